Source: an optimization exercise on an open RTL-to-GDS flow (aim: small area). Production flows keep margins and buffers that such runs may drop.
Where RTL was checked, it was by simulation tests only, not by an equivalence proof against the original.
The runs stand in the order in which they began. Some may have run side by side, so a run need not build on the results above it, and the first need not be the original design.
The series may have gaps, and a smaller design here may also do less where the tests do not look.
Function not checked in runs 2, 3, 7, 8, 19 and 20: the RTL went through the layout flow alone.
Power figures rest on the tool's default switching activity, not on a simulated workload.

==> flow/design.v <==
`timescale 1ns / 1ps
module vectoring_quadrant_init#(parameter data_width=16)(
    input clk,
    input enable,
    input nreset,
    input signed [data_width-1:0] x_vec_in,
    input signed [data_width-1:0] y_vec_in,
    output reg done,
    output reg signed [data_width-1:0] x_vec_out,
    output reg signed [data_width-1:0] y_vec_out,
    output reg [1:0]quadrant
    );
    always @(posedge clk) begin
        if (~nreset) begin
            x_vec_out <= {data_width{1'b0}};
            y_vec_out <= {data_width{1'b0}};
            quadrant <= 2'b00;
            done <= 1'b0;
        end
        else begin
            if (enable) begin
                if (x_vec_in[data_width-1]==1'b1) begin
                    if (y_vec_in[data_width-1]==1'b1) begin
                        x_vec_out <= -x_vec_in;
                        y_vec_out <= -y_vec_in;
                        quadrant <= 2'b11;
                    end
                    else begin
                        x_vec_out <= -x_vec_in;
                        y_vec_out <= y_vec_in;
                        quadrant <= 2'b10;
                    end
                end
                else begin
                    if (y_vec_in[data_width-1]==1'b1) begin
                        x_vec_out <= x_vec_in;
                        y_vec_out <= -y_vec_in;
                        quadrant <= 2'b01;
                    end
                    else begin
                        x_vec_out <= x_vec_in;
                        y_vec_out <= y_vec_in;
                        quadrant <= 2'b00;
                    end
                end
                done <= 1'b1;
            end
            else begin
                x_vec_out <= {data_width{1'b0}};
                y_vec_out <= {data_width{1'b0}};
                quadrant <= 2'b00;
                done <= 1'b0;
            end
        end
    end
endmodule
`timescale 1ns / 1ps
module assign_inital #(parameter data_width=16,cordic_steps=16)(
    input clk,
    input nreset,
    input enable,
    input signed [data_width-1:0] x_vec_in,
    input signed [data_width-1:0] y_vec_in,
    input [1:0] quad_in,
    output signed [data_width-1:0] x_vec_out,
    output signed [data_width-1:0] y_vec_out,
    output reg [cordic_steps-1:0]micro_rotation_out,
    output reg [1:0] quad_out,
    output reg done
    );
    reg [data_width-1:0]x_temp_out,y_temp_out;
    assign x_vec_out = x_temp_out;
    assign y_vec_out = y_temp_out;
    always @(posedge clk) begin
        if (~nreset) begin
            x_temp_out <= {data_width{1'b0}};
            y_temp_out <= {data_width{1'b0}};
            micro_rotation_out <= {cordic_steps{1'b0}};
            done <= 1'b0;
        end
        else begin
            if (enable) begin
                x_temp_out <= x_vec_in + y_vec_in;
                y_temp_out <= y_vec_in - x_vec_in;
                micro_rotation_out <= {{(cordic_steps-1){1'b0}},1'b1};
                quad_out <= quad_in;
                done <= 1'b1;
            end
            else begin
                done <= 1'b0;
            end
        end
    end
endmodule
`timescale 1ns / 1ps
module stages #(parameter rotation_stage = 1,data_width=16,cordic_steps=16)(
    input clk,
    input nreset,
    input enable,
    input signed [data_width-1:0] x_vec_in,
    input signed [data_width-1:0] y_vec_in,
    input [cordic_steps-1:0] micro_rotation_in,
    input [1:0] quad_in,
    output signed [data_width-1:0] x_vec_out,
    output signed [data_width-1:0] y_vec_out,
    output reg [cordic_steps-1:0] micro_rotation_out,
    output reg [1:0] quad_out,
    output reg done
    );
    reg [data_width-1:0]x_temp_out,y_temp_out;
    assign x_vec_out = x_temp_out;
    assign y_vec_out = y_temp_out;
    always @(posedge clk) begin
        if (~nreset) begin
            x_temp_out <= {data_width{1'b0}};
            y_temp_out <= {data_width{1'b0}};
            micro_rotation_out <= 1'b0;
            done <= 1'b0;
        end
        else begin
            if (enable) begin
                done <= 1'b1;
                if (!y_vec_in[data_width-1]) begin
                    x_temp_out <= x_vec_in + (y_vec_in>>>rotation_stage);
                    y_temp_out <= y_vec_in - (x_vec_in>>>rotation_stage);
                    micro_rotation_out <= {{(cordic_steps-1-rotation_stage){1'b0}},1'b1,micro_rotation_in[rotation_stage-1:0]};
                end
                else begin
                    x_temp_out <= x_vec_in - (y_vec_in>>>rotation_stage);
                    y_temp_out <= y_vec_in + (x_vec_in>>>rotation_stage);
                    micro_rotation_out <= {{(cordic_steps-1-rotation_stage){1'b0}},1'b0,micro_rotation_in[rotation_stage-1:0]};
                end
                quad_out <= quad_in;
            end
            else begin
                done <= 1'b0;
            end
        end
    end
endmodule
`timescale 1ns / 1ps
module micro_to_angle #(parameter cordic_steps=16,angle_width=16)(
    input clk,
    input nreset,
    input enable,
    input [1:0]quadrant,
    input [cordic_steps-1:0]micro_rotation,
    output reg signed [angle_width-1:0]angle_out,
    output reg done
    );
    wire signed [angle_width-1:0] atan [cordic_steps-1:0];
    assign atan[0] = 20'h02000; 
    assign atan[1] = 20'h012E4;
    assign atan[2] = 20'h009FB;
    assign atan[3] = 20'h00511;
    assign atan[4] = 20'h0028B;
    assign atan[5] = 20'h00145;
    assign atan[6] = 20'h000A2;
    assign atan[7] = 20'h00051;
    assign atan[8] = 20'h00028;
    assign atan[9] = 20'h00014;
    assign atan[10] = 20'h0000A;
    assign atan[11] = 20'h00005;
    assign atan[12] = 20'h00002;
    assign atan[13] = 20'h00001;
    assign atan[14] = 20'h00000;
    assign atan[15] = 20'h00000;
    wire signed [angle_width-1:0]angle_temp;
    assign angle_temp = (micro_rotation[0]?atan[0]:$signed(-atan[0])) + (micro_rotation[1]?atan[1]:$signed(-atan[1])) + (micro_rotation[2]?atan[2]:$signed(-atan[2])) + 
    (micro_rotation[3]?atan[3]:$signed(-atan[3])) + (micro_rotation[4]?atan[4]:$signed(-atan[4])) + (micro_rotation[5]?atan[5]:$signed(-atan[5])) +
    (micro_rotation[6]?atan[6]:$signed(-atan[6])) + (micro_rotation[7]?atan[7]:$signed(-atan[7])) + (micro_rotation[8]?atan[8]:$signed(-atan[8])) +
    (micro_rotation[9]?atan[9]:$signed(-atan[9])) + (micro_rotation[10]?atan[10]:$signed(-atan[10])) + (micro_rotation[11]?atan[11]:$signed(-atan[11])) +
    (micro_rotation[12]?atan[12]:$signed(-atan[12])) + (micro_rotation[13]?atan[13]:$signed(-atan[13])) + (micro_rotation[14]?atan[14]:$signed(-atan[14])) +
    (micro_rotation[15]?atan[15]:$signed(-atan[15]));
    always @(posedge clk) begin
        if (~nreset) begin
            angle_out <= {angle_width{1'b0}};
            done <= 1'b0;
        end
        else begin
            if (enable) begin
                if (quadrant == 2'b11) begin
                    angle_out <= $signed(angle_temp) - $signed(20'h08000);
                end
                else if (quadrant == 2'b10) begin
                    angle_out <= $signed(20'h08000) + $signed(-angle_temp);
                end
                else if (quadrant == 2'b01) begin
                    angle_out <= $signed(-angle_temp);
                end
                else begin
                    angle_out <= angle_temp;
                end
                done <= 1'b1;
            end
            else begin
                done <= 1'b0;
            end
        end
    end
endmodule
`timescale 1ns / 1ps
module cordic_vectoring_top #(parameter data_width=16,cordic_steps=16,angle_width=20)(
    input clk,
    input nreset,
    input enable,
    input signed [data_width-1:0] x_vec_in,
    input signed [data_width-1:0] y_vec_in,
    output wire signed [data_width-1:0] x_vec_out,
    output [cordic_steps-1:0] micro_rotation,
    output reg signed [angle_width-1:0] angle,
    output reg done
    );
    wire signed [data_width-1:0] x [0:cordic_steps];
    wire signed [data_width-1:0] y [0:cordic_steps];
    wire [0:cordic_steps-1] status;
    wire quad_out;
    wire [1:0] quadrant [0:cordic_steps];
    wire done_angle_conversion;
    wire signed [angle_width-1:0] temp_angle;
    reg counter;
    reg signed [data_width-1+16:0] temp_x_vec_out;
    reg signed [data_width-1:0] x_last;
    reg [cordic_steps-1:0] micro_last, micro_out;
    wire signed [data_width-1:0] temp_x_vec_in;
    wire signed [data_width-1:0] temp_y_vec_in;
    wire [cordic_steps-1:0]temp_micro_rotation[cordic_steps-1:0];
    assign x[0] = temp_x_vec_in;
    assign y[0] = temp_y_vec_in;
    assign micro_rotation = micro_out;
    vectoring_quadrant_init#(16)
    quad(
        .clk(clk),
        .enable(enable),
        .nreset(nreset),
        .x_vec_in(x_vec_in),
        .y_vec_in(y_vec_in),
        .done(quad_out),
        .x_vec_out(temp_x_vec_in),
        .y_vec_out(temp_y_vec_in),
        .quadrant(quadrant[0])
        );
    assign_inital INITIAL(
        .clk(clk),
        .nreset(nreset),
        .enable(quad_out),
        .x_vec_in(x[0]),
        .y_vec_in(y[0]),
        .quad_in(quadrant[0]),
        .x_vec_out(x[1]),
        .y_vec_out(y[1]),
        .quad_out(quadrant[1]),
        .micro_rotation_out(temp_micro_rotation[0]),
        .done(status[0])
        );
    genvar i;
    generate
        for (i=1;i<cordic_steps;i=i+1) begin:gen_vectoring
            stages #(
                .data_width(data_width),
                .rotation_stage(i),
                .cordic_steps(cordic_steps)
            )
            STAGE(
                .clk(clk),
                .nreset(nreset),
                .enable(status[i-1]),
                .x_vec_in(x[i]),
                .y_vec_in(y[i]),
                .quad_in(quadrant[i]),
                .micro_rotation_in(temp_micro_rotation[i-1]),
                .x_vec_out(x[i+1]),
                .y_vec_out(y[i+1]),
                .quad_out(quadrant[i+1]),
                .micro_rotation_out(temp_micro_rotation[i]),
                .done(status[i])
                );
        end
    endgenerate
    micro_to_angle #(
        .cordic_steps(cordic_steps),
        .angle_width(angle_width)
    )
    angle_conversion(
        .clk(clk),
        .nreset(nreset),
        .enable(status[cordic_steps-1]),
        .micro_rotation(temp_micro_rotation[cordic_steps-1]),
        .quadrant(quadrant[cordic_steps]),
        .angle_out(temp_angle),
        .done(done_angle_conversion)
        );
    assign x_vec_out = temp_x_vec_out[data_width+7:8];
    always @(posedge clk) begin
        if (status[cordic_steps-1]) begin
            x_last <= x[cordic_steps];
            micro_last <= temp_micro_rotation[cordic_steps-1];
        end
    end
    always @(posedge clk) begin
        if (~nreset) begin
            done <= 1'b0;
        end
        else begin
            done <= done_angle_conversion;
            if (done_angle_conversion) begin
                    temp_x_vec_out <= x_last*(16'b0000000010011011);
                    micro_out <= micro_last;
                    angle <= temp_angle;
            end
        end
    end
endmodule
==> flow/run.sh <==
#!/bin/bash
# synth_recipe.tcl (not shown) runs the flow's synth.tcl, then flattens the netlist and writes it again
# the make line also repeats each setting of config.mk as NAME=value (left out here)
make -C /OpenROAD-flow-scripts/flow DESIGN_CONFIG=/design/flow/config.mk WORK_HOME=/design/flow/orfs CLKGATE_MAP_FILE= SYNTH_SCRIPT=/design/flow/synth_recipe.tcl finish
==> flow/config.mk <==
export PLATFORM = sky130hd
export DESIGN_NAME = cordic_vectoring_top
export DESIGN_NICKNAME = cordic_vectoring_top
export VERILOG_FILES = /design/flow/design.v
export SDC_FILE = /design/flow/constraint.sdc
export NUM_CORES = 4
export LEC_CHECK = 0
export CAP_MARGIN = 20
export CORE_MARGIN = 2
export CORE_UTILIZATION = 40
export PLACE_DENSITY = 0.6
export SLEW_MARGIN = 20
==> flow/constraint.sdc <==
create_clock -name core_clock -period 7.0 [get_ports {clk}]
set_input_delay 1.4000 -clock core_clock [delete_from_list [all_inputs] [get_ports {clk}]]
set_output_delay 1.4000 -clock core_clock [all_outputs]
set_load 0.01 [all_outputs]
==> reports/metrics.yaml, run 1 <==
worst_setup_path:
  startpoint: "gen_vectoring[15].STAGE.micro_rotation_out[11]$_SDFFE_PN0P_"
  reg2reg_from: "gen_vectoring[15].STAGE.micro_rotation_out[11]$_SDFFE_PN0P_"
  criticalPathCategory: "reg2reg"
  rrSetupSlack_ps: 460
  end_kind: "flip-flop"
  required_ps: 7600
  r2r_end: "angle_conversion.angle_out[17]$_SDFFE_PN0P_"
  startpoint_type: "flip-flop"
  reg2reg_depth: 22
  cp_max_fo: 6
  arrival_ps: 7140
  crit_path_end: "angle_conversion.angle_out[17]$_SDFFE_PN0P_"
sta:
  hold_ws_ps: 417
  fin_crit_ps: 6540
  fin_ws_ps: 463
  period_share_pct: 93.4
  grt_setup_unrepaired: "no"
  hold_viol: 0
  maxSlewHeadroom_pct: 31.6
  fmax_mhz: 153
  skew_ps: 21.2
  tightest_slew_ps: 1010
  slew_viol_final: 0
  setup_viol: 0
  final.setup.tns_ps: 0
final_layout:
  fin_area_sq_mm: 0.0639
  antennaDiodeCount: 0
  layout.cells.non_filler: 8487
  fin_util_pct: 44.5
  finalNetCount: 7330
  syn_to_final_growth_pct: 10.4
  final_cell_mix: "nor2_1 (1011), dfxtp_1 (675), ha_1 (602)"
  drive_gt1_share_pct: 4.27
  layout_commonest_cell: "nor2_1"
clock_network:
  cts.sinks: 805
  insertion_delay_ps: 690
  clk_pin_slew_ps: 60
  htreeDepth: 3
  cts_buffer_depth: 3
  postCtsSetupRepairBufs: 0
  cts_root_buffer: "clkbuf_16"
  cts_buffers: 90
  cts_tree: "done"
synth:
  synth_seq_cells: 805
  syn-mean-instance-area_sq_um: 8.89
  synthCells: 6504
  synth_edf_count: 116
  synth_cell_type_count: 84
  synthesis.area_sq_mm: 0.0578
  yosysSeqAreaShare_pct: 29.9
  ys_warn_count: 19
  synth_top_flop_cell: "dfxtp_1"
  async_flop_share_pct: 0
hold_path:
  hold_class: "reg2reg"
die:
  die_w_um: 384
  die_y_um: 384
  start_util_pct: 40.3
  die_area_sq_mm: 0.148
  ios: 88
  core_sq_mm: 0.143
  rows: 139
flow_run:
  cap_viol_max_count: 0
power:
  powerDensity_mw_per_mm2: 197
  vdd_ir_drop_max_mv: 0.159
  p_leak_nw: 26.3
  design_power_total_mw: 12.6
placement:
  dp_slack_ps: 300
  placed_area_sq_mm: 0.0607
  gp_congestion: 0.842
  place_hpwl_mm: 99.5
  numPlacedInstances: 8321
  port_buffers: 87
drt:
  wl_mm: 131
  wl_per_cell_um: 15.4
  antenna_left: 0
  vias_per_cell: 5.27
  drtIter0Drc: 2207
  num_vias: 44700
  drc_errors: 0
  drt-pass1-iter-count: 5
global_routing:
  grt_pass1_wl_mm: 218
  grt_max_degree: 149
  grt_overflow: 0
  grt.total_usage_pct: 17.5
  grt_pass1_vias: 42600
  antenna_found_initial: 0
status:
  outcome: "no timing/DRC/antenna violations"
-- flip-flops by register name (all words and copies together), names as in the netlist, 16 cells and up --
| register | cells |
|---|---|
| micro_last | 16 |
| gen_vectoring.STAGE.quad_out | 30 |
| gen_vectoring.STAGE.y_temp_out | 209 |
| INITIAL.y_temp_out | 16 |
| angle | 20 |
| micro_out | 16 |
| gen_vectoring.STAGE.micro_rotation_out | 135 |
| gen_vectoring.STAGE.x_temp_out | 240 |
| quad.x_vec_out | 16 |
| quad.y_vec_out | 16 |
| angle_conversion.angle_out | 20 |
| temp_x_vec_out | 16 |
| x_last | 16 |
-- worst max-delay path: stages (launching register included) --
cell and delay (ps):
dfxtp_1 450, inv_2 150, fa_2 640, inv_1 80, fa_1 680, inv_2 130, fa_1 520, fa_1 540
fa_1 490, ha_1 310, ha_1 340, nor2b_1 160, o2111ai_1 320, nand3_1 130, a31oi_1 200, o21bai_1 90
xor2_1 250, inv_1 130, ha_1 230, nor2b_1 110, o22ai_1 100, xor2_1 160, a211oi_1 220
-- cell usage after synthesis (all sizes together), types with 59 or more instances --
library cell	n	share of area, %
nor2	1011	6.6
dfxtp	689	24
ha	602	13
mux2i	441	7.6
inv	426	2.8
xnor2	409	6.2
a21oi	357	3.1
nand2	263	1.7
o21ai	213	1.8
nor3	198	1.7
xor2	185	2.8
fa	183	6.3
clkbuf	169	1.1
a211oi	117	1.5
edfxtp	116	6.0
a21o	113	1.5
nand3	113	0.98
nand2b	72	0.78
nor2b	63	0.68
a31oi	59	0.64
-- cell type report --
| type | instances | area [sq um] |
|---|---|---|
| inverters | 429 | 1620 |
| multi-input cells | 5051 | 38100 |
| well taps | 1903 | 2380 |
| repair buffers | 133 | 1240 |
| fillers | 14000 | 79600 |
| clock buffers | 116 | 2480 |
| flip-flops and latches | 805 | 17300 |
| clock inverters | 50 | 712 |
-- layer usage --
layer	wire, um	vias to the layer above	track usage (%)	part of all wire, %
met5	0	-	0	0
met4	2380	0	3.63	1.8
met3	3840	137	2.18	2.9
met2	59200	508	28.6	45
met1	65500	21200	24.7	50
li1	-	22900	-	-
-- cells by family (layout without fill, tap and decap cells) --
family	Yosys count	count (layout)	synth area share (%)
xor+xnor	594	594	9.00
compound gates	1225	1225	14.0
buf+inv	648	728	4.21
flops	805	805	29.9
fa+ha+maj	785	785	19.4
mux	455	455	7.91
simple gates	1992	1992	15.7
-- timing repair --
action	CTS	global route
hold buffers	0	0
endpoints found under the setup margin	0	3
gates resized for setup	0	4
-- report_power, final --
part	internal [mW]	switching, mW
registers	4.74	0.0971
clock network	3.10	2.05
logic	1.17	1.44
total	9.01	3.59
-- how the worst min path moves through the flow --
stage | start | to | cells past startpoint
after CTS | gen_vectoring[6].STAGE.quad_out[1]$_DFFE_PP_ | gen_vectoring[7].STAGE.quad_out[1]$_DFFE_PP_ | 0
final | gen_vectoring[6].STAGE.quad_out[1]$_DFFE_PP_ | gen_vectoring[7].STAGE.quad_out[1]$_DFFE_PP_ | 0
after floorplan | quad.quadrant[0]$_SDFF_PN0_ | INITIAL.quad_out[0]$_DFFE_PP_ | 0
after global placement | gen_vectoring[5].STAGE.quad_out[0]$_DFFE_PP_ | gen_vectoring[6].STAGE.quad_out[0]$_DFFE_PP_ | 0
after detailed placement | gen_vectoring[6].STAGE.quad_out[1]$_DFFE_PP_ | gen_vectoring[7].STAGE.quad_out[1]$_DFFE_PP_ | 0
after global routing | gen_vectoring[6].STAGE.quad_out[1]$_DFFE_PP_ | gen_vectoring[7].STAGE.quad_out[1]$_DFFE_PP_ | 0
==> run 2: changes to the inputs <==
==> flow/design.v (replaced) <==
`timescale 1ns / 1ps
module cordic_vectoring_top #(parameter data_width=16,cordic_steps=16,angle_width=20)(
    input clk,
    input nreset,
    input enable,
    input signed [data_width-1:0] x_vec_in,
    input signed [data_width-1:0] y_vec_in,
    output wire signed [data_width-1:0] x_vec_out,
    output [cordic_steps-1:0] micro_rotation,
    output signed [angle_width-1:0] angle,
    output done
    );
    wire sx0 = x_vec_in[15], sy0 = y_vec_in[15];
    wire [15:0] ux = x_vec_in ^ {16{sx0}};
    wire [15:0] uy = y_vec_in ^ {16{sy0}};
    wire [15:0] ax = ux + {15'd0, sx0};
    wire [15:0] x_1, y_1;
    cv_add_sk #(16) a0x (.a(ax), .b(uy), .ci(sy0), .s(x_1));
    wire [15:0] axm = ax - {15'd0, sy0};
    cv_add_sk #(16) a0y (.a(uy), .b(~axm), .ci(1'b1), .s(y_1));
    wire n_1 = y_1[15];
    wire [14:0] z_1 = y_1[14:0] ^ {15{n_1}};
    wire [1:0] q_1 = {sx0, sx0 ^ sy0};    
    wire v_1 = nreset & enable;
    wire [15:0] m_1 = 16'd1;
    wire [15:0] x_2;
    cv_add_sk #(16) ax_2 (.a(x_1), .b({2'd0, z_1[14:1]}), .ci(n_1), .s(x_2));
    wire signed [15:0] xs_2 = $signed(x_1) >>> 1;
    wire [15:0] w_2;
    cv_add_sk #(16) aw_2 (.a({1'b0, z_1}), .b(~xs_2), .ci(1'b1), .s(w_2));
    wire n_2 = n_1 ^ w_2[15];
    wire [14:0] z_2 = w_2[14:0] ^ {15{w_2[15]}};
    wire [15:0] m_2 = m_1 | {14'd0, ~n_1, 1'd0};
    wire [1:0] q_2 = q_1;
    wire v_2 = v_1;
    reg [15:0] xr_2; reg [14:0] zr_2; reg nr_2; reg [1:0] qr_2; reg vr_2;
    reg [1:1] mr_2;
    always @(posedge clk) begin
        xr_2 <= x_2; zr_2 <= z_2; nr_2 <= n_2; qr_2 <= q_2;
        mr_2 <= m_2[1:1];
        vr_2 <= nreset & v_2;
    end
    wire [15:0] x_3;
    cv_add_sk #(16) ax_3 (.a(xr_2), .b({3'd0, zr_2[14:2]}), .ci(nr_2), .s(x_3));
    wire signed [15:0] xs_3 = $signed(xr_2) >>> 2;
    wire [15:0] w_3;
    cv_add_sk #(16) aw_3 (.a({1'b0, zr_2}), .b(~xs_3), .ci(1'b1), .s(w_3));
    wire n_3 = nr_2 ^ w_3[15];
    wire [14:0] z_3 = w_3[14:0] ^ {15{w_3[15]}};
    wire [15:0] m_3 = {14'd0, mr_2, 1'b1} | {13'd0, ~nr_2, 2'd0};
    wire [1:0] q_3 = qr_2;
    wire v_3 = vr_2;
    wire [15:0] x_4;
    cv_add_sk #(16) ax_4 (.a(x_3), .b({4'd0, z_3[14:3]}), .ci(n_3), .s(x_4));
    wire signed [15:0] xs_4 = $signed(x_3) >>> 3;
    wire [15:0] w_4;
    cv_add_sk #(16) aw_4 (.a({1'b0, z_3}), .b(~xs_4), .ci(1'b1), .s(w_4));
    wire n_4 = n_3 ^ w_4[15];
    wire [14:0] z_4 = w_4[14:0] ^ {15{w_4[15]}};
    wire [15:0] m_4 = m_3 | {12'd0, ~n_3, 3'd0};
    wire [1:0] q_4 = q_3;
    wire v_4 = v_3;
    wire [15:0] x_5;
    cv_add_sk #(16) ax_5 (.a(x_4), .b({5'd0, z_4[14:4]}), .ci(n_4), .s(x_5));
    wire signed [15:0] xs_5 = $signed(x_4) >>> 4;
    wire [15:0] w_5;
    cv_add_sk #(16) aw_5 (.a({1'b0, z_4}), .b(~xs_5), .ci(1'b1), .s(w_5));
    wire n_5 = n_4 ^ w_5[15];
    wire [14:0] z_5 = w_5[14:0] ^ {15{w_5[15]}};
    wire [15:0] m_5 = m_4 | {11'd0, ~n_4, 4'd0};
    wire [1:0] q_5 = q_4;
    wire v_5 = v_4;
    reg [15:0] xr_5; reg [14:0] zr_5; reg nr_5; reg [1:0] qr_5; reg vr_5;
    reg [4:1] mr_5;
    always @(posedge clk) begin
        xr_5 <= x_5; zr_5 <= z_5; nr_5 <= n_5; qr_5 <= q_5;
        mr_5 <= m_5[4:1];
        vr_5 <= nreset & v_5;
    end
    wire [15:0] x_6;
    cv_add_sk #(16) ax_6 (.a(xr_5), .b({6'd0, zr_5[14:5]}), .ci(nr_5), .s(x_6));
    wire signed [15:0] xs_6 = $signed(xr_5) >>> 5;
    wire [15:0] w_6;
    cv_add_sk #(16) aw_6 (.a({1'b0, zr_5}), .b(~xs_6), .ci(1'b1), .s(w_6));
    wire n_6 = nr_5 ^ w_6[15];
    wire [14:0] z_6 = w_6[14:0] ^ {15{w_6[15]}};
    wire [15:0] m_6 = {11'd0, mr_5, 1'b1} | {10'd0, ~nr_5, 5'd0};
    wire [1:0] q_6 = qr_5;
    wire v_6 = vr_5;
    wire [15:0] x_7;
    cv_add_sk #(16) ax_7 (.a(x_6), .b({7'd0, z_6[14:6]}), .ci(n_6), .s(x_7));
    wire signed [15:0] xs_7 = $signed(x_6) >>> 6;
    wire [15:0] w_7;
    cv_add_sk #(16) aw_7 (.a({1'b0, z_6}), .b(~xs_7), .ci(1'b1), .s(w_7));
    wire n_7 = n_6 ^ w_7[15];
    wire [14:0] z_7 = w_7[14:0] ^ {15{w_7[15]}};
    wire [15:0] m_7 = m_6 | {9'd0, ~n_6, 6'd0};
    wire [1:0] q_7 = q_6;
    wire v_7 = v_6;
    wire [15:0] x_8;
    cv_add_sk #(16) ax_8 (.a(x_7), .b({8'd0, z_7[14:7]}), .ci(n_7), .s(x_8));
    wire signed [15:0] xs_8 = $signed(x_7) >>> 7;
    wire [15:0] w_8;
    cv_add_sk #(16) aw_8 (.a({1'b0, z_7}), .b(~xs_8), .ci(1'b1), .s(w_8));
    wire n_8 = n_7 ^ w_8[15];
    wire [14:0] z_8 = w_8[14:0] ^ {15{w_8[15]}};
    wire [15:0] m_8 = m_7 | {8'd0, ~n_7, 7'd0};
    wire [1:0] q_8 = q_7;
    wire v_8 = v_7;
    reg [15:0] xr_8; reg [14:0] zr_8; reg nr_8; reg [1:0] qr_8; reg vr_8;
    reg [7:1] mr_8;
    always @(posedge clk) begin
        xr_8 <= x_8; zr_8 <= z_8; nr_8 <= n_8; qr_8 <= q_8;
        mr_8 <= m_8[7:1];
        vr_8 <= nreset & v_8;
    end
    wire [15:0] x_9;
    cv_add_sk #(16) ax_9 (.a(xr_8), .b({9'd0, zr_8[14:8]}), .ci(nr_8), .s(x_9));
    wire signed [15:0] xs_9 = $signed(xr_8) >>> 8;
    wire [15:0] w_9;
    cv_add_sk #(16) aw_9 (.a({1'b0, zr_8}), .b(~xs_9), .ci(1'b1), .s(w_9));
    wire n_9 = nr_8 ^ w_9[15];
    wire [14:0] z_9 = w_9[14:0] ^ {15{w_9[15]}};
    wire [15:0] m_9 = {8'd0, mr_8, 1'b1} | {7'd0, ~nr_8, 8'd0};
    wire [1:0] q_9 = qr_8;
    wire v_9 = vr_8;
    wire [15:0] x_10;
    cv_add_sk #(16) ax_10 (.a(x_9), .b({10'd0, z_9[14:9]}), .ci(n_9), .s(x_10));
    wire signed [15:0] xs_10 = $signed(x_9) >>> 9;
    wire [15:0] w_10;
    cv_add_sk #(16) aw_10 (.a({1'b0, z_9}), .b(~xs_10), .ci(1'b1), .s(w_10));
    wire n_10 = n_9 ^ w_10[15];
    wire [14:0] z_10 = w_10[14:0] ^ {15{w_10[15]}};
    wire [15:0] m_10 = m_9 | {6'd0, ~n_9, 9'd0};
    wire [1:0] q_10 = q_9;
    wire v_10 = v_9;
    wire [15:0] x_11;
    cv_add_sk #(16) ax_11 (.a(x_10), .b({11'd0, z_10[14:10]}), .ci(n_10), .s(x_11));
    wire signed [15:0] xs_11 = $signed(x_10) >>> 10;
    wire [15:0] w_11;
    cv_add_sk #(16) aw_11 (.a({1'b0, z_10}), .b(~xs_11), .ci(1'b1), .s(w_11));
    wire n_11 = n_10 ^ w_11[15];
    wire [14:0] z_11 = w_11[14:0] ^ {15{w_11[15]}};
    wire [15:0] m_11 = m_10 | {5'd0, ~n_10, 10'd0};
    wire [1:0] q_11 = q_10;
    wire v_11 = v_10;
    reg [15:0] xr_11; reg [14:0] zr_11; reg nr_11; reg [1:0] qr_11; reg vr_11;
    reg [10:1] mr_11;
    always @(posedge clk) begin
        xr_11 <= x_11; zr_11 <= z_11; nr_11 <= n_11; qr_11 <= q_11;
        mr_11 <= m_11[10:1];
        vr_11 <= nreset & v_11;
    end
    wire [15:0] x_12;
    cv_add_sk #(16) ax_12 (.a(xr_11), .b({12'd0, zr_11[14:11]}), .ci(nr_11), .s(x_12));
    wire signed [15:0] xs_12 = $signed(xr_11) >>> 11;
    wire [15:0] w_12;
    cv_add_sk #(16) aw_12 (.a({1'b0, zr_11}), .b(~xs_12), .ci(1'b1), .s(w_12));
    wire n_12 = nr_11 ^ w_12[15];
    wire [14:0] z_12 = w_12[14:0] ^ {15{w_12[15]}};
    wire [15:0] m_12 = {5'd0, mr_11, 1'b1} | {4'd0, ~nr_11, 11'd0};
    wire [1:0] q_12 = qr_11;
    wire v_12 = vr_11;
    wire [15:0] x_13;
    cv_add_sk #(16) ax_13 (.a(x_12), .b({13'd0, z_12[14:12]}), .ci(n_12), .s(x_13));
    wire signed [15:0] xs_13 = $signed(x_12) >>> 12;
    wire [15:0] w_13;
    cv_add_sk #(16) aw_13 (.a({1'b0, z_12}), .b(~xs_13), .ci(1'b1), .s(w_13));
    wire n_13 = n_12 ^ w_13[15];
    wire [14:0] z_13 = w_13[14:0] ^ {15{w_13[15]}};
    wire [15:0] m_13 = m_12 | {3'd0, ~n_12, 12'd0};
    wire [1:0] q_13 = q_12;
    wire v_13 = v_12;
    wire [15:0] x_14;
    cv_add_sk #(16) ax_14 (.a(x_13), .b({14'd0, z_13[14:13]}), .ci(n_13), .s(x_14));
    wire signed [15:0] xs_14 = $signed(x_13) >>> 13;
    wire [15:0] w_14;
    cv_add_sk #(16) aw_14 (.a({1'b0, z_13}), .b(~xs_14), .ci(1'b1), .s(w_14));
    wire n_14 = n_13 ^ w_14[15];
    wire [14:0] z_14 = w_14[14:0] ^ {15{w_14[15]}};
    wire [15:0] m_14 = m_13 | {2'd0, ~n_13, 13'd0};
    wire [1:0] q_14 = q_13;
    wire v_14 = v_13;
    reg [15:0] xr_14; reg [14:0] zr_14; reg nr_14; reg [1:0] qr_14; reg vr_14;
    reg [13:1] mr_14;
    always @(posedge clk) begin
        xr_14 <= x_14; zr_14 <= z_14; nr_14 <= n_14; qr_14 <= q_14;
        mr_14 <= m_14[13:1];
        vr_14 <= nreset & v_14;
    end
    wire [15:0] x_15;
    cv_add_sk #(16) ax_15 (.a(xr_14), .b({15'd0, zr_14[14:14]}), .ci(nr_14), .s(x_15));
    wire signed [15:0] xs_15 = $signed(xr_14) >>> 14;
    wire [15:0] w_15;
    cv_add_sk #(16) aw_15 (.a({1'b0, zr_14}), .b(~xs_15), .ci(1'b1), .s(w_15));
    wire n_15 = nr_14 ^ w_15[15];
    wire [14:0] z_15 = w_15[14:0] ^ {15{w_15[15]}};
    wire [15:0] m_15 = {2'd0, mr_14, 1'b1} | {1'd0, ~nr_14, 14'd0};
    wire [1:0] q_15 = qr_14;
    wire v_15 = vr_14;
    wire [15:0] x_16;
    assign x_16 = x_15 + {15'd0, n_15};
    wire [15:0] m_16 = m_15 | {~n_15, 15'd0};
    wire [1:0] q_16 = q_15;
    wire v_16 = v_15;
    reg [15:0] xr_16, mr_16; reg [1:0] qr_16; reg vr_16;
    always @(posedge clk) begin xr_16 <= x_16; mr_16 <= m_16; qr_16 <= q_16; vr_16 <= nreset & v_16; end
    assign micro_rotation = mr_16;
    assign done = vr_16;
    wire mt_s0 = ~xr_16[0] ^ ~xr_16[2] ^ 1'b1;
    wire mt_c0 = (~xr_16[0] & ~xr_16[2]) | (~xr_16[0] & 1'b1) | (~xr_16[2] & 1'b1);
    wire mt_s1 = xr_16[0] ^ ~xr_16[3] ^ ~xr_16[5];
    wire mt_c1 = (xr_16[0] & ~xr_16[3]) | (xr_16[0] & ~xr_16[5]) | (~xr_16[3] & ~xr_16[5]);
    wire mt_s2 = xr_16[1] ^ ~xr_16[4] ^ ~xr_16[6];
    wire mt_c2 = (xr_16[1] & ~xr_16[4]) | (xr_16[1] & ~xr_16[6]) | (~xr_16[4] & ~xr_16[6]);
    wire mt_s3 = xr_16[0] ^ xr_16[2] ^ ~xr_16[5];
    wire mt_c3 = (xr_16[0] & xr_16[2]) | (xr_16[0] & ~xr_16[5]) | (xr_16[2] & ~xr_16[5]);
    wire mt_s4 = xr_16[1] ^ xr_16[3] ^ ~xr_16[6];
    wire mt_c4 = (xr_16[1] & xr_16[3]) | (xr_16[1] & ~xr_16[6]) | (xr_16[3] & ~xr_16[6]);
    wire mt_s5 = xr_16[2] ^ xr_16[4] ^ ~xr_16[7];
    wire mt_c5 = (xr_16[2] & xr_16[4]) | (xr_16[2] & ~xr_16[7]) | (xr_16[4] & ~xr_16[7]);
    wire mt_s6 = xr_16[3] ^ xr_16[5] ^ ~xr_16[8];
    wire mt_c6 = (xr_16[3] & xr_16[5]) | (xr_16[3] & ~xr_16[8]) | (xr_16[5] & ~xr_16[8]);
    wire mt_s7 = xr_16[4] ^ xr_16[6] ^ ~xr_16[9];
    wire mt_c7 = (xr_16[4] & xr_16[6]) | (xr_16[4] & ~xr_16[9]) | (xr_16[6] & ~xr_16[9]);
    wire mt_s8 = xr_16[5] ^ xr_16[7] ^ ~xr_16[10];
    wire mt_c8 = (xr_16[5] & xr_16[7]) | (xr_16[5] & ~xr_16[10]) | (xr_16[7] & ~xr_16[10]);
    wire mt_s9 = xr_16[6] ^ xr_16[8] ^ ~xr_16[11];
    wire mt_c9 = (xr_16[6] & xr_16[8]) | (xr_16[6] & ~xr_16[11]) | (xr_16[8] & ~xr_16[11]);
    wire mt_s10 = xr_16[7] ^ xr_16[9] ^ ~xr_16[12];
    wire mt_c10 = (xr_16[7] & xr_16[9]) | (xr_16[7] & ~xr_16[12]) | (xr_16[9] & ~xr_16[12]);
    wire mt_s11 = xr_16[8] ^ xr_16[10] ^ ~xr_16[13];
    wire mt_c11 = (xr_16[8] & xr_16[10]) | (xr_16[8] & ~xr_16[13]) | (xr_16[10] & ~xr_16[13]);
    wire mt_s12 = xr_16[9] ^ xr_16[11] ^ ~xr_16[14];
    wire mt_c12 = (xr_16[9] & xr_16[11]) | (xr_16[9] & ~xr_16[14]) | (xr_16[11] & ~xr_16[14]);
    wire mt_s13 = xr_16[10] ^ xr_16[12] ^ ~xr_16[15];
    wire mt_c13 = (xr_16[10] & xr_16[12]) | (xr_16[10] & ~xr_16[15]) | (xr_16[12] & ~xr_16[15]);
    wire mt_s14 = xr_16[12] ^ xr_16[14] ^ 1'b1;
    wire mt_c14 = (xr_16[12] & xr_16[14]) | (xr_16[12] & 1'b1) | (xr_16[14] & 1'b1);
    wire mt_s15 = xr_16[13] ^ xr_16[15] ^ 1'b1;
    wire mt_c15 = (xr_16[13] & xr_16[15]) | (xr_16[13] & 1'b1) | (xr_16[15] & 1'b1);
    wire mt_s16 = mt_c0 ^ ~xr_16[1] ^ ~xr_16[3];
    wire mt_c16 = (mt_c0 & ~xr_16[1]) | (mt_c0 & ~xr_16[3]) | (~xr_16[1] & ~xr_16[3]);
    wire mt_s17 = mt_c2 ^ mt_s3 ^ ~xr_16[7];
    wire mt_c17 = (mt_c2 & mt_s3) | (mt_c2 & ~xr_16[7]) | (mt_s3 & ~xr_16[7]);
    wire mt_s18 = mt_c3 ^ mt_s4 ^ ~xr_16[8];
    wire mt_c18 = (mt_c3 & mt_s4) | (mt_c3 & ~xr_16[8]) | (mt_s4 & ~xr_16[8]);
    wire mt_s19 = mt_c4 ^ mt_s5 ^ ~xr_16[9];
    wire mt_c19 = (mt_c4 & mt_s5) | (mt_c4 & ~xr_16[9]) | (mt_s5 & ~xr_16[9]);
    wire mt_s20 = mt_c5 ^ mt_s6 ^ ~xr_16[10];
    wire mt_c20 = (mt_c5 & mt_s6) | (mt_c5 & ~xr_16[10]) | (mt_s6 & ~xr_16[10]);
    wire mt_s21 = mt_c6 ^ mt_s7 ^ ~xr_16[11];
    wire mt_c21 = (mt_c6 & mt_s7) | (mt_c6 & ~xr_16[11]) | (mt_s7 & ~xr_16[11]);
    wire mt_s22 = mt_c7 ^ mt_s8 ^ ~xr_16[12];
    wire mt_c22 = (mt_c7 & mt_s8) | (mt_c7 & ~xr_16[12]) | (mt_s8 & ~xr_16[12]);
    wire mt_s23 = mt_c8 ^ mt_s9 ^ ~xr_16[13];
    wire mt_c23 = (mt_c8 & mt_s9) | (mt_c8 & ~xr_16[13]) | (mt_s9 & ~xr_16[13]);
    wire mt_s24 = mt_c9 ^ mt_s10 ^ ~xr_16[14];
    wire mt_c24 = (mt_c9 & mt_s10) | (mt_c9 & ~xr_16[14]) | (mt_s10 & ~xr_16[14]);
    wire mt_s25 = mt_c10 ^ mt_s11 ^ ~xr_16[15];
    wire mt_c25 = (mt_c10 & mt_s11) | (mt_c10 & ~xr_16[15]) | (mt_s11 & ~xr_16[15]);
    wire mt_s26 = mt_c11 ^ mt_s12 ^ 1'b1;
    wire mt_c26 = (mt_c11 & mt_s12) | (mt_c11 & 1'b1) | (mt_s12 & 1'b1);
    wire mt_s27 = mt_c12 ^ mt_s13 ^ 1'b1;
    wire mt_c27 = (mt_c12 & mt_s13) | (mt_c12 & 1'b1) | (mt_s13 & 1'b1);
    wire mt_s28 = mt_c13 ^ xr_16[11] ^ xr_16[13];
    wire mt_c28 = (mt_c13 & xr_16[11]) | (mt_c13 & xr_16[13]) | (xr_16[11] & xr_16[13]);
    wire mt_s29 = mt_c15 ^ xr_16[14] ^ 1'b1;
    wire mt_c29 = (mt_c15 & xr_16[14]) | (mt_c15 & 1'b1) | (xr_16[14] & 1'b1);
    wire mt_s30 = mt_c16 ^ ~xr_16[2] ^ ~xr_16[4];
    wire mt_c30 = (mt_c16 & ~xr_16[2]) | (mt_c16 & ~xr_16[4]) | (~xr_16[2] & ~xr_16[4]);
    wire mt_s31 = mt_c29 ^ xr_16[15] ^ 1'b1;
    wire mt_c31 = (mt_c29 & xr_16[15]) | (mt_c29 & 1'b1) | (xr_16[15] & 1'b1);
    wire [23:0] mp_a = {mt_c31, mt_s31, mt_s29, mt_c14, mt_c28, mt_c27, mt_c26, mt_c25, mt_c24, mt_c23, mt_c22, mt_c21, mt_c20, mt_c19, mt_c18, mt_c17, mt_s17, mt_c1, mt_c30, mt_s30, mt_s16, mt_s0, ~xr_16[1], ~xr_16[0]};
    wire [23:0] mp_b = {1'b1, 1'b0, 1'b0, mt_s15, mt_s14, mt_s28, mt_s27, mt_s26, mt_s25, mt_s24, mt_s23, mt_s22, mt_s21, mt_s20, mt_s19, mt_s18, 1'b0, mt_s2, mt_s1, 1'b0, 1'b0, 1'b0, 1'b0, 1'b1};
    wire [23:0] mp_r;
    cv_add_ks #(24) mp_add (.a(mp_a), .b(mp_b), .ci(1'b0), .s(mp_r));
    assign x_vec_out = mp_r[23:8];
    wire neg = qr_16[0];
    wire [13:1] mq = mr_16[13:1] ^ {13{neg}};
    reg [19:0] kq;
    always @* case (qr_16) 2'd0: kq = 20'hff8ff; 2'd1: kq = 20'hfb8ff; 2'd2: kq = 20'hf78ff; default: kq = 20'h038ff; endcase
    wire at_s32 = mq[2] ^ mq[3] ^ mq[4];
    wire at_c32 = (mq[2] & mq[3]) | (mq[2] & mq[4]) | (mq[3] & mq[4]);
    wire at_s33 = mq[5] ^ mq[7] ^ mq[11];
    wire at_c33 = (mq[5] & mq[7]) | (mq[5] & mq[11]) | (mq[7] & mq[11]);
    wire at_s34 = mq[2] ^ mq[4] ^ mq[6];
    wire at_c34 = (mq[2] & mq[4]) | (mq[2] & mq[6]) | (mq[4] & mq[6]);
    wire at_s35 = mq[10] ^ mq[12] ^ 1'b1;
    wire at_c35 = (mq[10] & mq[12]) | (mq[10] & 1'b1) | (mq[12] & 1'b1);
    wire at_s36 = mq[1] ^ mq[5] ^ mq[9];
    wire at_c36 = (mq[1] & mq[5]) | (mq[1] & mq[9]) | (mq[5] & mq[9]);
    wire at_s37 = mq[2] ^ mq[4] ^ mq[8];
    wire at_c37 = (mq[2] & mq[4]) | (mq[2] & mq[8]) | (mq[4] & mq[8]);
    wire at_s38 = mq[2] ^ mq[3] ^ mq[7];
    wire at_c38 = (mq[2] & mq[3]) | (mq[2] & mq[7]) | (mq[3] & mq[7]);
    wire at_s39 = mq[1] ^ mq[2] ^ mq[6];
    wire at_c39 = (mq[1] & mq[2]) | (mq[1] & mq[6]) | (mq[2] & mq[6]);
    wire at_s40 = mq[1] ^ mq[2] ^ mq[5];
    wire at_c40 = (mq[1] & mq[2]) | (mq[1] & mq[5]) | (mq[2] & mq[5]);
    wire at_s41 = mq[1] ^ mq[2] ^ mq[4];
    wire at_c41 = (mq[1] & mq[2]) | (mq[1] & mq[4]) | (mq[2] & mq[4]);
    wire at_s42 = mq[2] ^ mq[3] ^ mq[5];
    wire at_c42 = (mq[2] & mq[3]) | (mq[2] & mq[5]) | (mq[3] & mq[5]);
    wire at_s43 = at_s32 ^ at_s33 ^ mq[13];
    wire at_c43 = (at_s32 & at_s33) | (at_s32 & mq[13]) | (at_s33 & mq[13]);
    wire at_s44 = at_c32 ^ at_c33 ^ at_s34;
    wire at_c44 = (at_c32 & at_c33) | (at_c32 & at_s34) | (at_c33 & at_s34);
    wire at_s45 = at_c34 ^ at_c35 ^ at_s36;
    wire at_c45 = (at_c34 & at_c35) | (at_c34 & at_s36) | (at_c35 & at_s36);
    wire at_s46 = at_c36 ^ at_s37 ^ mq[10];
    wire at_c46 = (at_c36 & at_s37) | (at_c36 & mq[10]) | (at_s37 & mq[10]);
    wire at_s47 = at_c37 ^ at_s38 ^ mq[9];
    wire at_c47 = (at_c37 & at_s38) | (at_c37 & mq[9]) | (at_s38 & mq[9]);
    wire at_s48 = at_c38 ^ at_s39 ^ mq[8];
    wire at_c48 = (at_c38 & at_s39) | (at_c38 & mq[8]) | (at_s39 & mq[8]);
    wire at_s49 = at_c39 ^ at_s40 ^ mq[7];
    wire at_c49 = (at_c39 & at_s40) | (at_c39 & mq[7]) | (at_s40 & mq[7]);
    wire at_s50 = at_c40 ^ at_s41 ^ mq[6];
    wire at_c50 = (at_c40 & at_s41) | (at_c40 & mq[6]) | (at_s41 & mq[6]);
    wire at_s51 = at_c42 ^ mq[1] ^ mq[4];
    wire at_c51 = (at_c42 & mq[1]) | (at_c42 & mq[4]) | (mq[1] & mq[4]);
    wire at_s52 = at_c43 ^ at_s44 ^ at_s35;
    wire at_c52 = (at_c43 & at_s44) | (at_c43 & at_s35) | (at_s44 & at_s35);
    wire at_s53 = at_c44 ^ at_s45 ^ mq[11];
    wire at_c53 = (at_c44 & at_s45) | (at_c44 & mq[11]) | (at_s45 & mq[11]);
    wire at_s54 = at_c45 ^ at_s46 ^ 1'b1;
    wire at_c54 = (at_c45 & at_s46) | (at_c45 & 1'b1) | (at_s46 & 1'b1);
    wire at_s55 = at_c46 ^ at_s47 ^ 1'b1;
    wire at_c55 = (at_c46 & at_s47) | (at_c46 & 1'b1) | (at_s47 & 1'b1);
    wire at_s56 = at_c47 ^ at_s48 ^ 1'b1;
    wire at_c56 = (at_c47 & at_s48) | (at_c47 & 1'b1) | (at_s48 & 1'b1);
    wire at_s57 = at_c48 ^ at_s49 ^ 1'b1;
    wire at_c57 = (at_c48 & at_s49) | (at_c48 & 1'b1) | (at_s49 & 1'b1);
    wire at_s58 = at_c50 ^ at_c41 ^ at_s42;
    wire at_c58 = (at_c50 & at_c41) | (at_c50 & at_s42) | (at_c41 & at_s42);
    wire at_s59 = at_c51 ^ mq[3] ^ 1'b1;
    wire at_c59 = (at_c51 & mq[3]) | (at_c51 & 1'b1) | (mq[3] & 1'b1);
    wire at_s60 = at_c52 ^ at_s53 ^ 1'b1;
    wire at_c60 = (at_c52 & at_s53) | (at_c52 & 1'b1) | (at_s53 & 1'b1);
    wire at_s61 = at_c57 ^ at_c49 ^ at_s50;
    wire at_c61 = (at_c57 & at_c49) | (at_c57 & at_s50) | (at_c49 & at_s50);
    wire at_s62 = at_c59 ^ mq[2] ^ 1'b1;
    wire at_c62 = (at_c59 & mq[2]) | (at_c59 & 1'b1) | (mq[2] & 1'b1);
    wire at_s63 = at_c60 ^ at_c53 ^ at_s54;
    wire at_c63 = (at_c60 & at_c53) | (at_c60 & at_s54) | (at_c53 & at_s54);
    wire at_s64 = at_c62 ^ mq[1] ^ 1'b1;
    wire at_c64 = (at_c62 & mq[1]) | (at_c62 & 1'b1) | (mq[1] & 1'b1);
    wire at_s65 = at_c63 ^ at_c54 ^ at_s55;
    wire at_c65 = (at_c63 & at_c54) | (at_c63 & at_s55) | (at_c54 & at_s55);
    wire at_s66 = at_c65 ^ at_c55 ^ at_s56;
    wire at_c66 = (at_c65 & at_c55) | (at_c65 & at_s56) | (at_c55 & at_s56);
    wire at_s67 = at_c66 ^ at_c56 ^ at_s57;
    wire at_c67 = (at_c66 & at_c56) | (at_c66 & at_s57) | (at_c56 & at_s57);
    wire [19:0] ap_a = {kq[19], kq[18], kq[17], kq[16], kq[15], at_c64, at_s64, at_s62, at_s59, at_c58, at_c61, at_c67, at_s67, at_s66, at_s65, at_s63, at_s60, at_s52, at_s43, 1'b1};
    wire [19:0] ap_b = {1'b0, 1'b0, 1'b0, 1'b0, 1'b0, kq[14], 1'b0, 1'b0, 1'b0, at_s51, at_s58, at_s61, 1'b0, 1'b0, 1'b0, 1'b0, 1'b0, 1'b0, 1'b1, 1'b0};
    wire [19:0] ap_r;
    cv_add_ks #(20) ap_add (.a(ap_a), .b(ap_b), .ci(1'b0), .s(ap_r));
    assign angle = ap_r;
endmodule
module cv_add_ks #(parameter W=16) (input [W-1:0] a, input [W-1:0] b, input ci, output [W-1:0] s);
    reg [W-1:0] p, g, pp, gg;
    integer i, j;
    always @* begin
        p = a ^ b;
        g = a & b;
        gg = g; pp = p;
        gg[0] = g[0] | (p[0] & ci);
        for (i = 0; (1 << i) < W; i = i + 1)
            for (j = W - 1; j >= (1 << i); j = j - 1) begin
                gg[j] = gg[j] | pp[j] & gg[j - (1 << i)];
                pp[j] = pp[j] & pp[j - (1 << i)];
            end
    end
    assign s = p ^ {gg[W-2:0], ci};
endmodule
module cv_add_sk #(parameter W=16) (input [W-1:0] a, input [W-1:0] b, input ci, output [W-1:0] s);
    reg [W-1:0] p, g, pp, gg;
    integer i, j;
    always @* begin
        p = a ^ b;
        g = a & b;
        gg = g; pp = p;
        gg[0] = g[0] | (p[0] & ci);
        for (i = 0; (1 << i) < W; i = i + 1)
            for (j = 0; j < W; j = j + 1)
                if (j & (1 << i)) begin
                    gg[j] = gg[j] | pp[j] & gg[((j >> i) << i) - 1];
                    pp[j] = pp[j] & pp[((j >> i) << i) - 1];
                end
    end
    assign s = p ^ {gg[W-2:0], ci};
endmodule
--- a/flow/config.mk
+++ b/flow/config.mk
@@ -5,8 +5,9 @@
 export SDC_FILE = /design/flow/constraint.sdc
 export NUM_CORES = 4
 export LEC_CHECK = 0
+export ABC_AREA = 1
 export CAP_MARGIN = 20
 export CORE_MARGIN = 2
-export CORE_UTILIZATION = 40
-export PLACE_DENSITY = 0.6
+export CORE_UTILIZATION = 50
+export PLACE_DENSITY = 0.65
 export SLEW_MARGIN = 20
==> reports/metrics.yaml, run 2 <==
synth:
  synth_common_cells: "inv_1 (627), nand2_1 (613), ha_1 (353)"
  synth.top_cell.area_share_pct: 18.7
  synth_top_flop_cell: "dfxtp_1"
  synth_compound_area_share_pct: 6.84
  async_flop_share_pct: 0
  synth_mux_area_share_pct: 0
  syn-mean-instance-area_sq_um: 8.00
  synth_edf_count: 0
  synthCells: 3257
  yosysMostFrequentCell: "inv_1"
  yosys.area_share.simple_pct: 17.5
  synth_area_leaders: "dfxtp_1 (19%), ha_1 (17%), fa_1 (13%)"
  synth_top_area_cell: "dfxtp_1"
  yosysSeqAreaShare_pct: 18.7
  synthesis.area_sq_mm: 0.0261
  ys_warn_count: 4
  synth_xor_xnor_area_share_pct: 17.5
  synth_cell_type_count: 60
  synth_seq_cells: 244
  synth_fa_ha_area_share_pct: 29.5
  synth_top_family_by_area: "adder cells"
global_routing:
  grt_use_met1_pct: 26.8
  grt_pass1_wl_mm: 101
  grtUsageMet3_pct: 2.20
  grt.total_usage_pct: 22.6
  grt.met2_usage_pct: 42.8
  grt_pass1_vias: 22100
  grt_overflow: 0
  busiest_layer: "met2"
  antenna_found_initial: 0
  grt_max_degree: 17
final_layout:
  final_cell_mix: "inv_1 (616), nand2_1 (564), ha_1 (339)"
  drive_gt1_share_pct: 19.7
  layout_commonest_cell: "inv_1"
  antennaDiodeCount: 0
  syn_to_final_growth_pct: 24.7
  n_fill_cell: 4377
  finalNetCount: 4256
worst_setup_path:
  end_kind: "output pin"
  required_ps: 5600
  reg2reg_depth: 51
  cp_max_fo: 5
  arrival_ps: 5740
  criticalPathCategory: "reg2out"
  startpoint_type: "flip-flop"
sta:
  grt_setup_unrepaired: "yes"
  period_share_pct: 102
  maxSlewHeadroom_pct: 56.9
  tightest_slew_ps: 643
  slew_viol_final: 0
  hold_ws_ps: 303
  fin_ws_ps: -145
  fmax_mhz: 140
  skew_ps: 27.3
  setup_viol: 7
  fin_crit_ps: 7140
  hold_viol: 0
drt:
  drt-pass1-iter-count: 6
  num_vias: 21500
  drtIter0Drc: 833
  antenna_left: 0
  vias_per_cell: 4.87
  drc_errors: 0
  wl_per_cell_um: 13.8
  wl_mm: 60.8
status:
  violatedChecks: "setup timing"
  outcome: "complete, but fails checks"
clock_network:
  clk_pin_slew_ps: 60
  hold_buffers: 0
  cts.sinks: 244
  insertion_delay_ps: 570
  cts_buffer_depth: 3
  cts_root_buffer: "clkbuf_16"
  cts_tree: "done"
  htreeDepth: 1
  cts_buffers: 28
hold_path:
  min_path_cells: 0
  hold_class: "reg2reg"
die:
  die_w_um: 232
  die_area_sq_mm: 0.0540
  core_sq_mm: 0.0514
  rows: 83
  ios: 88
  start_util_pct: 50.7
  die_y_um: 232
placement:
  gp_congestion: 0.922
  port_buffers: 85
  place_hpwl_mm: 51.6
flow_run:
  cap_viol_max_count: 0
-- run 2: layer usage --
metal / part of all wire (%) / wire length (um) / up-vias
met2: 51 / 31100 / 254
met4: 3.2 / 1950 / 0
met5: 0 / 0 / -
li1: - / - / 11100
met1: 43 / 26400 / 10000
met3: 2.2 / 1370 / 111
-- run 2: cell families after synthesis --
group	count (synthesis)
buffers and inverters	656
other	1
and+or+nand+nor	1036
AOI/OAI and AO/OA	299
xor gates and xnor gates	504
DFF	244
adders and majority gates	517
-- run 2: final timing paths --
path,from,slack [ps],endpoint
min reg2reg,mr_8[4]$_DFF_P_,300,mr_11[4]$_DFF_P_
max reg2reg,xr_8[8]$_DFF_P_,410,zr_11[14]$_DFF_P_
max,qr_16[0]$_DFF_P_,-140,angle[14]
min,mr_8[4]$_DFF_P_,300,mr_11[4]$_DFF_P_
-- run 2: per-stage QoR --
step	util [%]	setup TNS (ps)	cell area [sq um]	std cells	setup slack [ps]
2_1_floorplan	-	0	26100	3258	39.1
3_3_place_gp	58.5	-9970	30100	4316	-402
5_1_grt	63.2	-4370	32500	4405	-397
6_report	63.2	-710	32500	4405	-145
3_5_place_dp	58.5	-16750	30100	4316	-584
4_1_cts	60.8	-640	31200	4374	-195
-- run 2: layout make-up --
| type | count | area [sq um] | area share, % |
|---|---|---|---|
| Clock inverter | 16 | 216 | 0.666 |
| Inverter | 629 | 2360 | 7.28 |
| Tap cell | 680 | 851 | 2.62 |
| Timing Repair Buffer | 442 | 3650 | 11.2 |
| Multi-Input combinational cell | 2359 | 19700 | 60.7 |
| Clock buffer | 35 | 777 | 2.39 |
| Sequential cell | 244 | 4900 | 15.1 |
-- run 2: timing repair --
action,4_1_cts,5_1_grt
setup endpoints to repair,75,127
gates cloned,0,2
resized for setup,83,238
pin swaps,20,88
setup buffers,7,32
-- run 2: worst max-delay path, cell delays in order, from the launching register on --
cell     delay (ps)
dfxtp_4         370
buf_8           150
xnor2_4         140
fa_2            580
inv_2            40
fa_1            480
fa_2            360
inv_2            80
ha_4            120
inv_2            30
fa_2            330
fa_2            350
fa_2            350
fa_2            370
ha_4            290
nand2_2          50
inv_2            50
nand4_1          80
nand2_1         100
nand2_1          70
a21oi_2         160
nand2_1          80
nor2_2          130
buf_4           130
xor2_1          140
buf_2           150
Power of run 2 is left out: the tool's default activity adds up to more than one toggle a clock period on the data nets, which glitch-free logic cannot reach.
==> run 3: changes to the inputs <==
--- a/flow/design.v
+++ b/flow/design.v
@@ -23,33 +23,31 @@
     wire [1:0] q_1 = {sx0, sx0 ^ sy0};    
     wire v_1 = nreset & enable;
     wire [15:0] m_1 = 16'd1;
+    reg [15:0] xr_1; reg [14:0] zr_1; reg nr_1; reg [1:0] qr_1; reg vr_1;
+    always @(posedge clk) begin
+        xr_1 <= x_1; zr_1 <= z_1; nr_1 <= n_1; qr_1 <= q_1;
+        vr_1 <= nreset & v_1;
+    end
     wire [15:0] x_2;
-    cv_add_sk #(16) ax_2 (.a(x_1), .b({2'd0, z_1[14:1]}), .ci(n_1), .s(x_2));
-    wire signed [15:0] xs_2 = $signed(x_1) >>> 1;
+    cv_add_sk #(16) ax_2 (.a(xr_1), .b({2'd0, zr_1[14:1]}), .ci(nr_1), .s(x_2));
+    wire signed [15:0] xs_2 = $signed(xr_1) >>> 1;
     wire [15:0] w_2;
-    cv_add_sk #(16) aw_2 (.a({1'b0, z_1}), .b(~xs_2), .ci(1'b1), .s(w_2));
-    wire n_2 = n_1 ^ w_2[15];
+    cv_add_sk #(16) aw_2 (.a({1'b0, zr_1}), .b(~xs_2), .ci(1'b1), .s(w_2));
+    wire n_2 = nr_1 ^ w_2[15];
     wire [14:0] z_2 = w_2[14:0] ^ {15{w_2[15]}};
-    wire [15:0] m_2 = m_1 | {14'd0, ~n_1, 1'd0};
-    wire [1:0] q_2 = q_1;
-    wire v_2 = v_1;
-    reg [15:0] xr_2; reg [14:0] zr_2; reg nr_2; reg [1:0] qr_2; reg vr_2;
-    reg [1:1] mr_2;
-    always @(posedge clk) begin
-        xr_2 <= x_2; zr_2 <= z_2; nr_2 <= n_2; qr_2 <= q_2;
-        mr_2 <= m_2[1:1];
-        vr_2 <= nreset & v_2;
-    end
+    wire [15:0] m_2 = 16'd1 | {14'd0, ~nr_1, 1'd0};
+    wire [1:0] q_2 = qr_1;
+    wire v_2 = vr_1;
     wire [15:0] x_3;
-    cv_add_sk #(16) ax_3 (.a(xr_2), .b({3'd0, zr_2[14:2]}), .ci(nr_2), .s(x_3));
-    wire signed [15:0] xs_3 = $signed(xr_2) >>> 2;
+    cv_add_sk #(16) ax_3 (.a(x_2), .b({3'd0, z_2[14:2]}), .ci(n_2), .s(x_3));
+    wire signed [15:0] xs_3 = $signed(x_2) >>> 2;
     wire [15:0] w_3;
-    cv_add_sk #(16) aw_3 (.a({1'b0, zr_2}), .b(~xs_3), .ci(1'b1), .s(w_3));
-    wire n_3 = nr_2 ^ w_3[15];
+    cv_add_sk #(16) aw_3 (.a({1'b0, z_2}), .b(~xs_3), .ci(1'b1), .s(w_3));
+    wire n_3 = n_2 ^ w_3[15];
     wire [14:0] z_3 = w_3[14:0] ^ {15{w_3[15]}};
-    wire [15:0] m_3 = {14'd0, mr_2, 1'b1} | {13'd0, ~nr_2, 2'd0};
-    wire [1:0] q_3 = qr_2;
-    wire v_3 = vr_2;
+    wire [15:0] m_3 = m_2 | {13'd0, ~n_2, 2'd0};
+    wire [1:0] q_3 = q_2;
+    wire v_3 = v_2;
     wire [15:0] x_4;
     cv_add_sk #(16) ax_4 (.a(x_3), .b({4'd0, z_3[14:3]}), .ci(n_3), .s(x_4));
     wire signed [15:0] xs_4 = $signed(x_3) >>> 3;
@@ -60,33 +58,33 @@
     wire [15:0] m_4 = m_3 | {12'd0, ~n_3, 3'd0};
     wire [1:0] q_4 = q_3;
     wire v_4 = v_3;
+    reg [15:0] xr_4; reg [14:0] zr_4; reg nr_4; reg [1:0] qr_4; reg vr_4;
+    reg [3:1] mr_4;
+    always @(posedge clk) begin
+        xr_4 <= x_4; zr_4 <= z_4; nr_4 <= n_4; qr_4 <= q_4;
+        mr_4 <= m_4[3:1];
+        vr_4 <= nreset & v_4;
+    end
     wire [15:0] x_5;
-    cv_add_sk #(16) ax_5 (.a(x_4), .b({5'd0, z_4[14:4]}), .ci(n_4), .s(x_5));
-    wire signed [15:0] xs_5 = $signed(x_4) >>> 4;
+    cv_add_sk #(16) ax_5 (.a(xr_4), .b({5'd0, zr_4[14:4]}), .ci(nr_4), .s(x_5));
+    wire signed [15:0] xs_5 = $signed(xr_4) >>> 4;
     wire [15:0] w_5;
-    cv_add_sk #(16) aw_5 (.a({1'b0, z_4}), .b(~xs_5), .ci(1'b1), .s(w_5));
-    wire n_5 = n_4 ^ w_5[15];
+    cv_add_sk #(16) aw_5 (.a({1'b0, zr_4}), .b(~xs_5), .ci(1'b1), .s(w_5));
+    wire n_5 = nr_4 ^ w_5[15];
     wire [14:0] z_5 = w_5[14:0] ^ {15{w_5[15]}};
-    wire [15:0] m_5 = m_4 | {11'd0, ~n_4, 4'd0};
-    wire [1:0] q_5 = q_4;
-    wire v_5 = v_4;
-    reg [15:0] xr_5; reg [14:0] zr_5; reg nr_5; reg [1:0] qr_5; reg vr_5;
-    reg [4:1] mr_5;
-    always @(posedge clk) begin
-        xr_5 <= x_5; zr_5 <= z_5; nr_5 <= n_5; qr_5 <= q_5;
-        mr_5 <= m_5[4:1];
-        vr_5 <= nreset & v_5;
-    end
+    wire [15:0] m_5 = {12'd0, mr_4, 1'b1} | {11'd0, ~nr_4, 4'd0};
+    wire [1:0] q_5 = qr_4;
+    wire v_5 = vr_4;
     wire [15:0] x_6;
-    cv_add_sk #(16) ax_6 (.a(xr_5), .b({6'd0, zr_5[14:5]}), .ci(nr_5), .s(x_6));
-    wire signed [15:0] xs_6 = $signed(xr_5) >>> 5;
+    cv_add_sk #(16) ax_6 (.a(x_5), .b({6'd0, z_5[14:5]}), .ci(n_5), .s(x_6));
+    wire signed [15:0] xs_6 = $signed(x_5) >>> 5;
     wire [15:0] w_6;
-    cv_add_sk #(16) aw_6 (.a({1'b0, zr_5}), .b(~xs_6), .ci(1'b1), .s(w_6));
-    wire n_6 = nr_5 ^ w_6[15];
+    cv_add_sk #(16) aw_6 (.a({1'b0, z_5}), .b(~xs_6), .ci(1'b1), .s(w_6));
+    wire n_6 = n_5 ^ w_6[15];
     wire [14:0] z_6 = w_6[14:0] ^ {15{w_6[15]}};
-    wire [15:0] m_6 = {11'd0, mr_5, 1'b1} | {10'd0, ~nr_5, 5'd0};
-    wire [1:0] q_6 = qr_5;
-    wire v_6 = vr_5;
+    wire [15:0] m_6 = m_5 | {10'd0, ~n_5, 5'd0};
+    wire [1:0] q_6 = q_5;
+    wire v_6 = v_5;
     wire [15:0] x_7;
     cv_add_sk #(16) ax_7 (.a(x_6), .b({7'd0, z_6[14:6]}), .ci(n_6), .s(x_7));
     wire signed [15:0] xs_7 = $signed(x_6) >>> 6;
@@ -97,33 +95,33 @@
     wire [15:0] m_7 = m_6 | {9'd0, ~n_6, 6'd0};
     wire [1:0] q_7 = q_6;
     wire v_7 = v_6;
+    reg [15:0] xr_7; reg [14:0] zr_7; reg nr_7; reg [1:0] qr_7; reg vr_7;
+    reg [6:1] mr_7;
+    always @(posedge clk) begin
+        xr_7 <= x_7; zr_7 <= z_7; nr_7 <= n_7; qr_7 <= q_7;
+        mr_7 <= m_7[6:1];
+        vr_7 <= nreset & v_7;
+    end
     wire [15:0] x_8;
-    cv_add_sk #(16) ax_8 (.a(x_7), .b({8'd0, z_7[14:7]}), .ci(n_7), .s(x_8));
-    wire signed [15:0] xs_8 = $signed(x_7) >>> 7;
+    cv_add_sk #(16) ax_8 (.a(xr_7), .b({8'd0, zr_7[14:7]}), .ci(nr_7), .s(x_8));
+    wire signed [15:0] xs_8 = $signed(xr_7) >>> 7;
     wire [15:0] w_8;
-    cv_add_sk #(16) aw_8 (.a({1'b0, z_7}), .b(~xs_8), .ci(1'b1), .s(w_8));
-    wire n_8 = n_7 ^ w_8[15];
+    cv_add_sk #(16) aw_8 (.a({1'b0, zr_7}), .b(~xs_8), .ci(1'b1), .s(w_8));
+    wire n_8 = nr_7 ^ w_8[15];
     wire [14:0] z_8 = w_8[14:0] ^ {15{w_8[15]}};
-    wire [15:0] m_8 = m_7 | {8'd0, ~n_7, 7'd0};
-    wire [1:0] q_8 = q_7;
-    wire v_8 = v_7;
-    reg [15:0] xr_8; reg [14:0] zr_8; reg nr_8; reg [1:0] qr_8; reg vr_8;
-    reg [7:1] mr_8;
-    always @(posedge clk) begin
-        xr_8 <= x_8; zr_8 <= z_8; nr_8 <= n_8; qr_8 <= q_8;
-        mr_8 <= m_8[7:1];
-        vr_8 <= nreset & v_8;
-    end
+    wire [15:0] m_8 = {9'd0, mr_7, 1'b1} | {8'd0, ~nr_7, 7'd0};
+    wire [1:0] q_8 = qr_7;
+    wire v_8 = vr_7;
     wire [15:0] x_9;
-    cv_add_sk #(16) ax_9 (.a(xr_8), .b({9'd0, zr_8[14:8]}), .ci(nr_8), .s(x_9));
-    wire signed [15:0] xs_9 = $signed(xr_8) >>> 8;
+    cv_add_sk #(16) ax_9 (.a(x_8), .b({9'd0, z_8[14:8]}), .ci(n_8), .s(x_9));
+    wire signed [15:0] xs_9 = $signed(x_8) >>> 8;
     wire [15:0] w_9;
-    cv_add_sk #(16) aw_9 (.a({1'b0, zr_8}), .b(~xs_9), .ci(1'b1), .s(w_9));
-    wire n_9 = nr_8 ^ w_9[15];
+    cv_add_sk #(16) aw_9 (.a({1'b0, z_8}), .b(~xs_9), .ci(1'b1), .s(w_9));
+    wire n_9 = n_8 ^ w_9[15];
     wire [14:0] z_9 = w_9[14:0] ^ {15{w_9[15]}};
-    wire [15:0] m_9 = {8'd0, mr_8, 1'b1} | {7'd0, ~nr_8, 8'd0};
-    wire [1:0] q_9 = qr_8;
-    wire v_9 = vr_8;
+    wire [15:0] m_9 = m_8 | {7'd0, ~n_8, 8'd0};
+    wire [1:0] q_9 = q_8;
+    wire v_9 = v_8;
     wire [15:0] x_10;
     cv_add_sk #(16) ax_10 (.a(x_9), .b({10'd0, z_9[14:9]}), .ci(n_9), .s(x_10));
     wire signed [15:0] xs_10 = $signed(x_9) >>> 9;
@@ -134,33 +132,33 @@
     wire [15:0] m_10 = m_9 | {6'd0, ~n_9, 9'd0};
     wire [1:0] q_10 = q_9;
     wire v_10 = v_9;
+    reg [15:0] xr_10; reg [14:0] zr_10; reg nr_10; reg [1:0] qr_10; reg vr_10;
+    reg [9:1] mr_10;
+    always @(posedge clk) begin
+        xr_10 <= x_10; zr_10 <= z_10; nr_10 <= n_10; qr_10 <= q_10;
+        mr_10 <= m_10[9:1];
+        vr_10 <= nreset & v_10;
+    end
     wire [15:0] x_11;
-    cv_add_sk #(16) ax_11 (.a(x_10), .b({11'd0, z_10[14:10]}), .ci(n_10), .s(x_11));
-    wire signed [15:0] xs_11 = $signed(x_10) >>> 10;
+    cv_add_sk #(16) ax_11 (.a(xr_10), .b({11'd0, zr_10[14:10]}), .ci(nr_10), .s(x_11));
+    wire signed [15:0] xs_11 = $signed(xr_10) >>> 10;
     wire [15:0] w_11;
-    cv_add_sk #(16) aw_11 (.a({1'b0, z_10}), .b(~xs_11), .ci(1'b1), .s(w_11));
-    wire n_11 = n_10 ^ w_11[15];
+    cv_add_sk #(16) aw_11 (.a({1'b0, zr_10}), .b(~xs_11), .ci(1'b1), .s(w_11));
+    wire n_11 = nr_10 ^ w_11[15];
     wire [14:0] z_11 = w_11[14:0] ^ {15{w_11[15]}};
-    wire [15:0] m_11 = m_10 | {5'd0, ~n_10, 10'd0};
-    wire [1:0] q_11 = q_10;
-    wire v_11 = v_10;
-    reg [15:0] xr_11; reg [14:0] zr_11; reg nr_11; reg [1:0] qr_11; reg vr_11;
-    reg [10:1] mr_11;
-    always @(posedge clk) begin
-        xr_11 <= x_11; zr_11 <= z_11; nr_11 <= n_11; qr_11 <= q_11;
-        mr_11 <= m_11[10:1];
-        vr_11 <= nreset & v_11;
-    end
+    wire [15:0] m_11 = {6'd0, mr_10, 1'b1} | {5'd0, ~nr_10, 10'd0};
+    wire [1:0] q_11 = qr_10;
+    wire v_11 = vr_10;
     wire [15:0] x_12;
-    cv_add_sk #(16) ax_12 (.a(xr_11), .b({12'd0, zr_11[14:11]}), .ci(nr_11), .s(x_12));
-    wire signed [15:0] xs_12 = $signed(xr_11) >>> 11;
+    cv_add_sk #(16) ax_12 (.a(x_11), .b({12'd0, z_11[14:11]}), .ci(n_11), .s(x_12));
+    wire signed [15:0] xs_12 = $signed(x_11) >>> 11;
     wire [15:0] w_12;
-    cv_add_sk #(16) aw_12 (.a({1'b0, zr_11}), .b(~xs_12), .ci(1'b1), .s(w_12));
-    wire n_12 = nr_11 ^ w_12[15];
+    cv_add_sk #(16) aw_12 (.a({1'b0, z_11}), .b(~xs_12), .ci(1'b1), .s(w_12));
+    wire n_12 = n_11 ^ w_12[15];
     wire [14:0] z_12 = w_12[14:0] ^ {15{w_12[15]}};
-    wire [15:0] m_12 = {5'd0, mr_11, 1'b1} | {4'd0, ~nr_11, 11'd0};
-    wire [1:0] q_12 = qr_11;
-    wire v_12 = vr_11;
+    wire [15:0] m_12 = m_11 | {4'd0, ~n_11, 11'd0};
+    wire [1:0] q_12 = q_11;
+    wire v_12 = v_11;
     wire [15:0] x_13;
     cv_add_sk #(16) ax_13 (.a(x_12), .b({13'd0, z_12[14:12]}), .ci(n_12), .s(x_13));
     wire signed [15:0] xs_13 = $signed(x_12) >>> 12;
@@ -171,33 +169,33 @@
     wire [15:0] m_13 = m_12 | {3'd0, ~n_12, 12'd0};
     wire [1:0] q_13 = q_12;
     wire v_13 = v_12;
+    reg [15:0] xr_13; reg [14:0] zr_13; reg nr_13; reg [1:0] qr_13; reg vr_13;
+    reg [12:1] mr_13;
+    always @(posedge clk) begin
+        xr_13 <= x_13; zr_13 <= z_13; nr_13 <= n_13; qr_13 <= q_13;
+        mr_13 <= m_13[12:1];
+        vr_13 <= nreset & v_13;
+    end
     wire [15:0] x_14;
-    cv_add_sk #(16) ax_14 (.a(x_13), .b({14'd0, z_13[14:13]}), .ci(n_13), .s(x_14));
-    wire signed [15:0] xs_14 = $signed(x_13) >>> 13;
+    cv_add_sk #(16) ax_14 (.a(xr_13), .b({14'd0, zr_13[14:13]}), .ci(nr_13), .s(x_14));
+    wire signed [15:0] xs_14 = $signed(xr_13) >>> 13;
     wire [15:0] w_14;
-    cv_add_sk #(16) aw_14 (.a({1'b0, z_13}), .b(~xs_14), .ci(1'b1), .s(w_14));
-    wire n_14 = n_13 ^ w_14[15];
+    cv_add_sk #(16) aw_14 (.a({1'b0, zr_13}), .b(~xs_14), .ci(1'b1), .s(w_14));
+    wire n_14 = nr_13 ^ w_14[15];
     wire [14:0] z_14 = w_14[14:0] ^ {15{w_14[15]}};
-    wire [15:0] m_14 = m_13 | {2'd0, ~n_13, 13'd0};
-    wire [1:0] q_14 = q_13;
-    wire v_14 = v_13;
-    reg [15:0] xr_14; reg [14:0] zr_14; reg nr_14; reg [1:0] qr_14; reg vr_14;
-    reg [13:1] mr_14;
-    always @(posedge clk) begin
-        xr_14 <= x_14; zr_14 <= z_14; nr_14 <= n_14; qr_14 <= q_14;
-        mr_14 <= m_14[13:1];
-        vr_14 <= nreset & v_14;
-    end
+    wire [15:0] m_14 = {3'd0, mr_13, 1'b1} | {2'd0, ~nr_13, 13'd0};
+    wire [1:0] q_14 = qr_13;
+    wire v_14 = vr_13;
     wire [15:0] x_15;
-    cv_add_sk #(16) ax_15 (.a(xr_14), .b({15'd0, zr_14[14:14]}), .ci(nr_14), .s(x_15));
-    wire signed [15:0] xs_15 = $signed(xr_14) >>> 14;
+    cv_add_sk #(16) ax_15 (.a(x_14), .b({15'd0, z_14[14:14]}), .ci(n_14), .s(x_15));
+    wire signed [15:0] xs_15 = $signed(x_14) >>> 14;
     wire [15:0] w_15;
-    cv_add_sk #(16) aw_15 (.a({1'b0, zr_14}), .b(~xs_15), .ci(1'b1), .s(w_15));
-    wire n_15 = nr_14 ^ w_15[15];
+    cv_add_sk #(16) aw_15 (.a({1'b0, z_14}), .b(~xs_15), .ci(1'b1), .s(w_15));
+    wire n_15 = n_14 ^ w_15[15];
     wire [14:0] z_15 = w_15[14:0] ^ {15{w_15[15]}};
-    wire [15:0] m_15 = {2'd0, mr_14, 1'b1} | {1'd0, ~nr_14, 14'd0};
-    wire [1:0] q_15 = qr_14;
-    wire v_15 = vr_14;
+    wire [15:0] m_15 = m_14 | {1'd0, ~n_14, 14'd0};
+    wire [1:0] q_15 = q_14;
+    wire v_15 = v_14;
     wire [15:0] x_16;
     assign x_16 = x_15 + {15'd0, n_15};
     wire [15:0] m_16 = m_15 | {~n_15, 15'd0};
==> reports/metrics.yaml, run 3 <==
synth:
  synth_seq_cells: 239
  synth_edf_count: 0
  synth_top_area_cell: "dfxtp_1"
  synthesis.area_sq_mm: 0.0259
  syn-mean-instance-area_sq_um: 7.84
  synth_cell_type_count: 51
  yosysSeqAreaShare_pct: 18.5
  synth_common_cells: "nand2_1 (675), inv_1 (589), ha_1 (352)"
  synth_area_leaders: "dfxtp_1 (18%), ha_1 (17%), fa_1 (13%)"
  ys_warn_count: 4
  synthCells: 3300
  async_flop_share_pct: 0
  synth.top_cell.area_share_pct: 18.5
  synth_top_flop_cell: "dfxtp_1"
  yosysMostFrequentCell: "nand2_1"
final_layout:
  n_fill_cell: 4519
  layout_commonest_cell: "nand2_1"
  multi_input_area_sq_mm: 0.0198
  syn_to_final_growth_pct: 18.9
  seq_area_sq_mm: 0.00480
  fin_util_pct: 60.1
  final_cell_mix: "nand2_1 (612), inv_1 (567), ha_1 (340)"
  antennaDiodeCount: 0
  finalNetCount: 4116
  drive_gt1_share_pct: 13.6
global_routing:
  grt_overflow: 0
  antenna_found_initial: 0
  grt_pass1_vias: 21500
  grt.total_usage_pct: 21.4
  grt_max_degree: 19
  grt_pass1_wl_mm: 96.9
die:
  core_sq_mm: 0.0512
  ios: 88
  rows: 83
  die_y_um: 231
  die_area_sq_mm: 0.0536
  die_w_um: 231
  start_util_pct: 50.5
drt:
  drtIter0Drc: 693
  vias_per_cell: 5.00
  wl_per_cell_um: 13.6
  drc_errors: 0
  antenna_left: 0
  num_vias: 21300
  wl_mm: 58.1
  drt-pass1-iter-count: 5
worst_setup_path:
  reg2reg_from: "xr_7[15]$_DFF_P_"
  reg2reg_depth: 45
  arrival_ps: 5680
  criticalPathCategory: "reg2out"
  end_kind: "output pin"
  startpoint_type: "flip-flop"
  r2r_end: "zr_10[8]$_DFF_P_"
  required_ps: 5600
  cp_max_fo: 4
  rrSetupSlack_ps: 310
clock_network:
  cts_buffers: 28
  cts_tree: "done"
  cts_buffer_depth: 3
  insertion_delay_ps: 560
  htreeDepth: 1
  cts_root_buffer: "clkbuf_16"
  clk_pin_slew_ps: 60
  cts.sinks: 239
sta:
  skew_ps: 31.7
  fin_ws_ps: -82.7
  hold_ws_ps: 312
  setup_viol: 4
  hold_viol: 0
  fin_crit_ps: 7080
  tightest_slew_ps: 600
  fmax_mhz: 141
  slew_viol_final: 0
  period_share_pct: 101
  maxSlewHeadroom_pct: 59.6
  grt_setup_unrepaired: "yes"
placement:
  gp_congestion: 0.894
  place_hpwl_mm: 48.6
  port_buffers: 85
  dp_slack_ps: -399
hold_path:
  min_from: "qr_10[1]$_DFF_P_"
  whs_endpoint: "qr_13[1]$_DFF_P_"
  hold_class: "reg2reg"
  min_path_cells: 0
status:
  violatedChecks: "setup timing"
  outcome: "complete, but fails checks"
flow_run:
  cap_viol_max_count: 0
[run 3: cell types whose count changed in the layout (fill, tap and decap cells not counted), sizes merged, moves of 6 or more]
cell    delta
a211oi     +6
buf      -182
inv       -43
nand2     +44
nand3     +54
nand3b    +24
nand4      +8
o21ai     -10
or2        -7
xnor2     -20
[run 3: kinds of logic (layout without fill, tap and decap cells)]
family	Yosys count	in the layout	share of synthesized area, %
AOI/OAI and AO/OA	273	273	6.16
and+or+nand+nor	1160	1163	19.6
other	1	2	0.0145
buffers and inverters	620	894	9.30
DFF	239	239	18.5
adders and majority gates	518	518	29.9
xor gates and xnor gates	489	489	16.6
[run 3: critical path, stage by stage (launching register included)]
cell and delay, ps:
dfxtp_4 370, buf_12 150, xnor2_4 140, fa_2 580, inv_2 40, fa_1 490, fa_2 350, inv_2 70
ha_4 120, inv_2 30, fa_2 330, fa_2 340, fa_2 350, fa_2 360, ha_4 280, nand2_2 50
inv_2 50, nand4_1 80, nand2_1 130, a21oi_2 80, nor4_2 210, a21oi_1 130, nor2_1 170, a21oi_1 70
buf_2 150
[run 3: area by class of cell]
| cell class | count | area share (%) |
|---|---|---|
| sequential | 239 | 15.6 |
| timing repair buffer | 260 | 7.30 |
| tap | 680 | 2.77 |
| multi-input combinational | 2445 | 64.2 |
| clock inverter | 5 | 0.264 |
| inverter | 589 | 7.23 |
| clock buffer | 40 | 2.59 |
[run 3: worst max path at each step]
| stage | startpoint | end | slack (ps) |
|---|---|---|---|
| floorplan | xr_7[7]$_DFF_P_ | nr_10$_DFF_P_ | 30 |
| global placement | qr_16[0]$_DFF_P_ | angle[17] | -270 |
| detailed placement | qr_16[0]$_DFF_P_ | angle[18] | -400 |
| CTS | qr_16[0]$_DFF_P_ | angle[18] | -120 |
| global route | qr_16[0]$_DFF_P_ | angle[16] | -250 |
| finish | qr_16[0]$_DFF_P_ | angle[16] | -80 |
[run 3: layer usage]
metal  share of wire [%]  wire [um]  track usage [%]  vias to the layer above
met5                   0          0                0                        -
met4                 2.5       1440             6.09                        0
met3                 2.2       1310             1.82                       86
met2                  53      31000             42.0                      240
met1                  42      24300             24.4                    10000
li1                    -          -                -                    10900
[run 3: timing repair]
| action | CTS | global route |
|---|---|---|
| hold buffers | 0 | 0 |
| gates resized for setup | 82 | 233 |
| buffers inserted | 11 | 46 |
| endpoints found under the setup margin | 52 | 112 |
| pin swaps | 25 | 63 |
| cloned | 0 | 5 |
[run 3: stage by stage]
step	setup TNS [ps]	area, sq um	instances
after floorplan	0	26000	3301
after global placement	-1830	28400	4153
after detailed placement	-6810	28400	4153
after CTS	-370	29500	4209
after global routing	-6370	30800	4258
final	-244	30800	4258
Power of run 3 is left out for the same reason.
==> run 4: changes to the inputs <==
==> flow/design.v (replaced) <==
`timescale 1ns / 1ps
module cordic_vectoring_top #(parameter data_width=16,cordic_steps=16,angle_width=20)(
    input clk,
    input nreset,
    input enable,
    input signed [data_width-1:0] x_vec_in,
    input signed [data_width-1:0] y_vec_in,
    output wire signed [data_width-1:0] x_vec_out,
    output [cordic_steps-1:0] micro_rotation,
    output signed [angle_width-1:0] angle,
    output done
    );
    wire sx0 = x_vec_in[15], sy0 = y_vec_in[15];
    wire [15:0] ux = x_vec_in ^ {16{sx0}};
    wire [15:0] uy = y_vec_in ^ {16{sy0}};
    wire [15:0] ax = ux + {15'd0, sx0};
    wire [15:0] x_1, y_1;
    cv_add_sk #(16) a0x (.a(ax), .b(uy), .ci(sy0), .s(x_1));
    wire [15:0] axm = ax - {15'd0, sy0};
    cv_add_sk #(16) a0y (.a(uy), .b(~axm), .ci(1'b1), .s(y_1));
    wire n_1 = y_1[15];
    wire [14:0] z_1 = y_1[14:0] ^ {15{n_1}};
    wire [1:0] q_1 = {sx0, sx0 ^ sy0};    
    wire v_1 = nreset & enable;
    wire [15:0] m_1 = 16'd1;
    reg [15:0] xr_1; reg [14:0] zr_1; reg nr_1; reg [1:0] qr_1; reg vr_1;
    always @(posedge clk) begin
        xr_1 <= x_1; zr_1 <= z_1; nr_1 <= n_1; qr_1 <= q_1;
        vr_1 <= nreset & v_1;
    end
    wire [15:0] x_2;
    wire signed [15:0] xs_2 = $signed(xr_1) >>> 1;
    wire [15:0] w_2;
    cv_add_sk #(16) ax_2 (.a(xr_1), .b({2'd0, zr_1[14:1]}), .ci(nr_1), .s(x_2));
    cv_add_sk #(16) aw_2 (.a({1'b0, zr_1}), .b(~xs_2), .ci(1'b1), .s(w_2));
    wire n_2 = nr_1 ^ w_2[15];
    wire [14:0] z_2 = w_2[14:0] ^ {15{w_2[15]}};
    wire [15:0] m_2 = 16'd1 | {14'd0, ~nr_1, 1'd0};
    wire [1:0] q_2 = qr_1;
    wire v_2 = vr_1;
    wire [15:0] x_3;
    wire signed [15:0] xs_3 = $signed(x_2) >>> 2;
    wire [15:0] w_3;
    cv_add_sk #(16) ax_3 (.a(x_2), .b({3'd0, z_2[14:2]}), .ci(n_2), .s(x_3));
    cv_add_sk #(16) aw_3 (.a({1'b0, z_2}), .b(~xs_3), .ci(1'b1), .s(w_3));
    wire n_3 = n_2 ^ w_3[15];
    wire [14:0] z_3 = w_3[14:0] ^ {15{w_3[15]}};
    wire [15:0] m_3 = m_2 | {13'd0, ~n_2, 2'd0};
    wire [1:0] q_3 = q_2;
    wire v_3 = v_2;
    wire [15:0] x_4;
    wire signed [15:0] xs_4 = $signed(x_3) >>> 3;
    wire [15:0] w_4;
    cv_add_sk #(16) ax_4 (.a(x_3), .b({4'd0, z_3[14:3]}), .ci(n_3), .s(x_4));
    cv_add_sk #(16) aw_4 (.a({1'b0, z_3}), .b(~xs_4), .ci(1'b1), .s(w_4));
    wire n_4 = n_3 ^ w_4[15];
    wire [14:0] z_4 = w_4[14:0] ^ {15{w_4[15]}};
    wire [15:0] m_4 = m_3 | {12'd0, ~n_3, 3'd0};
    wire [1:0] q_4 = q_3;
    wire v_4 = v_3;
    reg [15:0] xr_4; reg [14:0] zr_4; reg nr_4; reg [1:0] qr_4; reg vr_4;
    reg [3:1] mr_4;
    always @(posedge clk) begin
        xr_4 <= x_4; zr_4 <= z_4; nr_4 <= n_4; qr_4 <= q_4;
        mr_4 <= m_4[3:1];
        vr_4 <= nreset & v_4;
    end
    wire [15:0] x_5;
    wire signed [15:0] xs_5 = $signed(xr_4) >>> 4;
    wire [15:0] w_5;
    cv_add_sk #(16) ax_5 (.a(xr_4), .b({5'd0, zr_4[14:4]}), .ci(nr_4), .s(x_5));
    cv_add_sk #(16) aw_5 (.a({1'b0, zr_4}), .b(~xs_5), .ci(1'b1), .s(w_5));
    wire n_5 = nr_4 ^ w_5[15];
    wire [14:0] z_5 = w_5[14:0] ^ {15{w_5[15]}};
    wire [15:0] m_5 = {12'd0, mr_4, 1'b1} | {11'd0, ~nr_4, 4'd0};
    wire [1:0] q_5 = qr_4;
    wire v_5 = vr_4;
    wire [15:0] x_6;
    wire signed [15:0] xs_6 = $signed(x_5) >>> 5;
    wire [15:0] w_6;
    cv_add_sk #(16) ax_6 (.a(x_5), .b({6'd0, z_5[14:5]}), .ci(n_5), .s(x_6));
    cv_add_sk #(16) aw_6 (.a({1'b0, z_5}), .b(~xs_6), .ci(1'b1), .s(w_6));
    wire n_6 = n_5 ^ w_6[15];
    wire [14:0] z_6 = w_6[14:0] ^ {15{w_6[15]}};
    wire [15:0] m_6 = m_5 | {10'd0, ~n_5, 5'd0};
    wire [1:0] q_6 = q_5;
    wire v_6 = v_5;
    wire [15:0] x_7;
    wire signed [15:0] xs_7 = $signed(x_6) >>> 6;
    wire [15:0] w_7;
    cv_add_sk #(16) ax_7 (.a(x_6), .b({7'd0, z_6[14:6]}), .ci(n_6), .s(x_7));
    cv_add_sk #(16) aw_7 (.a({1'b0, z_6}), .b(~xs_7), .ci(1'b1), .s(w_7));
    wire n_7 = n_6 ^ w_7[15];
    wire [14:0] z_7 = w_7[14:0] ^ {15{w_7[15]}};
    wire [15:0] m_7 = m_6 | {9'd0, ~n_6, 6'd0};
    wire [1:0] q_7 = q_6;
    wire v_7 = v_6;
    reg [15:0] xr_7; reg [14:0] zr_7; reg nr_7; reg [1:0] qr_7; reg vr_7;
    reg [6:1] mr_7;
    always @(posedge clk) begin
        xr_7 <= x_7; zr_7 <= z_7; nr_7 <= n_7; qr_7 <= q_7;
        mr_7 <= m_7[6:1];
        vr_7 <= nreset & v_7;
    end
    wire [15:0] x_8;
    wire signed [15:0] xs_8 = $signed(xr_7) >>> 7;
    wire [15:0] w_8;
    cv_add_sk #(16) ax_8 (.a(xr_7), .b({8'd0, zr_7[14:7]}), .ci(nr_7), .s(x_8));
    cv_add_sk #(16) aw_8 (.a({1'b0, zr_7}), .b(~xs_8), .ci(1'b1), .s(w_8));
    wire n_8 = nr_7 ^ w_8[15];
    wire [14:0] z_8 = w_8[14:0] ^ {15{w_8[15]}};
    wire [15:0] m_8 = {9'd0, mr_7, 1'b1} | {8'd0, ~nr_7, 7'd0};
    wire [1:0] q_8 = qr_7;
    wire v_8 = vr_7;
    wire [15:0] x_9;
    wire signed [15:0] xs_9 = $signed(x_8) >>> 8;
    wire [15:0] w_9;
    cv_add_sk #(16) ax_9 (.a(x_8), .b({9'd0, z_8[14:8]}), .ci(n_8), .s(x_9));
    cv_add_sk #(16) aw_9 (.a({1'b0, z_8}), .b(~xs_9), .ci(1'b1), .s(w_9));
    wire n_9 = n_8 ^ w_9[15];
    wire [14:0] z_9 = w_9[14:0] ^ {15{w_9[15]}};
    wire [15:0] m_9 = m_8 | {7'd0, ~n_8, 8'd0};
    wire [1:0] q_9 = q_8;
    wire v_9 = v_8;
    wire [15:0] x_10;
    wire signed [15:0] xs_10 = $signed(x_9) >>> 9;
    wire [15:0] w_10;
    cv_add_sk #(16) ax_10 (.a(x_9), .b({10'd0, z_9[14:9]}), .ci(n_9), .s(x_10));
    cv_add_sk #(16) aw_10 (.a({1'b0, z_9}), .b(~xs_10), .ci(1'b1), .s(w_10));
    wire n_10 = n_9 ^ w_10[15];
    wire [14:0] z_10 = w_10[14:0] ^ {15{w_10[15]}};
    wire [15:0] m_10 = m_9 | {6'd0, ~n_9, 9'd0};
    wire [1:0] q_10 = q_9;
    wire v_10 = v_9;
    reg [15:0] xr_10; reg [14:0] zr_10; reg nr_10; reg [1:0] qr_10; reg vr_10;
    reg [9:1] mr_10;
    always @(posedge clk) begin
        xr_10 <= x_10; zr_10 <= z_10; nr_10 <= n_10; qr_10 <= q_10;
        mr_10 <= m_10[9:1];
        vr_10 <= nreset & v_10;
    end
    wire [15:0] x_11;
    wire signed [15:0] xs_11 = $signed(xr_10) >>> 10;
    wire [15:0] w_11;
    cv_add_sk #(16) ax_11 (.a(xr_10), .b({11'd0, zr_10[14:10]}), .ci(nr_10), .s(x_11));
    cv_add_sk #(16) aw_11 (.a({1'b0, zr_10}), .b(~xs_11), .ci(1'b1), .s(w_11));
    wire n_11 = nr_10 ^ w_11[15];
    wire [14:0] z_11 = w_11[14:0] ^ {15{w_11[15]}};
    wire [15:0] m_11 = {6'd0, mr_10, 1'b1} | {5'd0, ~nr_10, 10'd0};
    wire [1:0] q_11 = qr_10;
    wire v_11 = vr_10;
    wire [15:0] x_12;
    wire signed [15:0] xs_12 = $signed(x_11) >>> 11;
    wire [15:0] w_12;
    cv_add_sk #(16) ax_12 (.a(x_11), .b({12'd0, z_11[14:11]}), .ci(n_11), .s(x_12));
    cv_add_sk #(16) aw_12 (.a({1'b0, z_11}), .b(~xs_12), .ci(1'b1), .s(w_12));
    wire n_12 = n_11 ^ w_12[15];
    wire [14:0] z_12 = w_12[14:0] ^ {15{w_12[15]}};
    wire [15:0] m_12 = m_11 | {4'd0, ~n_11, 11'd0};
    wire [1:0] q_12 = q_11;
    wire v_12 = v_11;
    wire [15:0] x_13;
    wire signed [15:0] xs_13 = $signed(x_12) >>> 12;
    wire [15:0] w_13;
    cv_add_sk #(16) ax_13 (.a(x_12), .b({13'd0, z_12[14:12]}), .ci(n_12), .s(x_13));
    cv_add_sk #(16) aw_13 (.a({1'b0, z_12}), .b(~xs_13), .ci(1'b1), .s(w_13));
    wire n_13 = n_12 ^ w_13[15];
    wire [14:0] z_13 = w_13[14:0] ^ {15{w_13[15]}};
    wire [15:0] m_13 = m_12 | {3'd0, ~n_12, 12'd0};
    wire [1:0] q_13 = q_12;
    wire v_13 = v_12;
    reg [15:0] xr_13; reg [14:0] zr_13; reg nr_13; reg [1:0] qr_13; reg vr_13;
    reg [12:1] mr_13;
    always @(posedge clk) begin
        xr_13 <= x_13; zr_13 <= z_13; nr_13 <= n_13; qr_13 <= q_13;
        mr_13 <= m_13[12:1];
        vr_13 <= nreset & v_13;
    end
    wire [15:0] x_14;
    wire signed [15:0] xs_14 = $signed(xr_13) >>> 13;
    wire [15:0] w_14;
    cv_add_sk #(16) ax_14 (.a(xr_13), .b({14'd0, zr_13[14:13]}), .ci(nr_13), .s(x_14));
    cv_add_sk #(16) aw_14 (.a({1'b0, zr_13}), .b(~xs_14), .ci(1'b1), .s(w_14));
    wire n_14 = nr_13 ^ w_14[15];
    wire [14:0] z_14 = w_14[14:0] ^ {15{w_14[15]}};
    wire [15:0] m_14 = {3'd0, mr_13, 1'b1} | {2'd0, ~nr_13, 13'd0};
    wire [1:0] q_14 = qr_13;
    wire v_14 = vr_13;
    wire [15:0] x_15;
    wire signed [15:0] xs_15 = $signed(x_14) >>> 14;
    wire [15:0] w_15;
    cv_add_sk #(16) ax_15 (.a(x_14), .b({15'd0, z_14[14:14]}), .ci(n_14), .s(x_15));
    cv_add_sk #(16) aw_15 (.a({1'b0, z_14}), .b(~xs_15), .ci(1'b1), .s(w_15));
    wire n_15 = n_14 ^ w_15[15];
    wire [14:0] z_15 = w_15[14:0] ^ {15{w_15[15]}};
    wire [15:0] m_15 = m_14 | {1'd0, ~n_14, 14'd0};
    wire [1:0] q_15 = q_14;
    wire v_15 = v_14;
    wire [15:0] x_16;
    assign x_16 = x_15 + {15'd0, n_15};
    wire [15:0] m_16 = m_15 | {~n_15, 15'd0};
    wire [1:0] q_16 = q_15;
    wire v_16 = v_15;
    reg [15:0] xr_16, mr_16; reg [1:0] qr_16; reg vr_16;
    always @(posedge clk) begin xr_16 <= x_16; mr_16 <= {m_16[15:14], m_16[13:1] ^ {13{q_16[0]}}, 1'b1}; qr_16 <= q_16; vr_16 <= nreset & v_16; end
    assign micro_rotation = {mr_16[15:14], mr_16[13:1] ^ {13{qr_16[0]}}, 1'b1};
    assign done = vr_16;
    wire mt_s0 = xr_16[0] ^ xr_16[2];
    wire mt_c0 = xr_16[0] & xr_16[2];
    wire mt_s1 = xr_16[1] ^ xr_16[3] ^ ~xr_16[6];
    wire mt_c1 = (xr_16[1] & xr_16[3]) | (xr_16[1] & ~xr_16[6]) | (xr_16[3] & ~xr_16[6]);
    wire mt_s2 = xr_16[2] ^ xr_16[4] ^ ~xr_16[7];
    wire mt_c2 = (xr_16[2] & xr_16[4]) | (xr_16[2] & ~xr_16[7]) | (xr_16[4] & ~xr_16[7]);
    wire mt_s3 = xr_16[3] ^ xr_16[5] ^ ~xr_16[8];
    wire mt_c3 = (xr_16[3] & xr_16[5]) | (xr_16[3] & ~xr_16[8]) | (xr_16[5] & ~xr_16[8]);
    wire mt_s4 = xr_16[4] ^ xr_16[6] ^ ~xr_16[9];
    wire mt_c4 = (xr_16[4] & xr_16[6]) | (xr_16[4] & ~xr_16[9]) | (xr_16[6] & ~xr_16[9]);
    wire mt_s5 = xr_16[5] ^ xr_16[7] ^ ~xr_16[10];
    wire mt_c5 = (xr_16[5] & xr_16[7]) | (xr_16[5] & ~xr_16[10]) | (xr_16[7] & ~xr_16[10]);
    wire mt_s6 = xr_16[6] ^ xr_16[8] ^ ~xr_16[11];
    wire mt_c6 = (xr_16[6] & xr_16[8]) | (xr_16[6] & ~xr_16[11]) | (xr_16[8] & ~xr_16[11]);
    wire mt_s7 = xr_16[7] ^ xr_16[9] ^ ~xr_16[12];
    wire mt_c7 = (xr_16[7] & xr_16[9]) | (xr_16[7] & ~xr_16[12]) | (xr_16[9] & ~xr_16[12]);
    wire mt_s8 = xr_16[8] ^ xr_16[10] ^ ~xr_16[13];
    wire mt_c8 = (xr_16[8] & xr_16[10]) | (xr_16[8] & ~xr_16[13]) | (xr_16[10] & ~xr_16[13]);
    wire mt_s9 = xr_16[9] ^ xr_16[11] ^ ~xr_16[14];
    wire mt_c9 = (xr_16[9] & xr_16[11]) | (xr_16[9] & ~xr_16[14]) | (xr_16[11] & ~xr_16[14]);
    wire mt_s10 = xr_16[10] ^ xr_16[12] ^ ~xr_16[15];
    wire mt_c10 = (xr_16[10] & xr_16[12]) | (xr_16[10] & ~xr_16[15]) | (xr_16[12] & ~xr_16[15]);
    wire mt_s11 = ~xr_16[0] ^ ~xr_16[2];
    wire mt_c11 = ~xr_16[0] & ~xr_16[2];
    wire mt_s12 = ~xr_16[1] ^ ~xr_16[3];
    wire mt_c12 = ~xr_16[1] & ~xr_16[3];
    wire mt_s13 = ~xr_16[2] ^ ~xr_16[4];
    wire mt_c13 = ~xr_16[2] & ~xr_16[4];
    wire mt_s14 = xr_16[0] ^ ~xr_16[3] ^ ~xr_16[5];
    wire mt_c14 = (xr_16[0] & ~xr_16[3]) | (xr_16[0] & ~xr_16[5]) | (~xr_16[3] & ~xr_16[5]);
    wire mt_s15 = xr_16[1] ^ ~xr_16[4] ^ ~xr_16[6];
    wire mt_c15 = (xr_16[1] & ~xr_16[4]) | (xr_16[1] & ~xr_16[6]) | (~xr_16[4] & ~xr_16[6]);
    wire mt_s16 = mt_s0 ^ ~xr_16[5] ^ ~xr_16[7];
    wire mt_c16 = (mt_s0 & ~xr_16[5]) | (mt_s0 & ~xr_16[7]) | (~xr_16[5] & ~xr_16[7]);
    wire mt_s17 = mt_c0 ^ mt_s1 ^ ~xr_16[8];
    wire mt_c17 = (mt_c0 & mt_s1) | (mt_c0 & ~xr_16[8]) | (mt_s1 & ~xr_16[8]);
    wire mt_s18 = mt_c1 ^ mt_s2 ^ ~xr_16[9];
    wire mt_c18 = (mt_c1 & mt_s2) | (mt_c1 & ~xr_16[9]) | (mt_s2 & ~xr_16[9]);
    wire mt_s19 = mt_c2 ^ mt_s3 ^ ~xr_16[10];
    wire mt_c19 = (mt_c2 & mt_s3) | (mt_c2 & ~xr_16[10]) | (mt_s3 & ~xr_16[10]);
    wire mt_s20 = mt_c3 ^ mt_s4 ^ ~xr_16[11];
    wire mt_c20 = (mt_c3 & mt_s4) | (mt_c3 & ~xr_16[11]) | (mt_s4 & ~xr_16[11]);
    wire mt_s21 = mt_c4 ^ mt_s5 ^ ~xr_16[12];
    wire mt_c21 = (mt_c4 & mt_s5) | (mt_c4 & ~xr_16[12]) | (mt_s5 & ~xr_16[12]);
    wire mt_s22 = mt_c5 ^ mt_s6 ^ ~xr_16[13];
    wire mt_c22 = (mt_c5 & mt_s6) | (mt_c5 & ~xr_16[13]) | (mt_s6 & ~xr_16[13]);
    wire mt_s23 = mt_c6 ^ mt_s7 ^ ~xr_16[14];
    wire mt_c23 = (mt_c6 & mt_s7) | (mt_c6 & ~xr_16[14]) | (mt_s7 & ~xr_16[14]);
    wire mt_s24 = mt_c7 ^ mt_s8 ^ ~xr_16[15];
    wire mt_c24 = (mt_c7 & mt_s8) | (mt_c7 & ~xr_16[15]) | (mt_s8 & ~xr_16[15]);
    wire mt_s25 = mt_c8 ^ mt_s9 ^ 1'b1;
    wire mt_c25 = (mt_c8 & mt_s9) | (mt_c8 & 1'b1) | (mt_s9 & 1'b1);
    wire mt_s26 = mt_c9 ^ mt_s10 ^ 1'b1;
    wire mt_c26 = (mt_c9 & mt_s10) | (mt_c9 & 1'b1) | (mt_s10 & 1'b1);
    wire mt_s27 = mt_c10 ^ xr_16[11] ^ xr_16[13];
    wire mt_c27 = (mt_c10 & xr_16[11]) | (mt_c10 & xr_16[13]) | (xr_16[11] & xr_16[13]);
    wire mt_s28 = xr_16[12] ^ xr_16[14] ^ 1'b1;
    wire mt_c28 = (xr_16[12] & xr_16[14]) | (xr_16[12] & 1'b1) | (xr_16[14] & 1'b1);
    wire mt_s29 = xr_16[13] ^ xr_16[15] ^ 1'b1;
    wire mt_c29 = (xr_16[13] & xr_16[15]) | (xr_16[13] & 1'b1) | (xr_16[15] & 1'b1);
    wire mt_s30 = xr_16[14] ^ 1'b1;
    wire mt_c30 = xr_16[14] & 1'b1;
    wire mt_s31 = xr_16[15] ^ 1'b1;
    wire mt_c31 = xr_16[15] & 1'b1;
    wire [23:0] mp_a = {mt_c31, mt_c30, mt_c29, mt_c28, mt_c27, mt_c26, mt_c25, mt_c24, mt_c23, mt_c22, mt_c21, mt_c20, mt_c19, mt_c18, mt_c17, mt_c16, mt_c15, mt_c14, mt_c13, mt_c12, mt_c11, mt_s11, ~xr_16[1], ~xr_16[0]};
    wire [23:0] mp_b = {1'b1, mt_s31, mt_s30, mt_s29, mt_s28, mt_s27, mt_s26, mt_s25, mt_s24, mt_s23, mt_s22, mt_s21, mt_s20, mt_s19, mt_s18, mt_s17, mt_s16, mt_s15, mt_s14, mt_s13, mt_s12, 1'b1, 1'b0, 1'b1};
    wire [23:0] mp_r;
    cv_add_bk #(24) mp_add (.a(mp_a), .b(mp_b), .ci(1'b0), .s(mp_r));
    assign x_vec_out = mp_r[23:8];
    wire neg = qr_16[0];
    wire [13:1] mq = mr_16[13:1];
    reg [19:0] kq;
    always @* case (qr_16) 2'd0: kq = 20'hff8ff; 2'd1: kq = 20'hfb8ff; 2'd2: kq = 20'hf78ff; default: kq = 20'h038ff; endcase
    wire at_s32 = mq[2] ^ mq[3] ^ mq[4];
    wire at_c32 = (mq[2] & mq[3]) | (mq[2] & mq[4]) | (mq[3] & mq[4]);
    wire at_s33 = mq[2] ^ mq[4];
    wire at_c33 = mq[2] & mq[4];
    wire at_s34 = at_s32 ^ mq[5] ^ mq[7];
    wire at_c34 = (at_s32 & mq[5]) | (at_s32 & mq[7]) | (mq[5] & mq[7]);
    wire at_s35 = at_c32 ^ at_s33 ^ mq[6];
    wire at_c35 = (at_c32 & at_s33) | (at_c32 & mq[6]) | (at_s33 & mq[6]);
    wire at_s36 = mq[10] ^ mq[12];
    wire at_c36 = mq[10] & mq[12];
    wire at_s37 = at_c33 ^ mq[1] ^ mq[5];
    wire at_c37 = (at_c33 & mq[1]) | (at_c33 & mq[5]) | (mq[1] & mq[5]);
    wire at_s38 = mq[9] ^ mq[11] ^ 1'b1;
    wire at_c38 = (mq[9] & mq[11]) | (mq[9] & 1'b1) | (mq[11] & 1'b1);
    wire at_s39 = mq[2] ^ mq[4] ^ mq[8];
    wire at_c39 = (mq[2] & mq[4]) | (mq[2] & mq[8]) | (mq[4] & mq[8]);
    wire at_s40 = mq[10] ^ 1'b1;
    wire at_c40 = mq[10] & 1'b1;
    wire at_s41 = mq[2] ^ mq[3] ^ mq[7];
    wire at_c41 = (mq[2] & mq[3]) | (mq[2] & mq[7]) | (mq[3] & mq[7]);
    wire at_s42 = mq[9] ^ 1'b1;
    wire at_c42 = mq[9] & 1'b1;
    wire at_s43 = mq[1] ^ mq[2] ^ mq[6];
    wire at_c43 = (mq[1] & mq[2]) | (mq[1] & mq[6]) | (mq[2] & mq[6]);
    wire at_s44 = mq[8] ^ 1'b1;
    wire at_c44 = mq[8] & 1'b1;
    wire at_s45 = mq[1] ^ mq[2] ^ mq[5];
    wire at_c45 = (mq[1] & mq[2]) | (mq[1] & mq[5]) | (mq[2] & mq[5]);
    wire at_s46 = mq[7] ^ 1'b1;
    wire at_c46 = mq[7] & 1'b1;
    wire at_s47 = mq[1] ^ mq[2] ^ mq[4];
    wire at_c47 = (mq[1] & mq[2]) | (mq[1] & mq[4]) | (mq[2] & mq[4]);
    wire at_s48 = at_s34 ^ mq[11];
    wire at_c48 = at_s34 & mq[11];
    wire at_s49 = at_c34 ^ at_s35 ^ at_s36;
    wire at_c49 = (at_c34 & at_s35) | (at_c34 & at_s36) | (at_s35 & at_s36);
    wire at_s50 = at_c35 ^ at_c36 ^ at_s37;
    wire at_c50 = (at_c35 & at_c36) | (at_c35 & at_s37) | (at_c36 & at_s37);
    wire at_s51 = at_c37 ^ at_c38 ^ at_s39;
    wire at_c51 = (at_c37 & at_c38) | (at_c37 & at_s39) | (at_c38 & at_s39);
    wire at_s52 = at_c39 ^ at_c40 ^ at_s41;
    wire at_c52 = (at_c39 & at_c40) | (at_c39 & at_s41) | (at_c40 & at_s41);
    wire at_s53 = at_c41 ^ at_c42 ^ at_s43;
    wire at_c53 = (at_c41 & at_c42) | (at_c41 & at_s43) | (at_c42 & at_s43);
    wire at_s54 = at_c43 ^ at_c44 ^ at_s45;
    wire at_c54 = (at_c43 & at_c44) | (at_c43 & at_s45) | (at_c44 & at_s45);
    wire at_s55 = at_c45 ^ at_c46 ^ at_s47;
    wire at_c55 = (at_c45 & at_c46) | (at_c45 & at_s47) | (at_c46 & at_s47);
    wire at_s56 = at_c47 ^ mq[2] ^ mq[3];
    wire at_c56 = (at_c47 & mq[2]) | (at_c47 & mq[3]) | (mq[2] & mq[3]);
    wire at_s57 = at_s48 ^ mq[13];
    wire at_c57 = at_s48 & mq[13];
    wire at_s58 = at_c48 ^ at_s49 ^ 1'b1;
    wire at_c58 = (at_c48 & at_s49) | (at_c48 & 1'b1) | (at_s49 & 1'b1);
    wire at_s59 = at_c49 ^ at_s50 ^ at_s38;
    wire at_c59 = (at_c49 & at_s50) | (at_c49 & at_s38) | (at_s50 & at_s38);
    wire at_s60 = at_c50 ^ at_s51 ^ at_s40;
    wire at_c60 = (at_c50 & at_s51) | (at_c50 & at_s40) | (at_s51 & at_s40);
    wire at_s61 = at_c51 ^ at_s52 ^ at_s42;
    wire at_c61 = (at_c51 & at_s52) | (at_c51 & at_s42) | (at_s52 & at_s42);
    wire at_s62 = at_c52 ^ at_s53 ^ at_s44;
    wire at_c62 = (at_c52 & at_s53) | (at_c52 & at_s44) | (at_s53 & at_s44);
    wire at_s63 = at_c53 ^ at_s54 ^ at_s46;
    wire at_c63 = (at_c53 & at_s54) | (at_c53 & at_s46) | (at_s54 & at_s46);
    wire at_s64 = at_c54 ^ at_s55 ^ mq[6];
    wire at_c64 = (at_c54 & at_s55) | (at_c54 & mq[6]) | (at_s55 & mq[6]);
    wire at_s65 = at_c55 ^ at_s56 ^ mq[5];
    wire at_c65 = (at_c55 & at_s56) | (at_c55 & mq[5]) | (at_s56 & mq[5]);
    wire at_s66 = at_c56 ^ mq[1] ^ mq[4];
    wire at_c66 = (at_c56 & mq[1]) | (at_c56 & mq[4]) | (mq[1] & mq[4]);
    wire at_s67 = mq[3] ^ 1'b1;
    wire at_c67 = mq[3] & 1'b1;
    wire at_s68 = mq[2] ^ 1'b1;
    wire at_c68 = mq[2] & 1'b1;
    wire at_s69 = mq[1] ^ 1'b1;
    wire at_c69 = mq[1] & 1'b1;
    wire [19:0] ap_a = {kq[19], kq[18], kq[17], kq[16], kq[15], at_c69, at_c68, at_c67, at_c66, at_c65, at_c64, at_c63, at_c62, at_c61, at_c60, at_c59, at_c58, at_c57, at_s57, 1'b1};
    wire [19:0] ap_b = {1'b0, 1'b0, 1'b0, 1'b0, 1'b0, kq[14], at_s69, at_s68, at_s67, at_s66, at_s65, at_s64, at_s63, at_s62, at_s61, at_s60, at_s59, at_s58, 1'b1, 1'b0};
    wire [19:0] ap_r;
    cv_add_bk #(20) ap_add (.a(ap_a), .b(ap_b), .ci(1'b0), .s(ap_r));
    assign angle = ap_r;
endmodule
module cv_add_bk #(parameter W=16) (input [W-1:0] a, input [W-1:0] b, input ci, output [W-1:0] s);
    reg [W-1:0] p, g, pp, gg;
    integer i, j;
    always @* begin
        p = a ^ b;
        g = a & b;
        gg = g; pp = p;
        gg[0] = g[0] | (p[0] & ci);
        for (i = 1; (1 << i) <= W; i = i + 1)
            for (j = (1 << i) - 1; j < W; j = j + (1 << i)) begin
                gg[j] = gg[j] | pp[j] & gg[j - (1 << (i-1))];
                pp[j] = pp[j] & pp[j - (1 << (i-1))];
            end
        for (i = 5; i > 0; i = i - 1)
            for (j = (1 << i) + (1 << (i-1)) - 1; j < W; j = j + (1 << i)) begin
                gg[j] = gg[j] | pp[j] & gg[j - (1 << (i-1))];
                pp[j] = pp[j] & pp[j - (1 << (i-1))];
            end
    end
    assign s = p ^ {gg[W-2:0], ci};
endmodule
module cv_add_sk #(parameter W=16) (input [W-1:0] a, input [W-1:0] b, input ci, output [W-1:0] s);
    reg [W-1:0] p, g, pp, gg;
    integer i, j;
    always @* begin
        p = a ^ b;
        g = a & b;
        gg = g; pp = p;
        gg[0] = g[0] | (p[0] & ci);
        for (i = 0; (1 << i) < W; i = i + 1)
            for (j = 0; j < W; j = j + 1)
                if (j & (1 << i)) begin
                    gg[j] = gg[j] | pp[j] & gg[((j >> i) << i) - 1];
                    pp[j] = pp[j] & pp[((j >> i) << i) - 1];
                end
    end
    assign s = p ^ {gg[W-2:0], ci};
endmodule
==> reports/metrics.yaml, run 4 <==
status:
  outcome: "no timing/DRC/antenna violations"
final_layout:
  finalNetCount: 4065
  layout_commonest_cell: "nand2_1"
  drive_gt1_share_pct: 13.5
  syn_to_final_growth_pct: 17.6
  n_fill_cell: 4509
  fin_util_pct: 59.6
  antennaDiodeCount: 0
  final_cell_mix: "nand2_1 (602), inv_1 (568), ha_1 (351)"
worst_setup_path:
  arrival_ps: 7270
  required_ps: 7530
  path_common_cell: "buf_4"
  critPathSlowestCell: "fa_1"
  cp_max_fo: 8
  reg2reg_from: "zr_1[0]$_DFF_P_"
  cp_slowest_stage_delay_ps: 380
  startpoint: "zr_1[0]$_DFF_P_"
  end_kind: "flip-flop"
  cp.depth: 53
  criticalPathCategory: "reg2reg"
  reg2reg_depth: 53
  rrSetupSlack_ps: 270
  startpoint_type: "flip-flop"
  crit_buf_inv: 15
  crit_path_end: "xr_4[7]$_DFF_P_"
  crit_family: "simple AND/OR/NAND/NOR gates"
  r2r_end: "xr_4[7]$_DFF_P_"
global_routing:
  antenna_found_initial: 0
  grt.total_usage_pct: 21.3
  grt_overflow: 0
  grt_pass1_vias: 21100
  grt_pass1_wl_mm: 96.5
  grt_max_degree: 19
synth:
  synth_top_flop_cell: "dfxtp_1"
  synth_edf_count: 0
  synth_top_area_cell: "dfxtp_1"
  synth_seq_cells: 239
  synth_cell_type_count: 56
  syn-mean-instance-area_sq_um: 7.99
  synth_common_cells: "nand2_1 (667), inv_1 (585), ha_1 (363)"
  yosysMostFrequentCell: "nand2_1"
  yosysSeqAreaShare_pct: 18.3
  ys_warn_count: 4
  async_flop_share_pct: 0
  synthCells: 3271
  synthesis.area_sq_mm: 0.0261
  synth_area_leaders: "dfxtp_1 (18%), ha_1 (17%), fa_1 (13%)"
  synth.top_cell.area_share_pct: 18.3
clock_network:
  hold_buffers: 0
  cts_root_buffer: "clkbuf_16"
  cts_buffers: 28
  cts_buffer_depth: 3
  htreeDepth: 1
  cts.sinks: 239
  insertion_delay_ps: 610
  cts_tree: "done"
  clk_pin_slew_ps: 60
die:
  ios: 88
  die_w_um: 233
  core_sq_mm: 0.0515
  die_y_um: 233
  start_util_pct: 50.7
  die_area_sq_mm: 0.0541
  rows: 83
sta:
  tightest_slew_ps: 750
  setup_viol: 0
  period_share_pct: 96.2
  skew_ps: 53.8
  fin_ws_ps: 269
  hold_viol: 0
  fin_crit_ps: 6730
  maxSlewHeadroom_pct: 50.0
  fmax_mhz: 149
  hold_ws_ps: 320
  slew_viol_final: 0
  final.setup.tns_ps: 0
placement:
  place_hpwl_mm: 47.8
  dp_slack_ps: -278
  port_buffers: 85
  gp_congestion: 0.856
drt:
  wl_mm: 58.2
  drt-pass1-iter-count: 5
  antenna_left: 0
  drc_errors: 0
  drtIter0Drc: 843
  wl_per_cell_um: 13.9
  num_vias: 20900
  vias_per_cell: 4.97
hold_path:
  hold_class: "reg2reg"
flow_run:
  cap_viol_max_count: 0
## run 4: worst min-delay path by stage
stage	startpoint	end	slack, ps	cells past startpoint
2_1_floorplan	mr_7[1]$_DFF_P_	mr_10[1]$_DFF_P_	310	0
6_report	qr_7[1]$_DFF_P_	qr_10[1]$_DFF_P_	320	0
4_1_cts	qr_7[1]$_DFF_P_	qr_10[1]$_DFF_P_	320	0
3_5_place_dp	qr_13[1]$_DFF_P_	qr_16[1]$_DFF_P_	310	0
5_1_grt	mr_10[7]$_DFF_P_	mr_13[7]$_DFF_P_	330	0
3_3_place_gp	qr_13[1]$_DFF_P_	qr_16[1]$_DFF_P_	310	0
## run 4: area by class of cell
cell class	count	area [sq um]	share of cell area [%]
clock buffer	34	763	2.48
clock inverter	17	210	0.684
tap	680	851	2.77
inverter	585	2210	7.18
multi-input combinational	2420	20000	65.0
sequential	239	4800	15.6
timing repair buffer	217	1920	6.24
## run 4: worst register-to-register path: cells and delay by family (launching register included)
family,cells,cell delay [ps]
buffers and inverters,15,1340
flip-flops,1,300
AO/OA/AOI/OAI,4,760
AND/OR/NAND/NOR,25,2100
XOR/XNOR,3,410
adder cells (fa/ha/maj),6,1750
## run 4: metrics by stage
| stage | cell area [sq um] | cells |
|---|---|---|
| after floorplan | 26100 | 3272 |
| after global placement | 28100 | 4071 |
| after detailed placement | 28100 | 4071 |
| after CTS | 29300 | 4139 |
| after global routing | 30700 | 4192 |
| final | 30700 | 4192 |
## run 4: metal layers
metal | track usage (%) | routed length [um] | part of all wire, % | up-vias
met3 | 1.85 | 1450 | 2.5 | 84
met1 | 25.2 | 24700 | 42 | 9821
met5 | 0 | 0 | 0 | -
met4 | 4.60 | 1100 | 1.9 | 0
met2 | 41.4 | 31000 | 53 | 248
li1 | - | - | - | 10700
## run 4: timing repair
| action | in CTS | in global routing |
|---|---|---|
| gates resized for setup | 25 | 233 |
| setup endpoints to repair | 60 | 108 |
| pin swaps | 10 | 81 |
| gates cloned | 2 | 1 |
| buffers inserted | 15 | 52 |
## run 4: cell families (layout without fill, tap and decap cells)
| family | Yosys count | count (layout) | share of synthesized area [%] |
|---|---|---|---|
| XOR/XNOR | 483 | 483 | 16.5 |
| other | 1 | 2 | 0.0143 |
| flip-flops | 239 | 239 | 18.3 |
| buffers and inverters | 616 | 853 | 9.26 |
| AND/OR/NAND/NOR | 1119 | 1122 | 18.8 |
| AO/OA/AOI/OAI | 274 | 274 | 6.28 |
| adder cells (fa/ha/maj) | 539 | 539 | 30.9 |
Power of run 4 is left out for the same reason.
==> run 5: changes to the inputs <==
--- a/flow/design.v
+++ b/flow/design.v
@@ -31,7 +31,7 @@
     wire [15:0] x_2;
     wire signed [15:0] xs_2 = $signed(xr_1) >>> 1;
     wire [15:0] w_2;
-    cv_add_sk #(16) ax_2 (.a(xr_1), .b({2'd0, zr_1[14:1]}), .ci(nr_1), .s(x_2));
+    cv_add_bk #(16) ax_2 (.a(xr_1), .b({2'd0, zr_1[14:1]}), .ci(nr_1), .s(x_2));
     cv_add_sk #(16) aw_2 (.a({1'b0, zr_1}), .b(~xs_2), .ci(1'b1), .s(w_2));
     wire n_2 = nr_1 ^ w_2[15];
     wire [14:0] z_2 = w_2[14:0] ^ {15{w_2[15]}};
@@ -41,7 +41,7 @@
     wire [15:0] x_3;
     wire signed [15:0] xs_3 = $signed(x_2) >>> 2;
     wire [15:0] w_3;
-    cv_add_sk #(16) ax_3 (.a(x_2), .b({3'd0, z_2[14:2]}), .ci(n_2), .s(x_3));
+    cv_add_bk #(16) ax_3 (.a(x_2), .b({3'd0, z_2[14:2]}), .ci(n_2), .s(x_3));
     cv_add_sk #(16) aw_3 (.a({1'b0, z_2}), .b(~xs_3), .ci(1'b1), .s(w_3));
     wire n_3 = n_2 ^ w_3[15];
     wire [14:0] z_3 = w_3[14:0] ^ {15{w_3[15]}};
@@ -51,7 +51,7 @@
     wire [15:0] x_4;
     wire signed [15:0] xs_4 = $signed(x_3) >>> 3;
     wire [15:0] w_4;
-    cv_add_sk #(16) ax_4 (.a(x_3), .b({4'd0, z_3[14:3]}), .ci(n_3), .s(x_4));
+    cv_add_bk #(16) ax_4 (.a(x_3), .b({4'd0, z_3[14:3]}), .ci(n_3), .s(x_4));
     cv_add_sk #(16) aw_4 (.a({1'b0, z_3}), .b(~xs_4), .ci(1'b1), .s(w_4));
     wire n_4 = n_3 ^ w_4[15];
     wire [14:0] z_4 = w_4[14:0] ^ {15{w_4[15]}};
@@ -68,7 +68,7 @@
     wire [15:0] x_5;
     wire signed [15:0] xs_5 = $signed(xr_4) >>> 4;
     wire [15:0] w_5;
-    cv_add_sk #(16) ax_5 (.a(xr_4), .b({5'd0, zr_4[14:4]}), .ci(nr_4), .s(x_5));
+    cv_add_bk #(16) ax_5 (.a(xr_4), .b({5'd0, zr_4[14:4]}), .ci(nr_4), .s(x_5));
     cv_add_sk #(16) aw_5 (.a({1'b0, zr_4}), .b(~xs_5), .ci(1'b1), .s(w_5));
     wire n_5 = nr_4 ^ w_5[15];
     wire [14:0] z_5 = w_5[14:0] ^ {15{w_5[15]}};
@@ -78,7 +78,7 @@
     wire [15:0] x_6;
     wire signed [15:0] xs_6 = $signed(x_5) >>> 5;
     wire [15:0] w_6;
-    cv_add_sk #(16) ax_6 (.a(x_5), .b({6'd0, z_5[14:5]}), .ci(n_5), .s(x_6));
+    cv_add_bk #(16) ax_6 (.a(x_5), .b({6'd0, z_5[14:5]}), .ci(n_5), .s(x_6));
     cv_add_sk #(16) aw_6 (.a({1'b0, z_5}), .b(~xs_6), .ci(1'b1), .s(w_6));
     wire n_6 = n_5 ^ w_6[15];
     wire [14:0] z_6 = w_6[14:0] ^ {15{w_6[15]}};
@@ -88,7 +88,7 @@
     wire [15:0] x_7;
     wire signed [15:0] xs_7 = $signed(x_6) >>> 6;
     wire [15:0] w_7;
-    cv_add_sk #(16) ax_7 (.a(x_6), .b({7'd0, z_6[14:6]}), .ci(n_6), .s(x_7));
+    cv_add_bk #(16) ax_7 (.a(x_6), .b({7'd0, z_6[14:6]}), .ci(n_6), .s(x_7));
     cv_add_sk #(16) aw_7 (.a({1'b0, z_6}), .b(~xs_7), .ci(1'b1), .s(w_7));
     wire n_7 = n_6 ^ w_7[15];
     wire [14:0] z_7 = w_7[14:0] ^ {15{w_7[15]}};
@@ -105,7 +105,7 @@
     wire [15:0] x_8;
     wire signed [15:0] xs_8 = $signed(xr_7) >>> 7;
     wire [15:0] w_8;
-    cv_add_sk #(16) ax_8 (.a(xr_7), .b({8'd0, zr_7[14:7]}), .ci(nr_7), .s(x_8));
+    cv_add_bk #(16) ax_8 (.a(xr_7), .b({8'd0, zr_7[14:7]}), .ci(nr_7), .s(x_8));
     cv_add_sk #(16) aw_8 (.a({1'b0, zr_7}), .b(~xs_8), .ci(1'b1), .s(w_8));
     wire n_8 = nr_7 ^ w_8[15];
     wire [14:0] z_8 = w_8[14:0] ^ {15{w_8[15]}};
@@ -115,7 +115,7 @@
     wire [15:0] x_9;
     wire signed [15:0] xs_9 = $signed(x_8) >>> 8;
     wire [15:0] w_9;
-    cv_add_sk #(16) ax_9 (.a(x_8), .b({9'd0, z_8[14:8]}), .ci(n_8), .s(x_9));
+    cv_add_bk #(16) ax_9 (.a(x_8), .b({9'd0, z_8[14:8]}), .ci(n_8), .s(x_9));
     cv_add_sk #(16) aw_9 (.a({1'b0, z_8}), .b(~xs_9), .ci(1'b1), .s(w_9));
     wire n_9 = n_8 ^ w_9[15];
     wire [14:0] z_9 = w_9[14:0] ^ {15{w_9[15]}};
@@ -125,7 +125,7 @@
     wire [15:0] x_10;
     wire signed [15:0] xs_10 = $signed(x_9) >>> 9;
     wire [15:0] w_10;
-    cv_add_sk #(16) ax_10 (.a(x_9), .b({10'd0, z_9[14:9]}), .ci(n_9), .s(x_10));
+    cv_add_bk #(16) ax_10 (.a(x_9), .b({10'd0, z_9[14:9]}), .ci(n_9), .s(x_10));
     cv_add_sk #(16) aw_10 (.a({1'b0, z_9}), .b(~xs_10), .ci(1'b1), .s(w_10));
     wire n_10 = n_9 ^ w_10[15];
     wire [14:0] z_10 = w_10[14:0] ^ {15{w_10[15]}};
@@ -142,7 +142,7 @@
     wire [15:0] x_11;
     wire signed [15:0] xs_11 = $signed(xr_10) >>> 10;
     wire [15:0] w_11;
-    cv_add_sk #(16) ax_11 (.a(xr_10), .b({11'd0, zr_10[14:10]}), .ci(nr_10), .s(x_11));
+    cv_add_bk #(16) ax_11 (.a(xr_10), .b({11'd0, zr_10[14:10]}), .ci(nr_10), .s(x_11));
     cv_add_sk #(16) aw_11 (.a({1'b0, zr_10}), .b(~xs_11), .ci(1'b1), .s(w_11));
     wire n_11 = nr_10 ^ w_11[15];
     wire [14:0] z_11 = w_11[14:0] ^ {15{w_11[15]}};
@@ -152,7 +152,7 @@
     wire [15:0] x_12;
     wire signed [15:0] xs_12 = $signed(x_11) >>> 11;
     wire [15:0] w_12;
-    cv_add_sk #(16) ax_12 (.a(x_11), .b({12'd0, z_11[14:11]}), .ci(n_11), .s(x_12));
+    cv_add_bk #(16) ax_12 (.a(x_11), .b({12'd0, z_11[14:11]}), .ci(n_11), .s(x_12));
     cv_add_sk #(16) aw_12 (.a({1'b0, z_11}), .b(~xs_12), .ci(1'b1), .s(w_12));
     wire n_12 = n_11 ^ w_12[15];
     wire [14:0] z_12 = w_12[14:0] ^ {15{w_12[15]}};
@@ -162,7 +162,7 @@
     wire [15:0] x_13;
     wire signed [15:0] xs_13 = $signed(x_12) >>> 12;
     wire [15:0] w_13;
-    cv_add_sk #(16) ax_13 (.a(x_12), .b({13'd0, z_12[14:12]}), .ci(n_12), .s(x_13));
+    cv_add_bk #(16) ax_13 (.a(x_12), .b({13'd0, z_12[14:12]}), .ci(n_12), .s(x_13));
     cv_add_sk #(16) aw_13 (.a({1'b0, z_12}), .b(~xs_13), .ci(1'b1), .s(w_13));
     wire n_13 = n_12 ^ w_13[15];
     wire [14:0] z_13 = w_13[14:0] ^ {15{w_13[15]}};
@@ -179,7 +179,7 @@
     wire [15:0] x_14;
     wire signed [15:0] xs_14 = $signed(xr_13) >>> 13;
     wire [15:0] w_14;
-    cv_add_sk #(16) ax_14 (.a(xr_13), .b({14'd0, zr_13[14:13]}), .ci(nr_13), .s(x_14));
+    cv_add_bk #(16) ax_14 (.a(xr_13), .b({14'd0, zr_13[14:13]}), .ci(nr_13), .s(x_14));
     cv_add_sk #(16) aw_14 (.a({1'b0, zr_13}), .b(~xs_14), .ci(1'b1), .s(w_14));
     wire n_14 = nr_13 ^ w_14[15];
     wire [14:0] z_14 = w_14[14:0] ^ {15{w_14[15]}};
@@ -189,7 +189,7 @@
     wire [15:0] x_15;
     wire signed [15:0] xs_15 = $signed(x_14) >>> 14;
     wire [15:0] w_15;
-    cv_add_sk #(16) ax_15 (.a(x_14), .b({15'd0, z_14[14:14]}), .ci(n_14), .s(x_15));
+    cv_add_bk #(16) ax_15 (.a(x_14), .b({15'd0, z_14[14:14]}), .ci(n_14), .s(x_15));
     cv_add_sk #(16) aw_15 (.a({1'b0, z_14}), .b(~xs_15), .ci(1'b1), .s(w_15));
     wire n_15 = n_14 ^ w_15[15];
     wire [14:0] z_15 = w_15[14:0] ^ {15{w_15[15]}};
@@ -272,7 +272,7 @@
     wire [23:0] mp_a = {mt_c31, mt_c30, mt_c29, mt_c28, mt_c27, mt_c26, mt_c25, mt_c24, mt_c23, mt_c22, mt_c21, mt_c20, mt_c19, mt_c18, mt_c17, mt_c16, mt_c15, mt_c14, mt_c13, mt_c12, mt_c11, mt_s11, ~xr_16[1], ~xr_16[0]};
     wire [23:0] mp_b = {1'b1, mt_s31, mt_s30, mt_s29, mt_s28, mt_s27, mt_s26, mt_s25, mt_s24, mt_s23, mt_s22, mt_s21, mt_s20, mt_s19, mt_s18, mt_s17, mt_s16, mt_s15, mt_s14, mt_s13, mt_s12, 1'b1, 1'b0, 1'b1};
     wire [23:0] mp_r;
-    cv_add_bk #(24) mp_add (.a(mp_a), .b(mp_b), .ci(1'b0), .s(mp_r));
+    cv_add_ks #(24) mp_add (.a(mp_a), .b(mp_b), .ci(1'b0), .s(mp_r));
     assign x_vec_out = mp_r[23:8];
     wire neg = qr_16[0];
     wire [13:1] mq = mr_16[13:1];
@@ -357,7 +357,7 @@
     wire [19:0] ap_a = {kq[19], kq[18], kq[17], kq[16], kq[15], at_c69, at_c68, at_c67, at_c66, at_c65, at_c64, at_c63, at_c62, at_c61, at_c60, at_c59, at_c58, at_c57, at_s57, 1'b1};
     wire [19:0] ap_b = {1'b0, 1'b0, 1'b0, 1'b0, 1'b0, kq[14], at_s69, at_s68, at_s67, at_s66, at_s65, at_s64, at_s63, at_s62, at_s61, at_s60, at_s59, at_s58, 1'b1, 1'b0};
     wire [19:0] ap_r;
-    cv_add_bk #(20) ap_add (.a(ap_a), .b(ap_b), .ci(1'b0), .s(ap_r));
+    cv_add_ks #(20) ap_add (.a(ap_a), .b(ap_b), .ci(1'b0), .s(ap_r));
     assign angle = ap_r;
 endmodule
 module cv_add_bk #(parameter W=16) (input [W-1:0] a, input [W-1:0] b, input ci, output [W-1:0] s);
@@ -380,6 +380,22 @@
             end
     end
     assign s = p ^ {gg[W-2:0], ci};
+endmodule
+module cv_add_ks #(parameter W=16) (input [W-1:0] a, input [W-1:0] b, input ci, output [W-1:0] s);
+    reg [W-1:0] p, g, pp, gg;
+    integer i, j;
+    always @* begin
+        p = a ^ b;
+        g = a & b;
+        gg = g; pp = p;
+        gg[0] = g[0] | (p[0] & ci);
+        for (i = 0; (1 << i) < W; i = i + 1)
+            for (j = W - 1; j >= (1 << i); j = j - 1) begin
+                gg[j] = gg[j] | pp[j] & gg[j - (1 << i)];
+                pp[j] = pp[j] & pp[j - (1 << i)];
+            end
+    end
+    assign s = p ^ {gg[W-2:0], ci};
 endmodule
 module cv_add_sk #(parameter W=16) (input [W-1:0] a, input [W-1:0] b, input ci, output [W-1:0] s);
     reg [W-1:0] p, g, pp, gg;
==> reports/metrics.yaml, run 5 <==
final_layout:
  drive_gt1_share_pct: 12.5
  multi_input_area_sq_mm: 0.0195
  n_fill_cell: 4480
  seq_area_sq_mm: 0.00480
  syn_to_final_growth_pct: 17.3
  layout_commonest_cell: "inv_1"
  antennaDiodeCount: 0
  finalNetCount: 3959
  layout.cells.non_filler: 4042
  final_cell_mix: "inv_1 (574), nand2_1 (483), ha_1 (396)"
worst_setup_path:
  end_kind: "output pin"
  reg2reg_from: "nr_4$_DFF_P_"
  cp_max_fo: 6
  rrSetupSlack_ps: 360
  arrival_ps: 5290
  path_cells: "fa_1, fa_1, inv_1, fa_1, fa_1, inv_1, ha_1, nand3_1, nand3_1, a21oi_1, o21bai_1, nand3_1, o21ai_2, nand3_1, nand2_1, nand2_1, a21oi_2, xor2_1, clkdlybuf4s50_1"
  cp_slowest_stage_delay_ps: 550
  critPathSlowestCell: "clkdlybuf4s50_1"
  startpoint_type: "flip-flop"
  startpoint: "mr_16[4]$_DFF_P_"
  required_ps: 5600
  crit_buf_inv: 3
  criticalPathCategory: "reg2out"
  crit_family: "adder cells"
  r2r_end: "xr_7[15]$_DFF_P_"
  reg2reg_depth: 42
sta:
  fmax_mhz: 149
  fin_crit_ps: 6690
  slew_viol_final: 0
  maxSlewHeadroom_pct: 35.4
  setup_viol: 0
  skew_ps: 24.3
  tightest_slew_ps: 967
  grt_setup_unrepaired: "yes"
  period_share_pct: 95.6
  hold_viol: 0
clock_network:
  cts_buffers: 28
  clk_pin_slew_ps: 60
  htreeDepth: 1
  cts_root_buffer: "clkbuf_16"
  cts_tree: "done"
  cts.sinks: 239
  cts_buffer_depth: 3
  insertion_delay_ps: 570
global_routing:
  grt_pass1_vias: 20200
  grt_pass1_wl_mm: 92.6
  grt.total_usage_pct: 20.8
  grt_use_met1_pct: 25.2
  antenna_found_initial: 0
  grt_overflow: 0
  grtUsageMet3_pct: 1.97
  grt_max_degree: 19
  busiest_layer: "met2"
  grt.met2_usage_pct: 38.9
synth:
  yosysSeqAreaShare_pct: 18.5
  synthCells: 3104
  yosysMostFrequentCell: "inv_1"
  syn-mean-instance-area_sq_um: 8.33
  async_flop_share_pct: 0
  synth_top_flop_cell: "dfxtp_1"
  synth_edf_count: 0
  synth_seq_cells: 239
  synth_area_leaders: "ha_1 (20%), dfxtp_1 (19%), fa_1 (14%)"
  synth_cell_type_count: 58
  synth.top_cell.area_share_pct: 19.6
  synth_top_area_cell: "ha_1"
  synth_common_cells: "inv_1 (580), nand2_1 (524), ha_1 (406)"
  synthesis.area_sq_mm: 0.0259
  ys_warn_count: 5
placement:
  gp_congestion: 0.888
  place_hpwl_mm: 47.8
  port_buffers: 85
  numPlacedInstances: 3953
status:
  outcome: "no timing/DRC/antenna violations"
die:
  core_sq_mm: 0.0512
  die_y_um: 231
  ios: 88
  rows: 83
  die_w_um: 231
  die_area_sq_mm: 0.0536
  start_util_pct: 50.5
drt:
  vias_per_cell: 4.96
  drt-pass1-iter-count: 5
  antenna_left: 0
  wl_per_cell_um: 14.0
  drc_errors: 0
  drtIter0Drc: 683
  wl_mm: 56.6
  num_vias: 20000
hold_path:
  hold_class: "reg2reg"
  whs_endpoint: "mr_13[5]$_DFF_P_"
  min_from: "mr_10[5]$_DFF_P_"
  min_path_cells: 0
flow_run:
  cap_viol_max_count: 0
==> run 5: layout make-up <==
cell class,instances,area share (%)
multi-input cells,2260,64.4
repair buffers,228,6.58
well taps,680,2.81
flip-flops and latches,239,15.8
clock buffers,33,2.47
clock inverters,18,0.672
inverters,584,7.24
==> run 5: metal layers <==
metal  wire [um]  up-vias
met4        1390        0
met1       24600     9460
li1            -    10200
met3        1820       93
met2       28900      263
met5           0        -
==> run 5: how the worst max path moves through the flow <==
stage | cells past startpoint | to
5_1_grt | 44 | xr_4[15]$_DFF_P_
3_3_place_gp | 42 | xr_7[15]$_DFF_P_
3_5_place_dp | 47 | zr_10[4]$_DFF_P_
6_report | 19 | angle[15]
4_1_cts | 45 | xr_10[15]$_DFF_P_
2_1_floorplan | 49 | zr_13[8]$_DFF_P_
==> run 5: through the flow <==
stage / util (%) / TNS [ps] / hold WS, ps / worst slack [ps] / cell area [sq um]
global placement: 55.2 / -855 / 310 / -157 / 28200
finish: 59.2 / 0 / 310 / 309 / 30300
detailed placement: 55.2 / -8920 / 312 / -342 / 28200
global route: 59.2 / -1410 / 311 / -91.3 / 30300
floorplan: - / 0 / 310 / 14.8 / 25900
CTS: 57.3 / 0 / 303 / 2.07 / 29400
==> run 5: logic make-up (layout without fill, tap and decap cells) <==
| logic type | count (synthesis) | after routing | share of synthesized area [%] |
|---|---|---|---|
| AOI/OAI and AO/OA | 294 | 294 | 6.63 |
| muxes | 2 | 2 | 0.0774 |
| adders and majority gates | 583 | 583 | 33.3 |
| buffers and inverters | 607 | 863 | 9.10 |
| DFF | 239 | 239 | 18.5 |
| and+or+nand+nor | 842 | 843 | 13.9 |
| xor gates and xnor gates | 536 | 536 | 18.5 |
| other | 1 | 2 | 0.0145 |
==> run 5: worst reg2reg max path, delay by kind of cell, from the launching register on <==
family	cells	cell delay, ps
buffers and inverters	6	490
adder cells (fa/ha/maj)	7	2140
AO/OA/AOI/OAI	11	1770
flip-flops	1	360
AND/OR/NAND/NOR	17	1600
XOR/XNOR	1	130
==> run 5: timing repair <==
action | 4_1_cts | 5_1_grt
buffers inserted | 2 | 34
hold endpoints to repair | 0 | 0
gates cloned | 0 | 2
hold buffers | 0 | 0
resized for setup | 30 | 178
setup endpoints to repair | 72 | 112
pin swaps | 2 | 69
Power of run 5 is left out for the same reason.
==> run 6: changes to the inputs <==
--- a/flow/config.mk
+++ b/flow/config.mk
@@ -6,8 +6,8 @@
 export NUM_CORES = 4
 export LEC_CHECK = 0
 export ABC_AREA = 1
-export CAP_MARGIN = 20
+export CAP_MARGIN = 0
 export CORE_MARGIN = 2
-export CORE_UTILIZATION = 50
-export PLACE_DENSITY = 0.65
-export SLEW_MARGIN = 20
+export CORE_UTILIZATION = 60
+export PLACE_DENSITY = 0.75
+export SLEW_MARGIN = 0
==> reports/metrics.yaml, run 6 <==
die:
  ios: 88
  die_area_sq_mm: 0.0448
  rows: 76
  core_sq_mm: 0.0428
  die_y_um: 212
  die_w_um: 212
  start_util_pct: 60.4
final_layout:
  final_cell_mix: "inv_1 (570), nand2_1 (485), ha_1 (390)"
  n_fill_cell: 3207
  antennaDiodeCount: 0
  fin_util_pct: 70.4
  finalNetCount: 3943
  multi_input_area_sq_mm: 0.0195
  layout_commonest_cell: "inv_1"
  fin_area_sq_mm: 0.0301
  syn_to_final_growth_pct: 16.5
  seq_area_sq_mm: 0.00480
  drive_gt1_share_pct: 12.6
sta:
  tightest_slew_ps: 869
  setup_viol: 0
  fmax_mhz: 148
  fin_crit_ps: 6750
  maxSlewHeadroom_pct: 42.0
  hold_viol: 0
  period_share_pct: 96.4
  grt_setup_unrepaired: "yes"
  skew_ps: 38.8
  hold_ws_ps: 304
  fin_ws_ps: 253
  slew_viol_final: 0
clock_network:
  cts_root_buffer: "clkbuf_16"
  hold_buffers: 0
  clk_pin_slew_ps: 70
  cts.sinks: 239
  cts_buffers: 28
  cts_tree: "done"
  htreeDepth: 1
  insertion_delay_ps: 590
  cts_buffer_depth: 3
global_routing:
  grt_pass1_wl_mm: 94.3
  grt_overflow: 0
  grt_max_degree: 19
  grt.total_usage_pct: 25.5
  antenna_found_initial: 0
  grt_pass1_vias: 21200
drt:
  drtIter0Drc: 743
  highest_layer: "met4"
  wl_met3_mm: 1.65
  routed-wl-met2_mm: 31.1
  drc_errors: 0
  wl_mm: 57.8
  drt-pass1-iter-count: 5
  vias_per_cell: 5.20
  antenna_left: 0
  drt-met1-wl_mm: 23.1
  wl_per_cell_um: 14.9
  num_vias: 20200
synth:
  syn-mean-instance-area_sq_um: 8.33
  synth_compound_area_share_pct: 6.63
  yosys.area_share.simple_pct: 13.9
  synthesis.area_sq_mm: 0.0259
  synth_fa_ha_area_share_pct: 33.3
  yosysMostFrequentCell: "inv_1"
  synth_mux_area_share_pct: 0.0774
  synth_edf_count: 0
  ys_warn_count: 5
  synth_top_area_cell: "ha_1"
  async_flop_share_pct: 0
  synth_seq_cells: 239
  synth_top_flop_cell: "dfxtp_1"
  synth_top_family_by_area: "adder cells"
  synthCells: 3104
  synth.top_cell.area_share_pct: 19.6
  yosysSeqAreaShare_pct: 18.5
  synth_area_leaders: "ha_1 (20%), dfxtp_1 (19%), fa_1 (14%)"
  synth_cell_type_count: 58
  synth_xor_xnor_area_share_pct: 18.5
  synth_common_cells: "inv_1 (580), nand2_1 (524), ha_1 (406)"
status:
  outcome: "no timing/DRC/antenna violations"
placement:
  place_hpwl_mm: 46.8
  placed_area_sq_mm: 0.0278
  dp_slack_ps: -167
  port_buffers: 85
  gp_congestion: 0.905
worst_setup_path:
  startpoint: "zr_7[0]$_DFF_P_"
  path_common_cell: "inv_1"
  criticalPathCategory: "reg2reg"
  end_kind: "flip-flop"
  required_ps: 7440
  cp_slowest_stage_delay_ps: 530
  reg2reg_from: "zr_7[0]$_DFF_P_"
  cp_max_fo: 12
  startpoint_type: "flip-flop"
  arrival_ps: 7190
  critPathSlowestCell: "fa_1"
hold_path:
  min_from: "qr_7[0]$_DFF_P_"
  hold_class: "reg2reg"
flow_run:
  cap_viol_max_count: 0
==> run 6: path summary, 6_finish.rpt <==
check	endpoint	slack (ps)	cells after the start
max	zr_10[5]$_DFF_P_	250	42
min	qr_10[0]$_DFF_P_	300	0
max reg2reg	zr_10[5]$_DFF_P_	250	42
min reg2reg	qr_10[0]$_DFF_P_	300	0
==> run 6: routing by layer <==
metal	up-vias	global-route usage, %
met1	9610	28.3
met3	127	2.67
met4	0	8.45
met2	312	50.2
li1	10200	-
met5	-	0
==> run 6: stage by stage <==
step / instances / setup TNS, ps
2_1_floorplan: 3105 / 0
3_3_place_gp: 3788 / 0
3_5_place_dp: 3788 / -1920
4_1_cts: 3839 / -36.4
5_1_grt: 3892 / -6890
6_report: 3892 / 0
==> run 6: layout make-up <==
| type | count | area share (%) |
|---|---|---|
| well taps | 546 | 2.27 |
| clock buffers | 34 | 2.60 |
| repair buffers | 213 | 6.38 |
| clock inverters | 17 | 0.698 |
| multi-input cells | 2259 | 64.8 |
| inverters | 584 | 7.30 |
| flip-flops and latches | 239 | 15.9 |
==> run 6: logic make-up after synthesis <==
kind of cell / count (synthesis)
other: 1
AO/OA/AOI/OAI: 294
buffers and inverters: 607
flip-flops: 239
XOR/XNOR: 536
adder cells (fa/ha/maj): 583
AND/OR/NAND/NOR: 842
multiplexers: 2
==> run 6: timing repair <==
item | 4_1_cts | 5_1_grt
gates resized for setup | 19 | 203
cloned | 0 | 1
endpoints found under the setup margin | 62 | 111
pin swaps | 1 | 70
buffers inserted | 0 | 52
==> run 6: critical path, delay by kind of cell, from the launching register on <==
kind | cells | cell delay [ps]
buffers and inverters | 9 | 760
XOR/XNOR | 3 | 560
AND/OR/NAND/NOR | 15 | 1320
AO/OA/AOI/OAI | 7 | 1270
adder cells (fa/ha/maj) | 8 | 2390
flip-flops | 1 | 310
Power of run 6 is left out for the same reason.
==> run 7: changes to the inputs <==
--- a/flow/design.v
+++ b/flow/design.v
@@ -23,31 +23,33 @@
     wire [1:0] q_1 = {sx0, sx0 ^ sy0};    
     wire v_1 = nreset & enable;
     wire [15:0] m_1 = 16'd1;
-    reg [15:0] xr_1; reg [14:0] zr_1; reg nr_1; reg [1:0] qr_1; reg vr_1;
-    always @(posedge clk) begin
-        xr_1 <= x_1; zr_1 <= z_1; nr_1 <= n_1; qr_1 <= q_1;
-        vr_1 <= nreset & v_1;
-    end
     wire [15:0] x_2;
-    wire signed [15:0] xs_2 = $signed(xr_1) >>> 1;
+    wire signed [15:0] xs_2 = $signed(x_1) >>> 1;
     wire [15:0] w_2;
-    cv_add_bk #(16) ax_2 (.a(xr_1), .b({2'd0, zr_1[14:1]}), .ci(nr_1), .s(x_2));
-    cv_add_sk #(16) aw_2 (.a({1'b0, zr_1}), .b(~xs_2), .ci(1'b1), .s(w_2));
-    wire n_2 = nr_1 ^ w_2[15];
+    cv_add_bk #(16) ax_2 (.a(x_1), .b({2'd0, z_1[14:1]}), .ci(n_1), .s(x_2));
+    cv_add_sk #(16) aw_2 (.a({1'b0, z_1}), .b(~xs_2), .ci(1'b1), .s(w_2));
+    wire n_2 = n_1 ^ w_2[15];
     wire [14:0] z_2 = w_2[14:0] ^ {15{w_2[15]}};
-    wire [15:0] m_2 = 16'd1 | {14'd0, ~nr_1, 1'd0};
-    wire [1:0] q_2 = qr_1;
-    wire v_2 = vr_1;
+    wire [15:0] m_2 = m_1 | {14'd0, ~n_1, 1'd0};
+    wire [1:0] q_2 = q_1;
+    wire v_2 = v_1;
+    reg [15:0] xr_2; reg [14:0] zr_2; reg nr_2; reg [1:0] qr_2; reg vr_2;
+    reg [1:1] mr_2;
+    always @(posedge clk) begin
+        xr_2 <= x_2; zr_2 <= z_2; nr_2 <= n_2; qr_2 <= q_2;
+        mr_2 <= m_2[1:1];
+        vr_2 <= nreset & v_2;
+    end
     wire [15:0] x_3;
-    wire signed [15:0] xs_3 = $signed(x_2) >>> 2;
+    wire signed [15:0] xs_3 = $signed(xr_2) >>> 2;
     wire [15:0] w_3;
-    cv_add_bk #(16) ax_3 (.a(x_2), .b({3'd0, z_2[14:2]}), .ci(n_2), .s(x_3));
-    cv_add_sk #(16) aw_3 (.a({1'b0, z_2}), .b(~xs_3), .ci(1'b1), .s(w_3));
-    wire n_3 = n_2 ^ w_3[15];
+    cv_add_bk #(16) ax_3 (.a(xr_2), .b({3'd0, zr_2[14:2]}), .ci(nr_2), .s(x_3));
+    cv_add_sk #(16) aw_3 (.a({1'b0, zr_2}), .b(~xs_3), .ci(1'b1), .s(w_3));
+    wire n_3 = nr_2 ^ w_3[15];
     wire [14:0] z_3 = w_3[14:0] ^ {15{w_3[15]}};
-    wire [15:0] m_3 = m_2 | {13'd0, ~n_2, 2'd0};
-    wire [1:0] q_3 = q_2;
-    wire v_3 = v_2;
+    wire [15:0] m_3 = {14'd0, mr_2, 1'b1} | {13'd0, ~nr_2, 2'd0};
+    wire [1:0] q_3 = qr_2;
+    wire v_3 = vr_2;
     wire [15:0] x_4;
     wire signed [15:0] xs_4 = $signed(x_3) >>> 3;
     wire [15:0] w_4;
@@ -58,33 +60,33 @@
     wire [15:0] m_4 = m_3 | {12'd0, ~n_3, 3'd0};
     wire [1:0] q_4 = q_3;
     wire v_4 = v_3;
-    reg [15:0] xr_4; reg [14:0] zr_4; reg nr_4; reg [1:0] qr_4; reg vr_4;
-    reg [3:1] mr_4;
-    always @(posedge clk) begin
-        xr_4 <= x_4; zr_4 <= z_4; nr_4 <= n_4; qr_4 <= q_4;
-        mr_4 <= m_4[3:1];
-        vr_4 <= nreset & v_4;
-    end
     wire [15:0] x_5;
-    wire signed [15:0] xs_5 = $signed(xr_4) >>> 4;
+    wire signed [15:0] xs_5 = $signed(x_4) >>> 4;
     wire [15:0] w_5;
-    cv_add_bk #(16) ax_5 (.a(xr_4), .b({5'd0, zr_4[14:4]}), .ci(nr_4), .s(x_5));
-    cv_add_sk #(16) aw_5 (.a({1'b0, zr_4}), .b(~xs_5), .ci(1'b1), .s(w_5));
-    wire n_5 = nr_4 ^ w_5[15];
+    cv_add_bk #(16) ax_5 (.a(x_4), .b({5'd0, z_4[14:4]}), .ci(n_4), .s(x_5));
+    cv_add_sk #(16) aw_5 (.a({1'b0, z_4}), .b(~xs_5), .ci(1'b1), .s(w_5));
+    wire n_5 = n_4 ^ w_5[15];
     wire [14:0] z_5 = w_5[14:0] ^ {15{w_5[15]}};
-    wire [15:0] m_5 = {12'd0, mr_4, 1'b1} | {11'd0, ~nr_4, 4'd0};
-    wire [1:0] q_5 = qr_4;
-    wire v_5 = vr_4;
+    wire [15:0] m_5 = m_4 | {11'd0, ~n_4, 4'd0};
+    wire [1:0] q_5 = q_4;
+    wire v_5 = v_4;
+    reg [15:0] xr_5; reg [14:0] zr_5; reg nr_5; reg [1:0] qr_5; reg vr_5;
+    reg [4:1] mr_5;
+    always @(posedge clk) begin
+        xr_5 <= x_5; zr_5 <= z_5; nr_5 <= n_5; qr_5 <= q_5;
+        mr_5 <= m_5[4:1];
+        vr_5 <= nreset & v_5;
+    end
     wire [15:0] x_6;
-    wire signed [15:0] xs_6 = $signed(x_5) >>> 5;
+    wire signed [15:0] xs_6 = $signed(xr_5) >>> 5;
     wire [15:0] w_6;
-    cv_add_bk #(16) ax_6 (.a(x_5), .b({6'd0, z_5[14:5]}), .ci(n_5), .s(x_6));
-    cv_add_sk #(16) aw_6 (.a({1'b0, z_5}), .b(~xs_6), .ci(1'b1), .s(w_6));
-    wire n_6 = n_5 ^ w_6[15];
+    cv_add_bk #(16) ax_6 (.a(xr_5), .b({6'd0, zr_5[14:5]}), .ci(nr_5), .s(x_6));
+    cv_add_sk #(16) aw_6 (.a({1'b0, zr_5}), .b(~xs_6), .ci(1'b1), .s(w_6));
+    wire n_6 = nr_5 ^ w_6[15];
     wire [14:0] z_6 = w_6[14:0] ^ {15{w_6[15]}};
-    wire [15:0] m_6 = m_5 | {10'd0, ~n_5, 5'd0};
-    wire [1:0] q_6 = q_5;
-    wire v_6 = v_5;
+    wire [15:0] m_6 = {11'd0, mr_5, 1'b1} | {10'd0, ~nr_5, 5'd0};
+    wire [1:0] q_6 = qr_5;
+    wire v_6 = vr_5;
     wire [15:0] x_7;
     wire signed [15:0] xs_7 = $signed(x_6) >>> 6;
     wire [15:0] w_7;
@@ -95,33 +97,33 @@
     wire [15:0] m_7 = m_6 | {9'd0, ~n_6, 6'd0};
     wire [1:0] q_7 = q_6;
     wire v_7 = v_6;
-    reg [15:0] xr_7; reg [14:0] zr_7; reg nr_7; reg [1:0] qr_7; reg vr_7;
-    reg [6:1] mr_7;
-    always @(posedge clk) begin
-        xr_7 <= x_7; zr_7 <= z_7; nr_7 <= n_7; qr_7 <= q_7;
-        mr_7 <= m_7[6:1];
-        vr_7 <= nreset & v_7;
-    end
     wire [15:0] x_8;
-    wire signed [15:0] xs_8 = $signed(xr_7) >>> 7;
+    wire signed [15:0] xs_8 = $signed(x_7) >>> 7;
     wire [15:0] w_8;
-    cv_add_bk #(16) ax_8 (.a(xr_7), .b({8'd0, zr_7[14:7]}), .ci(nr_7), .s(x_8));
-    cv_add_sk #(16) aw_8 (.a({1'b0, zr_7}), .b(~xs_8), .ci(1'b1), .s(w_8));
-    wire n_8 = nr_7 ^ w_8[15];
+    cv_add_bk #(16) ax_8 (.a(x_7), .b({8'd0, z_7[14:7]}), .ci(n_7), .s(x_8));
+    cv_add_sk #(16) aw_8 (.a({1'b0, z_7}), .b(~xs_8), .ci(1'b1), .s(w_8));
+    wire n_8 = n_7 ^ w_8[15];
     wire [14:0] z_8 = w_8[14:0] ^ {15{w_8[15]}};
-    wire [15:0] m_8 = {9'd0, mr_7, 1'b1} | {8'd0, ~nr_7, 7'd0};
-    wire [1:0] q_8 = qr_7;
-    wire v_8 = vr_7;
+    wire [15:0] m_8 = m_7 | {8'd0, ~n_7, 7'd0};
+    wire [1:0] q_8 = q_7;
+    wire v_8 = v_7;
+    reg [15:0] xr_8; reg [14:0] zr_8; reg nr_8; reg [1:0] qr_8; reg vr_8;
+    reg [7:1] mr_8;
+    always @(posedge clk) begin
+        xr_8 <= x_8; zr_8 <= z_8; nr_8 <= n_8; qr_8 <= q_8;
+        mr_8 <= m_8[7:1];
+        vr_8 <= nreset & v_8;
+    end
     wire [15:0] x_9;
-    wire signed [15:0] xs_9 = $signed(x_8) >>> 8;
+    wire signed [15:0] xs_9 = $signed(xr_8) >>> 8;
     wire [15:0] w_9;
-    cv_add_bk #(16) ax_9 (.a(x_8), .b({9'd0, z_8[14:8]}), .ci(n_8), .s(x_9));
-    cv_add_sk #(16) aw_9 (.a({1'b0, z_8}), .b(~xs_9), .ci(1'b1), .s(w_9));
-    wire n_9 = n_8 ^ w_9[15];
+    cv_add_bk #(16) ax_9 (.a(xr_8), .b({9'd0, zr_8[14:8]}), .ci(nr_8), .s(x_9));
+    cv_add_sk #(16) aw_9 (.a({1'b0, zr_8}), .b(~xs_9), .ci(1'b1), .s(w_9));
+    wire n_9 = nr_8 ^ w_9[15];
     wire [14:0] z_9 = w_9[14:0] ^ {15{w_9[15]}};
-    wire [15:0] m_9 = m_8 | {7'd0, ~n_8, 8'd0};
-    wire [1:0] q_9 = q_8;
-    wire v_9 = v_8;
+    wire [15:0] m_9 = {8'd0, mr_8, 1'b1} | {7'd0, ~nr_8, 8'd0};
+    wire [1:0] q_9 = qr_8;
+    wire v_9 = vr_8;
     wire [15:0] x_10;
     wire signed [15:0] xs_10 = $signed(x_9) >>> 9;
     wire [15:0] w_10;
@@ -132,33 +134,33 @@
     wire [15:0] m_10 = m_9 | {6'd0, ~n_9, 9'd0};
     wire [1:0] q_10 = q_9;
     wire v_10 = v_9;
-    reg [15:0] xr_10; reg [14:0] zr_10; reg nr_10; reg [1:0] qr_10; reg vr_10;
-    reg [9:1] mr_10;
-    always @(posedge clk) begin
-        xr_10 <= x_10; zr_10 <= z_10; nr_10 <= n_10; qr_10 <= q_10;
-        mr_10 <= m_10[9:1];
-        vr_10 <= nreset & v_10;
-    end
     wire [15:0] x_11;
-    wire signed [15:0] xs_11 = $signed(xr_10) >>> 10;
+    wire signed [15:0] xs_11 = $signed(x_10) >>> 10;
     wire [15:0] w_11;
-    cv_add_bk #(16) ax_11 (.a(xr_10), .b({11'd0, zr_10[14:10]}), .ci(nr_10), .s(x_11));
-    cv_add_sk #(16) aw_11 (.a({1'b0, zr_10}), .b(~xs_11), .ci(1'b1), .s(w_11));
-    wire n_11 = nr_10 ^ w_11[15];
+    cv_add_bk #(16) ax_11 (.a(x_10), .b({11'd0, z_10[14:10]}), .ci(n_10), .s(x_11));
+    cv_add_sk #(16) aw_11 (.a({1'b0, z_10}), .b(~xs_11), .ci(1'b1), .s(w_11));
+    wire n_11 = n_10 ^ w_11[15];
     wire [14:0] z_11 = w_11[14:0] ^ {15{w_11[15]}};
-    wire [15:0] m_11 = {6'd0, mr_10, 1'b1} | {5'd0, ~nr_10, 10'd0};
-    wire [1:0] q_11 = qr_10;
-    wire v_11 = vr_10;
+    wire [15:0] m_11 = m_10 | {5'd0, ~n_10, 10'd0};
+    wire [1:0] q_11 = q_10;
+    wire v_11 = v_10;
+    reg [15:0] xr_11; reg [14:0] zr_11; reg nr_11; reg [1:0] qr_11; reg vr_11;
+    reg [10:1] mr_11;
+    always @(posedge clk) begin
+        xr_11 <= x_11; zr_11 <= z_11; nr_11 <= n_11; qr_11 <= q_11;
+        mr_11 <= m_11[10:1];
+        vr_11 <= nreset & v_11;
+    end
     wire [15:0] x_12;
-    wire signed [15:0] xs_12 = $signed(x_11) >>> 11;
+    wire signed [15:0] xs_12 = $signed(xr_11) >>> 11;
     wire [15:0] w_12;
-    cv_add_bk #(16) ax_12 (.a(x_11), .b({12'd0, z_11[14:11]}), .ci(n_11), .s(x_12));
-    cv_add_sk #(16) aw_12 (.a({1'b0, z_11}), .b(~xs_12), .ci(1'b1), .s(w_12));
-    wire n_12 = n_11 ^ w_12[15];
+    cv_add_bk #(16) ax_12 (.a(xr_11), .b({12'd0, zr_11[14:11]}), .ci(nr_11), .s(x_12));
+    cv_add_sk #(16) aw_12 (.a({1'b0, zr_11}), .b(~xs_12), .ci(1'b1), .s(w_12));
+    wire n_12 = nr_11 ^ w_12[15];
     wire [14:0] z_12 = w_12[14:0] ^ {15{w_12[15]}};
-    wire [15:0] m_12 = m_11 | {4'd0, ~n_11, 11'd0};
-    wire [1:0] q_12 = q_11;
-    wire v_12 = v_11;
+    wire [15:0] m_12 = {5'd0, mr_11, 1'b1} | {4'd0, ~nr_11, 11'd0};
+    wire [1:0] q_12 = qr_11;
+    wire v_12 = vr_11;
     wire [15:0] x_13;
     wire signed [15:0] xs_13 = $signed(x_12) >>> 12;
     wire [15:0] w_13;
==> reports/metrics.yaml, run 7 <==
sta:
  tightest_slew_ps: 817
  period_share_pct: 97.2
  setup_viol: 0
  fin_crit_ps: 6800
  hold_ws_ps: 315
  hold_viol: 0
  skew_ps: 12.1
  maxSlewHeadroom_pct: 45.5
  fmax_mhz: 147
  slew_viol_final: 0
  fin_ws_ps: 197
final_layout:
  drive_gt1_share_pct: 14.9
  antennaDiodeCount: 0
  layout_commonest_cell: "inv_1"
  finalNetCount: 3997
  n_fill_cell: 2964
  syn_to_final_growth_pct: 20.1
  layout.cells.non_filler: 3937
  final_cell_mix: "inv_1 (548), nand2_1 (451), ha_1 (394)"
drt:
  vias_per_cell: 5.22
  antenna_left: 0
  wl_mm: 57.7
  drc_errors: 0
  drtIter0Drc: 938
  wl_per_cell_um: 14.7
  num_vias: 20500
  drt-pass1-iter-count: 5
synth:
  synth_cell_type_count: 50
  synth.top_cell.area_share_pct: 20.0
  synthesis.area_sq_mm: 0.0256
  synth_edf_count: 0
  ys_warn_count: 5
  synth_common_cells: "inv_1 (554), nand2_1 (483), ha_1 (409)"
  async_flop_share_pct: 0
  synthCells: 3036
  yosysMostFrequentCell: "inv_1"
  synth_seq_cells: 243
  syn-mean-instance-area_sq_um: 8.43
  yosysSeqAreaShare_pct: 19.0
  synth_top_area_cell: "ha_1"
  synth_area_leaders: "ha_1 (20%), dfxtp_1 (19%), fa_1 (14%)"
  synth_top_flop_cell: "dfxtp_1"
die:
  rows: 75
  core_sq_mm: 0.0420
  ios: 88
  start_util_pct: 60.9
  die_area_sq_mm: 0.0443
  die_y_um: 211
  die_w_um: 211
clock_network:
  cts_root_buffer: "clkbuf_16"
  cts_buffers: 29
  cts_tree: "done"
  cts_buffer_depth: 3
  insertion_delay_ps: 560
  htreeDepth: 1
  hold_buffers: 0
  cts.sinks: 243
  clk_pin_slew_ps: 60
worst_setup_path:
  startpoint: "nr_5$_DFF_P_"
  criticalPathCategory: "reg2reg"
  startpoint_type: "flip-flop"
  crit_family: "adder cells"
  crit_buf_inv: 4
  arrival_ps: 7260
  path_common_cell: "nand2_1"
  cp_max_fo: 8
  critPathSlowestCell: "fa_1"
  crit_path_end: "xr_8[15]$_DFF_P_"
  r2r_end: "xr_8[15]$_DFF_P_"
  required_ps: 7450
  cp.depth: 38
  end_kind: "flip-flop"
  reg2reg_from: "nr_5$_DFF_P_"
  cp_slowest_stage_delay_ps: 450
  rrSetupSlack_ps: 200
  reg2reg_depth: 38
global_routing:
  grt_pass1_vias: 21200
  grt.total_usage_pct: 25.2
  grt_max_degree: 19
  grt_pass1_wl_mm: 93.6
  antenna_found_initial: 0
  grt_overflow: 0
placement:
  dp_slack_ps: -579
  gp_congestion: 0.911
  numPlacedInstances: 3848
  place_hpwl_mm: 46.5
  port_buffers: 85
flow_run:
  cap_viol_max_count: 0
status:
  outcome: "no timing/DRC/antenna violations"
hold_path:
  hold_class: "reg2reg"
-- run 7: cell types whose count changed after synthesis, sizes merged, moves of 4 or more --
cell and delta:
nand3 -13, inv -29, o21ai +10, nand2 -48, xnor2 +27, xor2 -14
dfxtp +4, a21oi +9, o21bai -10
-- run 7: what timing repair did --
| item | 4_1_cts | 5_1_grt |
|---|---|---|
| buffers inserted | 1 | 36 |
| endpoints found under the hold margin | 0 | 0 |
| pin swaps | 5 | 77 |
| resized for setup | 26 | 189 |
| endpoints found under the setup margin | 67 | 102 |
-- run 7: worst min path at each step --
| stage | slack (ps) | depth (start not counted) | from | to |
|---|---|---|---|---|
| floorplan | 310 | 0 | mr_8[1]$_DFF_P_ | mr_11[1]$_DFF_P_ |
| global placement | 310 | 0 | mr_11[6]$_DFF_P_ | mr_13[6]$_DFF_P_ |
| global route | 320 | 0 | qr_5[1]$_DFF_P_ | qr_8[1]$_DFF_P_ |
| finish | 320 | 0 | qr_5[0]$_DFF_P_ | qr_8[0]$_DFF_P_ |
| CTS | 320 | 0 | qr_5[0]$_DFF_P_ | qr_8[0]$_DFF_P_ |
| detailed placement | 310 | 0 | mr_11[2]$_DFF_P_ | mr_13[2]$_DFF_P_ |
-- run 7: cells by family after synthesis --
kind of cell | after synthesis | synth area share [%]
other cells | 1 | 0.0147
fa+ha+maj | 585 | 33.8
simple gates | 779 | 12.9
xor+xnor | 549 | 18.9
buf+inv | 577 | 8.67
compound gates | 300 | 6.68
mux | 2 | 0.0782
flops | 243 | 19.0
-- run 7: layer usage --
| metal | wire (um) | part of all wire, % | vias up | track usage [%] |
|---|---|---|---|---|
| met5 | 0 | 0 | - | 0 |
| met4 | 1870 | 3.2 | 0 | 7.99 |
| li1 | - | - | 10200 | - |
| met3 | 1800 | 3.1 | 142 | 2.32 |
| met1 | 23200 | 40 | 9742 | 28.3 |
| met2 | 30800 | 53 | 399 | 49.8 |
-- run 7: cell type report --
type / count / area (sq um) / area share [%]
multi-input cells: 2217 / 19400 / 63.0
well taps: 539 / 674 / 2.20
clock buffers: 35 / 768 / 2.50
inverters: 555 / 2080 / 6.78
clock inverters: 17 / 214 / 0.696
repair buffers: 331 / 2740 / 8.92
flip-flops and latches: 243 / 4870 / 15.9
-- run 7: per-stage QoR --
| stage | utilization [%] | TNS (ps) | instance area, sq um |
|---|---|---|---|
| 2_1_floorplan | - | 0 | 25600 |
| 3_3_place_gp | 68.0 | -6260 | 28600 |
| 3_5_place_dp | 68.0 | -16470 | 28600 |
| 4_1_cts | 70.5 | 0 | 29600 |
| 5_1_grt | 73.1 | -7010 | 30700 |
| 6_report | 73.1 | 0 | 30700 |
Power of run 7 is left out for the same reason.
==> run 8: changes to the inputs <==
--- a/flow/config.mk
+++ b/flow/config.mk
@@ -6,8 +6,8 @@
 export NUM_CORES = 4
 export LEC_CHECK = 0
 export ABC_AREA = 1
-export CAP_MARGIN = 0
+export CAP_MARGIN = 20
 export CORE_MARGIN = 2
-export CORE_UTILIZATION = 60
-export PLACE_DENSITY = 0.75
-export SLEW_MARGIN = 0
+export CORE_UTILIZATION = 50
+export PLACE_DENSITY = 0.65
+export SLEW_MARGIN = 20
==> reports/metrics.yaml, run 8 <==
synth:
  synth_compound_area_share_pct: 6.68
  synth_edf_count: 0
  yosysSeqAreaShare_pct: 19.0
  synth_area_leaders: "ha_1 (20%), dfxtp_1 (19%), fa_1 (14%)"
  synth_cell_type_count: 50
  yosysMostFrequentCell: "inv_1"
  synth_mux_area_share_pct: 0.0782
  synth_top_family_by_area: "adder cells"
  synth_seq_cells: 243
  yosys.area_share.simple_pct: 12.9
  synth_common_cells: "inv_1 (554), nand2_1 (483), ha_1 (409)"
  synthesis.area_sq_mm: 0.0256
  synthCells: 3036
  ys_warn_count: 5
  synth_top_flop_cell: "dfxtp_1"
  syn-mean-instance-area_sq_um: 8.43
  async_flop_share_pct: 0
  synth_top_area_cell: "ha_1"
  synth.top_cell.area_share_pct: 20.0
  synth_fa_ha_area_share_pct: 33.8
  synth_xor_xnor_area_share_pct: 18.9
worst_setup_path:
  arrival_ps: 5220
  cp_max_fo: 5
  reg2reg_from: "xr_5[5]$_DFF_P_"
  criticalPathCategory: "reg2out"
  end_kind: "output pin"
  required_ps: 5600
  path_cells: "fa_1, fa_1, inv_1, fa_1, fa_1, inv_1, ha_1, nand3_1, nand2_1, inv_1, o21a_1, o21bai_1, a21oi_1, o21ai_0, nand2_1, a21oi_1, nor2_1, xnor2_1, clkdlybuf4s50_1"
  rrSetupSlack_ps: 390
  crit_buf_inv: 4
  r2r_end: "zr_8[4]$_DFF_P_"
  crit_family: "adder cells"
  reg2reg_depth: 41
  critPathSlowestCell: "clkdlybuf4s50_1"
  startpoint_type: "flip-flop"
  path_common_cell: "fa_1"
  cp_slowest_stage_delay_ps: 550
drt:
  drt-pass1-iter-count: 5
  wl_per_cell_um: 13.5
  antenna_left: 0
  drtIter0Drc: 580
  vias_per_cell: 4.89
  wl_mm: 55.0
  num_vias: 19900
  drc_errors: 0
die:
  die_area_sq_mm: 0.0530
  rows: 82
  die_w_um: 230
  core_sq_mm: 0.0504
  start_util_pct: 50.8
  die_y_um: 230
  ios: 88
sta:
  hold_ws_ps: 322
  tightest_slew_ps: 709
  fin_crit_ps: 6620
  slew_viol_final: 0
  hold_viol: 0
  fmax_mhz: 151
  maxSlewHeadroom_pct: 52.6
  period_share_pct: 94.5
  setup_viol: 0
  skew_ps: 24.3
hold_path:
  hold_class: "reg2reg"
  min_from: "mr_11[5]$_DFF_P_"
  min_path_cells: 0
  whs_endpoint: "mr_13[5]$_DFF_P_"
placement:
  place_hpwl_mm: 46.5
  placed_area_sq_mm: 0.0289
  numPlacedInstances: 3995
  gp_congestion: 0.883
  port_buffers: 85
clock_network:
  cts_tree: "done"
  cts.sinks: 243
  cts_buffers: 28
  cts_root_buffer: "clkbuf_16"
  clk_pin_slew_ps: 60
  insertion_delay_ps: 570
  cts_buffer_depth: 3
  hold_buffers: 0
  htreeDepth: 1
final_layout:
  layout_commonest_cell: "inv_1"
  layout.cells.non_filler: 4061
  fin_util_pct: 61.2
  final_cell_mix: "inv_1 (551), nand2_1 (455), ha_1 (402)"
  drive_gt1_share_pct: 14.1
  antennaDiodeCount: 0
  fin_area_sq_mm: 0.0308
  finalNetCount: 3990
  n_fill_cell: 4364
  syn_to_final_growth_pct: 20.5
global_routing:
  grt_pass1_vias: 20900
  grt_max_degree: 19
  grt_pass1_wl_mm: 93.6
  grt_overflow: 0
  antenna_found_initial: 0
  grt.total_usage_pct: 20.9
flow_run:
  cap_viol_max_count: 0
status:
  outcome: "no timing/DRC/antenna violations"
run 8: changes by cell type in the layout (fill, tap and decap cells not counted), sizes merged:
| cell | before | now |
|---|---|---|
| buf | 246 | 239 |
| clkinv | 10 | 3 |
| bufinv | 4 | 7 |
| inv | 557 | 559 |
| clkbuf | 36 | 35 |
| clkdlybuf4s50 | 83 | 84 |
run 8: worst reg2reg max path, delay by kind of cell, from the launching register on:
kind | cells | cell delay, ps
buffers and inverters | 5 | 590
xor gates and xnor gates | 3 | 560
DFF | 1 | 360
and+or+nand+nor | 19 | 1470
adders and majority gates | 6 | 2270
AOI/OAI and AO/OA | 8 | 1220
run 8: worst max path at each step:
stage,from,depth (start not counted),endpoint
floorplan,xr_8[8]$_DFF_P_,43,zr_11[1]$_DFF_P_
global placement,x_vec_in[15],37,xr_2[13]$_DFF_P_
detailed placement,x_vec_in[15],33,xr_2[12]$_DFF_P_
CTS,nr_5$_DFF_P_,41,xr_8[15]$_DFF_P_
global route,zr_8[0]$_DFF_P_,43,zr_11[8]$_DFF_P_
finish,mr_16[3]$_DFF_P_,19,angle[12]
run 8: cell type report:
type | count | area, sq um | share of cell area (%)
clock buffer | 34 | 753 | 2.44
clock inverter | 15 | 283 | 0.917
inverter | 555 | 2080 | 6.76
multi-input combinational | 2217 | 19300 | 62.5
sequential | 243 | 4880 | 15.8
tap | 672 | 841 | 2.73
timing repair buffer | 325 | 2730 | 8.86
run 8: repair_timing:
action                                 in CTS  in global routing
resized for setup                          16                175
pin swaps                                   2                 47
endpoints found under the hold margin       0                  0
setup buffers                               1                 15
setup endpoints to repair                  31                104
gates cloned                                0                  1
run 8: metrics by stage:
| stage | worst slack, ps | TNS (ps) |
|---|---|---|
| 2_1_floorplan | 146 | 0 |
| 3_3_place_gp | -311 | -7680 |
| 3_5_place_dp | -463 | -14580 |
| 4_1_cts | 1.17 | 0 |
| 5_1_grt | -123 | -1750 |
| 6_report | 383 | 0 |
run 8: metal layers:
metal	vias up	global-route usage (%)	share of wire, %
met5	-	0	0
met4	0	6.33	2.7
met3	98	1.97	2.5
met2	243	40.3	53
met1	9322	24.2	42
li1	10200	-	-
run 8: kinds of logic (layout without fill, tap and decap cells):
logic type | Yosys count | in the layout
AO/OA/AOI/OAI | 300 | 300
multiplexers | 2 | 2
adder cells (fa/ha/maj) | 585 | 585
buffers and inverters | 577 | 929
other | 1 | 2
AND/OR/NAND/NOR | 779 | 779
XOR/XNOR | 549 | 549
flip-flops | 243 | 243
Power of run 8 is left out for the same reason.
==> run 9: changes to the inputs <==
==> flow/design.v: back to that of run 5 <==
--- a/flow/config.mk
+++ b/flow/config.mk
@@ -8,6 +8,6 @@
 export ABC_AREA = 1
 export CAP_MARGIN = 20
 export CORE_MARGIN = 2
-export CORE_UTILIZATION = 50
-export PLACE_DENSITY = 0.65
+export CORE_UTILIZATION = 40
+export PLACE_DENSITY = 0.5
 export SLEW_MARGIN = 20
==> reports/metrics.yaml, run 9 <==
status:
  outcome: "no timing/DRC/antenna violations"
die:
  core_sq_mm: 0.0642
  ios: 88
  die_w_um: 258
  start_util_pct: 40.3
  rows: 93
  die_y_um: 258
  die_area_sq_mm: 0.0667
final_layout:
  drive_gt1_share_pct: 12.8
  layout.cells.non_filler: 4242
  syn_to_final_growth_pct: 18.9
  layout_commonest_cell: "inv_1"
  antennaDiodeCount: 0
  finalNetCount: 3984
  fin_util_pct: 47.9
  final_cell_mix: "inv_1 (572), nand2_1 (488), ha_1 (397)"
sta:
  fin_crit_ps: 6620
  slew_viol_final: 0
  maxSlewHeadroom_pct: 45.0
  period_share_pct: 94.6
  setup_viol: 0
  final.setup.tns_ps: 0
  hold_ws_ps: 307
  fmax_mhz: 151
  tightest_slew_ps: 817
  hold_viol: 0
  skew_ps: 32.3
  grt_setup_unrepaired: "yes"
clock_network:
  htreeDepth: 1
  insertion_delay_ps: 590
  cts_root_buffer: "clkbuf_16"
  cts_buffers: 28
  cts_tree: "done"
  hold_buffers: 0
  clk_pin_slew_ps: 60
  cts_buffer_depth: 3
  cts.sinks: 239
placement:
  place_hpwl_mm: 49.8
  numPlacedInstances: 4157
  gp_congestion: 0.854
  port_buffers: 85
drt:
  antenna_left: 0
  vias_per_cell: 4.64
  drt-pass1-iter-count: 5
  drt-met1-wl_mm: 25.7
  wl_per_cell_um: 13.5
  wl_met3_mm: 1.10
  routed-wl-met2_mm: 29.7
  highest_layer: "met4"
  wl_mm: 57.4
  num_vias: 19700
  drc_errors: 0
  drtIter0Drc: 617
worst_setup_path:
  arrival_ps: 5220
  reg2reg_depth: 42
  end_kind: "output pin"
  cp_max_fo: 6
  reg2reg_from: "nr_1$_DFF_P_"
  path_common_cell: "fa_1"
  path_cells: "fa_1, fa_1, inv_1, fa_1, fa_1, inv_1, ha_1, a21oi_1, nand2_1, nand2_1, nand2_1, a21oi_2, o21ai_0, buf_4, a21oi_1, o21ai_2, a21oi_2, xnor2_1, clkdlybuf4s50_1"
  startpoint_type: "flip-flop"
  r2r_end: "xr_4[15]$_DFF_P_"
  required_ps: 5600
  critPathSlowestCell: "clkdlybuf4s50_1"
  cp_slowest_stage_delay_ps: 570
  criticalPathCategory: "reg2out"
  rrSetupSlack_ps: 430
synth:
  synth_compound_area_share_pct: 6.63
  async_flop_share_pct: 0
  synth_area_leaders: "ha_1 (20%), dfxtp_1 (19%), fa_1 (14%)"
  synth.top_cell.area_share_pct: 19.6
  synth_xor_xnor_area_share_pct: 18.5
  yosysMostFrequentCell: "inv_1"
  ys_warn_count: 5
  yosys.area_share.simple_pct: 13.9
  synth_top_family_by_area: "adder cells"
  synth_top_flop_cell: "dfxtp_1"
  synth_edf_count: 0
  synth_common_cells: "inv_1 (580), nand2_1 (524), ha_1 (406)"
  synth_top_area_cell: "ha_1"
  synth_mux_area_share_pct: 0.0774
  synth_seq_cells: 239
  synth_cell_type_count: 58
  synth_fa_ha_area_share_pct: 33.3
  syn-mean-instance-area_sq_um: 8.33
  yosysSeqAreaShare_pct: 18.5
  synthCells: 3104
  synthesis.area_sq_mm: 0.0259
hold_path:
  min_path_cells: 0
  whs_endpoint: "mr_13[4]$_DFF_P_"
  min_from: "mr_10[4]$_DFF_P_"
  hold_class: "reg2reg"
global_routing:
  grt_pass1_vias: 20200
  grt.total_usage_pct: 17.2
  grt_max_degree: 19
  antenna_found_initial: 0
  grt_pass1_wl_mm: 95.0
  grt_overflow: 0
flow_run:
  cap_viol_max_count: 0
==> run 9: cell count changes after synthesis, sizes merged, moves of 9 or more <==
cell | previous run | this run
nand3 | 114 | 127
nand2 | 490 | 538
inv | 555 | 584
o21bai | 11 | 21
xor2 | 373 | 387
xnor2 | 176 | 149
a21oi | 165 | 156
o21ai | 53 | 43
==> run 9: layer usage <==
layer,GRT usage (%),vias up
li1,-,10200
met1,21.1,9248
met2,32.3,129
met3,1.68,58
met4,3.82,0
met5,0,-
==> run 9: cell type report <==
class / count / area (sq um)
Clock inverter: 10 / 164
Fill cell: 6274 / 33500
Inverter: 584 / 2190
Multi-Input combinational cell: 2259 / 19500
Clock buffer: 41 / 820
Sequential cell: 239 / 4790
Tap cell: 855 / 1070
Timing Repair Buffer: 254 / 2240
==> run 9: worst max-delay path by stage <==
stage               cells past startpoint  slack (ps)                 to         startpoint
finish                                 19         380          angle[12]   mr_16[4]$_DFF_P_
global route                           42        -100   xr_4[15]$_DFF_P_       nr_1$_DFF_P_
CTS                                    44         0.5       nr_4$_DFF_P_       nr_1$_DFF_P_
detailed placement                     39        -220  xr_10[15]$_DFF_P_       nr_7$_DFF_P_
global placement                       39        -180  xr_10[15]$_DFF_P_       nr_7$_DFF_P_
floorplan                              49          10   zr_13[8]$_DFF_P_  xr_10[10]$_DFF_P_
==> run 9: cells by family after synthesis <==
| kind of cell | after synthesis |
|---|---|
| xor gates and xnor gates | 536 |
| AOI/OAI and AO/OA | 294 |
| DFF | 239 |
| other | 1 |
| adders and majority gates | 583 |
| muxes | 2 |
| buffers and inverters | 607 |
| and+or+nand+nor | 842 |
==> run 9: what timing repair did <==
action / CTS / global route
endpoints found under the setup margin: 56 / 108
hold endpoints to repair: 0 / 0
setup buffers: 1 / 31
gates resized for setup: 17 / 178
pin swaps: 1 / 51
gates cloned: 0 / 2
==> run 9: through the flow <==
stage	instance area, sq um	setup slack (ps)
global placement	28700	-179
global route	30800	-97.6
finish	30800	378
floorplan	25900	14.8
detailed placement	28700	-224
CTS	29700	0.527
==> run 9: critical path, delay by kind of cell, from the launching register on <==
family	cells	cell delay, ps
adder cells (fa/ha/maj)	5	2220
AO/OA/AOI/OAI	6	820
buffers and inverters	4	820
flip-flops	1	390
AND/OR/NAND/NOR	3	230
XOR/XNOR	1	160
Power of run 9 is left out for the same reason.
==> run 10: changes to the inputs <==
--- a/flow/config.mk
+++ b/flow/config.mk
@@ -8,6 +8,8 @@
 export ABC_AREA = 1
 export CAP_MARGIN = 20
 export CORE_MARGIN = 2
-export CORE_UTILIZATION = 40
-export PLACE_DENSITY = 0.5
+export CORE_UTILIZATION = 50
+export CTS_CLUSTER_DIAMETER = 80
+export CTS_CLUSTER_SIZE = 50
+export PLACE_DENSITY = 0.65
 export SLEW_MARGIN = 20
==> reports/metrics.yaml, run 10 <==
worst_setup_path:
  cp_slowest_stage_delay_ps: 550
  rrSetupSlack_ps: 380
  critPathSlowestCell: "clkdlybuf4s50_1"
  path_cells: "fa_1, fa_1, inv_1, fa_1, fa_1, inv_1, ha_1, nand3_1, nand3_1, a21oi_1, o21bai_1, nand3_1, o21ai_1, nand3_1, nand2_1, nand2_1, a21oi_2, xor2_1, clkdlybuf4s50_1"
  crit_buf_inv: 3
  r2r_end: "zr_7[1]$_DFF_P_"
  criticalPathCategory: "reg2out"
  cp_max_fo: 6
  startpoint_type: "flip-flop"
  required_ps: 5600
  crit_family: "adder cells"
  reg2reg_from: "nr_4$_DFF_P_"
  end_kind: "output pin"
  arrival_ps: 5310
  reg2reg_depth: 42
synth:
  synthesis.area_sq_mm: 0.0259
  synthCells: 3104
  yosysSeqAreaShare_pct: 18.5
  synth_xor_xnor_area_share_pct: 18.5
  synth_seq_cells: 239
  synth.top_cell.area_share_pct: 19.6
  yosysMostFrequentCell: "inv_1"
  yosys.area_share.simple_pct: 13.9
  synth_fa_ha_area_share_pct: 33.3
  synth_top_flop_cell: "dfxtp_1"
  syn-mean-instance-area_sq_um: 8.33
  synth_top_family_by_area: "adder cells"
  synth_top_area_cell: "ha_1"
  synth_mux_area_share_pct: 0.0774
  synth_common_cells: "inv_1 (580), nand2_1 (524), ha_1 (406)"
  ys_warn_count: 5
  async_flop_share_pct: 0
  synth_compound_area_share_pct: 6.63
  synth_area_leaders: "ha_1 (20%), dfxtp_1 (19%), fa_1 (14%)"
  synth_cell_type_count: 58
  synth_edf_count: 0
die:
  die_area_sq_mm: 0.0536
  core_sq_mm: 0.0512
  ios: 88
  die_w_um: 231
  rows: 83
  start_util_pct: 50.5
  die_y_um: 231
flow_run:
  cap_viol_max_count: 0
hold_path:
  hold_class: "reg2reg"
  whs_endpoint: "qr_4[1]$_DFF_P_"
  min_from: "qr_1[1]$_DFF_P_"
  min_path_cells: 0
status:
  outcome: "no timing/DRC/antenna violations"
final_layout:
  fin_area_sq_mm: 0.0299
  layout_commonest_cell: "inv_1"
  final_cell_mix: "inv_1 (574), nand2_1 (484), ha_1 (397)"
  antennaDiodeCount: 0
  drive_gt1_share_pct: 11.6
  layout.cells.non_filler: 4015
  finalNetCount: 3944
  syn_to_final_growth_pct: 15.6
sta:
  skew_ps: 19.7
  tightest_slew_ps: 985
  hold_viol: 0
  fmax_mhz: 149
  final.setup.tns_ps: 0
  maxSlewHeadroom_pct: 34.3
  period_share_pct: 95.9
  setup_viol: 0
  slew_viol_final: 0
  fin_crit_ps: 6710
  fin_ws_ps: 285
global_routing:
  grt.total_usage_pct: 20.5
  grt_pass1_vias: 20000
  grt_max_degree: 27
  antenna_found_initial: 0
  grt_overflow: 0
  grt_pass1_wl_mm: 91.2
drt:
  vias_per_cell: 4.95
  wl_mm: 55.7
  antenna_left: 0
  drc_errors: 0
  num_vias: 19900
  drtIter0Drc: 698
  wl_per_cell_um: 13.9
  drt-pass1-iter-count: 5
placement:
  port_buffers: 85
  place_hpwl_mm: 47.8
  numPlacedInstances: 3953
  placed_area_sq_mm: 0.0282
  gp_congestion: 0.888
  dp_slack_ps: -342
clock_network:
  htreeDepth: 1
  cts.sinks: 239
  cts_root_buffer: "clkbuf_16"
  cts_buffers: 16
  cts_buffer_depth: 3
  clk_pin_slew_ps: 90
  cts_tree: "done"
  insertion_delay_ps: 520
run 10: stage by stage:
| step | util (%) | hold WS, ps |
|---|---|---|
| after detailed placement | 55.2 | 312 |
| after floorplan | - | 310 |
| final | 58.4 | 310 |
| after CTS | 56.5 | 307 |
| after global routing | 58.4 | 308 |
| after global placement | 55.2 | 310 |
run 10: how the worst max path moves through the flow:
stage                       from                 to  slack [ps]  cells after the start
2_1_floorplan  xr_10[10]$_DFF_P_   zr_13[8]$_DFF_P_          10                     49
3_3_place_gp        nr_4$_DFF_P_   xr_7[15]$_DFF_P_        -160                     42
3_5_place_dp     zr_7[0]$_DFF_P_   zr_10[4]$_DFF_P_        -340                     47
4_1_cts          zr_7[0]$_DFF_P_  xr_10[15]$_DFF_P_           9                     45
5_1_grt          zr_1[0]$_DFF_P_   xr_4[15]$_DFF_P_        -150                     47
6_report        mr_16[4]$_DFF_P_          angle[15]         290                     19
run 10: logic make-up after synthesis:
family,after synthesis
AOI/OAI and AO/OA,294
xor gates and xnor gates,536
adders and majority gates,583
buffers and inverters,607
DFF,239
muxes,2
other,1
and+or+nand+nor,842
run 10: per-layer routing:
layer | vias to the layer above | part of all wire, % | GRT usage [%]
met5 | - | 0 | 0
met3 | 76 | 2.6 | 1.83
met4 | 0 | 2.4 | 5.52
met1 | 9380 | 44 | 25.1
met2 | 232 | 51 | 38.3
li1 | 10200 | - | -
run 10: what timing repair did:
| item | 4_1_cts | 5_1_grt |
|---|---|---|
| hold buffers | 0 | 0 |
| pin swaps | 2 | 60 |
| cloned | 0 | 2 |
| setup buffers | 2 | 31 |
| gates resized for setup | 24 | 176 |
| endpoints found under the setup margin | 70 | 113 |
run 10: cell type report:
class | count | area (sq um)
sequential | 239 | 4800
multi-input combinational | 2260 | 19500
clock inverter | 9 | 135
fill | 4554 | 21300
inverter | 584 | 2190
tap | 680 | 851
timing repair buffer | 225 | 1970
clock buffer | 18 | 439
Power of run 10 is left out for the same reason.
==> run 11: changes to the inputs <==
==> flow/flow/run.sh (new file) <==
#!/bin/bash
# The standard layout, with the port buffers made of the smallest buffer cell
# instead of the default clkdlybuf4s50_1. Every port still gets its buffer.
cp standard.sh standard_copy.sh.txt 2>/dev/null
export BUFFER_PORTS_ARGS="-buffer_cell sky130_fd_sc_hd__buf_1"
bash standard.sh > standard.log 2>&1
==> flow/standard.sh (new file) <==
#!/bin/bash
# synth_recipe.tcl (not shown) runs the flow's synth.tcl, then flattens the netlist and writes it again
# the make line also repeats each setting of config.mk as NAME=value (left out here)
make -C /OpenROAD-flow-scripts/flow DESIGN_CONFIG=/design/flow/config.mk WORK_HOME=/design/flow/orfs CLKGATE_MAP_FILE= SYNTH_SCRIPT=/design/flow/synth_recipe.tcl "${@:-finish}"
--- a/flow/config.mk
+++ b/flow/config.mk
@@ -10,6 +10,6 @@
 export CORE_MARGIN = 2
 export CORE_UTILIZATION = 50
 export CTS_CLUSTER_DIAMETER = 80
-export CTS_CLUSTER_SIZE = 50
+export CTS_CLUSTER_SIZE = 40
 export PLACE_DENSITY = 0.65
 export SLEW_MARGIN = 20
removed: flow/run.sh
==> reports/metrics.yaml, run 11 <==
status:
  outcome: "no timing/DRC/antenna violations"
sta:
  fmax_mhz: 149
  hold_ws_ps: 302
  grt_setup_unrepaired: "yes"
  skew_ps: 44.9
  period_share_pct: 95.7
  hold_viol: 0
  maxSlewHeadroom_pct: 33.2
  fin_crit_ps: 6700
  setup_viol: 0
  tightest_slew_ps: 1000
  fin_ws_ps: 299
  slew_viol_final: 0
synth:
  synth_common_cells: "inv_1 (580), nand2_1 (524), ha_1 (406)"
  synth_cell_type_count: 58
  ys_warn_count: 5
  synth_seq_cells: 239
  yosysMostFrequentCell: "inv_1"
  synthesis.area_sq_mm: 0.0259
  synth_area_leaders: "ha_1 (20%), dfxtp_1 (19%), fa_1 (14%)"
  synth_edf_count: 0
  syn-mean-instance-area_sq_um: 8.33
  synth.top_cell.area_share_pct: 19.6
  synthCells: 3104
  yosysSeqAreaShare_pct: 18.5
  synth_top_area_cell: "ha_1"
  async_flop_share_pct: 0
  synth_top_flop_cell: "dfxtp_1"
global_routing:
  grt_overflow: 0
  grt_max_degree: 32
  grt.total_usage_pct: 20.8
  grt_use_met1_pct: 25.3
  busiest_layer: "met2"
  grt_pass1_vias: 19800
  antenna_found_initial: 0
  grtUsageMet3_pct: 1.96
  grt.met2_usage_pct: 38.6
  grt_pass1_wl_mm: 92.0
die:
  rows: 83
  start_util_pct: 50.5
  core_sq_mm: 0.0512
  die_w_um: 231
  ios: 88
  die_y_um: 231
  die_area_sq_mm: 0.0536
final_layout:
  fin_area_sq_mm: 0.0293
  n_fill_cell: 4569
  finalNetCount: 3923
  multi_input_area_sq_mm: 0.0195
  final_cell_mix: "inv_1 (569), nand2_1 (493), ha_1 (389)"
  layout_commonest_cell: "inv_1"
  syn_to_final_growth_pct: 13.3
  drive_gt1_share_pct: 10.9
  seq_area_sq_mm: 0.00479
clock_network:
  cts.sinks: 239
  htreeDepth: 1
  cts_buffer_depth: 3
  insertion_delay_ps: 550
  cts_root_buffer: "clkbuf_16"
  clk_pin_slew_ps: 110
  cts_buffers: 17
  cts_tree: "done"
worst_setup_path:
  cp_max_fo: 7
  arrival_ps: 7110
  end_kind: "flip-flop"
  cp_slowest_stage_delay_ps: 420
  criticalPathCategory: "reg2reg"
  startpoint_type: "flip-flop"
  critPathSlowestCell: "fa_1"
  required_ps: 7410
drt:
  num_vias: 19600
  wl_per_cell_um: 14.0
  antenna_left: 0
  vias_per_cell: 4.91
  wl_mm: 55.8
  drc_errors: 0
  drtIter0Drc: 688
  drt-pass1-iter-count: 5
flow_run:
  cap_viol_max_count: 0
placement:
  dp_slack_ps: -332
  gp_congestion: 0.890
  placed_area_sq_mm: 0.0275
  port_buffers: 85
  place_hpwl_mm: 47.8
hold_path:
  hold_class: "reg2reg"
[run 11: area by class of cell]
type	instances	share of cell area, %
Clock inverter	13	0.854
Tap cell	680	2.90
Timing Repair Buffer	204	4.38
Multi-Input combinational cell	2259	66.5
Antenna cell	1	0.00854
Inverter	584	7.50
Sequential cell	239	16.4
Clock buffer	17	1.45
[run 11: layer usage]
layer,routed length (um),part of all wire (%)
met3,1510,2.7
met2,28100,50
met1,24700,44
met4,1560,2.8
met5,0,0
[run 11: stage by stage]
step / setup TNS [ps] / instances / util (%)
after global placement: -1200 / 3930 / 53.8
after global routing: -1690 / 3996 / 57.2
after floorplan: 0 / 3105 / -
after CTS: 0 / 3960 / 55.3
final: 0 / 3997 / 57.2
after detailed placement: -7820 / 3930 / 53.8
[run 11: worst paths after layout]
path,slack (ps),endpoint,cells past startpoint,start
min,300,mr_10[4]$_DFF_P_,0,mr_7[4]$_DFF_P_
min reg2reg,300,mr_10[4]$_DFF_P_,0,mr_7[4]$_DFF_P_
max,300,xr_10[15]$_DFF_P_,44,zr_7[0]$_DFF_P_
max reg2reg,300,xr_10[15]$_DFF_P_,44,zr_7[0]$_DFF_P_
[run 11: worst max-delay path, delay by kind of cell (launching register included)]
kind / cells / cell delay (ps)
AOI/OAI and AO/OA: 6 / 900
and+or+nand+nor: 19 / 1550
DFF: 1 / 350
adders and majority gates: 7 / 2290
xor gates and xnor gates: 4 / 780
buffers and inverters: 8 / 690
[run 11: cells by family after synthesis]
kind of cell / share of synthesized area [%]
adder cells (fa/ha/maj): 33.3
flip-flops: 18.5
AND/OR/NAND/NOR: 13.9
multiplexers: 0.0774
XOR/XNOR: 18.5
other: 0.0145
buffers and inverters: 9.10
AO/OA/AOI/OAI: 6.63
[run 11: repair_timing]
item / CTS / global route
setup buffers: 0 / 34
gates resized for setup: 22 / 170
endpoints found under the hold margin: 0 / 0
pin swaps: 1 / 61
setup endpoints to repair: 65 / 108
cloned: 0 / 2
hold buffers: 0 / 0
Power of run 11 is left out for the same reason.
==> run 12: changes to the inputs <==
==> flow/flow/run.sh (replaced) <==
#!/bin/bash
# The standard layout, with the port buffers made of the smallest buffer cell
# instead of the default clkdlybuf4s50_1. Every port still gets its buffer.
export BUFFER_PORTS_ARGS="-buffer_cell sky130_fd_sc_hd__buf_1"
bash standard.sh > standard.log 2>&1
==> reports/metrics.yaml, run 12 <==
drt:
  drt-pass1-iter-count: 5
  wl_met3_mm: 1.51
  num_vias: 19600
  highest_layer: "met4"
  drtIter0Drc: 688
  drc_errors: 0
  antenna_left: 0
  wl_mm: 55.8
  drt-met1-wl_mm: 24.7
  vias_per_cell: 4.91
  wl_per_cell_um: 14.0
  routed-wl-met2_mm: 28.1
status:
  outcome: "no timing/DRC/antenna violations"
synth:
  synth_fa_ha_area_share_pct: 33.3
  synth_area_leaders: "ha_1 (20%), dfxtp_1 (19%), fa_1 (14%)"
  yosysSeqAreaShare_pct: 18.5
  synthesis.area_sq_mm: 0.0259
  syn-mean-instance-area_sq_um: 8.33
  synthCells: 3104
  synth_common_cells: "inv_1 (580), nand2_1 (524), ha_1 (406)"
  synth_cell_type_count: 58
  synth_compound_area_share_pct: 6.63
  yosysMostFrequentCell: "inv_1"
  synth_top_family_by_area: "adder cells"
  yosys.area_share.simple_pct: 13.9
  synth_mux_area_share_pct: 0.0774
  synth_xor_xnor_area_share_pct: 18.5
  synth_top_flop_cell: "dfxtp_1"
  synth_seq_cells: 239
  async_flop_share_pct: 0
  synth_top_area_cell: "ha_1"
  ys_warn_count: 5
  synth_edf_count: 0
  synth.top_cell.area_share_pct: 19.6
final_layout:
  fin_area_sq_mm: 0.0293
  fin_util_pct: 57.2
  layout.cells.non_filler: 3997
  multi_input_area_sq_mm: 0.0195
  syn_to_final_growth_pct: 13.3
  drive_gt1_share_pct: 10.9
  finalNetCount: 3923
  final_cell_mix: "inv_1 (569), nand2_1 (493), ha_1 (389)"
  n_fill_cell: 4569
  seq_area_sq_mm: 0.00479
  layout_commonest_cell: "inv_1"
sta:
  tightest_slew_ps: 1000
  setup_viol: 0
  fin_crit_ps: 6700
  period_share_pct: 95.7
  skew_ps: 44.9
  fmax_mhz: 149
  maxSlewHeadroom_pct: 33.2
  hold_viol: 0
  slew_viol_final: 0
  fin_ws_ps: 299
  grt_setup_unrepaired: "yes"
die:
  core_sq_mm: 0.0512
  die_y_um: 231
  ios: 88
  start_util_pct: 50.5
  rows: 83
  die_w_um: 231
  die_area_sq_mm: 0.0536
worst_setup_path:
  startpoint: "zr_7[0]$_DFF_P_"
  reg2reg_depth: 44
  r2r_end: "xr_10[15]$_DFF_P_"
  cp_slowest_stage_delay_ps: 420
  reg2reg_from: "zr_7[0]$_DFF_P_"
  end_kind: "flip-flop"
  critPathSlowestCell: "fa_1"
  startpoint_type: "flip-flop"
  required_ps: 7410
  criticalPathCategory: "reg2reg"
  cp_max_fo: 7
  crit_buf_inv: 8
  arrival_ps: 7110
  rrSetupSlack_ps: 300
  crit_family: "adder cells"
placement:
  gp_congestion: 0.890
  placed_area_sq_mm: 0.0275
  dp_slack_ps: -332
  port_buffers: 85
  place_hpwl_mm: 47.8
  numPlacedInstances: 3930
global_routing:
  grt.total_usage_pct: 20.8
  antenna_found_initial: 0
  grt_pass1_wl_mm: 92.0
  grt_overflow: 0
  grt_pass1_vias: 19800
  grt_max_degree: 32
clock_network:
  cts_buffer_depth: 3
  cts.sinks: 239
  hold_buffers: 0
  clk_pin_slew_ps: 110
  htreeDepth: 1
  insertion_delay_ps: 550
  cts_tree: "done"
  cts_root_buffer: "clkbuf_16"
  cts_buffers: 17
hold_path:
  hold_class: "reg2reg"
  whs_endpoint: "mr_10[4]$_DFF_P_"
  min_path_cells: 0
  min_from: "mr_7[4]$_DFF_P_"
flow_run:
  cap_viol_max_count: 0
==> run 12: cell counts in the layout (fill, tap and decap cells not counted) <==
Identical to the previous run, type by type.
==> run 12: per-layer routing <==
metal,up-vias,global-route usage (%)
li1,10100,-
met1,9167,25.3
met2,262,38.6
met3,84,1.96
met4,0,5.83
met5,-,0
==> run 12: cell families after synthesis <==
logic type,after synthesis
XOR/XNOR,536
other,1
AO/OA/AOI/OAI,294
adder cells (fa/ha/maj),583
AND/OR/NAND/NOR,842
buffers and inverters,607
flip-flops,239
multiplexers,2
==> run 12: worst max-delay path by stage <==
stage | cells past startpoint | end
after CTS | 48 | zr_10[12]$_DFF_P_
after floorplan | 49 | zr_13[8]$_DFF_P_
after global placement | 41 | xr_10[15]$_DFF_P_
after detailed placement | 47 | xr_10[15]$_DFF_P_
after global routing | 44 | xr_4[15]$_DFF_P_
final | 44 | xr_10[15]$_DFF_P_
==> run 12: layout make-up <==
type / instances / area share (%)
Inverter: 584 / 7.50
Clock buffer: 17 / 1.45
Sequential cell: 239 / 16.4
Clock inverter: 13 / 0.854
Tap cell: 680 / 2.90
Antenna cell: 1 / 0.00854
Timing Repair Buffer: 204 / 4.38
Multi-Input combinational cell: 2259 / 66.5
==> run 12: through the flow <==
stage | hold WS (ps) | setup TNS [ps]
5_1_grt | 326 | -1690
2_1_floorplan | 310 | 0
4_1_cts | 302 | 0
3_5_place_dp | 312 | -7820
3_3_place_gp | 310 | -1200
6_report | 302 | 0
==> run 12: timing repair <==
item                       4_1_cts  5_1_grt
gates resized for setup         22      170
buffers inserted                 0       34
setup endpoints to repair       65      108
pin swaps                        1       61
cloned                           0        2
Power of run 12 is left out for the same reason.
==> run 13: changes to the inputs <==
==> flow/run.sh (new file) <==
#!/bin/bash
# synth_recipe.tcl (not shown) runs the flow's synth.tcl, then flattens the netlist and writes it again
# the make line also repeats each setting of config.mk as NAME=value (left out here)
make -C /OpenROAD-flow-scripts/flow DESIGN_CONFIG=/design/flow/config.mk WORK_HOME=/design/flow/orfs CLKGATE_MAP_FILE= SYNTH_SCRIPT=/design/flow/synth_recipe.tcl finish
removed: flow/flow/run.sh
removed: flow/standard.sh
==> reports/metrics.yaml, run 13 <==
hold_path:
  whs_endpoint: "qr_4[1]$_DFF_P_"
  hold_class: "reg2reg"
  min_from: "qr_1[1]$_DFF_P_"
  min_path_cells: 0
sta:
  period_share_pct: 95.9
  slew_viol_final: 0
  fmax_mhz: 149
  maxSlewHeadroom_pct: 34.3
  setup_viol: 0
  tightest_slew_ps: 985
  fin_crit_ps: 6710
  fin_ws_ps: 285
  hold_viol: 0
  skew_ps: 19.7
global_routing:
  grt_pass1_vias: 20000
  grt.total_usage_pct: 20.5
  grt_max_degree: 27
  grt_overflow: 0
  antenna_found_initial: 0
  grt_pass1_wl_mm: 91.2
placement:
  port_buffers: 85
  place_hpwl_mm: 47.8
  dp_slack_ps: -342
  placed_area_sq_mm: 0.0282
  gp_congestion: 0.888
synth:
  synth_cell_type_count: 58
  syn-mean-instance-area_sq_um: 8.33
  synth_top_area_cell: "ha_1"
  synthesis.area_sq_mm: 0.0259
  ys_warn_count: 5
  synth_top_flop_cell: "dfxtp_1"
  synth_common_cells: "inv_1 (580), nand2_1 (524), ha_1 (406)"
  synth.top_cell.area_share_pct: 19.6
  synth_area_leaders: "ha_1 (20%), dfxtp_1 (19%), fa_1 (14%)"
  yosysMostFrequentCell: "inv_1"
  yosysSeqAreaShare_pct: 18.5
  synth_seq_cells: 239
  async_flop_share_pct: 0
  synth_edf_count: 0
  synthCells: 3104
worst_setup_path:
  rrSetupSlack_ps: 380
  reg2reg_depth: 42
  criticalPathCategory: "reg2out"
  startpoint_type: "flip-flop"
  reg2reg_from: "nr_4$_DFF_P_"
  r2r_end: "zr_7[1]$_DFF_P_"
  end_kind: "output pin"
  cp_max_fo: 6
  required_ps: 5600
  arrival_ps: 5310
die:
  die_area_sq_mm: 0.0536
  start_util_pct: 50.5
  die_y_um: 231
  core_sq_mm: 0.0512
  die_w_um: 231
  ios: 88
  rows: 83
clock_network:
  htreeDepth: 1
  cts_root_buffer: "clkbuf_16"
  cts_buffer_depth: 3
  cts_buffers: 16
  cts.sinks: 239
  cts_tree: "done"
  clk_pin_slew_ps: 90
  insertion_delay_ps: 520
final_layout:
  syn_to_final_growth_pct: 15.6
  antennaDiodeCount: 0
  fin_area_sq_mm: 0.0299
  final_cell_mix: "inv_1 (574), nand2_1 (484), ha_1 (397)"
  layout_commonest_cell: "inv_1"
  finalNetCount: 3944
  drive_gt1_share_pct: 11.6
drt:
  drt-pass1-iter-count: 5
  wl_mm: 55.7
  drtIter0Drc: 698
  wl_per_cell_um: 13.9
  drc_errors: 0
  vias_per_cell: 4.95
  num_vias: 19900
  antenna_left: 0
status:
  outcome: "no timing/DRC/antenna violations"
flow_run:
  cap_viol_max_count: 0
-- run 13: logic make-up (layout without fill, tap and decap cells) --
logic type / Yosys count / after routing / synth area share, %
buf+inv: 607 / 836 / 9.10
other cells: 1 / 2 / 0.0145
compound gates: 294 / 294 / 6.63
simple gates: 842 / 843 / 13.9
mux: 2 / 2 / 0.0774
fa+ha+maj: 583 / 583 / 33.3
xor+xnor: 536 / 536 / 18.5
flops: 239 / 239 / 18.5
-- run 13: layer usage --
layer  wire length [um]  vias to the layer above  track usage, %
met5                  0                        -               0
met4               1360                        0            5.52
met3               1430                       76            1.83
met2              28400                      232            38.3
met1              24500                     9380            25.1
li1                   -                    10200               -
-- run 13: critical path: stages (launching register included) --
cell and delay, ps:
dfxtp_2 400, fa_1 450, fa_1 490, inv_1 60, fa_1 430, fa_1 540
inv_1 40, ha_1 340, nand3_1 100, nand3_1 110, a21oi_1 90, o21bai_1 200
nand3_1 130, o21ai_1 240, nand3_1 110, nand2_1 100, nand2_1 70, a21oi_2 190
xor2_1 170, clkdlybuf4s50_1 550
-- run 13: layout make-up --
type                    count  area (sq um)
clock buffers              18           439
clock inverters             9           135
fillers                  4554         21300
inverters                 584          2190
multi-input cells        2260         19500
flip-flops and latches    239          4800
well taps                 680           851
repair buffers            225          1970
-- run 13: worst max path at each step --
stage	slack [ps]	start	endpoint
after global routing	-150	zr_1[0]$_DFF_P_	xr_4[15]$_DFF_P_
after detailed placement	-340	zr_7[0]$_DFF_P_	zr_10[4]$_DFF_P_
after global placement	-160	nr_4$_DFF_P_	xr_7[15]$_DFF_P_
after CTS	9	zr_7[0]$_DFF_P_	xr_10[15]$_DFF_P_
final	290	mr_16[4]$_DFF_P_	angle[15]
after floorplan	10	xr_10[10]$_DFF_P_	zr_13[8]$_DFF_P_
-- run 13: timing repair --
| action | CTS | global route |
|---|---|---|
| pin swaps | 2 | 60 |
| setup endpoints to repair | 70 | 113 |
| cloned | 0 | 2 |
| gates resized for setup | 24 | 176 |
| setup buffers | 2 | 31 |
| hold buffers | 0 | 0 |
-- run 13: per-stage QoR --
stage               hold WS (ps)  TNS [ps]  instances  util [%]
floorplan                    310         0       3105         -
global placement             310      -855       3953      55.2
detailed placement           312     -8920       3953      55.2
CTS                          307         0       3982      56.5
global route                 308     -1990       4015      58.4
finish                       310         0       4015      58.4
Power of run 13 is left out for the same reason.
==> run 14: changes to the inputs <==
==> flow/flow/run.sh (new file) <==
#!/bin/bash
# The standard layout, with two changes: the port buffers are the smallest
# buffer cell instead of clkdlybuf4s50_1 (every port still gets its buffer),
# and after global routing the resizer downsizes gates off the critical paths.
export BUFFER_PORTS_ARGS="-buffer_cell sky130_fd_sc_hd__buf_1"
export RECOVER_POWER=100
bash standard.sh > standard.log 2>&1
==> flow/standard.sh (new file) <==
#!/bin/bash
# synth_recipe.tcl (not shown) runs the flow's synth.tcl, then flattens the netlist and writes it again
# the make line also repeats each setting of config.mk as NAME=value (left out here)
make -C /OpenROAD-flow-scripts/flow DESIGN_CONFIG=/design/flow/config.mk WORK_HOME=/design/flow/orfs CLKGATE_MAP_FILE= SYNTH_SCRIPT=/design/flow/synth_recipe.tcl "${@:-finish}"
removed: flow/run.sh
==> reports/metrics.yaml, run 14 <==
hold_path:
  hold_class: "reg2reg"
  whs_endpoint: "mr_10[4]$_DFF_P_"
  min_path_cells: 0
  min_from: "mr_7[4]$_DFF_P_"
sta:
  maxSlewHeadroom_pct: 33.2
  fmax_mhz: 149
  period_share_pct: 95.7
  skew_ps: 44.8
  hold_viol: 0
  tightest_slew_ps: 1000
  grt_setup_unrepaired: "yes"
  slew_viol_final: 0
  hold_ws_ps: 303
  final.setup.tns_ps: 0
  fin_crit_ps: 6700
  setup_viol: 0
final_layout:
  layout_commonest_cell: "inv_1"
  finalNetCount: 3923
  seq_area_sq_mm: 0.00479
  layout.cells.non_filler: 3997
  fin_area_sq_mm: 0.0293
  multi_input_area_sq_mm: 0.0195
  final_cell_mix: "inv_1 (569), nand2_1 (494), ha_1 (389)"
  n_fill_cell: 4575
  syn_to_final_growth_pct: 13.2
  drive_gt1_share_pct: 10.8
synth:
  synth_cell_type_count: 58
  async_flop_share_pct: 0
  ys_warn_count: 5
  synth_edf_count: 0
  synth_top_area_cell: "ha_1"
  synthesis.area_sq_mm: 0.0259
  synthCells: 3104
  synth_common_cells: "inv_1 (580), nand2_1 (524), ha_1 (406)"
  synth.top_cell.area_share_pct: 19.6
  synth_top_flop_cell: "dfxtp_1"
  yosysSeqAreaShare_pct: 18.5
  yosysMostFrequentCell: "inv_1"
  syn-mean-instance-area_sq_um: 8.33
  synth_seq_cells: 239
  synth_area_leaders: "ha_1 (20%), dfxtp_1 (19%), fa_1 (14%)"
drt:
  wl_per_cell_um: 14.0
  vias_per_cell: 4.91
  num_vias: 19600
  wl_mm: 55.8
  drt-pass1-iter-count: 7
  antenna_left: 0
  drc_errors: 0
  drtIter0Drc: 693
clock_network:
  cts_root_buffer: "clkbuf_16"
  cts_tree: "done"
  htreeDepth: 1
  cts_buffer_depth: 3
  clk_pin_slew_ps: 110
  cts.sinks: 239
  hold_buffers: 0
  cts_buffers: 17
  insertion_delay_ps: 550
placement:
  place_hpwl_mm: 47.8
  numPlacedInstances: 3930
  placed_area_sq_mm: 0.0275
  gp_congestion: 0.890
  port_buffers: 85
worst_setup_path:
  criticalPathCategory: "reg2reg"
  cp_slowest_stage_delay_ps: 420
  arrival_ps: 7110
  startpoint_type: "flip-flop"
  reg2reg_from: "zr_7[0]$_DFF_P_"
  cp_max_fo: 7
  rrSetupSlack_ps: 300
  end_kind: "flip-flop"
  critPathSlowestCell: "fa_1"
  r2r_end: "xr_10[15]$_DFF_P_"
  required_ps: 7410
  reg2reg_depth: 44
global_routing:
  grt.total_usage_pct: 20.8
  grt_pass1_wl_mm: 92.0
  grt_pass1_vias: 19800
  grt_overflow: 0
  antenna_found_initial: 0
  grt_max_degree: 32
die:
  start_util_pct: 50.5
  die_y_um: 231
  ios: 88
  die_area_sq_mm: 0.0536
  die_w_um: 231
  rows: 83
  core_sq_mm: 0.0512
flow_run:
  cap_viol_max_count: 0
status:
  outcome: "no timing/DRC/antenna violations"
## run 14: cell counts after synthesis
No cell type changed its count.
## run 14: cell families after synthesis
group	count (synthesis)	share of synthesized area [%]
compound gates	294	6.63
xor+xnor	536	18.5
mux	2	0.0774
buf+inv	607	9.10
flops	239	18.5
simple gates	842	13.9
fa+ha+maj	583	33.3
other cells	1	0.0145
## run 14: worst max-delay path, delay by kind of cell (launching register included)
kind / cells / cell delay [ps]
flip-flops: 1 / 350
adder cells (fa/ha/maj): 7 / 2290
AO/OA/AOI/OAI: 6 / 900
buffers and inverters: 8 / 690
XOR/XNOR: 4 / 780
AND/OR/NAND/NOR: 19 / 1550
## run 14: how the worst max path moves through the flow
| stage | start | endpoint | slack (ps) |
|---|---|---|---|
| 6_report | zr_7[0]$_DFF_P_ | xr_10[15]$_DFF_P_ | 300 |
| 5_1_grt | nr_1$_DFF_P_ | xr_4[15]$_DFF_P_ | -90 |
| 4_1_cts | zr_7[0]$_DFF_P_ | zr_10[12]$_DFF_P_ | 3 |
| 3_5_place_dp | zr_7[0]$_DFF_P_ | xr_10[15]$_DFF_P_ | -330 |
| 3_3_place_gp | nr_7$_DFF_P_ | xr_10[15]$_DFF_P_ | -100 |
| 2_1_floorplan | xr_10[10]$_DFF_P_ | zr_13[8]$_DFF_P_ | 10 |
## run 14: layer usage
metal  vias up  global-route usage (%)  wire (um)
li1      10100                       -          -
met3        84                    1.96       1550
met5         -                       0          0
met1      9157                    25.3      24700
met4         0                    5.83       1560
met2       263                    38.6      28100
## run 14: area by class of cell
| type | instances | area share (%) |
|---|---|---|
| multi-input combinational | 2259 | 66.6 |
| antenna | 1 | 0.00855 |
| clock inverter | 13 | 0.855 |
| timing repair buffer | 204 | 4.37 |
| clock buffer | 17 | 1.45 |
| sequential | 239 | 16.4 |
| tap | 680 | 2.91 |
| inverter | 584 | 7.50 |
## run 14: repair_timing
action                                  in CTS  in global routing
cloned                                       0                  2
endpoints found under the setup margin      65                108
setup buffers                                0                 34
gates resized for setup                     22                170
pin swaps                                    1                 61
## run 14: per-stage QoR
step                      utilization [%]  setup slack [ps]
after CTS                            55.3              2.96
after floorplan                         -              14.8
after global routing                 57.2             -89.6
after detailed placement             53.8              -332
after global placement               53.8             -96.9
final                                57.2               298
Power of run 14 is left out for the same reason.
==> run 15: changes to the inputs <==
==> flow/flow/run.sh (replaced) <==
#!/bin/bash
# The standard layout, with the port buffers made of the smallest buffer cell
# instead of the default clkdlybuf4s50_1. Every port still gets its buffer.
export BUFFER_PORTS_ARGS="-buffer_cell sky130_fd_sc_hd__buf_1"
bash standard.sh > standard.log 2>&1
--- a/flow/config.mk
+++ b/flow/config.mk
@@ -12,4 +12,5 @@
 export CTS_CLUSTER_DIAMETER = 80
 export CTS_CLUSTER_SIZE = 40
 export PLACE_DENSITY = 0.65
+export SETUP_SLACK_MARGIN = -0.1
 export SLEW_MARGIN = 20
==> reports/metrics.yaml, run 15 <==
synth:
  synthesis.area_sq_mm: 0.0259
  synth_area_leaders: "ha_1 (20%), dfxtp_1 (19%), fa_1 (14%)"
  syn-mean-instance-area_sq_um: 8.33
  synthCells: 3104
  yosysSeqAreaShare_pct: 18.5
  synth_cell_type_count: 58
  synth_mux_area_share_pct: 0.0774
  synth_top_area_cell: "ha_1"
  synth_compound_area_share_pct: 6.63
  synth_top_family_by_area: "adder cells"
  synth_seq_cells: 239
  yosysMostFrequentCell: "inv_1"
  synth_common_cells: "inv_1 (580), nand2_1 (524), ha_1 (406)"
  synth_fa_ha_area_share_pct: 33.3
  async_flop_share_pct: 0
  synth_xor_xnor_area_share_pct: 18.5
  yosys.area_share.simple_pct: 13.9
  ys_warn_count: 5
  synth_top_flop_cell: "dfxtp_1"
  synth.top_cell.area_share_pct: 19.6
  synth_edf_count: 0
worst_setup_path:
  crit_family: "simple AND/OR/NAND/NOR gates"
  required_ps: 7420
  startpoint_type: "flip-flop"
  arrival_ps: 7170
  path_common_cell: "nand2_1"
  critPathSlowestCell: "fa_2"
  r2r_end: "zr_4[12]$_DFF_P_"
  cp_max_fo: 13
  criticalPathCategory: "reg2reg"
  reg2reg_from: "nr_1$_DFF_P_"
  reg2reg_depth: 43
  crit_buf_inv: 7
  end_kind: "flip-flop"
  cp_slowest_stage_delay_ps: 490
  rrSetupSlack_ps: 250
placement:
  place_hpwl_mm: 48.0
  gp_congestion: 0.916
  port_buffers: 85
  placed_area_sq_mm: 0.0276
hold_path:
  whs_endpoint: "mr_13[4]$_DFF_P_"
  min_from: "mr_10[4]$_DFF_P_"
  hold_class: "reg2reg"
  min_path_cells: 0
clock_network:
  insertion_delay_ps: 540
  cts_buffers: 16
  clk_pin_slew_ps: 110
  htreeDepth: 1
  hold_buffers: 0
  cts_root_buffer: "clkbuf_16"
  cts_buffer_depth: 3
  cts.sinks: 239
  cts_tree: "done"
die:
  core_sq_mm: 0.0512
  die_w_um: 231
  rows: 83
  die_area_sq_mm: 0.0536
  start_util_pct: 50.5
  ios: 88
  die_y_um: 231
sta:
  tightest_slew_ps: 978
  fin_crit_ps: 6750
  period_share_pct: 96.5
  slew_viol_final: 0
  setup_viol: 0
  skew_ps: 40.2
  hold_viol: 0
  maxSlewHeadroom_pct: 34.7
  fmax_mhz: 148
final_layout:
  fin_area_sq_mm: 0.0292
  syn_to_final_growth_pct: 12.9
  final_cell_mix: "inv_1 (574), nand2_1 (493), ha_1 (397)"
  drive_gt1_share_pct: 10.3
  layout_commonest_cell: "inv_1"
  antennaDiodeCount: 0
  finalNetCount: 3929
  fin_util_pct: 57.0
global_routing:
  grt_overflow: 0
  grt_pass1_vias: 20000
  grt_pass1_wl_mm: 92.1
  antenna_found_initial: 0
  grt_max_degree: 35
  grt.total_usage_pct: 20.7
drt:
  num_vias: 19700
  wl_mm: 55.8
  wl_per_cell_um: 14.0
  drt-pass1-iter-count: 5
  antenna_left: 0
  drc_errors: 0
  drtIter0Drc: 636
  vias_per_cell: 4.93
flow_run:
  cap_viol_max_count: 0
status:
  outcome: "no timing/DRC/antenna violations"
## run 15: cell counts after synthesis
No cell type changed its count.
## run 15: worst register-to-register path: cells and delay by family (launching register included)
family | cells | cell delay (ps)
buffers and inverters | 7 | 650
xor gates and xnor gates | 2 | 390
AOI/OAI and AO/OA | 7 | 1410
adders and majority gates | 6 | 1930
DFF | 1 | 350
and+or+nand+nor | 21 | 1930
## run 15: worst max-delay path by stage
stage / start / endpoint / slack [ps] / cells after the start
5_1_grt: zr_7[0]$_DFF_P_ / xr_10[15]$_DFF_P_ / -210 / 50
4_1_cts: nr_1$_DFF_P_ / zr_4[12]$_DFF_P_ / -90 / 43
6_report: nr_1$_DFF_P_ / zr_4[12]$_DFF_P_ / 250 / 43
3_3_place_gp: nr_4$_DFF_P_ / xr_7[15]$_DFF_P_ / -120 / 40
2_1_floorplan: xr_10[10]$_DFF_P_ / zr_13[8]$_DFF_P_ / -80 / 49
3_5_place_dp: nr_4$_DFF_P_ / xr_7[15]$_DFF_P_ / -290 / 40
## run 15: metal layers
layer	GRT usage, %	share of wire, %	vias up
li1	-	-	10100
met1	25.7	44	9324
met2	38.7	52	233
met3	1.62	2.2	61
met4	4.42	1.9	0
met5	0	0	-
## run 15: through the flow
stage / setup WS (ps) / setup TNS (ps) / instances / hold WS, ps
final: 248 / 0 / 4001 / 322
after detailed placement: -285 / -5710 / 3935 / 314
after global routing: -208 / -7580 / 4001 / 315
after CTS: -90.7 / -865 / 3963 / 324
after floorplan: -77.6 / -706 / 3105 / 310
after global placement: -117 / -411 / 3935 / 310
## run 15: kinds of logic after synthesis
kind of cell / Yosys count
buffers and inverters: 607
multiplexers: 2
other: 1
flip-flops: 239
AND/OR/NAND/NOR: 842
XOR/XNOR: 536
adder cells (fa/ha/maj): 583
AO/OA/AOI/OAI: 294
## run 15: cell type report
cell class              count  area [sq um]
clock inverters            11           181
clock buffers              17           425
well taps                 680           851
inverters                 584          2190
multi-input cells        2259         19400
flip-flops and latches    239          4790
repair buffers            211          1370
fillers                  4628         22000
## run 15: timing repair
| item | 4_1_cts | 5_1_grt |
|---|---|---|
| setup endpoints to repair | 31 | 104 |
| cloned | 0 | 2 |
| pin swaps | 0 | 58 |
| buffers inserted | 0 | 36 |
| resized for setup | 5 | 155 |
Power of run 15 is left out for the same reason.
==> run 16: changes to the inputs <==
--- a/flow/config.mk
+++ b/flow/config.mk
@@ -12,5 +12,5 @@
 export CTS_CLUSTER_DIAMETER = 80
 export CTS_CLUSTER_SIZE = 40
 export PLACE_DENSITY = 0.65
-export SETUP_SLACK_MARGIN = -0.1
+export SETUP_SLACK_MARGIN = -0.2
 export SLEW_MARGIN = 20
==> reports/metrics.yaml, run 16 <==
clock_network:
  cts.sinks: 239
  htreeDepth: 1
  cts_root_buffer: "clkbuf_16"
  cts_buffer_depth: 3
  insertion_delay_ps: 550
  cts_tree: "done"
  clk_pin_slew_ps: 100
  cts_buffers: 18
placement:
  gp_congestion: 0.867
  port_buffers: 85
  place_hpwl_mm: 48.5
sta:
  hold_viol: 0
  setup_viol: 0
  tightest_slew_ps: 995
  final.setup.tns_ps: 0
  fmax_mhz: 146
  slew_viol_final: 0
  period_share_pct: 97.8
  fin_crit_ps: 6840
  skew_ps: 30.0
  maxSlewHeadroom_pct: 33.6
drt:
  drc_errors: 0
  vias_per_cell: 4.91
  highest_layer: "met4"
  wl_mm: 56.6
  wl_per_cell_um: 14.0
  drt-met1-wl_mm: 25.3
  drt-pass1-iter-count: 5
  routed-wl-met2_mm: 28.6
  drtIter0Drc: 708
  antenna_left: 0
  wl_met3_mm: 1.36
  num_vias: 19800
synth:
  ys_warn_count: 5
  synth_common_cells: "inv_1 (580), nand2_1 (524), ha_1 (406)"
  async_flop_share_pct: 0
  yosysMostFrequentCell: "inv_1"
  synth_top_flop_cell: "dfxtp_1"
  synth_seq_cells: 239
  synth_area_leaders: "ha_1 (20%), dfxtp_1 (19%), fa_1 (14%)"
  synthCells: 3104
  syn-mean-instance-area_sq_um: 8.33
  synth.top_cell.area_share_pct: 19.6
  synth_cell_type_count: 58
  yosysSeqAreaShare_pct: 18.5
  synth_edf_count: 0
  synthesis.area_sq_mm: 0.0259
  synth_top_area_cell: "ha_1"
worst_setup_path:
  startpoint: "nr_1$_DFF_P_"
  end_kind: "flip-flop"
  required_ps: 7480
  r2r_end: "xr_4[15]$_DFF_P_"
  arrival_ps: 7320
  critPathSlowestCell: "fa_1"
  rrSetupSlack_ps: 160
  cp_slowest_stage_delay_ps: 460
  criticalPathCategory: "reg2reg"
  startpoint_type: "flip-flop"
  reg2reg_from: "nr_1$_DFF_P_"
  path_common_cell: "nand2_1"
  cp_max_fo: 4
  reg2reg_depth: 41
final_layout:
  final_cell_mix: "inv_1 (575), nand2_1 (504), ha_1 (400)"
  antennaDiodeCount: 0
  drive_gt1_share_pct: 10.0
  layout_commonest_cell: "inv_1"
  syn_to_final_growth_pct: 13.1
  finalNetCount: 3957
  fin_util_pct: 57.1
hold_path:
  whs_endpoint: "qr_13[1]$_DFF_P_"
  min_from: "qr_10[1]$_DFF_P_"
  hold_class: "reg2reg"
  min_path_cells: 0
die:
  die_area_sq_mm: 0.0536
  start_util_pct: 50.5
  rows: 83
  die_y_um: 231
  core_sq_mm: 0.0512
  die_w_um: 231
  ios: 88
global_routing:
  antenna_found_initial: 0
  grt_pass1_wl_mm: 94.2
  grt_pass1_vias: 20100
  grt_overflow: 0
  grt.total_usage_pct: 21.2
  grt_max_degree: 29
status:
  outcome: "no timing/DRC/antenna violations"
flow_run:
  cap_viol_max_count: 0
==> run 16: cell counts after synthesis <==
Identical to the previous run, type by type.
==> run 16: worst max path at each step <==
| stage | end | slack, ps | depth (start not counted) |
|---|---|---|---|
| 2_1_floorplan | zr_13[8]$_DFF_P_ | -150 | 49 |
| 3_3_place_gp | zr_7[0]$_DFF_P_ | -200 | 46 |
| 3_5_place_dp | zr_7[0]$_DFF_P_ | -390 | 45 |
| 4_1_cts | zr_7[0]$_DFF_P_ | -220 | 45 |
| 5_1_grt | xr_4[15]$_DFF_P_ | -290 | 41 |
| 6_report | xr_4[15]$_DFF_P_ | 160 | 41 |
==> run 16: critical path, delay by kind of cell, from the launching register on <==
family                     cells  cell delay (ps)
buffers and inverters          6              490
xor gates and xnor gates       1              160
DFF                            1              370
AOI/OAI and AO/OA              8             1560
and+or+nand+nor               19             1730
adders and majority gates      7             2470
==> run 16: logic make-up (layout without fill, tap and decap cells) <==
kind of cell               count (synthesis)  count (layout)  share of synthesized area [%]
muxes                                      2               2                         0.0774
and+or+nand+nor                          842             842                           13.9
other                                      1               2                         0.0145
DFF                                      239             239                           18.5
buffers and inverters                    607             853                           9.10
xor gates and xnor gates                 536             536                           18.5
AOI/OAI and AO/OA                        294             294                           6.63
adders and majority gates                583             583                           33.3
==> run 16: layout make-up <==
class,count,area (sq um)
fill,4611,21900
tap,680,851
multi-input combinational,2259,19200
clock buffer,20,489
inverter,584,2190
clock inverter,12,205
sequential,239,4790
timing repair buffer,237,1530
==> run 16: through the flow <==
stage	worst slack, ps	area [sq um]	hold WS, ps	cells
floorplan	-145	25900	310	3105
global placement	-204	27900	311	3982
detailed placement	-388	27900	312	3982
CTS	-218	28600	330	4014
global route	-291	29300	341	4031
finish	157	29300	330	4031
==> run 16: per-layer routing <==
layer / global-route usage (%) / vias up
li1: - / 10200
met5: 0 / -
met2: 39.4 / 268
met3: 1.77 / 82
met1: 26.3 / 9230
met4: 5.26 / 0
==> run 16: what timing repair did <==
| action | 4_1_cts | 5_1_grt |
|---|---|---|
| cloned | 0 | 1 |
| resized for setup | 3 | 118 |
| endpoints found under the hold margin | 0 | 0 |
| pin swaps | 0 | 32 |
| setup endpoints to repair | 23 | 104 |
| hold buffers | 0 | 0 |
| setup buffers | 0 | 16 |
Power of run 16 is left out for the same reason.
==> run 17: changes to the inputs <==
--- a/flow/design.v
+++ b/flow/design.v
@@ -15,9 +15,9 @@
     wire [15:0] uy = y_vec_in ^ {16{sy0}};
     wire [15:0] ax = ux + {15'd0, sx0};
     wire [15:0] x_1, y_1;
-    cv_add_sk #(16) a0x (.a(ax), .b(uy), .ci(sy0), .s(x_1));
+    cv_add_bk #(16) a0x (.a(ax), .b(uy), .ci(sy0), .s(x_1));
     wire [15:0] axm = ax - {15'd0, sy0};
-    cv_add_sk #(16) a0y (.a(uy), .b(~axm), .ci(1'b1), .s(y_1));
+    cv_add_bk #(16) a0y (.a(uy), .b(~axm), .ci(1'b1), .s(y_1));
     wire n_1 = y_1[15];
     wire [14:0] z_1 = y_1[14:0] ^ {15{n_1}};
     wire [1:0] q_1 = {sx0, sx0 ^ sy0};    
@@ -272,7 +272,7 @@
     wire [23:0] mp_a = {mt_c31, mt_c30, mt_c29, mt_c28, mt_c27, mt_c26, mt_c25, mt_c24, mt_c23, mt_c22, mt_c21, mt_c20, mt_c19, mt_c18, mt_c17, mt_c16, mt_c15, mt_c14, mt_c13, mt_c12, mt_c11, mt_s11, ~xr_16[1], ~xr_16[0]};
     wire [23:0] mp_b = {1'b1, mt_s31, mt_s30, mt_s29, mt_s28, mt_s27, mt_s26, mt_s25, mt_s24, mt_s23, mt_s22, mt_s21, mt_s20, mt_s19, mt_s18, mt_s17, mt_s16, mt_s15, mt_s14, mt_s13, mt_s12, 1'b1, 1'b0, 1'b1};
     wire [23:0] mp_r;
-    cv_add_ks #(24) mp_add (.a(mp_a), .b(mp_b), .ci(1'b0), .s(mp_r));
+    cv_add_bk #(24) mp_add (.a(mp_a), .b(mp_b), .ci(1'b0), .s(mp_r));
     assign x_vec_out = mp_r[23:8];
     wire neg = qr_16[0];
     wire [13:1] mq = mr_16[13:1];
@@ -357,7 +357,7 @@
     wire [19:0] ap_a = {kq[19], kq[18], kq[17], kq[16], kq[15], at_c69, at_c68, at_c67, at_c66, at_c65, at_c64, at_c63, at_c62, at_c61, at_c60, at_c59, at_c58, at_c57, at_s57, 1'b1};
     wire [19:0] ap_b = {1'b0, 1'b0, 1'b0, 1'b0, 1'b0, kq[14], at_s69, at_s68, at_s67, at_s66, at_s65, at_s64, at_s63, at_s62, at_s61, at_s60, at_s59, at_s58, 1'b1, 1'b0};
     wire [19:0] ap_r;
-    cv_add_ks #(20) ap_add (.a(ap_a), .b(ap_b), .ci(1'b0), .s(ap_r));
+    cv_add_bk #(20) ap_add (.a(ap_a), .b(ap_b), .ci(1'b0), .s(ap_r));
     assign angle = ap_r;
 endmodule
 module cv_add_bk #(parameter W=16) (input [W-1:0] a, input [W-1:0] b, input ci, output [W-1:0] s);
@@ -380,22 +380,6 @@
             end
     end
     assign s = p ^ {gg[W-2:0], ci};
-endmodule
-module cv_add_ks #(parameter W=16) (input [W-1:0] a, input [W-1:0] b, input ci, output [W-1:0] s);
-    reg [W-1:0] p, g, pp, gg;
-    integer i, j;
-    always @* begin
-        p = a ^ b;
-        g = a & b;
-        gg = g; pp = p;
-        gg[0] = g[0] | (p[0] & ci);
-        for (i = 0; (1 << i) < W; i = i + 1)
-            for (j = W - 1; j >= (1 << i); j = j - 1) begin
-                gg[j] = gg[j] | pp[j] & gg[j - (1 << i)];
-                pp[j] = pp[j] & pp[j - (1 << i)];
-            end
-    end
-    assign s = p ^ {gg[W-2:0], ci};
 endmodule
 module cv_add_sk #(parameter W=16) (input [W-1:0] a, input [W-1:0] b, input ci, output [W-1:0] s);
     reg [W-1:0] p, g, pp, gg;
--- a/flow/config.mk
+++ b/flow/config.mk
@@ -12,5 +12,4 @@
 export CTS_CLUSTER_DIAMETER = 80
 export CTS_CLUSTER_SIZE = 40
 export PLACE_DENSITY = 0.65
-export SETUP_SLACK_MARGIN = -0.2
 export SLEW_MARGIN = 20
==> reports/metrics.yaml, run 17 <==
final_layout:
  n_fill_cell: 4468
  layout.cells.non_filler: 3932
  fin_util_pct: 57.5
  finalNetCount: 3878
  seq_area_sq_mm: 0.00479
  multi_input_area_sq_mm: 0.0192
  antennaDiodeCount: 0
  layout_commonest_cell: "inv_1"
  drive_gt1_share_pct: 12.1
  final_cell_mix: "inv_1 (570), nand2_1 (414), ha_1 (398)"
  syn_to_final_growth_pct: 14.3
global_routing:
  grt.total_usage_pct: 20.1
  grt_pass1_vias: 19800
  antenna_found_initial: 0
  grt_max_degree: 32
  grt_overflow: 0
  grt_pass1_wl_mm: 89.3
sta:
  fin_ws_ps: 302
  final.setup.tns_ps: 0
  grt_setup_unrepaired: "yes"
  skew_ps: 49.8
  period_share_pct: 95.7
  hold_viol: 0
  maxSlewHeadroom_pct: 46.5
  slew_viol_final: 0
  fmax_mhz: 149
  tightest_slew_ps: 802
  fin_crit_ps: 6700
  setup_viol: 0
die:
  die_y_um: 231
  die_w_um: 231
  rows: 83
  ios: 88
  start_util_pct: 50.3
  die_area_sq_mm: 0.0531
  core_sq_mm: 0.0510
synth:
  synthesis.area_sq_mm: 0.0257
  synthCells: 3000
  synth_edf_count: 0
  synth_top_flop_cell: "dfxtp_1"
  yosysSeqAreaShare_pct: 18.7
  synth_cell_type_count: 48
  synth.top_cell.area_share_pct: 19.7
  synth_top_area_cell: "ha_1"
  synth_area_leaders: "ha_1 (20%), dfxtp_1 (19%), fa_1 (16%)"
  synth_common_cells: "inv_1 (578), nand2_1 (448), ha_1 (404)"
  synth_seq_cells: 239
  ys_warn_count: 5
  yosysMostFrequentCell: "inv_1"
  syn-mean-instance-area_sq_um: 8.55
  async_flop_share_pct: 0
worst_setup_path:
  reg2reg_depth: 43
  reg2reg_from: "nr_1$_DFF_P_"
  end_kind: "flip-flop"
  startpoint: "nr_1$_DFF_P_"
  startpoint_type: "flip-flop"
  cp_slowest_stage_delay_ps: 490
  critPathSlowestCell: "fa_2"
  rrSetupSlack_ps: 300
  r2r_end: "zr_4[3]$_DFF_P_"
  path_common_cell: "nand2_1"
  arrival_ps: 7130
  required_ps: 7430
  criticalPathCategory: "reg2reg"
  crit_path_end: "zr_4[3]$_DFF_P_"
  cp_max_fo: 8
clock_network:
  insertion_delay_ps: 550
  cts_root_buffer: "clkbuf_16"
  hold_buffers: 0
  clk_pin_slew_ps: 100
  htreeDepth: 1
  cts.sinks: 239
  cts_buffers: 18
  cts_tree: "done"
  cts_buffer_depth: 3
flow_run:
  cap_viol_max_count: 0
drt:
  vias_per_cell: 4.88
  drtIter0Drc: 495
  wl_mm: 54.0
  num_vias: 19200
  drt-pass1-iter-count: 5
  drc_errors: 0
  antenna_left: 0
  wl_per_cell_um: 13.7
placement:
  dp_slack_ps: -98.8
  port_buffers: 85
  place_hpwl_mm: 46.3
  gp_congestion: 0.894
  numPlacedInstances: 3866
status:
  outcome: "no timing/DRC/antenna violations"
hold_path:
  hold_class: "reg2reg"
-- run 17: cell types whose count changed in the layout (fill, tap and decap cells not counted), moves of 8 or more --
cell,delta
fa_1,+8
nor3_1,+8
nand2_2,+13
a21oi_1,-21
fa_2,+14
o21ai_0,-15
nand2_1,-90
xor2_1,-26
-- run 17: how the worst min path moves through the flow --
stage	from	to	slack, ps	depth (start not counted)
3_3_place_gp	qr_13[1]$_DFF_P_	qr_16[1]$_DFF_P_	310	0
6_report	mr_10[7]$_DFF_P_	mr_13[7]$_DFF_P_	290	0
2_1_floorplan	mr_7[1]$_DFF_P_	mr_10[1]$_DFF_P_	310	0
4_1_cts	mr_10[7]$_DFF_P_	mr_13[7]$_DFF_P_	290	0
3_5_place_dp	mr_10[6]$_DFF_P_	mr_13[6]$_DFF_P_	310	0
5_1_grt	mr_10[7]$_DFF_P_	mr_13[7]$_DFF_P_	270	0
-- run 17: routing by layer --
metal,part of all wire [%],global-route usage [%],up-vias
met5,0,0,-
met4,2.5,5.44,0
met3,2.0,1.78,81
met2,52,38.8,174
met1,43,23.5,9089
li1,-,-,9848
-- run 17: cell families after synthesis --
kind of cell | share of synthesized area (%)
AO/OA/AOI/OAI | 5.82
XOR/XNOR | 18.0
adder cells (fa/ha/maj) | 35.2
buffers and inverters | 9.12
flip-flops | 18.7
other | 0.0146
AND/OR/NAND/NOR | 13.2
-- run 17: final cells by class --
class,count,share of cell area [%]
multi-input combinational,2158,65.6
sequential,239,16.4
inverter,578,7.40
timing repair buffer,245,5.48
tap,680,2.90
clock buffer,20,1.60
clock inverter,12,0.670
-- run 17: critical path: cells and delay by family (launching register included) --
family | cells | cell delay [ps]
simple gates | 21 | 1980
fa+ha+maj | 6 | 1900
compound gates | 7 | 1450
flops | 1 | 350
xor+xnor | 2 | 350
buf+inv | 7 | 580
-- run 17: timing repair --
item | in CTS | in global routing
pin swaps | 0 | 63
cloned | 0 | 2
endpoints found under the setup margin | 58 | 106
buffers inserted | 0 | 32
gates resized for setup | 11 | 175
-- run 17: metrics by stage --
stage | hold slack (ps) | area, sq um
3_5_place_dp | 312 | 27600
4_1_cts | 285 | 28300
6_report | 286 | 29300
5_1_grt | 273 | 29300
3_3_place_gp | 310 | 27600
2_1_floorplan | 310 | 25700
Power of run 17 is left out for the same reason.
==> run 18: changes to the inputs <==
--- a/flow/config.mk
+++ b/flow/config.mk
@@ -12,4 +12,5 @@
 export CTS_CLUSTER_DIAMETER = 80
 export CTS_CLUSTER_SIZE = 40
 export PLACE_DENSITY = 0.65
+export SETUP_SLACK_MARGIN = -0.1
 export SLEW_MARGIN = 20
==> reports/metrics.yaml, run 18 <==
global_routing:
  grt_overflow: 0
  antenna_found_initial: 0
  grt.total_usage_pct: 20.1
  grt_max_degree: 32
  grt_pass1_wl_mm: 90.0
  grt_pass1_vias: 19900
final_layout:
  final_cell_mix: "inv_1 (572), nand2_1 (419), ha_1 (400)"
  finalNetCount: 3866
  seq_area_sq_mm: 0.00480
  fin_area_sq_mm: 0.0292
  syn_to_final_growth_pct: 13.8
  multi_input_area_sq_mm: 0.0192
  layout_commonest_cell: "inv_1"
  fin_util_pct: 57.3
  drive_gt1_share_pct: 11.4
  antennaDiodeCount: 0
  n_fill_cell: 4519
drt:
  wl_mm: 53.6
  wl_per_cell_um: 13.7
  drt-pass1-iter-count: 5
  antenna_left: 0
  vias_per_cell: 4.89
  drtIter0Drc: 542
  drc_errors: 0
  num_vias: 19200
clock_network:
  cts.sinks: 239
  htreeDepth: 1
  clk_pin_slew_ps: 100
  cts_tree: "done"
  cts_buffers: 19
  cts_buffer_depth: 3
  insertion_delay_ps: 540
  cts_root_buffer: "clkbuf_16"
sta:
  maxSlewHeadroom_pct: 47.9
  slew_viol_final: 0
  skew_ps: 23.2
  tightest_slew_ps: 780
  period_share_pct: 95.7
  fin_ws_ps: 300
  fmax_mhz: 149
  fin_crit_ps: 6700
  setup_viol: 0
  hold_viol: 0
worst_setup_path:
  rrSetupSlack_ps: 300
  arrival_ps: 7130
  crit_path_end: "xr_7[13]$_DFF_P_"
  reg2reg_from: "nr_4$_DFF_P_"
  required_ps: 7430
  end_kind: "flip-flop"
  reg2reg_depth: 42
  startpoint_type: "flip-flop"
  criticalPathCategory: "reg2reg"
  r2r_end: "xr_7[13]$_DFF_P_"
  startpoint: "nr_4$_DFF_P_"
  critPathSlowestCell: "fa_1"
  cp_max_fo: 4
  cp_slowest_stage_delay_ps: 430
synth:
  yosysMostFrequentCell: "inv_1"
  synth.top_cell.area_share_pct: 19.7
  synth_top_flop_cell: "dfxtp_1"
  synth_top_area_cell: "ha_1"
  ys_warn_count: 5
  synth_seq_cells: 239
  syn-mean-instance-area_sq_um: 8.55
  yosysSeqAreaShare_pct: 18.7
  synthesis.area_sq_mm: 0.0257
  synth_common_cells: "inv_1 (578), nand2_1 (448), ha_1 (404)"
  synth_area_leaders: "ha_1 (20%), dfxtp_1 (19%), fa_1 (16%)"
  synth_edf_count: 0
  synthCells: 3000
  synth_cell_type_count: 48
  async_flop_share_pct: 0
placement:
  placed_area_sq_mm: 0.0277
  port_buffers: 85
  place_hpwl_mm: 46.2
  dp_slack_ps: -138
  gp_congestion: 0.895
die:
  start_util_pct: 50.3
  die_area_sq_mm: 0.0531
  core_sq_mm: 0.0510
  ios: 88
  rows: 83
  die_y_um: 231
  die_w_um: 231
status:
  outcome: "no timing/DRC/antenna violations"
hold_path:
  hold_class: "reg2reg"
  min_from: "qr_10[0]$_DFF_P_"
flow_run:
  cap_viol_max_count: 0
==> run 18: changes by cell type in the layout (fill, tap and decap cells not counted), moves of 3 or more <==
cell,change
ha_2,-3
buf_4,-11
inv_12,+4
fa_1,+8
dfxtp_1,-3
nand2_4,-3
nand2_1,+5
fa_2,-8
==> run 18: final cells by class <==
class                      instances  share of cell area (%)
clock inverter                    14                   0.728
sequential                       239                    16.4
tap                              680                    2.91
inverter                         578                    7.43
multi-input combinational       2158                    65.7
clock buffer                      20                    1.68
timing repair buffer             232                    5.12
==> run 18: worst min path at each step <==
stage,endpoint,depth (start not counted)
6_report,qr_13[0]$_DFF_P_,0
3_5_place_dp,mr_13[5]$_DFF_P_,0
4_1_cts,qr_13[0]$_DFF_P_,0
5_1_grt,qr_13[0]$_DFF_P_,0
3_3_place_gp,qr_16[1]$_DFF_P_,0
2_1_floorplan,mr_10[1]$_DFF_P_,0
==> run 18: cell families after synthesis <==
group,Yosys count,share of synthesized area (%)
compound gates,257,5.82
buf+inv,604,9.12
xor+xnor,522,18.0
simple gates,774,13.2
flops,239,18.7
fa+ha+maj,603,35.2
other cells,1,0.0146
==> run 18: routing by layer <==
metal  routed length (um)  part of all wire [%]  track usage (%)  up-vias
met3                 1080                   2.0             2.03       90
li1                     -                     -                -     9841
met4                 1370                   2.6             5.44        0
met5                    0                     0                0        -
met1                22900                    43             23.5     9053
met2                28200                    53             38.8      179
==> run 18: per-stage QoR <==
stage,hold WS (ps),std cells,setup TNS [ps]
3_5_place_dp,312,3870,-1900
6_report,309,3921,0
5_1_grt,295,3921,-8320
2_1_floorplan,310,3001,-411
3_3_place_gp,311,3870,0
4_1_cts,310,3904,-1120
==> run 18: timing repair <==
action,4_1_cts,5_1_grt
setup endpoints to repair,23,109
buffers inserted,0,16
pin swaps,0,48
gates cloned,0,1
gates resized for setup,5,161
hold buffers,0,0
==> run 18: critical path, delay by kind of cell (launching register included) <==
kind                     cells  cell delay [ps]
AND/OR/NAND/NOR             15             1270
flip-flops                   1              350
adder cells (fa/ha/maj)      7             2240
XOR/XNOR                     1              130
AO/OA/AOI/OAI               12             2090
buffers and inverters        7              500
Power of run 18 is left out for the same reason.
==> run 19: changes to the inputs <==
==> flow/design.v (replaced) <==
`timescale 1ns / 1ps
module cordic_vectoring_top #(parameter data_width=16,cordic_steps=16,angle_width=20)(
    input clk,
    input nreset,
    input enable,
    input signed [data_width-1:0] x_vec_in,
    input signed [data_width-1:0] y_vec_in,
    output wire signed [data_width-1:0] x_vec_out,
    output [cordic_steps-1:0] micro_rotation,
    output signed [angle_width-1:0] angle,
    output done
    );
    wire sx0 = x_vec_in[15], sy0 = y_vec_in[15];
    wire [15:0] ux = x_vec_in ^ {16{sx0}};
    wire [15:0] uy = y_vec_in ^ {16{sy0}};
    wire [15:0] ax = ux + {15'd0, sx0};
    wire [15:0] x_1, y_1;
    cv_add_sk #(16) a0x (.a(ax), .b(uy), .ci(sy0), .s(x_1));
    wire [15:0] axm = ax - {15'd0, sy0};
    cv_add_sk #(16) a0y (.a(uy), .b(~axm), .ci(1'b1), .s(y_1));
    wire n_1 = y_1[15];
    wire [14:0] z_1 = y_1[14:0] ^ {15{n_1}};
    wire [1:0] q_1 = {sx0, sx0 ^ sy0};    
    wire v_1 = nreset & enable;
    wire [15:0] m_1 = 16'd1;
    wire [15:0] x_2;
    wire signed [15:0] xs_2 = $signed(x_1) >>> 1;
    wire [15:0] w_2;
    cv_add_bk #(16) ax_2 (.a(x_1), .b({2'd0, z_1[14:1]}), .ci(n_1), .s(x_2));
    cv_add_sk #(16) aw_2 (.a({1'b0, z_1}), .b(~xs_2), .ci(1'b1), .s(w_2));
    wire n_2 = n_1 ^ w_2[15];
    wire [14:0] z_2 = w_2[14:0] ^ {15{w_2[15]}};
    wire [15:0] m_2 = m_1 | {14'd0, ~n_1, 1'd0};
    wire [1:0] q_2 = q_1;
    wire v_2 = v_1;
    reg [15:0] xr_2; reg [14:0] zr_2; reg nr_2; reg [1:0] qr_2; reg vr_2;
    reg [1:1] mr_2;
    always @(posedge clk) begin
        xr_2 <= x_2; zr_2 <= z_2; nr_2 <= n_2; qr_2 <= q_2;
        mr_2 <= m_2[1:1];
        vr_2 <= nreset & v_2;
    end
    wire [15:0] x_3;
    wire signed [15:0] xs_3 = $signed(xr_2) >>> 2;
    wire [15:0] w_3;
    cv_add_bk #(16) ax_3 (.a(xr_2), .b({3'd0, zr_2[14:2]}), .ci(nr_2), .s(x_3));
    cv_add_sk #(16) aw_3 (.a({1'b0, zr_2}), .b(~xs_3), .ci(1'b1), .s(w_3));
    wire n_3 = nr_2 ^ w_3[15];
    wire [14:0] z_3 = w_3[14:0] ^ {15{w_3[15]}};
    wire [15:0] m_3 = {14'd0, mr_2, 1'b1} | {13'd0, ~nr_2, 2'd0};
    wire [1:0] q_3 = qr_2;
    wire v_3 = vr_2;
    wire [15:0] x_4;
    wire signed [15:0] xs_4 = $signed(x_3) >>> 3;
    wire [15:0] w_4;
    cv_add_bk #(16) ax_4 (.a(x_3), .b({4'd0, z_3[14:3]}), .ci(n_3), .s(x_4));
    cv_add_sk #(16) aw_4 (.a({1'b0, z_3}), .b(~xs_4), .ci(1'b1), .s(w_4));
    wire n_4 = n_3 ^ w_4[15];
    wire [14:0] z_4 = w_4[14:0] ^ {15{w_4[15]}};
    wire [15:0] m_4 = m_3 | {12'd0, ~n_3, 3'd0};
    wire [1:0] q_4 = q_3;
    wire v_4 = v_3;
    wire [15:0] x_5;
    wire signed [15:0] xs_5 = $signed(x_4) >>> 4;
    wire [15:0] w_5;
    cv_add_bk #(16) ax_5 (.a(x_4), .b({5'd0, z_4[14:4]}), .ci(n_4), .s(x_5));
    cv_add_sk #(16) aw_5 (.a({1'b0, z_4}), .b(~xs_5), .ci(1'b1), .s(w_5));
    wire n_5 = n_4 ^ w_5[15];
    wire [14:0] z_5 = w_5[14:0] ^ {15{w_5[15]}};
    wire [15:0] m_5 = m_4 | {11'd0, ~n_4, 4'd0};
    wire [1:0] q_5 = q_4;
    wire v_5 = v_4;
    reg [15:0] xr_5; reg [14:0] zr_5; reg nr_5; reg [1:0] qr_5; reg vr_5;
    reg [4:1] mr_5;
    always @(posedge clk) begin
        xr_5 <= x_5; zr_5 <= z_5; nr_5 <= n_5; qr_5 <= q_5;
        mr_5 <= m_5[4:1];
        vr_5 <= nreset & v_5;
    end
    wire [15:0] x_6;
    wire signed [15:0] xs_6 = $signed(xr_5) >>> 5;
    wire [15:0] w_6;
    cv_add_bk #(16) ax_6 (.a(xr_5), .b({6'd0, zr_5[14:5]}), .ci(nr_5), .s(x_6));
    cv_add_sk #(16) aw_6 (.a({1'b0, zr_5}), .b(~xs_6), .ci(1'b1), .s(w_6));
    wire n_6 = nr_5 ^ w_6[15];
    wire [14:0] z_6 = w_6[14:0] ^ {15{w_6[15]}};
    wire [15:0] m_6 = {11'd0, mr_5, 1'b1} | {10'd0, ~nr_5, 5'd0};
    wire [1:0] q_6 = qr_5;
    wire v_6 = vr_5;
    wire [15:0] x_7;
    wire signed [15:0] xs_7 = $signed(x_6) >>> 6;
    wire [15:0] w_7;
    cv_add_bk #(16) ax_7 (.a(x_6), .b({7'd0, z_6[14:6]}), .ci(n_6), .s(x_7));
    cv_add_sk #(16) aw_7 (.a({1'b0, z_6}), .b(~xs_7), .ci(1'b1), .s(w_7));
    wire n_7 = n_6 ^ w_7[15];
    wire [14:0] z_7 = w_7[14:0] ^ {15{w_7[15]}};
    wire [15:0] m_7 = m_6 | {9'd0, ~n_6, 6'd0};
    wire [1:0] q_7 = q_6;
    wire v_7 = v_6;
    wire [15:0] x_8;
    wire signed [15:0] xs_8 = $signed(x_7) >>> 7;
    wire [15:0] w_8;
    cv_add_bk #(16) ax_8 (.a(x_7), .b({8'd0, z_7[14:7]}), .ci(n_7), .s(x_8));
    cv_add_sk #(16) aw_8 (.a({1'b0, z_7}), .b(~xs_8), .ci(1'b1), .s(w_8));
    wire n_8 = n_7 ^ w_8[15];
    wire [14:0] z_8 = w_8[14:0] ^ {15{w_8[15]}};
    wire [15:0] m_8 = m_7 | {8'd0, ~n_7, 7'd0};
    wire [1:0] q_8 = q_7;
    wire v_8 = v_7;
    reg [15:0] xr_8; reg [14:0] zr_8; reg nr_8; reg [1:0] qr_8; reg vr_8;
    reg [7:1] mr_8;
    always @(posedge clk) begin
        xr_8 <= x_8; zr_8 <= z_8; nr_8 <= n_8; qr_8 <= q_8;
        mr_8 <= m_8[7:1];
        vr_8 <= nreset & v_8;
    end
    wire [15:0] x_9;
    wire signed [15:0] xs_9 = $signed(xr_8) >>> 8;
    wire [15:0] w_9;
    cv_add_bk #(16) ax_9 (.a(xr_8), .b({9'd0, zr_8[14:8]}), .ci(nr_8), .s(x_9));
    cv_add_sk #(16) aw_9 (.a({1'b0, zr_8}), .b(~xs_9), .ci(1'b1), .s(w_9));
    wire n_9 = nr_8 ^ w_9[15];
    wire [14:0] z_9 = w_9[14:0] ^ {15{w_9[15]}};
    wire [15:0] m_9 = {8'd0, mr_8, 1'b1} | {7'd0, ~nr_8, 8'd0};
    wire [1:0] q_9 = qr_8;
    wire v_9 = vr_8;
    wire [15:0] x_10;
    wire signed [15:0] xs_10 = $signed(x_9) >>> 9;
    wire [15:0] w_10;
    cv_add_bk #(16) ax_10 (.a(x_9), .b({10'd0, z_9[14:9]}), .ci(n_9), .s(x_10));
    cv_add_sk #(16) aw_10 (.a({1'b0, z_9}), .b(~xs_10), .ci(1'b1), .s(w_10));
    wire n_10 = n_9 ^ w_10[15];
    wire [14:0] z_10 = w_10[14:0] ^ {15{w_10[15]}};
    wire [15:0] m_10 = m_9 | {6'd0, ~n_9, 9'd0};
    wire [1:0] q_10 = q_9;
    wire v_10 = v_9;
    wire [15:0] x_11;
    wire signed [15:0] xs_11 = $signed(x_10) >>> 10;
    wire [15:0] w_11;
    cv_add_bk #(16) ax_11 (.a(x_10), .b({11'd0, z_10[14:10]}), .ci(n_10), .s(x_11));
    cv_add_sk #(16) aw_11 (.a({1'b0, z_10}), .b(~xs_11), .ci(1'b1), .s(w_11));
    wire n_11 = n_10 ^ w_11[15];
    wire [14:0] z_11 = w_11[14:0] ^ {15{w_11[15]}};
    wire [15:0] m_11 = m_10 | {5'd0, ~n_10, 10'd0};
    wire [1:0] q_11 = q_10;
    wire v_11 = v_10;
    reg [15:0] xr_11; reg [14:0] zr_11; reg nr_11; reg [1:0] qr_11; reg vr_11;
    reg [10:1] mr_11;
    always @(posedge clk) begin
        xr_11 <= x_11; zr_11 <= z_11; nr_11 <= n_11; qr_11 <= q_11;
        mr_11 <= m_11[10:1];
        vr_11 <= nreset & v_11;
    end
    wire [15:0] x_12;
    wire signed [15:0] xs_12 = $signed(xr_11) >>> 11;
    wire [15:0] w_12;
    cv_add_bk #(16) ax_12 (.a(xr_11), .b({12'd0, zr_11[14:11]}), .ci(nr_11), .s(x_12));
    cv_add_sk #(16) aw_12 (.a({1'b0, zr_11}), .b(~xs_12), .ci(1'b1), .s(w_12));
    wire n_12 = nr_11 ^ w_12[15];
    wire [14:0] z_12 = w_12[14:0] ^ {15{w_12[15]}};
    wire [15:0] m_12 = {5'd0, mr_11, 1'b1} | {4'd0, ~nr_11, 11'd0};
    wire [1:0] q_12 = qr_11;
    wire v_12 = vr_11;
    wire [15:0] x_13;
    wire signed [15:0] xs_13 = $signed(x_12) >>> 12;
    wire [15:0] w_13;
    cv_add_bk #(16) ax_13 (.a(x_12), .b({13'd0, z_12[14:12]}), .ci(n_12), .s(x_13));
    cv_add_sk #(16) aw_13 (.a({1'b0, z_12}), .b(~xs_13), .ci(1'b1), .s(w_13));
    wire n_13 = n_12 ^ w_13[15];
    wire [14:0] z_13 = w_13[14:0] ^ {15{w_13[15]}};
    wire [15:0] m_13 = m_12 | {3'd0, ~n_12, 12'd0};
    wire [1:0] q_13 = q_12;
    wire v_13 = v_12;
    wire [15:0] x_14;
    wire signed [15:0] xs_14 = $signed(x_13) >>> 13;
    wire [15:0] w_14;
    cv_add_bk #(16) ax_14 (.a(x_13), .b({14'd0, z_13[14:13]}), .ci(n_13), .s(x_14));
    cv_add_sk #(16) aw_14 (.a({1'b0, z_13}), .b(~xs_14), .ci(1'b1), .s(w_14));
    wire n_14 = n_13 ^ w_14[15];
    wire [14:0] z_14 = w_14[14:0] ^ {15{w_14[15]}};
    wire [15:0] m_14 = m_13 | {2'd0, ~n_13, 13'd0};
    wire [1:0] q_14 = q_13;
    wire v_14 = v_13;
    reg [15:0] xr_14; reg [14:0] zr_14; reg nr_14; reg [1:0] qr_14; reg vr_14;
    reg [13:1] mr_14;
    always @(posedge clk) begin
        xr_14 <= x_14; zr_14 <= z_14; nr_14 <= n_14; qr_14 <= q_14;
        mr_14 <= m_14[13:1] ^ {13{q_14[0]}};    
        vr_14 <= nreset & v_14;
    end
    wire [15:0] x_15;
    wire signed [15:0] xs_15 = $signed(xr_14) >>> 14;
    wire [15:0] w_15;
    cv_add_sk #(16) aw_15 (.a({1'b0, zr_14}), .b(~xs_15), .ci(1'b1), .s(w_15));
    wire n_15 = nr_14 ^ w_15[15];
    wire [14:0] z_15 = w_15[14:0] ^ {15{w_15[15]}};
    wire [15:0] m_15 = {2'd0, mr_14, 1'b1} | {1'd0, ~nr_14, 14'd0};
    wire [1:0] q_15 = qr_14;
    wire v_15 = vr_14;
    wire [15:0] x_16;
    wire [15:0] m_16 = m_15 | {~n_15, 15'd0};
    wire [1:0] q_16 = q_15;
    wire v_16 = v_15;
    assign micro_rotation = {m_16[15:14], m_16[13:1] ^ {13{q_16[0]}}, 1'b1};
    assign done = v_16;
    wire ovf = (&xr_14[15:2]) & (({1'b0, xr_14[1:0]} + zr_14[14] + nr_14 + n_15) >= 3'd4);
    wire mt_s0 = xr_14[0] ^ xr_14[2];
    wire mt_c0 = xr_14[0] & xr_14[2];
    wire mt_s1 = ~xr_14[0] ^ 1'b1;
    wire mt_c1 = ~xr_14[0] & 1'b1;
    wire mt_s2 = ~xr_14[1] ^ zr_14[14];
    wire mt_c2 = ~xr_14[1] & zr_14[14];
    wire mt_s3 = ~xr_14[1] ^ ~xr_14[3];
    wire mt_c3 = ~xr_14[1] & ~xr_14[3];
    wire mt_s4 = ~xr_14[2] ^ ~xr_14[4] ^ zr_14[14];
    wire mt_c4 = (~xr_14[2] & ~xr_14[4]) | (~xr_14[2] & zr_14[14]) | (~xr_14[4] & zr_14[14]);
    wire mt_s5 = mt_s0 ^ ~xr_14[5] ^ ~xr_14[7];
    wire mt_c5 = (mt_s0 & ~xr_14[5]) | (mt_s0 & ~xr_14[7]) | (~xr_14[5] & ~xr_14[7]);
    wire mt_s6 = mt_c0 ^ xr_14[1] ^ xr_14[3];
    wire mt_c6 = (mt_c0 & xr_14[1]) | (mt_c0 & xr_14[3]) | (xr_14[1] & xr_14[3]);
    wire mt_s7 = xr_14[2] ^ xr_14[4];
    wire mt_c7 = xr_14[2] & xr_14[4];
    wire mt_s8 = xr_14[3] ^ xr_14[5];
    wire mt_c8 = xr_14[3] & xr_14[5];
    wire mt_s9 = xr_14[4] ^ xr_14[6];
    wire mt_c9 = xr_14[4] & xr_14[6];
    wire mt_s10 = xr_14[5] ^ xr_14[7];
    wire mt_c10 = xr_14[5] & xr_14[7];
    wire mt_s11 = xr_14[6] ^ xr_14[8];
    wire mt_c11 = xr_14[6] & xr_14[8];
    wire mt_s12 = xr_14[7] ^ xr_14[9];
    wire mt_c12 = xr_14[7] & xr_14[9];
    wire mt_s13 = xr_14[8] ^ xr_14[10];
    wire mt_c13 = xr_14[8] & xr_14[10];
    wire mt_s14 = xr_14[9] ^ xr_14[11] ^ ~xr_14[14];
    wire mt_c14 = (xr_14[9] & xr_14[11]) | (xr_14[9] & ~xr_14[14]) | (xr_14[11] & ~xr_14[14]);
    wire mt_s15 = xr_14[10] ^ xr_14[12];
    wire mt_c15 = xr_14[10] & xr_14[12];
    wire mt_s16 = mt_s1 ^ zr_14[14];
    wire mt_c16 = mt_s1 & zr_14[14];
    wire mt_s17 = mt_c1 ^ mt_s2 ^ nr_14;
    wire mt_c17 = (mt_c1 & mt_s2) | (mt_c1 & nr_14) | (mt_s2 & nr_14);
    wire mt_s18 = mt_c2 ^ ~xr_14[0] ^ ~xr_14[2];
    wire mt_c18 = (mt_c2 & ~xr_14[0]) | (mt_c2 & ~xr_14[2]) | (~xr_14[0] & ~xr_14[2]);
    wire mt_s19 = mt_s3 ^ zr_14[14] ^ nr_14;
    wire mt_c19 = (mt_s3 & zr_14[14]) | (mt_s3 & nr_14) | (zr_14[14] & nr_14);
    wire mt_s20 = mt_c3 ^ mt_s4 ^ nr_14;
    wire mt_c20 = (mt_c3 & mt_s4) | (mt_c3 & nr_14) | (mt_s4 & nr_14);
    wire mt_s21 = mt_c4 ^ xr_14[0] ^ ~xr_14[3];
    wire mt_c21 = (mt_c4 & xr_14[0]) | (mt_c4 & ~xr_14[3]) | (xr_14[0] & ~xr_14[3]);
    wire mt_s22 = xr_14[1] ^ ~xr_14[4];
    wire mt_c22 = xr_14[1] & ~xr_14[4];
    wire mt_s23 = mt_s5 ^ zr_14[14] ^ nr_14;
    wire mt_c23 = (mt_s5 & zr_14[14]) | (mt_s5 & nr_14) | (zr_14[14] & nr_14);
    wire mt_s24 = mt_c5 ^ mt_s6 ^ ~xr_14[6];
    wire mt_c24 = (mt_c5 & mt_s6) | (mt_c5 & ~xr_14[6]) | (mt_s6 & ~xr_14[6]);
    wire mt_s25 = mt_c6 ^ mt_s7 ^ ~xr_14[7];
    wire mt_c25 = (mt_c6 & mt_s7) | (mt_c6 & ~xr_14[7]) | (mt_s7 & ~xr_14[7]);
    wire mt_s26 = mt_c7 ^ mt_s8 ^ ~xr_14[8];
    wire mt_c26 = (mt_c7 & mt_s8) | (mt_c7 & ~xr_14[8]) | (mt_s8 & ~xr_14[8]);
    wire mt_s27 = mt_c8 ^ mt_s9 ^ ~xr_14[9];
    wire mt_c27 = (mt_c8 & mt_s9) | (mt_c8 & ~xr_14[9]) | (mt_s9 & ~xr_14[9]);
    wire mt_s28 = mt_c9 ^ mt_s10 ^ ~xr_14[10];
    wire mt_c28 = (mt_c9 & mt_s10) | (mt_c9 & ~xr_14[10]) | (mt_s10 & ~xr_14[10]);
    wire mt_s29 = mt_c10 ^ mt_s11 ^ ~xr_14[11];
    wire mt_c29 = (mt_c10 & mt_s11) | (mt_c10 & ~xr_14[11]) | (mt_s11 & ~xr_14[11]);
    wire mt_s30 = mt_c11 ^ mt_s12 ^ ~xr_14[12];
    wire mt_c30 = (mt_c11 & mt_s12) | (mt_c11 & ~xr_14[12]) | (mt_s12 & ~xr_14[12]);
    wire mt_s31 = mt_c12 ^ mt_s13 ^ ~xr_14[13];
    wire mt_c31 = (mt_c12 & mt_s13) | (mt_c12 & ~xr_14[13]) | (mt_s13 & ~xr_14[13]);
    wire mt_s32 = mt_c13 ^ mt_s14 ^ 1'b1;
    wire mt_c32 = (mt_c13 & mt_s14) | (mt_c13 & 1'b1) | (mt_s14 & 1'b1);
    wire mt_s33 = mt_c14 ^ mt_s15 ^ ~xr_14[15];
    wire mt_c33 = (mt_c14 & mt_s15) | (mt_c14 & ~xr_14[15]) | (mt_s15 & ~xr_14[15]);
    wire mt_s34 = mt_c15 ^ xr_14[11] ^ xr_14[13];
    wire mt_c34 = (mt_c15 & xr_14[11]) | (mt_c15 & xr_14[13]) | (xr_14[11] & xr_14[13]);
    wire mt_s35 = xr_14[12] ^ xr_14[14];
    wire mt_c35 = xr_14[12] & xr_14[14];
    wire mt_s36 = xr_14[13] ^ xr_14[15];
    wire mt_c36 = xr_14[13] & xr_14[15];
    wire mt_s37 = xr_14[14] ^ 1'b1;
    wire mt_c37 = xr_14[14] & 1'b1;
    wire mt_s38 = xr_14[15] ^ 1'b1;
    wire mt_c38 = xr_14[15] & 1'b1;
    wire mt_s39 = mt_s16 ^ nr_14;
    wire mt_c39 = mt_s16 & nr_14;
    wire mt_s40 = mt_c16 ^ mt_s17 ^ n_15;
    wire mt_c40 = (mt_c16 & mt_s17) | (mt_c16 & n_15) | (mt_s17 & n_15);
    wire mt_s41 = mt_c17 ^ mt_s18 ^ 1'b1;
    wire mt_c41 = (mt_c17 & mt_s18) | (mt_c17 & 1'b1) | (mt_s18 & 1'b1);
    wire mt_s42 = mt_c18 ^ mt_s19 ^ n_15;
    wire mt_c42 = (mt_c18 & mt_s19) | (mt_c18 & n_15) | (mt_s19 & n_15);
    wire mt_s43 = mt_c19 ^ mt_s20 ^ n_15;
    wire mt_c43 = (mt_c19 & mt_s20) | (mt_c19 & n_15) | (mt_s20 & n_15);
    wire mt_s44 = mt_c20 ^ mt_s21 ^ ~xr_14[5];
    wire mt_c44 = (mt_c20 & mt_s21) | (mt_c20 & ~xr_14[5]) | (mt_s21 & ~xr_14[5]);
    wire mt_s45 = mt_c21 ^ mt_s22 ^ ~xr_14[6];
    wire mt_c45 = (mt_c21 & mt_s22) | (mt_c21 & ~xr_14[6]) | (mt_s22 & ~xr_14[6]);
    wire mt_s46 = mt_c22 ^ mt_s23 ^ n_15;
    wire mt_c46 = (mt_c22 & mt_s23) | (mt_c22 & n_15) | (mt_s23 & n_15);
    wire mt_s47 = mt_c23 ^ mt_s24 ^ ~xr_14[8];
    wire mt_c47 = (mt_c23 & mt_s24) | (mt_c23 & ~xr_14[8]) | (mt_s24 & ~xr_14[8]);
    wire mt_s48 = mt_c24 ^ mt_s25 ^ ~xr_14[9];
    wire mt_c48 = (mt_c24 & mt_s25) | (mt_c24 & ~xr_14[9]) | (mt_s25 & ~xr_14[9]);
    wire mt_s49 = mt_c25 ^ mt_s26 ^ ~xr_14[10];
    wire mt_c49 = (mt_c25 & mt_s26) | (mt_c25 & ~xr_14[10]) | (mt_s26 & ~xr_14[10]);
    wire mt_s50 = mt_c26 ^ mt_s27 ^ ~xr_14[11];
    wire mt_c50 = (mt_c26 & mt_s27) | (mt_c26 & ~xr_14[11]) | (mt_s27 & ~xr_14[11]);
    wire mt_s51 = mt_c27 ^ mt_s28 ^ ~xr_14[12];
    wire mt_c51 = (mt_c27 & mt_s28) | (mt_c27 & ~xr_14[12]) | (mt_s28 & ~xr_14[12]);
    wire mt_s52 = mt_c28 ^ mt_s29 ^ ~xr_14[13];
    wire mt_c52 = (mt_c28 & mt_s29) | (mt_c28 & ~xr_14[13]) | (mt_s29 & ~xr_14[13]);
    wire mt_s53 = mt_c29 ^ mt_s30 ^ ~xr_14[14];
    wire mt_c53 = (mt_c29 & mt_s30) | (mt_c29 & ~xr_14[14]) | (mt_s30 & ~xr_14[14]);
    wire mt_s54 = mt_c30 ^ mt_s31 ^ ~xr_14[15];
    wire mt_c54 = (mt_c30 & mt_s31) | (mt_c30 & ~xr_14[15]) | (mt_s31 & ~xr_14[15]);
    wire mt_s55 = mt_c31 ^ mt_s32 ^ ovf;
    wire mt_c55 = (mt_c31 & mt_s32) | (mt_c31 & ovf) | (mt_s32 & ovf);
    wire mt_s56 = mt_c32 ^ mt_s33 ^ 1'b1;
    wire mt_c56 = (mt_c32 & mt_s33) | (mt_c32 & 1'b1) | (mt_s33 & 1'b1);
    wire mt_s57 = mt_c33 ^ mt_s34 ^ ovf;
    wire mt_c57 = (mt_c33 & mt_s34) | (mt_c33 & ovf) | (mt_s34 & ovf);
    wire mt_s58 = mt_c34 ^ mt_s35 ^ 1'b1;
    wire mt_c58 = (mt_c34 & mt_s35) | (mt_c34 & 1'b1) | (mt_s35 & 1'b1);
    wire mt_s59 = mt_c35 ^ mt_s36 ^ 1'b1;
    wire mt_c59 = (mt_c35 & mt_s36) | (mt_c35 & 1'b1) | (mt_s36 & 1'b1);
    wire mt_s60 = mt_c36 ^ mt_s37 ^ ovf;
    wire mt_c60 = (mt_c36 & mt_s37) | (mt_c36 & ovf) | (mt_s37 & ovf);
    wire mt_s61 = mt_c37 ^ mt_s38 ^ ovf;
    wire mt_c61 = (mt_c37 & mt_s38) | (mt_c37 & ovf) | (mt_s38 & ovf);
    wire mt_s62 = mt_c38 ^ 1'b1;
    wire mt_c62 = mt_c38 & 1'b1;
    wire [23:0] mp_a = {mt_c61, mt_c60, mt_c59, mt_c58, mt_c57, mt_c56, mt_c55, mt_c54, mt_c53, mt_c52, mt_c51, mt_c50, mt_c49, mt_c48, mt_c47, mt_c46, mt_c45, mt_c44, mt_c43, mt_c42, mt_c41, mt_c40, mt_c39, mt_s39};
    wire [23:0] mp_b = {mt_s62, mt_s61, mt_s60, mt_s59, mt_s58, mt_s57, mt_s56, mt_s55, mt_s54, mt_s53, mt_s52, mt_s51, mt_s50, mt_s49, mt_s48, mt_s47, mt_s46, mt_s45, mt_s44, mt_s43, mt_s42, mt_s41, mt_s40, n_15};
    wire [23:0] mp_r;
    cv_add_ks #(24) mp_add (.a(mp_a), .b(mp_b), .ci(1'b0), .s(mp_r));
    assign x_vec_out = mp_r[23:8];
    wire neg = q_16[0];
    wire [13:1] mq = m_16[13:1];
    reg [19:0] kq;
    always @* case (q_16) 2'd0: kq = 20'hff8ff; 2'd1: kq = 20'hfb8ff; 2'd2: kq = 20'hf78ff; default: kq = 20'h038ff; endcase
    wire at_s63 = mq[2] ^ mq[3] ^ mq[4];
    wire at_c63 = (mq[2] & mq[3]) | (mq[2] & mq[4]) | (mq[3] & mq[4]);
    wire at_s64 = mq[2] ^ mq[4];
    wire at_c64 = mq[2] & mq[4];
    wire at_s65 = at_s63 ^ mq[5] ^ mq[7];
    wire at_c65 = (at_s63 & mq[5]) | (at_s63 & mq[7]) | (mq[5] & mq[7]);
    wire at_s66 = at_c63 ^ at_s64 ^ mq[6];
    wire at_c66 = (at_c63 & at_s64) | (at_c63 & mq[6]) | (at_s64 & mq[6]);
    wire at_s67 = mq[10] ^ mq[12];
    wire at_c67 = mq[10] & mq[12];
    wire at_s68 = at_c64 ^ mq[1] ^ mq[5];
    wire at_c68 = (at_c64 & mq[1]) | (at_c64 & mq[5]) | (mq[1] & mq[5]);
    wire at_s69 = mq[9] ^ mq[11] ^ 1'b1;
    wire at_c69 = (mq[9] & mq[11]) | (mq[9] & 1'b1) | (mq[11] & 1'b1);
    wire at_s70 = mq[2] ^ mq[4] ^ mq[8];
    wire at_c70 = (mq[2] & mq[4]) | (mq[2] & mq[8]) | (mq[4] & mq[8]);
    wire at_s71 = mq[10] ^ 1'b1;
    wire at_c71 = mq[10] & 1'b1;
    wire at_s72 = mq[2] ^ mq[3] ^ mq[7];
    wire at_c72 = (mq[2] & mq[3]) | (mq[2] & mq[7]) | (mq[3] & mq[7]);
    wire at_s73 = mq[9] ^ 1'b1;
    wire at_c73 = mq[9] & 1'b1;
    wire at_s74 = mq[1] ^ mq[2] ^ mq[6];
    wire at_c74 = (mq[1] & mq[2]) | (mq[1] & mq[6]) | (mq[2] & mq[6]);
    wire at_s75 = mq[8] ^ 1'b1;
    wire at_c75 = mq[8] & 1'b1;
    wire at_s76 = mq[1] ^ mq[2] ^ mq[5];
    wire at_c76 = (mq[1] & mq[2]) | (mq[1] & mq[5]) | (mq[2] & mq[5]);
    wire at_s77 = mq[7] ^ 1'b1;
    wire at_c77 = mq[7] & 1'b1;
    wire at_s78 = mq[1] ^ mq[2] ^ mq[4];
    wire at_c78 = (mq[1] & mq[2]) | (mq[1] & mq[4]) | (mq[2] & mq[4]);
    wire at_s79 = at_s65 ^ mq[11];
    wire at_c79 = at_s65 & mq[11];
    wire at_s80 = at_c65 ^ at_s66 ^ at_s67;
    wire at_c80 = (at_c65 & at_s66) | (at_c65 & at_s67) | (at_s66 & at_s67);
    wire at_s81 = at_c66 ^ at_c67 ^ at_s68;
    wire at_c81 = (at_c66 & at_c67) | (at_c66 & at_s68) | (at_c67 & at_s68);
    wire at_s82 = at_c68 ^ at_c69 ^ at_s70;
    wire at_c82 = (at_c68 & at_c69) | (at_c68 & at_s70) | (at_c69 & at_s70);
    wire at_s83 = at_c70 ^ at_c71 ^ at_s72;
    wire at_c83 = (at_c70 & at_c71) | (at_c70 & at_s72) | (at_c71 & at_s72);
    wire at_s84 = at_c72 ^ at_c73 ^ at_s74;
    wire at_c84 = (at_c72 & at_c73) | (at_c72 & at_s74) | (at_c73 & at_s74);
    wire at_s85 = at_c74 ^ at_c75 ^ at_s76;
    wire at_c85 = (at_c74 & at_c75) | (at_c74 & at_s76) | (at_c75 & at_s76);
    wire at_s86 = at_c76 ^ at_c77 ^ at_s78;
    wire at_c86 = (at_c76 & at_c77) | (at_c76 & at_s78) | (at_c77 & at_s78);
    wire at_s87 = at_c78 ^ mq[2] ^ mq[3];
    wire at_c87 = (at_c78 & mq[2]) | (at_c78 & mq[3]) | (mq[2] & mq[3]);
    wire at_s88 = at_s79 ^ mq[13];
    wire at_c88 = at_s79 & mq[13];
    wire at_s89 = at_c79 ^ at_s80 ^ 1'b1;
    wire at_c89 = (at_c79 & at_s80) | (at_c79 & 1'b1) | (at_s80 & 1'b1);
    wire at_s90 = at_c80 ^ at_s81 ^ at_s69;
    wire at_c90 = (at_c80 & at_s81) | (at_c80 & at_s69) | (at_s81 & at_s69);
    wire at_s91 = at_c81 ^ at_s82 ^ at_s71;
    wire at_c91 = (at_c81 & at_s82) | (at_c81 & at_s71) | (at_s82 & at_s71);
    wire at_s92 = at_c82 ^ at_s83 ^ at_s73;
    wire at_c92 = (at_c82 & at_s83) | (at_c82 & at_s73) | (at_s83 & at_s73);
    wire at_s93 = at_c83 ^ at_s84 ^ at_s75;
    wire at_c93 = (at_c83 & at_s84) | (at_c83 & at_s75) | (at_s84 & at_s75);
    wire at_s94 = at_c84 ^ at_s85 ^ at_s77;
    wire at_c94 = (at_c84 & at_s85) | (at_c84 & at_s77) | (at_s85 & at_s77);
    wire at_s95 = at_c85 ^ at_s86 ^ mq[6];
    wire at_c95 = (at_c85 & at_s86) | (at_c85 & mq[6]) | (at_s86 & mq[6]);
    wire at_s96 = at_c86 ^ at_s87 ^ mq[5];
    wire at_c96 = (at_c86 & at_s87) | (at_c86 & mq[5]) | (at_s87 & mq[5]);
    wire at_s97 = at_c87 ^ mq[1] ^ mq[4];
    wire at_c97 = (at_c87 & mq[1]) | (at_c87 & mq[4]) | (mq[1] & mq[4]);
    wire at_s98 = mq[3] ^ 1'b1;
    wire at_c98 = mq[3] & 1'b1;
    wire at_s99 = mq[2] ^ 1'b1;
    wire at_c99 = mq[2] & 1'b1;
    wire at_s100 = mq[1] ^ 1'b1;
    wire at_c100 = mq[1] & 1'b1;
    wire [19:0] ap_a = {kq[19], kq[18], kq[17], kq[16], kq[15], at_c100, at_c99, at_c98, at_c97, at_c96, at_c95, at_c94, at_c93, at_c92, at_c91, at_c90, at_c89, at_c88, at_s88, 1'b1};
    wire [19:0] ap_b = {1'b0, 1'b0, 1'b0, 1'b0, 1'b0, kq[14], at_s100, at_s99, at_s98, at_s97, at_s96, at_s95, at_s94, at_s93, at_s92, at_s91, at_s90, at_s89, 1'b1, 1'b0};
    wire [19:0] ap_r;
    cv_add_ks #(20) ap_add (.a(ap_a), .b(ap_b), .ci(1'b0), .s(ap_r));
    assign angle = ap_r;
endmodule
module cv_add_bk #(parameter W=16) (input [W-1:0] a, input [W-1:0] b, input ci, output [W-1:0] s);
    reg [W-1:0] p, g, pp, gg;
    integer i, j;
    always @* begin
        p = a ^ b;
        g = a & b;
        gg = g; pp = p;
        gg[0] = g[0] | (p[0] & ci);
        for (i = 1; (1 << i) <= W; i = i + 1)
            for (j = (1 << i) - 1; j < W; j = j + (1 << i)) begin
                gg[j] = gg[j] | pp[j] & gg[j - (1 << (i-1))];
                pp[j] = pp[j] & pp[j - (1 << (i-1))];
            end
        for (i = 5; i > 0; i = i - 1)
            for (j = (1 << i) + (1 << (i-1)) - 1; j < W; j = j + (1 << i)) begin
                gg[j] = gg[j] | pp[j] & gg[j - (1 << (i-1))];
                pp[j] = pp[j] & pp[j - (1 << (i-1))];
            end
    end
    assign s = p ^ {gg[W-2:0], ci};
endmodule
module cv_add_ks #(parameter W=16) (input [W-1:0] a, input [W-1:0] b, input ci, output [W-1:0] s);
    reg [W-1:0] p, g, pp, gg;
    integer i, j;
    always @* begin
        p = a ^ b;
        g = a & b;
        gg = g; pp = p;
        gg[0] = g[0] | (p[0] & ci);
        for (i = 0; (1 << i) < W; i = i + 1)
            for (j = W - 1; j >= (1 << i); j = j - 1) begin
                gg[j] = gg[j] | pp[j] & gg[j - (1 << i)];
                pp[j] = pp[j] & pp[j - (1 << i)];
            end
    end
    assign s = p ^ {gg[W-2:0], ci};
endmodule
module cv_add_sk #(parameter W=16) (input [W-1:0] a, input [W-1:0] b, input ci, output [W-1:0] s);
    reg [W-1:0] p, g, pp, gg;
    integer i, j;
    always @* begin
        p = a ^ b;
        g = a & b;
        gg = g; pp = p;
        gg[0] = g[0] | (p[0] & ci);
        for (i = 0; (1 << i) < W; i = i + 1)
            for (j = 0; j < W; j = j + 1)
                if (j & (1 << i)) begin
                    gg[j] = gg[j] | pp[j] & gg[((j >> i) << i) - 1];
                    pp[j] = pp[j] & pp[((j >> i) << i) - 1];
                end
    end
    assign s = p ^ {gg[W-2:0], ci};
endmodule
--- a/flow/config.mk
+++ b/flow/config.mk
@@ -12,5 +12,4 @@
 export CTS_CLUSTER_DIAMETER = 80
 export CTS_CLUSTER_SIZE = 40
 export PLACE_DENSITY = 0.65
-export SETUP_SLACK_MARGIN = -0.1
 export SLEW_MARGIN = 20
==> reports/metrics.yaml, run 19 <==
final_layout:
  seq_area_sq_mm: 0.00422
  syn_to_final_growth_pct: 17.6
  drive_gt1_share_pct: 15.4
  antennaDiodeCount: 0
  layout_commonest_cell: "inv_1"
  n_fill_cell: 4363
  multi_input_area_sq_mm: 0.0201
  final_cell_mix: "inv_1 (508), ha_1 (394), nand2_1 (390)"
  fin_area_sq_mm: 0.0297
  finalNetCount: 3901
drt:
  antenna_left: 0
  wl_per_cell_um: 14.3
  drc_errors: 0
  num_vias: 19600
  drtIter0Drc: 599
  vias_per_cell: 4.97
  drt-pass1-iter-count: 6
  wl_mm: 56.2
worst_setup_path:
  reg2reg_from: "xr_5[5]$_DFF_P_"
  arrival_ps: 7130
  r2r_end: "zr_8[7]$_DFF_P_"
  cp_slowest_stage_delay_ps: 430
  required_ps: 7390
  startpoint_type: "flip-flop"
  critPathSlowestCell: "fa_1"
  end_kind: "flip-flop"
  cp_max_fo: 7
  path_common_cell: "nand2_1"
  reg2reg_depth: 41
  criticalPathCategory: "reg2reg"
  rrSetupSlack_ps: 260
sta:
  setup_viol: 0
  tightest_slew_ps: 596
  fmax_mhz: 148
  hold_viol: 0
  period_share_pct: 96.3
  slew_viol_final: 0
  skew_ps: 19.4
  maxSlewHeadroom_pct: 60.2
  fin_ws_ps: 262
  fin_crit_ps: 6740
hold_path:
  hold_class: "reg2reg"
  min_path_cells: 0
  min_from: "mr_8[3]$_DFF_P_"
  whs_endpoint: "mr_11[3]$_DFF_P_"
synth:
  synth_common_cells: "inv_1 (528), nand2_1 (434), ha_1 (419)"
  synth_top_flop_cell: "dfxtp_1"
  ys_warn_count: 5
  synth_cell_type_count: 47
  synth_edf_count: 0
  async_flop_share_pct: 0
  yosysMostFrequentCell: "inv_1"
  synth_top_area_cell: "ha_1"
  synthCells: 2978
  synth_seq_cells: 210
  syn-mean-instance-area_sq_um: 8.48
  synth.top_cell.area_share_pct: 20.8
  synthesis.area_sq_mm: 0.0252
  yosysSeqAreaShare_pct: 16.7
  synth_area_leaders: "ha_1 (21%), dfxtp_1 (17%), fa_1 (15%)"
die:
  die_y_um: 229
  ios: 88
  core_sq_mm: 0.0500
  die_area_sq_mm: 0.0523
  rows: 82
  start_util_pct: 50.5
  die_w_um: 229
status:
  outcome: "no timing/DRC/antenna violations"
clock_network:
  cts_buffers: 17
  htreeDepth: 1
  cts_root_buffer: "clkbuf_16"
  cts_buffer_depth: 3
  clk_pin_slew_ps: 80
  insertion_delay_ps: 520
  hold_buffers: 0
  cts_tree: "done"
  cts.sinks: 210
flow_run:
  cap_viol_max_count: 0
global_routing:
  grt_pass1_vias: 20500
  antenna_found_initial: 1
  grt_overflow: 0
  grt.total_usage_pct: 21.1
  grt_max_degree: 25
  grt_pass1_wl_mm: 92.9
placement:
  placed_area_sq_mm: 0.0274
  port_buffers: 85
  place_hpwl_mm: 47.6
  gp_congestion: 0.896
  dp_slack_ps: -400
-- run 19: cell types whose count changed in the layout (fill, tap and decap cells not counted), sizes merged, moves of 10 or more --
cell   change
a21oi     +34
buf       +48
dfxtp     -29
ha        +15
inv       -52
nand2     -24
nand3     -34
nor2      +23
o21ai     +28
xnor2     +37
xor2      -10
-- run 19: layer usage --
| layer | vias up | share of wire, % | GRT usage [%] |
|---|---|---|---|
| li1 | 9952 | - | - |
| met1 | 9319 | 41 | 24.3 |
| met2 | 216 | 54 | 41.2 |
| met3 | 88 | 2.4 | 2.22 |
| met4 | 2 | 2.1 | 4.88 |
| met5 | - | 0.023 | 0 |
-- run 19: critical path, delay by kind of cell (launching register included) --
kind | cells | cell delay (ps)
fa+ha+maj | 7 | 2240
simple gates | 15 | 1180
buf+inv | 7 | 790
xor+xnor | 4 | 710
compound gates | 8 | 1340
flops | 1 | 330
-- run 19: logic make-up (layout without fill, tap and decap cells) --
family | count (synthesis) | in the layout | share of synthesized area [%]
muxes | 2 | 2 | 0.0793
DFF | 210 | 210 | 16.7
xor gates and xnor gates | 549 | 549 | 19.3
buffers and inverters | 554 | 840 | 8.53
and+or+nand+nor | 723 | 723 | 12.0
adders and majority gates | 611 | 611 | 36.0
other | 1 | 2 | 0.0149
AOI/OAI and AO/OA | 328 | 328 | 7.40
-- run 19: worst max path at each step --
stage                                    to  slack [ps]  depth (start not counted)              from
after CTS                 zr_14[10]$_DFF_P_           3                         49  zr_11[0]$_DFF_P_
final                       zr_8[7]$_DFF_P_         260                         41   xr_5[5]$_DFF_P_
after global routing       zr_11[1]$_DFF_P_        -140                         44   zr_8[0]$_DFF_P_
after global placement     xr_5[15]$_DFF_P_        -220                         40      nr_2$_DFF_P_
after floorplan            zr_8[10]$_DFF_P_          20                         42      nr_5$_DFF_P_
after detailed placement   xr_5[15]$_DFF_P_        -400                         40      nr_2$_DFF_P_
-- run 19: repair_timing --
item	CTS	global route
resized for setup	52	254
buffers inserted	6	46
setup endpoints to repair	88	128
cloned	0	2
pin swaps	11	84
-- run 19: per-stage QoR --
stage	instances	hold WS, ps	util [%]	TNS (ps)
CTS	3890	331	56.4	0
detailed placement	3855	313	54.8	-17880
global placement	3855	311	54.8	-3620
floorplan	2979	310	-	0
finish	3937	333	59.4	0
global route	3937	333	59.4	-4540
-- run 19: layout make-up --
type	instances	area share (%)
clock inverter	10	0.510
tap	672	2.83
sequential	210	14.2
timing repair buffer	282	6.48
multi-input combinational	2215	67.8
clock buffer	19	1.49
inverter	529	6.72
Power of run 19 is left out for the same reason.
==> run 20: changes to the inputs <==
--- a/flow/config.mk
+++ b/flow/config.mk
@@ -12,4 +12,5 @@
 export CTS_CLUSTER_DIAMETER = 80
 export CTS_CLUSTER_SIZE = 40
 export PLACE_DENSITY = 0.65
+export SETUP_SLACK_MARGIN = -0.1
 export SLEW_MARGIN = 20
==> reports/metrics.yaml, run 20 <==
status:
  outcome: "no timing/DRC/antenna violations"
drt:
  num_vias: 19500
  wl_mm: 55.5
  wl_per_cell_um: 14.1
  drc_errors: 0
  drt-pass1-iter-count: 5
  drtIter0Drc: 532
  antenna_left: 0
  vias_per_cell: 4.96
synth:
  ys_warn_count: 5
  synth_common_cells: "inv_1 (528), nand2_1 (434), ha_1 (419)"
  synth_edf_count: 0
  syn-mean-instance-area_sq_um: 8.48
  synth_seq_cells: 210
  synth_top_flop_cell: "dfxtp_1"
  synth_top_area_cell: "ha_1"
  yosysMostFrequentCell: "inv_1"
  yosysSeqAreaShare_pct: 16.7
  async_flop_share_pct: 0
  synth.top_cell.area_share_pct: 20.8
  synth_cell_type_count: 47
  synth_area_leaders: "ha_1 (21%), dfxtp_1 (17%), fa_1 (15%)"
  synthCells: 2978
  synthesis.area_sq_mm: 0.0252
clock_network:
  insertion_delay_ps: 550
  cts_buffer_depth: 3
  hold_buffers: 0
  cts.sinks: 210
  clk_pin_slew_ps: 130
  cts_root_buffer: "clkbuf_16"
  cts_tree: "done"
  cts_buffers: 17
  htreeDepth: 1
hold_path:
  min_path_cells: 0
  min_from: "mr_8[7]$_DFF_P_"
  hold_class: "reg2reg"
  whs_endpoint: "mr_11[7]$_DFF_P_"
sta:
  fmax_mhz: 147
  slew_viol_final: 0
  tightest_slew_ps: 586
  skew_ps: 57.9
  fin_crit_ps: 6820
  period_share_pct: 97.4
  hold_viol: 0
  setup_viol: 0
  maxSlewHeadroom_pct: 60.9
global_routing:
  grt_overflow: 0
  grt_max_degree: 41
  grt_pass1_vias: 20400
  grt.total_usage_pct: 21.0
  grt_pass1_wl_mm: 92.5
  antenna_found_initial: 0
final_layout:
  layout_commonest_cell: "inv_1"
  finalNetCount: 3888
  antennaDiodeCount: 0
  layout.cells.non_filler: 3925
  drive_gt1_share_pct: 12.8
  final_cell_mix: "inv_1 (516), ha_1 (409), nand2_1 (408)"
  syn_to_final_growth_pct: 15.8
flow_run:
  cap_viol_max_count: 0
die:
  ios: 88
  start_util_pct: 50.5
  die_area_sq_mm: 0.0523
  rows: 82
  core_sq_mm: 0.0500
  die_y_um: 229
  die_w_um: 229
worst_setup_path:
  crit_buf_inv: 6
  critPathSlowestCell: "fa_1"
  reg2reg_from: "nr_2$_DFF_P_"
  crit_family: "adder cells"
  reg2reg_depth: 39
  cp_slowest_stage_delay_ps: 500
  criticalPathCategory: "reg2out"
  rrSetupSlack_ps: 310
  cp_max_fo: 14
  startpoint_type: "flip-flop"
  arrival_ps: 5420
  r2r_end: "xr_5[15]$_DFF_P_"
  required_ps: 5600
  end_kind: "output pin"
placement:
  port_buffers: 85
  gp_congestion: 0.900
  numPlacedInstances: 3856
  place_hpwl_mm: 47.8
run 20: cell counts after synthesis:
Identical to the previous run, type by type.
run 20: what timing repair did:
item / in CTS / in global routing
setup endpoints to repair: 50 / 113
gates cloned: 0 / 2
gates resized for setup: 25 / 175
buffers inserted: 2 / 35
pin swaps: 0 / 46
run 20: metrics by stage:
stage	area (sq um)	utilization [%]	hold slack [ps]	setup TNS (ps)	worst slack [ps]
global route	29200	58.5	274	-9410	-209
floorplan	25300	-	310	-1070	-92.2
finish	29200	58.5	287	0	182
global placement	27400	54.8	310	-3650	-269
CTS	28200	56.5	283	-1190	-82.6
detailed placement	27400	54.8	312	-9960	-416
run 20: area by class of cell:
| cell class | instances | area (sq um) |
|---|---|---|
| Fill cell | 4401 | 20700 |
| Multi-Input combinational cell | 2215 | 19700 |
| Sequential cell | 210 | 4220 |
| Inverter | 529 | 1990 |
| Timing Repair Buffer | 268 | 1800 |
| Tap cell | 672 | 841 |
| Clock buffer | 17 | 425 |
| Clock inverter | 13 | 310 |
| Timing Repair inverter | 1 | 5.00 |
run 20: logic make-up (layout without fill, tap and decap cells):
kind of cell | after synthesis | in the layout | synth area share, %
simple gates | 723 | 723 | 12.0
fa+ha+maj | 611 | 611 | 36.0
other cells | 1 | 2 | 0.0149
compound gates | 328 | 328 | 7.40
mux | 2 | 2 | 0.0793
xor+xnor | 549 | 549 | 19.3
buf+inv | 554 | 828 | 8.53
flops | 210 | 210 | 16.7
run 20: worst reg2reg max path: cells and delay by family (launching register included):
family	cells	cell delay (ps)
AO/OA/AOI/OAI	14	2280
buffers and inverters	3	310
flip-flops	1	370
AND/OR/NAND/NOR	14	1150
XOR/XNOR	1	140
adder cells (fa/ha/maj)	7	2320
run 20: per-layer routing:
metal  wire [um]  track usage, %  vias to the layer above
li1            -               -                     9918
met1       23400            24.4                     9307
met2       29900            41.3                      161
met3        1090            1.56                       73
met4        1110            4.92                        0
met5           0               0                        -
run 20: how the worst max path moves through the flow:
stage	start	to	depth (start not counted)
global route	zr_11[0]$_DFF_P_	zr_14[6]$_DFF_P_	49
floorplan	xr_11[11]$_DFF_P_	zr_14[10]$_DFF_P_	50
CTS	xr_14[15]$_DFF_P_	x_vec_out[15]	25
global placement	nr_2$_DFF_P_	xr_5[15]$_DFF_P_	40
finish	xr_14[15]$_DFF_P_	x_vec_out[13]	25
detailed placement	nr_2$_DFF_P_	xr_5[15]$_DFF_P_	40
Power of run 20 is left out for the same reason.
==> run 21: changes to the inputs <==
==> flow/design.v: back to that of run 17 <==
--- a/flow/config.mk
+++ b/flow/config.mk
@@ -8,9 +8,9 @@
 export ABC_AREA = 1
 export CAP_MARGIN = 20
 export CORE_MARGIN = 2
-export CORE_UTILIZATION = 50
+export CORE_UTILIZATION = 60
 export CTS_CLUSTER_DIAMETER = 80
 export CTS_CLUSTER_SIZE = 40
-export PLACE_DENSITY = 0.65
+export PLACE_DENSITY = 0.75
 export SETUP_SLACK_MARGIN = -0.1
 export SLEW_MARGIN = 20
==> reports/metrics.yaml, run 21 <==
flow_run:
  cap_viol_max_count: 0
synth:
  synth_cell_type_count: 48
  syn-mean-instance-area_sq_um: 8.55
  synth_seq_cells: 239
  synth_top_flop_cell: "dfxtp_1"
  yosysMostFrequentCell: "inv_1"
  synth_top_area_cell: "ha_1"
  synth_area_leaders: "ha_1 (20%), dfxtp_1 (19%), fa_1 (16%)"
  synthesis.area_sq_mm: 0.0257
  synth.top_cell.area_share_pct: 19.7
  synth_common_cells: "inv_1 (578), nand2_1 (448), ha_1 (404)"
  ys_warn_count: 5
  async_flop_share_pct: 0
  yosysSeqAreaShare_pct: 18.7
  synthCells: 3000
  synth_edf_count: 0
drt:
  drc_errors: 0
  wl_per_cell_um: 14.6
  drtIter0Drc: 726
  antenna_left: 0
  vias_per_cell: 5.18
  drt-pass1-iter-count: 5
  wl_mm: 55.6
  num_vias: 19700
clock_network:
  insertion_delay_ps: 530
  cts_buffers: 17
  clk_pin_slew_ps: 110
  cts.sinks: 239
  hold_buffers: 0
  htreeDepth: 1
  cts_buffer_depth: 3
  cts_root_buffer: "clkbuf_16"
  cts_tree: "done"
die:
  die_w_um: 211
  core_sq_mm: 0.0420
  die_y_um: 211
  die_area_sq_mm: 0.0444
  ios: 88
  rows: 75
  start_util_pct: 61.0
hold_path:
  min_path_cells: 0
  hold_class: "reg2reg"
  min_from: "mr_7[5]$_DFF_P_"
  whs_endpoint: "mr_10[5]$_DFF_P_"
sta:
  maxSlewHeadroom_pct: 46.3
  period_share_pct: 97.4
  setup_viol: 0
  slew_viol_final: 0
  fmax_mhz: 147
  tightest_slew_ps: 804
  hold_viol: 0
  fin_crit_ps: 6820
  skew_ps: 48.1
final_layout:
  drive_gt1_share_pct: 12.0
  syn_to_final_growth_pct: 13.4
  fin_area_sq_mm: 0.0291
  antennaDiodeCount: 0
  final_cell_mix: "inv_1 (570), nand2_1 (415), ha_1 (400)"
  layout_commonest_cell: "inv_1"
  fin_util_pct: 69.2
  finalNetCount: 3882
  layout.cells.non_filler: 3794
placement:
  port_buffers: 85
  place_hpwl_mm: 46.7
  gp_congestion: 0.901
  numPlacedInstances: 3737
  placed_area_sq_mm: 0.0276
worst_setup_path:
  required_ps: 7390
  criticalPathCategory: "reg2reg"
  r2r_end: "nr_7$_DFF_P_"
  arrival_ps: 7200
  rrSetupSlack_ps: 180
  reg2reg_from: "nr_4$_DFF_P_"
  reg2reg_depth: 47
  end_kind: "flip-flop"
  cp_max_fo: 4
  cp_slowest_stage_delay_ps: 410
  path_common_cell: "nand2_1"
  critPathSlowestCell: "fa_1"
  crit_buf_inv: 6
  startpoint_type: "flip-flop"
  crit_family: "simple AND/OR/NAND/NOR gates"
global_routing:
  antenna_found_initial: 0
  grt_overflow: 0
  grt_pass1_wl_mm: 92.3
  grt.total_usage_pct: 25.0
  grt_pass1_vias: 20600
  grt_max_degree: 34
status:
  outcome: "no timing/DRC/antenna violations"
[run 21: cell type report]
class,count,area [sq um]
inverter,578,2170
tap,539,674
fill,3238,12900
timing repair inverter,1,7.51
clock inverter,10,196
timing repair buffer,249,1610
sequential,239,4790
clock buffer,20,467
multi-input combinational,2158,19200
[run 21: cells by family after synthesis]
logic type      count (synthesis)  share of synthesized area (%)
simple gates                  774                           13.2
buf+inv                       604                           9.12
flops                         239                           18.7
xor+xnor                      522                           18.0
compound gates                257                           5.82
other cells                     1                         0.0146
fa+ha+maj                     603                           35.2
[run 21: worst max-delay path by stage]
stage,start,to,slack (ps),depth (start not counted)
6_report,nr_4$_DFF_P_,nr_7$_DFF_P_,180,47
5_1_grt,nr_4$_DFF_P_,zr_7[9]$_DFF_P_,-240,48
4_1_cts,nr_4$_DFF_P_,xr_7[15]$_DFF_P_,-90,39
3_5_place_dp,xr_10[10]$_DFF_P_,zr_13[9]$_DFF_P_,-130,47
3_3_place_gp,xr_4[4]$_DFF_P_,nr_7$_DFF_P_,80,42
2_1_floorplan,xr_10[10]$_DFF_P_,zr_13[8]$_DFF_P_,-50,52
[run 21: timing repair]
item                                    in CTS  in global routing
buffers inserted                             0                 25
endpoints found under the setup margin      17                105
resized for setup                            5                164
pin swaps                                    0                 54
cloned                                       0                  2
[run 21: layer usage]
layer | track usage (%) | wire, um
met1 | 29.3 | 22900
met2 | 47.4 | 29200
met3 | 2.41 | 1700
met4 | 8.45 | 1830
met5 | 0 | 0
[run 21: stage by stage]
| step | hold slack (ps) | worst slack, ps | TNS (ps) |
|---|---|---|---|
| after floorplan | 310 | -45.4 | -411 |
| after global placement | 312 | 77.9 | 0 |
| after detailed placement | 312 | -130 | -1040 |
| after CTS | 304 | -88.3 | -943 |
| after global routing | 289 | -237 | -9390 |
| final | 295 | 183 | 0 |
[run 21: worst reg2reg max path: cells and delay by family, from the launching register on]
| kind | cells | cell delay (ps) |
|---|---|---|
| simple gates | 24 | 2090 |
| fa+ha+maj | 6 | 1840 |
| compound gates | 9 | 1580 |
| buf+inv | 6 | 570 |
| flops | 1 | 340 |
| xor+xnor | 2 | 280 |
Power of run 21 is left out for the same reason.
==> run 22: changes to the inputs <==
--- a/flow/config.mk
+++ b/flow/config.mk
@@ -8,9 +8,9 @@
 export ABC_AREA = 1
 export CAP_MARGIN = 20
 export CORE_MARGIN = 2
-export CORE_UTILIZATION = 60
-export CTS_CLUSTER_DIAMETER = 80
-export CTS_CLUSTER_SIZE = 40
-export PLACE_DENSITY = 0.75
+export CORE_UTILIZATION = 50
+export CTS_CLUSTER_DIAMETER = 100
+export CTS_CLUSTER_SIZE = 50
+export PLACE_DENSITY = 0.65
 export SETUP_SLACK_MARGIN = -0.1
 export SLEW_MARGIN = 20
==> reports/metrics.yaml, run 22 <==
sta:
  tightest_slew_ps: 762
  fmax_mhz: 149
  hold_ws_ps: 331
  final.setup.tns_ps: 0
  setup_viol: 0
  slew_viol_final: 0
  fin_crit_ps: 6700
  period_share_pct: 95.8
  skew_ps: 28.3
  fin_ws_ps: 296
  hold_viol: 0
  maxSlewHeadroom_pct: 49.1
final_layout:
  fin_area_sq_mm: 0.0290
  finalNetCount: 3862
  syn_to_final_growth_pct: 13.1
  layout_commonest_cell: "inv_1"
  antennaDiodeCount: 0
  final_cell_mix: "inv_1 (571), nand2_1 (420), ha_1 (399)"
  drive_gt1_share_pct: 11.0
placement:
  place_hpwl_mm: 46.2
  placed_area_sq_mm: 0.0277
  dp_slack_ps: -138
  port_buffers: 85
  gp_congestion: 0.895
synth:
  synth_seq_cells: 239
  yosysSeqAreaShare_pct: 18.7
  synthesis.area_sq_mm: 0.0257
  synth_edf_count: 0
  ys_warn_count: 5
  yosysMostFrequentCell: "inv_1"
  synth_top_area_cell: "ha_1"
  synth_common_cells: "inv_1 (578), nand2_1 (448), ha_1 (404)"
  synthCells: 3000
  syn-mean-instance-area_sq_um: 8.55
  synth_top_flop_cell: "dfxtp_1"
  async_flop_share_pct: 0
  synth_cell_type_count: 48
  synth_area_leaders: "ha_1 (20%), dfxtp_1 (19%), fa_1 (16%)"
  synth.top_cell.area_share_pct: 19.7
clock_network:
  clk_pin_slew_ps: 120
  cts.sinks: 239
  cts_buffer_depth: 3
  cts_buffers: 15
  cts_root_buffer: "clkbuf_16"
  htreeDepth: 1
  hold_buffers: 0
  cts_tree: "done"
  insertion_delay_ps: 530
die:
  die_area_sq_mm: 0.0531
  start_util_pct: 50.3
  die_y_um: 231
  rows: 83
  die_w_um: 231
  ios: 88
  core_sq_mm: 0.0510
worst_setup_path:
  critPathSlowestCell: "fa_1"
  rrSetupSlack_ps: 300
  criticalPathCategory: "reg2out"
  required_ps: 5600
  end_kind: "output pin"
  startpoint_type: "flip-flop"
  arrival_ps: 5300
  crit_family: "adder cells"
  path_common_cell: "fa_1"
  cp_max_fo: 5
  crit_buf_inv: 4
  cp_slowest_stage_delay_ps: 560
  path_cells: "fa_1, fa_1, inv_1, fa_1, fa_1, inv_1, ha_1, a21oi_1, o21ai_1, a21oi_1, o21bai_1, nand3_1, o21ai_1, inv_1, o31ai_1, fa_1, buf_1"
drt:
  wl_per_cell_um: 13.7
  drc_errors: 0
  num_vias: 19100
  drtIter0Drc: 531
  vias_per_cell: 4.89
  wl_mm: 53.7
  antenna_left: 0
  drt-pass1-iter-count: 5
flow_run:
  cap_viol_max_count: 0
global_routing:
  grt_overflow: 0
  grt_pass1_vias: 19900
  grt.total_usage_pct: 20.2
  grt_max_degree: 36
  antenna_found_initial: 0
  grt_pass1_wl_mm: 90.2
status:
  outcome: "no timing/DRC/antenna violations"
hold_path:
  hold_class: "reg2reg"
[run 22: cell count changes in the layout (fill, tap and decap cells not counted), moves of 4 or more]
| cell | previous run | this run |
|---|---|---|
| dfxtp_1 | 232 | 228 |
| buf_4 | 157 | 138 |
| nand2_2 | 40 | 33 |
| a21oi_2 | 21 | 14 |
| a21oi_1 | 118 | 124 |
| nand2_1 | 415 | 420 |
| xor2_2 | 21 | 16 |
| xor2_1 | 345 | 349 |
[run 22: layout make-up]
cell class | instances | area, sq um
clock buffer | 17 | 393
multi-input combinational | 2158 | 19200
tap | 680 | 851
clock inverter | 8 | 148
sequential | 239 | 4800
inverter | 578 | 2170
fill | 4544 | 22000
timing repair buffer | 232 | 1500
[run 22: per-layer routing]
layer  global-route usage, %  share of wire [%]
met1                    23.7                 43
met2                    39.1                 53
met3                    1.67                2.2
met4                    5.38                2.6
met5                       0                  0
[run 22: repair_timing]
item,in CTS,in global routing
resized for setup,5,158
pin swaps,0,42
gates cloned,0,1
setup buffers,0,16
setup endpoints to repair,26,108
[run 22: logic make-up after synthesis]
logic type               count (synthesis)  synth area share [%]
AO/OA/AOI/OAI                          257                  5.82
adder cells (fa/ha/maj)                603                  35.2
other                                    1                0.0146
AND/OR/NAND/NOR                        774                  13.2
XOR/XNOR                               522                  18.0
flip-flops                             239                  18.7
buffers and inverters                  604                  9.12
[run 22: stage by stage]
stage	utilization [%]	instances
floorplan	-	3001
global placement	54.3	3870
detailed placement	54.3	3870
CTS	55.4	3895
global route	56.9	3912
finish	56.9	3912
[run 22: path summary, 6_finish.rpt]
check,depth (start not counted),to,from
worst max-delay path,17,angle[14],mr_16[3]$_DFF_P_
worst max register to register,44,nr_4$_DFF_P_,nr_1$_DFF_P_
worst min register to register,0,mr_13[4]$_DFF_P_,mr_10[4]$_DFF_P_
worst min-delay path,0,mr_13[4]$_DFF_P_,mr_10[4]$_DFF_P_
[run 22: worst register-to-register path: cells and delay by family, from the launching register on]
family	cells	cell delay (ps)
compound gates	7	1490
xor+xnor	1	140
fa+ha+maj	6	1940
buf+inv	7	590
flops	1	360
simple gates	23	2140
Power of run 22 is left out for the same reason.

-- static timing again, ports no longer ideal --
How much do the figures lean on ideal ports? The routed layouts below were timed once more, with nothing changed but the port constraints. Step 1 sets driving cells, clkbuf_16 on the clock port and buf_2 on the other inputs (assumed; they add their load-dependent delay and slew). Step 2 moves the port delays by t, midway between the first and last clock arrival at a register: inputs arrive t later, outputs are due t later. That takes back most of the time a late clock gives input paths. a / b / c = ideal ports / drivers / drivers and shift; a / b = the first two.
| run | shift t [ns] | setup slack, ns | worst setup path after step 2 |
|---|---|---|---|
| run 1 | 0.740 | 0.463 / 0.463 / 0.463 | register to register |
| run 2 | 0.617 | -0.145 / -0.204 / -0.277 | input to register |
| run 3 | 0.609 | -0.083 / -0.145 / 0.308 | register to register |
| run 4 | 0.639 | 0.269 / 0.220 / 0.269 | register to register |
| run 5 | 0.609 | 0.309 / 0.254 / 0.359 | register to register |
| run 6 | 0.628 | 0.253 / 0.253 / 0.253 | register to register |
| run 7 | 0.609 | 0.197 / 0.197 / -0.210 | input to register |
| run 8 | 0.611 | 0.383 / 0.326 / -0.098 | input to register |
| run 9 | 0.633 | 0.378 / 0.315 / 0.435 | register to register |
| run 10 | 0.566 | 0.285 / 0.229 / 0.379 | register to register |
| run 11 | 0.585 | 0.299 / 0.299 / 0.299 | register to register |
| run 12 | 0.585 | 0.299 / 0.299 / 0.299 | register to register |
| run 13 | 0.566 | 0.285 / 0.229 / 0.379 | register to register |
| run 14 | 0.586 | 0.298 / 0.298 / 0.298 | register to register |
| run 15 | 0.571 | 0.248 / 0.194 / 0.248 | register to register |
| run 16 | 0.587 | 0.157 / 0.136 / 0.157 | register to register |
| run 17 | 0.582 | 0.302 / 0.253 / 0.302 | register to register |
| run 18 | 0.597 | 0.300 / 0.270 / 0.300 | register to register |
| run 19 | 0.563 | 0.262 / 0.208 / 0.037 | input to register |
| run 20 | 0.580 | 0.182 / 0.126 / -0.123 | input to register |
| run 21 | 0.570 | 0.183 / 0.156 / 0.183 | register to register |
| run 22 | 0.575 | 0.296 / 0.236 / 0.296 | register to register |
Met with ideal ports but missed after step 2: setup timing in run 7, run 8 and run 20. The setup slack of run 8, which loses most, moves by -0.057 ns with the drivers and by -0.481 ns with both steps.
